Source: an optimization exercise on an open RTL-to-GDS flow (aim: small area, a short achievable clock period and few clock cycles). Production flows keep margins and buffers that such runs may drop.
RTL that was checked went through simulation tests only; none was proved equivalent to the original.
The runs stand in the order in which they began. Some may have run side by side, so a run need not build on the results above it, and the first need not be the original design.
Some runs may be left out. An edit can pass the tests and still lose a function that they never use.
Function not checked in runs 3, 4, 11, 13, 15, 17 and 18: the RTL went through the layout flow alone.
Power is estimated from default activity; no workload was simulated.

==> design/flow/design.v <==
package BasicTypes;
localparam TRUE  = 1'b1;
localparam FALSE = 1'b0;
localparam DATA_WIDTH = 32;
typedef logic [DATA_WIDTH-1:0] DataPath;
endpackage
package OpFormatTypes;
typedef enum logic [1:0]     
{
    AC_MUL    = 2'b00,     
    AC_MULH   = 2'b01,     
    AC_MULHSU = 2'b10,     
    AC_MULHU  = 2'b11      
} IntMUL_Code;
typedef enum logic [1:0]     
{
    AC_DIV    = 2'b00,     
    AC_DIVU   = 2'b01,     
    AC_REM    = 2'b10,     
    AC_REMU   = 2'b11      
} IntDIV_Code;
endpackage
module SignExtender #( 
    parameter BIT_WIDTH = 32
)(
    input  logic [   BIT_WIDTH-1:0 ] in, 
    input  logic sign,
    output logic [   BIT_WIDTH:0 ] out
);
    always_comb begin
        if (sign) begin
            out = {in[BIT_WIDTH-1], in};
        end
        else begin
            out = {1'b0, in};
        end
    end    
endmodule : SignExtender
module PipelinedMultiplier #(
    parameter BIT_WIDTH = 32,
    parameter PIPELINE_DEPTH = 3
)(
    input  logic clk, stall,
    input  logic [   BIT_WIDTH-1:0 ] srcA,
    input  logic [   BIT_WIDTH-1:0 ] srcB,
    input  logic signA,
    input  logic signB,
    output logic [ 2*BIT_WIDTH-1:0 ] dst
);
    localparam RESULT_PIPELINE_DEPTH = PIPELINE_DEPTH - 2;
    logic signed [ 2*BIT_WIDTH+1:0 ] pipeReg [RESULT_PIPELINE_DEPTH];  
    logic signed [ 2*BIT_WIDTH+1:0 ] mulResult;
    logic signed [ BIT_WIDTH:0 ] exSrcA;
    logic signed [ BIT_WIDTH:0 ] exSrcB;
    logic signed [ BIT_WIDTH:0 ] exSrcA_Reg;
    logic signed [ BIT_WIDTH:0 ] exSrcB_Reg;
    SignExtender #( 
        .BIT_WIDTH(BIT_WIDTH) 
    ) signExtenderA (
        .in(srcA),
        .sign(signA),
        .out(exSrcA)
    );
    SignExtender #( 
        .BIT_WIDTH(BIT_WIDTH) 
    ) signExtenderB (
        .in(srcB),
        .sign(signB),
        .out(exSrcB)
    );
    always_comb begin
        mulResult = exSrcA_Reg * exSrcB_Reg;    
        dst = pipeReg[RESULT_PIPELINE_DEPTH-1][2*BIT_WIDTH-1:0];
    end
    always_ff @(posedge clk) begin
        if (stall) begin
            exSrcA_Reg <= exSrcA_Reg;
            exSrcB_Reg <= exSrcB_Reg;
            for ( int i = 0; i < RESULT_PIPELINE_DEPTH; i++) begin
                pipeReg[i] <= pipeReg[i];
            end
        end
        else begin
            exSrcA_Reg <= exSrcA;
            exSrcB_Reg <= exSrcB;
            pipeReg[0] <= mulResult;
            for ( int i = 1; i < RESULT_PIPELINE_DEPTH; i++) begin
                pipeReg[i] <= pipeReg[i-1];
            end
        end
    end
endmodule : PipelinedMultiplier
import BasicTypes::*;
import OpFormatTypes::*;
module PipelinedMultiplierUnit #( 
    parameter BIT_WIDTH = 32,
    parameter PIPELINE_DEPTH = 3
)( 
    input logic clk, stall,
    input BasicTypes::DataPath fuOpA_In,
    input BasicTypes::DataPath fuOpB_In,
    input logic getUpper,  
    input OpFormatTypes::IntMUL_Code mulCode,
    output BasicTypes::DataPath dataOut
);
    logic [ PIPELINE_DEPTH-2:0 ] pipeRegGetUpper;
    logic [ 1:0 ] pipeRegMulCode [ PIPELINE_DEPTH-1 ];
    logic [ 2*DATA_WIDTH-1:0 ] mulResult;
    logic signed [ DATA_WIDTH-1:0 ] fuOpA_signed;
    logic signed [ DATA_WIDTH-1:0 ] fuOpB_signed;
    logic fuOpA_sign;
    logic fuOpB_sign;
    logic signA;
    logic signB;
    logic [ DATA_WIDTH-1:0 ] srcA;
    logic [ DATA_WIDTH-1:0 ] srcB;
    PipelinedMultiplier #( 
        .BIT_WIDTH( DATA_WIDTH ),
        .PIPELINE_DEPTH( PIPELINE_DEPTH )
    ) mul (
        .clk( clk ),
        .stall( stall ),
        .srcA(srcA),
        .srcB(srcB),
        .signA(signA),
        .signB(signB),
        .dst(mulResult)
    );
    always_comb begin
        if ( mulCode == AC_MULHU ) begin
            signA = '0;
        end
        else begin
            signA = '1;
        end
        if ( (mulCode == AC_MULHU) || (mulCode == AC_MULHSU) ) begin
            signB = '0;
        end
        else begin
            signB = '1;
        end
        srcA = fuOpA_In;
        srcB = fuOpB_In;
    end
    always_comb begin
        if ( pipeRegGetUpper[ PIPELINE_DEPTH-2 ] ) begin
            dataOut = mulResult[ 2*DATA_WIDTH-1:DATA_WIDTH ];
        end
        else begin
            dataOut = mulResult[ DATA_WIDTH-1:0 ];
        end
    end
    always_ff @(posedge clk) begin
        if ( stall ) begin
            for ( int i = 0; i < PIPELINE_DEPTH-1; i++) begin
                pipeRegGetUpper[i] <= pipeRegGetUpper[i];
                pipeRegMulCode[i] <= pipeRegMulCode[i];
            end
        end
        else begin
            pipeRegGetUpper[0] <= getUpper;
            pipeRegMulCode[0]  <= mulCode;
            for ( int i = 1; i < PIPELINE_DEPTH-1; i++) begin
                pipeRegGetUpper[i] <= pipeRegGetUpper[i-1];
                pipeRegMulCode[i] <= pipeRegMulCode[i-1];
            end
        end
    end
endmodule : PipelinedMultiplierUnit
import BasicTypes::*;
module QuickDivider(
    input logic clk, rst,          
    input logic req,               
    input BasicTypes::DataPath dividend,
    input BasicTypes::DataPath divisor,
    input logic isSigned,           
    output logic finished,
    output BasicTypes::DataPath quotient,
    output BasicTypes::DataPath remainder
);
    parameter DIVIDER_WIDTH = DATA_WIDTH + 1;
    typedef logic [DIVIDER_WIDTH-1:0] DividerPath;
    function automatic logic [$clog2(DIVIDER_WIDTH+1)-1:0] CountSignificantBits(
    input
        DividerPath dividend
    );
        CountSignificantBits = 1;
        for (int i = 0; i <= DIVIDER_WIDTH-2; ++i) begin
            if (dividend[DIVIDER_WIDTH-1] != dividend[i]) begin
                CountSignificantBits = i + 2;
            end
        end
    endfunction
    parameter MAX_LOOP_COUNT = DATA_WIDTH + 1;
    parameter DATA_MINUS_ONE = (1 << DATA_WIDTH) - 1;
    parameter DATA_MINIMUM = (1 << (DATA_WIDTH - 1));
    DividerPath regZ, nextZ;   
    DividerPath regD, nextD;   
    DividerPath regQ, nextQ;   
    DividerPath regR, nextR;   
    logic regSigned, nextSigned;  
    logic [$clog2(MAX_LOOP_COUNT+1)-1:0] regCounter, nextCounter;
    typedef enum logic[1:0]
    {
        PHASE_FINISHED = 0,      
        PHASE_FIRSTBIT = 1,      
        PHASE_PROCESSING = 2,    
        PHASE_COMPENSATING = 3   
    } Phase;
    Phase regPhase, nextPhase;
    always_ff @(posedge clk) begin
        if (rst) begin
            regZ <= 0;
            regD <= 0;
            regQ <= 0;
            regR <= 0;
            regPhase <= PHASE_FINISHED;
            regCounter <= 0;
            regSigned <= FALSE;
        end
        else begin
            regZ <= nextZ;
            regD <= nextD;
            regQ <= nextQ;
            regR <= nextR;
            regPhase <= nextPhase;
            regCounter <= nextCounter;
            regSigned <= nextSigned;
        end
    end
    always_comb begin
        finished = (regPhase == PHASE_FINISHED) ? TRUE : FALSE;
        if (req) begin
            if (isSigned) begin
                nextZ = dividend[DATA_WIDTH - 1] ? {1'b1, dividend} : {1'b0, dividend};
                nextD = divisor[DATA_WIDTH - 1] ? {1'b1, divisor} : {1'b0, divisor};
            end
            else begin
                nextZ = {1'b0, dividend};
                nextD = {1'b0, divisor};
            end
            nextQ = 0;
            nextR = nextZ[DIVIDER_WIDTH-1] ? -1 : 0;
            nextSigned = isSigned;
            nextPhase = PHASE_FIRSTBIT;
            nextCounter = CountSignificantBits(nextZ);
        end
        else begin 
            nextZ = regZ;
            nextD = regD;
            nextQ = regQ;
            nextR = regR;
            nextSigned = regSigned;
            nextCounter = regCounter;
            if (regPhase == PHASE_FIRSTBIT) begin
                nextR = (regR << 1) | regZ[regCounter - 1];
                if (regR[DIVIDER_WIDTH-1] != regD[DIVIDER_WIDTH-1]) begin
                    nextR += regD;
                    nextQ = -1;
                end
                else begin
                    nextR -= regD;
                    nextQ = 0;
                end
                nextCounter = regCounter - 1;
                nextPhase = (nextCounter == 0) ? PHASE_COMPENSATING : PHASE_PROCESSING;
            end
            else if (regPhase == PHASE_PROCESSING) begin
                nextR = (regR << 1) | regZ[regCounter - 1];
                if (regR[DIVIDER_WIDTH-1] != regD[DIVIDER_WIDTH-1]) begin
                    nextR += regD;
                    nextQ = regQ << 1;
                end
                else begin
                    nextR -= regD;
                    nextQ = (regQ << 1) | 1;
                end
                nextCounter = regCounter - 1;
                nextPhase = (nextCounter == 0) ? PHASE_COMPENSATING : PHASE_PROCESSING;
            end
            else if (regPhase == PHASE_COMPENSATING) begin
                nextQ = (regQ << 1) + 1;
                nextR = regR;
                if (regR == 0) begin
                end 
                else begin
                    if (regR == regD) begin
                        nextR -= regD;
                        nextQ += 1;
                    end
                    else if (regR == -regD) begin
                        nextR += regD;
                        nextQ -= 1;
                    end
                    else if (regR[DIVIDER_WIDTH-1] != regZ[DIVIDER_WIDTH-1]) begin
                        if (regR[DIVIDER_WIDTH-1] != regD[DIVIDER_WIDTH-1]) begin
                            nextR += regD;
                            nextQ -= 1;
                        end
                        else begin
                            nextR -= regD;
                            nextQ += 1;
                        end
                    end
                end
                if (regD == 0) begin
                    nextQ = -1;
                    nextR = regZ;
                end
                else if (regSigned && regZ == DATA_MINIMUM && regD == DATA_MINUS_ONE) begin 
                    nextQ = regZ;
                    nextR = 0;
                end
                nextPhase = PHASE_FINISHED;
            end
            else begin   
                nextPhase = regPhase;
            end
        end
        quotient = regQ;
        remainder = regR;
    end
endmodule : QuickDivider
import BasicTypes::*;
import OpFormatTypes::*;
module DividerUnit (
    input logic clk, rst,
    input logic req,
    input BasicTypes::DataPath fuOpA_In,
    input BasicTypes::DataPath fuOpB_In,
    input OpFormatTypes::IntDIV_Code divCode,
    output logic finished,
    output BasicTypes::DataPath dataOut
);
    logic regIsSigned, nextIsSigned;
    BasicTypes::DataPath regDividend, nextDividend;
    BasicTypes::DataPath regDivisor, nextDivisor;
    OpFormatTypes::IntDIV_Code regDivCode, nextDivCode;
    BasicTypes::DataPath quotient, remainder;
    QuickDivider div ( 
        .clk( clk ),
        .rst( rst ),
        .req ( req ),
        .dividend ( nextDividend ),
        .divisor ( nextDivisor ),
        .isSigned ( nextIsSigned ),
        .finished ( finished ),
        .quotient ( quotient ),
        .remainder ( remainder )
    );
    always_ff @(posedge clk) begin
        if (rst) begin
            regIsSigned <= FALSE;
            regDividend <= '0;
            regDivisor <= '0;
            regDivCode <= AC_DIV;
        end
        else begin
            regIsSigned <= nextIsSigned;
            regDividend <= nextDividend;
            regDivisor <= nextDivisor;
            regDivCode <= nextDivCode;
        end
    end
    always_comb begin
        if (req) begin
            if (divCode == AC_DIVU || divCode == AC_REMU) begin
                nextIsSigned = FALSE;
            end
            else begin
                nextIsSigned = TRUE;
            end
            nextDividend = fuOpA_In;
            nextDivisor = fuOpB_In;
            nextDivCode = divCode;
        end
        else begin
            nextIsSigned = regIsSigned;
            nextDividend = regDividend;
            nextDivisor = regDivisor;
            nextDivCode = regDivCode;
        end
        if (regDivCode == AC_DIV || regDivCode == AC_DIVU) begin
            dataOut = quotient;
        end
        else begin
            dataOut = remainder;
        end
    end
endmodule : DividerUnit
import BasicTypes::*;
import OpFormatTypes::*;
module MulDivUnit (
    input logic clk,
    input logic rst,
    input logic stall,
    input logic [DATA_WIDTH-1:0] dataInA,
    input logic [DATA_WIDTH-1:0] dataInB,
    input logic mulGetUpper,
    input logic [1:0] mulCode,
    input logic [1:0] divCode,
    input logic divReset,
    input logic divResetFromCI_Stage,
    input logic divReq,
    input logic divAcquire,
    input logic divRelease,
    output logic [DATA_WIDTH-1:0] mulDataOut,
    output logic [DATA_WIDTH-1:0] divDataOut,
    output logic divFinished,
    output logic divBusy,
    output logic divReserved,
    output logic divFree
);
    localparam MULDIV_STAGE_DEPTH = 3;
    PipelinedMultiplierUnit #(
        .BIT_WIDTH(DATA_WIDTH),
        .PIPELINE_DEPTH(MULDIV_STAGE_DEPTH)
    ) mulUnit (
        .clk(clk),
        .stall(stall),
        .fuOpA_In(dataInA),
        .fuOpB_In(dataInB),
        .getUpper(mulGetUpper),
        .mulCode(mulCode),
        .dataOut(mulDataOut)
    );
    typedef enum logic[1:0]
    {
        DIVIDER_PHASE_FREE       = 0,   
        DIVIDER_PHASE_RESERVED   = 1,   
        DIVIDER_PHASE_PROCESSING = 2,   
        DIVIDER_PHASE_WAITING    = 3    
    } DividerPhase;
    DividerPhase regPhase;
    DividerPhase nextPhase;
    logic finished;
    DividerUnit divUnit(
        .clk(clk),
        .rst(rst),
        .req(divReq),
        .fuOpA_In(dataInA),
        .fuOpB_In(dataInB),
        .divCode(divCode),
        .finished(finished),
        .dataOut(divDataOut)
    );
    always_ff @(posedge clk) begin
        if (rst) begin
            regPhase <= DIVIDER_PHASE_FREE;
        end
        else begin
            regPhase <= nextPhase;
        end
    end
    always_comb begin
        nextPhase = regPhase;
        case (regPhase)
        default: begin
            nextPhase = DIVIDER_PHASE_FREE;
        end
        DIVIDER_PHASE_FREE: begin
            if (divAcquire) begin
                nextPhase = DIVIDER_PHASE_RESERVED;
            end
        end
        DIVIDER_PHASE_RESERVED: begin
            if (divReq) begin
                nextPhase = DIVIDER_PHASE_PROCESSING;
            end
        end
        DIVIDER_PHASE_PROCESSING: begin
            if (finished) begin
                nextPhase = DIVIDER_PHASE_WAITING;
            end
        end
        DIVIDER_PHASE_WAITING: begin
            if (divRelease) begin
                nextPhase = DIVIDER_PHASE_FREE;
            end
        end
        endcase  
        if (divReset) begin
            nextPhase = DIVIDER_PHASE_FREE;
        end
        if (divResetFromCI_Stage) begin
            nextPhase = DIVIDER_PHASE_FREE;
        end
        divFree     = nextPhase == DIVIDER_PHASE_FREE ? TRUE : FALSE;
        divFinished = regPhase == DIVIDER_PHASE_WAITING ? TRUE : FALSE;
        divBusy     = regPhase == DIVIDER_PHASE_PROCESSING ? TRUE : FALSE;
        divReserved = regPhase == DIVIDER_PHASE_RESERVED ? TRUE : FALSE;
    end  
endmodule
==> design/flow/run.sh <==
#!/bin/bash
# synth_recipe.tcl (not shown) runs the flow's synth.tcl, then flattens the netlist and writes it again
# the make line also repeats each setting of config.mk as NAME=value (left out here)
make -C /OpenROAD-flow-scripts/flow DESIGN_CONFIG=/design/flow/config.mk WORK_HOME=/design/flow/orfs CLKGATE_MAP_FILE= SYNTH_SCRIPT=/design/flow/synth_recipe.tcl finish
==> design/flow/config.mk <==
export PLATFORM = sky130hd
export DESIGN_NAME = MulDivUnit
export DESIGN_NICKNAME = MulDivUnit
export VERILOG_FILES = /design/flow/design.v
export SDC_FILE = /design/flow/constraint.sdc
export NUM_CORES = 4
export LEC_CHECK = 0
export CAP_MARGIN = 20
export CORE_MARGIN = 2
export CORE_UTILIZATION = 40
export SLEW_MARGIN = 20
==> design/flow/constraint.sdc <==
create_clock -name core_clock -period 10.0 [get_ports {clk}]
set_input_delay 2.0000 -clock core_clock [delete_from_list [all_inputs] [get_ports {clk}]]
set_output_delay 2.0000 -clock core_clock [all_outputs]
set_load 0.01 [all_outputs]
==> impl_metrics.yaml, run 1 <==
status:
  outcome: "complete, no violations"
synthesis:
  async_flop_share: 0
  synthesis.area_sq_um: 59300
  synth_nets: 8055
  syn_inst: 6531
  ys_seq_area_frac: 0.126
  synthFlopType: "dfxtp_1"
  synth-seq-cells: 307
  synth_area_leader_cell: "fa_1"
  synth_cell_types: 90
  synthTopCellsByArea: "fa_1 38%, inv_1 7.7%, ha_1 6.7%"
  synth-edff-count: 132
  yosys_warnings: 8
  yosys.area.top_type_share: 0.381
  avgSynthCellArea_sq_um: 9.07
sta:
  slew_violations: 0
  worst_slew_margin_rel: 0.144
  finalCritPeriodShare: 0.924
  worstMarginPinSlew_ns: 1.27
  finalSetupViolations: 0
  final-hold-violation-count: 0
  max_freq_ghz: 0.108
  fin_ws_ns: 0.762
  skew_ns: 0.0559
  rsz0062_at_grt: "no"
  hold_ws_ns: 0.418
  setup-tns-final_ns: 0
  fin_crit_ns: 9.24
cts:
  cts_sinks: 307
  cts_root_buffer: "clkbuf_16"
  cts-buffers-inserted: 42
  cts.clk_slew.worst_paths_ns: 0.06
  cts_tree: "built"
  clk_latency_ns: 0.66
  hold_buffers: 0
  cts_buffer_depth: 3
  ctsResizeCount: 0
  cts_setup_buffers: 0
  htree_levels: 2
global_routing:
  grt_max_degree: 111
  overflow: 0
  antenna_found_initial: 9
  grt_pass1_wl_microns: 297000
  grt_pass1_vias: 48000
  track_usage: 0.259
critical_path:
  crit_arrival_ns: 9.61
  endpoint: "mulUnit.mul.pipeReg[0][62]"
  cp.depth: 25
  path_buf_inv: 5
  rr_worst_depth: 25
  critPathCaptureType: "flip-flop"
  worstSetupStartpoint: "mulUnit.mul.exSrcB_Reg[7]"
  path_class: "reg -> reg"
  cpMostUsedCell: "fa_1"
  r2r-start: "mulUnit.mul.exSrcB_Reg[7]"
  crit-reg2reg-capture: "mulUnit.mul.pipeReg[0][62]"
  worstPathRequired_ns: 10.37
  cp-start-kind: "flip-flop"
  r2r_slack_ns: 0.76
  critPathSlowestCell: "edfxtp_1"
  cp_top_family: "adder cells"
  cpPeakStageDelay_ns: 0.93
  cp_max_fo: 20
placed_design:
  port_buffers: 144
  gp_congestion: 0.972
  post-place-ws_ns: 0.765
  hpwl_microns: 158000
routing:
  first_pass_iters: 5
  viasPerCell: 5.48
  vias: 46400
  drc: 0
  wl_microns: 196000
  drt-initial-drc-count: 4068
  routedWlPerCell_microns: 23.1
  ant_nets: 0
layout:
  final_nets: 8019
  area_growth_pct: 8.52
  drive_gt1_frac: 0.0501
floorplanning:
  die_area_sq_um: 151000
  die_w_microns: 389
  coreArea_sq_um: 147000
  ioPinCount: 145
  die_y_microns: 389
  start_util: 0.402
  rows: 141
worst_hold_path:
  hp-class: "reg -> reg"
flow_run:
  cap_violations: 0
==> registers in the layout, indices dropped and copies added, names as in the netlist <==
signal                   cells
divUnit.div.regSigned        1
regPhase                     2
divUnit.div.regD            33
divUnit.div.regPhase         2
divUnit.regDividend         31
divUnit.div.regQ            32
mulUnit.mul.exSrcB_Reg      33
divUnit.regDivCode           1
divUnit.div.regR            33
mulUnit.mul.exSrcA_Reg      33
divUnit.regIsSigned          1
mulUnit.pipeRegGetUpper      2
divUnit.div.regZ            33
mulUnit.mul.pipeReg         64
divUnit.div.regCounter       6
==> stage by stage <==
stage               instance area (sq um)  instances   util
CTS                                 64200       8451  0.435
global placement                    62700       8372  0.425
detailed placement                  62700       8374  0.425
floorplan                           59300       6531      -
global route                        64300       8458  0.436
finish                              64300       8459  0.436
==> Yosys cell counts, types with 33 or more instances <==
| library cell | n |
|---|---|
| fa_1 | 1128 |
| nand2b_1 | 89 |
| nor2b_1 | 58 |
| mux2i_1 | 77 |
| mux2_2 | 66 |
| a31oi_1 | 42 |
| clkbuf_1 | 326 |
| inv_1 | 1212 |
| nor3_1 | 69 |
| a211oi_1 | 33 |
| nand3_1 | 73 |
| and2_1 | 559 |
| a21oi_1 | 293 |
| ha_1 | 319 |
| nor4_1 | 45 |
| a21o_1 | 59 |
| nand2_1 | 692 |
| edfxtp_1 | 132 |
| dfxtp_1 | 175 |
| xnor2_1 | 151 |
| or3_1 | 35 |
| nor2_1 | 225 |
| o21ai_0 | 163 |
| xor2_1 | 61 |
==> kinds of logic (layout without fill, tap and decap cells) <==
logic type / Yosys count / after routing / synth area share
buffers and inverters: 1569 / 1566 / 0.100
flip-flops: 307 / 307 / 0.126
AND/OR/NAND/NOR: 1980 / 1980 / 0.171
multiplexers: 154 / 154 / 0.0292
other: 0 / 1 / 0
adder cells (fa/ha/maj): 1447 / 1447 / 0.448
XOR/XNOR: 212 / 212 / 0.0313
AO/OA/AOI/OAI: 862 / 862 / 0.0941
==> cell usage in the layout (no fill, tap or decap), types with 11 or more instances in the layout <==
| master | count |
|---|---|
| nor2b_1 | 58 |
| edfxtp_1 | 132 |
| o21a_1 | 28 |
| clkbuf_16 | 42 |
| nor3b_1 | 12 |
| a31oi_1 | 42 |
| dfxtp_1 | 175 |
| o211ai_1 | 15 |
| buf_4 | 125 |
| a21boi_0 | 11 |
| mux2_2 | 66 |
| inv_1 | 1211 |
| nand2_1 | 692 |
| xor2_1 | 60 |
| clkdlybuf4s50_1 | 142 |
| nand2b_1 | 89 |
| xnor2_1 | 150 |
| or3_1 | 35 |
| o21ai_0 | 162 |
| a211oi_1 | 33 |
| nor4_1 | 45 |
| o21bai_1 | 27 |
| nor3_1 | 69 |
| a21oi_1 | 292 |
| nor2_1 | 224 |
| nand4_1 | 28 |
| and2_1 | 559 |
| and4_1 | 13 |
| or4_1 | 13 |
| a21o_1 | 59 |
| nand3_1 | 73 |
| mux2i_1 | 77 |
| a211o_1 | 14 |
| o221ai_1 | 23 |
| fa_1 | 1128 |
| and3_1 | 21 |
| o31ai_1 | 16 |
| ha_1 | 319 |
==> how the worst min path moves through the flow <==
stage,end,from,cells past startpoint
final,mulUnit.pipeRegGetUpper[1],mulUnit.pipeRegGetUpper[0],0
after detailed placement,mulUnit.pipeRegGetUpper[1],mulUnit.pipeRegGetUpper[0],0
after global placement,mulUnit.pipeRegGetUpper[1],mulUnit.pipeRegGetUpper[0],0
after global routing,mulUnit.pipeRegGetUpper[1],mulUnit.pipeRegGetUpper[0],0
after floorplan,mulUnit.pipeRegGetUpper[1],mulUnit.pipeRegGetUpper[0],0
after CTS,mulUnit.pipeRegGetUpper[1],mulUnit.pipeRegGetUpper[0],0
==> per-layer routing <==
metal	up-vias	wire length (microns)	track usage
li1	20400	-	-
met1	23600	80900	0.348
met2	1892	90200	0.415
met3	437	15300	0.0416
met4	10	9090	0.107
met5	-	64	0
==> layout make-up <==
type	count	area, sq um
antenna	1	2.50
fill	14400	83200
inverter	1212	4550
clock inverter	30	390
clock buffer	47	1080
sequential	307	7470
timing repair buffer	277	2510
tap	1930	2410
multi-input combinational	4655	45900
Testbench counts, summed over its fixed seeds: cycles 59,690.
Power of run 1 is not shown: default switching activity piles up to over one toggle a cycle in this logic, so the estimate is an artifact.
==> run 2, diff against run 1 <==
==> design/flow/design.v (replaced) <==
package BasicTypes;
localparam TRUE  = 1'b1;
localparam FALSE = 1'b0;
localparam DATA_WIDTH = 32;
typedef logic [DATA_WIDTH-1:0] DataPath;
endpackage
package OpFormatTypes;
typedef enum logic [1:0]     
{
    AC_MUL    = 2'b00,     
    AC_MULH   = 2'b01,     
    AC_MULHSU = 2'b10,     
    AC_MULHU  = 2'b11      
} IntMUL_Code;
typedef enum logic [1:0]     
{
    AC_DIV    = 2'b00,     
    AC_DIVU   = 2'b01,     
    AC_REM    = 2'b10,     
    AC_REMU   = 2'b11      
} IntDIV_Code;
endpackage
module BoothDaddaMul33 (
    input  logic [32:0] x,    
    input  logic [32:0] y,    
    output logic [63:0] s,
    output logic [63:0] c
);
    logic [16:0] neg, one, two;
    logic [33:0] pp0;
    logic [33:0] pp1;
    logic [33:0] pp2;
    logic [33:0] pp3;
    logic [33:0] pp4;
    logic [33:0] pp5;
    logic [33:0] pp6;
    logic [33:0] pp7;
    logic [33:0] pp8;
    logic [33:0] pp9;
    logic [33:0] pp10;
    logic [33:0] pp11;
    logic [33:0] pp12;
    logic [33:0] pp13;
    logic [33:0] pp14;
    logic [33:0] pp15;
    logic [33:0] pp16;
    logic [34:0] yy;
    logic [34:0] xx;
    assign yy = {y[32], y, 1'b0};    
    assign xx = {x[32], x, 1'b0};    
    always_comb begin
        for (int j = 0; j < 17; j++) begin
            neg[j] = yy[2*j+2];
            one[j] = yy[2*j+1] ^ yy[2*j];
            two[j] = (yy[2*j+2] & ~yy[2*j+1] & ~yy[2*j]) | (~yy[2*j+2] & yy[2*j+1] & yy[2*j]);
        end
    end
    always_comb for (int k = 0; k <= 33; k++) pp0[k] = ((one[0] & xx[k+1]) | (two[0] & xx[k])) ^ neg[0];
    always_comb for (int k = 0; k <= 33; k++) pp1[k] = ((one[1] & xx[k+1]) | (two[1] & xx[k])) ^ neg[1];
    always_comb for (int k = 0; k <= 33; k++) pp2[k] = ((one[2] & xx[k+1]) | (two[2] & xx[k])) ^ neg[2];
    always_comb for (int k = 0; k <= 33; k++) pp3[k] = ((one[3] & xx[k+1]) | (two[3] & xx[k])) ^ neg[3];
    always_comb for (int k = 0; k <= 33; k++) pp4[k] = ((one[4] & xx[k+1]) | (two[4] & xx[k])) ^ neg[4];
    always_comb for (int k = 0; k <= 33; k++) pp5[k] = ((one[5] & xx[k+1]) | (two[5] & xx[k])) ^ neg[5];
    always_comb for (int k = 0; k <= 33; k++) pp6[k] = ((one[6] & xx[k+1]) | (two[6] & xx[k])) ^ neg[6];
    always_comb for (int k = 0; k <= 33; k++) pp7[k] = ((one[7] & xx[k+1]) | (two[7] & xx[k])) ^ neg[7];
    always_comb for (int k = 0; k <= 33; k++) pp8[k] = ((one[8] & xx[k+1]) | (two[8] & xx[k])) ^ neg[8];
    always_comb for (int k = 0; k <= 33; k++) pp9[k] = ((one[9] & xx[k+1]) | (two[9] & xx[k])) ^ neg[9];
    always_comb for (int k = 0; k <= 33; k++) pp10[k] = ((one[10] & xx[k+1]) | (two[10] & xx[k])) ^ neg[10];
    always_comb for (int k = 0; k <= 33; k++) pp11[k] = ((one[11] & xx[k+1]) | (two[11] & xx[k])) ^ neg[11];
    always_comb for (int k = 0; k <= 33; k++) pp12[k] = ((one[12] & xx[k+1]) | (two[12] & xx[k])) ^ neg[12];
    always_comb for (int k = 0; k <= 33; k++) pp13[k] = ((one[13] & xx[k+1]) | (two[13] & xx[k])) ^ neg[13];
    always_comb for (int k = 0; k <= 33; k++) pp14[k] = ((one[14] & xx[k+1]) | (two[14] & xx[k])) ^ neg[14];
    always_comb for (int k = 0; k <= 33; k++) pp15[k] = ((one[15] & xx[k+1]) | (two[15] & xx[k])) ^ neg[15];
    always_comb for (int k = 0; k <= 33; k++) pp16[k] = ((one[16] & xx[k+1]) | (two[16] & xx[k])) ^ neg[16];
    logic t1, t2, t3, t4, t5, t6, t7, t8, t9, t10, t11, t12, t13, t14, t15, t16, t17, t18, t19, t20, t21, t22, t23, t24, t25, t26, t27, t28, t29, t30, t31, t32, t33, t34, t35, t36, t37, t38, t39, t40, t41, t42, t43, t44, t45, t46, t47, t48, t49, t50, t51, t52, t53, t54, t55, t56, t57, t58, t59, t60, t61, t62, t63, t64, t65, t66, t67, t68, t69, t70, t71, t72, t73, t74, t75, t76, t77, t78, t79, t80, t81, t82, t83, t84, t85, t86, t87, t88, t89, t90, t91, t92, t93, t94, t95, t96, t97, t98, t99, t100, t101, t102, t103, t104, t105, t106, t107, t108, t109, t110, t111, t112, t113, t114, t115, t116, t117, t118, t119, t120, t121, t122, t123, t124, t125, t126, t127, t128, t129, t130, t131, t132, t133, t134, t135, t136, t137, t138, t139, t140, t141, t142, t143, t144, t145, t146, t147, t148, t149, t150, t151, t152, t153, t154, t155, t156, t157, t158, t159, t160, t161, t162, t163, t164, t165, t166, t167, t168, t169, t170, t171, t172, t173, t174, t175, t176, t177, t178, t179, t180, t181, t182, t183, t184, t185, t186, t187, t188, t189, t190, t191, t192, t193, t194, t195, t196, t197, t198, t199, t200, t201, t202, t203, t204, t205, t206, t207, t208, t209, t210, t211, t212, t213, t214, t215, t216, t217, t218, t219, t220, t221, t222, t223, t224, t225, t226, t227, t228, t229, t230, t231, t232, t233, t234, t235, t236, t237, t238, t239, t240, t241, t242, t243, t244, t245, t246, t247, t248, t249, t250, t251, t252, t253, t254, t255, t256, t257, t258, t259, t260, t261, t262, t263, t264, t265, t266, t267, t268, t269, t270, t271, t272, t273, t274, t275, t276, t277, t278, t279, t280, t281, t282, t283, t284, t285, t286, t287, t288, t289, t290, t291, t292, t293, t294, t295, t296, t297, t298, t299, t300, t301, t302, t303, t304, t305, t306, t307, t308, t309, t310, t311, t312, t313, t314, t315, t316, t317, t318, t319, t320, t321, t322, t323, t324, t325, t326, t327, t328, t329, t330, t331, t332, t333, t334, t335, t336, t337, t338, t339, t340, t341, t342, t343, t344, t345, t346, t347, t348, t349, t350, t351, t352, t353, t354, t355, t356, t357, t358, t359, t360, t361, t362, t363, t364, t365, t366, t367, t368, t369, t370, t371, t372, t373, t374, t375, t376, t377, t378, t379, t380, t381, t382, t383, t384, t385, t386, t387, t388, t389, t390, t391, t392, t393, t394, t395, t396, t397, t398, t399, t400, t401, t402, t403, t404, t405, t406, t407, t408, t409, t410, t411, t412, t413, t414, t415, t416, t417, t418, t419, t420, t421, t422, t423, t424, t425, t426, t427, t428, t429, t430, t431, t432, t433, t434, t435, t436, t437, t438, t439, t440, t441, t442, t443, t444, t445, t446, t447, t448, t449, t450, t451, t452, t453, t454, t455, t456, t457, t458, t459, t460, t461, t462, t463, t464, t465, t466, t467, t468, t469, t470, t471, t472, t473, t474, t475, t476, t477, t478, t479, t480, t481, t482, t483, t484, t485, t486, t487, t488, t489, t490, t491, t492, t493, t494, t495, t496, t497, t498, t499, t500, t501, t502, t503, t504, t505, t506, t507, t508, t509, t510, t511, t512, t513, t514, t515, t516, t517, t518, t519, t520, t521, t522, t523, t524, t525, t526, t527, t528, t529, t530, t531, t532, t533, t534, t535, t536, t537, t538, t539, t540, t541, t542, t543, t544, t545, t546, t547, t548, t549, t550, t551, t552, t553, t554, t555, t556, t557, t558, t559, t560, t561, t562, t563, t564, t565, t566, t567, t568, t569, t570, t571, t572, t573, t574, t575, t576, t577, t578, t579, t580, t581, t582, t583, t584, t585, t586, t587, t588, t589, t590, t591, t592, t593, t594, t595, t596, t597, t598, t599, t600, t601, t602, t603, t604, t605, t606, t607, t608, t609, t610, t611, t612, t613, t614, t615, t616, t617, t618, t619, t620, t621, t622, t623, t624, t625, t626, t627, t628, t629, t630, t631, t632, t633, t634, t635, t636, t637, t638, t639, t640, t641, t642, t643, t644, t645, t646, t647, t648, t649, t650, t651, t652, t653, t654, t655, t656, t657, t658, t659, t660, t661, t662, t663, t664, t665, t666, t667, t668, t669, t670, t671, t672, t673, t674, t675, t676, t677, t678, t679, t680, t681, t682, t683, t684, t685, t686, t687, t688, t689, t690, t691, t692, t693, t694, t695, t696, t697, t698, t699, t700, t701, t702, t703, t704, t705, t706, t707, t708, t709, t710, t711, t712, t713, t714, t715, t716, t717, t718, t719, t720, t721, t722, t723, t724, t725, t726, t727, t728, t729, t730, t731, t732, t733, t734, t735, t736, t737, t738, t739, t740, t741, t742, t743, t744, t745, t746, t747, t748, t749, t750, t751, t752, t753, t754, t755, t756, t757, t758, t759, t760, t761, t762, t763, t764, t765, t766, t767, t768, t769, t770, t771, t772, t773, t774, t775, t776, t777, t778, t779, t780, t781, t782, t783, t784, t785, t786, t787, t788, t789, t790, t791, t792, t793, t794, t795, t796, t797, t798, t799, t800, t801, t802, t803, t804, t805, t806, t807, t808, t809, t810, t811, t812, t813, t814, t815, t816, t817, t818, t819, t820, t821, t822, t823, t824, t825, t826, t827, t828, t829, t830, t831, t832, t833, t834, t835, t836, t837, t838, t839, t840, t841, t842, t843, t844, t845, t846, t847, t848, t849, t850, t851, t852, t853, t854, t855, t856, t857, t858, t859, t860, t861, t862, t863, t864, t865, t866, t867, t868, t869, t870, t871, t872, t873, t874, t875, t876, t877, t878, t879, t880, t881, t882, t883, t884, t885, t886, t887, t888, t889, t890, t891, t892, t893, t894, t895, t896, t897, t898, t899, t900, t901, t902, t903, t904, t905, t906, t907, t908, t909, t910, t911, t912, t913, t914, t915, t916, t917, t918, t919, t920, t921, t922, t923, t924, t925, t926, t927, t928, t929, t930, t931, t932, t933, t934, t935, t936, t937, t938, t939, t940, t941, t942, t943, t944, t945, t946, t947, t948, t949, t950, t951, t952, t953, t954, t955, t956, t957, t958, t959, t960, t961, t962, t963, t964, t965, t966, t967, t968, t969, t970, t971, t972, t973, t974, t975, t976, t977, t978, t979, t980, t981, t982, t983, t984, t985, t986, t987, t988, t989, t990, t991, t992, t993, t994, t995, t996, t997, t998, t999, t1000, t1001, t1002, t1003, t1004, t1005, t1006, t1007, t1008, t1009, t1010, t1011, t1012, t1013, t1014, t1015, t1016, t1017, t1018, t1019, t1020, t1021, t1022, t1023, t1024, t1025, t1026, t1027, t1028, t1029, t1030, t1031, t1032, t1033, t1034, t1035, t1036, t1037, t1038, t1039, t1040, t1041, t1042, t1043, t1044, t1045, t1046, t1047, t1048, t1049, t1050, t1051, t1052, t1053, t1054;
    assign t1 = pp0[24] ^ pp1[22];
    assign t2 = pp0[24] & pp1[22];
    assign t3 = pp0[25] ^ pp1[23];
    assign t4 = pp0[25] & pp1[23];
    assign t5 = pp0[26] ^ pp1[24] ^ pp2[22];
    assign t6 = (pp0[26] & pp1[24]) | (pp0[26] & pp2[22]) | (pp1[24] & pp2[22]);
    assign t7 = pp3[20] ^ pp4[18];
    assign t8 = pp3[20] & pp4[18];
    assign t9 = pp0[27] ^ pp1[25] ^ pp2[23];
    assign t10 = (pp0[27] & pp1[25]) | (pp0[27] & pp2[23]) | (pp1[25] & pp2[23]);
    assign t11 = pp3[21] ^ pp4[19];
    assign t12 = pp3[21] & pp4[19];
    assign t13 = pp0[28] ^ pp1[26] ^ pp2[24];
    assign t14 = (pp0[28] & pp1[26]) | (pp0[28] & pp2[24]) | (pp1[26] & pp2[24]);
    assign t15 = pp3[22] ^ pp4[20] ^ pp5[18];
    assign t16 = (pp3[22] & pp4[20]) | (pp3[22] & pp5[18]) | (pp4[20] & pp5[18]);
    assign t17 = pp6[16] ^ pp7[14];
    assign t18 = pp6[16] & pp7[14];
    assign t19 = pp0[29] ^ pp1[27] ^ pp2[25];
    assign t20 = (pp0[29] & pp1[27]) | (pp0[29] & pp2[25]) | (pp1[27] & pp2[25]);
    assign t21 = pp3[23] ^ pp4[21] ^ pp5[19];
    assign t22 = (pp3[23] & pp4[21]) | (pp3[23] & pp5[19]) | (pp4[21] & pp5[19]);
    assign t23 = pp6[17] ^ pp7[15];
    assign t24 = pp6[17] & pp7[15];
    assign t25 = pp0[30] ^ pp1[28] ^ pp2[26];
    assign t26 = (pp0[30] & pp1[28]) | (pp0[30] & pp2[26]) | (pp1[28] & pp2[26]);
    assign t27 = pp3[24] ^ pp4[22] ^ pp5[20];
    assign t28 = (pp3[24] & pp4[22]) | (pp3[24] & pp5[20]) | (pp4[22] & pp5[20]);
    assign t29 = pp6[18] ^ pp7[16] ^ pp8[14];
    assign t30 = (pp6[18] & pp7[16]) | (pp6[18] & pp8[14]) | (pp7[16] & pp8[14]);
    assign t31 = pp9[12] ^ pp10[10];
    assign t32 = pp9[12] & pp10[10];
    assign t33 = pp0[31] ^ pp1[29] ^ pp2[27];
    assign t34 = (pp0[31] & pp1[29]) | (pp0[31] & pp2[27]) | (pp1[29] & pp2[27]);
    assign t35 = pp3[25] ^ pp4[23] ^ pp5[21];
    assign t36 = (pp3[25] & pp4[23]) | (pp3[25] & pp5[21]) | (pp4[23] & pp5[21]);
    assign t37 = pp6[19] ^ pp7[17] ^ pp8[15];
    assign t38 = (pp6[19] & pp7[17]) | (pp6[19] & pp8[15]) | (pp7[17] & pp8[15]);
    assign t39 = pp9[13] ^ pp10[11];
    assign t40 = pp9[13] & pp10[11];
    assign t41 = pp0[32] ^ pp1[30] ^ pp2[28];
    assign t42 = (pp0[32] & pp1[30]) | (pp0[32] & pp2[28]) | (pp1[30] & pp2[28]);
    assign t43 = pp3[26] ^ pp4[24] ^ pp5[22];
    assign t44 = (pp3[26] & pp4[24]) | (pp3[26] & pp5[22]) | (pp4[24] & pp5[22]);
    assign t45 = pp6[20] ^ pp7[18] ^ pp8[16];
    assign t46 = (pp6[20] & pp7[18]) | (pp6[20] & pp8[16]) | (pp7[18] & pp8[16]);
    assign t47 = pp9[14] ^ pp10[12] ^ pp11[10];
    assign t48 = (pp9[14] & pp10[12]) | (pp9[14] & pp11[10]) | (pp10[12] & pp11[10]);
    assign t49 = pp12[8] ^ pp13[6];
    assign t50 = pp12[8] & pp13[6];
    assign t51 = ~pp0[33] ^ pp1[31] ^ pp2[29];
    assign t52 = (~pp0[33] & pp1[31]) | (~pp0[33] & pp2[29]) | (pp1[31] & pp2[29]);
    assign t53 = pp3[27] ^ pp4[25] ^ pp5[23];
    assign t54 = (pp3[27] & pp4[25]) | (pp3[27] & pp5[23]) | (pp4[25] & pp5[23]);
    assign t55 = pp6[21] ^ pp7[19] ^ pp8[17];
    assign t56 = (pp6[21] & pp7[19]) | (pp6[21] & pp8[17]) | (pp7[19] & pp8[17]);
    assign t57 = pp9[15] ^ pp10[13] ^ pp11[11];
    assign t58 = (pp9[15] & pp10[13]) | (pp9[15] & pp11[11]) | (pp10[13] & pp11[11]);
    assign t59 = pp12[9] ^ pp13[7] ^ pp14[5];
    assign t60 = (pp12[9] & pp13[7]) | (pp12[9] & pp14[5]) | (pp13[7] & pp14[5]);
    assign t61 = pp1[32] ^ pp2[30] ^ pp3[28];
    assign t62 = (pp1[32] & pp2[30]) | (pp1[32] & pp3[28]) | (pp2[30] & pp3[28]);
    assign t63 = pp4[26] ^ pp5[24] ^ pp6[22];
    assign t64 = (pp4[26] & pp5[24]) | (pp4[26] & pp6[22]) | (pp5[24] & pp6[22]);
    assign t65 = pp7[20] ^ pp8[18] ^ pp9[16];
    assign t66 = (pp7[20] & pp8[18]) | (pp7[20] & pp9[16]) | (pp8[18] & pp9[16]);
    assign t67 = pp10[14] ^ pp11[12] ^ pp12[10];
    assign t68 = (pp10[14] & pp11[12]) | (pp10[14] & pp12[10]) | (pp11[12] & pp12[10]);
    assign t69 = pp13[8] ^ pp14[6];
    assign t70 = pp13[8] & pp14[6];
    assign t71 = ~pp1[33] ^ pp2[31] ^ pp3[29];
    assign t72 = (~pp1[33] & pp2[31]) | (~pp1[33] & pp3[29]) | (pp2[31] & pp3[29]);
    assign t73 = pp4[27] ^ pp5[25] ^ pp6[23];
    assign t74 = (pp4[27] & pp5[25]) | (pp4[27] & pp6[23]) | (pp5[25] & pp6[23]);
    assign t75 = pp7[21] ^ pp8[19] ^ pp9[17];
    assign t76 = (pp7[21] & pp8[19]) | (pp7[21] & pp9[17]) | (pp8[19] & pp9[17]);
    assign t77 = pp10[15] ^ pp11[13] ^ pp12[11];
    assign t78 = (pp10[15] & pp11[13]) | (pp10[15] & pp12[11]) | (pp11[13] & pp12[11]);
    assign t79 = pp2[32] ^ pp3[30] ^ pp4[28];
    assign t80 = (pp2[32] & pp3[30]) | (pp2[32] & pp4[28]) | (pp3[30] & pp4[28]);
    assign t81 = pp5[26] ^ pp6[24] ^ pp7[22];
    assign t82 = (pp5[26] & pp6[24]) | (pp5[26] & pp7[22]) | (pp6[24] & pp7[22]);
    assign t83 = pp8[20] ^ pp9[18] ^ pp10[16];
    assign t84 = (pp8[20] & pp9[18]) | (pp8[20] & pp10[16]) | (pp9[18] & pp10[16]);
    assign t85 = pp11[14] ^ pp12[12];
    assign t86 = pp11[14] & pp12[12];
    assign t87 = ~pp2[33] ^ pp3[31] ^ pp4[29];
    assign t88 = (~pp2[33] & pp3[31]) | (~pp2[33] & pp4[29]) | (pp3[31] & pp4[29]);
    assign t89 = pp5[27] ^ pp6[25] ^ pp7[23];
    assign t90 = (pp5[27] & pp6[25]) | (pp5[27] & pp7[23]) | (pp6[25] & pp7[23]);
    assign t91 = pp8[21] ^ pp9[19] ^ pp10[17];
    assign t92 = (pp8[21] & pp9[19]) | (pp8[21] & pp10[17]) | (pp9[19] & pp10[17]);
    assign t93 = pp3[32] ^ pp4[30] ^ pp5[28];
    assign t94 = (pp3[32] & pp4[30]) | (pp3[32] & pp5[28]) | (pp4[30] & pp5[28]);
    assign t95 = pp6[26] ^ pp7[24] ^ pp8[22];
    assign t96 = (pp6[26] & pp7[24]) | (pp6[26] & pp8[22]) | (pp7[24] & pp8[22]);
    assign t97 = pp9[20] ^ pp10[18];
    assign t98 = pp9[20] & pp10[18];
    assign t99 = ~pp3[33] ^ pp4[31] ^ pp5[29];
    assign t100 = (~pp3[33] & pp4[31]) | (~pp3[33] & pp5[29]) | (pp4[31] & pp5[29]);
    assign t101 = pp6[27] ^ pp7[25] ^ pp8[23];
    assign t102 = (pp6[27] & pp7[25]) | (pp6[27] & pp8[23]) | (pp7[25] & pp8[23]);
    assign t103 = pp4[32] ^ pp5[30] ^ pp6[28];
    assign t104 = (pp4[32] & pp5[30]) | (pp4[32] & pp6[28]) | (pp5[30] & pp6[28]);
    assign t105 = pp7[26] ^ pp8[24];
    assign t106 = pp7[26] & pp8[24];
    assign t107 = ~pp4[33] ^ pp5[31] ^ pp6[29];
    assign t108 = (~pp4[33] & pp5[31]) | (~pp4[33] & pp6[29]) | (pp5[31] & pp6[29]);
    assign t109 = pp5[32] ^ pp6[30];
    assign t110 = pp5[32] & pp6[30];
    assign t111 = pp0[16] ^ pp1[14];
    assign t112 = pp0[16] & pp1[14];
    assign t113 = pp0[17] ^ pp1[15];
    assign t114 = pp0[17] & pp1[15];
    assign t115 = pp0[18] ^ pp1[16] ^ pp2[14];
    assign t116 = (pp0[18] & pp1[16]) | (pp0[18] & pp2[14]) | (pp1[16] & pp2[14]);
    assign t117 = pp3[12] ^ pp4[10];
    assign t118 = pp3[12] & pp4[10];
    assign t119 = pp0[19] ^ pp1[17] ^ pp2[15];
    assign t120 = (pp0[19] & pp1[17]) | (pp0[19] & pp2[15]) | (pp1[17] & pp2[15]);
    assign t121 = pp3[13] ^ pp4[11];
    assign t122 = pp3[13] & pp4[11];
    assign t123 = pp0[20] ^ pp1[18] ^ pp2[16];
    assign t124 = (pp0[20] & pp1[18]) | (pp0[20] & pp2[16]) | (pp1[18] & pp2[16]);
    assign t125 = pp3[14] ^ pp4[12] ^ pp5[10];
    assign t126 = (pp3[14] & pp4[12]) | (pp3[14] & pp5[10]) | (pp4[12] & pp5[10]);
    assign t127 = pp6[8] ^ pp7[6];
    assign t128 = pp6[8] & pp7[6];
    assign t129 = pp0[21] ^ pp1[19] ^ pp2[17];
    assign t130 = (pp0[21] & pp1[19]) | (pp0[21] & pp2[17]) | (pp1[19] & pp2[17]);
    assign t131 = pp3[15] ^ pp4[13] ^ pp5[11];
    assign t132 = (pp3[15] & pp4[13]) | (pp3[15] & pp5[11]) | (pp4[13] & pp5[11]);
    assign t133 = pp6[9] ^ pp7[7];
    assign t134 = pp6[9] & pp7[7];
    assign t135 = pp0[22] ^ pp1[20] ^ pp2[18];
    assign t136 = (pp0[22] & pp1[20]) | (pp0[22] & pp2[18]) | (pp1[20] & pp2[18]);
    assign t137 = pp3[16] ^ pp4[14] ^ pp5[12];
    assign t138 = (pp3[16] & pp4[14]) | (pp3[16] & pp5[12]) | (pp4[14] & pp5[12]);
    assign t139 = pp6[10] ^ pp7[8] ^ pp8[6];
    assign t140 = (pp6[10] & pp7[8]) | (pp6[10] & pp8[6]) | (pp7[8] & pp8[6]);
    assign t141 = pp9[4] ^ pp10[2];
    assign t142 = pp9[4] & pp10[2];
    assign t143 = pp0[23] ^ pp1[21] ^ pp2[19];
    assign t144 = (pp0[23] & pp1[21]) | (pp0[23] & pp2[19]) | (pp1[21] & pp2[19]);
    assign t145 = pp3[17] ^ pp4[15] ^ pp5[13];
    assign t146 = (pp3[17] & pp4[15]) | (pp3[17] & pp5[13]) | (pp4[15] & pp5[13]);
    assign t147 = pp6[11] ^ pp7[9] ^ pp8[7];
    assign t148 = (pp6[11] & pp7[9]) | (pp6[11] & pp8[7]) | (pp7[9] & pp8[7]);
    assign t149 = pp9[5] ^ pp10[3];
    assign t150 = pp9[5] & pp10[3];
    assign t151 = t1 ^ pp2[20] ^ pp3[18];
    assign t152 = (t1 & pp2[20]) | (t1 & pp3[18]) | (pp2[20] & pp3[18]);
    assign t153 = pp4[16] ^ pp5[14] ^ pp6[12];
    assign t154 = (pp4[16] & pp5[14]) | (pp4[16] & pp6[12]) | (pp5[14] & pp6[12]);
    assign t155 = pp7[10] ^ pp8[8] ^ pp9[6];
    assign t156 = (pp7[10] & pp8[8]) | (pp7[10] & pp9[6]) | (pp8[8] & pp9[6]);
    assign t157 = pp10[4] ^ pp11[2] ^ pp12[0];
    assign t158 = (pp10[4] & pp11[2]) | (pp10[4] & pp12[0]) | (pp11[2] & pp12[0]);
    assign t159 = t2 ^ t3 ^ pp2[21];
    assign t160 = (t2 & t3) | (t2 & pp2[21]) | (t3 & pp2[21]);
    assign t161 = pp3[19] ^ pp4[17] ^ pp5[15];
    assign t162 = (pp3[19] & pp4[17]) | (pp3[19] & pp5[15]) | (pp4[17] & pp5[15]);
    assign t163 = pp6[13] ^ pp7[11] ^ pp8[9];
    assign t164 = (pp6[13] & pp7[11]) | (pp6[13] & pp8[9]) | (pp7[11] & pp8[9]);
    assign t165 = pp9[7] ^ pp10[5] ^ pp11[3];
    assign t166 = (pp9[7] & pp10[5]) | (pp9[7] & pp11[3]) | (pp10[5] & pp11[3]);
    assign t167 = t4 ^ t5 ^ t7;
    assign t168 = (t4 & t5) | (t4 & t7) | (t5 & t7);
    assign t169 = pp5[16] ^ pp6[14] ^ pp7[12];
    assign t170 = (pp5[16] & pp6[14]) | (pp5[16] & pp7[12]) | (pp6[14] & pp7[12]);
    assign t171 = pp8[10] ^ pp9[8] ^ pp10[6];
    assign t172 = (pp8[10] & pp9[8]) | (pp8[10] & pp10[6]) | (pp9[8] & pp10[6]);
    assign t173 = pp11[4] ^ pp12[2] ^ pp13[0];
    assign t174 = (pp11[4] & pp12[2]) | (pp11[4] & pp13[0]) | (pp12[2] & pp13[0]);
    assign t175 = t6 ^ t8 ^ t9;
    assign t176 = (t6 & t8) | (t6 & t9) | (t8 & t9);
    assign t177 = t11 ^ pp5[17] ^ pp6[15];
    assign t178 = (t11 & pp5[17]) | (t11 & pp6[15]) | (pp5[17] & pp6[15]);
    assign t179 = pp7[13] ^ pp8[11] ^ pp9[9];
    assign t180 = (pp7[13] & pp8[11]) | (pp7[13] & pp9[9]) | (pp8[11] & pp9[9]);
    assign t181 = pp10[7] ^ pp11[5] ^ pp12[3];
    assign t182 = (pp10[7] & pp11[5]) | (pp10[7] & pp12[3]) | (pp11[5] & pp12[3]);
    assign t183 = t10 ^ t12 ^ t13;
    assign t184 = (t10 & t12) | (t10 & t13) | (t12 & t13);
    assign t185 = t15 ^ t17 ^ pp8[12];
    assign t186 = (t15 & t17) | (t15 & pp8[12]) | (t17 & pp8[12]);
    assign t187 = pp9[10] ^ pp10[8] ^ pp11[6];
    assign t188 = (pp9[10] & pp10[8]) | (pp9[10] & pp11[6]) | (pp10[8] & pp11[6]);
    assign t189 = pp12[4] ^ pp13[2] ^ pp14[0];
    assign t190 = (pp12[4] & pp13[2]) | (pp12[4] & pp14[0]) | (pp13[2] & pp14[0]);
    assign t191 = t14 ^ t16 ^ t18;
    assign t192 = (t14 & t16) | (t14 & t18) | (t16 & t18);
    assign t193 = t19 ^ t21 ^ t23;
    assign t194 = (t19 & t21) | (t19 & t23) | (t21 & t23);
    assign t195 = pp8[13] ^ pp9[11] ^ pp10[9];
    assign t196 = (pp8[13] & pp9[11]) | (pp8[13] & pp10[9]) | (pp9[11] & pp10[9]);
    assign t197 = pp11[7] ^ pp12[5] ^ pp13[3];
    assign t198 = (pp11[7] & pp12[5]) | (pp11[7] & pp13[3]) | (pp12[5] & pp13[3]);
    assign t199 = t20 ^ t22 ^ t24;
    assign t200 = (t20 & t22) | (t20 & t24) | (t22 & t24);
    assign t201 = t25 ^ t27 ^ t29;
    assign t202 = (t25 & t27) | (t25 & t29) | (t27 & t29);
    assign t203 = t31 ^ pp11[8] ^ pp12[6];
    assign t204 = (t31 & pp11[8]) | (t31 & pp12[6]) | (pp11[8] & pp12[6]);
    assign t205 = pp13[4] ^ pp14[2] ^ pp15[0];
    assign t206 = (pp13[4] & pp14[2]) | (pp13[4] & pp15[0]) | (pp14[2] & pp15[0]);
    assign t207 = t26 ^ t28 ^ t30;
    assign t208 = (t26 & t28) | (t26 & t30) | (t28 & t30);
    assign t209 = t32 ^ t33 ^ t35;
    assign t210 = (t32 & t33) | (t32 & t35) | (t33 & t35);
    assign t211 = t37 ^ t39 ^ pp11[9];
    assign t212 = (t37 & t39) | (t37 & pp11[9]) | (t39 & pp11[9]);
    assign t213 = pp12[7] ^ pp13[5] ^ pp14[3];
    assign t214 = (pp12[7] & pp13[5]) | (pp12[7] & pp14[3]) | (pp13[5] & pp14[3]);
    assign t215 = t34 ^ t36 ^ t38;
    assign t216 = (t34 & t36) | (t34 & t38) | (t36 & t38);
    assign t217 = t40 ^ t41 ^ t43;
    assign t218 = (t40 & t41) | (t40 & t43) | (t41 & t43);
    assign t219 = t45 ^ t47 ^ t49;
    assign t220 = (t45 & t47) | (t45 & t49) | (t47 & t49);
    assign t221 = pp14[4] ^ pp15[2] ^ pp16[0];
    assign t222 = (pp14[4] & pp15[2]) | (pp14[4] & pp16[0]) | (pp15[2] & pp16[0]);
    assign t223 = t42 ^ t44 ^ t46;
    assign t224 = (t42 & t44) | (t42 & t46) | (t44 & t46);
    assign t225 = t48 ^ t50 ^ t51;
    assign t226 = (t48 & t50) | (t48 & t51) | (t50 & t51);
    assign t227 = t53 ^ t55 ^ t57;
    assign t228 = (t53 & t55) | (t53 & t57) | (t55 & t57);
    assign t229 = t59 ^ pp15[3] ^ pp16[1];
    assign t230 = (t59 & pp15[3]) | (t59 & pp16[1]) | (pp15[3] & pp16[1]);
    assign t231 = t52 ^ t54 ^ t56;
    assign t232 = (t52 & t54) | (t52 & t56) | (t54 & t56);
    assign t233 = t58 ^ t60 ^ t61;
    assign t234 = (t58 & t60) | (t58 & t61) | (t60 & t61);
    assign t235 = t63 ^ t65 ^ t67;
    assign t236 = (t63 & t65) | (t63 & t67) | (t65 & t67);
    assign t237 = t69 ^ pp15[4] ^ pp16[2];
    assign t238 = (t69 & pp15[4]) | (t69 & pp16[2]) | (pp15[4] & pp16[2]);
    assign t239 = t62 ^ t64 ^ t66;
    assign t240 = (t62 & t64) | (t62 & t66) | (t64 & t66);
    assign t241 = t68 ^ t70 ^ t71;
    assign t242 = (t68 & t70) | (t68 & t71) | (t70 & t71);
    assign t243 = t73 ^ t75 ^ t77;
    assign t244 = (t73 & t75) | (t73 & t77) | (t75 & t77);
    assign t245 = pp13[9] ^ pp14[7] ^ pp15[5];
    assign t246 = (pp13[9] & pp14[7]) | (pp13[9] & pp15[5]) | (pp14[7] & pp15[5]);
    assign t247 = t72 ^ t74 ^ t76;
    assign t248 = (t72 & t74) | (t72 & t76) | (t74 & t76);
    assign t249 = t78 ^ t79 ^ t81;
    assign t250 = (t78 & t79) | (t78 & t81) | (t79 & t81);
    assign t251 = t83 ^ t85 ^ pp13[10];
    assign t252 = (t83 & t85) | (t83 & pp13[10]) | (t85 & pp13[10]);
    assign t253 = pp14[8] ^ pp15[6] ^ pp16[4];
    assign t254 = (pp14[8] & pp15[6]) | (pp14[8] & pp16[4]) | (pp15[6] & pp16[4]);
    assign t255 = t80 ^ t82 ^ t84;
    assign t256 = (t80 & t82) | (t80 & t84) | (t82 & t84);
    assign t257 = t86 ^ t87 ^ t89;
    assign t258 = (t86 & t87) | (t86 & t89) | (t87 & t89);
    assign t259 = t91 ^ pp11[15] ^ pp12[13];
    assign t260 = (t91 & pp11[15]) | (t91 & pp12[13]) | (pp11[15] & pp12[13]);
    assign t261 = pp13[11] ^ pp14[9] ^ pp15[7];
    assign t262 = (pp13[11] & pp14[9]) | (pp13[11] & pp15[7]) | (pp14[9] & pp15[7]);
    assign t263 = t88 ^ t90 ^ t92;
    assign t264 = (t88 & t90) | (t88 & t92) | (t90 & t92);
    assign t265 = t93 ^ t95 ^ t97;
    assign t266 = (t93 & t95) | (t93 & t97) | (t95 & t97);
    assign t267 = pp11[16] ^ pp12[14] ^ pp13[12];
    assign t268 = (pp11[16] & pp12[14]) | (pp11[16] & pp13[12]) | (pp12[14] & pp13[12]);
    assign t269 = pp14[10] ^ pp15[8] ^ pp16[6];
    assign t270 = (pp14[10] & pp15[8]) | (pp14[10] & pp16[6]) | (pp15[8] & pp16[6]);
    assign t271 = t94 ^ t96 ^ t98;
    assign t272 = (t94 & t96) | (t94 & t98) | (t96 & t98);
    assign t273 = t99 ^ t101 ^ pp9[21];
    assign t274 = (t99 & t101) | (t99 & pp9[21]) | (t101 & pp9[21]);
    assign t275 = pp10[19] ^ pp11[17] ^ pp12[15];
    assign t276 = (pp10[19] & pp11[17]) | (pp10[19] & pp12[15]) | (pp11[17] & pp12[15]);
    assign t277 = pp13[13] ^ pp14[11] ^ pp15[9];
    assign t278 = (pp13[13] & pp14[11]) | (pp13[13] & pp15[9]) | (pp14[11] & pp15[9]);
    assign t279 = t100 ^ t102 ^ t103;
    assign t280 = (t100 & t102) | (t100 & t103) | (t102 & t103);
    assign t281 = t105 ^ pp9[22] ^ pp10[20];
    assign t282 = (t105 & pp9[22]) | (t105 & pp10[20]) | (pp9[22] & pp10[20]);
    assign t283 = pp11[18] ^ pp12[16] ^ pp13[14];
    assign t284 = (pp11[18] & pp12[16]) | (pp11[18] & pp13[14]) | (pp12[16] & pp13[14]);
    assign t285 = pp14[12] ^ pp15[10] ^ pp16[8];
    assign t286 = (pp14[12] & pp15[10]) | (pp14[12] & pp16[8]) | (pp15[10] & pp16[8]);
    assign t287 = t104 ^ t106 ^ t107;
    assign t288 = (t104 & t106) | (t104 & t107) | (t106 & t107);
    assign t289 = pp7[27] ^ pp8[25] ^ pp9[23];
    assign t290 = (pp7[27] & pp8[25]) | (pp7[27] & pp9[23]) | (pp8[25] & pp9[23]);
    assign t291 = pp10[21] ^ pp11[19] ^ pp12[17];
    assign t292 = (pp10[21] & pp11[19]) | (pp10[21] & pp12[17]) | (pp11[19] & pp12[17]);
    assign t293 = pp13[15] ^ pp14[13] ^ pp15[11];
    assign t294 = (pp13[15] & pp14[13]) | (pp13[15] & pp15[11]) | (pp14[13] & pp15[11]);
    assign t295 = t108 ^ t109 ^ pp7[28];
    assign t296 = (t108 & t109) | (t108 & pp7[28]) | (t109 & pp7[28]);
    assign t297 = pp8[26] ^ pp9[24] ^ pp10[22];
    assign t298 = (pp8[26] & pp9[24]) | (pp8[26] & pp10[22]) | (pp9[24] & pp10[22]);
    assign t299 = pp11[20] ^ pp12[18] ^ pp13[16];
    assign t300 = (pp11[20] & pp12[18]) | (pp11[20] & pp13[16]) | (pp12[18] & pp13[16]);
    assign t301 = pp14[14] ^ pp15[12] ^ pp16[10];
    assign t302 = (pp14[14] & pp15[12]) | (pp14[14] & pp16[10]) | (pp15[12] & pp16[10]);
    assign t303 = t110 ^ ~pp5[33] ^ pp6[31];
    assign t304 = (t110 & ~pp5[33]) | (t110 & pp6[31]) | (~pp5[33] & pp6[31]);
    assign t305 = pp7[29] ^ pp8[27] ^ pp9[25];
    assign t306 = (pp7[29] & pp8[27]) | (pp7[29] & pp9[25]) | (pp8[27] & pp9[25]);
    assign t307 = pp10[23] ^ pp11[21] ^ pp12[19];
    assign t308 = (pp10[23] & pp11[21]) | (pp10[23] & pp12[19]) | (pp11[21] & pp12[19]);
    assign t309 = pp13[17] ^ pp14[15] ^ pp15[13];
    assign t310 = (pp13[17] & pp14[15]) | (pp13[17] & pp15[13]) | (pp14[15] & pp15[13]);
    assign t311 = pp6[32] ^ pp7[30] ^ pp8[28];
    assign t312 = (pp6[32] & pp7[30]) | (pp6[32] & pp8[28]) | (pp7[30] & pp8[28]);
    assign t313 = pp9[26] ^ pp10[24] ^ pp11[22];
    assign t314 = (pp9[26] & pp10[24]) | (pp9[26] & pp11[22]) | (pp10[24] & pp11[22]);
    assign t315 = pp12[20] ^ pp13[18] ^ pp14[16];
    assign t316 = (pp12[20] & pp13[18]) | (pp12[20] & pp14[16]) | (pp13[18] & pp14[16]);
    assign t317 = pp15[14] ^ pp16[12];
    assign t318 = pp15[14] & pp16[12];
    assign t319 = ~pp6[33] ^ pp7[31] ^ pp8[29];
    assign t320 = (~pp6[33] & pp7[31]) | (~pp6[33] & pp8[29]) | (pp7[31] & pp8[29]);
    assign t321 = pp9[27] ^ pp10[25] ^ pp11[23];
    assign t322 = (pp9[27] & pp10[25]) | (pp9[27] & pp11[23]) | (pp10[25] & pp11[23]);
    assign t323 = pp12[21] ^ pp13[19] ^ pp14[17];
    assign t324 = (pp12[21] & pp13[19]) | (pp12[21] & pp14[17]) | (pp13[19] & pp14[17]);
    assign t325 = pp7[32] ^ pp8[30] ^ pp9[28];
    assign t326 = (pp7[32] & pp8[30]) | (pp7[32] & pp9[28]) | (pp8[30] & pp9[28]);
    assign t327 = pp10[26] ^ pp11[24] ^ pp12[22];
    assign t328 = (pp10[26] & pp11[24]) | (pp10[26] & pp12[22]) | (pp11[24] & pp12[22]);
    assign t329 = pp13[20] ^ pp14[18];
    assign t330 = pp13[20] & pp14[18];
    assign t331 = ~pp7[33] ^ pp8[31] ^ pp9[29];
    assign t332 = (~pp7[33] & pp8[31]) | (~pp7[33] & pp9[29]) | (pp8[31] & pp9[29]);
    assign t333 = pp10[27] ^ pp11[25] ^ pp12[23];
    assign t334 = (pp10[27] & pp11[25]) | (pp10[27] & pp12[23]) | (pp11[25] & pp12[23]);
    assign t335 = pp8[32] ^ pp9[30] ^ pp10[28];
    assign t336 = (pp8[32] & pp9[30]) | (pp8[32] & pp10[28]) | (pp9[30] & pp10[28]);
    assign t337 = pp11[26] ^ pp12[24];
    assign t338 = pp11[26] & pp12[24];
    assign t339 = ~pp8[33] ^ pp9[31] ^ pp10[29];
    assign t340 = (~pp8[33] & pp9[31]) | (~pp8[33] & pp10[29]) | (pp9[31] & pp10[29]);
    assign t341 = pp9[32] ^ pp10[30];
    assign t342 = pp9[32] & pp10[30];
    assign t343 = pp0[10] ^ pp1[8];
    assign t344 = pp0[10] & pp1[8];
    assign t345 = pp0[11] ^ pp1[9];
    assign t346 = pp0[11] & pp1[9];
    assign t347 = pp0[12] ^ pp1[10] ^ pp2[8];
    assign t348 = (pp0[12] & pp1[10]) | (pp0[12] & pp2[8]) | (pp1[10] & pp2[8]);
    assign t349 = pp3[6] ^ pp4[4];
    assign t350 = pp3[6] & pp4[4];
    assign t351 = pp0[13] ^ pp1[11] ^ pp2[9];
    assign t352 = (pp0[13] & pp1[11]) | (pp0[13] & pp2[9]) | (pp1[11] & pp2[9]);
    assign t353 = pp3[7] ^ pp4[5];
    assign t354 = pp3[7] & pp4[5];
    assign t355 = pp0[14] ^ pp1[12] ^ pp2[10];
    assign t356 = (pp0[14] & pp1[12]) | (pp0[14] & pp2[10]) | (pp1[12] & pp2[10]);
    assign t357 = pp3[8] ^ pp4[6] ^ pp5[4];
    assign t358 = (pp3[8] & pp4[6]) | (pp3[8] & pp5[4]) | (pp4[6] & pp5[4]);
    assign t359 = pp6[2] ^ pp7[0];
    assign t360 = pp6[2] & pp7[0];
    assign t361 = pp0[15] ^ pp1[13] ^ pp2[11];
    assign t362 = (pp0[15] & pp1[13]) | (pp0[15] & pp2[11]) | (pp1[13] & pp2[11]);
    assign t363 = pp3[9] ^ pp4[7] ^ pp5[5];
    assign t364 = (pp3[9] & pp4[7]) | (pp3[9] & pp5[5]) | (pp4[7] & pp5[5]);
    assign t365 = pp6[3] ^ pp7[1];
    assign t366 = pp6[3] & pp7[1];
    assign t367 = t111 ^ pp2[12] ^ pp3[10];
    assign t368 = (t111 & pp2[12]) | (t111 & pp3[10]) | (pp2[12] & pp3[10]);
    assign t369 = pp4[8] ^ pp5[6] ^ pp6[4];
    assign t370 = (pp4[8] & pp5[6]) | (pp4[8] & pp6[4]) | (pp5[6] & pp6[4]);
    assign t371 = pp7[2] ^ pp8[0] ^ neg[8];
    assign t372 = (pp7[2] & pp8[0]) | (pp7[2] & neg[8]) | (pp8[0] & neg[8]);
    assign t373 = t112 ^ t113 ^ pp2[13];
    assign t374 = (t112 & t113) | (t112 & pp2[13]) | (t113 & pp2[13]);
    assign t375 = pp3[11] ^ pp4[9] ^ pp5[7];
    assign t376 = (pp3[11] & pp4[9]) | (pp3[11] & pp5[7]) | (pp4[9] & pp5[7]);
    assign t377 = pp6[5] ^ pp7[3] ^ pp8[1];
    assign t378 = (pp6[5] & pp7[3]) | (pp6[5] & pp8[1]) | (pp7[3] & pp8[1]);
    assign t379 = t114 ^ t115 ^ t117;
    assign t380 = (t114 & t115) | (t114 & t117) | (t115 & t117);
    assign t381 = pp5[8] ^ pp6[6] ^ pp7[4];
    assign t382 = (pp5[8] & pp6[6]) | (pp5[8] & pp7[4]) | (pp6[6] & pp7[4]);
    assign t383 = pp8[2] ^ pp9[0] ^ neg[9];
    assign t384 = (pp8[2] & pp9[0]) | (pp8[2] & neg[9]) | (pp9[0] & neg[9]);
    assign t385 = t116 ^ t118 ^ t119;
    assign t386 = (t116 & t118) | (t116 & t119) | (t118 & t119);
    assign t387 = t121 ^ pp5[9] ^ pp6[7];
    assign t388 = (t121 & pp5[9]) | (t121 & pp6[7]) | (pp5[9] & pp6[7]);
    assign t389 = pp7[5] ^ pp8[3] ^ pp9[1];
    assign t390 = (pp7[5] & pp8[3]) | (pp7[5] & pp9[1]) | (pp8[3] & pp9[1]);
    assign t391 = t120 ^ t122 ^ t123;
    assign t392 = (t120 & t122) | (t120 & t123) | (t122 & t123);
    assign t393 = t125 ^ t127 ^ pp8[4];
    assign t394 = (t125 & t127) | (t125 & pp8[4]) | (t127 & pp8[4]);
    assign t395 = pp9[2] ^ pp10[0] ^ neg[10];
    assign t396 = (pp9[2] & pp10[0]) | (pp9[2] & neg[10]) | (pp10[0] & neg[10]);
    assign t397 = t124 ^ t126 ^ t128;
    assign t398 = (t124 & t126) | (t124 & t128) | (t126 & t128);
    assign t399 = t129 ^ t131 ^ t133;
    assign t400 = (t129 & t131) | (t129 & t133) | (t131 & t133);
    assign t401 = pp8[5] ^ pp9[3] ^ pp10[1];
    assign t402 = (pp8[5] & pp9[3]) | (pp8[5] & pp10[1]) | (pp9[3] & pp10[1]);
    assign t403 = t130 ^ t132 ^ t134;
    assign t404 = (t130 & t132) | (t130 & t134) | (t132 & t134);
    assign t405 = t135 ^ t137 ^ t139;
    assign t406 = (t135 & t137) | (t135 & t139) | (t137 & t139);
    assign t407 = t141 ^ pp11[0] ^ neg[11];
    assign t408 = (t141 & pp11[0]) | (t141 & neg[11]) | (pp11[0] & neg[11]);
    assign t409 = t136 ^ t138 ^ t140;
    assign t410 = (t136 & t138) | (t136 & t140) | (t138 & t140);
    assign t411 = t142 ^ t143 ^ t145;
    assign t412 = (t142 & t143) | (t142 & t145) | (t143 & t145);
    assign t413 = t147 ^ t149 ^ pp11[1];
    assign t414 = (t147 & t149) | (t147 & pp11[1]) | (t149 & pp11[1]);
    assign t415 = t144 ^ t146 ^ t148;
    assign t416 = (t144 & t146) | (t144 & t148) | (t146 & t148);
    assign t417 = t150 ^ t151 ^ t153;
    assign t418 = (t150 & t151) | (t150 & t153) | (t151 & t153);
    assign t419 = t155 ^ t157 ^ neg[12];
    assign t420 = (t155 & t157) | (t155 & neg[12]) | (t157 & neg[12]);
    assign t421 = t152 ^ t154 ^ t156;
    assign t422 = (t152 & t154) | (t152 & t156) | (t154 & t156);
    assign t423 = t158 ^ t159 ^ t161;
    assign t424 = (t158 & t159) | (t158 & t161) | (t159 & t161);
    assign t425 = t163 ^ t165 ^ pp12[1];
    assign t426 = (t163 & t165) | (t163 & pp12[1]) | (t165 & pp12[1]);
    assign t427 = t160 ^ t162 ^ t164;
    assign t428 = (t160 & t162) | (t160 & t164) | (t162 & t164);
    assign t429 = t166 ^ t167 ^ t169;
    assign t430 = (t166 & t167) | (t166 & t169) | (t167 & t169);
    assign t431 = t171 ^ t173 ^ neg[13];
    assign t432 = (t171 & t173) | (t171 & neg[13]) | (t173 & neg[13]);
    assign t433 = t168 ^ t170 ^ t172;
    assign t434 = (t168 & t170) | (t168 & t172) | (t170 & t172);
    assign t435 = t174 ^ t175 ^ t177;
    assign t436 = (t174 & t175) | (t174 & t177) | (t175 & t177);
    assign t437 = t179 ^ t181 ^ pp13[1];
    assign t438 = (t179 & t181) | (t179 & pp13[1]) | (t181 & pp13[1]);
    assign t439 = t176 ^ t178 ^ t180;
    assign t440 = (t176 & t178) | (t176 & t180) | (t178 & t180);
    assign t441 = t182 ^ t183 ^ t185;
    assign t442 = (t182 & t183) | (t182 & t185) | (t183 & t185);
    assign t443 = t187 ^ t189 ^ neg[14];
    assign t444 = (t187 & t189) | (t187 & neg[14]) | (t189 & neg[14]);
    assign t445 = t184 ^ t186 ^ t188;
    assign t446 = (t184 & t186) | (t184 & t188) | (t186 & t188);
    assign t447 = t190 ^ t191 ^ t193;
    assign t448 = (t190 & t191) | (t190 & t193) | (t191 & t193);
    assign t449 = t195 ^ t197 ^ pp14[1];
    assign t450 = (t195 & t197) | (t195 & pp14[1]) | (t197 & pp14[1]);
    assign t451 = t192 ^ t194 ^ t196;
    assign t452 = (t192 & t194) | (t192 & t196) | (t194 & t196);
    assign t453 = t198 ^ t199 ^ t201;
    assign t454 = (t198 & t199) | (t198 & t201) | (t199 & t201);
    assign t455 = t203 ^ t205 ^ neg[15];
    assign t456 = (t203 & t205) | (t203 & neg[15]) | (t205 & neg[15]);
    assign t457 = t200 ^ t202 ^ t204;
    assign t458 = (t200 & t202) | (t200 & t204) | (t202 & t204);
    assign t459 = t206 ^ t207 ^ t209;
    assign t460 = (t206 & t207) | (t206 & t209) | (t207 & t209);
    assign t461 = t211 ^ t213 ^ pp15[1];
    assign t462 = (t211 & t213) | (t211 & pp15[1]) | (t213 & pp15[1]);
    assign t463 = t208 ^ t210 ^ t212;
    assign t464 = (t208 & t210) | (t208 & t212) | (t210 & t212);
    assign t465 = t214 ^ t215 ^ t217;
    assign t466 = (t214 & t215) | (t214 & t217) | (t215 & t217);
    assign t467 = t219 ^ t221 ^ neg[16];
    assign t468 = (t219 & t221) | (t219 & neg[16]) | (t221 & neg[16]);
    assign t469 = t216 ^ t218 ^ t220;
    assign t470 = (t216 & t218) | (t216 & t220) | (t218 & t220);
    assign t471 = t222 ^ t223 ^ t225;
    assign t472 = (t222 & t223) | (t222 & t225) | (t223 & t225);
    assign t473 = t227 ^ t229 ^ 1'b1;
    assign t474 = (t227 & t229) | (t227 & 1'b1) | (t229 & 1'b1);
    assign t475 = t224 ^ t226 ^ t228;
    assign t476 = (t224 & t226) | (t224 & t228) | (t226 & t228);
    assign t477 = t230 ^ t231 ^ t233;
    assign t478 = (t230 & t231) | (t230 & t233) | (t231 & t233);
    assign t479 = t235 ^ t237 ^ 1'b1;
    assign t480 = (t235 & t237) | (t235 & 1'b1) | (t237 & 1'b1);
    assign t481 = t232 ^ t234 ^ t236;
    assign t482 = (t232 & t234) | (t232 & t236) | (t234 & t236);
    assign t483 = t238 ^ t239 ^ t241;
    assign t484 = (t238 & t239) | (t238 & t241) | (t239 & t241);
    assign t485 = t243 ^ t245 ^ pp16[3];
    assign t486 = (t243 & t245) | (t243 & pp16[3]) | (t245 & pp16[3]);
    assign t487 = t240 ^ t242 ^ t244;
    assign t488 = (t240 & t242) | (t240 & t244) | (t242 & t244);
    assign t489 = t246 ^ t247 ^ t249;
    assign t490 = (t246 & t247) | (t246 & t249) | (t247 & t249);
    assign t491 = t251 ^ t253 ^ 1'b1;
    assign t492 = (t251 & t253) | (t251 & 1'b1) | (t253 & 1'b1);
    assign t493 = t248 ^ t250 ^ t252;
    assign t494 = (t248 & t250) | (t248 & t252) | (t250 & t252);
    assign t495 = t254 ^ t255 ^ t257;
    assign t496 = (t254 & t255) | (t254 & t257) | (t255 & t257);
    assign t497 = t259 ^ t261 ^ pp16[5];
    assign t498 = (t259 & t261) | (t259 & pp16[5]) | (t261 & pp16[5]);
    assign t499 = t256 ^ t258 ^ t260;
    assign t500 = (t256 & t258) | (t256 & t260) | (t258 & t260);
    assign t501 = t262 ^ t263 ^ t265;
    assign t502 = (t262 & t263) | (t262 & t265) | (t263 & t265);
    assign t503 = t267 ^ t269 ^ 1'b1;
    assign t504 = (t267 & t269) | (t267 & 1'b1) | (t269 & 1'b1);
    assign t505 = t264 ^ t266 ^ t268;
    assign t506 = (t264 & t266) | (t264 & t268) | (t266 & t268);
    assign t507 = t270 ^ t271 ^ t273;
    assign t508 = (t270 & t271) | (t270 & t273) | (t271 & t273);
    assign t509 = t275 ^ t277 ^ pp16[7];
    assign t510 = (t275 & t277) | (t275 & pp16[7]) | (t277 & pp16[7]);
    assign t511 = t272 ^ t274 ^ t276;
    assign t512 = (t272 & t274) | (t272 & t276) | (t274 & t276);
    assign t513 = t278 ^ t279 ^ t281;
    assign t514 = (t278 & t279) | (t278 & t281) | (t279 & t281);
    assign t515 = t283 ^ t285 ^ 1'b1;
    assign t516 = (t283 & t285) | (t283 & 1'b1) | (t285 & 1'b1);
    assign t517 = t280 ^ t282 ^ t284;
    assign t518 = (t280 & t282) | (t280 & t284) | (t282 & t284);
    assign t519 = t286 ^ t287 ^ t289;
    assign t520 = (t286 & t287) | (t286 & t289) | (t287 & t289);
    assign t521 = t291 ^ t293 ^ pp16[9];
    assign t522 = (t291 & t293) | (t291 & pp16[9]) | (t293 & pp16[9]);
    assign t523 = t288 ^ t290 ^ t292;
    assign t524 = (t288 & t290) | (t288 & t292) | (t290 & t292);
    assign t525 = t294 ^ t295 ^ t297;
    assign t526 = (t294 & t295) | (t294 & t297) | (t295 & t297);
    assign t527 = t299 ^ t301 ^ 1'b1;
    assign t528 = (t299 & t301) | (t299 & 1'b1) | (t301 & 1'b1);
    assign t529 = t296 ^ t298 ^ t300;
    assign t530 = (t296 & t298) | (t296 & t300) | (t298 & t300);
    assign t531 = t302 ^ t303 ^ t305;
    assign t532 = (t302 & t303) | (t302 & t305) | (t303 & t305);
    assign t533 = t307 ^ t309 ^ pp16[11];
    assign t534 = (t307 & t309) | (t307 & pp16[11]) | (t309 & pp16[11]);
    assign t535 = t304 ^ t306 ^ t308;
    assign t536 = (t304 & t306) | (t304 & t308) | (t306 & t308);
    assign t537 = t310 ^ t311 ^ t313;
    assign t538 = (t310 & t311) | (t310 & t313) | (t311 & t313);
    assign t539 = t315 ^ t317 ^ 1'b1;
    assign t540 = (t315 & t317) | (t315 & 1'b1) | (t317 & 1'b1);
    assign t541 = t312 ^ t314 ^ t316;
    assign t542 = (t312 & t314) | (t312 & t316) | (t314 & t316);
    assign t543 = t318 ^ t319 ^ t321;
    assign t544 = (t318 & t319) | (t318 & t321) | (t319 & t321);
    assign t545 = t323 ^ pp15[15] ^ pp16[13];
    assign t546 = (t323 & pp15[15]) | (t323 & pp16[13]) | (pp15[15] & pp16[13]);
    assign t547 = t320 ^ t322 ^ t324;
    assign t548 = (t320 & t322) | (t320 & t324) | (t322 & t324);
    assign t549 = t325 ^ t327 ^ t329;
    assign t550 = (t325 & t327) | (t325 & t329) | (t327 & t329);
    assign t551 = pp15[16] ^ pp16[14] ^ 1'b1;
    assign t552 = (pp15[16] & pp16[14]) | (pp15[16] & 1'b1) | (pp16[14] & 1'b1);
    assign t553 = t326 ^ t328 ^ t330;
    assign t554 = (t326 & t328) | (t326 & t330) | (t328 & t330);
    assign t555 = t331 ^ t333 ^ pp13[21];
    assign t556 = (t331 & t333) | (t331 & pp13[21]) | (t333 & pp13[21]);
    assign t557 = pp14[19] ^ pp15[17] ^ pp16[15];
    assign t558 = (pp14[19] & pp15[17]) | (pp14[19] & pp16[15]) | (pp15[17] & pp16[15]);
    assign t559 = t332 ^ t334 ^ t335;
    assign t560 = (t332 & t334) | (t332 & t335) | (t334 & t335);
    assign t561 = t337 ^ pp13[22] ^ pp14[20];
    assign t562 = (t337 & pp13[22]) | (t337 & pp14[20]) | (pp13[22] & pp14[20]);
    assign t563 = pp15[18] ^ pp16[16] ^ 1'b1;
    assign t564 = (pp15[18] & pp16[16]) | (pp15[18] & 1'b1) | (pp16[16] & 1'b1);
    assign t565 = t336 ^ t338 ^ t339;
    assign t566 = (t336 & t338) | (t336 & t339) | (t338 & t339);
    assign t567 = pp11[27] ^ pp12[25] ^ pp13[23];
    assign t568 = (pp11[27] & pp12[25]) | (pp11[27] & pp13[23]) | (pp12[25] & pp13[23]);
    assign t569 = pp14[21] ^ pp15[19] ^ pp16[17];
    assign t570 = (pp14[21] & pp15[19]) | (pp14[21] & pp16[17]) | (pp15[19] & pp16[17]);
    assign t571 = t340 ^ t341 ^ pp11[28];
    assign t572 = (t340 & t341) | (t340 & pp11[28]) | (t341 & pp11[28]);
    assign t573 = pp12[26] ^ pp13[24] ^ pp14[22];
    assign t574 = (pp12[26] & pp13[24]) | (pp12[26] & pp14[22]) | (pp13[24] & pp14[22]);
    assign t575 = pp15[20] ^ pp16[18] ^ 1'b1;
    assign t576 = (pp15[20] & pp16[18]) | (pp15[20] & 1'b1) | (pp16[18] & 1'b1);
    assign t577 = t342 ^ ~pp9[33] ^ pp10[31];
    assign t578 = (t342 & ~pp9[33]) | (t342 & pp10[31]) | (~pp9[33] & pp10[31]);
    assign t579 = pp11[29] ^ pp12[27] ^ pp13[25];
    assign t580 = (pp11[29] & pp12[27]) | (pp11[29] & pp13[25]) | (pp12[27] & pp13[25]);
    assign t581 = pp14[23] ^ pp15[21] ^ pp16[19];
    assign t582 = (pp14[23] & pp15[21]) | (pp14[23] & pp16[19]) | (pp15[21] & pp16[19]);
    assign t583 = pp10[32] ^ pp11[30] ^ pp12[28];
    assign t584 = (pp10[32] & pp11[30]) | (pp10[32] & pp12[28]) | (pp11[30] & pp12[28]);
    assign t585 = pp13[26] ^ pp14[24] ^ pp15[22];
    assign t586 = (pp13[26] & pp14[24]) | (pp13[26] & pp15[22]) | (pp14[24] & pp15[22]);
    assign t587 = pp16[20] ^ 1'b1;
    assign t588 = pp16[20] & 1'b1;
    assign t589 = ~pp10[33] ^ pp11[31] ^ pp12[29];
    assign t590 = (~pp10[33] & pp11[31]) | (~pp10[33] & pp12[29]) | (pp11[31] & pp12[29]);
    assign t591 = pp13[27] ^ pp14[25] ^ pp15[23];
    assign t592 = (pp13[27] & pp14[25]) | (pp13[27] & pp15[23]) | (pp14[25] & pp15[23]);
    assign t593 = pp11[32] ^ pp12[30] ^ pp13[28];
    assign t594 = (pp11[32] & pp12[30]) | (pp11[32] & pp13[28]) | (pp12[30] & pp13[28]);
    assign t595 = pp14[26] ^ pp15[24];
    assign t596 = pp14[26] & pp15[24];
    assign t597 = ~pp11[33] ^ pp12[31] ^ pp13[29];
    assign t598 = (~pp11[33] & pp12[31]) | (~pp11[33] & pp13[29]) | (pp12[31] & pp13[29]);
    assign t599 = pp12[32] ^ pp13[30];
    assign t600 = pp12[32] & pp13[30];
    assign t601 = pp0[6] ^ pp1[4];
    assign t602 = pp0[6] & pp1[4];
    assign t603 = pp0[7] ^ pp1[5];
    assign t604 = pp0[7] & pp1[5];
    assign t605 = pp0[8] ^ pp1[6] ^ pp2[4];
    assign t606 = (pp0[8] & pp1[6]) | (pp0[8] & pp2[4]) | (pp1[6] & pp2[4]);
    assign t607 = pp3[2] ^ pp4[0];
    assign t608 = pp3[2] & pp4[0];
    assign t609 = pp0[9] ^ pp1[7] ^ pp2[5];
    assign t610 = (pp0[9] & pp1[7]) | (pp0[9] & pp2[5]) | (pp1[7] & pp2[5]);
    assign t611 = pp3[3] ^ pp4[1];
    assign t612 = pp3[3] & pp4[1];
    assign t613 = t343 ^ pp2[6] ^ pp3[4];
    assign t614 = (t343 & pp2[6]) | (t343 & pp3[4]) | (pp2[6] & pp3[4]);
    assign t615 = pp4[2] ^ pp5[0] ^ neg[5];
    assign t616 = (pp4[2] & pp5[0]) | (pp4[2] & neg[5]) | (pp5[0] & neg[5]);
    assign t617 = t344 ^ t345 ^ pp2[7];
    assign t618 = (t344 & t345) | (t344 & pp2[7]) | (t345 & pp2[7]);
    assign t619 = pp3[5] ^ pp4[3] ^ pp5[1];
    assign t620 = (pp3[5] & pp4[3]) | (pp3[5] & pp5[1]) | (pp4[3] & pp5[1]);
    assign t621 = t346 ^ t347 ^ t349;
    assign t622 = (t346 & t347) | (t346 & t349) | (t347 & t349);
    assign t623 = pp5[2] ^ pp6[0] ^ neg[6];
    assign t624 = (pp5[2] & pp6[0]) | (pp5[2] & neg[6]) | (pp6[0] & neg[6]);
    assign t625 = t348 ^ t350 ^ t351;
    assign t626 = (t348 & t350) | (t348 & t351) | (t350 & t351);
    assign t627 = t353 ^ pp5[3] ^ pp6[1];
    assign t628 = (t353 & pp5[3]) | (t353 & pp6[1]) | (pp5[3] & pp6[1]);
    assign t629 = t352 ^ t354 ^ t355;
    assign t630 = (t352 & t354) | (t352 & t355) | (t354 & t355);
    assign t631 = t357 ^ t359 ^ neg[7];
    assign t632 = (t357 & t359) | (t357 & neg[7]) | (t359 & neg[7]);
    assign t633 = t356 ^ t358 ^ t360;
    assign t634 = (t356 & t358) | (t356 & t360) | (t358 & t360);
    assign t635 = t361 ^ t363 ^ t365;
    assign t636 = (t361 & t363) | (t361 & t365) | (t363 & t365);
    assign t637 = t362 ^ t364 ^ t366;
    assign t638 = (t362 & t364) | (t362 & t366) | (t364 & t366);
    assign t639 = t367 ^ t369 ^ t371;
    assign t640 = (t367 & t369) | (t367 & t371) | (t369 & t371);
    assign t641 = t368 ^ t370 ^ t372;
    assign t642 = (t368 & t370) | (t368 & t372) | (t370 & t372);
    assign t643 = t373 ^ t375 ^ t377;
    assign t644 = (t373 & t375) | (t373 & t377) | (t375 & t377);
    assign t645 = t374 ^ t376 ^ t378;
    assign t646 = (t374 & t376) | (t374 & t378) | (t376 & t378);
    assign t647 = t379 ^ t381 ^ t383;
    assign t648 = (t379 & t381) | (t379 & t383) | (t381 & t383);
    assign t649 = t380 ^ t382 ^ t384;
    assign t650 = (t380 & t382) | (t380 & t384) | (t382 & t384);
    assign t651 = t385 ^ t387 ^ t389;
    assign t652 = (t385 & t387) | (t385 & t389) | (t387 & t389);
    assign t653 = t386 ^ t388 ^ t390;
    assign t654 = (t386 & t388) | (t386 & t390) | (t388 & t390);
    assign t655 = t391 ^ t393 ^ t395;
    assign t656 = (t391 & t393) | (t391 & t395) | (t393 & t395);
    assign t657 = t392 ^ t394 ^ t396;
    assign t658 = (t392 & t394) | (t392 & t396) | (t394 & t396);
    assign t659 = t397 ^ t399 ^ t401;
    assign t660 = (t397 & t399) | (t397 & t401) | (t399 & t401);
    assign t661 = t398 ^ t400 ^ t402;
    assign t662 = (t398 & t400) | (t398 & t402) | (t400 & t402);
    assign t663 = t403 ^ t405 ^ t407;
    assign t664 = (t403 & t405) | (t403 & t407) | (t405 & t407);
    assign t665 = t404 ^ t406 ^ t408;
    assign t666 = (t404 & t406) | (t404 & t408) | (t406 & t408);
    assign t667 = t409 ^ t411 ^ t413;
    assign t668 = (t409 & t411) | (t409 & t413) | (t411 & t413);
    assign t669 = t410 ^ t412 ^ t414;
    assign t670 = (t410 & t412) | (t410 & t414) | (t412 & t414);
    assign t671 = t415 ^ t417 ^ t419;
    assign t672 = (t415 & t417) | (t415 & t419) | (t417 & t419);
    assign t673 = t416 ^ t418 ^ t420;
    assign t674 = (t416 & t418) | (t416 & t420) | (t418 & t420);
    assign t675 = t421 ^ t423 ^ t425;
    assign t676 = (t421 & t423) | (t421 & t425) | (t423 & t425);
    assign t677 = t422 ^ t424 ^ t426;
    assign t678 = (t422 & t424) | (t422 & t426) | (t424 & t426);
    assign t679 = t427 ^ t429 ^ t431;
    assign t680 = (t427 & t429) | (t427 & t431) | (t429 & t431);
    assign t681 = t428 ^ t430 ^ t432;
    assign t682 = (t428 & t430) | (t428 & t432) | (t430 & t432);
    assign t683 = t433 ^ t435 ^ t437;
    assign t684 = (t433 & t435) | (t433 & t437) | (t435 & t437);
    assign t685 = t434 ^ t436 ^ t438;
    assign t686 = (t434 & t436) | (t434 & t438) | (t436 & t438);
    assign t687 = t439 ^ t441 ^ t443;
    assign t688 = (t439 & t441) | (t439 & t443) | (t441 & t443);
    assign t689 = t440 ^ t442 ^ t444;
    assign t690 = (t440 & t442) | (t440 & t444) | (t442 & t444);
    assign t691 = t445 ^ t447 ^ t449;
    assign t692 = (t445 & t447) | (t445 & t449) | (t447 & t449);
    assign t693 = t446 ^ t448 ^ t450;
    assign t694 = (t446 & t448) | (t446 & t450) | (t448 & t450);
    assign t695 = t451 ^ t453 ^ t455;
    assign t696 = (t451 & t453) | (t451 & t455) | (t453 & t455);
    assign t697 = t452 ^ t454 ^ t456;
    assign t698 = (t452 & t454) | (t452 & t456) | (t454 & t456);
    assign t699 = t457 ^ t459 ^ t461;
    assign t700 = (t457 & t459) | (t457 & t461) | (t459 & t461);
    assign t701 = t458 ^ t460 ^ t462;
    assign t702 = (t458 & t460) | (t458 & t462) | (t460 & t462);
    assign t703 = t463 ^ t465 ^ t467;
    assign t704 = (t463 & t465) | (t463 & t467) | (t465 & t467);
    assign t705 = t464 ^ t466 ^ t468;
    assign t706 = (t464 & t466) | (t464 & t468) | (t466 & t468);
    assign t707 = t469 ^ t471 ^ t473;
    assign t708 = (t469 & t471) | (t469 & t473) | (t471 & t473);
    assign t709 = t470 ^ t472 ^ t474;
    assign t710 = (t470 & t472) | (t470 & t474) | (t472 & t474);
    assign t711 = t475 ^ t477 ^ t479;
    assign t712 = (t475 & t477) | (t475 & t479) | (t477 & t479);
    assign t713 = t476 ^ t478 ^ t480;
    assign t714 = (t476 & t478) | (t476 & t480) | (t478 & t480);
    assign t715 = t481 ^ t483 ^ t485;
    assign t716 = (t481 & t483) | (t481 & t485) | (t483 & t485);
    assign t717 = t482 ^ t484 ^ t486;
    assign t718 = (t482 & t484) | (t482 & t486) | (t484 & t486);
    assign t719 = t487 ^ t489 ^ t491;
    assign t720 = (t487 & t489) | (t487 & t491) | (t489 & t491);
    assign t721 = t488 ^ t490 ^ t492;
    assign t722 = (t488 & t490) | (t488 & t492) | (t490 & t492);
    assign t723 = t493 ^ t495 ^ t497;
    assign t724 = (t493 & t495) | (t493 & t497) | (t495 & t497);
    assign t725 = t494 ^ t496 ^ t498;
    assign t726 = (t494 & t496) | (t494 & t498) | (t496 & t498);
    assign t727 = t499 ^ t501 ^ t503;
    assign t728 = (t499 & t501) | (t499 & t503) | (t501 & t503);
    assign t729 = t500 ^ t502 ^ t504;
    assign t730 = (t500 & t502) | (t500 & t504) | (t502 & t504);
    assign t731 = t505 ^ t507 ^ t509;
    assign t732 = (t505 & t507) | (t505 & t509) | (t507 & t509);
    assign t733 = t506 ^ t508 ^ t510;
    assign t734 = (t506 & t508) | (t506 & t510) | (t508 & t510);
    assign t735 = t511 ^ t513 ^ t515;
    assign t736 = (t511 & t513) | (t511 & t515) | (t513 & t515);
    assign t737 = t512 ^ t514 ^ t516;
    assign t738 = (t512 & t514) | (t512 & t516) | (t514 & t516);
    assign t739 = t517 ^ t519 ^ t521;
    assign t740 = (t517 & t519) | (t517 & t521) | (t519 & t521);
    assign t741 = t518 ^ t520 ^ t522;
    assign t742 = (t518 & t520) | (t518 & t522) | (t520 & t522);
    assign t743 = t523 ^ t525 ^ t527;
    assign t744 = (t523 & t525) | (t523 & t527) | (t525 & t527);
    assign t745 = t524 ^ t526 ^ t528;
    assign t746 = (t524 & t526) | (t524 & t528) | (t526 & t528);
    assign t747 = t529 ^ t531 ^ t533;
    assign t748 = (t529 & t531) | (t529 & t533) | (t531 & t533);
    assign t749 = t530 ^ t532 ^ t534;
    assign t750 = (t530 & t532) | (t530 & t534) | (t532 & t534);
    assign t751 = t535 ^ t537 ^ t539;
    assign t752 = (t535 & t537) | (t535 & t539) | (t537 & t539);
    assign t753 = t536 ^ t538 ^ t540;
    assign t754 = (t536 & t538) | (t536 & t540) | (t538 & t540);
    assign t755 = t541 ^ t543 ^ t545;
    assign t756 = (t541 & t543) | (t541 & t545) | (t543 & t545);
    assign t757 = t542 ^ t544 ^ t546;
    assign t758 = (t542 & t544) | (t542 & t546) | (t544 & t546);
    assign t759 = t547 ^ t549 ^ t551;
    assign t760 = (t547 & t549) | (t547 & t551) | (t549 & t551);
    assign t761 = t548 ^ t550 ^ t552;
    assign t762 = (t548 & t550) | (t548 & t552) | (t550 & t552);
    assign t763 = t553 ^ t555 ^ t557;
    assign t764 = (t553 & t555) | (t553 & t557) | (t555 & t557);
    assign t765 = t554 ^ t556 ^ t558;
    assign t766 = (t554 & t556) | (t554 & t558) | (t556 & t558);
    assign t767 = t559 ^ t561 ^ t563;
    assign t768 = (t559 & t561) | (t559 & t563) | (t561 & t563);
    assign t769 = t560 ^ t562 ^ t564;
    assign t770 = (t560 & t562) | (t560 & t564) | (t562 & t564);
    assign t771 = t565 ^ t567 ^ t569;
    assign t772 = (t565 & t567) | (t565 & t569) | (t567 & t569);
    assign t773 = t566 ^ t568 ^ t570;
    assign t774 = (t566 & t568) | (t566 & t570) | (t568 & t570);
    assign t775 = t571 ^ t573 ^ t575;
    assign t776 = (t571 & t573) | (t571 & t575) | (t573 & t575);
    assign t777 = t572 ^ t574 ^ t576;
    assign t778 = (t572 & t574) | (t572 & t576) | (t574 & t576);
    assign t779 = t577 ^ t579 ^ t581;
    assign t780 = (t577 & t579) | (t577 & t581) | (t579 & t581);
    assign t781 = t578 ^ t580 ^ t582;
    assign t782 = (t578 & t580) | (t578 & t582) | (t580 & t582);
    assign t783 = t583 ^ t585 ^ t587;
    assign t784 = (t583 & t585) | (t583 & t587) | (t585 & t587);
    assign t785 = t584 ^ t586 ^ t588;
    assign t786 = (t584 & t586) | (t584 & t588) | (t586 & t588);
    assign t787 = t589 ^ t591 ^ pp16[21];
    assign t788 = (t589 & t591) | (t589 & pp16[21]) | (t591 & pp16[21]);
    assign t789 = t590 ^ t592 ^ t593;
    assign t790 = (t590 & t592) | (t590 & t593) | (t592 & t593);
    assign t791 = t595 ^ pp16[22] ^ 1'b1;
    assign t792 = (t595 & pp16[22]) | (t595 & 1'b1) | (pp16[22] & 1'b1);
    assign t793 = t594 ^ t596 ^ t597;
    assign t794 = (t594 & t596) | (t594 & t597) | (t596 & t597);
    assign t795 = pp14[27] ^ pp15[25] ^ pp16[23];
    assign t796 = (pp14[27] & pp15[25]) | (pp14[27] & pp16[23]) | (pp15[25] & pp16[23]);
    assign t797 = t598 ^ t599 ^ pp14[28];
    assign t798 = (t598 & t599) | (t598 & pp14[28]) | (t599 & pp14[28]);
    assign t799 = pp15[26] ^ pp16[24] ^ 1'b1;
    assign t800 = (pp15[26] & pp16[24]) | (pp15[26] & 1'b1) | (pp16[24] & 1'b1);
    assign t801 = t600 ^ ~pp12[33] ^ pp13[31];
    assign t802 = (t600 & ~pp12[33]) | (t600 & pp13[31]) | (~pp12[33] & pp13[31]);
    assign t803 = pp14[29] ^ pp15[27] ^ pp16[25];
    assign t804 = (pp14[29] & pp15[27]) | (pp14[29] & pp16[25]) | (pp15[27] & pp16[25]);
    assign t805 = pp13[32] ^ pp14[30] ^ pp15[28];
    assign t806 = (pp13[32] & pp14[30]) | (pp13[32] & pp15[28]) | (pp14[30] & pp15[28]);
    assign t807 = pp16[26] ^ 1'b1;
    assign t808 = pp16[26] & 1'b1;
    assign t809 = ~pp13[33] ^ pp14[31] ^ pp15[29];
    assign t810 = (~pp13[33] & pp14[31]) | (~pp13[33] & pp15[29]) | (pp14[31] & pp15[29]);
    assign t811 = pp14[32] ^ pp15[30];
    assign t812 = pp14[32] & pp15[30];
    assign t813 = pp0[4] ^ pp1[2];
    assign t814 = pp0[4] & pp1[2];
    assign t815 = pp0[5] ^ pp1[3];
    assign t816 = pp0[5] & pp1[3];
    assign t817 = t601 ^ pp2[2] ^ pp3[0];
    assign t818 = (t601 & pp2[2]) | (t601 & pp3[0]) | (pp2[2] & pp3[0]);
    assign t819 = t602 ^ t603 ^ pp2[3];
    assign t820 = (t602 & t603) | (t602 & pp2[3]) | (t603 & pp2[3]);
    assign t821 = t604 ^ t605 ^ t607;
    assign t822 = (t604 & t605) | (t604 & t607) | (t605 & t607);
    assign t823 = t606 ^ t608 ^ t609;
    assign t824 = (t606 & t608) | (t606 & t609) | (t608 & t609);
    assign t825 = t610 ^ t612 ^ t613;
    assign t826 = (t610 & t612) | (t610 & t613) | (t612 & t613);
    assign t827 = t614 ^ t616 ^ t617;
    assign t828 = (t614 & t616) | (t614 & t617) | (t616 & t617);
    assign t829 = t618 ^ t620 ^ t621;
    assign t830 = (t618 & t620) | (t618 & t621) | (t620 & t621);
    assign t831 = t622 ^ t624 ^ t625;
    assign t832 = (t622 & t624) | (t622 & t625) | (t624 & t625);
    assign t833 = t626 ^ t628 ^ t629;
    assign t834 = (t626 & t628) | (t626 & t629) | (t628 & t629);
    assign t835 = t630 ^ t632 ^ t633;
    assign t836 = (t630 & t632) | (t630 & t633) | (t632 & t633);
    assign t837 = t634 ^ t636 ^ t637;
    assign t838 = (t634 & t636) | (t634 & t637) | (t636 & t637);
    assign t839 = t638 ^ t640 ^ t641;
    assign t840 = (t638 & t640) | (t638 & t641) | (t640 & t641);
    assign t841 = t642 ^ t644 ^ t645;
    assign t842 = (t642 & t644) | (t642 & t645) | (t644 & t645);
    assign t843 = t646 ^ t648 ^ t649;
    assign t844 = (t646 & t648) | (t646 & t649) | (t648 & t649);
    assign t845 = t650 ^ t652 ^ t653;
    assign t846 = (t650 & t652) | (t650 & t653) | (t652 & t653);
    assign t847 = t654 ^ t656 ^ t657;
    assign t848 = (t654 & t656) | (t654 & t657) | (t656 & t657);
    assign t849 = t658 ^ t660 ^ t661;
    assign t850 = (t658 & t660) | (t658 & t661) | (t660 & t661);
    assign t851 = t662 ^ t664 ^ t665;
    assign t852 = (t662 & t664) | (t662 & t665) | (t664 & t665);
    assign t853 = t666 ^ t668 ^ t669;
    assign t854 = (t666 & t668) | (t666 & t669) | (t668 & t669);
    assign t855 = t670 ^ t672 ^ t673;
    assign t856 = (t670 & t672) | (t670 & t673) | (t672 & t673);
    assign t857 = t674 ^ t676 ^ t677;
    assign t858 = (t674 & t676) | (t674 & t677) | (t676 & t677);
    assign t859 = t678 ^ t680 ^ t681;
    assign t860 = (t678 & t680) | (t678 & t681) | (t680 & t681);
    assign t861 = t682 ^ t684 ^ t685;
    assign t862 = (t682 & t684) | (t682 & t685) | (t684 & t685);
    assign t863 = t686 ^ t688 ^ t689;
    assign t864 = (t686 & t688) | (t686 & t689) | (t688 & t689);
    assign t865 = t690 ^ t692 ^ t693;
    assign t866 = (t690 & t692) | (t690 & t693) | (t692 & t693);
    assign t867 = t694 ^ t696 ^ t697;
    assign t868 = (t694 & t696) | (t694 & t697) | (t696 & t697);
    assign t869 = t698 ^ t700 ^ t701;
    assign t870 = (t698 & t700) | (t698 & t701) | (t700 & t701);
    assign t871 = t702 ^ t704 ^ t705;
    assign t872 = (t702 & t704) | (t702 & t705) | (t704 & t705);
    assign t873 = t706 ^ t708 ^ t709;
    assign t874 = (t706 & t708) | (t706 & t709) | (t708 & t709);
    assign t875 = t710 ^ t712 ^ t713;
    assign t876 = (t710 & t712) | (t710 & t713) | (t712 & t713);
    assign t877 = t714 ^ t716 ^ t717;
    assign t878 = (t714 & t716) | (t714 & t717) | (t716 & t717);
    assign t879 = t718 ^ t720 ^ t721;
    assign t880 = (t718 & t720) | (t718 & t721) | (t720 & t721);
    assign t881 = t722 ^ t724 ^ t725;
    assign t882 = (t722 & t724) | (t722 & t725) | (t724 & t725);
    assign t883 = t726 ^ t728 ^ t729;
    assign t884 = (t726 & t728) | (t726 & t729) | (t728 & t729);
    assign t885 = t730 ^ t732 ^ t733;
    assign t886 = (t730 & t732) | (t730 & t733) | (t732 & t733);
    assign t887 = t734 ^ t736 ^ t737;
    assign t888 = (t734 & t736) | (t734 & t737) | (t736 & t737);
    assign t889 = t738 ^ t740 ^ t741;
    assign t890 = (t738 & t740) | (t738 & t741) | (t740 & t741);
    assign t891 = t742 ^ t744 ^ t745;
    assign t892 = (t742 & t744) | (t742 & t745) | (t744 & t745);
    assign t893 = t746 ^ t748 ^ t749;
    assign t894 = (t746 & t748) | (t746 & t749) | (t748 & t749);
    assign t895 = t750 ^ t752 ^ t753;
    assign t896 = (t750 & t752) | (t750 & t753) | (t752 & t753);
    assign t897 = t754 ^ t756 ^ t757;
    assign t898 = (t754 & t756) | (t754 & t757) | (t756 & t757);
    assign t899 = t758 ^ t760 ^ t761;
    assign t900 = (t758 & t760) | (t758 & t761) | (t760 & t761);
    assign t901 = t762 ^ t764 ^ t765;
    assign t902 = (t762 & t764) | (t762 & t765) | (t764 & t765);
    assign t903 = t766 ^ t768 ^ t769;
    assign t904 = (t766 & t768) | (t766 & t769) | (t768 & t769);
    assign t905 = t770 ^ t772 ^ t773;
    assign t906 = (t770 & t772) | (t770 & t773) | (t772 & t773);
    assign t907 = t774 ^ t776 ^ t777;
    assign t908 = (t774 & t776) | (t774 & t777) | (t776 & t777);
    assign t909 = t778 ^ t780 ^ t781;
    assign t910 = (t778 & t780) | (t778 & t781) | (t780 & t781);
    assign t911 = t782 ^ t784 ^ t785;
    assign t912 = (t782 & t784) | (t782 & t785) | (t784 & t785);
    assign t913 = t786 ^ t788 ^ t789;
    assign t914 = (t786 & t788) | (t786 & t789) | (t788 & t789);
    assign t915 = t790 ^ t792 ^ t793;
    assign t916 = (t790 & t792) | (t790 & t793) | (t792 & t793);
    assign t917 = t794 ^ t796 ^ t797;
    assign t918 = (t794 & t796) | (t794 & t797) | (t796 & t797);
    assign t919 = t798 ^ t800 ^ t801;
    assign t920 = (t798 & t800) | (t798 & t801) | (t800 & t801);
    assign t921 = t802 ^ t804 ^ t805;
    assign t922 = (t802 & t804) | (t802 & t805) | (t804 & t805);
    assign t923 = t806 ^ t808 ^ t809;
    assign t924 = (t806 & t808) | (t806 & t809) | (t808 & t809);
    assign t925 = t810 ^ t811 ^ pp16[28];
    assign t926 = (t810 & t811) | (t810 & pp16[28]) | (t811 & pp16[28]);
    assign t927 = t812 ^ ~pp14[33] ^ pp15[31];
    assign t928 = (t812 & ~pp14[33]) | (t812 & pp15[31]) | (~pp14[33] & pp15[31]);
    assign t929 = pp15[32] ^ pp16[30];
    assign t930 = pp15[32] & pp16[30];
    assign t931 = pp0[2] ^ pp1[0];
    assign t932 = pp0[2] & pp1[0];
    assign t933 = pp0[3] ^ pp1[1];
    assign t934 = pp0[3] & pp1[1];
    assign t935 = t813 ^ pp2[0] ^ neg[2];
    assign t936 = (t813 & pp2[0]) | (t813 & neg[2]) | (pp2[0] & neg[2]);
    assign t937 = t814 ^ t815 ^ pp2[1];
    assign t938 = (t814 & t815) | (t814 & pp2[1]) | (t815 & pp2[1]);
    assign t939 = t816 ^ t817 ^ neg[3];
    assign t940 = (t816 & t817) | (t816 & neg[3]) | (t817 & neg[3]);
    assign t941 = t818 ^ t819 ^ pp3[1];
    assign t942 = (t818 & t819) | (t818 & pp3[1]) | (t819 & pp3[1]);
    assign t943 = t820 ^ t821 ^ neg[4];
    assign t944 = (t820 & t821) | (t820 & neg[4]) | (t821 & neg[4]);
    assign t945 = t822 ^ t823 ^ t611;
    assign t946 = (t822 & t823) | (t822 & t611) | (t823 & t611);
    assign t947 = t824 ^ t825 ^ t615;
    assign t948 = (t824 & t825) | (t824 & t615) | (t825 & t615);
    assign t949 = t826 ^ t827 ^ t619;
    assign t950 = (t826 & t827) | (t826 & t619) | (t827 & t619);
    assign t951 = t828 ^ t829 ^ t623;
    assign t952 = (t828 & t829) | (t828 & t623) | (t829 & t623);
    assign t953 = t830 ^ t831 ^ t627;
    assign t954 = (t830 & t831) | (t830 & t627) | (t831 & t627);
    assign t955 = t832 ^ t833 ^ t631;
    assign t956 = (t832 & t833) | (t832 & t631) | (t833 & t631);
    assign t957 = t834 ^ t835 ^ t635;
    assign t958 = (t834 & t835) | (t834 & t635) | (t835 & t635);
    assign t959 = t836 ^ t837 ^ t639;
    assign t960 = (t836 & t837) | (t836 & t639) | (t837 & t639);
    assign t961 = t838 ^ t839 ^ t643;
    assign t962 = (t838 & t839) | (t838 & t643) | (t839 & t643);
    assign t963 = t840 ^ t841 ^ t647;
    assign t964 = (t840 & t841) | (t840 & t647) | (t841 & t647);
    assign t965 = t842 ^ t843 ^ t651;
    assign t966 = (t842 & t843) | (t842 & t651) | (t843 & t651);
    assign t967 = t844 ^ t845 ^ t655;
    assign t968 = (t844 & t845) | (t844 & t655) | (t845 & t655);
    assign t969 = t846 ^ t847 ^ t659;
    assign t970 = (t846 & t847) | (t846 & t659) | (t847 & t659);
    assign t971 = t848 ^ t849 ^ t663;
    assign t972 = (t848 & t849) | (t848 & t663) | (t849 & t663);
    assign t973 = t850 ^ t851 ^ t667;
    assign t974 = (t850 & t851) | (t850 & t667) | (t851 & t667);
    assign t975 = t852 ^ t853 ^ t671;
    assign t976 = (t852 & t853) | (t852 & t671) | (t853 & t671);
    assign t977 = t854 ^ t855 ^ t675;
    assign t978 = (t854 & t855) | (t854 & t675) | (t855 & t675);
    assign t979 = t856 ^ t857 ^ t679;
    assign t980 = (t856 & t857) | (t856 & t679) | (t857 & t679);
    assign t981 = t858 ^ t859 ^ t683;
    assign t982 = (t858 & t859) | (t858 & t683) | (t859 & t683);
    assign t983 = t860 ^ t861 ^ t687;
    assign t984 = (t860 & t861) | (t860 & t687) | (t861 & t687);
    assign t985 = t862 ^ t863 ^ t691;
    assign t986 = (t862 & t863) | (t862 & t691) | (t863 & t691);
    assign t987 = t864 ^ t865 ^ t695;
    assign t988 = (t864 & t865) | (t864 & t695) | (t865 & t695);
    assign t989 = t866 ^ t867 ^ t699;
    assign t990 = (t866 & t867) | (t866 & t699) | (t867 & t699);
    assign t991 = t868 ^ t869 ^ t703;
    assign t992 = (t868 & t869) | (t868 & t703) | (t869 & t703);
    assign t993 = t870 ^ t871 ^ t707;
    assign t994 = (t870 & t871) | (t870 & t707) | (t871 & t707);
    assign t995 = t872 ^ t873 ^ t711;
    assign t996 = (t872 & t873) | (t872 & t711) | (t873 & t711);
    assign t997 = t874 ^ t875 ^ t715;
    assign t998 = (t874 & t875) | (t874 & t715) | (t875 & t715);
    assign t999 = t876 ^ t877 ^ t719;
    assign t1000 = (t876 & t877) | (t876 & t719) | (t877 & t719);
    assign t1001 = t878 ^ t879 ^ t723;
    assign t1002 = (t878 & t879) | (t878 & t723) | (t879 & t723);
    assign t1003 = t880 ^ t881 ^ t727;
    assign t1004 = (t880 & t881) | (t880 & t727) | (t881 & t727);
    assign t1005 = t882 ^ t883 ^ t731;
    assign t1006 = (t882 & t883) | (t882 & t731) | (t883 & t731);
    assign t1007 = t884 ^ t885 ^ t735;
    assign t1008 = (t884 & t885) | (t884 & t735) | (t885 & t735);
    assign t1009 = t886 ^ t887 ^ t739;
    assign t1010 = (t886 & t887) | (t886 & t739) | (t887 & t739);
    assign t1011 = t888 ^ t889 ^ t743;
    assign t1012 = (t888 & t889) | (t888 & t743) | (t889 & t743);
    assign t1013 = t890 ^ t891 ^ t747;
    assign t1014 = (t890 & t891) | (t890 & t747) | (t891 & t747);
    assign t1015 = t892 ^ t893 ^ t751;
    assign t1016 = (t892 & t893) | (t892 & t751) | (t893 & t751);
    assign t1017 = t894 ^ t895 ^ t755;
    assign t1018 = (t894 & t895) | (t894 & t755) | (t895 & t755);
    assign t1019 = t896 ^ t897 ^ t759;
    assign t1020 = (t896 & t897) | (t896 & t759) | (t897 & t759);
    assign t1021 = t898 ^ t899 ^ t763;
    assign t1022 = (t898 & t899) | (t898 & t763) | (t899 & t763);
    assign t1023 = t900 ^ t901 ^ t767;
    assign t1024 = (t900 & t901) | (t900 & t767) | (t901 & t767);
    assign t1025 = t902 ^ t903 ^ t771;
    assign t1026 = (t902 & t903) | (t902 & t771) | (t903 & t771);
    assign t1027 = t904 ^ t905 ^ t775;
    assign t1028 = (t904 & t905) | (t904 & t775) | (t905 & t775);
    assign t1029 = t906 ^ t907 ^ t779;
    assign t1030 = (t906 & t907) | (t906 & t779) | (t907 & t779);
    assign t1031 = t908 ^ t909 ^ t783;
    assign t1032 = (t908 & t909) | (t908 & t783) | (t909 & t783);
    assign t1033 = t910 ^ t911 ^ t787;
    assign t1034 = (t910 & t911) | (t910 & t787) | (t911 & t787);
    assign t1035 = t912 ^ t913 ^ t791;
    assign t1036 = (t912 & t913) | (t912 & t791) | (t913 & t791);
    assign t1037 = t914 ^ t915 ^ t795;
    assign t1038 = (t914 & t915) | (t914 & t795) | (t915 & t795);
    assign t1039 = t916 ^ t917 ^ t799;
    assign t1040 = (t916 & t917) | (t916 & t799) | (t917 & t799);
    assign t1041 = t918 ^ t919 ^ t803;
    assign t1042 = (t918 & t919) | (t918 & t803) | (t919 & t803);
    assign t1043 = t920 ^ t921 ^ t807;
    assign t1044 = (t920 & t921) | (t920 & t807) | (t921 & t807);
    assign t1045 = t922 ^ t923 ^ pp16[27];
    assign t1046 = (t922 & t923) | (t922 & pp16[27]) | (t923 & pp16[27]);
    assign t1047 = t924 ^ t925 ^ 1'b1;
    assign t1048 = (t924 & t925) | (t924 & 1'b1) | (t925 & 1'b1);
    assign t1049 = t926 ^ t927 ^ pp16[29];
    assign t1050 = (t926 & t927) | (t926 & pp16[29]) | (t927 & pp16[29]);
    assign t1051 = t928 ^ t929 ^ 1'b1;
    assign t1052 = (t928 & t929) | (t928 & 1'b1) | (t929 & 1'b1);
    assign t1053 = t930 ^ ~pp15[33] ^ pp16[31];
    assign t1054 = (t930 & ~pp15[33]) | (t930 & pp16[31]) | (~pp15[33] & pp16[31]);
    assign s[0] = pp0[0];
    assign c[0] = neg[0];
    assign s[1] = pp0[1];
    assign c[1] = 1'b0;
    assign s[2] = t931;
    assign c[2] = neg[1];
    assign s[3] = t932;
    assign c[3] = t933;
    assign s[4] = t934;
    assign c[4] = t935;
    assign s[5] = t936;
    assign c[5] = t937;
    assign s[6] = t938;
    assign c[6] = t939;
    assign s[7] = t940;
    assign c[7] = t941;
    assign s[8] = t942;
    assign c[8] = t943;
    assign s[9] = t944;
    assign c[9] = t945;
    assign s[10] = t946;
    assign c[10] = t947;
    assign s[11] = t948;
    assign c[11] = t949;
    assign s[12] = t950;
    assign c[12] = t951;
    assign s[13] = t952;
    assign c[13] = t953;
    assign s[14] = t954;
    assign c[14] = t955;
    assign s[15] = t956;
    assign c[15] = t957;
    assign s[16] = t958;
    assign c[16] = t959;
    assign s[17] = t960;
    assign c[17] = t961;
    assign s[18] = t962;
    assign c[18] = t963;
    assign s[19] = t964;
    assign c[19] = t965;
    assign s[20] = t966;
    assign c[20] = t967;
    assign s[21] = t968;
    assign c[21] = t969;
    assign s[22] = t970;
    assign c[22] = t971;
    assign s[23] = t972;
    assign c[23] = t973;
    assign s[24] = t974;
    assign c[24] = t975;
    assign s[25] = t976;
    assign c[25] = t977;
    assign s[26] = t978;
    assign c[26] = t979;
    assign s[27] = t980;
    assign c[27] = t981;
    assign s[28] = t982;
    assign c[28] = t983;
    assign s[29] = t984;
    assign c[29] = t985;
    assign s[30] = t986;
    assign c[30] = t987;
    assign s[31] = t988;
    assign c[31] = t989;
    assign s[32] = t990;
    assign c[32] = t991;
    assign s[33] = t992;
    assign c[33] = t993;
    assign s[34] = t994;
    assign c[34] = t995;
    assign s[35] = t996;
    assign c[35] = t997;
    assign s[36] = t998;
    assign c[36] = t999;
    assign s[37] = t1000;
    assign c[37] = t1001;
    assign s[38] = t1002;
    assign c[38] = t1003;
    assign s[39] = t1004;
    assign c[39] = t1005;
    assign s[40] = t1006;
    assign c[40] = t1007;
    assign s[41] = t1008;
    assign c[41] = t1009;
    assign s[42] = t1010;
    assign c[42] = t1011;
    assign s[43] = t1012;
    assign c[43] = t1013;
    assign s[44] = t1014;
    assign c[44] = t1015;
    assign s[45] = t1016;
    assign c[45] = t1017;
    assign s[46] = t1018;
    assign c[46] = t1019;
    assign s[47] = t1020;
    assign c[47] = t1021;
    assign s[48] = t1022;
    assign c[48] = t1023;
    assign s[49] = t1024;
    assign c[49] = t1025;
    assign s[50] = t1026;
    assign c[50] = t1027;
    assign s[51] = t1028;
    assign c[51] = t1029;
    assign s[52] = t1030;
    assign c[52] = t1031;
    assign s[53] = t1032;
    assign c[53] = t1033;
    assign s[54] = t1034;
    assign c[54] = t1035;
    assign s[55] = t1036;
    assign c[55] = t1037;
    assign s[56] = t1038;
    assign c[56] = t1039;
    assign s[57] = t1040;
    assign c[57] = t1041;
    assign s[58] = t1042;
    assign c[58] = t1043;
    assign s[59] = t1044;
    assign c[59] = t1045;
    assign s[60] = t1046;
    assign c[60] = t1047;
    assign s[61] = t1048;
    assign c[61] = t1049;
    assign s[62] = t1050;
    assign c[62] = t1051;
    assign s[63] = t1052;
    assign c[63] = t1053;
endmodule : BoothDaddaMul33
import BasicTypes::*;
import OpFormatTypes::*;
module PipelinedMultiplierUnit #(
    parameter BIT_WIDTH = 32,
    parameter PIPELINE_DEPTH = 3
)(
    input logic clk, stall,
    input BasicTypes::DataPath fuOpA_In,
    input BasicTypes::DataPath fuOpB_In,
    input logic getUpper,  
    input OpFormatTypes::IntMUL_Code mulCode,
    output BasicTypes::DataPath dataOut
);
    logic [DATA_WIDTH:0] exSrcA_Reg, exSrcB_Reg;
    logic getUpperReg;
    BasicTypes::DataPath sumReg, carryReg;
    logic carryInReg;
    logic signA, signB;
    logic [2*DATA_WIDTH-1:0] prodS, prodC;
    logic [DATA_WIDTH:0] lowerSum;
    always_comb begin
        signA = (mulCode != AC_MULHU);
        signB = (mulCode == AC_MUL) || (mulCode == AC_MULH);
    end
    BoothDaddaMul33 mul (
        .x(exSrcA_Reg),
        .y(exSrcB_Reg),
        .s(prodS),
        .c(prodC)
    );
    assign lowerSum = {1'b0, prodS[DATA_WIDTH-1:0]} + {1'b0, prodC[DATA_WIDTH-1:0]};
    always_ff @(posedge clk) begin
        if (!stall) begin
            exSrcA_Reg <= {signA & fuOpA_In[DATA_WIDTH-1], fuOpA_In};
            exSrcB_Reg <= {signB & fuOpB_In[DATA_WIDTH-1], fuOpB_In};
            getUpperReg <= getUpper;
            if (getUpperReg) begin
                sumReg <= prodS[2*DATA_WIDTH-1:DATA_WIDTH];
                carryReg <= prodC[2*DATA_WIDTH-1:DATA_WIDTH];
                carryInReg <= lowerSum[DATA_WIDTH];
            end
            else begin
                sumReg <= prodS[DATA_WIDTH-1:0];
                carryReg <= prodC[DATA_WIDTH-1:0];
                carryInReg <= 1'b0;
            end
        end
    end
    assign dataOut = sumReg + carryReg + {{(DATA_WIDTH-1){1'b0}}, carryInReg};
endmodule : PipelinedMultiplierUnit
import BasicTypes::*;
module QuickDivider(
    input logic clk,
    input logic req,               
    input logic busy,              
    input BasicTypes::DataPath dividend,   
    input BasicTypes::DataPath divisor,    
    output logic doneAtReq,        
    output logic doneNext,         
    output BasicTypes::DataPath quotient,
    output BasicTypes::DataPath remainder
);
    localparam SHIFT_WIDTH = $clog2(DATA_WIDTH) + 1;
    function automatic logic [$clog2(DATA_WIDTH)-1:0] LeadingZeros(
        input BasicTypes::DataPath value
    );
        LeadingZeros = DATA_WIDTH - 1;
        for (int i = 0; i < DATA_WIDTH; ++i) begin
            if (value[i]) begin
                LeadingZeros = DATA_WIDTH - 1 - i;
            end
        end
    endfunction
    BasicTypes::DataPath regR, regQ, regD;
    logic [$clog2(DATA_WIDTH)-1:0] regLzA, regLzB;
    logic [SHIFT_WIDTH-2:0] regCount;      
    logic regFirst;                        
    logic divisorIsZero, dividendIsSmaller;
    logic [$clog2(DATA_WIDTH)-1:0] shift;
    logic [SHIFT_WIDTH-1:0] shiftEven;
    logic [DATA_WIDTH:0] shiftedD;         
    logic [DATA_WIDTH:0] stepD;
    logic [DATA_WIDTH+1:0] diff1;
    logic [DATA_WIDTH:0] diff2;
    logic ge1, ge2;
    BasicTypes::DataPath r1, r2;
    always_comb begin
        divisorIsZero = (divisor == '0);
        dividendIsSmaller = (dividend < divisor);
        doneAtReq = divisorIsZero || dividendIsSmaller;
        shift = regLzB - regLzA;
        shiftEven = {1'b0, shift} + {{(SHIFT_WIDTH-1){1'b0}}, shift[0]};
        shiftedD = {1'b0, regD} << shiftEven;
        stepD = regFirst ? shiftedD : {1'b0, regD};
        diff1 = {2'b0, regR} - {1'b0, stepD};
        ge1 = !diff1[DATA_WIDTH+1];
        r1 = ge1 ? diff1[DATA_WIDTH-1:0] : regR;
        diff2 = {1'b0, r1} - {2'b0, regD[DATA_WIDTH-1:1]};
        ge2 = !diff2[DATA_WIDTH];
        r2 = ge2 ? diff2[DATA_WIDTH-1:0] : r1;
        doneNext = regFirst ? (shiftEven == '0) : (regCount == 1);
        quotient = regQ;
        remainder = regR;
    end
    always_ff @(posedge clk) begin
        if (req) begin
            regR <= dividend;
            regQ <= divisorIsZero ? '1 : '0;
            regD <= divisor;
            regLzA <= LeadingZeros(dividend);
            regLzB <= LeadingZeros(divisor);
            regFirst <= 1'b1;
        end
        else if (busy) begin
            regFirst <= 1'b0;
            if (regFirst) begin
                regR <= r1;
                regQ <= {regQ[DATA_WIDTH-2:0], ge1};
                regD <= shiftedD[DATA_WIDTH:1];
                regCount <= shiftEven[SHIFT_WIDTH-1:1];
            end
            else begin
                regR <= r2;
                regQ <= {regQ[DATA_WIDTH-3:0], ge1, ge2};
                regD <= {2'b0, regD[DATA_WIDTH-1:2]};
                regCount <= regCount - 1;
            end
        end
    end
endmodule : QuickDivider
import BasicTypes::*;
import OpFormatTypes::*;
module DividerUnit (
    input logic clk,
    input logic req,
    input logic busy,
    input BasicTypes::DataPath fuOpA_In,
    input BasicTypes::DataPath fuOpB_In,
    input OpFormatTypes::IntDIV_Code divCode,
    output logic doneAtReq,
    output logic doneNext,
    output BasicTypes::DataPath dataOut
);
    logic isSigned, signA, signB;
    BasicTypes::DataPath absA, absB;
    BasicTypes::DataPath quotient, remainder, result;
    logic regNegate, regIsRem;
    QuickDivider div (
        .clk(clk),
        .req(req),
        .busy(busy),
        .dividend(absA),
        .divisor(absB),
        .doneAtReq(doneAtReq),
        .doneNext(doneNext),
        .quotient(quotient),
        .remainder(remainder)
    );
    always_comb begin
        isSigned = (divCode == AC_DIV) || (divCode == AC_REM);
        signA = isSigned && fuOpA_In[DATA_WIDTH-1];
        signB = isSigned && fuOpB_In[DATA_WIDTH-1];
        absA = signA ? -fuOpA_In : fuOpA_In;
        absB = signB ? -fuOpB_In : fuOpB_In;
        result = regIsRem ? remainder : quotient;
        dataOut = regNegate ? -result : result;
    end
    always_ff @(posedge clk) begin
        if (req) begin
            regIsRem <= (divCode == AC_REM) || (divCode == AC_REMU);
            if ((divCode == AC_REM) || (divCode == AC_REMU)) begin
                regNegate <= signA;
            end
            else begin
                regNegate <= (signA ^ signB) && (fuOpB_In != '0);
            end
        end
    end
endmodule : DividerUnit
import BasicTypes::*;
import OpFormatTypes::*;
module MulDivUnit (
    input logic clk,
    input logic rst,
    input logic stall,
    input logic [DATA_WIDTH-1:0] dataInA,
    input logic [DATA_WIDTH-1:0] dataInB,
    input logic mulGetUpper,
    input logic [1:0] mulCode,
    input logic [1:0] divCode,
    input logic divReset,
    input logic divResetFromCI_Stage,
    input logic divReq,
    input logic divAcquire,
    input logic divRelease,
    output logic [DATA_WIDTH-1:0] mulDataOut,
    output logic [DATA_WIDTH-1:0] divDataOut,
    output logic divFinished,
    output logic divBusy,
    output logic divReserved,
    output logic divFree
);
    localparam MULDIV_STAGE_DEPTH = 3;
    PipelinedMultiplierUnit #(
        .BIT_WIDTH(DATA_WIDTH),
        .PIPELINE_DEPTH(MULDIV_STAGE_DEPTH)
    ) mulUnit (
        .clk(clk),
        .stall(stall),
        .fuOpA_In(dataInA),
        .fuOpB_In(dataInB),
        .getUpper(mulGetUpper),
        .mulCode(mulCode),
        .dataOut(mulDataOut)
    );
    typedef enum logic[1:0]
    {
        DIVIDER_PHASE_FREE       = 0,   
        DIVIDER_PHASE_RESERVED   = 1,   
        DIVIDER_PHASE_PROCESSING = 2,   
        DIVIDER_PHASE_WAITING    = 3    
    } DividerPhase;
    DividerPhase regPhase;
    DividerPhase nextPhase;
    logic divStart, doneAtReq, doneNext, flush;
    assign divStart = (regPhase == DIVIDER_PHASE_RESERVED) && divReq;
    DividerUnit divUnit(
        .clk(clk),
        .req(divStart),
        .busy(regPhase == DIVIDER_PHASE_PROCESSING),
        .fuOpA_In(dataInA),
        .fuOpB_In(dataInB),
        .divCode(divCode),
        .doneAtReq(doneAtReq),
        .doneNext(doneNext),
        .dataOut(divDataOut)
    );
    always_ff @(posedge clk) begin
        if (rst) begin
            regPhase <= DIVIDER_PHASE_FREE;
        end
        else begin
            regPhase <= nextPhase;
        end
    end
    always_comb begin
        nextPhase = regPhase;
        case (regPhase)
        default: begin
            nextPhase = DIVIDER_PHASE_FREE;
        end
        DIVIDER_PHASE_FREE: begin
            if (divAcquire) begin
                nextPhase = DIVIDER_PHASE_RESERVED;
            end
        end
        DIVIDER_PHASE_RESERVED: begin
            if (divReq) begin
                nextPhase = doneAtReq ? DIVIDER_PHASE_WAITING : DIVIDER_PHASE_PROCESSING;
            end
        end
        DIVIDER_PHASE_PROCESSING: begin
            if (doneNext) begin
                nextPhase = DIVIDER_PHASE_WAITING;
            end
        end
        DIVIDER_PHASE_WAITING: begin
            if (divRelease) begin
                nextPhase = DIVIDER_PHASE_FREE;
            end
        end
        endcase  
        flush = divReset || divResetFromCI_Stage;
        if (flush) begin
            nextPhase = DIVIDER_PHASE_FREE;
        end
        divFree     = flush ||
                      (regPhase == DIVIDER_PHASE_FREE && !divAcquire) ||
                      (regPhase == DIVIDER_PHASE_WAITING && divRelease);
        divFinished = regPhase == DIVIDER_PHASE_WAITING ? TRUE : FALSE;
        divBusy     = regPhase == DIVIDER_PHASE_PROCESSING ? TRUE : FALSE;
        divReserved = regPhase == DIVIDER_PHASE_RESERVED ? TRUE : FALSE;
    end  
endmodule
--- a/design/flow/config.mk
+++ b/design/flow/config.mk
@@ -7,2 +7,3 @@
 export LEC_CHECK = 0
+export ABC_AREA = 1
 export CAP_MARGIN = 20
@@ -10,2 +11,4 @@
 export CORE_UTILIZATION = 40
+export SETUP_SLACK_MARGIN = 5.0
 export SLEW_MARGIN = 20
+export TNS_END_PERCENT = 100
==> impl_metrics.yaml, run 2 <==
status:
  outcome: "complete, no violations"
layout:
  area_growth_pct: 29.8
  final_cell_mix: "757 x nand2_1, 741 x inv_1, 604 x xor2_1"
  final_nets: 6624
  drive_gt1_frac: 0.255
  fillCellCount: 9787
  reg_top3: "mulUnit.exSrcA_Reg x33, mulUnit.exSrcB_Reg x33"
  layout_commonest_cell: "nand2_1"
synthesis:
  syn_inst: 5431
  avgSynthCellArea_sq_um: 7.95
  synthTopCellsByArea: "fa_1 22%, edfxtp_1 17%, xor2_1 13%"
  synth_compound_area_frac: 0.170
  synth_common_cells: "892 x nand2_1, 855 x inv_1, 643 x xor2_1"
  synth-adder-area-share: 0.281
  synth_most_common_cell: "nand2_1"
  synthSimpleGateAreaFrac: 0.124
  synthesis.area_sq_um: 43200
  synth-seq-cells: 248
  synth.mux.area_fraction: 0.000754
  synthFlopType: "edfxtp_1"
  async_flop_share: 0
  yosys_warnings: 5
  synth-edff-count: 245
  yosys.area.top_type_share: 0.215
  synthXorXnorAreaFrac: 0.143
  synth_area_leader_cell: "fa_1"
  synth_nets: 6200
  synth_cell_types: 69
  synth_top_family_by_area: "adder cells"
  ys_seq_area_frac: 0.172
sta:
  worstMarginPinSlew_ns: 1.20
  slew_violations: 0
  setup-tns-final_ns: 0
  finalCritPeriodShare: 0.781
  max_freq_ghz: 0.128
  finalSetupViolations: 0
  fin_crit_ns: 7.81
  skew_ns: 0.0308
  worst_slew_margin_rel: 0.201
  rsz0062_at_grt: "yes"
  final-hold-violation-count: 0
worst_hold_path:
  hp-class: "reg -> reg"
  min-delay-start: "regPhase[0]"
  hold_depth: 2
  hold_end: "regPhase[0]"
global_routing:
  grt_max_degree: 72
  antenna_found_initial: 4
  overflow: 0
  track_usage: 0.325
  grt_pass1_vias: 42700
  grt_pass1_wl_microns: 270000
cts:
  htree_levels: 2
  clk_latency_ns: 0.66
  cts_buffer_depth: 3
  hold_buffers: 0
  cts.clk_slew.worst_paths_ns: 0.06
  cts_sinks: 248
  cts_root_buffer: "clkbuf_16"
  cts-buffers-inserted: 36
  cts_tree: "built"
routing:
  highest_layer: "met5"
  wl_met2_microns: 83500
  routedWlPerCell_microns: 25.8
  drc: 0
  viasPerCell: 5.92
  drt-initial-drc-count: 4880
  wl_met1_microns: 65900
  vias: 43100
  first_pass_iters: 6
  ant_nets: 0
  wl_microns: 188000
  met3_length_microns: 22800
floorplanning:
  ioPinCount: 145
  die_area_sq_um: 111000
  rows: 120
  die_y_microns: 333
  coreArea_sq_um: 107000
  die_w_microns: 333
  start_util: 0.403
critical_path:
  critPathSlowestCell: "fa_2"
  critPathCaptureType: "flip-flop"
  cp-start-kind: "flip-flop"
  crit_arrival_ns: 8.16
  rr_worst_depth: 43
  r2r_slack_ns: 2.19
  cp_top_family: "compound AO/OA/AOI/OAI gates"
  r2r-start: "divUnit.div.regLzB[0]"
  path_buf_inv: 9
  worstPathRequired_ns: 10.35
  crit-reg2reg-capture: "divUnit.div.regR[10]"
  cp_max_fo: 16
  cpPeakStageDelay_ns: 0.62
  path_class: "reg -> reg"
placed_design:
  hpwl_microns: 120000
  gp_congestion: 0.985
  port_buffers: 144
flow_run:
  cap_violations: 0
## run 2: cell families after synthesis
group           after synthesis
simple gates               1292
mux                           3
compound gates             1258
xor+xnor                    701
buf+inv                    1237
fa+ha+maj                   692
flops                       248
## run 2: cell type report
class | count | area, sq um | share of cell area
Clock inverter | 23 | 308 | 0.00549
Timing Repair inverter | 3 | 23.8 | 0.000424
Tap cell | 1403 | 1760 | 0.0313
Clock buffer | 42 | 923 | 0.0165
Antenna cell | 1 | 2.50 | 0.0000447
Inverter | 880 | 3490 | 0.0623
Multi-Input combinational cell | 3959 | 34600 | 0.618
Timing Repair Buffer | 727 | 7500 | 0.134
Sequential cell | 248 | 7420 | 0.132
## run 2: metal layers
layer / global-route usage / vias to the layer above
li1: - / 18700
met1: 0.378 / 20700
met2: 0.519 / 2788
met3: 0.102 / 917
met4: 0.210 / 4
met5: 0.000434 / -
## run 2: how the worst max path moves through the flow
stage          slack, ns                   from  cells after the start              endpoint
4_1_cts             2.45  divUnit.div.regLzB[0]                     50  divUnit.div.regR[30]
2_1_floorplan       2.62  divUnit.div.regLzB[0]                     56  divUnit.div.regR[25]
5_1_grt             1.86  divUnit.div.regLzB[0]                     52  divUnit.div.regR[17]
3_3_place_gp        0.66  divUnit.div.regLzB[0]                     44   divUnit.div.regQ[0]
3_5_place_dp        0.49  divUnit.div.regLzB[0]                     44  divUnit.div.regR[30]
6_report            2.19  divUnit.div.regLzB[0]                     43  divUnit.div.regR[10]
## run 2: worst reg2reg max path: cells and delay by family (launching register included)
| kind | cells | cell delay [ns] |
|---|---|---|
| adders and majority gates | 5 | 1.64 |
| and+or+nand+nor | 10 | 1.20 |
| buffers and inverters | 9 | 0.87 |
| AOI/OAI and AO/OA | 19 | 3.48 |
| DFF | 1 | 0.35 |
## run 2: what timing repair did
| action | CTS | global route |
|---|---|---|
| buffers inserted | 284 | 162 |
| pin swaps | 186 | 301 |
| resized for setup | 873 | 639 |
| endpoints found under the setup margin | 192 | 169 |
| gates cloned | 36 | 6 |
## run 2: metrics by stage
stage	setup WS, ns	cell area, sq um	util	cells	hold WS (ns)
final	2.19	56000	0.523	7286	0.565
after global routing	1.86	56000	0.523	7286	0.587
after CTS	2.45	52600	0.491	7117	0.564
after global placement	0.662	46000	0.430	6732	0.550
after floorplan	2.62	43400	-	5431	0.515
after detailed placement	0.495	46000	0.430	6732	0.554
Testbench counts for the RTL of run 2, summed over its fixed seeds: cycles 9,861.
Power of run 2 is left out for the same reason.
==> run 3, diff against run 2 <==
--- a/design/flow/design.v
+++ b/design/flow/design.v
@@ -6,2 +6,33 @@
 endpackage
+module PrefixAdder #(
+    parameter WIDTH = 32
+)(
+    input  logic [WIDTH-1:0] a,
+    input  logic [WIDTH-1:0] b,
+    input  logic cin,
+    output logic [WIDTH-1:0] sum,
+    output logic cout
+);
+    localparam LEVELS = $clog2(WIDTH);
+    logic [WIDTH-1:0] g [LEVELS+1];
+    logic [WIDTH-1:0] p [LEVELS+1];
+    logic [WIDTH:0] c;
+    assign g[0] = a & b;
+    assign p[0] = a ^ b;
+    for (genvar l = 0; l < LEVELS; l++) begin : level
+        for (genvar i = 0; i < WIDTH; i++) begin : bit_
+            if ((i >> l) & 1) begin : merge
+                assign g[l+1][i] = g[l][i] | (p[l][i] & g[l][((i >> l) << l) - 1]);
+                assign p[l+1][i] = p[l][i] & p[l][((i >> l) << l) - 1];
+            end
+            else begin : pass
+                assign g[l+1][i] = g[l][i];
+                assign p[l+1][i] = p[l][i];
+            end
+        end
+    end
+    assign c = {g[LEVELS] | (p[LEVELS] & {WIDTH{cin}}), cin};
+    assign sum = p[0] ^ c[WIDTH-1:0];
+    assign cout = c[WIDTH];
+endmodule : PrefixAdder
 package OpFormatTypes;
@@ -1271,2 +1302,3 @@
 );
+    localparam GROUPS = DATA_WIDTH / 4;
     logic [DATA_WIDTH:0] exSrcA_Reg, exSrcB_Reg;
@@ -1274,6 +1306,9 @@
     BasicTypes::DataPath sumReg, carryReg;
-    logic carryInReg;
+    logic [GROUPS-1:0] lowerGenReg, lowerPropReg;
+    logic upperReg;
     logic signA, signB;
     logic [2*DATA_WIDTH-1:0] prodS, prodC;
-    logic [DATA_WIDTH:0] lowerSum;
+    logic [DATA_WIDTH-1:0] lowG, lowP;
+    logic [GROUPS-1:0] groupG, groupP;
+    logic lowerCarry;
     always_comb begin
@@ -1288,3 +1323,13 @@
     );
-    assign lowerSum = {1'b0, prodS[DATA_WIDTH-1:0]} + {1'b0, prodC[DATA_WIDTH-1:0]};
+    always_comb begin
+        lowG = prodS[DATA_WIDTH-1:0] & prodC[DATA_WIDTH-1:0];
+        lowP = prodS[DATA_WIDTH-1:0] ^ prodC[DATA_WIDTH-1:0];
+        for (int k = 0; k < GROUPS; k++) begin
+            groupG[k] = lowG[4*k+3] |
+                        (lowP[4*k+3] & lowG[4*k+2]) |
+                        (lowP[4*k+3] & lowP[4*k+2] & lowG[4*k+1]) |
+                        (lowP[4*k+3] & lowP[4*k+2] & lowP[4*k+1] & lowG[4*k]);
+            groupP[k] = lowP[4*k+3] & lowP[4*k+2] & lowP[4*k+1] & lowP[4*k];
+        end
+    end
     always_ff @(posedge clk) begin
@@ -1294,2 +1339,5 @@
             getUpperReg <= getUpper;
+            upperReg <= getUpperReg;
+            lowerGenReg <= groupG;
+            lowerPropReg <= groupP;
             if (getUpperReg) begin
@@ -1297,3 +1345,2 @@
                 carryReg <= prodC[2*DATA_WIDTH-1:DATA_WIDTH];
-                carryInReg <= lowerSum[DATA_WIDTH];
             end
@@ -1302,3 +1349,2 @@
                 carryReg <= prodC[DATA_WIDTH-1:0];
-                carryInReg <= 1'b0;
             end
@@ -1306,3 +1352,24 @@
     end
-    assign dataOut = sumReg + carryReg + {{(DATA_WIDTH-1){1'b0}}, carryInReg};
+    logic [GROUPS-1:0] treeG [$clog2(GROUPS)+1];
+    logic [GROUPS-1:0] treeP [$clog2(GROUPS)+1];
+    always_comb begin
+        treeG[0] = lowerGenReg;
+        treeP[0] = lowerPropReg;
+        for (int l = 0; l < $clog2(GROUPS); l++) begin
+            treeG[l+1] = '0;
+            treeP[l+1] = '0;
+            for (int k = 0; k < (GROUPS >> (l+1)); k++) begin
+                treeG[l+1][k] = treeG[l][2*k+1] | (treeP[l][2*k+1] & treeG[l][2*k]);
+                treeP[l+1][k] = treeP[l][2*k+1] & treeP[l][2*k];
+            end
+        end
+        lowerCarry = treeG[$clog2(GROUPS)][0];
+    end
+    PrefixAdder #(.WIDTH(DATA_WIDTH)) finalAdder (
+        .a(sumReg),
+        .b(carryReg),
+        .cin(upperReg & lowerCarry),
+        .sum(dataOut),
+        .cout()
+    );
 endmodule : PipelinedMultiplierUnit
@@ -1313,4 +1380,5 @@
     input logic busy,              
-    input BasicTypes::DataPath dividend,   
-    input BasicTypes::DataPath divisor,    
+    input BasicTypes::DataPath dividend,
+    input BasicTypes::DataPath divisor,
+    input logic isSigned,
     output logic doneAtReq,        
@@ -1320,41 +1388,104 @@
 );
-    localparam SHIFT_WIDTH = $clog2(DATA_WIDTH) + 1;
-    function automatic logic [$clog2(DATA_WIDTH)-1:0] LeadingZeros(
+    localparam SHIFT_WIDTH = $clog2(DATA_WIDTH) + 1;    
+    function automatic BasicTypes::DataPath LeadingOne(
         input BasicTypes::DataPath value
     );
-        LeadingZeros = DATA_WIDTH - 1;
-        for (int i = 0; i < DATA_WIDTH; ++i) begin
-            if (value[i]) begin
-                LeadingZeros = DATA_WIDTH - 1 - i;
+        BasicTypes::DataPath smear;
+        smear = value;
+        for (int l = 1; l < DATA_WIDTH; l = l * 2) begin
+            smear = smear | (smear >> l);
+        end
+        LeadingOne = smear & ~(smear >> 1);
+    endfunction
+    function automatic logic [$clog2(DATA_WIDTH)-1:0] Encode(
+        input BasicTypes::DataPath oneHot
+    );
+        for (int j = 0; j < $clog2(DATA_WIDTH); j++) begin
+            BasicTypes::DataPath mask;
+            for (int i = 0; i < DATA_WIDTH; i++) begin
+                mask[i] = (i >> j) & 1;
             end
+            Encode[j] = |(oneHot & mask);
         end
     endfunction
+    function automatic logic LowOnes(
+        input BasicTypes::DataPath value
+    );
+        LowOnes = !(|(value[DATA_WIDTH-1:1] & ~value[DATA_WIDTH-2:0]));
+    endfunction
     BasicTypes::DataPath regR, regQ, regD;
-    logic [$clog2(DATA_WIDTH)-1:0] regLzA, regLzB;
+    logic [SHIFT_WIDTH-2:0] regHalfShift;   
     logic [SHIFT_WIDTH-2:0] regCount;      
     logic regFirst;                        
-    logic divisorIsZero, dividendIsSmaller;
-    logic [$clog2(DATA_WIDTH)-1:0] shift;
-    logic [SHIFT_WIDTH-1:0] shiftEven;
+    logic signA, signB;
+    BasicTypes::DataPath onesA, onesB;     
+    BasicTypes::DataPath absA, absB;
+    logic divisorIsZero, lessThan, lessEqual, nextTo, dividendIsSmaller;
+    BasicTypes::DataPath diffBits;
+    BasicTypes::DataPath leadA, leadB;
+    logic [$clog2(DATA_WIDTH)-1:0] posA, posB;
+    logic [SHIFT_WIDTH-2:0] halfShift;
     logic [DATA_WIDTH:0] shiftedD;         
     logic [DATA_WIDTH:0] stepD;
-    logic [DATA_WIDTH+1:0] diff1;
-    logic [DATA_WIDTH:0] diff2;
+    logic [DATA_WIDTH:0] diff1;
+    BasicTypes::DataPath diff2;
+    logic carry1, carry2;
     logic ge1, ge2;
     BasicTypes::DataPath r1, r2;
+    PrefixAdder #(.WIDTH(DATA_WIDTH+1)) sub1 (
+        .a({1'b0, regR}),
+        .b(~stepD),
+        .cin(1'b1),
+        .sum(diff1),
+        .cout(carry1)
+    );
+    PrefixAdder #(.WIDTH(DATA_WIDTH)) sub2 (
+        .a(r1),
+        .b(~{1'b0, regD[DATA_WIDTH-1:1]}),
+        .cin(1'b1),
+        .sum(diff2),
+        .cout(carry2)
+    );
     always_comb begin
+        signA = isSigned && dividend[DATA_WIDTH-1];
+        signB = isSigned && divisor[DATA_WIDTH-1];
+        onesA = signA ? ~dividend : dividend;
+        onesB = signB ? ~divisor : divisor;
+        absA = onesA + {{(DATA_WIDTH-1){1'b0}}, signA};
+        absB = onesB + {{(DATA_WIDTH-1){1'b0}}, signB};
         divisorIsZero = (divisor == '0);
-        dividendIsSmaller = (dividend < divisor);
+        lessThan = (onesA < onesB);
+        lessEqual = (onesA <= onesB);
+        diffBits = onesA ^ onesB;
+        nextTo = LowOnes(diffBits) && (diffBits != '0) &&
+                 ((onesB & diffBits) == (diffBits & ~(diffBits >> 1)));
+        if (signA == signB) begin
+            dividendIsSmaller = lessThan;
+        end
+        else if (signB) begin
+            dividendIsSmaller = lessEqual;
+        end
+        else begin
+            dividendIsSmaller = lessThan && !nextTo;
+        end
         doneAtReq = divisorIsZero || dividendIsSmaller;
-        shift = regLzB - regLzA;
-        shiftEven = {1'b0, shift} + {{(SHIFT_WIDTH-1){1'b0}}, shift[0]};
-        shiftedD = {1'b0, regD} << shiftEven;
+        leadA = LeadingOne(onesA);
+        leadB = LeadingOne(onesB);
+        if (signA && LowOnes(onesA)) begin
+            leadA = {leadA[DATA_WIDTH-2:0], onesA == '0};
+        end
+        if (signB && LowOnes(onesB)) begin
+            leadB = {leadB[DATA_WIDTH-2:0], onesB == '0};
+        end
+        posA = Encode(leadA);
+        posB = Encode(leadB);
+        halfShift = {1'b0, posA[$clog2(DATA_WIDTH)-1:1]} - {1'b0, posB[$clog2(DATA_WIDTH)-1:1]} +
+                    {{($clog2(DATA_WIDTH)-1){1'b0}}, posA[0] && !posB[0]};
+        shiftedD = {1'b0, regD} << {regHalfShift, 1'b0};
         stepD = regFirst ? shiftedD : {1'b0, regD};
-        diff1 = {2'b0, regR} - {1'b0, stepD};
-        ge1 = !diff1[DATA_WIDTH+1];
+        ge1 = carry1;
         r1 = ge1 ? diff1[DATA_WIDTH-1:0] : regR;
-        diff2 = {1'b0, r1} - {2'b0, regD[DATA_WIDTH-1:1]};
-        ge2 = !diff2[DATA_WIDTH];
-        r2 = ge2 ? diff2[DATA_WIDTH-1:0] : r1;
-        doneNext = regFirst ? (shiftEven == '0) : (regCount == 1);
+        ge2 = carry2;
+        r2 = ge2 ? diff2 : r1;
+        doneNext = regFirst ? (regHalfShift == '0) : (regCount == 1);
         quotient = regQ;
@@ -1364,7 +1495,6 @@
         if (req) begin
-            regR <= dividend;
+            regR <= absA;
             regQ <= divisorIsZero ? '1 : '0;
-            regD <= divisor;
-            regLzA <= LeadingZeros(dividend);
-            regLzB <= LeadingZeros(divisor);
+            regD <= absB;
+            regHalfShift <= halfShift;
             regFirst <= 1'b1;
@@ -1377,3 +1507,3 @@
                 regD <= shiftedD[DATA_WIDTH:1];
-                regCount <= shiftEven[SHIFT_WIDTH-1:1];
+                regCount <= regHalfShift;
             end
@@ -1401,6 +1531,7 @@
 );
-    logic isSigned, signA, signB;
-    BasicTypes::DataPath absA, absB;
+    localparam LEVELS = $clog2(DATA_WIDTH);
+    logic isSigned, isRem, signA, signB;
     BasicTypes::DataPath quotient, remainder, result;
     logic regNegate, regIsRem;
+    BasicTypes::DataPath lowOr [LEVELS+1];
     QuickDivider div (
@@ -1409,4 +1540,5 @@
         .busy(busy),
-        .dividend(absA),
-        .divisor(absB),
+        .dividend(fuOpA_In),
+        .divisor(fuOpB_In),
+        .isSigned(isSigned),
         .doneAtReq(doneAtReq),
@@ -1418,8 +1550,11 @@
         isSigned = (divCode == AC_DIV) || (divCode == AC_REM);
+        isRem = (divCode == AC_REM) || (divCode == AC_REMU);
         signA = isSigned && fuOpA_In[DATA_WIDTH-1];
         signB = isSigned && fuOpB_In[DATA_WIDTH-1];
-        absA = signA ? -fuOpA_In : fuOpA_In;
-        absB = signB ? -fuOpB_In : fuOpB_In;
         result = regIsRem ? remainder : quotient;
-        dataOut = regNegate ? -result : result;
+        lowOr[0] = {result[DATA_WIDTH-2:0], 1'b0};
+        for (int l = 0; l < LEVELS; l++) begin
+            lowOr[l+1] = lowOr[l] | (lowOr[l] << (1 << l));
+        end
+        dataOut = result ^ ({DATA_WIDTH{regNegate}} & lowOr[LEVELS]);
     end
@@ -1427,4 +1562,4 @@
         if (req) begin
-            regIsRem <= (divCode == AC_REM) || (divCode == AC_REMU);
-            if ((divCode == AC_REM) || (divCode == AC_REMU)) begin
+            regIsRem <= isRem;
+            if (isRem) begin
                 regNegate <= signA;
--- a/design/flow/config.mk
+++ b/design/flow/config.mk
@@ -11,3 +11,3 @@
 export CORE_UTILIZATION = 40
-export SETUP_SLACK_MARGIN = 5.0
+export SETUP_SLACK_MARGIN = 4.8
 export SLEW_MARGIN = 20
==> impl_metrics.yaml, run 3 <==
critical_path:
  r2r_slack_ns: 4.34
  worstPathRequired_ns: 10.38
  r2r-start: "divUnit.div.regHalfShift[0]"
  critPathCaptureType: "flip-flop"
  cpMostUsedCell: "buf_12"
  rr_worst_depth: 33
  cp_max_fo: 8
  cp-start-kind: "flip-flop"
  crit_arrival_ns: 6.04
  critPathSlowestCell: "edfxtp_1"
  path_class: "reg -> reg"
  cpPeakStageDelay_ns: 0.41
  crit-reg2reg-capture: "divUnit.div.regR[0]"
floorplanning:
  rows: 128
  coreArea_sq_um: 122000
  die_y_microns: 354
  die_area_sq_um: 125000
  start_util: 0.403
  ioPinCount: 145
  die_w_microns: 354
synthesis:
  synth_most_common_cell: "nand2_1"
  synth-edff-count: 255
  synth_nets: 7643
  async_flop_share: 0
  synthesis.area_sq_um: 49100
  avgSynthCellArea_sq_um: 7.18
  synth-seq-cells: 258
  yosys_warnings: 14
  yosys.area.top_type_share: 0.188
  syn_inst: 6838
  synth_common_cells: "1585 x nand2_1, 979 x inv_1, 621 x xor2_1"
  ys_seq_area_frac: 0.157
  synth_area_leader_cell: "fa_1"
  synthTopCellsByArea: "fa_1 19%, edfxtp_1 16%, nand2_1 12%"
  synth_cell_types: 50
  synthFlopType: "edfxtp_1"
routing:
  drt-initial-drc-count: 7131
  drc: 0
  viasPerCell: 6.03
  vias: 53700
  routedWlPerCell_microns: 26.8
  ant_nets: 0
  first_pass_iters: 10
  wl_microns: 239000
global_routing:
  grt_pass1_wl_microns: 336000
  antenna_found_initial: 15
  grt_max_degree: 71
  grt_pass1_vias: 51300
  track_usage: 0.359
  overflow: 0
worst_hold_path:
  hp-class: "reg -> reg"
  hold_depth: 2
  hold_end: "regPhase[0]"
  min-delay-start: "regPhase[0]"
layout:
  final_nets: 8049
  final_cell_mix: "1311 x nand2_1, 897 x inv_1, 611 x xor2_1"
  drive_gt1_frac: 0.221
  layout_commonest_cell: "nand2_1"
  area_growth_pct: 30.2
  reg_top3: "mulUnit.exSrcA_Reg x33, mulUnit.exSrcB_Reg x33"
sta:
  finalSetupViolations: 0
  setup-tns-final_ns: 0
  skew_ns: 0.0361
  worst_slew_margin_rel: 0.233
  fin_crit_ns: 5.66
  finalCritPeriodShare: 0.566
  worstMarginPinSlew_ns: 1.14
  rsz0062_at_grt: "yes"
  final-hold-violation-count: 0
  slew_violations: 0
  fin_ws_ns: 4.34
  max_freq_ghz: 0.177
flow_run:
  cap_violations: 0
cts:
  clk_latency_ns: 0.65
  cts-buffers-inserted: 35
  cts_tree: "built"
  hold_buffers: 0
  htree_levels: 2
  cts_sinks: 258
  cts_root_buffer: "clkbuf_16"
  cts.clk_slew.worst_paths_ns: 0.07
  cts_buffer_depth: 3
placed_design:
  hpwl_microns: 156000
  port_buffers: 144
  post-place-ws_ns: 1.74
  gp_congestion: 1.02
status:
  outcome: "complete, no violations"
## run 3: routing by layer
layer / vias up / track usage / part of all wire
met1: 25700 / 0.434 / 0.36
met5: - / 0.00604 / 0.0010
met2: 3624 / 0.553 / 0.43
met4: 12 / 0.255 / 0.093
li1: 23200 / - / -
met3: 1187 / 0.0948 / 0.11
## run 3: cells by family (layout without fill, tap and decap cells)
logic type | after synthesis | in the layout | synth area share
compound gates | 1161 | 1164 | 0.140
xor+xnor | 655 | 655 | 0.117
fa+ha+maj | 728 | 728 | 0.256
buf+inv | 1390 | 1801 | 0.108
flops | 258 | 258 | 0.157
mux | 13 | 13 | 0.00268
other cells | 0 | 7 | 0
simple gates | 2633 | 2651 | 0.220
## run 3: worst max-delay path by stage
stage	from	endpoint	slack (ns)	depth (start not counted)
2_1_floorplan	divCode[0]	divUnit.div.regHalfShift[4]	4.59	29
3_3_place_gp	dataInA[31]	divUnit.div.regHalfShift[4]	1.76	27
3_5_place_dp	divCode[0]	divUnit.div.regHalfShift[4]	1.74	27
4_1_cts	divUnit.div.regHalfShift[0]	divUnit.div.regR[5]	4.47	38
5_1_grt	divUnit.div.regHalfShift[0]	divUnit.div.regR[1]	4.11	35
6_report	divUnit.div.regHalfShift[0]	divUnit.div.regR[0]	4.34	33
## run 3: cell type report
type / count / area, sq um
multi-input combinational: 5211 / 40700
sequential: 258 / 7720
fill: 11500 / 57800
inverter: 998 / 3970
timing repair inverter: 6 / 56.3
clock inverter: 24 / 299
tap: 1625 / 2030
clock buffer: 39 / 911
antenna: 7 / 17.5
timing repair buffer: 734 / 8190
## run 3: stage by stage
| stage | area [sq um] | utilization | instances | hold WS [ns] |
|---|---|---|---|---|
| floorplan | 49200 | - | 6838 | 0.478 |
| global placement | 52100 | 0.428 | 8344 | 0.519 |
| detailed placement | 52100 | 0.428 | 8344 | 0.519 |
| CTS | 60100 | 0.494 | 8717 | 0.528 |
| global route | 63900 | 0.525 | 8895 | 0.560 |
| finish | 63900 | 0.525 | 8902 | 0.529 |
## run 3: what timing repair did
action | CTS | global route
cloned | 59 | 15
buffers inserted | 251 | 163
endpoints found under the setup margin | 198 | 121
gates resized for setup | 1104 | 647
pin swaps | 204 | 291
endpoints found under the hold margin | 0 | 0
## run 3: worst max-delay path, delay by kind of cell, from the launching register on
family / cells / cell delay, ns
compound gates: 11 / 1.91
mux: 1 / 0.12
simple gates: 13 / 1.38
fa+ha+maj: 2 / 0.66
flops: 1 / 0.41
buf+inv: 6 / 0.88
Power of run 3 is not shown: the default activity estimate is doubtful for this run.
==> run 4, diff against run 3 <==
--- a/design/flow/design.v
+++ b/design/flow/design.v
@@ -13,3 +13,5 @@
     output logic [WIDTH-1:0] sum,
-    output logic cout
+    output logic cout,
+    output logic gAll,       
+    output logic pAll        
 );
@@ -36,2 +38,4 @@
     assign cout = c[WIDTH];
+    assign gAll = g[LEVELS][WIDTH-1];
+    assign pAll = p[LEVELS][WIDTH-1];
 endmodule : PrefixAdder
@@ -1372,3 +1376,5 @@
         .sum(dataOut),
-        .cout()
+        .cout(),
+        .gAll(),
+        .pAll()
     );
@@ -1428,2 +1434,3 @@
     logic [DATA_WIDTH:0] shiftedD;         
+    logic [DATA_WIDTH:0] shiftedFine;
     logic [DATA_WIDTH:0] stepD;
@@ -1439,3 +1446,5 @@
         .sum(diff1),
-        .cout(carry1)
+        .cout(carry1),
+        .gAll(),
+        .pAll()
     );
@@ -1443,6 +1452,18 @@
         .a(r1),
-        .b(~{1'b0, regD[DATA_WIDTH-1:1]}),
+        .b(~shiftedD[DATA_WIDTH-1:0]),
         .cin(1'b1),
         .sum(diff2),
-        .cout(carry2)
+        .cout(carry2),
+        .gAll(),
+        .pAll()
+    );
+    logic cmpG, cmpP;
+    PrefixAdder #(.WIDTH(DATA_WIDTH)) cmp (
+        .a(onesA),
+        .b(~onesB),
+        .cin(1'b0),
+        .sum(),
+        .cout(),
+        .gAll(cmpG),
+        .pAll(cmpP)
     );
@@ -1456,4 +1477,4 @@
         divisorIsZero = (divisor == '0);
-        lessThan = (onesA < onesB);
-        lessEqual = (onesA <= onesB);
+        lessThan = !(cmpG || cmpP);
+        lessEqual = !cmpG;
         diffBits = onesA ^ onesB;
@@ -1481,6 +1502,17 @@
         posB = Encode(leadB);
-        halfShift = {1'b0, posA[$clog2(DATA_WIDTH)-1:1]} - {1'b0, posB[$clog2(DATA_WIDTH)-1:1]} +
-                    {{($clog2(DATA_WIDTH)-1){1'b0}}, posA[0] && !posB[0]};
-        shiftedD = {1'b0, regD} << {regHalfShift, 1'b0};
-        stepD = regFirst ? shiftedD : {1'b0, regD};
+        halfShift = {1'b0, posA[$clog2(DATA_WIDTH)-1:1]} - {1'b0, posB[$clog2(DATA_WIDTH)-1:1]} -
+                    {{($clog2(DATA_WIDTH)-1){1'b0}}, !posA[0] && posB[0]};
+        shiftedFine = '0;
+        for (int v = 0; v < 4; v++) begin
+            if (regHalfShift[1:0] == v) begin
+                shiftedFine = shiftedFine | ({1'b0, regD} << (2*v));
+            end
+        end
+        shiftedD = '0;
+        for (int u = 0; u <= (DATA_WIDTH / 8); u++) begin
+            if (regHalfShift[SHIFT_WIDTH-2:2] == u) begin
+                shiftedD = shiftedD | (shiftedFine << (8*u));
+            end
+        end
+        stepD = {shiftedD[DATA_WIDTH-1:0], 1'b0};
         ge1 = carry1;
@@ -1503,14 +1535,7 @@
             regFirst <= 1'b0;
-            if (regFirst) begin
-                regR <= r1;
-                regQ <= {regQ[DATA_WIDTH-2:0], ge1};
-                regD <= shiftedD[DATA_WIDTH:1];
-                regCount <= regHalfShift;
-            end
-            else begin
-                regR <= r2;
-                regQ <= {regQ[DATA_WIDTH-3:0], ge1, ge2};
-                regD <= {2'b0, regD[DATA_WIDTH-1:2]};
-                regCount <= regCount - 1;
-            end
+            regHalfShift <= '0;
+            regR <= r2;
+            regQ <= {regQ[DATA_WIDTH-3:0], ge1, ge2};
+            regD <= {2'b0, shiftedD[DATA_WIDTH-1:2]};
+            regCount <= regFirst ? regHalfShift : regCount - 1;
         end
--- a/design/flow/config.mk
+++ b/design/flow/config.mk
@@ -11,3 +11,3 @@
 export CORE_UTILIZATION = 40
-export SETUP_SLACK_MARGIN = 4.8
+export SETUP_SLACK_MARGIN = 4.3
 export SLEW_MARGIN = 20
==> impl_metrics.yaml, run 4 <==
floorplanning:
  start_util: 0.405
  rows: 125
  die_w_microns: 347
  die_y_microns: 347
  die_area_sq_um: 121000
  ioPinCount: 145
  coreArea_sq_um: 117000
cts:
  cts_sinks: 258
  clk_latency_ns: 0.63
  cts-buffers-inserted: 35
  cts_root_buffer: "clkbuf_16"
  cts_tree: "built"
  hold_buffers: 0
  htree_levels: 2
  cts.clk_slew.worst_paths_ns: 0.07
  cts_buffer_depth: 3
synthesis:
  synth_nets: 7009
  yosys_warnings: 14
  synth_most_common_cell: "nand2_1"
  synth_common_cells: "1217 x nand2_1, 904 x inv_1, 645 x xor2_1"
  async_flop_share: 0
  synthesis.area_sq_um: 47200
  syn_inst: 6208
  synth_cell_types: 65
  yosys.area.top_type_share: 0.196
  ys_seq_area_frac: 0.164
  synthFlopType: "edfxtp_1"
  synth-seq-cells: 258
  synth-edff-count: 255
  synth_area_leader_cell: "fa_1"
  synthTopCellsByArea: "fa_1 20%, edfxtp_1 16%, xor2_1 12%"
  avgSynthCellArea_sq_um: 7.60
critical_path:
  r2r-start: "divUnit.div.regHalfShift[1]"
  endpoint: "divUnit.div.regR[14]"
  cp-start-kind: "flip-flop"
  cp_max_fo: 7
  r2r_slack_ns: 4.08
  crit-reg2reg-capture: "divUnit.div.regR[14]"
  rr_worst_depth: 36
  cpPeakStageDelay_ns: 0.45
  critPathSlowestCell: "edfxtp_1"
  worstSetupStartpoint: "divUnit.div.regHalfShift[1]"
  crit_arrival_ns: 6.30
  path_class: "reg -> reg"
  cpMostUsedCell: "buf_12"
  critPathCaptureType: "flip-flop"
  worstPathRequired_ns: 10.39
sta:
  hold_ws_ns: 0.542
  fin_crit_ns: 5.92
  worst_slew_margin_rel: 0.198
  worstMarginPinSlew_ns: 1.20
  finalSetupViolations: 0
  slew_violations: 0
  setup-tns-final_ns: 0
  skew_ns: 0.0339
  final-hold-violation-count: 0
  rsz0062_at_grt: "yes"
  finalCritPeriodShare: 0.592
  max_freq_ghz: 0.169
placed_design:
  gp_congestion: 1.02
  hpwl_microns: 143000
  port_buffers: 144
routing:
  drc: 0
  viasPerCell: 5.97
  routedWlPerCell_microns: 26.1
  vias: 47600
  first_pass_iters: 8
  wl_microns: 208000
  drt-initial-drc-count: 5903
  ant_nets: 0
global_routing:
  grt_pass1_vias: 45400
  grt_pass1_wl_microns: 294000
  grt_max_degree: 90
  track_usage: 0.326
  antenna_found_initial: 6
  overflow: 0
worst_hold_path:
  hp-class: "reg -> reg"
layout:
  fin_util: 0.495
  fillCellCount: 11200
  final_cell_mix: "1119 x nand2_1, 857 x inv_1, 641 x xor2_1"
  drive_gt1_frac: 0.153
  layout_commonest_cell: "nand2_1"
  final_nets: 7226
  area_growth_pct: 22.2
  reg_top3: "mulUnit.exSrcA_Reg x33, mulUnit.exSrcB_Reg x33"
flow_run:
  cap_violations: 0
status:
  outcome: "complete, no violations"
==> run 4: layout make-up <==
class,instances,area [sq um],area share
multi-input cells,4678,37600,0.653
flip-flops and latches,258,7720,0.134
repair buffers,517,5480,0.0951
inverters,931,3650,0.0633
well taps,1524,1910,0.0331
clock buffers,36,880,0.0153
clock inverters,28,342,0.00593
repair inverters,4,37.5,0.000651
diodes,2,5.00,0.0000868
==> run 4: repair_timing <==
| item | in CTS | in global routing |
|---|---|---|
| setup buffers | 70 | 149 |
| gates cloned | 20 | 25 |
| resized for setup | 373 | 543 |
| setup endpoints to repair | 136 | 83 |
| pin swaps | 44 | 108 |
==> run 4: kinds of logic after synthesis <==
logic type / share of synthesized area
compound gates: 0.145
xor+xnor: 0.138
fa+ha+maj: 0.266
buf+inv: 0.104
flops: 0.164
mux: 0.00130
simple gates: 0.182
==> run 4: worst min path at each step <==
| stage | cells after the start | from | end | slack [ns] |
|---|---|---|---|---|
| CTS | 2 | divUnit.div.regQ[26] | divUnit.div.regQ[28] | 0.54 |
| finish | 2 | divUnit.div.regQ[26] | divUnit.div.regQ[28] | 0.54 |
| global placement | 2 | divUnit.div.regQ[3] | divUnit.div.regQ[5] | 0.52 |
| global route | 2 | divUnit.div.regQ[9] | divUnit.div.regQ[11] | 0.56 |
| detailed placement | 2 | divUnit.div.regQ[26] | divUnit.div.regQ[28] | 0.53 |
| floorplan | 0 | mulUnit.getUpperReg | mulUnit.upperReg | 0.48 |
==> run 4: per-stage QoR <==
step / cell area [sq um] / setup slack (ns) / instances
3_3_place_gp: 50200 / 2.03 / 7648
4_1_cts: 53800 / 4.12 / 7802
6_report: 57600 / 4.08 / 7978
2_1_floorplan: 47200 / 4.35 / 6208
5_1_grt: 57600 / 3.86 / 7976
3_5_place_dp: 50200 / 1.99 / 7648
==> run 4: metal layers <==
metal  routed length [microns]  up-vias  track usage
met5                        17        -            0
li1                          -    20800            -
met3                     21900      886       0.0706
met2                     90800     2992        0.509
met4                     18900        2        0.240
met1                     76600    22900        0.398
==> run 4: worst max-delay path, delay by kind of cell (launching register included) <==
family,cells,cell delay (ns)
buf+inv,12,1.72
simple gates,13,1.50
flops,1,0.45
fa+ha+maj,2,0.44
compound gates,9,1.60
Power of run 4 is not shown: the default activity estimate is doubtful for this run.
==> run 5, diff against run 4 <==
--- a/design/flow/design.v
+++ b/design/flow/design.v
@@ -59,3 +59,5 @@
     input  logic [32:0] x,    
-    input  logic [32:0] y,    
+    input  logic [16:0] neg,   
+    input  logic [16:0] one,   
+    input  logic [16:0] two,   
     output logic [63:0] s,
@@ -63,3 +65,2 @@
 );
-    logic [16:0] neg, one, two;
     logic [33:0] pp0;
@@ -81,13 +82,4 @@
     logic [33:0] pp16;
-    logic [34:0] yy;
     logic [34:0] xx;
-    assign yy = {y[32], y, 1'b0};    
     assign xx = {x[32], x, 1'b0};    
-    always_comb begin
-        for (int j = 0; j < 17; j++) begin
-            neg[j] = yy[2*j+2];
-            one[j] = yy[2*j+1] ^ yy[2*j];
-            two[j] = (yy[2*j+2] & ~yy[2*j+1] & ~yy[2*j]) | (~yy[2*j+2] & yy[2*j+1] & yy[2*j]);
-        end
-    end
     always_comb for (int k = 0; k <= 33; k++) pp0[k] = ((one[0] & xx[k+1]) | (two[0] & xx[k])) ^ neg[0];
@@ -1307,3 +1299,5 @@
     localparam GROUPS = DATA_WIDTH / 4;
-    logic [DATA_WIDTH:0] exSrcA_Reg, exSrcB_Reg;
+    localparam DIGITS = (DATA_WIDTH + 2) / 2;
+    logic [DATA_WIDTH:0] exSrcA_Reg;
+    logic [DIGITS-1:0] boothNegReg, boothOneReg, boothTwoReg;
     logic getUpperReg;
@@ -1313,2 +1307,4 @@
     logic signA, signB;
+    logic [DATA_WIDTH+2:0] exSrcB;     
+    logic [DIGITS-1:0] boothNeg, boothOne, boothTwo;
     logic [2*DATA_WIDTH-1:0] prodS, prodC;
@@ -1320,2 +1316,9 @@
         signB = (mulCode == AC_MUL) || (mulCode == AC_MULH);
+        exSrcB = {{2{signB & fuOpB_In[DATA_WIDTH-1]}}, fuOpB_In, 1'b0};
+        for (int j = 0; j < DIGITS; j++) begin
+            boothNeg[j] = exSrcB[2*j+2];
+            boothOne[j] = exSrcB[2*j+1] ^ exSrcB[2*j];
+            boothTwo[j] = (exSrcB[2*j+2] & ~exSrcB[2*j+1] & ~exSrcB[2*j]) |
+                          (~exSrcB[2*j+2] & exSrcB[2*j+1] & exSrcB[2*j]);
+        end
     end
@@ -1323,3 +1326,5 @@
         .x(exSrcA_Reg),
-        .y(exSrcB_Reg),
+        .neg(boothNegReg),
+        .one(boothOneReg),
+        .two(boothTwoReg),
         .s(prodS),
@@ -1341,3 +1346,5 @@
             exSrcA_Reg <= {signA & fuOpA_In[DATA_WIDTH-1], fuOpA_In};
-            exSrcB_Reg <= {signB & fuOpB_In[DATA_WIDTH-1], fuOpB_In};
+            boothNegReg <= boothNeg;
+            boothOneReg <= boothOne;
+            boothTwoReg <= boothTwo;
             getUpperReg <= getUpper;
@@ -1435,11 +1442,13 @@
     logic [DATA_WIDTH:0] shiftedFine;
-    logic [DATA_WIDTH:0] stepD;
+    BasicTypes::DataPath alignedD;
     logic [DATA_WIDTH:0] diff1;
-    BasicTypes::DataPath diff2;
-    logic carry1, carry2;
-    logic ge1, ge2;
-    BasicTypes::DataPath r1, r2;
+    BasicTypes::DataPath diffA;
+    logic [DATA_WIDTH+2:0] diffB;
+    logic [DATA_WIDTH+2:0] csaX, csaY, csaZ, csaS, csaC;
+    logic carry1, carryA;
+    logic ge1, ge2, geB;
+    BasicTypes::DataPath r2;
     PrefixAdder #(.WIDTH(DATA_WIDTH+1)) sub1 (
         .a({1'b0, regR}),
-        .b(~stepD),
+        .b(~{alignedD, 1'b0}),
         .cin(1'b1),
@@ -1450,8 +1459,26 @@
     );
-    PrefixAdder #(.WIDTH(DATA_WIDTH)) sub2 (
-        .a(r1),
-        .b(~shiftedD[DATA_WIDTH-1:0]),
+    PrefixAdder #(.WIDTH(DATA_WIDTH)) subA (
+        .a(regR),
+        .b(~alignedD),
         .cin(1'b1),
-        .sum(diff2),
-        .cout(carry2),
+        .sum(diffA),
+        .cout(carryA),
+        .gAll(),
+        .pAll()
+    );
+    always_comb begin
+        csaX = {3'b0, regR};
+        csaY = ~{3'b0, alignedD};
+        csaZ = ~{2'b0, alignedD, 1'b0};
+        csaS = csaX ^ csaY ^ csaZ;
+        csaC = {(csaX[DATA_WIDTH+1:0] & csaY[DATA_WIDTH+1:0]) |
+                (csaX[DATA_WIDTH+1:0] & csaZ[DATA_WIDTH+1:0]) |
+                (csaY[DATA_WIDTH+1:0] & csaZ[DATA_WIDTH+1:0]), 1'b1};
+    end
+    PrefixAdder #(.WIDTH(DATA_WIDTH+3)) subB (
+        .a(csaS),
+        .b(csaC),
+        .cin(1'b1),
+        .sum(diffB),
+        .cout(),
         .gAll(),
@@ -1516,7 +1543,12 @@
         end
-        stepD = {shiftedD[DATA_WIDTH-1:0], 1'b0};
-        ge1 = carry1;
-        r1 = ge1 ? diff1[DATA_WIDTH-1:0] : regR;
-        ge2 = carry2;
-        r2 = ge2 ? diff2 : r1;
+        alignedD = shiftedD[DATA_WIDTH-1:0];
+        ge1 = carry1;                        
+        geB = !diffB[DATA_WIDTH+2];          
+        ge2 = ge1 ? geB : carryA;
+        if (ge1) begin
+            r2 = geB ? diffB[DATA_WIDTH-1:0] : diff1[DATA_WIDTH-1:0];
+        end
+        else begin
+            r2 = carryA ? diffA : regR;
+        end
         doneNext = regFirst ? (regHalfShift == '0) : (regCount == 1);
@@ -1529,14 +1561,19 @@
             regQ <= divisorIsZero ? '1 : '0;
-            regD <= absB;
-            regHalfShift <= halfShift;
-            regFirst <= 1'b1;
         end
         else if (busy) begin
-            regFirst <= 1'b0;
-            regHalfShift <= '0;
             regR <= r2;
             regQ <= {regQ[DATA_WIDTH-3:0], ge1, ge2};
+        end
+    end
+    always_ff @(posedge clk) begin
+        regFirst <= req;
+        if (req) begin
+            regD <= absB;
+            regHalfShift <= halfShift;
+        end
+        else begin
             regD <= {2'b0, shiftedD[DATA_WIDTH-1:2]};
-            regCount <= regFirst ? regHalfShift : regCount - 1;
+            regHalfShift <= '0;
         end
+        regCount <= regFirst ? regHalfShift : regCount - 1;
     end
--- a/design/flow/config.mk
+++ b/design/flow/config.mk
@@ -11,3 +11,3 @@
 export CORE_UTILIZATION = 40
-export SETUP_SLACK_MARGIN = 4.3
+export SETUP_SLACK_MARGIN = 4.8
 export SLEW_MARGIN = 20
==> impl_metrics.yaml, run 5 <==
status:
  outcome: "complete, no violations"
routing:
  viasPerCell: 5.82
  routedWlPerCell_microns: 25.9
  drc: 0
  vias: 48200
  drt-initial-drc-count: 5389
  first_pass_iters: 11
  wl_microns: 214000
  ant_nets: 0
layout:
  layout_commonest_cell: "nand2_1"
  fillCellCount: 12100
  final_nets: 7491
  largest_reg_flops: 33
  final_cell_mix: "1089 x nand2_1, 920 x inv_1, 703 x xor2_1"
  seq_area_sq_um: 7820
  area_growth_pct: 18.4
  drive_gt1_frac: 0.147
  fin_cells: 8289
  fin_util: 0.479
  multi_input_area_sq_um: 38200
  regMostFlops: "mulUnit.exSrcA_Reg"
synthesis:
  synth_area_leader_cell: "fa_1"
  synthFlopType: "edfxtp_1"
  avgSynthCellArea_sq_um: 7.69
  synth_common_cells: "1208 x nand2_1, 980 x inv_1, 709 x xor2_1"
  yosys.area.top_type_share: 0.199
  synth-edff-count: 230
  syn_inst: 6414
  synthesis.area_sq_um: 49400
  synth-seq-cells: 275
  synth_cell_types: 69
  synth_nets: 7273
  synth_most_common_cell: "nand2_1"
  yosys_warnings: 17
  synthTopCellsByArea: "fa_1 20%, edfxtp_1 14%, xor2_1 13%"
  async_flop_share: 0
  ys_seq_area_frac: 0.158
sta:
  fin_crit_ns: 5.47
  finalSetupViolations: 0
  finalCritPeriodShare: 0.547
  rsz0062_at_grt: "yes"
  worst_slew_margin_rel: 0.209
  max_freq_ghz: 0.183
  fin_ws_ns: 4.53
  worstMarginPinSlew_ns: 1.18
  setup-tns-final_ns: 0
  final-hold-violation-count: 0
  slew_violations: 0
  skew_ns: 0.0485
flow_run:
  cap_violations: 0
floorplanning:
  die_w_microns: 355
  ioPinCount: 145
  die_area_sq_um: 126000
  die_y_microns: 355
  coreArea_sq_um: 122000
  start_util: 0.404
  rows: 128
placed_design:
  gp_congestion: 1.01
  port_buffers: 144
  dp_cells: 7930
  hpwl_microns: 154000
  post-place-ws_ns: 2.16
global_routing:
  antenna_found_initial: 5
  track_usage: 0.327
  overflow: 0
  grt_pass1_wl_microns: 307000
  grt_max_degree: 68
  grt_pass1_vias: 46900
cts:
  clk_latency_ns: 0.65
  hold_buffers: 0
  cts-buffers-inserted: 37
  cts_sinks: 275
  cts.clk_slew.worst_paths_ns: 0.06
  htree_levels: 2
  cts_root_buffer: "clkbuf_16"
  cts_buffer_depth: 3
  cts_tree: "built"
critical_path:
  critPathCaptureType: "output pin"
  worstPathRequired_ns: 8.00
  path_buf_inv: 3
  cp_max_fo: 5
  crit_arrival_ns: 3.47
  r2r_slack_ns: 4.91
  cp-start-kind: "flip-flop"
  cpPeakStageDelay_ns: 0.51
  crit_chain: "clkbuf_16 > o21ai_4 > nand2_2 > nor2_4 > nand4_1 > nor2_2 > nand2_2 > nor2_4 > nand4_1 > nor2_2 > nand2_2 > nor2_4 > buf_4 > a21oi_2 > xnor2_1 > buf_2"
  cp_top_family: "simple AND/OR/NAND/NOR gates"
  path_class: "reg -> out"
  critPathSlowestCell: "edfxtp_1"
worst_hold_path:
  hp-class: "reg -> reg"
run 5: cell types whose count changed after synthesis, moves of 11 or more:
cell	before	now
inv_1	904	980
xor2_1	645	709
ha_1	262	291
xor2_4	1	15
nand3_1	247	263
a21boi_0	13	2
o21ai_1	24	11
fa_1	462	491
a21oi_1	162	195
o21ai_0	258	207
mux2i_1	5	17
dfxtp_1	3	45
and2_1	18	2
edfxtp_1	255	230
run 5: cell families (layout without fill, tap and decap cells):
logic type      Yosys count  after routing  synth area share
compound gates         1093           1093             0.132
xor+xnor                787            787             0.148
fa+ha+maj               782            782             0.273
buf+inv                1366           1604             0.106
flops                   275            275             0.158
mux                      22             22           0.00459
other cells               0              3                 0
simple gates           2089           2098             0.177
run 5: what timing repair did:
action / 4_1_cts / 5_1_grt
setup buffers: 95 / 161
pin swaps: 60 / 132
setup endpoints to repair: 185 / 141
resized for setup: 583 / 359
endpoints found under the hold margin: 0 / 0
cloned: 17 / 15
run 5: worst register-to-register path: stages, from the launching register on:
cell	delay, ns
edfxtp_1	0.53
inv_1	0.17
buf_6	0.37
o22ai_2	0.15
xor2_2	0.18
fa_1	0.53
fa_1	0.59
inv_1	0.07
fa_1	0.42
inv_1	0.08
fa_2	0.43
fa_1	0.52
inv_1	0.06
fa_1	0.46
nand2_1	0.11
o21ai_0	0.12
run 5: cell type report:
cell class,count,share of cell area
Antenna cell,3,0.000128
Inverter,1010,0.0685
Timing Repair inverter,5,0.000599
Multi-Input combinational cell,4782,0.654
Timing Repair Buffer,521,0.0877
Tap cell,1625,0.0348
Clock inverter,22,0.00381
Sequential cell,275,0.134
Clock buffer,46,0.0169
run 5: worst paths after layout:
check                                                to  cells after the start                     from
worst min register to register  divUnit.div.regCount[0]                      1  divUnit.div.regCount[0]
worst max-delay path                     divDataOut[25]                     16         divUnit.regIsRem
worst max register to register      mulUnit.carryReg[6]                     15  mulUnit.boothOneReg[10]
worst min-delay path            divUnit.div.regCount[0]                      1  divUnit.div.regCount[0]
run 5: metrics by stage:
stage	instance area [sq um]	hold slack [ns]
6_report	58400	0.515
5_1_grt	58400	0.563
4_1_cts	55800	0.517
3_5_place_dp	52200	0.511
3_3_place_gp	52200	0.490
2_1_floorplan	49400	0.424
run 5: metal layers:
layer / vias to the layer above / GRT usage / routed length, microns
met3: 848 / 0.0770 / 21400
met5: - / 0.00226 / 59
met2: 2919 / 0.512 / 93400
met1: 23100 / 0.398 / 79700
li1: 21300 / - / -
met4: 4 / 0.230 / 19800
Testbench counts for the RTL of run 5, summed over its fixed seeds: cycles 9,452.
Power of run 5 is not shown: the default activity estimate is doubtful for this run.
==> run 6, diff against run 5 <==
--- a/design/flow/config.mk
+++ b/design/flow/config.mk
@@ -13,2 +13,2 @@
 export SLEW_MARGIN = 20
-export TNS_END_PERCENT = 100
+export TNS_END_PERCENT = 20
==> impl_metrics.yaml, run 6 <==
placed_design:
  port_buffers: 144
  dp_cells: 7946
  gp_congestion: 1.02
  hpwl_microns: 146000
  placed_area_sq_um: 52300
cts:
  cts_root_buffer: "clkbuf_16"
  cts-buffers-inserted: 36
  cts_tree: "built"
  hold_buffers: 0
  cts_buffer_depth: 3
  htree_levels: 2
  cts_sinks: 275
  clk_latency_ns: 0.62
  cts.clk_slew.worst_paths_ns: 0.08
floorplanning:
  die_area_sq_um: 126000
  coreArea_sq_um: 122000
  die_y_microns: 355
  start_util: 0.404
  rows: 128
  ioPinCount: 145
  die_w_microns: 355
sta:
  slew_violations: 0
  finalCritPeriodShare: 0.544
  final-hold-violation-count: 0
  setup-tns-final_ns: 0
  max_freq_ghz: 0.184
  finalSetupViolations: 0
  skew_ns: 0.0306
  worstMarginPinSlew_ns: 1.24
  worst_slew_margin_rel: 0.166
  fin_crit_ns: 5.44
  rsz0062_at_grt: "yes"
synthesis:
  synth_nets: 7273
  synthTopCellsByArea: "fa_1 20%, edfxtp_1 14%, xor2_1 13%"
  synth_area_leader_cell: "fa_1"
  yosys_warnings: 17
  synth_cell_types: 69
  ys_seq_area_frac: 0.158
  synth_common_cells: "1208 x nand2_1, 980 x inv_1, 709 x xor2_1"
  synth-seq-cells: 275
  synth-edff-count: 230
  synth_most_common_cell: "nand2_1"
  async_flop_share: 0
  synthesis.area_sq_um: 49400
  avgSynthCellArea_sq_um: 7.69
  syn_inst: 6414
  synthFlopType: "edfxtp_1"
  yosys.area.top_type_share: 0.199
routing:
  highest_layer: "met5"
  met3_length_microns: 20500
  first_pass_iters: 7
  drc: 0
  wl_met2_microns: 87000
  wl_microns: 200000
  routedWlPerCell_microns: 24.5
  viasPerCell: 5.75
  vias: 46900
  wl_met1_microns: 76300
  drt-initial-drc-count: 5157
  ant_nets: 0
layout:
  layout_commonest_cell: "nand2_1"
  stdcell_area_sq_um: 56000
  fillCellCount: 12200
  seq_area_sq_um: 7820
  fin_cells: 8150
  regMostFlops: "mulUnit.exSrcA_Reg"
  multi_input_area_sq_um: 37500
  largest_reg_flops: 33
  area_growth_pct: 13.5
  final_nets: 7355
  final_cell_mix: "1139 x nand2_1, 950 x inv_1, 704 x xor2_1"
  drive_gt1_frac: 0.105
critical_path:
  cpMostUsedCell: "fa_1"
  cp_max_fo: 32
  path_class: "reg -> reg"
  critPathSlowestCell: "fa_2"
  critPathCaptureType: "flip-flop"
  cp_top_family: "adder cells"
  cp-start-kind: "flip-flop"
  crit_arrival_ns: 5.80
  worstPathRequired_ns: 10.36
  cpPeakStageDelay_ns: 0.64
  crit_chain: "inv_1 > buf_4 > o22ai_1 > xor2_1 > fa_1 > fa_1 > inv_1 > fa_1 > inv_1 > fa_1 > fa_1 > fa_2 > inv_1 > ha_1 > a21oi_1 > nand3_1"
  path_buf_inv: 5
global_routing:
  grt_pass1_vias: 46300
  grt_pass1_wl_microns: 295000
  antenna_found_initial: 5
  grt_max_degree: 81
  overflow: 0
  track_usage: 0.311
status:
  outcome: "complete, no violations"
worst_hold_path:
  hp-class: "reg -> reg"
flow_run:
  cap_violations: 0
==> run 6: cell counts after synthesis <==
Identical to the previous run, type by type.
==> run 6: repair_timing <==
| action | CTS | global route |
|---|---|---|
| buffers inserted | 79 | 44 |
| cloned | 12 | 1 |
| gates resized for setup | 406 | 137 |
| pin swaps | 50 | 35 |
| endpoints found under the setup margin | 159 | 158 |
==> run 6: cell type report <==
cell class | count | area share
tap | 1625 | 0.0363
inverter | 1010 | 0.0687
timing repair buffer | 392 | 0.0643
multi-input combinational | 4779 | 0.669
timing repair inverter | 2 | 0.000268
clock inverter | 21 | 0.00474
antenna | 1 | 0.0000447
clock buffer | 45 | 0.0172
sequential | 275 | 0.140
==> run 6: final timing paths <==
path / startpoint / end / slack, ns / cells past startpoint
hold reg to reg: divUnit.div.regHalfShift[4] / divUnit.div.regCount[4] / 0.51 / 2
setup / recovery: mulUnit.exSrcA_Reg[13] / mulUnit.lowerGenReg[7] / 4.56 / 16
hold / removal: divUnit.div.regHalfShift[4] / divUnit.div.regCount[4] / 0.51 / 2
setup reg to reg: mulUnit.exSrcA_Reg[13] / mulUnit.lowerGenReg[7] / 4.56 / 16
==> run 6: tightest hold or removal path, delay by kind of cell (launching register included) <==
kind            cells  cell delay, ns
flops               1            0.31
buf+inv             1            0.08
compound gates      1            0.07
==> run 6: cells by family after synthesis <==
group / synth area share
simple gates: 0.177
buf+inv: 0.106
compound gates: 0.132
xor+xnor: 0.148
fa+ha+maj: 0.273
flops: 0.158
mux: 0.00459
==> run 6: layer usage <==
metal,GRT usage,vias to the layer above
li1,-,21000
met1,0.387,22600
met2,0.481,2600
met3,0.0742,682
met4,0.204,6
met5,0,-
==> run 6: per-stage QoR <==
step / setup WS (ns) / utilization / hold WS (ns)
finish: 4.56 / 0.459 / 0.511
global route: 4.41 / 0.459 / 0.554
CTS: 4.52 / 0.452 / 0.506
detailed placement: 2.52 / 0.428 / 0.498
global placement: 2.48 / 0.428 / 0.494
floorplan: 4.33 / - / 0.424
Power of run 6 is not shown: the default activity estimate is doubtful for this run.
==> run 7, diff against run 6 <==
--- a/design/flow/design.v
+++ b/design/flow/design.v
@@ -1402,22 +1402,18 @@
     localparam SHIFT_WIDTH = $clog2(DATA_WIDTH) + 1;    
-    function automatic BasicTypes::DataPath LeadingOne(
+    localparam POS_WIDTH = $clog2(DATA_WIDTH);
+    function automatic logic [POS_WIDTH-1:0] MsbPosition(
         input BasicTypes::DataPath value
     );
-        BasicTypes::DataPath smear;
-        smear = value;
-        for (int l = 1; l < DATA_WIDTH; l = l * 2) begin
-            smear = smear | (smear >> l);
-        end
-        LeadingOne = smear & ~(smear >> 1);
-    endfunction
-    function automatic logic [$clog2(DATA_WIDTH)-1:0] Encode(
-        input BasicTypes::DataPath oneHot
-    );
-        for (int j = 0; j < $clog2(DATA_WIDTH); j++) begin
-            BasicTypes::DataPath mask;
-            for (int i = 0; i < DATA_WIDTH; i++) begin
-                mask[i] = (i >> j) & 1;
+        logic [DATA_WIDTH-1:0] any;
+        logic [DATA_WIDTH-1:0][POS_WIDTH-1:0] pos;
+        any = value;
+        pos = '0;
+        for (int l = 0; l < POS_WIDTH; l++) begin
+            for (int k = 0; k < (DATA_WIDTH >> (l+1)); k++) begin
+                pos[k] = any[2*k+1] ? pos[2*k+1] : pos[2*k];
+                pos[k][l] = any[2*k+1];
+                any[k] = any[2*k+1] | any[2*k];
             end
-            Encode[j] = |(oneHot & mask);
         end
+        MsbPosition = pos[0];
     endfunction
@@ -1437,4 +1433,5 @@
     BasicTypes::DataPath diffBits;
-    BasicTypes::DataPath leadA, leadB;
-    logic [$clog2(DATA_WIDTH)-1:0] posA, posB;
+    logic [POS_WIDTH-1:0] posA, posB;
+    logic upA, upB;
+    logic [POS_WIDTH:0] distance;
     logic [SHIFT_WIDTH-2:0] halfShift;
@@ -1519,14 +1516,8 @@
         doneAtReq = divisorIsZero || dividendIsSmaller;
-        leadA = LeadingOne(onesA);
-        leadB = LeadingOne(onesB);
-        if (signA && LowOnes(onesA)) begin
-            leadA = {leadA[DATA_WIDTH-2:0], onesA == '0};
-        end
-        if (signB && LowOnes(onesB)) begin
-            leadB = {leadB[DATA_WIDTH-2:0], onesB == '0};
-        end
-        posA = Encode(leadA);
-        posB = Encode(leadB);
-        halfShift = {1'b0, posA[$clog2(DATA_WIDTH)-1:1]} - {1'b0, posB[$clog2(DATA_WIDTH)-1:1]} -
-                    {{($clog2(DATA_WIDTH)-1){1'b0}}, !posA[0] && posB[0]};
+        posA = MsbPosition(onesA);
+        posB = MsbPosition(onesB);
+        upA = signA && LowOnes(onesA) && (onesA != '0);
+        upB = signB && LowOnes(onesB) && (onesB != '0);
+        distance = {1'b0, posA} + {1'b0, ~posB} + {{POS_WIDTH{1'b0}}, upA} + {{POS_WIDTH{1'b0}}, !upB};
+        halfShift = {1'b0, distance[POS_WIDTH-1:1]};
         shiftedFine = '0;
==> impl_metrics.yaml, run 7 <==
status:
  outcome: "complete, no violations"
cts:
  cts.clk_slew.worst_paths_ns: 0.06
  htree_levels: 2
  cts_sinks: 274
  cts_buffer_depth: 3
  cts_tree: "built"
  hold_buffers: 0
  clk_latency_ns: 0.62
  cts_root_buffer: "clkbuf_16"
  cts-buffers-inserted: 36
routing:
  vias: 43900
  ant_nets: 0
  drt-initial-drc-count: 5206
  drc: 0
  viasPerCell: 5.83
  routedWlPerCell_microns: 25.7
  first_pass_iters: 9
  wl_microns: 194000
flow_run:
  cap_violations: 0
synthesis:
  async_flop_share: 0
  synth_nets: 6770
  ys_seq_area_frac: 0.164
  synth_area_leader_cell: "fa_1"
  synth_common_cells: "954 x inv_1, 917 x nand2_1, 725 x xor2_1"
  synthFlopType: "edfxtp_1"
  synthTopCellsByArea: "fa_1 21%, edfxtp_1 15%, xor2_1 13%"
  synthesis.area_sq_um: 47600
  synth-seq-cells: 274
  yosys.area.top_type_share: 0.207
  yosys_warnings: 17
  syn_inst: 5909
  synth_cell_types: 66
  synth-edff-count: 230
  synth_most_common_cell: "inv_1"
  avgSynthCellArea_sq_um: 8.05
critical_path:
  cp-start-kind: "flip-flop"
  worstPathRequired_ns: 10.33
  path_class: "reg -> reg"
  cp_max_fo: 25
  crit_arrival_ns: 5.76
  critPathCaptureType: "flip-flop"
layout:
  layout_commonest_cell: "inv_1"
  fin_util: 0.454
  drive_gt1_frac: 0.0937
  regMostFlops: "mulUnit.exSrcA_Reg"
  largest_reg_flops: 33
  final_cell_mix: "920 x inv_1, 906 x nand2_1, 708 x xor2_1"
  area_growth_pct: 12.8
  final_nets: 6824
  fillCellCount: 11700
floorplanning:
  die_w_microns: 349
  coreArea_sq_um: 118000
  die_area_sq_um: 122000
  start_util: 0.403
  rows: 126
  ioPinCount: 145
  die_y_microns: 349
sta:
  worst_slew_margin_rel: 0.288
  finalCritPeriodShare: 0.543
  fin_crit_ns: 5.43
  slew_violations: 0
  worstMarginPinSlew_ns: 1.07
  final-hold-violation-count: 0
  rsz0062_at_grt: "yes"
  setup-tns-final_ns: 0
  skew_ns: 0.0384
  finalSetupViolations: 0
  max_freq_ghz: 0.184
placed_design:
  hpwl_microns: 144000
  port_buffers: 144
  gp_congestion: 0.974
global_routing:
  track_usage: 0.315
  grt_max_degree: 150
  grt_pass1_wl_microns: 285000
  overflow: 0
  antenna_found_initial: 6
  grt_pass1_vias: 43100
worst_hold_path:
  hp-class: "reg -> reg"
==> run 7: cell types whose count changed after synthesis, moves of 15 or more <==
| cell | before | now |
|---|---|---|
| nand2_1 | 1208 | 917 |
| nand3_1 | 263 | 168 |
| a21oi_1 | 195 | 211 |
| nor3_1 | 62 | 47 |
| xor2_1 | 709 | 725 |
| nor2_1 | 393 | 275 |
| nand4_1 | 70 | 55 |
| inv_1 | 980 | 954 |
==> run 7: layout make-up <==
type,instances,area (sq um),share of cell area
well taps,1536,1920,0.0358
repair buffers,344,3200,0.0597
multi-input cells,4320,35800,0.667
inverters,987,3790,0.0706
clock buffers,42,923,0.0172
clock inverters,21,206,0.00385
diodes,2,5.00,0.0000933
flip-flops and latches,274,7790,0.145
==> run 7: path summary, 6_finish.rpt <==
path,from,to,slack (ns),cells past startpoint
max reg2reg,mulUnit.boothOneReg[3],mulUnit.lowerGenReg[7],4.57,16
min reg2reg,divUnit.div.regCount[4],divUnit.div.regCount[4],0.54,2
min,divUnit.div.regCount[4],divUnit.div.regCount[4],0.54,2
max,mulUnit.boothOneReg[3],mulUnit.lowerGenReg[7],4.57,16
==> run 7: timing repair <==
| item | CTS | global route |
|---|---|---|
| setup endpoints to repair | 183 | 151 |
| setup buffers | 44 | 33 |
| gates cloned | 7 | 2 |
| pin swaps | 32 | 19 |
| resized for setup | 284 | 89 |
==> run 7: metal layers <==
layer,global-route usage,vias up,wire [microns]
li1,-,19400,-
met1,0.409,21400,76500
met2,0.501,2563,86800
met3,0.0742,566,19700
met4,0.136,4,10700
met5,0,-,27
==> run 7: metrics by stage <==
stage	area [sq um]	cells	setup WS (ns)	hold slack, ns
global route	53600	7524	4.47	0.560
CTS	53000	7489	4.52	0.538
finish	53600	7526	4.57	0.536
floorplan	47600	5909	4.66	0.424
detailed placement	50400	7375	2.83	0.503
global placement	50400	7375	2.80	0.506
==> run 7: cell families (layout without fill, tap and decap cells) <==
| logic type | Yosys count | after routing | synth area share |
|---|---|---|---|
| XOR/XNOR | 820 | 820 | 0.159 |
| adder cells (fa/ha/maj) | 784 | 784 | 0.284 |
| AND/OR/NAND/NOR | 1579 | 1584 | 0.143 |
| multiplexers | 20 | 20 | 0.00434 |
| other | 0 | 2 | 0 |
| flip-flops | 274 | 274 | 0.164 |
| AO/OA/AOI/OAI | 1112 | 1112 | 0.138 |
| buffers and inverters | 1320 | 1394 | 0.107 |
==> run 7: worst max-delay path: stages, from the launching register on <==
cell and delay (ns):
edfxtp_1 0.55, inv_2 0.23, buf_6 0.31, o22ai_1 0.14, xor2_1 0.19, fa_1 0.53, fa_1 0.53, inv_1 0.05
fa_1 0.47, inv_1 0.05, fa_1 0.41, fa_1 0.50, fa_1 0.55, inv_1 0.06, ha_1 0.32, a21oi_1 0.18
nand3_1 0.09
Testbench counts for the RTL of run 7, summed over its fixed seeds: cycles 9,452.
Power of run 7 is not shown: the default activity estimate is doubtful for this run.
==> run 8, diff against run 7 <==
--- a/design/flow/config.mk
+++ b/design/flow/config.mk
@@ -11,4 +11,4 @@
 export CORE_UTILIZATION = 40
-export SETUP_SLACK_MARGIN = 4.8
+export SETUP_SLACK_MARGIN = 5.0
 export SLEW_MARGIN = 20
-export TNS_END_PERCENT = 20
+export TNS_END_PERCENT = 5
==> impl_metrics.yaml, run 8 <==
layout:
  drive_gt1_frac: 0.0991
  largest_reg_flops: 33
  final_cell_mix: "918 x inv_1, 904 x nand2_1, 706 x xor2_1"
  area_growth_pct: 13.3
  seq_area_sq_um: 7800
  fillCellCount: 11600
  layout_commonest_cell: "inv_1"
  stdcell_area_sq_um: 53900
  final_nets: 6841
  multi_input_area_sq_um: 35900
  regMostFlops: "mulUnit.exSrcA_Reg"
sta:
  max_freq_ghz: 0.186
  worst_slew_margin_rel: 0.291
  finalSetupViolations: 0
  fin_crit_ns: 5.37
  finalCritPeriodShare: 0.537
  worstMarginPinSlew_ns: 1.06
  final-hold-violation-count: 0
  skew_ns: 0.0357
  rsz0062_at_grt: "yes"
  setup-tns-final_ns: 0
  slew_violations: 0
synthesis:
  synth_nets: 6770
  avgSynthCellArea_sq_um: 8.05
  synth-edff-count: 230
  yosys.area.top_type_share: 0.207
  yosys_warnings: 17
  syn_inst: 5909
  synthesis.area_sq_um: 47600
  synth_area_leader_cell: "fa_1"
  ys_seq_area_frac: 0.164
  synthTopCellsByArea: "fa_1 21%, edfxtp_1 15%, xor2_1 13%"
  synth_cell_types: 66
  async_flop_share: 0
  synth-seq-cells: 274
  synth_common_cells: "954 x inv_1, 917 x nand2_1, 725 x xor2_1"
  synthFlopType: "edfxtp_1"
  synth_most_common_cell: "inv_1"
routing:
  ant_nets: 0
  vias: 44000
  wl_microns: 194000
  drt-initial-drc-count: 5229
  first_pass_iters: 7
  drc: 0
  routedWlPerCell_microns: 25.7
  viasPerCell: 5.83
global_routing:
  track_usage: 0.315
  grt_pass1_wl_microns: 286000
  antenna_found_initial: 5
  grt_max_degree: 150
  overflow: 0
  grt_pass1_vias: 43200
cts:
  cts_tree: "built"
  cts-buffers-inserted: 36
  cts.clk_slew.worst_paths_ns: 0.06
  htree_levels: 2
  cts_sinks: 274
  clk_latency_ns: 0.61
  cts_buffer_depth: 3
  cts_root_buffer: "clkbuf_16"
critical_path:
  cp-start-kind: "input pin"
  cp_max_fo: 5
  crit_arrival_ns: 5.80
  path_class: "in -> reg"
  critPathCaptureType: "flip-flop"
  worstPathRequired_ns: 10.43
floorplanning:
  start_util: 0.403
  die_w_microns: 349
  die_y_microns: 349
  rows: 126
  ioPinCount: 145
  coreArea_sq_um: 118000
  die_area_sq_um: 122000
placed_design:
  gp_congestion: 0.974
  hpwl_microns: 144000
  port_buffers: 144
  placed_area_sq_um: 50400
worst_hold_path:
  hp-class: "reg -> reg"
flow_run:
  cap_violations: 0
status:
  outcome: "complete, no violations"
## run 8: repair_timing
action | CTS | global route
gates cloned | 7 | 3
endpoints found under the setup margin | 209 | 187
hold buffers | 0 | 0
gates resized for setup | 350 | 77
endpoints found under the hold margin | 0 | 0
pin swaps | 36 | 15
buffers inserted | 61 | 32
## run 8: final timing paths
kind                      startpoint                      end  slack, ns  cells after the start
max                       dataInB[1]     divUnit.div.regD[30]       4.63                     14
min          divUnit.div.regCount[4]  divUnit.div.regCount[4]       0.54                      2
max reg2reg   mulUnit.boothOneReg[3]   mulUnit.lowerGenReg[7]       4.66                     16
min reg2reg  divUnit.div.regCount[4]  divUnit.div.regCount[4]       0.54                      2
## run 8: worst max-delay path: stages
cell	delay, ns
clkdlybuf4s50_1	0.76
inv_1	0.28
xor2_4	0.34
ha_1	0.25
inv_1	0.06
nor2_2	0.22
nand2_1	0.17
nor2_2	0.26
nand4_2	0.18
nor2_2	0.23
nand2_2	0.14
nor2_1	0.23
a21oi_1	0.10
nor3_1	0.56
## run 8: metrics by stage
step | worst slack (ns) | std cells | util | hold slack, ns
after global placement | 2.80 | 7375 | 0.427 | 0.506
after floorplan | 4.66 | 5909 | - | 0.424
after global routing | 4.54 | 7541 | 0.456 | 0.560
after CTS | 4.70 | 7506 | 0.451 | 0.538
final | 4.63 | 7546 | 0.457 | 0.536
after detailed placement | 2.83 | 7375 | 0.427 | 0.503
## run 8: final cells by class
type,instances,share of cell area
Inverter,987,0.0704
Antenna cell,5,0.000232
Tap cell,1536,0.0356
Sequential cell,274,0.145
Clock inverter,21,0.00383
Timing Repair Buffer,360,0.0624
Clock buffer,42,0.0171
Multi-Input combinational cell,4320,0.666
Timing Repair inverter,1,0.0000928
## run 8: logic make-up (layout without fill, tap and decap cells)
| kind of cell | Yosys count | count (layout) | share of synthesized area |
|---|---|---|---|
| compound gates | 1112 | 1112 | 0.138 |
| xor+xnor | 820 | 820 | 0.159 |
| fa+ha+maj | 784 | 784 | 0.284 |
| buf+inv | 1320 | 1411 | 0.107 |
| flops | 274 | 274 | 0.164 |
| mux | 20 | 20 | 0.00434 |
| other cells | 0 | 5 | 0 |
| simple gates | 1579 | 1584 | 0.143 |
## run 8: layer usage
| metal | vias up | GRT usage | wire length [microns] |
|---|---|---|---|
| met3 | 567 | 0.0759 | 19800 |
| met4 | 2 | 0.136 | 10600 |
| met1 | 21500 | 0.408 | 76500 |
| met5 | - | 0 | 13 |
| met2 | 2547 | 0.502 | 87000 |
| li1 | 19400 | - | - |
Power of run 8 is not shown: the default activity estimate is doubtful for this run.
==> run 9, diff against run 8 <==
--- a/design/flow/config.mk
+++ b/design/flow/config.mk
@@ -11,2 +11,3 @@
 export CORE_UTILIZATION = 40
+export PLACE_DENSITY = 0.72
 export SETUP_SLACK_MARGIN = 5.0
==> impl_metrics.yaml, run 9 <==
routing:
  viasPerCell: 5.92
  wl_microns: 187000
  vias: 44600
  drt-initial-drc-count: 6041
  first_pass_iters: 7
  routedWlPerCell_microns: 24.8
  ant_nets: 0
  drc: 0
synthesis:
  synth-adder-area-share: 0.284
  synth_compound_area_frac: 0.138
  synth_common_cells: "954 x inv_1, 917 x nand2_1, 725 x xor2_1"
  synth_most_common_cell: "inv_1"
  synth_nets: 6770
  yosys_warnings: 17
  synthXorXnorAreaFrac: 0.159
  synth-seq-cells: 274
  avgSynthCellArea_sq_um: 8.05
  synthTopCellsByArea: "fa_1 21%, edfxtp_1 15%, xor2_1 13%"
  synthesis.area_sq_um: 47600
  synth_area_leader_cell: "fa_1"
  synth.mux.area_fraction: 0.00434
  async_flop_share: 0
  synth_cell_types: 66
  yosys.area.top_type_share: 0.207
  synthFlopType: "edfxtp_1"
  synth-edff-count: 230
  ys_seq_area_frac: 0.164
  synth_top_family_by_area: "adder cells"
  synthSimpleGateAreaFrac: 0.143
  syn_inst: 5909
placed_design:
  placed_area_sq_um: 50400
  gp_congestion: 0.999
  port_buffers: 144
  dp_cells: 7370
  hpwl_microns: 136000
cts:
  clk_latency_ns: 0.65
  htree_levels: 2
  hold_buffers: 0
  cts_sinks: 274
  cts_root_buffer: "clkbuf_16"
  cts.clk_slew.worst_paths_ns: 0.06
  cts_tree: "built"
  cts-buffers-inserted: 37
  cts_buffer_depth: 3
floorplanning:
  die_w_microns: 349
  die_y_microns: 349
  ioPinCount: 145
  die_area_sq_um: 122000
  rows: 126
  coreArea_sq_um: 118000
  start_util: 0.403
layout:
  final_nets: 6827
  fin_util: 0.457
  drive_gt1_frac: 0.0952
  stdcell_area_sq_um: 53900
  final_cell_mix: "929 x inv_1, 905 x nand2_1, 710 x xor2_1"
  area_growth_pct: 13.3
  layout_commonest_cell: "inv_1"
  regMostFlops: "mulUnit.exSrcA_Reg"
  fin_cells: 7533
  largest_reg_flops: 33
global_routing:
  overflow: 0
  track_usage: 0.300
  grt_pass1_wl_microns: 275000
  grt_max_degree: 82
  antenna_found_initial: 8
  grt_pass1_vias: 44000
sta:
  max_freq_ghz: 0.182
  setup-tns-final_ns: 0
  skew_ns: 0.0461
  worst_slew_margin_rel: 0.298
  worstMarginPinSlew_ns: 1.05
  rsz0062_at_grt: "yes"
  slew_violations: 0
  final-hold-violation-count: 0
  finalCritPeriodShare: 0.548
  finalSetupViolations: 0
  fin_crit_ns: 5.48
flow_run:
  cap_violations: 0
worst_hold_path:
  hold_depth: 2
  hp-class: "reg -> reg"
  min-delay-start: "divUnit.div.regCount[4]"
critical_path:
  crit_arrival_ns: 5.83
  cp_max_fo: 17
  rr_worst_depth: 15
  worstPathRequired_ns: 10.35
  r2r-start: "mulUnit.exSrcA_Reg[32]"
  critPathCaptureType: "flip-flop"
  cp-start-kind: "flip-flop"
  worstSetupStartpoint: "mulUnit.exSrcA_Reg[32]"
  path_class: "reg -> reg"
status:
  outcome: "complete, no violations"
==> run 9: cells by family after synthesis <==
group,after synthesis
AO/OA/AOI/OAI,1112
XOR/XNOR,820
adder cells (fa/ha/maj),784
buffers and inverters,1320
flip-flops,274
multiplexers,20
AND/OR/NAND/NOR,1579
==> run 9: worst paths after layout <==
path | to | slack, ns
worst max-delay path | mulUnit.carryReg[10] | 4.52
worst min-delay path | divUnit.div.regCount[4] | 0.52
worst max register to register | mulUnit.carryReg[10] | 4.52
worst min register to register | divUnit.div.regCount[4] | 0.52
==> run 9: what timing repair did <==
item | 4_1_cts | 5_1_grt
cloned | 8 | 1
endpoints found under the setup margin | 192 | 182
gates resized for setup | 269 | 113
pin swaps | 29 | 24
buffers inserted | 50 | 33
==> run 9: layout make-up <==
class | count | area (sq um)
Antenna cell | 2 | 5.00
Clock buffer | 49 | 1070
Clock inverter | 19 | 213
Fill cell | 11300 | 64200
Inverter | 987 | 3760
Multi-Input combinational cell | 4319 | 35900
Sequential cell | 274 | 7790
Tap cell | 1536 | 1920
Timing Repair Buffer | 347 | 3280
==> run 9: metrics by stage <==
step / setup slack, ns / hold WS, ns
after global placement: 2.61 / 0.496
after CTS: 4.59 / 0.515
after detailed placement: 2.69 / 0.501
final: 4.52 / 0.517
after floorplan: 4.66 / 0.424
after global routing: 4.48 / 0.545
==> run 9: critical path: stages, from the launching register on <==
cell and delay [ns]:
edfxtp_1 0.35, buf_4 0.24, inv_1 0.77, o22ai_1 0.21, xor2_1 0.20, fa_1 0.47, fa_1 0.56, inv_1 0.08
fa_1 0.40, inv_1 0.09, fa_1 0.43, fa_1 0.53, inv_1 0.07, fa_1 0.61, nand2_1 0.13, nand2_1 0.06
==> run 9: layer usage <==
| metal | part of all wire | GRT usage | vias up |
|---|---|---|---|
| met5 | 0.00091 | 0 | - |
| met4 | 0.071 | 0.158 | 8 |
| met3 | 0.12 | 0.0940 | 918 |
| met2 | 0.44 | 0.476 | 3167 |
| met1 | 0.36 | 0.363 | 21200 |
| li1 | - | - | 19300 |
Power of run 9 is not shown: the default activity estimate is doubtful for this run.
==> run 10, diff against run 9 <==
--- a/design/flow/config.mk
+++ b/design/flow/config.mk
@@ -10,4 +10,3 @@
 export CORE_MARGIN = 2
-export CORE_UTILIZATION = 40
-export PLACE_DENSITY = 0.72
+export CORE_UTILIZATION = 50
 export SETUP_SLACK_MARGIN = 5.0
==> impl_metrics.yaml, run 10 <==
global_routing:
  grt_max_degree: 77
  grt_pass1_vias: 43900
  grt_pass1_wl_microns: 285000
  track_usage: 0.393
  antenna_found_initial: 2
  overflow: 0
sta:
  fin_ws_ns: 4.61
  final-hold-violation-count: 0
  worstMarginPinSlew_ns: 1.06
  slew_violations: 0
  fin_crit_ns: 5.39
  rsz0062_at_grt: "yes"
  setup-tns-final_ns: 0
  skew_ns: 0.0393
  finalCritPeriodShare: 0.539
  worst_slew_margin_rel: 0.289
  max_freq_ghz: 0.186
  finalSetupViolations: 0
placed_design:
  gp_congestion: 1.01
  post-place-ws_ns: 2.86
  port_buffers: 144
  hpwl_microns: 140000
floorplanning:
  die_w_microns: 312
  ioPinCount: 145
  start_util: 0.503
  die_area_sq_um: 97600
  coreArea_sq_um: 94600
  rows: 113
  die_y_microns: 312
layout:
  layout_commonest_cell: "inv_1"
  regMostFlops: "mulUnit.exSrcA_Reg"
  area_growth_pct: 14.0
  drive_gt1_frac: 0.110
  final_nets: 6883
  multi_input_area_sq_um: 36100
  largest_reg_flops: 33
  final_cell_mix: "915 x inv_1, 899 x nand2_1, 704 x xor2_1"
  seq_area_sq_um: 7790
  fillCellCount: 8767
critical_path:
  path_class: "reg -> reg"
  crit_chain: "inv_1 > buf_6 > o22ai_1 > xor2_1 > fa_1 > fa_1 > inv_1 > fa_1 > inv_1 > fa_1 > fa_1 > fa_1 > inv_1 > ha_1 > a21oi_1 > nand3_1"
  cp_max_fo: 32
  cpPeakStageDelay_ns: 0.59
  critPathCaptureType: "flip-flop"
  cp-start-kind: "flip-flop"
  crit_arrival_ns: 5.75
  critPathSlowestCell: "fa_1"
  cpMostUsedCell: "fa_1"
  worstPathRequired_ns: 10.36
synthesis:
  synthTopCellsByArea: "fa_1 21%, edfxtp_1 15%, xor2_1 13%"
  syn_inst: 5909
  synth-seq-cells: 274
  synthesis.area_sq_um: 47600
  synth_common_cells: "954 x inv_1, 917 x nand2_1, 725 x xor2_1"
  synth-edff-count: 230
  synth_cell_types: 66
  async_flop_share: 0
  synthFlopType: "edfxtp_1"
  avgSynthCellArea_sq_um: 8.05
  synth_nets: 6770
  synth_most_common_cell: "inv_1"
  yosys.area.top_type_share: 0.207
  ys_seq_area_frac: 0.164
  yosys_warnings: 17
  synth_area_leader_cell: "fa_1"
routing:
  drt-initial-drc-count: 5085
  routedWlPerCell_microns: 26.5
  first_pass_iters: 8
  ant_nets: 0
  drc: 0
  wl_microns: 194000
  vias: 44200
  viasPerCell: 6.05
cts:
  cts_buffer_depth: 3
  cts_tree: "built"
  hold_buffers: 0
  htree_levels: 2
  clk_latency_ns: 0.63
  cts_sinks: 274
  cts_root_buffer: "clkbuf_16"
  cts.clk_slew.worst_paths_ns: 0.06
  cts-buffers-inserted: 34
flow_run:
  cap_violations: 0
status:
  outcome: "complete, no violations"
worst_hold_path:
  hp-class: "reg -> reg"
[run 10: cell types whose count changed in the layout (fill, tap and decap cells not counted), sizes merged]
cell	previous run	this run
dlygate4sd2	19	53
buf	206	259
inv	975	967
clkinvlp	13	9
dlymetal6s2s	10	5
clkdlybuf4s50	96	61
nand2	938	941
clkbuf	55	56
bufinv	1	2
clkinv	17	26
clkdlybuf4s15	7	9
[run 10: final timing paths]
path                            slack (ns)  depth (start not counted)                   startpoint                 endpoint
worst max-delay path                  4.61                         16       mulUnit.boothOneReg[8]   mulUnit.lowerGenReg[7]
worst min register to register        0.52                          2  divUnit.div.regHalfShift[3]  divUnit.div.regCount[3]
worst min-delay path                  0.52                          2  divUnit.div.regHalfShift[3]  divUnit.div.regCount[3]
worst max register to register        4.61                         16       mulUnit.boothOneReg[8]   mulUnit.lowerGenReg[7]
[run 10: layout make-up]
type                            instances  area share
Multi-Input combinational cell       4322       0.666
Sequential cell                       274       0.144
Timing Repair Buffer                  402      0.0709
Inverter                              987      0.0695
Tap cell                             1265      0.0292
Clock buffer                           44      0.0173
Clock inverter                         16     0.00344
Timing Repair inverter                  1    0.000115
Antenna cell                            2   0.0000923
[run 10: cells by family (layout without fill, tap and decap cells)]
family,count (synthesis),in the layout,synth area share
muxes,20,20,0.00434
other,0,2,0
adders and majority gates,784,784,0.284
buffers and inverters,1320,1450,0.107
and+or+nand+nor,1579,1586,0.143
AOI/OAI and AO/OA,1112,1112,0.138
xor gates and xnor gates,820,820,0.159
DFF,274,274,0.164
[run 10: critical path, delay by kind of cell, from the launching register on]
family	cells	cell delay [ns]
adders and majority gates	7	3.36
buffers and inverters	5	0.58
DFF	1	0.42
xor gates and xnor gates	1	0.34
AOI/OAI and AO/OA	2	0.30
and+or+nand+nor	1	0.11
[run 10: through the flow]
step           hold WS, ns  area [sq um]  instances  utilization
6_report             0.521         54200       7313        0.573
5_1_grt              0.564         54200       7311        0.573
4_1_cts              0.519         53300       7270        0.563
3_5_place_dp         0.499         50100       7107        0.530
3_3_place_gp         0.500         50100       7106        0.530
2_1_floorplan        0.424         47600       5909            -
[run 10: what timing repair did]
action	in CTS	in global routing
gates resized for setup	360	164
pin swaps	54	24
endpoints found under the setup margin	197	183
cloned	11	5
setup buffers	92	36
[run 10: routing by layer]
layer	wire (microns)	global-route usage
met2	86100	0.625
met1	70100	0.469
met3	20200	0.0958
met4	17700	0.275
met5	57	0
Power of run 10 is not shown: the default activity estimate is doubtful for this run.
==> run 11, diff against run 10 <==
==> design/flow/design.v (replaced) <==
package BasicTypes;
localparam TRUE  = 1'b1;
localparam FALSE = 1'b0;
localparam DATA_WIDTH = 32;
typedef logic [DATA_WIDTH-1:0] DataPath;
endpackage
module PrefixAdder #(
    parameter WIDTH = 32
)(
    input  logic [WIDTH-1:0] a,
    input  logic [WIDTH-1:0] b,
    input  logic cin,
    output logic [WIDTH-1:0] sum,
    output logic cout,
    output logic gAll,       
    output logic pAll        
);
    localparam LEVELS = $clog2(WIDTH);
    logic [WIDTH-1:0] g [LEVELS+1];
    logic [WIDTH-1:0] p [LEVELS+1];
    logic [WIDTH:0] c;
    assign g[0] = a & b;
    assign p[0] = a ^ b;
    for (genvar l = 0; l < LEVELS; l++) begin : level
        for (genvar i = 0; i < WIDTH; i++) begin : bit_
            if ((i >> l) & 1) begin : merge
                assign g[l+1][i] = g[l][i] | (p[l][i] & g[l][((i >> l) << l) - 1]);
                assign p[l+1][i] = p[l][i] & p[l][((i >> l) << l) - 1];
            end
            else begin : pass
                assign g[l+1][i] = g[l][i];
                assign p[l+1][i] = p[l][i];
            end
        end
    end
    assign c = {g[LEVELS] | (p[LEVELS] & {WIDTH{cin}}), cin};
    assign sum = p[0] ^ c[WIDTH-1:0];
    assign cout = c[WIDTH];
    assign gAll = g[LEVELS][WIDTH-1];
    assign pAll = p[LEVELS][WIDTH-1];
endmodule : PrefixAdder
package OpFormatTypes;
typedef enum logic [1:0]     
{
    AC_MUL    = 2'b00,     
    AC_MULH   = 2'b01,     
    AC_MULHSU = 2'b10,     
    AC_MULHU  = 2'b11      
} IntMUL_Code;
typedef enum logic [1:0]     
{
    AC_DIV    = 2'b00,     
    AC_DIVU   = 2'b01,     
    AC_REM    = 2'b10,     
    AC_REMU   = 2'b11      
} IntDIV_Code;
endpackage
module BoothDaddaMul33 (
    input  logic [32:0] x,    
    input  logic [16:0] neg,   
    input  logic [16:0] one,   
    input  logic [16:0] two,   
    output logic [63:0] s,
    output logic [63:0] c
);
    logic [33:0] pp0;
    logic [33:0] pp1;
    logic [33:0] pp2;
    logic [33:0] pp3;
    logic [33:0] pp4;
    logic [33:0] pp5;
    logic [33:0] pp6;
    logic [33:0] pp7;
    logic [33:0] pp8;
    logic [33:0] pp9;
    logic [33:0] pp10;
    logic [33:0] pp11;
    logic [33:0] pp12;
    logic [33:0] pp13;
    logic [33:0] pp14;
    logic [33:0] pp15;
    logic [33:0] pp16;
    logic [34:0] xx;
    assign xx = {x[32], x, 1'b0};    
    always_comb for (int k = 0; k <= 33; k++) pp0[k] = ((one[0] & xx[k+1]) | (two[0] & xx[k])) ^ neg[0];
    always_comb for (int k = 0; k <= 33; k++) pp1[k] = ((one[1] & xx[k+1]) | (two[1] & xx[k])) ^ neg[1];
    always_comb for (int k = 0; k <= 33; k++) pp2[k] = ((one[2] & xx[k+1]) | (two[2] & xx[k])) ^ neg[2];
    always_comb for (int k = 0; k <= 33; k++) pp3[k] = ((one[3] & xx[k+1]) | (two[3] & xx[k])) ^ neg[3];
    always_comb for (int k = 0; k <= 33; k++) pp4[k] = ((one[4] & xx[k+1]) | (two[4] & xx[k])) ^ neg[4];
    always_comb for (int k = 0; k <= 33; k++) pp5[k] = ((one[5] & xx[k+1]) | (two[5] & xx[k])) ^ neg[5];
    always_comb for (int k = 0; k <= 33; k++) pp6[k] = ((one[6] & xx[k+1]) | (two[6] & xx[k])) ^ neg[6];
    always_comb for (int k = 0; k <= 33; k++) pp7[k] = ((one[7] & xx[k+1]) | (two[7] & xx[k])) ^ neg[7];
    always_comb for (int k = 0; k <= 33; k++) pp8[k] = ((one[8] & xx[k+1]) | (two[8] & xx[k])) ^ neg[8];
    always_comb for (int k = 0; k <= 33; k++) pp9[k] = ((one[9] & xx[k+1]) | (two[9] & xx[k])) ^ neg[9];
    always_comb for (int k = 0; k <= 33; k++) pp10[k] = ((one[10] & xx[k+1]) | (two[10] & xx[k])) ^ neg[10];
    always_comb for (int k = 0; k <= 33; k++) pp11[k] = ((one[11] & xx[k+1]) | (two[11] & xx[k])) ^ neg[11];
    always_comb for (int k = 0; k <= 33; k++) pp12[k] = ((one[12] & xx[k+1]) | (two[12] & xx[k])) ^ neg[12];
    always_comb for (int k = 0; k <= 33; k++) pp13[k] = ((one[13] & xx[k+1]) | (two[13] & xx[k])) ^ neg[13];
    always_comb for (int k = 0; k <= 33; k++) pp14[k] = ((one[14] & xx[k+1]) | (two[14] & xx[k])) ^ neg[14];
    always_comb for (int k = 0; k <= 33; k++) pp15[k] = ((one[15] & xx[k+1]) | (two[15] & xx[k])) ^ neg[15];
    always_comb for (int k = 0; k <= 33; k++) pp16[k] = ((one[16] & xx[k+1]) | (two[16] & xx[k])) ^ neg[16];
    logic t1, t2, t3, t4, t5, t6, t7, t8, t9, t10, t11, t12, t13, t14, t15, t16, t17, t18, t19, t20, t21, t22, t23, t24, t25, t26, t27, t28, t29, t30, t31, t32, t33, t34, t35, t36, t37, t38, t39, t40, t41, t42, t43, t44, t45, t46, t47, t48, t49, t50, t51, t52, t53, t54, t55, t56, t57, t58, t59, t60, t61, t62, t63, t64, t65, t66, t67, t68, t69, t70, t71, t72, t73, t74, t75, t76, t77, t78, t79, t80, t81, t82, t83, t84, t85, t86, t87, t88, t89, t90, t91, t92, t93, t94, t95, t96, t97, t98, t99, t100, t101, t102, t103, t104, t105, t106, t107, t108, t109, t110, t111, t112, t113, t114, t115, t116, t117, t118, t119, t120, t121, t122, t123, t124, t125, t126, t127, t128, t129, t130, t131, t132, t133, t134, t135, t136, t137, t138, t139, t140, t141, t142, t143, t144, t145, t146, t147, t148, t149, t150, t151, t152, t153, t154, t155, t156, t157, t158, t159, t160, t161, t162, t163, t164, t165, t166, t167, t168, t169, t170, t171, t172, t173, t174, t175, t176, t177, t178, t179, t180, t181, t182, t183, t184, t185, t186, t187, t188, t189, t190, t191, t192, t193, t194, t195, t196, t197, t198, t199, t200, t201, t202, t203, t204, t205, t206, t207, t208, t209, t210, t211, t212, t213, t214, t215, t216, t217, t218, t219, t220, t221, t222, t223, t224, t225, t226, t227, t228, t229, t230, t231, t232, t233, t234, t235, t236, t237, t238, t239, t240, t241, t242, t243, t244, t245, t246, t247, t248, t249, t250, t251, t252, t253, t254, t255, t256, t257, t258, t259, t260, t261, t262, t263, t264, t265, t266, t267, t268, t269, t270, t271, t272, t273, t274, t275, t276, t277, t278, t279, t280, t281, t282, t283, t284, t285, t286, t287, t288, t289, t290, t291, t292, t293, t294, t295, t296, t297, t298, t299, t300, t301, t302, t303, t304, t305, t306, t307, t308, t309, t310, t311, t312, t313, t314, t315, t316, t317, t318, t319, t320, t321, t322, t323, t324, t325, t326, t327, t328, t329, t330, t331, t332, t333, t334, t335, t336, t337, t338, t339, t340, t341, t342, t343, t344, t345, t346, t347, t348, t349, t350, t351, t352, t353, t354, t355, t356, t357, t358, t359, t360, t361, t362, t363, t364, t365, t366, t367, t368, t369, t370, t371, t372, t373, t374, t375, t376, t377, t378, t379, t380, t381, t382, t383, t384, t385, t386, t387, t388, t389, t390, t391, t392, t393, t394, t395, t396, t397, t398, t399, t400, t401, t402, t403, t404, t405, t406, t407, t408, t409, t410, t411, t412, t413, t414, t415, t416, t417, t418, t419, t420, t421, t422, t423, t424, t425, t426, t427, t428, t429, t430, t431, t432, t433, t434, t435, t436, t437, t438, t439, t440, t441, t442, t443, t444, t445, t446, t447, t448, t449, t450, t451, t452, t453, t454, t455, t456, t457, t458, t459, t460, t461, t462, t463, t464, t465, t466, t467, t468, t469, t470, t471, t472, t473, t474, t475, t476, t477, t478, t479, t480, t481, t482, t483, t484, t485, t486, t487, t488, t489, t490, t491, t492, t493, t494, t495, t496, t497, t498, t499, t500, t501, t502, t503, t504, t505, t506, t507, t508, t509, t510, t511, t512, t513, t514, t515, t516, t517, t518, t519, t520, t521, t522, t523, t524, t525, t526, t527, t528, t529, t530, t531, t532, t533, t534, t535, t536, t537, t538, t539, t540, t541, t542, t543, t544, t545, t546, t547, t548, t549, t550, t551, t552, t553, t554, t555, t556, t557, t558, t559, t560, t561, t562, t563, t564, t565, t566, t567, t568, t569, t570, t571, t572, t573, t574, t575, t576, t577, t578, t579, t580, t581, t582, t583, t584, t585, t586, t587, t588, t589, t590, t591, t592, t593, t594, t595, t596, t597, t598, t599, t600, t601, t602, t603, t604, t605, t606, t607, t608, t609, t610, t611, t612, t613, t614, t615, t616, t617, t618, t619, t620, t621, t622, t623, t624, t625, t626, t627, t628, t629, t630, t631, t632, t633, t634, t635, t636, t637, t638, t639, t640, t641, t642, t643, t644, t645, t646, t647, t648, t649, t650, t651, t652, t653, t654, t655, t656, t657, t658, t659, t660, t661, t662, t663, t664, t665, t666, t667, t668, t669, t670, t671, t672, t673, t674, t675, t676, t677, t678, t679, t680, t681, t682, t683, t684, t685, t686, t687, t688, t689, t690, t691, t692, t693, t694, t695, t696, t697, t698, t699, t700, t701, t702, t703, t704, t705, t706, t707, t708, t709, t710, t711, t712, t713, t714, t715, t716, t717, t718, t719, t720, t721, t722, t723, t724, t725, t726, t727, t728, t729, t730, t731, t732, t733, t734, t735, t736, t737, t738, t739, t740, t741, t742, t743, t744, t745, t746, t747, t748, t749, t750, t751, t752, t753, t754, t755, t756, t757, t758, t759, t760, t761, t762, t763, t764, t765, t766, t767, t768, t769, t770, t771, t772, t773, t774, t775, t776, t777, t778, t779, t780, t781, t782, t783, t784, t785, t786, t787, t788, t789, t790, t791, t792, t793, t794, t795, t796, t797, t798, t799, t800, t801, t802, t803, t804, t805, t806, t807, t808, t809, t810, t811, t812, t813, t814, t815, t816, t817, t818, t819, t820, t821, t822, t823, t824, t825, t826, t827, t828, t829, t830, t831, t832, t833, t834, t835, t836, t837, t838, t839, t840, t841, t842, t843, t844, t845, t846, t847, t848, t849, t850, t851, t852, t853, t854, t855, t856, t857, t858, t859, t860, t861, t862, t863, t864, t865, t866, t867, t868, t869, t870, t871, t872, t873, t874, t875, t876, t877, t878, t879, t880, t881, t882, t883, t884, t885, t886, t887, t888, t889, t890, t891, t892, t893, t894, t895, t896, t897, t898, t899, t900, t901, t902, t903, t904, t905, t906, t907, t908, t909, t910, t911, t912, t913, t914, t915, t916, t917, t918, t919, t920, t921, t922, t923, t924, t925, t926, t927, t928, t929, t930, t931, t932, t933, t934, t935, t936, t937, t938, t939, t940, t941, t942, t943, t944, t945, t946, t947, t948, t949, t950, t951, t952, t953, t954, t955, t956, t957, t958, t959, t960, t961, t962, t963, t964, t965, t966, t967, t968, t969, t970, t971, t972, t973, t974, t975, t976, t977, t978, t979, t980, t981, t982, t983, t984, t985, t986, t987, t988, t989, t990, t991, t992, t993, t994, t995, t996, t997, t998, t999, t1000, t1001, t1002, t1003, t1004, t1005, t1006, t1007, t1008, t1009, t1010, t1011, t1012, t1013, t1014, t1015, t1016, t1017, t1018, t1019, t1020, t1021, t1022, t1023, t1024, t1025, t1026, t1027, t1028, t1029, t1030, t1031, t1032, t1033, t1034, t1035, t1036, t1037, t1038, t1039, t1040, t1041, t1042, t1043, t1044, t1045, t1046, t1047, t1048, t1049, t1050, t1051, t1052, t1053, t1054;
    assign t1 = pp0[24] ^ pp1[22];
    assign t2 = pp0[24] & pp1[22];
    assign t3 = pp0[25] ^ pp1[23];
    assign t4 = pp0[25] & pp1[23];
    assign {t6, t5} = {1'b0, pp0[26]} + {1'b0, pp1[24]} + {1'b0, pp2[22]};
    assign t7 = pp3[20] ^ pp4[18];
    assign t8 = pp3[20] & pp4[18];
    assign {t10, t9} = {1'b0, pp0[27]} + {1'b0, pp1[25]} + {1'b0, pp2[23]};
    assign t11 = pp3[21] ^ pp4[19];
    assign t12 = pp3[21] & pp4[19];
    assign {t14, t13} = {1'b0, pp0[28]} + {1'b0, pp1[26]} + {1'b0, pp2[24]};
    assign {t16, t15} = {1'b0, pp3[22]} + {1'b0, pp4[20]} + {1'b0, pp5[18]};
    assign t17 = pp6[16] ^ pp7[14];
    assign t18 = pp6[16] & pp7[14];
    assign {t20, t19} = {1'b0, pp0[29]} + {1'b0, pp1[27]} + {1'b0, pp2[25]};
    assign {t22, t21} = {1'b0, pp3[23]} + {1'b0, pp4[21]} + {1'b0, pp5[19]};
    assign t23 = pp6[17] ^ pp7[15];
    assign t24 = pp6[17] & pp7[15];
    assign {t26, t25} = {1'b0, pp0[30]} + {1'b0, pp1[28]} + {1'b0, pp2[26]};
    assign {t28, t27} = {1'b0, pp3[24]} + {1'b0, pp4[22]} + {1'b0, pp5[20]};
    assign {t30, t29} = {1'b0, pp6[18]} + {1'b0, pp7[16]} + {1'b0, pp8[14]};
    assign t31 = pp9[12] ^ pp10[10];
    assign t32 = pp9[12] & pp10[10];
    assign {t34, t33} = {1'b0, pp0[31]} + {1'b0, pp1[29]} + {1'b0, pp2[27]};
    assign {t36, t35} = {1'b0, pp3[25]} + {1'b0, pp4[23]} + {1'b0, pp5[21]};
    assign {t38, t37} = {1'b0, pp6[19]} + {1'b0, pp7[17]} + {1'b0, pp8[15]};
    assign t39 = pp9[13] ^ pp10[11];
    assign t40 = pp9[13] & pp10[11];
    assign {t42, t41} = {1'b0, pp0[32]} + {1'b0, pp1[30]} + {1'b0, pp2[28]};
    assign {t44, t43} = {1'b0, pp3[26]} + {1'b0, pp4[24]} + {1'b0, pp5[22]};
    assign {t46, t45} = {1'b0, pp6[20]} + {1'b0, pp7[18]} + {1'b0, pp8[16]};
    assign {t48, t47} = {1'b0, pp9[14]} + {1'b0, pp10[12]} + {1'b0, pp11[10]};
    assign t49 = pp12[8] ^ pp13[6];
    assign t50 = pp12[8] & pp13[6];
    assign {t52, t51} = {1'b0, ~pp0[33]} + {1'b0, pp1[31]} + {1'b0, pp2[29]};
    assign {t54, t53} = {1'b0, pp3[27]} + {1'b0, pp4[25]} + {1'b0, pp5[23]};
    assign {t56, t55} = {1'b0, pp6[21]} + {1'b0, pp7[19]} + {1'b0, pp8[17]};
    assign {t58, t57} = {1'b0, pp9[15]} + {1'b0, pp10[13]} + {1'b0, pp11[11]};
    assign {t60, t59} = {1'b0, pp12[9]} + {1'b0, pp13[7]} + {1'b0, pp14[5]};
    assign {t62, t61} = {1'b0, pp1[32]} + {1'b0, pp2[30]} + {1'b0, pp3[28]};
    assign {t64, t63} = {1'b0, pp4[26]} + {1'b0, pp5[24]} + {1'b0, pp6[22]};
    assign {t66, t65} = {1'b0, pp7[20]} + {1'b0, pp8[18]} + {1'b0, pp9[16]};
    assign {t68, t67} = {1'b0, pp10[14]} + {1'b0, pp11[12]} + {1'b0, pp12[10]};
    assign t69 = pp13[8] ^ pp14[6];
    assign t70 = pp13[8] & pp14[6];
    assign {t72, t71} = {1'b0, ~pp1[33]} + {1'b0, pp2[31]} + {1'b0, pp3[29]};
    assign {t74, t73} = {1'b0, pp4[27]} + {1'b0, pp5[25]} + {1'b0, pp6[23]};
    assign {t76, t75} = {1'b0, pp7[21]} + {1'b0, pp8[19]} + {1'b0, pp9[17]};
    assign {t78, t77} = {1'b0, pp10[15]} + {1'b0, pp11[13]} + {1'b0, pp12[11]};
    assign {t80, t79} = {1'b0, pp2[32]} + {1'b0, pp3[30]} + {1'b0, pp4[28]};
    assign {t82, t81} = {1'b0, pp5[26]} + {1'b0, pp6[24]} + {1'b0, pp7[22]};
    assign {t84, t83} = {1'b0, pp8[20]} + {1'b0, pp9[18]} + {1'b0, pp10[16]};
    assign t85 = pp11[14] ^ pp12[12];
    assign t86 = pp11[14] & pp12[12];
    assign {t88, t87} = {1'b0, ~pp2[33]} + {1'b0, pp3[31]} + {1'b0, pp4[29]};
    assign {t90, t89} = {1'b0, pp5[27]} + {1'b0, pp6[25]} + {1'b0, pp7[23]};
    assign {t92, t91} = {1'b0, pp8[21]} + {1'b0, pp9[19]} + {1'b0, pp10[17]};
    assign {t94, t93} = {1'b0, pp3[32]} + {1'b0, pp4[30]} + {1'b0, pp5[28]};
    assign {t96, t95} = {1'b0, pp6[26]} + {1'b0, pp7[24]} + {1'b0, pp8[22]};
    assign t97 = pp9[20] ^ pp10[18];
    assign t98 = pp9[20] & pp10[18];
    assign {t100, t99} = {1'b0, ~pp3[33]} + {1'b0, pp4[31]} + {1'b0, pp5[29]};
    assign {t102, t101} = {1'b0, pp6[27]} + {1'b0, pp7[25]} + {1'b0, pp8[23]};
    assign {t104, t103} = {1'b0, pp4[32]} + {1'b0, pp5[30]} + {1'b0, pp6[28]};
    assign t105 = pp7[26] ^ pp8[24];
    assign t106 = pp7[26] & pp8[24];
    assign {t108, t107} = {1'b0, ~pp4[33]} + {1'b0, pp5[31]} + {1'b0, pp6[29]};
    assign t109 = pp5[32] ^ pp6[30];
    assign t110 = pp5[32] & pp6[30];
    assign t111 = pp0[16] ^ pp1[14];
    assign t112 = pp0[16] & pp1[14];
    assign t113 = pp0[17] ^ pp1[15];
    assign t114 = pp0[17] & pp1[15];
    assign {t116, t115} = {1'b0, pp0[18]} + {1'b0, pp1[16]} + {1'b0, pp2[14]};
    assign t117 = pp3[12] ^ pp4[10];
    assign t118 = pp3[12] & pp4[10];
    assign {t120, t119} = {1'b0, pp0[19]} + {1'b0, pp1[17]} + {1'b0, pp2[15]};
    assign t121 = pp3[13] ^ pp4[11];
    assign t122 = pp3[13] & pp4[11];
    assign {t124, t123} = {1'b0, pp0[20]} + {1'b0, pp1[18]} + {1'b0, pp2[16]};
    assign {t126, t125} = {1'b0, pp3[14]} + {1'b0, pp4[12]} + {1'b0, pp5[10]};
    assign t127 = pp6[8] ^ pp7[6];
    assign t128 = pp6[8] & pp7[6];
    assign {t130, t129} = {1'b0, pp0[21]} + {1'b0, pp1[19]} + {1'b0, pp2[17]};
    assign {t132, t131} = {1'b0, pp3[15]} + {1'b0, pp4[13]} + {1'b0, pp5[11]};
    assign t133 = pp6[9] ^ pp7[7];
    assign t134 = pp6[9] & pp7[7];
    assign {t136, t135} = {1'b0, pp0[22]} + {1'b0, pp1[20]} + {1'b0, pp2[18]};
    assign {t138, t137} = {1'b0, pp3[16]} + {1'b0, pp4[14]} + {1'b0, pp5[12]};
    assign {t140, t139} = {1'b0, pp6[10]} + {1'b0, pp7[8]} + {1'b0, pp8[6]};
    assign t141 = pp9[4] ^ pp10[2];
    assign t142 = pp9[4] & pp10[2];
    assign {t144, t143} = {1'b0, pp0[23]} + {1'b0, pp1[21]} + {1'b0, pp2[19]};
    assign {t146, t145} = {1'b0, pp3[17]} + {1'b0, pp4[15]} + {1'b0, pp5[13]};
    assign {t148, t147} = {1'b0, pp6[11]} + {1'b0, pp7[9]} + {1'b0, pp8[7]};
    assign t149 = pp9[5] ^ pp10[3];
    assign t150 = pp9[5] & pp10[3];
    assign {t152, t151} = {1'b0, t1} + {1'b0, pp2[20]} + {1'b0, pp3[18]};
    assign {t154, t153} = {1'b0, pp4[16]} + {1'b0, pp5[14]} + {1'b0, pp6[12]};
    assign {t156, t155} = {1'b0, pp7[10]} + {1'b0, pp8[8]} + {1'b0, pp9[6]};
    assign {t158, t157} = {1'b0, pp10[4]} + {1'b0, pp11[2]} + {1'b0, pp12[0]};
    assign {t160, t159} = {1'b0, t2} + {1'b0, t3} + {1'b0, pp2[21]};
    assign {t162, t161} = {1'b0, pp3[19]} + {1'b0, pp4[17]} + {1'b0, pp5[15]};
    assign {t164, t163} = {1'b0, pp6[13]} + {1'b0, pp7[11]} + {1'b0, pp8[9]};
    assign {t166, t165} = {1'b0, pp9[7]} + {1'b0, pp10[5]} + {1'b0, pp11[3]};
    assign {t168, t167} = {1'b0, t4} + {1'b0, t5} + {1'b0, t7};
    assign {t170, t169} = {1'b0, pp5[16]} + {1'b0, pp6[14]} + {1'b0, pp7[12]};
    assign {t172, t171} = {1'b0, pp8[10]} + {1'b0, pp9[8]} + {1'b0, pp10[6]};
    assign {t174, t173} = {1'b0, pp11[4]} + {1'b0, pp12[2]} + {1'b0, pp13[0]};
    assign {t176, t175} = {1'b0, t6} + {1'b0, t8} + {1'b0, t9};
    assign {t178, t177} = {1'b0, t11} + {1'b0, pp5[17]} + {1'b0, pp6[15]};
    assign {t180, t179} = {1'b0, pp7[13]} + {1'b0, pp8[11]} + {1'b0, pp9[9]};
    assign {t182, t181} = {1'b0, pp10[7]} + {1'b0, pp11[5]} + {1'b0, pp12[3]};
    assign {t184, t183} = {1'b0, t10} + {1'b0, t12} + {1'b0, t13};
    assign {t186, t185} = {1'b0, t15} + {1'b0, t17} + {1'b0, pp8[12]};
    assign {t188, t187} = {1'b0, pp9[10]} + {1'b0, pp10[8]} + {1'b0, pp11[6]};
    assign {t190, t189} = {1'b0, pp12[4]} + {1'b0, pp13[2]} + {1'b0, pp14[0]};
    assign {t192, t191} = {1'b0, t14} + {1'b0, t16} + {1'b0, t18};
    assign {t194, t193} = {1'b0, t19} + {1'b0, t21} + {1'b0, t23};
    assign {t196, t195} = {1'b0, pp8[13]} + {1'b0, pp9[11]} + {1'b0, pp10[9]};
    assign {t198, t197} = {1'b0, pp11[7]} + {1'b0, pp12[5]} + {1'b0, pp13[3]};
    assign {t200, t199} = {1'b0, t20} + {1'b0, t22} + {1'b0, t24};
    assign {t202, t201} = {1'b0, t25} + {1'b0, t27} + {1'b0, t29};
    assign {t204, t203} = {1'b0, t31} + {1'b0, pp11[8]} + {1'b0, pp12[6]};
    assign {t206, t205} = {1'b0, pp13[4]} + {1'b0, pp14[2]} + {1'b0, pp15[0]};
    assign {t208, t207} = {1'b0, t26} + {1'b0, t28} + {1'b0, t30};
    assign {t210, t209} = {1'b0, t32} + {1'b0, t33} + {1'b0, t35};
    assign {t212, t211} = {1'b0, t37} + {1'b0, t39} + {1'b0, pp11[9]};
    assign {t214, t213} = {1'b0, pp12[7]} + {1'b0, pp13[5]} + {1'b0, pp14[3]};
    assign {t216, t215} = {1'b0, t34} + {1'b0, t36} + {1'b0, t38};
    assign {t218, t217} = {1'b0, t40} + {1'b0, t41} + {1'b0, t43};
    assign {t220, t219} = {1'b0, t45} + {1'b0, t47} + {1'b0, t49};
    assign {t222, t221} = {1'b0, pp14[4]} + {1'b0, pp15[2]} + {1'b0, pp16[0]};
    assign {t224, t223} = {1'b0, t42} + {1'b0, t44} + {1'b0, t46};
    assign {t226, t225} = {1'b0, t48} + {1'b0, t50} + {1'b0, t51};
    assign {t228, t227} = {1'b0, t53} + {1'b0, t55} + {1'b0, t57};
    assign {t230, t229} = {1'b0, t59} + {1'b0, pp15[3]} + {1'b0, pp16[1]};
    assign {t232, t231} = {1'b0, t52} + {1'b0, t54} + {1'b0, t56};
    assign {t234, t233} = {1'b0, t58} + {1'b0, t60} + {1'b0, t61};
    assign {t236, t235} = {1'b0, t63} + {1'b0, t65} + {1'b0, t67};
    assign {t238, t237} = {1'b0, t69} + {1'b0, pp15[4]} + {1'b0, pp16[2]};
    assign {t240, t239} = {1'b0, t62} + {1'b0, t64} + {1'b0, t66};
    assign {t242, t241} = {1'b0, t68} + {1'b0, t70} + {1'b0, t71};
    assign {t244, t243} = {1'b0, t73} + {1'b0, t75} + {1'b0, t77};
    assign {t246, t245} = {1'b0, pp13[9]} + {1'b0, pp14[7]} + {1'b0, pp15[5]};
    assign {t248, t247} = {1'b0, t72} + {1'b0, t74} + {1'b0, t76};
    assign {t250, t249} = {1'b0, t78} + {1'b0, t79} + {1'b0, t81};
    assign {t252, t251} = {1'b0, t83} + {1'b0, t85} + {1'b0, pp13[10]};
    assign {t254, t253} = {1'b0, pp14[8]} + {1'b0, pp15[6]} + {1'b0, pp16[4]};
    assign {t256, t255} = {1'b0, t80} + {1'b0, t82} + {1'b0, t84};
    assign {t258, t257} = {1'b0, t86} + {1'b0, t87} + {1'b0, t89};
    assign {t260, t259} = {1'b0, t91} + {1'b0, pp11[15]} + {1'b0, pp12[13]};
    assign {t262, t261} = {1'b0, pp13[11]} + {1'b0, pp14[9]} + {1'b0, pp15[7]};
    assign {t264, t263} = {1'b0, t88} + {1'b0, t90} + {1'b0, t92};
    assign {t266, t265} = {1'b0, t93} + {1'b0, t95} + {1'b0, t97};
    assign {t268, t267} = {1'b0, pp11[16]} + {1'b0, pp12[14]} + {1'b0, pp13[12]};
    assign {t270, t269} = {1'b0, pp14[10]} + {1'b0, pp15[8]} + {1'b0, pp16[6]};
    assign {t272, t271} = {1'b0, t94} + {1'b0, t96} + {1'b0, t98};
    assign {t274, t273} = {1'b0, t99} + {1'b0, t101} + {1'b0, pp9[21]};
    assign {t276, t275} = {1'b0, pp10[19]} + {1'b0, pp11[17]} + {1'b0, pp12[15]};
    assign {t278, t277} = {1'b0, pp13[13]} + {1'b0, pp14[11]} + {1'b0, pp15[9]};
    assign {t280, t279} = {1'b0, t100} + {1'b0, t102} + {1'b0, t103};
    assign {t282, t281} = {1'b0, t105} + {1'b0, pp9[22]} + {1'b0, pp10[20]};
    assign {t284, t283} = {1'b0, pp11[18]} + {1'b0, pp12[16]} + {1'b0, pp13[14]};
    assign {t286, t285} = {1'b0, pp14[12]} + {1'b0, pp15[10]} + {1'b0, pp16[8]};
    assign {t288, t287} = {1'b0, t104} + {1'b0, t106} + {1'b0, t107};
    assign {t290, t289} = {1'b0, pp7[27]} + {1'b0, pp8[25]} + {1'b0, pp9[23]};
    assign {t292, t291} = {1'b0, pp10[21]} + {1'b0, pp11[19]} + {1'b0, pp12[17]};
    assign {t294, t293} = {1'b0, pp13[15]} + {1'b0, pp14[13]} + {1'b0, pp15[11]};
    assign {t296, t295} = {1'b0, t108} + {1'b0, t109} + {1'b0, pp7[28]};
    assign {t298, t297} = {1'b0, pp8[26]} + {1'b0, pp9[24]} + {1'b0, pp10[22]};
    assign {t300, t299} = {1'b0, pp11[20]} + {1'b0, pp12[18]} + {1'b0, pp13[16]};
    assign {t302, t301} = {1'b0, pp14[14]} + {1'b0, pp15[12]} + {1'b0, pp16[10]};
    assign {t304, t303} = {1'b0, t110} + {1'b0, ~pp5[33]} + {1'b0, pp6[31]};
    assign {t306, t305} = {1'b0, pp7[29]} + {1'b0, pp8[27]} + {1'b0, pp9[25]};
    assign {t308, t307} = {1'b0, pp10[23]} + {1'b0, pp11[21]} + {1'b0, pp12[19]};
    assign {t310, t309} = {1'b0, pp13[17]} + {1'b0, pp14[15]} + {1'b0, pp15[13]};
    assign {t312, t311} = {1'b0, pp6[32]} + {1'b0, pp7[30]} + {1'b0, pp8[28]};
    assign {t314, t313} = {1'b0, pp9[26]} + {1'b0, pp10[24]} + {1'b0, pp11[22]};
    assign {t316, t315} = {1'b0, pp12[20]} + {1'b0, pp13[18]} + {1'b0, pp14[16]};
    assign t317 = pp15[14] ^ pp16[12];
    assign t318 = pp15[14] & pp16[12];
    assign {t320, t319} = {1'b0, ~pp6[33]} + {1'b0, pp7[31]} + {1'b0, pp8[29]};
    assign {t322, t321} = {1'b0, pp9[27]} + {1'b0, pp10[25]} + {1'b0, pp11[23]};
    assign {t324, t323} = {1'b0, pp12[21]} + {1'b0, pp13[19]} + {1'b0, pp14[17]};
    assign {t326, t325} = {1'b0, pp7[32]} + {1'b0, pp8[30]} + {1'b0, pp9[28]};
    assign {t328, t327} = {1'b0, pp10[26]} + {1'b0, pp11[24]} + {1'b0, pp12[22]};
    assign t329 = pp13[20] ^ pp14[18];
    assign t330 = pp13[20] & pp14[18];
    assign {t332, t331} = {1'b0, ~pp7[33]} + {1'b0, pp8[31]} + {1'b0, pp9[29]};
    assign {t334, t333} = {1'b0, pp10[27]} + {1'b0, pp11[25]} + {1'b0, pp12[23]};
    assign {t336, t335} = {1'b0, pp8[32]} + {1'b0, pp9[30]} + {1'b0, pp10[28]};
    assign t337 = pp11[26] ^ pp12[24];
    assign t338 = pp11[26] & pp12[24];
    assign {t340, t339} = {1'b0, ~pp8[33]} + {1'b0, pp9[31]} + {1'b0, pp10[29]};
    assign t341 = pp9[32] ^ pp10[30];
    assign t342 = pp9[32] & pp10[30];
    assign t343 = pp0[10] ^ pp1[8];
    assign t344 = pp0[10] & pp1[8];
    assign t345 = pp0[11] ^ pp1[9];
    assign t346 = pp0[11] & pp1[9];
    assign {t348, t347} = {1'b0, pp0[12]} + {1'b0, pp1[10]} + {1'b0, pp2[8]};
    assign t349 = pp3[6] ^ pp4[4];
    assign t350 = pp3[6] & pp4[4];
    assign {t352, t351} = {1'b0, pp0[13]} + {1'b0, pp1[11]} + {1'b0, pp2[9]};
    assign t353 = pp3[7] ^ pp4[5];
    assign t354 = pp3[7] & pp4[5];
    assign {t356, t355} = {1'b0, pp0[14]} + {1'b0, pp1[12]} + {1'b0, pp2[10]};
    assign {t358, t357} = {1'b0, pp3[8]} + {1'b0, pp4[6]} + {1'b0, pp5[4]};
    assign t359 = pp6[2] ^ pp7[0];
    assign t360 = pp6[2] & pp7[0];
    assign {t362, t361} = {1'b0, pp0[15]} + {1'b0, pp1[13]} + {1'b0, pp2[11]};
    assign {t364, t363} = {1'b0, pp3[9]} + {1'b0, pp4[7]} + {1'b0, pp5[5]};
    assign t365 = pp6[3] ^ pp7[1];
    assign t366 = pp6[3] & pp7[1];
    assign {t368, t367} = {1'b0, t111} + {1'b0, pp2[12]} + {1'b0, pp3[10]};
    assign {t370, t369} = {1'b0, pp4[8]} + {1'b0, pp5[6]} + {1'b0, pp6[4]};
    assign {t372, t371} = {1'b0, pp7[2]} + {1'b0, pp8[0]} + {1'b0, neg[8]};
    assign {t374, t373} = {1'b0, t112} + {1'b0, t113} + {1'b0, pp2[13]};
    assign {t376, t375} = {1'b0, pp3[11]} + {1'b0, pp4[9]} + {1'b0, pp5[7]};
    assign {t378, t377} = {1'b0, pp6[5]} + {1'b0, pp7[3]} + {1'b0, pp8[1]};
    assign {t380, t379} = {1'b0, t114} + {1'b0, t115} + {1'b0, t117};
    assign {t382, t381} = {1'b0, pp5[8]} + {1'b0, pp6[6]} + {1'b0, pp7[4]};
    assign {t384, t383} = {1'b0, pp8[2]} + {1'b0, pp9[0]} + {1'b0, neg[9]};
    assign {t386, t385} = {1'b0, t116} + {1'b0, t118} + {1'b0, t119};
    assign {t388, t387} = {1'b0, t121} + {1'b0, pp5[9]} + {1'b0, pp6[7]};
    assign {t390, t389} = {1'b0, pp7[5]} + {1'b0, pp8[3]} + {1'b0, pp9[1]};
    assign {t392, t391} = {1'b0, t120} + {1'b0, t122} + {1'b0, t123};
    assign {t394, t393} = {1'b0, t125} + {1'b0, t127} + {1'b0, pp8[4]};
    assign {t396, t395} = {1'b0, pp9[2]} + {1'b0, pp10[0]} + {1'b0, neg[10]};
    assign {t398, t397} = {1'b0, t124} + {1'b0, t126} + {1'b0, t128};
    assign {t400, t399} = {1'b0, t129} + {1'b0, t131} + {1'b0, t133};
    assign {t402, t401} = {1'b0, pp8[5]} + {1'b0, pp9[3]} + {1'b0, pp10[1]};
    assign {t404, t403} = {1'b0, t130} + {1'b0, t132} + {1'b0, t134};
    assign {t406, t405} = {1'b0, t135} + {1'b0, t137} + {1'b0, t139};
    assign {t408, t407} = {1'b0, t141} + {1'b0, pp11[0]} + {1'b0, neg[11]};
    assign {t410, t409} = {1'b0, t136} + {1'b0, t138} + {1'b0, t140};
    assign {t412, t411} = {1'b0, t142} + {1'b0, t143} + {1'b0, t145};
    assign {t414, t413} = {1'b0, t147} + {1'b0, t149} + {1'b0, pp11[1]};
    assign {t416, t415} = {1'b0, t144} + {1'b0, t146} + {1'b0, t148};
    assign {t418, t417} = {1'b0, t150} + {1'b0, t151} + {1'b0, t153};
    assign {t420, t419} = {1'b0, t155} + {1'b0, t157} + {1'b0, neg[12]};
    assign {t422, t421} = {1'b0, t152} + {1'b0, t154} + {1'b0, t156};
    assign {t424, t423} = {1'b0, t158} + {1'b0, t159} + {1'b0, t161};
    assign {t426, t425} = {1'b0, t163} + {1'b0, t165} + {1'b0, pp12[1]};
    assign {t428, t427} = {1'b0, t160} + {1'b0, t162} + {1'b0, t164};
    assign {t430, t429} = {1'b0, t166} + {1'b0, t167} + {1'b0, t169};
    assign {t432, t431} = {1'b0, t171} + {1'b0, t173} + {1'b0, neg[13]};
    assign {t434, t433} = {1'b0, t168} + {1'b0, t170} + {1'b0, t172};
    assign {t436, t435} = {1'b0, t174} + {1'b0, t175} + {1'b0, t177};
    assign {t438, t437} = {1'b0, t179} + {1'b0, t181} + {1'b0, pp13[1]};
    assign {t440, t439} = {1'b0, t176} + {1'b0, t178} + {1'b0, t180};
    assign {t442, t441} = {1'b0, t182} + {1'b0, t183} + {1'b0, t185};
    assign {t444, t443} = {1'b0, t187} + {1'b0, t189} + {1'b0, neg[14]};
    assign {t446, t445} = {1'b0, t184} + {1'b0, t186} + {1'b0, t188};
    assign {t448, t447} = {1'b0, t190} + {1'b0, t191} + {1'b0, t193};
    assign {t450, t449} = {1'b0, t195} + {1'b0, t197} + {1'b0, pp14[1]};
    assign {t452, t451} = {1'b0, t192} + {1'b0, t194} + {1'b0, t196};
    assign {t454, t453} = {1'b0, t198} + {1'b0, t199} + {1'b0, t201};
    assign {t456, t455} = {1'b0, t203} + {1'b0, t205} + {1'b0, neg[15]};
    assign {t458, t457} = {1'b0, t200} + {1'b0, t202} + {1'b0, t204};
    assign {t460, t459} = {1'b0, t206} + {1'b0, t207} + {1'b0, t209};
    assign {t462, t461} = {1'b0, t211} + {1'b0, t213} + {1'b0, pp15[1]};
    assign {t464, t463} = {1'b0, t208} + {1'b0, t210} + {1'b0, t212};
    assign {t466, t465} = {1'b0, t214} + {1'b0, t215} + {1'b0, t217};
    assign {t468, t467} = {1'b0, t219} + {1'b0, t221} + {1'b0, neg[16]};
    assign {t470, t469} = {1'b0, t216} + {1'b0, t218} + {1'b0, t220};
    assign {t472, t471} = {1'b0, t222} + {1'b0, t223} + {1'b0, t225};
    assign {t474, t473} = {1'b0, t227} + {1'b0, t229} + {1'b0, 1'b1};
    assign {t476, t475} = {1'b0, t224} + {1'b0, t226} + {1'b0, t228};
    assign {t478, t477} = {1'b0, t230} + {1'b0, t231} + {1'b0, t233};
    assign {t480, t479} = {1'b0, t235} + {1'b0, t237} + {1'b0, 1'b1};
    assign {t482, t481} = {1'b0, t232} + {1'b0, t234} + {1'b0, t236};
    assign {t484, t483} = {1'b0, t238} + {1'b0, t239} + {1'b0, t241};
    assign {t486, t485} = {1'b0, t243} + {1'b0, t245} + {1'b0, pp16[3]};
    assign {t488, t487} = {1'b0, t240} + {1'b0, t242} + {1'b0, t244};
    assign {t490, t489} = {1'b0, t246} + {1'b0, t247} + {1'b0, t249};
    assign {t492, t491} = {1'b0, t251} + {1'b0, t253} + {1'b0, 1'b1};
    assign {t494, t493} = {1'b0, t248} + {1'b0, t250} + {1'b0, t252};
    assign {t496, t495} = {1'b0, t254} + {1'b0, t255} + {1'b0, t257};
    assign {t498, t497} = {1'b0, t259} + {1'b0, t261} + {1'b0, pp16[5]};
    assign {t500, t499} = {1'b0, t256} + {1'b0, t258} + {1'b0, t260};
    assign {t502, t501} = {1'b0, t262} + {1'b0, t263} + {1'b0, t265};
    assign {t504, t503} = {1'b0, t267} + {1'b0, t269} + {1'b0, 1'b1};
    assign {t506, t505} = {1'b0, t264} + {1'b0, t266} + {1'b0, t268};
    assign {t508, t507} = {1'b0, t270} + {1'b0, t271} + {1'b0, t273};
    assign {t510, t509} = {1'b0, t275} + {1'b0, t277} + {1'b0, pp16[7]};
    assign {t512, t511} = {1'b0, t272} + {1'b0, t274} + {1'b0, t276};
    assign {t514, t513} = {1'b0, t278} + {1'b0, t279} + {1'b0, t281};
    assign {t516, t515} = {1'b0, t283} + {1'b0, t285} + {1'b0, 1'b1};
    assign {t518, t517} = {1'b0, t280} + {1'b0, t282} + {1'b0, t284};
    assign {t520, t519} = {1'b0, t286} + {1'b0, t287} + {1'b0, t289};
    assign {t522, t521} = {1'b0, t291} + {1'b0, t293} + {1'b0, pp16[9]};
    assign {t524, t523} = {1'b0, t288} + {1'b0, t290} + {1'b0, t292};
    assign {t526, t525} = {1'b0, t294} + {1'b0, t295} + {1'b0, t297};
    assign {t528, t527} = {1'b0, t299} + {1'b0, t301} + {1'b0, 1'b1};
    assign {t530, t529} = {1'b0, t296} + {1'b0, t298} + {1'b0, t300};
    assign {t532, t531} = {1'b0, t302} + {1'b0, t303} + {1'b0, t305};
    assign {t534, t533} = {1'b0, t307} + {1'b0, t309} + {1'b0, pp16[11]};
    assign {t536, t535} = {1'b0, t304} + {1'b0, t306} + {1'b0, t308};
    assign {t538, t537} = {1'b0, t310} + {1'b0, t311} + {1'b0, t313};
    assign {t540, t539} = {1'b0, t315} + {1'b0, t317} + {1'b0, 1'b1};
    assign {t542, t541} = {1'b0, t312} + {1'b0, t314} + {1'b0, t316};
    assign {t544, t543} = {1'b0, t318} + {1'b0, t319} + {1'b0, t321};
    assign {t546, t545} = {1'b0, t323} + {1'b0, pp15[15]} + {1'b0, pp16[13]};
    assign {t548, t547} = {1'b0, t320} + {1'b0, t322} + {1'b0, t324};
    assign {t550, t549} = {1'b0, t325} + {1'b0, t327} + {1'b0, t329};
    assign {t552, t551} = {1'b0, pp15[16]} + {1'b0, pp16[14]} + {1'b0, 1'b1};
    assign {t554, t553} = {1'b0, t326} + {1'b0, t328} + {1'b0, t330};
    assign {t556, t555} = {1'b0, t331} + {1'b0, t333} + {1'b0, pp13[21]};
    assign {t558, t557} = {1'b0, pp14[19]} + {1'b0, pp15[17]} + {1'b0, pp16[15]};
    assign {t560, t559} = {1'b0, t332} + {1'b0, t334} + {1'b0, t335};
    assign {t562, t561} = {1'b0, t337} + {1'b0, pp13[22]} + {1'b0, pp14[20]};
    assign {t564, t563} = {1'b0, pp15[18]} + {1'b0, pp16[16]} + {1'b0, 1'b1};
    assign {t566, t565} = {1'b0, t336} + {1'b0, t338} + {1'b0, t339};
    assign {t568, t567} = {1'b0, pp11[27]} + {1'b0, pp12[25]} + {1'b0, pp13[23]};
    assign {t570, t569} = {1'b0, pp14[21]} + {1'b0, pp15[19]} + {1'b0, pp16[17]};
    assign {t572, t571} = {1'b0, t340} + {1'b0, t341} + {1'b0, pp11[28]};
    assign {t574, t573} = {1'b0, pp12[26]} + {1'b0, pp13[24]} + {1'b0, pp14[22]};
    assign {t576, t575} = {1'b0, pp15[20]} + {1'b0, pp16[18]} + {1'b0, 1'b1};
    assign {t578, t577} = {1'b0, t342} + {1'b0, ~pp9[33]} + {1'b0, pp10[31]};
    assign {t580, t579} = {1'b0, pp11[29]} + {1'b0, pp12[27]} + {1'b0, pp13[25]};
    assign {t582, t581} = {1'b0, pp14[23]} + {1'b0, pp15[21]} + {1'b0, pp16[19]};
    assign {t584, t583} = {1'b0, pp10[32]} + {1'b0, pp11[30]} + {1'b0, pp12[28]};
    assign {t586, t585} = {1'b0, pp13[26]} + {1'b0, pp14[24]} + {1'b0, pp15[22]};
    assign t587 = pp16[20] ^ 1'b1;
    assign t588 = pp16[20] & 1'b1;
    assign {t590, t589} = {1'b0, ~pp10[33]} + {1'b0, pp11[31]} + {1'b0, pp12[29]};
    assign {t592, t591} = {1'b0, pp13[27]} + {1'b0, pp14[25]} + {1'b0, pp15[23]};
    assign {t594, t593} = {1'b0, pp11[32]} + {1'b0, pp12[30]} + {1'b0, pp13[28]};
    assign t595 = pp14[26] ^ pp15[24];
    assign t596 = pp14[26] & pp15[24];
    assign {t598, t597} = {1'b0, ~pp11[33]} + {1'b0, pp12[31]} + {1'b0, pp13[29]};
    assign t599 = pp12[32] ^ pp13[30];
    assign t600 = pp12[32] & pp13[30];
    assign t601 = pp0[6] ^ pp1[4];
    assign t602 = pp0[6] & pp1[4];
    assign t603 = pp0[7] ^ pp1[5];
    assign t604 = pp0[7] & pp1[5];
    assign {t606, t605} = {1'b0, pp0[8]} + {1'b0, pp1[6]} + {1'b0, pp2[4]};
    assign t607 = pp3[2] ^ pp4[0];
    assign t608 = pp3[2] & pp4[0];
    assign {t610, t609} = {1'b0, pp0[9]} + {1'b0, pp1[7]} + {1'b0, pp2[5]};
    assign t611 = pp3[3] ^ pp4[1];
    assign t612 = pp3[3] & pp4[1];
    assign {t614, t613} = {1'b0, t343} + {1'b0, pp2[6]} + {1'b0, pp3[4]};
    assign {t616, t615} = {1'b0, pp4[2]} + {1'b0, pp5[0]} + {1'b0, neg[5]};
    assign {t618, t617} = {1'b0, t344} + {1'b0, t345} + {1'b0, pp2[7]};
    assign {t620, t619} = {1'b0, pp3[5]} + {1'b0, pp4[3]} + {1'b0, pp5[1]};
    assign {t622, t621} = {1'b0, t346} + {1'b0, t347} + {1'b0, t349};
    assign {t624, t623} = {1'b0, pp5[2]} + {1'b0, pp6[0]} + {1'b0, neg[6]};
    assign {t626, t625} = {1'b0, t348} + {1'b0, t350} + {1'b0, t351};
    assign {t628, t627} = {1'b0, t353} + {1'b0, pp5[3]} + {1'b0, pp6[1]};
    assign {t630, t629} = {1'b0, t352} + {1'b0, t354} + {1'b0, t355};
    assign {t632, t631} = {1'b0, t357} + {1'b0, t359} + {1'b0, neg[7]};
    assign {t634, t633} = {1'b0, t356} + {1'b0, t358} + {1'b0, t360};
    assign {t636, t635} = {1'b0, t361} + {1'b0, t363} + {1'b0, t365};
    assign {t638, t637} = {1'b0, t362} + {1'b0, t364} + {1'b0, t366};
    assign {t640, t639} = {1'b0, t367} + {1'b0, t369} + {1'b0, t371};
    assign {t642, t641} = {1'b0, t368} + {1'b0, t370} + {1'b0, t372};
    assign {t644, t643} = {1'b0, t373} + {1'b0, t375} + {1'b0, t377};
    assign {t646, t645} = {1'b0, t374} + {1'b0, t376} + {1'b0, t378};
    assign {t648, t647} = {1'b0, t379} + {1'b0, t381} + {1'b0, t383};
    assign {t650, t649} = {1'b0, t380} + {1'b0, t382} + {1'b0, t384};
    assign {t652, t651} = {1'b0, t385} + {1'b0, t387} + {1'b0, t389};
    assign {t654, t653} = {1'b0, t386} + {1'b0, t388} + {1'b0, t390};
    assign {t656, t655} = {1'b0, t391} + {1'b0, t393} + {1'b0, t395};
    assign {t658, t657} = {1'b0, t392} + {1'b0, t394} + {1'b0, t396};
    assign {t660, t659} = {1'b0, t397} + {1'b0, t399} + {1'b0, t401};
    assign {t662, t661} = {1'b0, t398} + {1'b0, t400} + {1'b0, t402};
    assign {t664, t663} = {1'b0, t403} + {1'b0, t405} + {1'b0, t407};
    assign {t666, t665} = {1'b0, t404} + {1'b0, t406} + {1'b0, t408};
    assign {t668, t667} = {1'b0, t409} + {1'b0, t411} + {1'b0, t413};
    assign {t670, t669} = {1'b0, t410} + {1'b0, t412} + {1'b0, t414};
    assign {t672, t671} = {1'b0, t415} + {1'b0, t417} + {1'b0, t419};
    assign {t674, t673} = {1'b0, t416} + {1'b0, t418} + {1'b0, t420};
    assign {t676, t675} = {1'b0, t421} + {1'b0, t423} + {1'b0, t425};
    assign {t678, t677} = {1'b0, t422} + {1'b0, t424} + {1'b0, t426};
    assign {t680, t679} = {1'b0, t427} + {1'b0, t429} + {1'b0, t431};
    assign {t682, t681} = {1'b0, t428} + {1'b0, t430} + {1'b0, t432};
    assign {t684, t683} = {1'b0, t433} + {1'b0, t435} + {1'b0, t437};
    assign {t686, t685} = {1'b0, t434} + {1'b0, t436} + {1'b0, t438};
    assign {t688, t687} = {1'b0, t439} + {1'b0, t441} + {1'b0, t443};
    assign {t690, t689} = {1'b0, t440} + {1'b0, t442} + {1'b0, t444};
    assign {t692, t691} = {1'b0, t445} + {1'b0, t447} + {1'b0, t449};
    assign {t694, t693} = {1'b0, t446} + {1'b0, t448} + {1'b0, t450};
    assign {t696, t695} = {1'b0, t451} + {1'b0, t453} + {1'b0, t455};
    assign {t698, t697} = {1'b0, t452} + {1'b0, t454} + {1'b0, t456};
    assign {t700, t699} = {1'b0, t457} + {1'b0, t459} + {1'b0, t461};
    assign {t702, t701} = {1'b0, t458} + {1'b0, t460} + {1'b0, t462};
    assign {t704, t703} = {1'b0, t463} + {1'b0, t465} + {1'b0, t467};
    assign {t706, t705} = {1'b0, t464} + {1'b0, t466} + {1'b0, t468};
    assign {t708, t707} = {1'b0, t469} + {1'b0, t471} + {1'b0, t473};
    assign {t710, t709} = {1'b0, t470} + {1'b0, t472} + {1'b0, t474};
    assign {t712, t711} = {1'b0, t475} + {1'b0, t477} + {1'b0, t479};
    assign {t714, t713} = {1'b0, t476} + {1'b0, t478} + {1'b0, t480};
    assign {t716, t715} = {1'b0, t481} + {1'b0, t483} + {1'b0, t485};
    assign {t718, t717} = {1'b0, t482} + {1'b0, t484} + {1'b0, t486};
    assign {t720, t719} = {1'b0, t487} + {1'b0, t489} + {1'b0, t491};
    assign {t722, t721} = {1'b0, t488} + {1'b0, t490} + {1'b0, t492};
    assign {t724, t723} = {1'b0, t493} + {1'b0, t495} + {1'b0, t497};
    assign {t726, t725} = {1'b0, t494} + {1'b0, t496} + {1'b0, t498};
    assign {t728, t727} = {1'b0, t499} + {1'b0, t501} + {1'b0, t503};
    assign {t730, t729} = {1'b0, t500} + {1'b0, t502} + {1'b0, t504};
    assign {t732, t731} = {1'b0, t505} + {1'b0, t507} + {1'b0, t509};
    assign {t734, t733} = {1'b0, t506} + {1'b0, t508} + {1'b0, t510};
    assign {t736, t735} = {1'b0, t511} + {1'b0, t513} + {1'b0, t515};
    assign {t738, t737} = {1'b0, t512} + {1'b0, t514} + {1'b0, t516};
    assign {t740, t739} = {1'b0, t517} + {1'b0, t519} + {1'b0, t521};
    assign {t742, t741} = {1'b0, t518} + {1'b0, t520} + {1'b0, t522};
    assign {t744, t743} = {1'b0, t523} + {1'b0, t525} + {1'b0, t527};
    assign {t746, t745} = {1'b0, t524} + {1'b0, t526} + {1'b0, t528};
    assign {t748, t747} = {1'b0, t529} + {1'b0, t531} + {1'b0, t533};
    assign {t750, t749} = {1'b0, t530} + {1'b0, t532} + {1'b0, t534};
    assign {t752, t751} = {1'b0, t535} + {1'b0, t537} + {1'b0, t539};
    assign {t754, t753} = {1'b0, t536} + {1'b0, t538} + {1'b0, t540};
    assign {t756, t755} = {1'b0, t541} + {1'b0, t543} + {1'b0, t545};
    assign {t758, t757} = {1'b0, t542} + {1'b0, t544} + {1'b0, t546};
    assign {t760, t759} = {1'b0, t547} + {1'b0, t549} + {1'b0, t551};
    assign {t762, t761} = {1'b0, t548} + {1'b0, t550} + {1'b0, t552};
    assign {t764, t763} = {1'b0, t553} + {1'b0, t555} + {1'b0, t557};
    assign {t766, t765} = {1'b0, t554} + {1'b0, t556} + {1'b0, t558};
    assign {t768, t767} = {1'b0, t559} + {1'b0, t561} + {1'b0, t563};
    assign {t770, t769} = {1'b0, t560} + {1'b0, t562} + {1'b0, t564};
    assign {t772, t771} = {1'b0, t565} + {1'b0, t567} + {1'b0, t569};
    assign {t774, t773} = {1'b0, t566} + {1'b0, t568} + {1'b0, t570};
    assign {t776, t775} = {1'b0, t571} + {1'b0, t573} + {1'b0, t575};
    assign {t778, t777} = {1'b0, t572} + {1'b0, t574} + {1'b0, t576};
    assign {t780, t779} = {1'b0, t577} + {1'b0, t579} + {1'b0, t581};
    assign {t782, t781} = {1'b0, t578} + {1'b0, t580} + {1'b0, t582};
    assign {t784, t783} = {1'b0, t583} + {1'b0, t585} + {1'b0, t587};
    assign {t786, t785} = {1'b0, t584} + {1'b0, t586} + {1'b0, t588};
    assign {t788, t787} = {1'b0, t589} + {1'b0, t591} + {1'b0, pp16[21]};
    assign {t790, t789} = {1'b0, t590} + {1'b0, t592} + {1'b0, t593};
    assign {t792, t791} = {1'b0, t595} + {1'b0, pp16[22]} + {1'b0, 1'b1};
    assign {t794, t793} = {1'b0, t594} + {1'b0, t596} + {1'b0, t597};
    assign {t796, t795} = {1'b0, pp14[27]} + {1'b0, pp15[25]} + {1'b0, pp16[23]};
    assign {t798, t797} = {1'b0, t598} + {1'b0, t599} + {1'b0, pp14[28]};
    assign {t800, t799} = {1'b0, pp15[26]} + {1'b0, pp16[24]} + {1'b0, 1'b1};
    assign {t802, t801} = {1'b0, t600} + {1'b0, ~pp12[33]} + {1'b0, pp13[31]};
    assign {t804, t803} = {1'b0, pp14[29]} + {1'b0, pp15[27]} + {1'b0, pp16[25]};
    assign {t806, t805} = {1'b0, pp13[32]} + {1'b0, pp14[30]} + {1'b0, pp15[28]};
    assign t807 = pp16[26] ^ 1'b1;
    assign t808 = pp16[26] & 1'b1;
    assign {t810, t809} = {1'b0, ~pp13[33]} + {1'b0, pp14[31]} + {1'b0, pp15[29]};
    assign t811 = pp14[32] ^ pp15[30];
    assign t812 = pp14[32] & pp15[30];
    assign t813 = pp0[4] ^ pp1[2];
    assign t814 = pp0[4] & pp1[2];
    assign t815 = pp0[5] ^ pp1[3];
    assign t816 = pp0[5] & pp1[3];
    assign {t818, t817} = {1'b0, t601} + {1'b0, pp2[2]} + {1'b0, pp3[0]};
    assign {t820, t819} = {1'b0, t602} + {1'b0, t603} + {1'b0, pp2[3]};
    assign {t822, t821} = {1'b0, t604} + {1'b0, t605} + {1'b0, t607};
    assign {t824, t823} = {1'b0, t606} + {1'b0, t608} + {1'b0, t609};
    assign {t826, t825} = {1'b0, t610} + {1'b0, t612} + {1'b0, t613};
    assign {t828, t827} = {1'b0, t614} + {1'b0, t616} + {1'b0, t617};
    assign {t830, t829} = {1'b0, t618} + {1'b0, t620} + {1'b0, t621};
    assign {t832, t831} = {1'b0, t622} + {1'b0, t624} + {1'b0, t625};
    assign {t834, t833} = {1'b0, t626} + {1'b0, t628} + {1'b0, t629};
    assign {t836, t835} = {1'b0, t630} + {1'b0, t632} + {1'b0, t633};
    assign {t838, t837} = {1'b0, t634} + {1'b0, t636} + {1'b0, t637};
    assign {t840, t839} = {1'b0, t638} + {1'b0, t640} + {1'b0, t641};
    assign {t842, t841} = {1'b0, t642} + {1'b0, t644} + {1'b0, t645};
    assign {t844, t843} = {1'b0, t646} + {1'b0, t648} + {1'b0, t649};
    assign {t846, t845} = {1'b0, t650} + {1'b0, t652} + {1'b0, t653};
    assign {t848, t847} = {1'b0, t654} + {1'b0, t656} + {1'b0, t657};
    assign {t850, t849} = {1'b0, t658} + {1'b0, t660} + {1'b0, t661};
    assign {t852, t851} = {1'b0, t662} + {1'b0, t664} + {1'b0, t665};
    assign {t854, t853} = {1'b0, t666} + {1'b0, t668} + {1'b0, t669};
    assign {t856, t855} = {1'b0, t670} + {1'b0, t672} + {1'b0, t673};
    assign {t858, t857} = {1'b0, t674} + {1'b0, t676} + {1'b0, t677};
    assign {t860, t859} = {1'b0, t678} + {1'b0, t680} + {1'b0, t681};
    assign {t862, t861} = {1'b0, t682} + {1'b0, t684} + {1'b0, t685};
    assign {t864, t863} = {1'b0, t686} + {1'b0, t688} + {1'b0, t689};
    assign {t866, t865} = {1'b0, t690} + {1'b0, t692} + {1'b0, t693};
    assign {t868, t867} = {1'b0, t694} + {1'b0, t696} + {1'b0, t697};
    assign {t870, t869} = {1'b0, t698} + {1'b0, t700} + {1'b0, t701};
    assign {t872, t871} = {1'b0, t702} + {1'b0, t704} + {1'b0, t705};
    assign {t874, t873} = {1'b0, t706} + {1'b0, t708} + {1'b0, t709};
    assign {t876, t875} = {1'b0, t710} + {1'b0, t712} + {1'b0, t713};
    assign {t878, t877} = {1'b0, t714} + {1'b0, t716} + {1'b0, t717};
    assign {t880, t879} = {1'b0, t718} + {1'b0, t720} + {1'b0, t721};
    assign {t882, t881} = {1'b0, t722} + {1'b0, t724} + {1'b0, t725};
    assign {t884, t883} = {1'b0, t726} + {1'b0, t728} + {1'b0, t729};
    assign {t886, t885} = {1'b0, t730} + {1'b0, t732} + {1'b0, t733};
    assign {t888, t887} = {1'b0, t734} + {1'b0, t736} + {1'b0, t737};
    assign {t890, t889} = {1'b0, t738} + {1'b0, t740} + {1'b0, t741};
    assign {t892, t891} = {1'b0, t742} + {1'b0, t744} + {1'b0, t745};
    assign {t894, t893} = {1'b0, t746} + {1'b0, t748} + {1'b0, t749};
    assign {t896, t895} = {1'b0, t750} + {1'b0, t752} + {1'b0, t753};
    assign {t898, t897} = {1'b0, t754} + {1'b0, t756} + {1'b0, t757};
    assign {t900, t899} = {1'b0, t758} + {1'b0, t760} + {1'b0, t761};
    assign {t902, t901} = {1'b0, t762} + {1'b0, t764} + {1'b0, t765};
    assign {t904, t903} = {1'b0, t766} + {1'b0, t768} + {1'b0, t769};
    assign {t906, t905} = {1'b0, t770} + {1'b0, t772} + {1'b0, t773};
    assign {t908, t907} = {1'b0, t774} + {1'b0, t776} + {1'b0, t777};
    assign {t910, t909} = {1'b0, t778} + {1'b0, t780} + {1'b0, t781};
    assign {t912, t911} = {1'b0, t782} + {1'b0, t784} + {1'b0, t785};
    assign {t914, t913} = {1'b0, t786} + {1'b0, t788} + {1'b0, t789};
    assign {t916, t915} = {1'b0, t790} + {1'b0, t792} + {1'b0, t793};
    assign {t918, t917} = {1'b0, t794} + {1'b0, t796} + {1'b0, t797};
    assign {t920, t919} = {1'b0, t798} + {1'b0, t800} + {1'b0, t801};
    assign {t922, t921} = {1'b0, t802} + {1'b0, t804} + {1'b0, t805};
    assign {t924, t923} = {1'b0, t806} + {1'b0, t808} + {1'b0, t809};
    assign {t926, t925} = {1'b0, t810} + {1'b0, t811} + {1'b0, pp16[28]};
    assign {t928, t927} = {1'b0, t812} + {1'b0, ~pp14[33]} + {1'b0, pp15[31]};
    assign t929 = pp15[32] ^ pp16[30];
    assign t930 = pp15[32] & pp16[30];
    assign t931 = pp0[2] ^ pp1[0];
    assign t932 = pp0[2] & pp1[0];
    assign t933 = pp0[3] ^ pp1[1];
    assign t934 = pp0[3] & pp1[1];
    assign {t936, t935} = {1'b0, t813} + {1'b0, pp2[0]} + {1'b0, neg[2]};
    assign {t938, t937} = {1'b0, t814} + {1'b0, t815} + {1'b0, pp2[1]};
    assign {t940, t939} = {1'b0, t816} + {1'b0, t817} + {1'b0, neg[3]};
    assign {t942, t941} = {1'b0, t818} + {1'b0, t819} + {1'b0, pp3[1]};
    assign {t944, t943} = {1'b0, t820} + {1'b0, t821} + {1'b0, neg[4]};
    assign {t946, t945} = {1'b0, t822} + {1'b0, t823} + {1'b0, t611};
    assign {t948, t947} = {1'b0, t824} + {1'b0, t825} + {1'b0, t615};
    assign {t950, t949} = {1'b0, t826} + {1'b0, t827} + {1'b0, t619};
    assign {t952, t951} = {1'b0, t828} + {1'b0, t829} + {1'b0, t623};
    assign {t954, t953} = {1'b0, t830} + {1'b0, t831} + {1'b0, t627};
    assign {t956, t955} = {1'b0, t832} + {1'b0, t833} + {1'b0, t631};
    assign {t958, t957} = {1'b0, t834} + {1'b0, t835} + {1'b0, t635};
    assign {t960, t959} = {1'b0, t836} + {1'b0, t837} + {1'b0, t639};
    assign {t962, t961} = {1'b0, t838} + {1'b0, t839} + {1'b0, t643};
    assign {t964, t963} = {1'b0, t840} + {1'b0, t841} + {1'b0, t647};
    assign {t966, t965} = {1'b0, t842} + {1'b0, t843} + {1'b0, t651};
    assign {t968, t967} = {1'b0, t844} + {1'b0, t845} + {1'b0, t655};
    assign {t970, t969} = {1'b0, t846} + {1'b0, t847} + {1'b0, t659};
    assign {t972, t971} = {1'b0, t848} + {1'b0, t849} + {1'b0, t663};
    assign {t974, t973} = {1'b0, t850} + {1'b0, t851} + {1'b0, t667};
    assign {t976, t975} = {1'b0, t852} + {1'b0, t853} + {1'b0, t671};
    assign {t978, t977} = {1'b0, t854} + {1'b0, t855} + {1'b0, t675};
    assign {t980, t979} = {1'b0, t856} + {1'b0, t857} + {1'b0, t679};
    assign {t982, t981} = {1'b0, t858} + {1'b0, t859} + {1'b0, t683};
    assign {t984, t983} = {1'b0, t860} + {1'b0, t861} + {1'b0, t687};
    assign {t986, t985} = {1'b0, t862} + {1'b0, t863} + {1'b0, t691};
    assign {t988, t987} = {1'b0, t864} + {1'b0, t865} + {1'b0, t695};
    assign {t990, t989} = {1'b0, t866} + {1'b0, t867} + {1'b0, t699};
    assign {t992, t991} = {1'b0, t868} + {1'b0, t869} + {1'b0, t703};
    assign {t994, t993} = {1'b0, t870} + {1'b0, t871} + {1'b0, t707};
    assign {t996, t995} = {1'b0, t872} + {1'b0, t873} + {1'b0, t711};
    assign {t998, t997} = {1'b0, t874} + {1'b0, t875} + {1'b0, t715};
    assign {t1000, t999} = {1'b0, t876} + {1'b0, t877} + {1'b0, t719};
    assign {t1002, t1001} = {1'b0, t878} + {1'b0, t879} + {1'b0, t723};
    assign {t1004, t1003} = {1'b0, t880} + {1'b0, t881} + {1'b0, t727};
    assign {t1006, t1005} = {1'b0, t882} + {1'b0, t883} + {1'b0, t731};
    assign {t1008, t1007} = {1'b0, t884} + {1'b0, t885} + {1'b0, t735};
    assign {t1010, t1009} = {1'b0, t886} + {1'b0, t887} + {1'b0, t739};
    assign {t1012, t1011} = {1'b0, t888} + {1'b0, t889} + {1'b0, t743};
    assign {t1014, t1013} = {1'b0, t890} + {1'b0, t891} + {1'b0, t747};
    assign {t1016, t1015} = {1'b0, t892} + {1'b0, t893} + {1'b0, t751};
    assign {t1018, t1017} = {1'b0, t894} + {1'b0, t895} + {1'b0, t755};
    assign {t1020, t1019} = {1'b0, t896} + {1'b0, t897} + {1'b0, t759};
    assign {t1022, t1021} = {1'b0, t898} + {1'b0, t899} + {1'b0, t763};
    assign {t1024, t1023} = {1'b0, t900} + {1'b0, t901} + {1'b0, t767};
    assign {t1026, t1025} = {1'b0, t902} + {1'b0, t903} + {1'b0, t771};
    assign {t1028, t1027} = {1'b0, t904} + {1'b0, t905} + {1'b0, t775};
    assign {t1030, t1029} = {1'b0, t906} + {1'b0, t907} + {1'b0, t779};
    assign {t1032, t1031} = {1'b0, t908} + {1'b0, t909} + {1'b0, t783};
    assign {t1034, t1033} = {1'b0, t910} + {1'b0, t911} + {1'b0, t787};
    assign {t1036, t1035} = {1'b0, t912} + {1'b0, t913} + {1'b0, t791};
    assign {t1038, t1037} = {1'b0, t914} + {1'b0, t915} + {1'b0, t795};
    assign {t1040, t1039} = {1'b0, t916} + {1'b0, t917} + {1'b0, t799};
    assign {t1042, t1041} = {1'b0, t918} + {1'b0, t919} + {1'b0, t803};
    assign {t1044, t1043} = {1'b0, t920} + {1'b0, t921} + {1'b0, t807};
    assign {t1046, t1045} = {1'b0, t922} + {1'b0, t923} + {1'b0, pp16[27]};
    assign {t1048, t1047} = {1'b0, t924} + {1'b0, t925} + {1'b0, 1'b1};
    assign {t1050, t1049} = {1'b0, t926} + {1'b0, t927} + {1'b0, pp16[29]};
    assign {t1052, t1051} = {1'b0, t928} + {1'b0, t929} + {1'b0, 1'b1};
    assign {t1054, t1053} = {1'b0, t930} + {1'b0, ~pp15[33]} + {1'b0, pp16[31]};
    assign s[0] = pp0[0];
    assign c[0] = neg[0];
    assign s[1] = pp0[1];
    assign c[1] = 1'b0;
    assign s[2] = t931;
    assign c[2] = neg[1];
    assign s[3] = t932;
    assign c[3] = t933;
    assign s[4] = t934;
    assign c[4] = t935;
    assign s[5] = t936;
    assign c[5] = t937;
    assign s[6] = t938;
    assign c[6] = t939;
    assign s[7] = t940;
    assign c[7] = t941;
    assign s[8] = t942;
    assign c[8] = t943;
    assign s[9] = t944;
    assign c[9] = t945;
    assign s[10] = t946;
    assign c[10] = t947;
    assign s[11] = t948;
    assign c[11] = t949;
    assign s[12] = t950;
    assign c[12] = t951;
    assign s[13] = t952;
    assign c[13] = t953;
    assign s[14] = t954;
    assign c[14] = t955;
    assign s[15] = t956;
    assign c[15] = t957;
    assign s[16] = t958;
    assign c[16] = t959;
    assign s[17] = t960;
    assign c[17] = t961;
    assign s[18] = t962;
    assign c[18] = t963;
    assign s[19] = t964;
    assign c[19] = t965;
    assign s[20] = t966;
    assign c[20] = t967;
    assign s[21] = t968;
    assign c[21] = t969;
    assign s[22] = t970;
    assign c[22] = t971;
    assign s[23] = t972;
    assign c[23] = t973;
    assign s[24] = t974;
    assign c[24] = t975;
    assign s[25] = t976;
    assign c[25] = t977;
    assign s[26] = t978;
    assign c[26] = t979;
    assign s[27] = t980;
    assign c[27] = t981;
    assign s[28] = t982;
    assign c[28] = t983;
    assign s[29] = t984;
    assign c[29] = t985;
    assign s[30] = t986;
    assign c[30] = t987;
    assign s[31] = t988;
    assign c[31] = t989;
    assign s[32] = t990;
    assign c[32] = t991;
    assign s[33] = t992;
    assign c[33] = t993;
    assign s[34] = t994;
    assign c[34] = t995;
    assign s[35] = t996;
    assign c[35] = t997;
    assign s[36] = t998;
    assign c[36] = t999;
    assign s[37] = t1000;
    assign c[37] = t1001;
    assign s[38] = t1002;
    assign c[38] = t1003;
    assign s[39] = t1004;
    assign c[39] = t1005;
    assign s[40] = t1006;
    assign c[40] = t1007;
    assign s[41] = t1008;
    assign c[41] = t1009;
    assign s[42] = t1010;
    assign c[42] = t1011;
    assign s[43] = t1012;
    assign c[43] = t1013;
    assign s[44] = t1014;
    assign c[44] = t1015;
    assign s[45] = t1016;
    assign c[45] = t1017;
    assign s[46] = t1018;
    assign c[46] = t1019;
    assign s[47] = t1020;
    assign c[47] = t1021;
    assign s[48] = t1022;
    assign c[48] = t1023;
    assign s[49] = t1024;
    assign c[49] = t1025;
    assign s[50] = t1026;
    assign c[50] = t1027;
    assign s[51] = t1028;
    assign c[51] = t1029;
    assign s[52] = t1030;
    assign c[52] = t1031;
    assign s[53] = t1032;
    assign c[53] = t1033;
    assign s[54] = t1034;
    assign c[54] = t1035;
    assign s[55] = t1036;
    assign c[55] = t1037;
    assign s[56] = t1038;
    assign c[56] = t1039;
    assign s[57] = t1040;
    assign c[57] = t1041;
    assign s[58] = t1042;
    assign c[58] = t1043;
    assign s[59] = t1044;
    assign c[59] = t1045;
    assign s[60] = t1046;
    assign c[60] = t1047;
    assign s[61] = t1048;
    assign c[61] = t1049;
    assign s[62] = t1050;
    assign c[62] = t1051;
    assign s[63] = t1052;
    assign c[63] = t1053;
endmodule : BoothDaddaMul33
import BasicTypes::*;
import OpFormatTypes::*;
module PipelinedMultiplierUnit #(
    parameter BIT_WIDTH = 32,
    parameter PIPELINE_DEPTH = 3
)(
    input logic clk, stall,
    input BasicTypes::DataPath fuOpA_In,
    input BasicTypes::DataPath fuOpB_In,
    input logic getUpper,  
    input OpFormatTypes::IntMUL_Code mulCode,
    output BasicTypes::DataPath dataOut
);
    localparam GROUPS = DATA_WIDTH / 4;
    localparam DIGITS = (DATA_WIDTH + 2) / 2;
    logic [DATA_WIDTH:0] exSrcA_Reg;
    logic [DIGITS-1:0] boothNegReg, boothOneReg, boothTwoReg;
    logic getUpperReg;
    BasicTypes::DataPath sumReg, carryReg;
    logic [GROUPS-1:0] lowerGenReg, lowerPropReg;
    logic upperReg;
    logic signA, signB;
    logic [DATA_WIDTH+2:0] exSrcB;     
    logic [DIGITS-1:0] boothNeg, boothOne, boothTwo;
    logic [2*DATA_WIDTH-1:0] prodS, prodC;
    logic [DATA_WIDTH-1:0] lowG, lowP;
    logic [GROUPS-1:0] groupG, groupP;
    logic lowerCarry;
    always_comb begin
        signA = (mulCode != AC_MULHU);
        signB = (mulCode == AC_MUL) || (mulCode == AC_MULH);
        exSrcB = {{2{signB & fuOpB_In[DATA_WIDTH-1]}}, fuOpB_In, 1'b0};
        for (int j = 0; j < DIGITS; j++) begin
            boothNeg[j] = exSrcB[2*j+2];
            boothOne[j] = exSrcB[2*j+1] ^ exSrcB[2*j];
            boothTwo[j] = (exSrcB[2*j+2] & ~exSrcB[2*j+1] & ~exSrcB[2*j]) |
                          (~exSrcB[2*j+2] & exSrcB[2*j+1] & exSrcB[2*j]);
        end
    end
    BoothDaddaMul33 mul (
        .x(exSrcA_Reg),
        .neg(boothNegReg),
        .one(boothOneReg),
        .two(boothTwoReg),
        .s(prodS),
        .c(prodC)
    );
    always_comb begin
        lowG = prodS[DATA_WIDTH-1:0] & prodC[DATA_WIDTH-1:0];
        lowP = prodS[DATA_WIDTH-1:0] ^ prodC[DATA_WIDTH-1:0];
        for (int k = 0; k < GROUPS; k++) begin
            groupG[k] = lowG[4*k+3] |
                        (lowP[4*k+3] & lowG[4*k+2]) |
                        (lowP[4*k+3] & lowP[4*k+2] & lowG[4*k+1]) |
                        (lowP[4*k+3] & lowP[4*k+2] & lowP[4*k+1] & lowG[4*k]);
            groupP[k] = lowP[4*k+3] & lowP[4*k+2] & lowP[4*k+1] & lowP[4*k];
        end
    end
    always_ff @(posedge clk) begin
        if (!stall) begin
            exSrcA_Reg <= {signA & fuOpA_In[DATA_WIDTH-1], fuOpA_In};
            boothNegReg <= boothNeg;
            boothOneReg <= boothOne;
            boothTwoReg <= boothTwo;
            getUpperReg <= getUpper;
            upperReg <= getUpperReg;
            lowerGenReg <= groupG;
            lowerPropReg <= groupP;
            if (getUpperReg) begin
                sumReg <= prodS[2*DATA_WIDTH-1:DATA_WIDTH];
                carryReg <= prodC[2*DATA_WIDTH-1:DATA_WIDTH];
            end
            else begin
                sumReg <= prodS[DATA_WIDTH-1:0];
                carryReg <= prodC[DATA_WIDTH-1:0];
            end
        end
    end
    logic [GROUPS-1:0] treeG [$clog2(GROUPS)+1];
    logic [GROUPS-1:0] treeP [$clog2(GROUPS)+1];
    always_comb begin
        treeG[0] = lowerGenReg;
        treeP[0] = lowerPropReg;
        for (int l = 0; l < $clog2(GROUPS); l++) begin
            treeG[l+1] = '0;
            treeP[l+1] = '0;
            for (int k = 0; k < (GROUPS >> (l+1)); k++) begin
                treeG[l+1][k] = treeG[l][2*k+1] | (treeP[l][2*k+1] & treeG[l][2*k]);
                treeP[l+1][k] = treeP[l][2*k+1] & treeP[l][2*k];
            end
        end
        lowerCarry = treeG[$clog2(GROUPS)][0];
    end
    PrefixAdder #(.WIDTH(DATA_WIDTH)) finalAdder (
        .a(sumReg),
        .b(carryReg),
        .cin(upperReg & lowerCarry),
        .sum(dataOut),
        .cout(),
        .gAll(),
        .pAll()
    );
endmodule : PipelinedMultiplierUnit
import BasicTypes::*;
module QuickDivider(
    input logic clk,
    input logic req,               
    input logic busy,              
    input BasicTypes::DataPath dividend,
    input BasicTypes::DataPath divisor,
    input logic isSigned,
    output logic doneAtReq,        
    output logic doneNext,         
    output BasicTypes::DataPath quotient,
    output BasicTypes::DataPath remainder
);
    localparam SHIFT_WIDTH = $clog2(DATA_WIDTH) + 1;    
    localparam POS_WIDTH = $clog2(DATA_WIDTH);
    function automatic logic [POS_WIDTH-1:0] MsbPosition(
        input BasicTypes::DataPath value
    );
        logic [DATA_WIDTH-1:0] any;
        logic [DATA_WIDTH-1:0][POS_WIDTH-1:0] pos;
        any = value;
        pos = '0;
        for (int l = 0; l < POS_WIDTH; l++) begin
            for (int k = 0; k < (DATA_WIDTH >> (l+1)); k++) begin
                pos[k] = any[2*k+1] ? pos[2*k+1] : pos[2*k];
                pos[k][l] = any[2*k+1];
                any[k] = any[2*k+1] | any[2*k];
            end
        end
        MsbPosition = pos[0];
    endfunction
    function automatic logic LowOnes(
        input BasicTypes::DataPath value
    );
        LowOnes = !(|(value[DATA_WIDTH-1:1] & ~value[DATA_WIDTH-2:0]));
    endfunction
    BasicTypes::DataPath regR, regQ, regD;
    logic [SHIFT_WIDTH-2:0] regHalfShift;   
    logic [SHIFT_WIDTH-2:0] regCount;      
    logic regFirst;                        
    logic signA, signB;
    BasicTypes::DataPath onesA, onesB;     
    BasicTypes::DataPath absA, absB;
    logic divisorIsZero, lessThan, lessEqual, nextTo, dividendIsSmaller;
    BasicTypes::DataPath diffBits;
    logic [POS_WIDTH-1:0] posA, posB;
    logic upA, upB;
    logic [POS_WIDTH:0] distance;
    logic [SHIFT_WIDTH-2:0] halfShift;
    logic [DATA_WIDTH:0] shiftedD;         
    logic [DATA_WIDTH:0] shiftedFine;
    BasicTypes::DataPath alignedD;
    logic [DATA_WIDTH:0] diff1;
    BasicTypes::DataPath diffA;
    logic [DATA_WIDTH+2:0] diffB;
    logic [DATA_WIDTH+2:0] csaX, csaY, csaZ, csaS, csaC;
    logic carry1, carryA;
    logic ge1, ge2, geB;
    BasicTypes::DataPath r2;
    PrefixAdder #(.WIDTH(DATA_WIDTH+1)) sub1 (
        .a({1'b0, regR}),
        .b(~{alignedD, 1'b0}),
        .cin(1'b1),
        .sum(diff1),
        .cout(carry1),
        .gAll(),
        .pAll()
    );
    PrefixAdder #(.WIDTH(DATA_WIDTH)) subA (
        .a(regR),
        .b(~alignedD),
        .cin(1'b1),
        .sum(diffA),
        .cout(carryA),
        .gAll(),
        .pAll()
    );
    always_comb begin
        csaX = {3'b0, regR};
        csaY = ~{3'b0, alignedD};
        csaZ = ~{2'b0, alignedD, 1'b0};
        csaS = csaX ^ csaY ^ csaZ;
        csaC = {(csaX[DATA_WIDTH+1:0] & csaY[DATA_WIDTH+1:0]) |
                (csaX[DATA_WIDTH+1:0] & csaZ[DATA_WIDTH+1:0]) |
                (csaY[DATA_WIDTH+1:0] & csaZ[DATA_WIDTH+1:0]), 1'b1};
    end
    PrefixAdder #(.WIDTH(DATA_WIDTH+3)) subB (
        .a(csaS),
        .b(csaC),
        .cin(1'b1),
        .sum(diffB),
        .cout(),
        .gAll(),
        .pAll()
    );
    logic cmpG, cmpP;
    PrefixAdder #(.WIDTH(DATA_WIDTH)) cmp (
        .a(onesA),
        .b(~onesB),
        .cin(1'b0),
        .sum(),
        .cout(),
        .gAll(cmpG),
        .pAll(cmpP)
    );
    always_comb begin
        signA = isSigned && dividend[DATA_WIDTH-1];
        signB = isSigned && divisor[DATA_WIDTH-1];
        onesA = signA ? ~dividend : dividend;
        onesB = signB ? ~divisor : divisor;
        absA = onesA + {{(DATA_WIDTH-1){1'b0}}, signA};
        absB = onesB + {{(DATA_WIDTH-1){1'b0}}, signB};
        divisorIsZero = (divisor == '0);
        lessThan = !(cmpG || cmpP);
        lessEqual = !cmpG;
        diffBits = onesA ^ onesB;
        nextTo = LowOnes(diffBits) && (diffBits != '0) &&
                 ((onesB & diffBits) == (diffBits & ~(diffBits >> 1)));
        if (signA == signB) begin
            dividendIsSmaller = lessThan;
        end
        else if (signB) begin
            dividendIsSmaller = lessEqual;
        end
        else begin
            dividendIsSmaller = lessThan && !nextTo;
        end
        doneAtReq = divisorIsZero || dividendIsSmaller;
        posA = MsbPosition(onesA);
        posB = MsbPosition(onesB);
        upA = signA && LowOnes(onesA) && (onesA != '0);
        upB = signB && LowOnes(onesB) && (onesB != '0);
        distance = {1'b0, posA} + {1'b0, ~posB} + {{POS_WIDTH{1'b0}}, upA} + {{POS_WIDTH{1'b0}}, !upB};
        halfShift = {1'b0, distance[POS_WIDTH-1:1]};
        shiftedFine = '0;
        for (int v = 0; v < 4; v++) begin
            if (regHalfShift[1:0] == v) begin
                shiftedFine = shiftedFine | ({1'b0, regD} << (2*v));
            end
        end
        shiftedD = '0;
        for (int u = 0; u <= (DATA_WIDTH / 8); u++) begin
            if (regHalfShift[SHIFT_WIDTH-2:2] == u) begin
                shiftedD = shiftedD | (shiftedFine << (8*u));
            end
        end
        alignedD = shiftedD[DATA_WIDTH-1:0];
        ge1 = carry1;                        
        geB = !diffB[DATA_WIDTH+2];          
        ge2 = ge1 ? geB : carryA;
        if (ge1) begin
            r2 = geB ? diffB[DATA_WIDTH-1:0] : diff1[DATA_WIDTH-1:0];
        end
        else begin
            r2 = carryA ? diffA : regR;
        end
        doneNext = regFirst ? (regHalfShift == '0) : (regCount == 1);
        quotient = regQ;
        remainder = regR;
    end
    always_ff @(posedge clk) begin
        if (req) begin
            regR <= absA;
            regQ <= divisorIsZero ? '1 : '0;
        end
        else if (busy) begin
            regR <= r2;
            regQ <= {regQ[DATA_WIDTH-3:0], ge1, ge2};
        end
    end
    always_ff @(posedge clk) begin
        regFirst <= req;
        if (req) begin
            regD <= absB;
            regHalfShift <= halfShift;
        end
        else begin
            regD <= {2'b0, shiftedD[DATA_WIDTH-1:2]};
            regHalfShift <= '0;
        end
        regCount <= regFirst ? regHalfShift : regCount - 1;
    end
endmodule : QuickDivider
import BasicTypes::*;
import OpFormatTypes::*;
module DividerUnit (
    input logic clk,
    input logic req,
    input logic busy,
    input BasicTypes::DataPath fuOpA_In,
    input BasicTypes::DataPath fuOpB_In,
    input OpFormatTypes::IntDIV_Code divCode,
    output logic doneAtReq,
    output logic doneNext,
    output BasicTypes::DataPath dataOut
);
    localparam LEVELS = $clog2(DATA_WIDTH);
    logic isSigned, isRem, signA, signB;
    BasicTypes::DataPath quotient, remainder, result;
    logic regNegate, regIsRem;
    BasicTypes::DataPath lowOr [LEVELS+1];
    QuickDivider div (
        .clk(clk),
        .req(req),
        .busy(busy),
        .dividend(fuOpA_In),
        .divisor(fuOpB_In),
        .isSigned(isSigned),
        .doneAtReq(doneAtReq),
        .doneNext(doneNext),
        .quotient(quotient),
        .remainder(remainder)
    );
    always_comb begin
        isSigned = (divCode == AC_DIV) || (divCode == AC_REM);
        isRem = (divCode == AC_REM) || (divCode == AC_REMU);
        signA = isSigned && fuOpA_In[DATA_WIDTH-1];
        signB = isSigned && fuOpB_In[DATA_WIDTH-1];
        result = regIsRem ? remainder : quotient;
        lowOr[0] = {result[DATA_WIDTH-2:0], 1'b0};
        for (int l = 0; l < LEVELS; l++) begin
            lowOr[l+1] = lowOr[l] | (lowOr[l] << (1 << l));
        end
        dataOut = result ^ ({DATA_WIDTH{regNegate}} & lowOr[LEVELS]);
    end
    always_ff @(posedge clk) begin
        if (req) begin
            regIsRem <= isRem;
            if (isRem) begin
                regNegate <= signA;
            end
            else begin
                regNegate <= (signA ^ signB) && (fuOpB_In != '0);
            end
        end
    end
endmodule : DividerUnit
import BasicTypes::*;
import OpFormatTypes::*;
module MulDivUnit (
    input logic clk,
    input logic rst,
    input logic stall,
    input logic [DATA_WIDTH-1:0] dataInA,
    input logic [DATA_WIDTH-1:0] dataInB,
    input logic mulGetUpper,
    input logic [1:0] mulCode,
    input logic [1:0] divCode,
    input logic divReset,
    input logic divResetFromCI_Stage,
    input logic divReq,
    input logic divAcquire,
    input logic divRelease,
    output logic [DATA_WIDTH-1:0] mulDataOut,
    output logic [DATA_WIDTH-1:0] divDataOut,
    output logic divFinished,
    output logic divBusy,
    output logic divReserved,
    output logic divFree
);
    localparam MULDIV_STAGE_DEPTH = 3;
    PipelinedMultiplierUnit #(
        .BIT_WIDTH(DATA_WIDTH),
        .PIPELINE_DEPTH(MULDIV_STAGE_DEPTH)
    ) mulUnit (
        .clk(clk),
        .stall(stall),
        .fuOpA_In(dataInA),
        .fuOpB_In(dataInB),
        .getUpper(mulGetUpper),
        .mulCode(mulCode),
        .dataOut(mulDataOut)
    );
    typedef enum logic[1:0]
    {
        DIVIDER_PHASE_FREE       = 0,   
        DIVIDER_PHASE_RESERVED   = 1,   
        DIVIDER_PHASE_PROCESSING = 2,   
        DIVIDER_PHASE_WAITING    = 3    
    } DividerPhase;
    DividerPhase regPhase;
    DividerPhase nextPhase;
    logic divStart, doneAtReq, doneNext, flush;
    assign divStart = (regPhase == DIVIDER_PHASE_RESERVED) && divReq;
    DividerUnit divUnit(
        .clk(clk),
        .req(divStart),
        .busy(regPhase == DIVIDER_PHASE_PROCESSING),
        .fuOpA_In(dataInA),
        .fuOpB_In(dataInB),
        .divCode(divCode),
        .doneAtReq(doneAtReq),
        .doneNext(doneNext),
        .dataOut(divDataOut)
    );
    always_ff @(posedge clk) begin
        if (rst) begin
            regPhase <= DIVIDER_PHASE_FREE;
        end
        else begin
            regPhase <= nextPhase;
        end
    end
    always_comb begin
        nextPhase = regPhase;
        case (regPhase)
        default: begin
            nextPhase = DIVIDER_PHASE_FREE;
        end
        DIVIDER_PHASE_FREE: begin
            if (divAcquire) begin
                nextPhase = DIVIDER_PHASE_RESERVED;
            end
        end
        DIVIDER_PHASE_RESERVED: begin
            if (divReq) begin
                nextPhase = doneAtReq ? DIVIDER_PHASE_WAITING : DIVIDER_PHASE_PROCESSING;
            end
        end
        DIVIDER_PHASE_PROCESSING: begin
            if (doneNext) begin
                nextPhase = DIVIDER_PHASE_WAITING;
            end
        end
        DIVIDER_PHASE_WAITING: begin
            if (divRelease) begin
                nextPhase = DIVIDER_PHASE_FREE;
            end
        end
        endcase  
        flush = divReset || divResetFromCI_Stage;
        if (flush) begin
            nextPhase = DIVIDER_PHASE_FREE;
        end
        divFree     = flush ||
                      (regPhase == DIVIDER_PHASE_FREE && !divAcquire) ||
                      (regPhase == DIVIDER_PHASE_WAITING && divRelease);
        divFinished = regPhase == DIVIDER_PHASE_WAITING ? TRUE : FALSE;
        divBusy     = regPhase == DIVIDER_PHASE_PROCESSING ? TRUE : FALSE;
        divReserved = regPhase == DIVIDER_PHASE_RESERVED ? TRUE : FALSE;
    end  
endmodule
--- a/design/flow/config.mk
+++ b/design/flow/config.mk
@@ -10,5 +10,5 @@
 export CORE_MARGIN = 2
-export CORE_UTILIZATION = 50
+export CORE_UTILIZATION = 40
 export SETUP_SLACK_MARGIN = 5.0
 export SLEW_MARGIN = 20
-export TNS_END_PERCENT = 5
+export TNS_END_PERCENT = 1
==> impl_metrics.yaml, run 11 <==
status:
  outcome: "complete, no violations"
critical_path:
  r2r_slack_ns: 4.67
  crit_arrival_ns: 5.87
  crit-reg2reg-capture: "mulUnit.carryReg[0]"
  critPathCaptureType: "flip-flop"
  path_class: "in -> reg"
  endpoint: "regPhase[0]"
  cp.depth: 18
  path_buf_inv: 4
  cpPeakStageDelay_ns: 0.72
  critPathSlowestCell: "clkdlybuf4s50_1"
  rr_worst_depth: 13
  cp-start-kind: "input pin"
  cp_top_family: "simple AND/OR/NAND/NOR gates"
  worstSetupStartpoint: "dataInB[3]"
  r2r-start: "mulUnit.boothOneReg[4]"
  cp_max_fo: 7
  crit_chain: "clkdlybuf4s50_1 > inv_1 > xor2_2 > inv_1 > ha_1 > inv_1 > nand2_1 > o211ai_1 > nor2_1 > nand2_1 > nor2_1 > nand3_1 > nand2_1 > nand2_1 > nand2_1 > nand2_1 > nand2_1 > a21oi_1"
  cpMostUsedCell: "nand2_1"
  worstPathRequired_ns: 10.50
placed_design:
  gp_congestion: 1.05
  hpwl_microns: 147000
  port_buffers: 144
  post-place-ws_ns: 3.06
layout:
  fin_util: 0.461
  area_growth_pct: 14.9
  regMostFlops: "mulUnit.exSrcA_Reg"
  layout_commonest_cell: "nand2_1"
  final_cell_mix: "993 x nand2_1, 747 x inv_1, 692 x xor2_1"
  final_nets: 7002
  drive_gt1_frac: 0.0994
  largest_reg_flops: 33
sta:
  finalCritPeriodShare: 0.538
  worst_slew_margin_rel: 0.323
  finalSetupViolations: 0
  max_freq_ghz: 0.186
  final-hold-violation-count: 0
  hold_ws_ns: 0.517
  setup-tns-final_ns: 0
  skew_ns: 0.0347
  fin_crit_ns: 5.38
  worstMarginPinSlew_ns: 1.00
  fin_ws_ns: 4.62
  slew_violations: 0
  rsz0062_at_grt: "yes"
routing:
  routedWlPerCell_microns: 25.8
  viasPerCell: 5.89
  wl_microns: 200000
  ant_nets: 0
  drc: 0
  first_pass_iters: 10
  vias: 45800
  drt-initial-drc-count: 5348
synthesis:
  ys_seq_area_frac: 0.162
  synth_most_common_cell: "nand2_1"
  synth-seq-cells: 274
  synth_cell_types: 61
  avgSynthCellArea_sq_um: 7.95
  synthTopCellsByArea: "fa_1 21%, edfxtp_1 14%, xor2_1 13%"
  synth-edff-count: 230
  synth_common_cells: "1014 x nand2_1, 784 x inv_1, 711 x xor2_1"
  synthesis.area_sq_um: 48000
  synth_nets: 6910
  synthFlopType: "edfxtp_1"
  syn_inst: 6038
  yosys_warnings: 17
  yosys.area.top_type_share: 0.206
  synth_area_leader_cell: "fa_1"
  async_flop_share: 0
floorplanning:
  die_y_microns: 350
  coreArea_sq_um: 119000
  ioPinCount: 145
  die_w_microns: 350
  start_util: 0.402
  rows: 127
  die_area_sq_um: 123000
cts:
  cts.clk_slew.worst_paths_ns: 0.06
  cts_sinks: 274
  cts_buffer_depth: 3
  clk_latency_ns: 0.61
  cts_tree: "built"
  cts_root_buffer: "clkbuf_16"
  cts-buffers-inserted: 35
  htree_levels: 2
global_routing:
  antenna_found_initial: 9
  grt_pass1_wl_microns: 291000
  overflow: 0
  grt_max_degree: 94
  grt_pass1_vias: 44100
  track_usage: 0.320
flow_run:
  cap_violations: 0
worst_hold_path:
  hp-class: "reg -> reg"
-- run 11: cells by family (layout without fill, tap and decap cells) --
kind of cell             after synthesis  after routing  synth area share
AO/OA/AOI/OAI                       1165           1165             0.143
XOR/XNOR                             803            803             0.154
adder cells (fa/ha/maj)              795            795             0.284
buffers and inverters               1149           1262            0.0922
flip-flops                           274            274             0.162
multiplexers                           3              3          0.000678
other                                  0              6                 0
AND/OR/NAND/NOR                     1849           1854             0.163
-- run 11: worst min path at each step --
| stage | from | endpoint | slack, ns | depth (start not counted) |
|---|---|---|---|---|
| floorplan | divUnit.div.regHalfShift[2] | divUnit.div.regCount[2] | 0.46 | 2 |
| global placement | divUnit.div.regCount[0] | divUnit.div.regCount[0] | 0.49 | 1 |
| detailed placement | divUnit.div.regCount[0] | divUnit.div.regCount[0] | 0.50 | 1 |
| CTS | divUnit.div.regCount[0] | divUnit.div.regCount[0] | 0.51 | 1 |
| global route | divUnit.div.regCount[4] | divUnit.div.regCount[4] | 0.56 | 2 |
| finish | divUnit.div.regCount[0] | divUnit.div.regCount[0] | 0.52 | 1 |
-- run 11: worst reg2reg max path, stage by stage (launching register included) --
cell and delay, ns:
edfxtp_1 0.62, clkinvlp_4 0.32, buf_12 0.21, buf_12 0.13, buf_4 0.16, o22ai_1 0.18
xor2_1 0.20, fa_1 0.47, fa_1 0.50, fa_1 0.42, fa_1 0.47, fa_1 0.57
fa_1 0.48, o21ai_0 0.36
-- run 11: timing repair --
item	CTS	global route
gates resized for setup	298	133
setup endpoints to repair	192	173
pin swaps	34	44
hold buffers	0	0
cloned	10	3
buffers inserted	77	45
-- run 11: layout make-up --
cell class              count  area (sq um)
clock inverters            18           235
fillers                 11800         64400
inverters                 807          3150
well taps                1612          2020
flip-flops and latches    274          7790
diodes                      6          15.0
clock buffers              45           965
repair inverters            2          12.5
multi-input cells        4620         37300
repair buffers            390          3670
-- run 11: per-layer routing --
layer	vias up	wire (microns)	global-route usage
met3	747	19700	0.0746
met1	22200	74400	0.391
met5	-	57	0
li1	20200	-	-
met2	2664	89100	0.505
met4	10	17000	0.216
-- run 11: metrics by stage --
| stage | instance area (sq um) | instances |
|---|---|---|
| 3_5_place_dp | 50900 | 7570 |
| 6_report | 55100 | 7774 |
| 3_3_place_gp | 50900 | 7570 |
| 2_1_floorplan | 48000 | 6038 |
| 5_1_grt | 55100 | 7768 |
| 4_1_cts | 54300 | 7720 |
Power of run 11 is not shown: the default activity estimate is doubtful for this run.
==> run 12, diff against run 11 <==
==> design/flow/design.v: back to that of run 7 <==
==> design/flow/flow/run.sh (new file) <==
#!/bin/bash
# The standard layout, except that the ports are buffered with buf_2 cells
# (the default picks clkdlybuf4s50_1, a delay cell, for every port buffer).
set -euo pipefail
echo 'export BUFFER_PORTS_ARGS = -buffer_cell sky130_fd_sc_hd__buf_2' >> config.mk
bash standard.sh finish > standard.log 2>&1
==> design/flow/standard.sh (new file) <==
#!/bin/bash
# synth_recipe.tcl (not shown) runs the flow's synth.tcl, then flattens the netlist and writes it again
# the make line also repeats each setting of config.mk as NAME=value (left out here)
make -C /OpenROAD-flow-scripts/flow DESIGN_CONFIG=/design/flow/config.mk WORK_HOME=/design/flow/orfs CLKGATE_MAP_FILE= SYNTH_SCRIPT=/design/flow/synth_recipe.tcl "${@:-finish}"
--- a/design/flow/config.mk
+++ b/design/flow/config.mk
@@ -14 +14,2 @@
 export TNS_END_PERCENT = 1
+export BUFFER_PORTS_ARGS = -buffer_cell sky130_fd_sc_hd__buf_2
removed: design/flow/run.sh
==> impl_metrics.yaml, run 12 <==
synthesis:
  synth_area_leader_cell: "fa_1"
  synth_common_cells: "954 x inv_1, 917 x nand2_1, 725 x xor2_1"
  synth_nets: 6770
  synthesis.area_sq_um: 47600
  synth-edff-count: 230
  synth_most_common_cell: "inv_1"
  yosys.area.top_type_share: 0.207
  synthTopCellsByArea: "fa_1 21%, edfxtp_1 15%, xor2_1 13%"
  avgSynthCellArea_sq_um: 8.05
  ys_seq_area_frac: 0.164
  synth_cell_types: 66
  synth-seq-cells: 274
  syn_inst: 5909
  yosys_warnings: 17
  async_flop_share: 0
  synthFlopType: "edfxtp_1"
critical_path:
  r2r-start: "mulUnit.boothNegReg[11]"
  cp_top_family: "adder cells"
  cp-start-kind: "flip-flop"
  r2r_slack_ns: 4.59
  critPathSlowestCell: "edfxtp_1"
  rr_worst_depth: 14
  path_buf_inv: 5
  cpMostUsedCell: "fa_1"
  worstPathRequired_ns: 10.33
  cp.depth: 14
  path_class: "reg -> reg"
  cp_max_fo: 21
  crit_arrival_ns: 5.74
  crit-reg2reg-capture: "mulUnit.lowerGenReg[7]"
  crit_chain: "inv_2 > buf_4 > xor2_1 > fa_1 > inv_1 > fa_1 > inv_1 > fa_1 > fa_1 > fa_1 > inv_1 > ha_1 > a21oi_1 > nand3_1"
  critPathCaptureType: "flip-flop"
  cpPeakStageDelay_ns: 0.87
status:
  outcome: "complete, no violations"
cts:
  cts_sinks: 274
  cts_tree: "built"
  cts_buffer_depth: 3
  cts_root_buffer: "clkbuf_16"
  cts-buffers-inserted: 34
  cts.clk_slew.worst_paths_ns: 0.06
  htree_levels: 2
  clk_latency_ns: 0.64
floorplanning:
  die_y_microns: 349
  die_area_sq_um: 122000
  ioPinCount: 145
  start_util: 0.403
  coreArea_sq_um: 118000
  rows: 126
  die_w_microns: 349
routing:
  ant_nets: 0
  routedWlPerCell_microns: 25.8
  vias: 43800
  viasPerCell: 5.83
  drt-initial-drc-count: 5179
  drc: 0
  wl_microns: 194000
  first_pass_iters: 8
sta:
  slew_violations: 0
  worst_slew_margin_rel: 0.291
  fin_crit_ns: 5.41
  worstMarginPinSlew_ns: 1.06
  setup-tns-final_ns: 0
  rsz0062_at_grt: "yes"
  skew_ns: 0.0576
  max_freq_ghz: 0.185
  final-hold-violation-count: 0
  finalSetupViolations: 0
  finalCritPeriodShare: 0.541
layout:
  stdcell_area_sq_um: 52900
  fillCellCount: 11700
  fin_util: 0.448
  regMostFlops: "mulUnit.exSrcA_Reg"
  drive_gt1_frac: 0.111
  final_nets: 6807
  fin_cells: 7511
  layout_commonest_cell: "inv_1"
  final_cell_mix: "923 x inv_1, 907 x nand2_1, 714 x xor2_1"
  largest_reg_flops: 33
  area_growth_pct: 11.1
placed_design:
  gp_congestion: 0.989
  hpwl_microns: 143000
  dp_cells: 7370
  port_buffers: 144
  placed_area_sq_um: 49700
worst_hold_path:
  hold_end: "divUnit.div.regCount[4]"
  min-delay-start: "divUnit.div.regCount[4]"
  hp-class: "reg -> reg"
  hold_depth: 2
global_routing:
  grt_util_met1: 0.408
  antenna_found_initial: 7
  grt_max_degree: 89
  grtUsageMet2: 0.492
  grt_pass1_vias: 43200
  use_met3: 0.0828
  grt_pass1_wl_microns: 287000
  track_usage: 0.316
  overflow: 0
  gr-max-usage-layer: "met2"
flow_run:
  cap_violations: 0
==> run 12: cell types whose count changed in the layout (fill, tap and decap cells not counted), moves of 66 or more <==
cell	previous run	this run
o21ai_0	255	189
nand3_1	252	166
inv_1	747	923
nand2_1	993	907
nor2_1	341	257
buf_2	3	144
clkdlybuf4s50_1	90	0
==> run 12: routing by layer <==
| layer | part of all wire | vias to the layer above |
|---|---|---|
| met5 | 0.00022 | - |
| met4 | 0.060 | 6 |
| met3 | 0.11 | 622 |
| met2 | 0.44 | 2597 |
| met1 | 0.39 | 21200 |
| li1 | - | 19300 |
==> run 12: stage by stage <==
step / setup WS (ns) / hold WS [ns]
CTS: 4.76 / 0.516
global placement: 3.32 / 0.504
detailed placement: 3.31 / 0.502
floorplan: 4.66 / 0.424
finish: 4.59 / 0.517
global route: 4.59 / 0.546
==> run 12: worst max path at each step <==
stage                                       start                     endpoint  slack [ns]
final                     mulUnit.boothNegReg[11]       mulUnit.lowerGenReg[7]        4.59
after global routing             divUnit.regIsRem               divDataOut[28]        4.59
after CTS                        divUnit.regIsRem               divDataOut[31]        4.76
after detailed placement               divCode[0]  divUnit.div.regHalfShift[3]        3.31
after global placement                dataInB[31]  divUnit.div.regHalfShift[3]        3.32
after floorplan                        divCode[0]  divUnit.div.regHalfShift[3]        4.66
==> run 12: timing repair <==
action | in CTS | in global routing
setup buffers | 48 | 18
endpoints found under the setup margin | 178 | 158
hold buffers | 0 | 0
cloned | 8 | 2
pin swaps | 17 | 13
resized for setup | 199 | 82
==> run 12: final cells by class <==
cell class	instances	area, sq um	area share
clock buffers	43	932	0.0176
flip-flops and latches	274	7790	0.147
repair buffers	333	2610	0.0493
diodes	3	7.51	0.000142
well taps	1536	1920	0.0364
clock inverters	19	228	0.00431
inverters	987	3790	0.0717
multi-input cells	4316	35600	0.673
==> run 12: tightest hold or removal path, delay by kind of cell, from the launching register on <==
family / cells / cell delay, ns
buffers and inverters: 1 / 0.08
AO/OA/AOI/OAI: 1 / 0.12
flip-flops: 1 / 0.29
==> run 12: kinds of logic (layout without fill, tap and decap cells) <==
logic type	Yosys count	in the layout	share of synthesized area
mux	20	20	0.00434
buf+inv	1320	1382	0.107
other cells	0	3	0
fa+ha+maj	784	784	0.284
xor+xnor	820	820	0.159
simple gates	1579	1580	0.143
compound gates	1112	1112	0.138
flops	274	274	0.164
Testbench counts for the RTL of run 12, summed over its fixed seeds: cycles 9,452.
Power of run 12 is not shown: the default activity estimate is doubtful for this run.
==> run 13, diff against run 12 <==
==> design/flow/design.v (replaced) <==
package BasicTypes;
localparam TRUE  = 1'b1;
localparam FALSE = 1'b0;
localparam DATA_WIDTH = 32;
typedef logic [DATA_WIDTH-1:0] DataPath;
endpackage
module PrefixAdder #(
    parameter WIDTH = 32
)(
    input  logic [WIDTH-1:0] a,
    input  logic [WIDTH-1:0] b,
    input  logic cin,
    output logic [WIDTH-1:0] sum,
    output logic cout,
    output logic gAll,       
    output logic pAll        
);
    localparam LEVELS = $clog2(WIDTH);
    logic [WIDTH-1:0] g [LEVELS+1];
    logic [WIDTH-1:0] p [LEVELS+1];
    logic [WIDTH:0] c;
    assign g[0] = a & b;
    assign p[0] = a ^ b;
    for (genvar l = 0; l < LEVELS; l++) begin : level
        for (genvar i = 0; i < WIDTH; i++) begin : bit_
            if ((i >> l) & 1) begin : merge
                assign g[l+1][i] = g[l][i] | (p[l][i] & g[l][((i >> l) << l) - 1]);
                assign p[l+1][i] = p[l][i] & p[l][((i >> l) << l) - 1];
            end
            else begin : pass
                assign g[l+1][i] = g[l][i];
                assign p[l+1][i] = p[l][i];
            end
        end
    end
    assign c = {g[LEVELS] | (p[LEVELS] & {WIDTH{cin}}), cin};
    assign sum = p[0] ^ c[WIDTH-1:0];
    assign cout = c[WIDTH];
    assign gAll = g[LEVELS][WIDTH-1];
    assign pAll = p[LEVELS][WIDTH-1];
endmodule : PrefixAdder
package OpFormatTypes;
typedef enum logic [1:0]     
{
    AC_MUL    = 2'b00,     
    AC_MULH   = 2'b01,     
    AC_MULHSU = 2'b10,     
    AC_MULHU  = 2'b11      
} IntMUL_Code;
typedef enum logic [1:0]     
{
    AC_DIV    = 2'b00,     
    AC_DIVU   = 2'b01,     
    AC_REM    = 2'b10,     
    AC_REMU   = 2'b11      
} IntDIV_Code;
endpackage
module BoothDaddaMul33 (
    input  logic [32:0] x,     
    input  logic [34:0] x3,    
    input  logic [10:0] neg,   
    input  logic [10:0] sel1,  
    input  logic [10:0] sel2,  
    input  logic [10:0] sel3,  
    input  logic [10:0] sel4,  
    output logic [63:0] s,
    output logic [63:0] c
);
    logic [35:0] pp0;
    logic [35:0] pp1;
    logic [35:0] pp2;
    logic [35:0] pp3;
    logic [35:0] pp4;
    logic [35:0] pp5;
    logic [35:0] pp6;
    logic [35:0] pp7;
    logic [35:0] pp8;
    logic [35:0] pp9;
    logic [35:0] pp10;
    logic [37:0] xx;     
    logic [35:0] xx3;    
    assign xx = {{3{x[32]}}, x, 2'b00};
    assign xx3 = {x3[34], x3};
    always_comb for (int k = 0; k < 36; k++) pp0[k] = ((sel1[0] & xx[k+2]) | (sel2[0] & xx[k+1]) | (sel3[0] & xx3[k]) | (sel4[0] & xx[k])) ^ neg[0];
    always_comb for (int k = 0; k < 36; k++) pp1[k] = ((sel1[1] & xx[k+2]) | (sel2[1] & xx[k+1]) | (sel3[1] & xx3[k]) | (sel4[1] & xx[k])) ^ neg[1];
    always_comb for (int k = 0; k < 36; k++) pp2[k] = ((sel1[2] & xx[k+2]) | (sel2[2] & xx[k+1]) | (sel3[2] & xx3[k]) | (sel4[2] & xx[k])) ^ neg[2];
    always_comb for (int k = 0; k < 36; k++) pp3[k] = ((sel1[3] & xx[k+2]) | (sel2[3] & xx[k+1]) | (sel3[3] & xx3[k]) | (sel4[3] & xx[k])) ^ neg[3];
    always_comb for (int k = 0; k < 36; k++) pp4[k] = ((sel1[4] & xx[k+2]) | (sel2[4] & xx[k+1]) | (sel3[4] & xx3[k]) | (sel4[4] & xx[k])) ^ neg[4];
    always_comb for (int k = 0; k < 36; k++) pp5[k] = ((sel1[5] & xx[k+2]) | (sel2[5] & xx[k+1]) | (sel3[5] & xx3[k]) | (sel4[5] & xx[k])) ^ neg[5];
    always_comb for (int k = 0; k < 36; k++) pp6[k] = ((sel1[6] & xx[k+2]) | (sel2[6] & xx[k+1]) | (sel3[6] & xx3[k]) | (sel4[6] & xx[k])) ^ neg[6];
    always_comb for (int k = 0; k < 36; k++) pp7[k] = ((sel1[7] & xx[k+2]) | (sel2[7] & xx[k+1]) | (sel3[7] & xx3[k]) | (sel4[7] & xx[k])) ^ neg[7];
    always_comb for (int k = 0; k < 36; k++) pp8[k] = ((sel1[8] & xx[k+2]) | (sel2[8] & xx[k+1]) | (sel3[8] & xx3[k]) | (sel4[8] & xx[k])) ^ neg[8];
    always_comb for (int k = 0; k < 36; k++) pp9[k] = ((sel1[9] & xx[k+2]) | (sel2[9] & xx[k+1]) | (sel3[9] & xx3[k]) | (sel4[9] & xx[k])) ^ neg[9];
    always_comb for (int k = 0; k < 36; k++) pp10[k] = ((sel1[10] & xx[k+2]) | (sel2[10] & xx[k+1]) | (sel3[10] & xx3[k]) | (sel4[10] & xx[k])) ^ neg[10];
    logic t1, t2, t3, t4, t5, t6, t7, t8, t9, t10, t11, t12, t13, t14, t15, t16, t17, t18, t19, t20, t21, t22, t23, t24, t25, t26, t27, t28, t29, t30, t31, t32, t33, t34, t35, t36, t37, t38, t39, t40, t41, t42, t43, t44, t45, t46, t47, t48, t49, t50, t51, t52, t53, t54, t55, t56, t57, t58, t59, t60, t61, t62, t63, t64, t65, t66, t67, t68, t69, t70, t71, t72, t73, t74, t75, t76, t77, t78, t79, t80, t81, t82, t83, t84, t85, t86, t87, t88, t89, t90, t91, t92, t93, t94, t95, t96, t97, t98, t99, t100, t101, t102, t103, t104, t105, t106, t107, t108, t109, t110, t111, t112, t113, t114, t115, t116, t117, t118, t119, t120, t121, t122, t123, t124, t125, t126, t127, t128, t129, t130, t131, t132, t133, t134, t135, t136, t137, t138, t139, t140, t141, t142, t143, t144, t145, t146, t147, t148, t149, t150, t151, t152, t153, t154, t155, t156, t157, t158, t159, t160, t161, t162, t163, t164, t165, t166, t167, t168, t169, t170, t171, t172, t173, t174, t175, t176, t177, t178, t179, t180, t181, t182, t183, t184, t185, t186, t187, t188, t189, t190, t191, t192, t193, t194, t195, t196, t197, t198, t199, t200, t201, t202, t203, t204, t205, t206, t207, t208, t209, t210, t211, t212, t213, t214, t215, t216, t217, t218, t219, t220, t221, t222, t223, t224, t225, t226, t227, t228, t229, t230, t231, t232, t233, t234, t235, t236, t237, t238, t239, t240, t241, t242, t243, t244, t245, t246, t247, t248, t249, t250, t251, t252, t253, t254, t255, t256, t257, t258, t259, t260, t261, t262, t263, t264, t265, t266, t267, t268, t269, t270, t271, t272, t273, t274, t275, t276, t277, t278, t279, t280, t281, t282, t283, t284, t285, t286, t287, t288, t289, t290, t291, t292, t293, t294, t295, t296, t297, t298, t299, t300, t301, t302, t303, t304, t305, t306, t307, t308, t309, t310, t311, t312, t313, t314, t315, t316, t317, t318, t319, t320, t321, t322, t323, t324, t325, t326, t327, t328, t329, t330, t331, t332, t333, t334, t335, t336, t337, t338, t339, t340, t341, t342, t343, t344, t345, t346, t347, t348, t349, t350, t351, t352, t353, t354, t355, t356, t357, t358, t359, t360, t361, t362, t363, t364, t365, t366, t367, t368, t369, t370, t371, t372, t373, t374, t375, t376, t377, t378, t379, t380, t381, t382, t383, t384, t385, t386, t387, t388, t389, t390, t391, t392, t393, t394, t395, t396, t397, t398, t399, t400, t401, t402, t403, t404, t405, t406, t407, t408, t409, t410, t411, t412, t413, t414, t415, t416, t417, t418, t419, t420, t421, t422, t423, t424, t425, t426, t427, t428, t429, t430, t431, t432, t433, t434, t435, t436, t437, t438, t439, t440, t441, t442, t443, t444, t445, t446, t447, t448, t449, t450, t451, t452, t453, t454, t455, t456, t457, t458, t459, t460, t461, t462, t463, t464, t465, t466, t467, t468, t469, t470, t471, t472, t473, t474, t475, t476, t477, t478, t479, t480, t481, t482, t483, t484, t485, t486, t487, t488, t489, t490, t491, t492, t493, t494, t495, t496, t497, t498, t499, t500, t501, t502, t503, t504, t505, t506, t507, t508, t509, t510, t511, t512, t513, t514, t515, t516, t517, t518, t519, t520, t521, t522, t523, t524, t525, t526, t527, t528, t529, t530, t531, t532, t533, t534, t535, t536, t537, t538, t539, t540, t541, t542, t543, t544, t545, t546, t547, t548, t549, t550, t551, t552, t553, t554, t555, t556, t557, t558, t559, t560, t561, t562, t563, t564, t565, t566, t567, t568, t569, t570, t571, t572, t573, t574, t575, t576, t577, t578, t579, t580, t581, t582, t583, t584, t585, t586, t587, t588, t589, t590, t591, t592, t593, t594, t595, t596, t597, t598, t599, t600, t601, t602, t603, t604, t605, t606, t607, t608, t609, t610, t611, t612, t613, t614, t615, t616, t617, t618, t619, t620, t621, t622, t623, t624, t625, t626, t627, t628, t629, t630, t631, t632, t633, t634, t635, t636, t637, t638, t639, t640, t641, t642, t643, t644, t645, t646, t647, t648, t649, t650, t651, t652, t653, t654, t655, t656, t657, t658, t659, t660, t661, t662, t663, t664, t665, t666, t667, t668, t669, t670, t671, t672, t673, t674, t675, t676, t677, t678, t679, t680, t681, t682, t683, t684, t685, t686, t687, t688, t689, t690, t691, t692, t693, t694, t695, t696, t697, t698;
    assign t1 = pp0[24] ^ pp1[21];
    assign t2 = pp0[24] & pp1[21];
    assign t3 = pp0[25] ^ pp1[22];
    assign t4 = pp0[25] & pp1[22];
    assign t5 = pp0[26] ^ pp1[23];
    assign t6 = pp0[26] & pp1[23];
    assign {t8, t7} = {1'b0, pp0[27]} + {1'b0, pp1[24]} + {1'b0, pp2[21]};
    assign t9 = pp3[18] ^ pp4[15];
    assign t10 = pp3[18] & pp4[15];
    assign {t12, t11} = {1'b0, pp0[28]} + {1'b0, pp1[25]} + {1'b0, pp2[22]};
    assign t13 = pp3[19] ^ pp4[16];
    assign t14 = pp3[19] & pp4[16];
    assign {t16, t15} = {1'b0, pp0[29]} + {1'b0, pp1[26]} + {1'b0, pp2[23]};
    assign t17 = pp3[20] ^ pp4[17];
    assign t18 = pp3[20] & pp4[17];
    assign {t20, t19} = {1'b0, pp0[30]} + {1'b0, pp1[27]} + {1'b0, pp2[24]};
    assign {t22, t21} = {1'b0, pp3[21]} + {1'b0, pp4[18]} + {1'b0, pp5[15]};
    assign t23 = pp6[12] ^ pp7[9];
    assign t24 = pp6[12] & pp7[9];
    assign {t26, t25} = {1'b0, pp0[31]} + {1'b0, pp1[28]} + {1'b0, pp2[25]};
    assign {t28, t27} = {1'b0, pp3[22]} + {1'b0, pp4[19]} + {1'b0, pp5[16]};
    assign t29 = pp6[13] ^ pp7[10];
    assign t30 = pp6[13] & pp7[10];
    assign {t32, t31} = {1'b0, pp0[32]} + {1'b0, pp1[29]} + {1'b0, pp2[26]};
    assign {t34, t33} = {1'b0, pp3[23]} + {1'b0, pp4[20]} + {1'b0, pp5[17]};
    assign t35 = pp6[14] ^ pp7[11];
    assign t36 = pp6[14] & pp7[11];
    assign {t38, t37} = {1'b0, pp0[33]} + {1'b0, pp1[30]} + {1'b0, pp2[27]};
    assign {t40, t39} = {1'b0, pp3[24]} + {1'b0, pp4[21]} + {1'b0, pp5[18]};
    assign t41 = pp6[15] ^ pp7[12];
    assign t42 = pp6[15] & pp7[12];
    assign {t44, t43} = {1'b0, pp0[34]} + {1'b0, pp1[31]} + {1'b0, pp2[28]};
    assign {t46, t45} = {1'b0, pp3[25]} + {1'b0, pp4[22]} + {1'b0, pp5[19]};
    assign t47 = pp6[16] ^ pp7[13];
    assign t48 = pp6[16] & pp7[13];
    assign {t50, t49} = {1'b0, ~pp0[35]} + {1'b0, pp1[32]} + {1'b0, pp2[29]};
    assign {t52, t51} = {1'b0, pp3[26]} + {1'b0, pp4[23]} + {1'b0, pp5[20]};
    assign {t54, t53} = {1'b0, pp6[17]} + {1'b0, pp7[14]} + {1'b0, pp8[11]};
    assign {t56, t55} = {1'b0, pp1[33]} + {1'b0, pp2[30]} + {1'b0, pp3[27]};
    assign {t58, t57} = {1'b0, pp4[24]} + {1'b0, pp5[21]} + {1'b0, pp6[18]};
    assign t59 = pp7[15] ^ pp8[12];
    assign t60 = pp7[15] & pp8[12];
    assign {t62, t61} = {1'b0, pp1[34]} + {1'b0, pp2[31]} + {1'b0, pp3[28]};
    assign {t64, t63} = {1'b0, pp4[25]} + {1'b0, pp5[22]} + {1'b0, pp6[19]};
    assign t65 = pp7[16] ^ pp8[13];
    assign t66 = pp7[16] & pp8[13];
    assign {t68, t67} = {1'b0, ~pp1[35]} + {1'b0, pp2[32]} + {1'b0, pp3[29]};
    assign {t70, t69} = {1'b0, pp4[26]} + {1'b0, pp5[23]} + {1'b0, pp6[20]};
    assign {t72, t71} = {1'b0, pp2[33]} + {1'b0, pp3[30]} + {1'b0, pp4[27]};
    assign t73 = pp5[24] ^ pp6[21];
    assign t74 = pp5[24] & pp6[21];
    assign {t76, t75} = {1'b0, pp2[34]} + {1'b0, pp3[31]} + {1'b0, pp4[28]};
    assign t77 = pp5[25] ^ pp6[22];
    assign t78 = pp5[25] & pp6[22];
    assign {t80, t79} = {1'b0, ~pp2[35]} + {1'b0, pp3[32]} + {1'b0, pp4[29]};
    assign t81 = pp3[33] ^ pp4[30];
    assign t82 = pp3[33] & pp4[30];
    assign t83 = pp3[34] ^ pp4[31];
    assign t84 = pp3[34] & pp4[31];
    assign t85 = pp0[15] ^ pp1[12];
    assign t86 = pp0[15] & pp1[12];
    assign t87 = pp0[16] ^ pp1[13];
    assign t88 = pp0[16] & pp1[13];
    assign t89 = pp0[17] ^ pp1[14];
    assign t90 = pp0[17] & pp1[14];
    assign {t92, t91} = {1'b0, pp0[18]} + {1'b0, pp1[15]} + {1'b0, pp2[12]};
    assign t93 = pp3[9] ^ pp4[6];
    assign t94 = pp3[9] & pp4[6];
    assign {t96, t95} = {1'b0, pp0[19]} + {1'b0, pp1[16]} + {1'b0, pp2[13]};
    assign t97 = pp3[10] ^ pp4[7];
    assign t98 = pp3[10] & pp4[7];
    assign {t100, t99} = {1'b0, pp0[20]} + {1'b0, pp1[17]} + {1'b0, pp2[14]};
    assign t101 = pp3[11] ^ pp4[8];
    assign t102 = pp3[11] & pp4[8];
    assign {t104, t103} = {1'b0, pp0[21]} + {1'b0, pp1[18]} + {1'b0, pp2[15]};
    assign {t106, t105} = {1'b0, pp3[12]} + {1'b0, pp4[9]} + {1'b0, pp5[6]};
    assign t107 = pp6[3] ^ pp7[0];
    assign t108 = pp6[3] & pp7[0];
    assign {t110, t109} = {1'b0, pp0[22]} + {1'b0, pp1[19]} + {1'b0, pp2[16]};
    assign {t112, t111} = {1'b0, pp3[13]} + {1'b0, pp4[10]} + {1'b0, pp5[7]};
    assign t113 = pp6[4] ^ pp7[1];
    assign t114 = pp6[4] & pp7[1];
    assign {t116, t115} = {1'b0, pp0[23]} + {1'b0, pp1[20]} + {1'b0, pp2[17]};
    assign {t118, t117} = {1'b0, pp3[14]} + {1'b0, pp4[11]} + {1'b0, pp5[8]};
    assign t119 = pp6[5] ^ pp7[2];
    assign t120 = pp6[5] & pp7[2];
    assign {t122, t121} = {1'b0, t1} + {1'b0, pp2[18]} + {1'b0, pp3[15]};
    assign {t124, t123} = {1'b0, pp4[12]} + {1'b0, pp5[9]} + {1'b0, pp6[6]};
    assign {t126, t125} = {1'b0, pp7[3]} + {1'b0, pp8[0]} + {1'b0, neg[8]};
    assign {t128, t127} = {1'b0, t2} + {1'b0, t3} + {1'b0, pp2[19]};
    assign {t130, t129} = {1'b0, pp3[16]} + {1'b0, pp4[13]} + {1'b0, pp5[10]};
    assign {t132, t131} = {1'b0, pp6[7]} + {1'b0, pp7[4]} + {1'b0, pp8[1]};
    assign {t134, t133} = {1'b0, t4} + {1'b0, t5} + {1'b0, pp2[20]};
    assign {t136, t135} = {1'b0, pp3[17]} + {1'b0, pp4[14]} + {1'b0, pp5[11]};
    assign {t138, t137} = {1'b0, pp6[8]} + {1'b0, pp7[5]} + {1'b0, pp8[2]};
    assign {t140, t139} = {1'b0, t6} + {1'b0, t7} + {1'b0, t9};
    assign {t142, t141} = {1'b0, pp5[12]} + {1'b0, pp6[9]} + {1'b0, pp7[6]};
    assign {t144, t143} = {1'b0, pp8[3]} + {1'b0, pp9[0]} + {1'b0, neg[9]};
    assign {t146, t145} = {1'b0, t8} + {1'b0, t10} + {1'b0, t11};
    assign {t148, t147} = {1'b0, t13} + {1'b0, pp5[13]} + {1'b0, pp6[10]};
    assign {t150, t149} = {1'b0, pp7[7]} + {1'b0, pp8[4]} + {1'b0, pp9[1]};
    assign {t152, t151} = {1'b0, t12} + {1'b0, t14} + {1'b0, t15};
    assign {t154, t153} = {1'b0, t17} + {1'b0, pp5[14]} + {1'b0, pp6[11]};
    assign {t156, t155} = {1'b0, pp7[8]} + {1'b0, pp8[5]} + {1'b0, pp9[2]};
    assign {t158, t157} = {1'b0, t16} + {1'b0, t18} + {1'b0, t19};
    assign {t160, t159} = {1'b0, t21} + {1'b0, t23} + {1'b0, pp8[6]};
    assign {t162, t161} = {1'b0, pp9[3]} + {1'b0, pp10[0]} + {1'b0, neg[10]};
    assign {t164, t163} = {1'b0, t20} + {1'b0, t22} + {1'b0, t24};
    assign {t166, t165} = {1'b0, t25} + {1'b0, t27} + {1'b0, t29};
    assign {t168, t167} = {1'b0, pp8[7]} + {1'b0, pp9[4]} + {1'b0, pp10[1]};
    assign {t170, t169} = {1'b0, t26} + {1'b0, t28} + {1'b0, t30};
    assign {t172, t171} = {1'b0, t31} + {1'b0, t33} + {1'b0, t35};
    assign {t174, t173} = {1'b0, pp8[8]} + {1'b0, pp9[5]} + {1'b0, pp10[2]};
    assign {t176, t175} = {1'b0, t32} + {1'b0, t34} + {1'b0, t36};
    assign {t178, t177} = {1'b0, t37} + {1'b0, t39} + {1'b0, t41};
    assign {t180, t179} = {1'b0, pp8[9]} + {1'b0, pp9[6]} + {1'b0, pp10[3]};
    assign {t182, t181} = {1'b0, t38} + {1'b0, t40} + {1'b0, t42};
    assign {t184, t183} = {1'b0, t43} + {1'b0, t45} + {1'b0, t47};
    assign {t186, t185} = {1'b0, pp8[10]} + {1'b0, pp9[7]} + {1'b0, pp10[4]};
    assign {t188, t187} = {1'b0, t44} + {1'b0, t46} + {1'b0, t48};
    assign {t190, t189} = {1'b0, t49} + {1'b0, t51} + {1'b0, t53};
    assign {t192, t191} = {1'b0, pp9[8]} + {1'b0, pp10[5]} + {1'b0, 1'b1};
    assign {t194, t193} = {1'b0, t50} + {1'b0, t52} + {1'b0, t54};
    assign {t196, t195} = {1'b0, t55} + {1'b0, t57} + {1'b0, t59};
    assign {t198, t197} = {1'b0, pp9[9]} + {1'b0, pp10[6]} + {1'b0, 1'b1};
    assign {t200, t199} = {1'b0, t56} + {1'b0, t58} + {1'b0, t60};
    assign {t202, t201} = {1'b0, t61} + {1'b0, t63} + {1'b0, t65};
    assign {t204, t203} = {1'b0, pp9[10]} + {1'b0, pp10[7]} + {1'b0, 1'b1};
    assign {t206, t205} = {1'b0, t62} + {1'b0, t64} + {1'b0, t66};
    assign {t208, t207} = {1'b0, t67} + {1'b0, t69} + {1'b0, pp7[17]};
    assign {t210, t209} = {1'b0, pp8[14]} + {1'b0, pp9[11]} + {1'b0, pp10[8]};
    assign {t212, t211} = {1'b0, t68} + {1'b0, t70} + {1'b0, t71};
    assign {t214, t213} = {1'b0, t73} + {1'b0, pp7[18]} + {1'b0, pp8[15]};
    assign {t216, t215} = {1'b0, pp9[12]} + {1'b0, pp10[9]} + {1'b0, 1'b1};
    assign {t218, t217} = {1'b0, t72} + {1'b0, t74} + {1'b0, t75};
    assign {t220, t219} = {1'b0, t77} + {1'b0, pp7[19]} + {1'b0, pp8[16]};
    assign {t222, t221} = {1'b0, pp9[13]} + {1'b0, pp10[10]} + {1'b0, 1'b1};
    assign {t224, t223} = {1'b0, t76} + {1'b0, t78} + {1'b0, t79};
    assign {t226, t225} = {1'b0, pp5[26]} + {1'b0, pp6[23]} + {1'b0, pp7[20]};
    assign {t228, t227} = {1'b0, pp8[17]} + {1'b0, pp9[14]} + {1'b0, pp10[11]};
    assign {t230, t229} = {1'b0, t80} + {1'b0, t81} + {1'b0, pp5[27]};
    assign {t232, t231} = {1'b0, pp6[24]} + {1'b0, pp7[21]} + {1'b0, pp8[18]};
    assign {t234, t233} = {1'b0, pp9[15]} + {1'b0, pp10[12]} + {1'b0, 1'b1};
    assign {t236, t235} = {1'b0, t82} + {1'b0, t83} + {1'b0, pp5[28]};
    assign {t238, t237} = {1'b0, pp6[25]} + {1'b0, pp7[22]} + {1'b0, pp8[19]};
    assign {t240, t239} = {1'b0, pp9[16]} + {1'b0, pp10[13]} + {1'b0, 1'b1};
    assign {t242, t241} = {1'b0, t84} + {1'b0, ~pp3[35]} + {1'b0, pp4[32]};
    assign {t244, t243} = {1'b0, pp5[29]} + {1'b0, pp6[26]} + {1'b0, pp7[23]};
    assign {t246, t245} = {1'b0, pp8[20]} + {1'b0, pp9[17]} + {1'b0, pp10[14]};
    assign {t248, t247} = {1'b0, pp4[33]} + {1'b0, pp5[30]} + {1'b0, pp6[27]};
    assign {t250, t249} = {1'b0, pp7[24]} + {1'b0, pp8[21]} + {1'b0, pp9[18]};
    assign t251 = pp10[15] ^ 1'b1;
    assign t252 = pp10[15] & 1'b1;
    assign {t254, t253} = {1'b0, pp4[34]} + {1'b0, pp5[31]} + {1'b0, pp6[28]};
    assign {t256, t255} = {1'b0, pp7[25]} + {1'b0, pp8[22]} + {1'b0, pp9[19]};
    assign t257 = pp10[16] ^ 1'b1;
    assign t258 = pp10[16] & 1'b1;
    assign {t260, t259} = {1'b0, ~pp4[35]} + {1'b0, pp5[32]} + {1'b0, pp6[29]};
    assign {t262, t261} = {1'b0, pp7[26]} + {1'b0, pp8[23]} + {1'b0, pp9[20]};
    assign {t264, t263} = {1'b0, pp5[33]} + {1'b0, pp6[30]} + {1'b0, pp7[27]};
    assign t265 = pp8[24] ^ pp9[21];
    assign t266 = pp8[24] & pp9[21];
    assign {t268, t267} = {1'b0, pp5[34]} + {1'b0, pp6[31]} + {1'b0, pp7[28]};
    assign t269 = pp8[25] ^ pp9[22];
    assign t270 = pp8[25] & pp9[22];
    assign {t272, t271} = {1'b0, ~pp5[35]} + {1'b0, pp6[32]} + {1'b0, pp7[29]};
    assign t273 = pp6[33] ^ pp7[30];
    assign t274 = pp6[33] & pp7[30];
    assign t275 = pp6[34] ^ pp7[31];
    assign t276 = pp6[34] & pp7[31];
    assign t277 = pp0[9] ^ pp1[6];
    assign t278 = pp0[9] & pp1[6];
    assign t279 = pp0[10] ^ pp1[7];
    assign t280 = pp0[10] & pp1[7];
    assign t281 = pp0[11] ^ pp1[8];
    assign t282 = pp0[11] & pp1[8];
    assign {t284, t283} = {1'b0, pp0[12]} + {1'b0, pp1[9]} + {1'b0, pp2[6]};
    assign t285 = pp3[3] ^ pp4[0];
    assign t286 = pp3[3] & pp4[0];
    assign {t288, t287} = {1'b0, pp0[13]} + {1'b0, pp1[10]} + {1'b0, pp2[7]};
    assign t289 = pp3[4] ^ pp4[1];
    assign t290 = pp3[4] & pp4[1];
    assign {t292, t291} = {1'b0, pp0[14]} + {1'b0, pp1[11]} + {1'b0, pp2[8]};
    assign t293 = pp3[5] ^ pp4[2];
    assign t294 = pp3[5] & pp4[2];
    assign {t296, t295} = {1'b0, t85} + {1'b0, pp2[9]} + {1'b0, pp3[6]};
    assign {t298, t297} = {1'b0, pp4[3]} + {1'b0, pp5[0]} + {1'b0, neg[5]};
    assign {t300, t299} = {1'b0, t86} + {1'b0, t87} + {1'b0, pp2[10]};
    assign {t302, t301} = {1'b0, pp3[7]} + {1'b0, pp4[4]} + {1'b0, pp5[1]};
    assign {t304, t303} = {1'b0, t88} + {1'b0, t89} + {1'b0, pp2[11]};
    assign {t306, t305} = {1'b0, pp3[8]} + {1'b0, pp4[5]} + {1'b0, pp5[2]};
    assign {t308, t307} = {1'b0, t90} + {1'b0, t91} + {1'b0, t93};
    assign {t310, t309} = {1'b0, pp5[3]} + {1'b0, pp6[0]} + {1'b0, neg[6]};
    assign {t312, t311} = {1'b0, t92} + {1'b0, t94} + {1'b0, t95};
    assign {t314, t313} = {1'b0, t97} + {1'b0, pp5[4]} + {1'b0, pp6[1]};
    assign {t316, t315} = {1'b0, t96} + {1'b0, t98} + {1'b0, t99};
    assign {t318, t317} = {1'b0, t101} + {1'b0, pp5[5]} + {1'b0, pp6[2]};
    assign {t320, t319} = {1'b0, t100} + {1'b0, t102} + {1'b0, t103};
    assign {t322, t321} = {1'b0, t105} + {1'b0, t107} + {1'b0, neg[7]};
    assign {t324, t323} = {1'b0, t104} + {1'b0, t106} + {1'b0, t108};
    assign {t326, t325} = {1'b0, t109} + {1'b0, t111} + {1'b0, t113};
    assign {t328, t327} = {1'b0, t110} + {1'b0, t112} + {1'b0, t114};
    assign {t330, t329} = {1'b0, t115} + {1'b0, t117} + {1'b0, t119};
    assign {t332, t331} = {1'b0, t116} + {1'b0, t118} + {1'b0, t120};
    assign {t334, t333} = {1'b0, t121} + {1'b0, t123} + {1'b0, t125};
    assign {t336, t335} = {1'b0, t122} + {1'b0, t124} + {1'b0, t126};
    assign {t338, t337} = {1'b0, t127} + {1'b0, t129} + {1'b0, t131};
    assign {t340, t339} = {1'b0, t128} + {1'b0, t130} + {1'b0, t132};
    assign {t342, t341} = {1'b0, t133} + {1'b0, t135} + {1'b0, t137};
    assign {t344, t343} = {1'b0, t134} + {1'b0, t136} + {1'b0, t138};
    assign {t346, t345} = {1'b0, t139} + {1'b0, t141} + {1'b0, t143};
    assign {t348, t347} = {1'b0, t140} + {1'b0, t142} + {1'b0, t144};
    assign {t350, t349} = {1'b0, t145} + {1'b0, t147} + {1'b0, t149};
    assign {t352, t351} = {1'b0, t146} + {1'b0, t148} + {1'b0, t150};
    assign {t354, t353} = {1'b0, t151} + {1'b0, t153} + {1'b0, t155};
    assign {t356, t355} = {1'b0, t152} + {1'b0, t154} + {1'b0, t156};
    assign {t358, t357} = {1'b0, t157} + {1'b0, t159} + {1'b0, t161};
    assign {t360, t359} = {1'b0, t158} + {1'b0, t160} + {1'b0, t162};
    assign {t362, t361} = {1'b0, t163} + {1'b0, t165} + {1'b0, t167};
    assign {t364, t363} = {1'b0, t164} + {1'b0, t166} + {1'b0, t168};
    assign {t366, t365} = {1'b0, t169} + {1'b0, t171} + {1'b0, t173};
    assign {t368, t367} = {1'b0, t170} + {1'b0, t172} + {1'b0, t174};
    assign {t370, t369} = {1'b0, t175} + {1'b0, t177} + {1'b0, t179};
    assign {t372, t371} = {1'b0, t176} + {1'b0, t178} + {1'b0, t180};
    assign {t374, t373} = {1'b0, t181} + {1'b0, t183} + {1'b0, t185};
    assign {t376, t375} = {1'b0, t182} + {1'b0, t184} + {1'b0, t186};
    assign {t378, t377} = {1'b0, t187} + {1'b0, t189} + {1'b0, t191};
    assign {t380, t379} = {1'b0, t188} + {1'b0, t190} + {1'b0, t192};
    assign {t382, t381} = {1'b0, t193} + {1'b0, t195} + {1'b0, t197};
    assign {t384, t383} = {1'b0, t194} + {1'b0, t196} + {1'b0, t198};
    assign {t386, t385} = {1'b0, t199} + {1'b0, t201} + {1'b0, t203};
    assign {t388, t387} = {1'b0, t200} + {1'b0, t202} + {1'b0, t204};
    assign {t390, t389} = {1'b0, t205} + {1'b0, t207} + {1'b0, t209};
    assign {t392, t391} = {1'b0, t206} + {1'b0, t208} + {1'b0, t210};
    assign {t394, t393} = {1'b0, t211} + {1'b0, t213} + {1'b0, t215};
    assign {t396, t395} = {1'b0, t212} + {1'b0, t214} + {1'b0, t216};
    assign {t398, t397} = {1'b0, t217} + {1'b0, t219} + {1'b0, t221};
    assign {t400, t399} = {1'b0, t218} + {1'b0, t220} + {1'b0, t222};
    assign {t402, t401} = {1'b0, t223} + {1'b0, t225} + {1'b0, t227};
    assign {t404, t403} = {1'b0, t224} + {1'b0, t226} + {1'b0, t228};
    assign {t406, t405} = {1'b0, t229} + {1'b0, t231} + {1'b0, t233};
    assign {t408, t407} = {1'b0, t230} + {1'b0, t232} + {1'b0, t234};
    assign {t410, t409} = {1'b0, t235} + {1'b0, t237} + {1'b0, t239};
    assign {t412, t411} = {1'b0, t236} + {1'b0, t238} + {1'b0, t240};
    assign {t414, t413} = {1'b0, t241} + {1'b0, t243} + {1'b0, t245};
    assign {t416, t415} = {1'b0, t242} + {1'b0, t244} + {1'b0, t246};
    assign {t418, t417} = {1'b0, t247} + {1'b0, t249} + {1'b0, t251};
    assign {t420, t419} = {1'b0, t248} + {1'b0, t250} + {1'b0, t252};
    assign {t422, t421} = {1'b0, t253} + {1'b0, t255} + {1'b0, t257};
    assign {t424, t423} = {1'b0, t254} + {1'b0, t256} + {1'b0, t258};
    assign {t426, t425} = {1'b0, t259} + {1'b0, t261} + {1'b0, pp10[17]};
    assign {t428, t427} = {1'b0, t260} + {1'b0, t262} + {1'b0, t263};
    assign {t430, t429} = {1'b0, t265} + {1'b0, pp10[18]} + {1'b0, 1'b1};
    assign {t432, t431} = {1'b0, t264} + {1'b0, t266} + {1'b0, t267};
    assign {t434, t433} = {1'b0, t269} + {1'b0, pp10[19]} + {1'b0, 1'b1};
    assign {t436, t435} = {1'b0, t268} + {1'b0, t270} + {1'b0, t271};
    assign {t438, t437} = {1'b0, pp8[26]} + {1'b0, pp9[23]} + {1'b0, pp10[20]};
    assign {t440, t439} = {1'b0, t272} + {1'b0, t273} + {1'b0, pp8[27]};
    assign {t442, t441} = {1'b0, pp9[24]} + {1'b0, pp10[21]} + {1'b0, 1'b1};
    assign {t444, t443} = {1'b0, t274} + {1'b0, t275} + {1'b0, pp8[28]};
    assign {t446, t445} = {1'b0, pp9[25]} + {1'b0, pp10[22]} + {1'b0, 1'b1};
    assign {t448, t447} = {1'b0, t276} + {1'b0, ~pp6[35]} + {1'b0, pp7[32]};
    assign {t450, t449} = {1'b0, pp8[29]} + {1'b0, pp9[26]} + {1'b0, pp10[23]};
    assign {t452, t451} = {1'b0, pp7[33]} + {1'b0, pp8[30]} + {1'b0, pp9[27]};
    assign t453 = pp10[24] ^ 1'b1;
    assign t454 = pp10[24] & 1'b1;
    assign {t456, t455} = {1'b0, pp7[34]} + {1'b0, pp8[31]} + {1'b0, pp9[28]};
    assign t457 = pp10[25] ^ 1'b1;
    assign t458 = pp10[25] & 1'b1;
    assign {t460, t459} = {1'b0, ~pp7[35]} + {1'b0, pp8[32]} + {1'b0, pp9[29]};
    assign t461 = pp8[33] ^ pp9[30];
    assign t462 = pp8[33] & pp9[30];
    assign t463 = pp8[34] ^ pp9[31];
    assign t464 = pp8[34] & pp9[31];
    assign t465 = pp0[6] ^ pp1[3];
    assign t466 = pp0[6] & pp1[3];
    assign t467 = pp0[7] ^ pp1[4];
    assign t468 = pp0[7] & pp1[4];
    assign t469 = pp0[8] ^ pp1[5];
    assign t470 = pp0[8] & pp1[5];
    assign {t472, t471} = {1'b0, t277} + {1'b0, pp2[3]} + {1'b0, pp3[0]};
    assign {t474, t473} = {1'b0, t278} + {1'b0, t279} + {1'b0, pp2[4]};
    assign {t476, t475} = {1'b0, t280} + {1'b0, t281} + {1'b0, pp2[5]};
    assign {t478, t477} = {1'b0, t282} + {1'b0, t283} + {1'b0, t285};
    assign {t480, t479} = {1'b0, t284} + {1'b0, t286} + {1'b0, t287};
    assign {t482, t481} = {1'b0, t288} + {1'b0, t290} + {1'b0, t291};
    assign {t484, t483} = {1'b0, t292} + {1'b0, t294} + {1'b0, t295};
    assign {t486, t485} = {1'b0, t296} + {1'b0, t298} + {1'b0, t299};
    assign {t488, t487} = {1'b0, t300} + {1'b0, t302} + {1'b0, t303};
    assign {t490, t489} = {1'b0, t304} + {1'b0, t306} + {1'b0, t307};
    assign {t492, t491} = {1'b0, t308} + {1'b0, t310} + {1'b0, t311};
    assign {t494, t493} = {1'b0, t312} + {1'b0, t314} + {1'b0, t315};
    assign {t496, t495} = {1'b0, t316} + {1'b0, t318} + {1'b0, t319};
    assign {t498, t497} = {1'b0, t320} + {1'b0, t322} + {1'b0, t323};
    assign {t500, t499} = {1'b0, t324} + {1'b0, t326} + {1'b0, t327};
    assign {t502, t501} = {1'b0, t328} + {1'b0, t330} + {1'b0, t331};
    assign {t504, t503} = {1'b0, t332} + {1'b0, t334} + {1'b0, t335};
    assign {t506, t505} = {1'b0, t336} + {1'b0, t338} + {1'b0, t339};
    assign {t508, t507} = {1'b0, t340} + {1'b0, t342} + {1'b0, t343};
    assign {t510, t509} = {1'b0, t344} + {1'b0, t346} + {1'b0, t347};
    assign {t512, t511} = {1'b0, t348} + {1'b0, t350} + {1'b0, t351};
    assign {t514, t513} = {1'b0, t352} + {1'b0, t354} + {1'b0, t355};
    assign {t516, t515} = {1'b0, t356} + {1'b0, t358} + {1'b0, t359};
    assign {t518, t517} = {1'b0, t360} + {1'b0, t362} + {1'b0, t363};
    assign {t520, t519} = {1'b0, t364} + {1'b0, t366} + {1'b0, t367};
    assign {t522, t521} = {1'b0, t368} + {1'b0, t370} + {1'b0, t371};
    assign {t524, t523} = {1'b0, t372} + {1'b0, t374} + {1'b0, t375};
    assign {t526, t525} = {1'b0, t376} + {1'b0, t378} + {1'b0, t379};
    assign {t528, t527} = {1'b0, t380} + {1'b0, t382} + {1'b0, t383};
    assign {t530, t529} = {1'b0, t384} + {1'b0, t386} + {1'b0, t387};
    assign {t532, t531} = {1'b0, t388} + {1'b0, t390} + {1'b0, t391};
    assign {t534, t533} = {1'b0, t392} + {1'b0, t394} + {1'b0, t395};
    assign {t536, t535} = {1'b0, t396} + {1'b0, t398} + {1'b0, t399};
    assign {t538, t537} = {1'b0, t400} + {1'b0, t402} + {1'b0, t403};
    assign {t540, t539} = {1'b0, t404} + {1'b0, t406} + {1'b0, t407};
    assign {t542, t541} = {1'b0, t408} + {1'b0, t410} + {1'b0, t411};
    assign {t544, t543} = {1'b0, t412} + {1'b0, t414} + {1'b0, t415};
    assign {t546, t545} = {1'b0, t416} + {1'b0, t418} + {1'b0, t419};
    assign {t548, t547} = {1'b0, t420} + {1'b0, t422} + {1'b0, t423};
    assign {t550, t549} = {1'b0, t424} + {1'b0, t426} + {1'b0, t427};
    assign {t552, t551} = {1'b0, t428} + {1'b0, t430} + {1'b0, t431};
    assign {t554, t553} = {1'b0, t432} + {1'b0, t434} + {1'b0, t435};
    assign {t556, t555} = {1'b0, t436} + {1'b0, t438} + {1'b0, t439};
    assign {t558, t557} = {1'b0, t440} + {1'b0, t442} + {1'b0, t443};
    assign {t560, t559} = {1'b0, t444} + {1'b0, t446} + {1'b0, t447};
    assign {t562, t561} = {1'b0, t448} + {1'b0, t450} + {1'b0, t451};
    assign {t564, t563} = {1'b0, t452} + {1'b0, t454} + {1'b0, t455};
    assign {t566, t565} = {1'b0, t456} + {1'b0, t458} + {1'b0, t459};
    assign {t568, t567} = {1'b0, t460} + {1'b0, t461} + {1'b0, pp10[27]};
    assign {t570, t569} = {1'b0, t462} + {1'b0, t463} + {1'b0, pp10[28]};
    assign {t572, t571} = {1'b0, t464} + {1'b0, ~pp8[35]} + {1'b0, pp9[32]};
    assign t573 = pp9[33] ^ pp10[30];
    assign t574 = pp9[33] & pp10[30];
    assign t575 = pp9[34] ^ pp10[31];
    assign t576 = pp9[34] & pp10[31];
    assign t577 = pp0[3] ^ pp1[0];
    assign t578 = pp0[3] & pp1[0];
    assign t579 = pp0[4] ^ pp1[1];
    assign t580 = pp0[4] & pp1[1];
    assign t581 = pp0[5] ^ pp1[2];
    assign t582 = pp0[5] & pp1[2];
    assign {t584, t583} = {1'b0, t465} + {1'b0, pp2[0]} + {1'b0, neg[2]};
    assign {t586, t585} = {1'b0, t466} + {1'b0, t467} + {1'b0, pp2[1]};
    assign {t588, t587} = {1'b0, t468} + {1'b0, t469} + {1'b0, pp2[2]};
    assign {t590, t589} = {1'b0, t470} + {1'b0, t471} + {1'b0, neg[3]};
    assign {t592, t591} = {1'b0, t472} + {1'b0, t473} + {1'b0, pp3[1]};
    assign {t594, t593} = {1'b0, t474} + {1'b0, t475} + {1'b0, pp3[2]};
    assign {t596, t595} = {1'b0, t476} + {1'b0, t477} + {1'b0, neg[4]};
    assign {t598, t597} = {1'b0, t478} + {1'b0, t479} + {1'b0, t289};
    assign {t600, t599} = {1'b0, t480} + {1'b0, t481} + {1'b0, t293};
    assign {t602, t601} = {1'b0, t482} + {1'b0, t483} + {1'b0, t297};
    assign {t604, t603} = {1'b0, t484} + {1'b0, t485} + {1'b0, t301};
    assign {t606, t605} = {1'b0, t486} + {1'b0, t487} + {1'b0, t305};
    assign {t608, t607} = {1'b0, t488} + {1'b0, t489} + {1'b0, t309};
    assign {t610, t609} = {1'b0, t490} + {1'b0, t491} + {1'b0, t313};
    assign {t612, t611} = {1'b0, t492} + {1'b0, t493} + {1'b0, t317};
    assign {t614, t613} = {1'b0, t494} + {1'b0, t495} + {1'b0, t321};
    assign {t616, t615} = {1'b0, t496} + {1'b0, t497} + {1'b0, t325};
    assign {t618, t617} = {1'b0, t498} + {1'b0, t499} + {1'b0, t329};
    assign {t620, t619} = {1'b0, t500} + {1'b0, t501} + {1'b0, t333};
    assign {t622, t621} = {1'b0, t502} + {1'b0, t503} + {1'b0, t337};
    assign {t624, t623} = {1'b0, t504} + {1'b0, t505} + {1'b0, t341};
    assign {t626, t625} = {1'b0, t506} + {1'b0, t507} + {1'b0, t345};
    assign {t628, t627} = {1'b0, t508} + {1'b0, t509} + {1'b0, t349};
    assign {t630, t629} = {1'b0, t510} + {1'b0, t511} + {1'b0, t353};
    assign {t632, t631} = {1'b0, t512} + {1'b0, t513} + {1'b0, t357};
    assign {t634, t633} = {1'b0, t514} + {1'b0, t515} + {1'b0, t361};
    assign {t636, t635} = {1'b0, t516} + {1'b0, t517} + {1'b0, t365};
    assign {t638, t637} = {1'b0, t518} + {1'b0, t519} + {1'b0, t369};
    assign {t640, t639} = {1'b0, t520} + {1'b0, t521} + {1'b0, t373};
    assign {t642, t641} = {1'b0, t522} + {1'b0, t523} + {1'b0, t377};
    assign {t644, t643} = {1'b0, t524} + {1'b0, t525} + {1'b0, t381};
    assign {t646, t645} = {1'b0, t526} + {1'b0, t527} + {1'b0, t385};
    assign {t648, t647} = {1'b0, t528} + {1'b0, t529} + {1'b0, t389};
    assign {t650, t649} = {1'b0, t530} + {1'b0, t531} + {1'b0, t393};
    assign {t652, t651} = {1'b0, t532} + {1'b0, t533} + {1'b0, t397};
    assign {t654, t653} = {1'b0, t534} + {1'b0, t535} + {1'b0, t401};
    assign {t656, t655} = {1'b0, t536} + {1'b0, t537} + {1'b0, t405};
    assign {t658, t657} = {1'b0, t538} + {1'b0, t539} + {1'b0, t409};
    assign {t660, t659} = {1'b0, t540} + {1'b0, t541} + {1'b0, t413};
    assign {t662, t661} = {1'b0, t542} + {1'b0, t543} + {1'b0, t417};
    assign {t664, t663} = {1'b0, t544} + {1'b0, t545} + {1'b0, t421};
    assign {t666, t665} = {1'b0, t546} + {1'b0, t547} + {1'b0, t425};
    assign {t668, t667} = {1'b0, t548} + {1'b0, t549} + {1'b0, t429};
    assign {t670, t669} = {1'b0, t550} + {1'b0, t551} + {1'b0, t433};
    assign {t672, t671} = {1'b0, t552} + {1'b0, t553} + {1'b0, t437};
    assign {t674, t673} = {1'b0, t554} + {1'b0, t555} + {1'b0, t441};
    assign {t676, t675} = {1'b0, t556} + {1'b0, t557} + {1'b0, t445};
    assign {t678, t677} = {1'b0, t558} + {1'b0, t559} + {1'b0, t449};
    assign {t680, t679} = {1'b0, t560} + {1'b0, t561} + {1'b0, t453};
    assign {t682, t681} = {1'b0, t562} + {1'b0, t563} + {1'b0, t457};
    assign {t684, t683} = {1'b0, t564} + {1'b0, t565} + {1'b0, pp10[26]};
    assign {t686, t685} = {1'b0, t566} + {1'b0, t567} + {1'b0, 1'b1};
    assign {t688, t687} = {1'b0, t568} + {1'b0, t569} + {1'b0, 1'b1};
    assign {t690, t689} = {1'b0, t570} + {1'b0, t571} + {1'b0, pp10[29]};
    assign {t692, t691} = {1'b0, t572} + {1'b0, t573} + {1'b0, 1'b1};
    assign {t694, t693} = {1'b0, t574} + {1'b0, t575} + {1'b0, 1'b1};
    assign {t696, t695} = {1'b0, t576} + {1'b0, ~pp9[35]} + {1'b0, pp10[32]};
    assign t697 = pp10[33] ^ 1'b1;
    assign t698 = pp10[33] & 1'b1;
    assign s[0] = pp0[0];
    assign c[0] = neg[0];
    assign s[1] = pp0[1];
    assign c[1] = 1'b0;
    assign s[2] = pp0[2];
    assign c[2] = 1'b0;
    assign s[3] = t577;
    assign c[3] = neg[1];
    assign s[4] = t578;
    assign c[4] = t579;
    assign s[5] = t580;
    assign c[5] = t581;
    assign s[6] = t582;
    assign c[6] = t583;
    assign s[7] = t584;
    assign c[7] = t585;
    assign s[8] = t586;
    assign c[8] = t587;
    assign s[9] = t588;
    assign c[9] = t589;
    assign s[10] = t590;
    assign c[10] = t591;
    assign s[11] = t592;
    assign c[11] = t593;
    assign s[12] = t594;
    assign c[12] = t595;
    assign s[13] = t596;
    assign c[13] = t597;
    assign s[14] = t598;
    assign c[14] = t599;
    assign s[15] = t600;
    assign c[15] = t601;
    assign s[16] = t602;
    assign c[16] = t603;
    assign s[17] = t604;
    assign c[17] = t605;
    assign s[18] = t606;
    assign c[18] = t607;
    assign s[19] = t608;
    assign c[19] = t609;
    assign s[20] = t610;
    assign c[20] = t611;
    assign s[21] = t612;
    assign c[21] = t613;
    assign s[22] = t614;
    assign c[22] = t615;
    assign s[23] = t616;
    assign c[23] = t617;
    assign s[24] = t618;
    assign c[24] = t619;
    assign s[25] = t620;
    assign c[25] = t621;
    assign s[26] = t622;
    assign c[26] = t623;
    assign s[27] = t624;
    assign c[27] = t625;
    assign s[28] = t626;
    assign c[28] = t627;
    assign s[29] = t628;
    assign c[29] = t629;
    assign s[30] = t630;
    assign c[30] = t631;
    assign s[31] = t632;
    assign c[31] = t633;
    assign s[32] = t634;
    assign c[32] = t635;
    assign s[33] = t636;
    assign c[33] = t637;
    assign s[34] = t638;
    assign c[34] = t639;
    assign s[35] = t640;
    assign c[35] = t641;
    assign s[36] = t642;
    assign c[36] = t643;
    assign s[37] = t644;
    assign c[37] = t645;
    assign s[38] = t646;
    assign c[38] = t647;
    assign s[39] = t648;
    assign c[39] = t649;
    assign s[40] = t650;
    assign c[40] = t651;
    assign s[41] = t652;
    assign c[41] = t653;
    assign s[42] = t654;
    assign c[42] = t655;
    assign s[43] = t656;
    assign c[43] = t657;
    assign s[44] = t658;
    assign c[44] = t659;
    assign s[45] = t660;
    assign c[45] = t661;
    assign s[46] = t662;
    assign c[46] = t663;
    assign s[47] = t664;
    assign c[47] = t665;
    assign s[48] = t666;
    assign c[48] = t667;
    assign s[49] = t668;
    assign c[49] = t669;
    assign s[50] = t670;
    assign c[50] = t671;
    assign s[51] = t672;
    assign c[51] = t673;
    assign s[52] = t674;
    assign c[52] = t675;
    assign s[53] = t676;
    assign c[53] = t677;
    assign s[54] = t678;
    assign c[54] = t679;
    assign s[55] = t680;
    assign c[55] = t681;
    assign s[56] = t682;
    assign c[56] = t683;
    assign s[57] = t684;
    assign c[57] = t685;
    assign s[58] = t686;
    assign c[58] = t687;
    assign s[59] = t688;
    assign c[59] = t689;
    assign s[60] = t690;
    assign c[60] = t691;
    assign s[61] = t692;
    assign c[61] = t693;
    assign s[62] = t694;
    assign c[62] = t695;
    assign s[63] = t696;
    assign c[63] = t697;
endmodule : BoothDaddaMul33
import BasicTypes::*;
import OpFormatTypes::*;
module PipelinedMultiplierUnit #(
    parameter BIT_WIDTH = 32,
    parameter PIPELINE_DEPTH = 3
)(
    input logic clk, stall,
    input BasicTypes::DataPath fuOpA_In,
    input BasicTypes::DataPath fuOpB_In,
    input logic getUpper,  
    input OpFormatTypes::IntMUL_Code mulCode,
    output BasicTypes::DataPath dataOut
);
    localparam GROUPS = DATA_WIDTH / 4;
    localparam DIGITS = (DATA_WIDTH + 3) / 3;
    logic [DATA_WIDTH:0] exSrcA_Reg;
    logic [DATA_WIDTH+2:0] tripleA_Reg;
    logic [DIGITS-1:0] boothNegReg, boothSel1Reg, boothSel2Reg, boothSel3Reg, boothSel4Reg;
    logic getUpperReg;
    BasicTypes::DataPath sumReg, carryReg;
    logic [GROUPS-1:0] lowerGenReg, lowerPropReg;
    logic upperReg;
    logic signA, signB;
    logic [DATA_WIDTH:0] exSrcA;
    logic [DATA_WIDTH+2:0] tripleA;
    logic [DATA_WIDTH+1:0] exSrcB;     
    logic [DIGITS-1:0] boothNeg, boothSel1, boothSel2, boothSel3, boothSel4;
    logic [3:0] bits;
    logic [2*DATA_WIDTH-1:0] prodS, prodC;
    logic [DATA_WIDTH-1:0] lowG, lowP;
    logic [GROUPS-1:0] groupG, groupP;
    logic lowerCarry;
    always_comb begin
        signA = (mulCode != AC_MULHU);
        signB = (mulCode == AC_MUL) || (mulCode == AC_MULH);
        exSrcA = {signA & fuOpA_In[DATA_WIDTH-1], fuOpA_In};
        tripleA = {{2{exSrcA[DATA_WIDTH]}}, exSrcA} + {exSrcA[DATA_WIDTH], exSrcA, 1'b0};
        exSrcB = {signB & fuOpB_In[DATA_WIDTH-1], fuOpB_In, 1'b0};
        for (int j = 0; j < DIGITS; j++) begin
            bits = exSrcB[3*j +: 4];
            boothNeg[j] = bits[3] & ~(bits[2] & bits[1] & bits[0]);
            boothSel1[j] = (bits[1] ^ bits[0]) & ~(bits[3] ^ bits[2]);
            boothSel2[j] = ~(bits[1] ^ bits[0]) & (bits[2] ^ bits[1]);
            boothSel3[j] = (bits[1] ^ bits[0]) & (bits[3] ^ bits[2]);
            boothSel4[j] = (bits[3] ^ bits[2]) & ~(bits[2] ^ bits[1]) & ~(bits[1] ^ bits[0]);
        end
    end
    BoothDaddaMul33 mul (
        .x(exSrcA_Reg),
        .x3(tripleA_Reg),
        .neg(boothNegReg),
        .sel1(boothSel1Reg),
        .sel2(boothSel2Reg),
        .sel3(boothSel3Reg),
        .sel4(boothSel4Reg),
        .s(prodS),
        .c(prodC)
    );
    always_comb begin
        lowG = prodS[DATA_WIDTH-1:0] & prodC[DATA_WIDTH-1:0];
        lowP = prodS[DATA_WIDTH-1:0] ^ prodC[DATA_WIDTH-1:0];
        for (int k = 0; k < GROUPS; k++) begin
            groupG[k] = lowG[4*k+3] |
                        (lowP[4*k+3] & lowG[4*k+2]) |
                        (lowP[4*k+3] & lowP[4*k+2] & lowG[4*k+1]) |
                        (lowP[4*k+3] & lowP[4*k+2] & lowP[4*k+1] & lowG[4*k]);
            groupP[k] = lowP[4*k+3] & lowP[4*k+2] & lowP[4*k+1] & lowP[4*k];
        end
    end
    always_ff @(posedge clk) begin
        if (!stall) begin
            exSrcA_Reg <= exSrcA;
            tripleA_Reg <= tripleA;
            boothNegReg <= boothNeg;
            boothSel1Reg <= boothSel1;
            boothSel2Reg <= boothSel2;
            boothSel3Reg <= boothSel3;
            boothSel4Reg <= boothSel4;
            getUpperReg <= getUpper;
            upperReg <= getUpperReg;
            lowerGenReg <= groupG;
            lowerPropReg <= groupP;
            if (getUpperReg) begin
                sumReg <= prodS[2*DATA_WIDTH-1:DATA_WIDTH];
                carryReg <= prodC[2*DATA_WIDTH-1:DATA_WIDTH];
            end
            else begin
                sumReg <= prodS[DATA_WIDTH-1:0];
                carryReg <= prodC[DATA_WIDTH-1:0];
            end
        end
    end
    logic [GROUPS-1:0] treeG [$clog2(GROUPS)+1];
    logic [GROUPS-1:0] treeP [$clog2(GROUPS)+1];
    always_comb begin
        treeG[0] = lowerGenReg;
        treeP[0] = lowerPropReg;
        for (int l = 0; l < $clog2(GROUPS); l++) begin
            treeG[l+1] = '0;
            treeP[l+1] = '0;
            for (int k = 0; k < (GROUPS >> (l+1)); k++) begin
                treeG[l+1][k] = treeG[l][2*k+1] | (treeP[l][2*k+1] & treeG[l][2*k]);
                treeP[l+1][k] = treeP[l][2*k+1] & treeP[l][2*k];
            end
        end
        lowerCarry = treeG[$clog2(GROUPS)][0];
    end
    PrefixAdder #(.WIDTH(DATA_WIDTH)) finalAdder (
        .a(sumReg),
        .b(carryReg),
        .cin(upperReg & lowerCarry),
        .sum(dataOut),
        .cout(),
        .gAll(),
        .pAll()
    );
endmodule : PipelinedMultiplierUnit
import BasicTypes::*;
module QuickDivider(
    input logic clk,
    input logic req,               
    input logic busy,              
    input BasicTypes::DataPath dividend,
    input BasicTypes::DataPath divisor,
    input logic isSigned,
    input logic wantRemainder,     
    output logic doneAtReq,        
    output logic doneNext,         
    output BasicTypes::DataPath result     
);
    localparam SHIFT_WIDTH = $clog2(DATA_WIDTH) + 1;    
    localparam POS_WIDTH = $clog2(DATA_WIDTH);
    function automatic logic [POS_WIDTH-1:0] MsbPosition(
        input BasicTypes::DataPath value
    );
        logic [DATA_WIDTH-1:0] any;
        logic [DATA_WIDTH-1:0][POS_WIDTH-1:0] pos;
        any = value;
        pos = '0;
        for (int l = 0; l < POS_WIDTH; l++) begin
            for (int k = 0; k < (DATA_WIDTH >> (l+1)); k++) begin
                pos[k] = any[2*k+1] ? pos[2*k+1] : pos[2*k];
                pos[k][l] = any[2*k+1];
                any[k] = any[2*k+1] | any[2*k];
            end
        end
        MsbPosition = pos[0];
    endfunction
    function automatic logic LowOnes(
        input BasicTypes::DataPath value
    );
        LowOnes = !(|(value[DATA_WIDTH-1:1] & ~value[DATA_WIDTH-2:0]));
    endfunction
    BasicTypes::DataPath regR, regQ, regD;
    logic [SHIFT_WIDTH-2:0] regHalfShift;   
    logic [SHIFT_WIDTH-2:0] regCount;      
    logic regFirst;                        
    logic signA, signB;
    BasicTypes::DataPath onesA, onesB;     
    BasicTypes::DataPath absA, absB;
    logic divisorIsZero, lessThan, lessEqual, nextTo, dividendIsSmaller;
    BasicTypes::DataPath diffBits;
    logic [POS_WIDTH-1:0] posA, posB;
    logic upA, upB;
    logic [POS_WIDTH:0] distance;
    logic [SHIFT_WIDTH-2:0] halfShift;
    logic [DATA_WIDTH:0] shiftedD;         
    logic [DATA_WIDTH:0] shiftedFine;
    BasicTypes::DataPath alignedD;
    logic [DATA_WIDTH:0] diff1;
    BasicTypes::DataPath diffA;
    logic [DATA_WIDTH+2:0] diffB;
    logic [DATA_WIDTH+2:0] csaX, csaY, csaZ, csaS, csaC;
    logic carry1, carryA;
    logic ge1, ge2, geB;
    BasicTypes::DataPath r2;
    PrefixAdder #(.WIDTH(DATA_WIDTH+1)) sub1 (
        .a({1'b0, regR}),
        .b(~{alignedD, 1'b0}),
        .cin(1'b1),
        .sum(diff1),
        .cout(carry1),
        .gAll(),
        .pAll()
    );
    PrefixAdder #(.WIDTH(DATA_WIDTH)) subA (
        .a(regR),
        .b(~alignedD),
        .cin(1'b1),
        .sum(diffA),
        .cout(carryA),
        .gAll(),
        .pAll()
    );
    always_comb begin
        csaX = {3'b0, regR};
        csaY = ~{3'b0, alignedD};
        csaZ = ~{2'b0, alignedD, 1'b0};
        csaS = csaX ^ csaY ^ csaZ;
        csaC = {(csaX[DATA_WIDTH+1:0] & csaY[DATA_WIDTH+1:0]) |
                (csaX[DATA_WIDTH+1:0] & csaZ[DATA_WIDTH+1:0]) |
                (csaY[DATA_WIDTH+1:0] & csaZ[DATA_WIDTH+1:0]), 1'b1};
    end
    PrefixAdder #(.WIDTH(DATA_WIDTH+3)) subB (
        .a(csaS),
        .b(csaC),
        .cin(1'b1),
        .sum(diffB),
        .cout(),
        .gAll(),
        .pAll()
    );
    logic cmpG, cmpP;
    PrefixAdder #(.WIDTH(DATA_WIDTH)) cmp (
        .a(onesA),
        .b(~onesB),
        .cin(1'b0),
        .sum(),
        .cout(),
        .gAll(cmpG),
        .pAll(cmpP)
    );
    always_comb begin
        signA = isSigned && dividend[DATA_WIDTH-1];
        signB = isSigned && divisor[DATA_WIDTH-1];
        onesA = signA ? ~dividend : dividend;
        onesB = signB ? ~divisor : divisor;
        absA = onesA + {{(DATA_WIDTH-1){1'b0}}, signA};
        absB = onesB + {{(DATA_WIDTH-1){1'b0}}, signB};
        divisorIsZero = (divisor == '0);
        lessThan = !(cmpG || cmpP);
        lessEqual = !cmpG;
        diffBits = onesA ^ onesB;
        nextTo = LowOnes(diffBits) && (diffBits != '0) &&
                 ((onesB & diffBits) == (diffBits & ~(diffBits >> 1)));
        if (signA == signB) begin
            dividendIsSmaller = lessThan;
        end
        else if (signB) begin
            dividendIsSmaller = lessEqual;
        end
        else begin
            dividendIsSmaller = lessThan && !nextTo;
        end
        doneAtReq = divisorIsZero || dividendIsSmaller;
        posA = MsbPosition(onesA);
        posB = MsbPosition(onesB);
        upA = signA && LowOnes(onesA) && (onesA != '0);
        upB = signB && LowOnes(onesB) && (onesB != '0);
        distance = {1'b0, posA} + {1'b0, ~posB} + {{POS_WIDTH{1'b0}}, upA} + {{POS_WIDTH{1'b0}}, !upB};
        halfShift = {1'b0, distance[POS_WIDTH-1:1]};
        shiftedFine = '0;
        for (int v = 0; v < 4; v++) begin
            if (regHalfShift[1:0] == v) begin
                shiftedFine = shiftedFine | ({1'b0, regD} << (2*v));
            end
        end
        shiftedD = '0;
        for (int u = 0; u <= (DATA_WIDTH / 8); u++) begin
            if (regHalfShift[SHIFT_WIDTH-2:2] == u) begin
                shiftedD = shiftedD | (shiftedFine << (8*u));
            end
        end
        alignedD = shiftedD[DATA_WIDTH-1:0];
        ge1 = carry1;                        
        geB = !diffB[DATA_WIDTH+2];          
        ge2 = ge1 ? geB : carryA;
        if (ge1) begin
            r2 = geB ? diffB[DATA_WIDTH-1:0] : diff1[DATA_WIDTH-1:0];
        end
        else begin
            r2 = carryA ? diffA : regR;
        end
        doneNext = regFirst ? (regHalfShift == '0) : (regCount == 1);
        result = regR;
    end
    logic regWantRemainder;
    always_ff @(posedge clk) begin
        if (req) begin
            regWantRemainder <= wantRemainder;
            regR <= (doneAtReq && !wantRemainder) ? (divisorIsZero ? '1 : '0) : absA;
            regQ <= '0;
        end
        else if (busy) begin
            regR <= (doneNext && !regWantRemainder) ? {regQ[DATA_WIDTH-3:0], ge1, ge2} : r2;
            regQ <= {regQ[DATA_WIDTH-3:0], ge1, ge2};
        end
    end
    always_ff @(posedge clk) begin
        regFirst <= req;
        if (req) begin
            regD <= absB;
            regHalfShift <= halfShift;
        end
        else begin
            regD <= {2'b0, shiftedD[DATA_WIDTH-1:2]};
            regHalfShift <= '0;
        end
        regCount <= regFirst ? regHalfShift : regCount - 1;
    end
endmodule : QuickDivider
import BasicTypes::*;
import OpFormatTypes::*;
module DividerUnit (
    input logic clk,
    input logic req,
    input logic busy,
    input BasicTypes::DataPath fuOpA_In,
    input BasicTypes::DataPath fuOpB_In,
    input OpFormatTypes::IntDIV_Code divCode,
    output logic doneAtReq,
    output logic doneNext,
    output BasicTypes::DataPath dataOut
);
    localparam LEVELS = $clog2(DATA_WIDTH);
    logic isSigned, isRem, signA, signB;
    BasicTypes::DataPath result;
    logic regNegate;
    BasicTypes::DataPath lowOr [LEVELS+1];
    QuickDivider div (
        .clk(clk),
        .req(req),
        .busy(busy),
        .dividend(fuOpA_In),
        .divisor(fuOpB_In),
        .isSigned(isSigned),
        .wantRemainder(isRem),
        .doneAtReq(doneAtReq),
        .doneNext(doneNext),
        .result(result)
    );
    always_comb begin
        isSigned = (divCode == AC_DIV) || (divCode == AC_REM);
        isRem = (divCode == AC_REM) || (divCode == AC_REMU);
        signA = isSigned && fuOpA_In[DATA_WIDTH-1];
        signB = isSigned && fuOpB_In[DATA_WIDTH-1];
        lowOr[0] = {result[DATA_WIDTH-2:0], 1'b0};
        for (int l = 0; l < LEVELS; l++) begin
            lowOr[l+1] = lowOr[l] | (lowOr[l] << (1 << l));
        end
        dataOut = result ^ ({DATA_WIDTH{regNegate}} & lowOr[LEVELS]);
    end
    always_ff @(posedge clk) begin
        if (req) begin
            if (isRem) begin
                regNegate <= signA;
            end
            else begin
                regNegate <= (signA ^ signB) && (fuOpB_In != '0);
            end
        end
    end
endmodule : DividerUnit
import BasicTypes::*;
import OpFormatTypes::*;
module MulDivUnit (
    input logic clk,
    input logic rst,
    input logic stall,
    input logic [DATA_WIDTH-1:0] dataInA,
    input logic [DATA_WIDTH-1:0] dataInB,
    input logic mulGetUpper,
    input logic [1:0] mulCode,
    input logic [1:0] divCode,
    input logic divReset,
    input logic divResetFromCI_Stage,
    input logic divReq,
    input logic divAcquire,
    input logic divRelease,
    output logic [DATA_WIDTH-1:0] mulDataOut,
    output logic [DATA_WIDTH-1:0] divDataOut,
    output logic divFinished,
    output logic divBusy,
    output logic divReserved,
    output logic divFree
);
    localparam MULDIV_STAGE_DEPTH = 3;
    PipelinedMultiplierUnit #(
        .BIT_WIDTH(DATA_WIDTH),
        .PIPELINE_DEPTH(MULDIV_STAGE_DEPTH)
    ) mulUnit (
        .clk(clk),
        .stall(stall),
        .fuOpA_In(dataInA),
        .fuOpB_In(dataInB),
        .getUpper(mulGetUpper),
        .mulCode(mulCode),
        .dataOut(mulDataOut)
    );
    typedef enum logic[1:0]
    {
        DIVIDER_PHASE_FREE       = 0,   
        DIVIDER_PHASE_RESERVED   = 1,   
        DIVIDER_PHASE_PROCESSING = 2,   
        DIVIDER_PHASE_WAITING    = 3    
    } DividerPhase;
    DividerPhase regPhase;
    DividerPhase nextPhase;
    logic divStart, doneAtReq, doneNext, flush;
    assign divStart = (regPhase == DIVIDER_PHASE_RESERVED) && divReq;
    DividerUnit divUnit(
        .clk(clk),
        .req(divStart),
        .busy(regPhase == DIVIDER_PHASE_PROCESSING),
        .fuOpA_In(dataInA),
        .fuOpB_In(dataInB),
        .divCode(divCode),
        .doneAtReq(doneAtReq),
        .doneNext(doneNext),
        .dataOut(divDataOut)
    );
    always_ff @(posedge clk) begin
        if (rst) begin
            regPhase <= DIVIDER_PHASE_FREE;
        end
        else begin
            regPhase <= nextPhase;
        end
    end
    always_comb begin
        nextPhase = regPhase;
        case (regPhase)
        default: begin
            nextPhase = DIVIDER_PHASE_FREE;
        end
        DIVIDER_PHASE_FREE: begin
            if (divAcquire) begin
                nextPhase = DIVIDER_PHASE_RESERVED;
            end
        end
        DIVIDER_PHASE_RESERVED: begin
            if (divReq) begin
                nextPhase = doneAtReq ? DIVIDER_PHASE_WAITING : DIVIDER_PHASE_PROCESSING;
            end
        end
        DIVIDER_PHASE_PROCESSING: begin
            if (doneNext) begin
                nextPhase = DIVIDER_PHASE_WAITING;
            end
        end
        DIVIDER_PHASE_WAITING: begin
            if (divRelease) begin
                nextPhase = DIVIDER_PHASE_FREE;
            end
        end
        endcase  
        flush = divReset || divResetFromCI_Stage;
        if (flush) begin
            nextPhase = DIVIDER_PHASE_FREE;
        end
        divFree     = flush ||
                      (regPhase == DIVIDER_PHASE_FREE && !divAcquire) ||
                      (regPhase == DIVIDER_PHASE_WAITING && divRelease);
        divFinished = regPhase == DIVIDER_PHASE_WAITING ? TRUE : FALSE;
        divBusy     = regPhase == DIVIDER_PHASE_PROCESSING ? TRUE : FALSE;
        divReserved = regPhase == DIVIDER_PHASE_RESERVED ? TRUE : FALSE;
    end  
endmodule
==> design/flow/run.sh (new file) <==
#!/bin/bash
# synth_recipe.tcl (not shown) runs the flow's synth.tcl, then flattens the netlist and writes it again
# the make line also repeats each setting of config.mk as NAME=value (left out here)
make -C /OpenROAD-flow-scripts/flow DESIGN_CONFIG=/design/flow/config.mk WORK_HOME=/design/flow/orfs CLKGATE_MAP_FILE= SYNTH_SCRIPT=/design/flow/synth_recipe.tcl finish
--- a/design/flow/config.mk
+++ b/design/flow/config.mk
@@ -14,2 +14 @@
 export TNS_END_PERCENT = 1
-export BUFFER_PORTS_ARGS = -buffer_cell sky130_fd_sc_hd__buf_2
removed: design/flow/flow/run.sh
removed: design/flow/standard.sh
==> impl_metrics.yaml, run 13 <==
sta:
  hold_ws_ns: 0.479
  finalSetupViolations: 0
  fin_crit_ns: 5.55
  setup-tns-final_ns: 0
  worstMarginPinSlew_ns: 1.12
  worst_slew_margin_rel: 0.251
  finalCritPeriodShare: 0.555
  max_freq_ghz: 0.180
  rsz0062_at_grt: "yes"
  slew_violations: 0
  skew_ns: 0.0531
  final-hold-violation-count: 0
synthesis:
  synth-edff-count: 236
  synth_common_cells: "747 x inv_1, 721 x nand2_1, 568 x xor2_1"
  syn_inst: 5839
  synth_cell_types: 69
  synthesis.area_sq_um: 46500
  synth_most_common_cell: "inv_1"
  yosys_warnings: 17
  yosys.area.top_type_share: 0.153
  synth-seq-cells: 310
  avgSynthCellArea_sq_um: 7.96
  synthTopCellsByArea: "edfxtp_1 15%, fa_1 13%, xor2_1 11%"
  ys_seq_area_frac: 0.184
  synthFlopType: "edfxtp_1"
  synth_nets: 6579
  async_flop_share: 0
  synth_area_leader_cell: "edfxtp_1"
global_routing:
  antenna_found_initial: 6
  grt_max_degree: 115
  grt_pass1_vias: 44300
  overflow: 0
  grt_pass1_wl_microns: 300000
  track_usage: 0.342
layout:
  largest_reg_flops: 35
  final_cell_mix: "710 x inv_1, 698 x nand2_1, 545 x xor2_1"
  drive_gt1_frac: 0.128
  fin_util: 0.464
  stdcell_area_sq_um: 53700
  layout_commonest_cell: "inv_1"
  area_growth_pct: 15.5
  regMostFlops: "mulUnit.tripleA_Reg"
  final_nets: 6661
cts:
  cts_sinks: 310
  cts_buffer_depth: 3
  cts_root_buffer: "clkbuf_16"
  htree_levels: 2
  cts_tree: "built"
  cts.clk_slew.worst_paths_ns: 0.06
  hold_buffers: 0
  clk_latency_ns: 0.62
  cts-buffers-inserted: 38
critical_path:
  cp-start-kind: "flip-flop"
  crit_arrival_ns: 5.90
  path_class: "reg -> reg"
  cpPeakStageDelay_ns: 0.72
  critPathCaptureType: "flip-flop"
  worstSetupStartpoint: "mulUnit.exSrcA_Reg[18]"
  cpMostUsedCell: "fa_1"
  r2r-start: "mulUnit.exSrcA_Reg[18]"
  crit_chain: "inv_1 > buf_4 > o22ai_1 > a221oi_1 > xor2_1 > fa_1 > fa_1 > fa_1 > fa_1 > inv_1 > fa_1 > ha_1 > a21oi_1 > nand3_1"
  rr_worst_depth: 14
  worstPathRequired_ns: 10.35
  cp_max_fo: 17
  critPathSlowestCell: "edfxtp_1"
power_and_ir_drop:
  vdd_drop_max_uv: 330
  cellPowerDensity_nw_per_um2: 333
  p_total_mw: 17.9
  power.leakage_nw: 23.3
routing:
  drt-initial-drc-count: 6559
  viasPerCell: 6.24
  ant_nets: 0
  routedWlPerCell_microns: 28.2
  wl_microns: 211000
  first_pass_iters: 10
  drc: 0
  vias: 46600
floorplanning:
  rows: 125
  die_w_microns: 345
  die_y_microns: 345
  die_area_sq_um: 119000
  coreArea_sq_um: 116000
  ioPinCount: 145
  start_util: 0.402
worst_hold_path:
  min-delay-start: "divUnit.div.regQ[0]"
  hold_depth: 2
  hp-class: "reg -> reg"
flow_run:
  cap_violations: 0
placed_design:
  gp_congestion: 1.07
  hpwl_microns: 152000
  port_buffers: 144
  placed_area_sq_um: 49300
status:
  outcome: "complete, no violations"
## run 13: changes by cell type in the layout (fill, tap and decap cells not counted), moves of 52 or more
cell and change:
fa_1 -186, nand2_1 -209, a221oi_1 +347, buf_2 -133
xor2_1 -169, o21ai_0 +71, ha_1 +52, buf_4 +135
a21oi_1 +58, o22ai_1 -169, inv_1 -213
## run 13: power breakdown
part | internal [mW] | switching [mW]
Combinational | 5.58 | 8.46
Sequential | 2.09 | 0.288
Clock | 0.861 | 0.615
Total | 8.53 | 9.36
## run 13: path summary, 6_finish.rpt
check / to / slack, ns
min: divUnit.div.regQ[0] / 0.48
max reg2reg: mulUnit.lowerGenReg[7] / 4.45
min reg2reg: divUnit.div.regQ[0] / 0.48
max: mulUnit.lowerGenReg[7] / 4.45
## run 13: routing by layer
metal / wire, microns / vias to the layer above / part of all wire / track usage
li1: - / 20300 / - / -
met1: 78500 / 22000 / 0.37 / 0.426
met2: 88600 / 3322 / 0.42 / 0.516
met3: 24800 / 958 / 0.12 / 0.0972
met4: 18800 / 8 / 0.089 / 0.225
met5: 115 / - / 0.00055 / 0.00441
## run 13: final cells by class
| type | instances | area [sq um] |
|---|---|---|
| clock buffers | 49 | 1060 |
| inverters | 788 | 3030 |
| well taps | 1524 | 1910 |
| fillers | 11400 | 62100 |
| diodes | 2 | 5.00 |
| flip-flops and latches | 310 | 8580 |
| repair buffers | 444 | 3880 |
| clock inverters | 21 | 256 |
| repair inverters | 3 | 20.0 |
| multi-input cells | 4336 | 34900 |
## run 13: worst max-delay path: cells and delay by family, from the launching register on
family | cells | cell delay (ns)
xor+xnor | 1 | 0.23
simple gates | 1 | 0.10
compound gates | 3 | 0.58
buf+inv | 3 | 0.78
fa+ha+maj | 6 | 2.86
flops | 1 | 0.72
## run 13: kinds of logic (layout without fill, tap and decap cells)
kind of cell | after synthesis | count (layout) | share of synthesized area
AOI/OAI and AO/OA | 1445 | 1445 | 0.203
DFF | 310 | 310 | 0.184
other | 0 | 2 | 0
buffers and inverters | 1199 | 1305 | 0.0998
adders and majority gates | 663 | 663 | 0.228
xor gates and xnor gates | 684 | 684 | 0.137
and+or+nand+nor | 1536 | 1542 | 0.147
muxes | 2 | 2 | 0.000431
## run 13: timing repair
action | CTS | global route
setup buffers | 55 | 92
setup endpoints to repair | 152 | 242
cloned | 4 | 7
pin swaps | 32 | 50
gates resized for setup | 211 | 269
## run 13: per-stage QoR
stage	setup slack (ns)	instances
after global routing	4.41	7475
after global placement	2.44	7246
final	4.45	7477
after CTS	4.51	7376
after floorplan	4.66	5839
after detailed placement	2.66	7247
==> run 14, diff against run 13 <==
==> design/flow/design.v: back to that of run 7 <==
==> impl_metrics.yaml, run 14 <==
status:
  outcome: "complete, no violations"
layout:
  drive_gt1_frac: 0.0932
  regMostFlops: "mulUnit.exSrcA_Reg"
  final_cell_mix: "921 x inv_1, 907 x nand2_1, 706 x xor2_1"
  fillCellCount: 11600
  layout_commonest_cell: "inv_1"
  multi_input_area_sq_um: 35800
  fin_cells: 7526
  seq_area_sq_um: 7790
  area_growth_pct: 12.8
  final_nets: 6824
  largest_reg_flops: 33
synthesis:
  yosys.area.top_type_share: 0.207
  synth_cell_types: 66
  synthFlopType: "edfxtp_1"
  synth-seq-cells: 274
  yosys_warnings: 17
  avgSynthCellArea_sq_um: 8.05
  ys_seq_area_frac: 0.164
  async_flop_share: 0
  synth_most_common_cell: "inv_1"
  synth-edff-count: 230
  synth_common_cells: "954 x inv_1, 917 x nand2_1, 725 x xor2_1"
  synth_nets: 6770
  synth_area_leader_cell: "fa_1"
  synthesis.area_sq_um: 47600
  synthTopCellsByArea: "fa_1 21%, edfxtp_1 15%, xor2_1 13%"
  syn_inst: 5909
global_routing:
  gr-max-usage-layer: "met2"
  grt_max_degree: 150
  track_usage: 0.315
  grt_pass1_vias: 43200
  overflow: 0
  grt_util_met1: 0.409
  antenna_found_initial: 5
  grt_pass1_wl_microns: 286000
  grtUsageMet2: 0.502
  use_met3: 0.0758
cts:
  cts_sinks: 274
  clk_latency_ns: 0.61
  cts_root_buffer: "clkbuf_16"
  cts_tree: "built"
  cts-buffers-inserted: 36
  cts.clk_slew.worst_paths_ns: 0.06
  htree_levels: 2
  cts_buffer_depth: 3
  hold_buffers: 0
critical_path:
  crit_arrival_ns: 3.38
  cp-start-kind: "flip-flop"
  worstPathRequired_ns: 8.00
  path_class: "reg -> out"
  critPathCaptureType: "output pin"
  cp_max_fo: 7
routing:
  ant_nets: 0
  drt-initial-drc-count: 5190
  vias: 43800
  wl_microns: 193000
  routedWlPerCell_microns: 25.7
  first_pass_iters: 7
  drc: 0
  viasPerCell: 5.82
sta:
  finalCritPeriodShare: 0.538
  fin_crit_ns: 5.38
  skew_ns: 0.0348
  setup-tns-final_ns: 0
  max_freq_ghz: 0.186
  rsz0062_at_grt: "yes"
  worstMarginPinSlew_ns: 1.06
  worst_slew_margin_rel: 0.293
  finalSetupViolations: 0
  slew_violations: 0
  final-hold-violation-count: 0
placed_design:
  hpwl_microns: 144000
  dp_cells: 7375
  gp_congestion: 0.974
  port_buffers: 144
floorplanning:
  die_y_microns: 349
  coreArea_sq_um: 118000
  start_util: 0.403
  die_w_microns: 349
  ioPinCount: 145
  die_area_sq_um: 122000
  rows: 126
flow_run:
  cap_violations: 0
worst_hold_path:
  hp-class: "reg -> reg"
-- run 14: cell types whose count changed after synthesis, sizes merged, moves of 48 or more --
| cell | change |
|---|---|
| a221oi | -350 |
| inv | +203 |
| nand2 | +196 |
| fa | +185 |
| o22ai | +164 |
| xor2 | +154 |
| clkbuf | -75 |
| o21ai | -70 |
| ha | -64 |
| a21oi | -62 |
| nand3 | -52 |
| nor2 | -48 |
-- run 14: routing by layer --
layer	routed length (microns)	part of all wire	up-vias
met4	10400	0.054	2
met5	13	0.000067	-
met2	86700	0.45	2532
li1	-	-	19400
met3	20500	0.11	569
met1	75600	0.39	21400
-- run 14: layout make-up --
| class | count | share of cell area |
|---|---|---|
| multi-input combinational | 4319 | 0.667 |
| tap | 1536 | 0.0358 |
| timing repair buffer | 345 | 0.0604 |
| inverter | 987 | 0.0704 |
| sequential | 274 | 0.145 |
| clock inverter | 21 | 0.00385 |
| antenna | 2 | 0.0000933 |
| clock buffer | 42 | 0.0172 |
-- run 14: through the flow --
step	setup slack, ns	cell area (sq um)	hold WS, ns	utilization
after global routing	4.53	53600	0.560	0.454
final	4.62	53600	0.534	0.454
after CTS	4.70	53100	0.538	0.450
after detailed placement	2.83	50400	0.503	0.427
after global placement	2.80	50400	0.506	0.427
after floorplan	4.66	47600	0.424	-
-- run 14: kinds of logic (layout without fill, tap and decap cells) --
family / after synthesis / in the layout / share of synthesized area
adder cells (fa/ha/maj): 784 / 784 / 0.284
XOR/XNOR: 820 / 820 / 0.159
other: 0 / 2 / 0
buffers and inverters: 1320 / 1395 / 0.107
multiplexers: 20 / 20 / 0.00434
flip-flops: 274 / 274 / 0.164
AO/OA/AOI/OAI: 1112 / 1112 / 0.138
AND/OR/NAND/NOR: 1579 / 1583 / 0.143
-- run 14: what timing repair did --
action | in CTS | in global routing
gates cloned | 7 | 1
setup buffers | 55 | 23
endpoints found under the setup margin | 209 | 187
resized for setup | 311 | 70
endpoints found under the hold margin | 0 | 0
pin swaps | 34 | 12
-- run 14: path summary, 6_finish.rpt --
check | slack (ns) | startpoint | to | cells after the start
setup / recovery | 4.62 | divUnit.regIsRem | divDataOut[15] | 9
hold / removal | 0.53 | divUnit.div.regCount[4] | divUnit.div.regCount[4] | 2
setup reg to reg | 4.66 | mulUnit.boothTwoReg[7] | mulUnit.lowerGenReg[7] | 16
hold reg to reg | 0.53 | divUnit.div.regCount[4] | divUnit.div.regCount[4] | 2
-- run 14: critical path: stages (launching register included) --
cell and delay, ns:
edfxtp_1 0.38, buf_6 0.16, buf_16 0.15, o21ai_0 0.63
inv_1 0.24, nor2_4 0.20, nand3_4 0.12, o21ai_0 0.22
xor2_1 0.32, dlygate4sd2_1 0.31
Testbench counts for the RTL of run 14, summed over its fixed seeds: cycles 9,452.
Power of run 14 is not shown: the default activity estimate is doubtful for this run.
==> run 15, diff against run 14 <==
--- a/design/flow/design.v
+++ b/design/flow/design.v
@@ -1396,6 +1396,6 @@
     input logic isSigned,
+    input logic wantRemainder,     
     output logic doneAtReq,        
     output logic doneNext,         
-    output BasicTypes::DataPath quotient,
-    output BasicTypes::DataPath remainder
+    output BasicTypes::DataPath result     
 );
@@ -1545,12 +1545,13 @@
         doneNext = regFirst ? (regHalfShift == '0) : (regCount == 1);
-        quotient = regQ;
-        remainder = regR;
+        result = regR;
     end
+    logic regWantRemainder;
     always_ff @(posedge clk) begin
         if (req) begin
-            regR <= absA;
-            regQ <= divisorIsZero ? '1 : '0;
+            regWantRemainder <= wantRemainder;
+            regR <= (doneAtReq && !wantRemainder) ? (divisorIsZero ? '1 : '0) : absA;
+            regQ <= '0;
         end
         else if (busy) begin
-            regR <= r2;
+            regR <= (doneNext && !regWantRemainder) ? {regQ[DATA_WIDTH-3:0], ge1, ge2} : r2;
             regQ <= {regQ[DATA_WIDTH-3:0], ge1, ge2};
@@ -1586,4 +1587,4 @@
     logic isSigned, isRem, signA, signB;
-    BasicTypes::DataPath quotient, remainder, result;
-    logic regNegate, regIsRem;
+    BasicTypes::DataPath result;
+    logic regNegate;
     BasicTypes::DataPath lowOr [LEVELS+1];
@@ -1596,6 +1597,6 @@
         .isSigned(isSigned),
+        .wantRemainder(isRem),
         .doneAtReq(doneAtReq),
         .doneNext(doneNext),
-        .quotient(quotient),
-        .remainder(remainder)
+        .result(result)
     );
@@ -1606,3 +1607,2 @@
         signB = isSigned && fuOpB_In[DATA_WIDTH-1];
-        result = regIsRem ? remainder : quotient;
         lowOr[0] = {result[DATA_WIDTH-2:0], 1'b0};
@@ -1615,3 +1615,2 @@
         if (req) begin
-            regIsRem <= isRem;
             if (isRem) begin
==> impl_metrics.yaml, run 15 <==
cts:
  htree_levels: 2
  cts.clk_slew.worst_paths_ns: 0.06
  clk_latency_ns: 0.62
  cts_buffer_depth: 3
  cts_root_buffer: "clkbuf_16"
  cts_sinks: 272
  cts-buffers-inserted: 34
  cts_tree: "built"
floorplanning:
  start_util: 0.401
  die_area_sq_um: 121000
  coreArea_sq_um: 118000
  die_w_microns: 348
  die_y_microns: 348
  rows: 126
  ioPinCount: 145
worst_hold_path:
  hold_depth: 2
  min-delay-start: "divUnit.div.regQ[0]"
  hold_end: "divUnit.div.regQ[0]"
  hp-class: "reg -> reg"
placed_design:
  port_buffers: 144
  gp_congestion: 0.994
  hpwl_microns: 142000
global_routing:
  grt_pass1_vias: 43800
  track_usage: 0.317
  overflow: 0
  grt_max_degree: 148
  antenna_found_initial: 4
  grt_pass1_wl_microns: 286000
synthesis:
  synth-seq-cells: 272
  ys_seq_area_frac: 0.157
  synthesis.area_sq_um: 47200
  synth_nets: 6779
  syn_inst: 5918
  synth_common_cells: "907 x inv_1, 859 x nand2_1, 754 x xor2_1"
  synth_area_leader_cell: "fa_1"
  synthTopCellsByArea: "fa_1 21%, xor2_1 14%, edfxtp_1 13%"
  synth_most_common_cell: "inv_1"
  async_flop_share: 0
  yosys.area.top_type_share: 0.208
  avgSynthCellArea_sq_um: 7.98
  synth_cell_types: 68
  synth-edff-count: 198
  yosys_warnings: 17
  synthFlopType: "edfxtp_1"
routing:
  vias: 44000
  routedWlPerCell_microns: 26.0
  drc: 0
  ant_nets: 0
  drt-initial-drc-count: 4926
  wl_microns: 197000
  viasPerCell: 5.82
  first_pass_iters: 6
layout:
  regMostFlops: "mulUnit.exSrcA_Reg"
  final_cell_mix: "864 x inv_1, 839 x nand2_1, 725 x xor2_1"
  drive_gt1_frac: 0.108
  final_nets: 6869
  area_growth_pct: 14.0
  layout_commonest_cell: "inv_1"
  largest_reg_flops: 33
  fillCellCount: 11700
  antenna_cells: 0
sta:
  rsz0062_at_grt: "yes"
  worstMarginPinSlew_ns: 1.09
  finalCritPeriodShare: 0.531
  finalSetupViolations: 0
  max_freq_ghz: 0.188
  fin_crit_ns: 5.31
  final-hold-violation-count: 0
  worst_slew_margin_rel: 0.272
  slew_violations: 0
  setup-tns-final_ns: 0
  skew_ns: 0.0439
critical_path:
  cpMostUsedCell: "nand2_1"
  path_class: "in -> reg"
  worstPathRequired_ns: 10.33
  critPathCaptureType: "flip-flop"
  r2r_slack_ns: 4.71
  cp-start-kind: "input pin"
  cp_max_fo: 6
  crit-reg2reg-capture: "mulUnit.lowerGenReg[7]"
  cp_top_family: "simple AND/OR/NAND/NOR gates"
  rr_worst_depth: 16
  cpPeakStageDelay_ns: 0.63
  critPathSlowestCell: "clkdlybuf4s50_1"
  path_buf_inv: 3
  r2r-start: "mulUnit.boothOneReg[4]"
  crit_arrival_ns: 5.64
  crit_chain: "clkdlybuf4s50_1 > xor2_1 > inv_2 > ha_1 > inv_1 > nor3_2 > nand2_1 > nor2_4 > nand2_1 > nor2_4 > nand2_1 > nor2_1 > nand3_1 > xor2_2 > nand2_1 > nand2_1 > nand2_1 > nand2_1"
status:
  outcome: "complete, no violations"
flow_run:
  cap_violations: 0
==> run 15: cell types whose count changed after synthesis, moves of 21 or more <==
| cell | previous run | this run |
|---|---|---|
| nand2_1 | 917 | 859 |
| nor2_1 | 275 | 327 |
| inv_1 | 954 | 907 |
| nand3_1 | 168 | 205 |
| edfxtp_1 | 230 | 198 |
| dfxtp_1 | 44 | 74 |
| xor2_1 | 725 | 754 |
| or2_2 | 17 | 38 |
==> run 15: worst min-delay path: cells and delay by family (launching register included) <==
family           cells  cell delay, ns
flip-flops           1            0.32
AND/OR/NAND/NOR      1            0.06
AO/OA/AOI/OAI        1            0.06
==> run 15: kinds of logic after synthesis <==
| family | count (synthesis) | share of synthesized area |
|---|---|---|
| simple gates | 1618 | 0.147 |
| buf+inv | 1294 | 0.106 |
| compound gates | 1090 | 0.137 |
| xor+xnor | 852 | 0.165 |
| fa+ha+maj | 784 | 0.286 |
| flops | 272 | 0.157 |
| mux | 8 | 0.00188 |
==> run 15: per-layer routing <==
metal / global-route usage / wire (microns) / vias to the layer above
met1: 0.394 / 75100 / 21200
met4: 0.169 / 12900 / 6
met3: 0.0862 / 21300 / 750
li1: - / - / 19400
met5: 0.00360 / 70 / -
met2: 0.500 / 87300 / 2617
==> run 15: worst max-delay path by stage <==
stage | startpoint | end | slack (ns) | depth (start not counted)
final | dataInA[1] | divUnit.div.regR[26] | 4.69 | 18
after global routing | mulUnit.boothOneReg[4] | mulUnit.lowerGenReg[7] | 4.60 | 16
after CTS | divUnit.div.regR[2] | divDataOut[31] | 4.63 | 17
after detailed placement | divCode[0] | divUnit.div.regR[2] | 2.77 | 23
after global placement | divCode[0] | divUnit.div.regR[0] | 2.74 | 23
after floorplan | divCode[0] | divUnit.div.regHalfShift[3] | 4.64 | 22
==> run 15: stage by stage <==
stage	cell area, sq um	setup WS [ns]	hold slack [ns]	instances	utilization
2_1_floorplan	47200	4.64	0.424	5918	-
3_3_place_gp	50000	2.74	0.465	7374	0.426
3_5_place_dp	50100	2.77	0.475	7375	0.426
4_1_cts	52600	4.63	0.484	7500	0.447
5_1_grt	53800	4.60	0.507	7568	0.458
6_report	53800	4.69	0.491	7568	0.458
==> run 15: cell type report <==
type / count / area [sq um] / area share
Multi-Input combinational cell: 4355 / 36100 / 0.670
Sequential cell: 272 / 7430 / 0.138
Inverter: 952 / 3680 / 0.0683
Timing Repair Buffer: 391 / 3620 / 0.0673
Tap cell: 1536 / 1920 / 0.0357
Clock buffer: 43 / 885 / 0.0164
Clock inverter: 17 / 198 / 0.00367
Timing Repair inverter: 2 / 13.8 / 0.000256
==> run 15: repair_timing <==
item	CTS	global route
hold buffers	0	0
cloned	3	5
pin swaps	33	36
endpoints found under the setup margin	191	180
gates resized for setup	263	175
buffers inserted	62	63
Power of run 15 is not shown: the default activity estimate is doubtful for this run.
==> run 16, diff against run 15 <==
--- a/design/flow/design.v
+++ b/design/flow/design.v
@@ -1396,6 +1396,6 @@
     input logic isSigned,
-    input logic wantRemainder,     
     output logic doneAtReq,        
     output logic doneNext,         
-    output BasicTypes::DataPath result     
+    output BasicTypes::DataPath quotient,
+    output BasicTypes::DataPath remainder
 );
@@ -1545,13 +1545,12 @@
         doneNext = regFirst ? (regHalfShift == '0) : (regCount == 1);
-        result = regR;
+        quotient = regQ;
+        remainder = regR;
     end
-    logic regWantRemainder;
     always_ff @(posedge clk) begin
         if (req) begin
-            regWantRemainder <= wantRemainder;
-            regR <= (doneAtReq && !wantRemainder) ? (divisorIsZero ? '1 : '0) : absA;
-            regQ <= '0;
+            regR <= absA;
+            regQ <= divisorIsZero ? '1 : '0;
         end
         else if (busy) begin
-            regR <= (doneNext && !regWantRemainder) ? {regQ[DATA_WIDTH-3:0], ge1, ge2} : r2;
+            regR <= r2;
             regQ <= {regQ[DATA_WIDTH-3:0], ge1, ge2};
@@ -1587,4 +1586,4 @@
     logic isSigned, isRem, signA, signB;
-    BasicTypes::DataPath result;
-    logic regNegate;
+    BasicTypes::DataPath quotient, remainder, result;
+    logic regNegate, regIsRem;
     BasicTypes::DataPath lowOr [LEVELS+1];
@@ -1597,6 +1596,6 @@
         .isSigned(isSigned),
-        .wantRemainder(isRem),
         .doneAtReq(doneAtReq),
         .doneNext(doneNext),
-        .result(result)
+        .quotient(quotient),
+        .remainder(remainder)
     );
@@ -1607,2 +1606,3 @@
         signB = isSigned && fuOpB_In[DATA_WIDTH-1];
+        result = regIsRem ? remainder : quotient;
         lowOr[0] = {result[DATA_WIDTH-2:0], 1'b0};
@@ -1615,2 +1615,3 @@
         if (req) begin
+            regIsRem <= isRem;
             if (isRem) begin
--- a/design/flow/config.mk
+++ b/design/flow/config.mk
@@ -8,3 +8,3 @@
 export ABC_AREA = 1
-export CAP_MARGIN = 20
+export CAP_MARGIN = 10
 export CORE_MARGIN = 2
@@ -12,3 +12,3 @@
 export SETUP_SLACK_MARGIN = 5.0
-export SLEW_MARGIN = 20
+export SLEW_MARGIN = 10
 export TNS_END_PERCENT = 1
==> impl_metrics.yaml, run 16 <==
global_routing:
  grt_max_degree: 150
  antenna_found_initial: 5
  grt_pass1_vias: 43200
  grt_pass1_wl_microns: 286000
  overflow: 0
  track_usage: 0.315
sta:
  fin_crit_ns: 5.40
  finalCritPeriodShare: 0.540
  rsz0062_at_grt: "yes"
  setup-tns-final_ns: 0
  worstMarginPinSlew_ns: 1.13
  max_freq_ghz: 0.185
  final-hold-violation-count: 0
  hold_ws_ns: 0.534
  skew_ns: 0.0346
  slew_violations: 0
  finalSetupViolations: 0
  worst_slew_margin_rel: 0.243
routing:
  wl_met1_microns: 75800
  met3_length_microns: 20000
  vias: 43800
  highest_layer: "met5"
  drt-initial-drc-count: 5214
  ant_nets: 0
  routedWlPerCell_microns: 25.6
  drc: 0
  viasPerCell: 5.81
  wl_met2_microns: 87100
  first_pass_iters: 7
  wl_microns: 193000
synthesis:
  synth.mux.area_fraction: 0.00434
  synthXorXnorAreaFrac: 0.159
  synth_most_common_cell: "inv_1"
  ys_seq_area_frac: 0.164
  syn_inst: 5909
  async_flop_share: 0
  synth_cell_types: 66
  synth_common_cells: "954 x inv_1, 917 x nand2_1, 725 x xor2_1"
  yosys.area.top_type_share: 0.207
  synthSimpleGateAreaFrac: 0.143
  synth-adder-area-share: 0.284
  synth_compound_area_frac: 0.138
  synth_area_leader_cell: "fa_1"
  synth-seq-cells: 274
  avgSynthCellArea_sq_um: 8.05
  synthesis.area_sq_um: 47600
  synthTopCellsByArea: "fa_1 21%, edfxtp_1 15%, xor2_1 13%"
  synth_top_family_by_area: "adder cells"
  synthFlopType: "edfxtp_1"
  synth_nets: 6770
  yosys_warnings: 17
  synth-edff-count: 230
floorplanning:
  ioPinCount: 145
  die_y_microns: 349
  coreArea_sq_um: 118000
  die_area_sq_um: 122000
  start_util: 0.403
  rows: 126
  die_w_microns: 349
cts:
  cts_buffer_depth: 3
  cts_root_buffer: "clkbuf_16"
  cts_tree: "built"
  clk_latency_ns: 0.61
  htree_levels: 2
  cts-buffers-inserted: 36
  cts_sinks: 274
  hold_buffers: 0
  cts.clk_slew.worst_paths_ns: 0.06
layout:
  final_nets: 6824
  layout_commonest_cell: "inv_1"
  final_cell_mix: "921 x inv_1, 908 x nand2_1, 706 x xor2_1"
  largest_reg_flops: 33
  fin_util: 0.454
  fillCellCount: 11600
  stdcell_area_sq_um: 53600
  regMostFlops: "mulUnit.exSrcA_Reg"
  drive_gt1_frac: 0.0930
  area_growth_pct: 12.8
critical_path:
  critPathSlowestCell: "o21ai_0"
  path_buf_inv: 4
  r2r-start: "mulUnit.boothTwoReg[7]"
  cp_max_fo: 7
  cp_top_family: "buffers and inverters"
  path_class: "reg -> out"
  cpPeakStageDelay_ns: 0.63
  crit_chain: "buf_6 > buf_16 > o21ai_0 > inv_1 > nor2_4 > nand3_4 > o21ai_0 > xor2_1 > dlygate4sd2_1"
  cpMostUsedCell: "o21ai_0"
  critPathCaptureType: "output pin"
  cp-start-kind: "flip-flop"
  worstSetupStartpoint: "divUnit.regIsRem"
  crit_arrival_ns: 3.40
  worstPathRequired_ns: 8.00
placed_design:
  port_buffers: 144
  placed_area_sq_um: 50400
  gp_congestion: 0.974
  hpwl_microns: 144000
status:
  outcome: "complete, no violations"
worst_hold_path:
  hp-class: "reg -> reg"
  min-delay-start: "divUnit.div.regCount[4]"
flow_run:
  cap_violations: 0
==> run 16: metrics by stage <==
| stage | setup WS [ns] | std cells |
|---|---|---|
| after global routing | 4.53 | 7524 |
| after floorplan | 4.66 | 5909 |
| after detailed placement | 2.83 | 7375 |
| after global placement | 2.80 | 7375 |
| final | 4.60 | 7527 |
| after CTS | 4.70 | 7500 |
==> run 16: worst register-to-register path, delay by kind of cell (launching register included) <==
kind	cells	cell delay, ns
AO/OA/AOI/OAI	2	0.40
flip-flops	1	0.42
AND/OR/NAND/NOR	1	0.09
XOR/XNOR	1	0.25
adder cells (fa/ha/maj)	7	3.23
buffers and inverters	5	0.69
==> run 16: path summary, 6_finish.rpt <==
check	end	slack, ns	cells past startpoint
worst max-delay path	divDataOut[15]	4.60	9
worst min register to register	divUnit.div.regCount[4]	0.53	2
worst max register to register	mulUnit.lowerGenReg[7]	4.65	16
worst min-delay path	divUnit.div.regCount[4]	0.53	2
==> run 16: routing by layer <==
| metal | GRT usage | vias up |
|---|---|---|
| met5 | 0 | - |
| met4 | 0.134 | 2 |
| met3 | 0.0758 | 556 |
| met2 | 0.502 | 2519 |
| met1 | 0.409 | 21300 |
| li1 | - | 19400 |
==> run 16: layout make-up <==
| cell class | instances | area, sq um | share of cell area |
|---|---|---|---|
| Multi-Input combinational cell | 4319 | 35800 | 0.667 |
| Antenna cell | 3 | 7.51 | 0.000140 |
| Timing Repair Buffer | 345 | 3240 | 0.0604 |
| Tap cell | 1536 | 1920 | 0.0358 |
| Clock inverter | 21 | 206 | 0.00385 |
| Inverter | 987 | 3780 | 0.0704 |
| Clock buffer | 42 | 923 | 0.0172 |
| Sequential cell | 274 | 7790 | 0.145 |
==> run 16: cells by family (layout without fill, tap and decap cells) <==
kind of cell | Yosys count | after routing
DFF | 274 | 274
and+or+nand+nor | 1579 | 1583
AOI/OAI and AO/OA | 1112 | 1112
muxes | 20 | 20
other | 0 | 3
buffers and inverters | 1320 | 1395
xor gates and xnor gates | 820 | 820
adders and majority gates | 784 | 784
==> run 16: timing repair <==
action	in CTS	in global routing
gates resized for setup	311	70
setup endpoints to repair	209	189
endpoints found under the hold margin	0	0
buffers inserted	55	23
gates cloned	7	1
pin swaps	34	12
Testbench counts for the RTL of run 16, summed over its fixed seeds: cycles 9,452.
Power of run 16 is not shown: the default activity estimate is doubtful for this run.
--- run 17: outline of the changes from run 16 ---
design/flow/design.v: 1730 -> 2210 lines; modules unchanged: 3
  BoothDaddaMul33: edited, 1228 -> 1709 lines, shown in part
  QuickDivider: edited, 182 -> 183 lines
  DividerUnit: edited, 52 -> 50 lines
==> module BoothDaddaMul33, changes in run 17, first 37 of 2481 lines <==
@@ -49,106 +49,147 @@
     assign t4 = pp0[25] & pp1[23];
-    assign t5 = pp0[26] ^ pp1[24] ^ pp2[22];
-    assign t6 = (pp0[26] & pp1[24]) | (pp0[26] & pp2[22]) | (pp1[24] & pp2[22]);
+    wire t5_t = pp0[26] ^ pp1[24];
+    assign t5 = t5_t ^ pp2[22];
+    assign t6 = (pp0[26] & pp1[24]) | (t5_t & pp2[22]);
     assign t7 = pp3[20] ^ pp4[18];
     assign t8 = pp3[20] & pp4[18];
-    assign t9 = pp0[27] ^ pp1[25] ^ pp2[23];
-    assign t10 = (pp0[27] & pp1[25]) | (pp0[27] & pp2[23]) | (pp1[25] & pp2[23]);
+    wire t9_t = pp0[27] ^ pp1[25];
+    assign t9 = t9_t ^ pp2[23];
+    assign t10 = (pp0[27] & pp1[25]) | (t9_t & pp2[23]);
     assign t11 = pp3[21] ^ pp4[19];
     assign t12 = pp3[21] & pp4[19];
-    assign t13 = pp0[28] ^ pp1[26] ^ pp2[24];
-    assign t14 = (pp0[28] & pp1[26]) | (pp0[28] & pp2[24]) | (pp1[26] & pp2[24]);
-    assign t15 = pp3[22] ^ pp4[20] ^ pp5[18];
-    assign t16 = (pp3[22] & pp4[20]) | (pp3[22] & pp5[18]) | (pp4[20] & pp5[18]);
+    wire t13_t = pp0[28] ^ pp1[26];
+    assign t13 = t13_t ^ pp2[24];
+    assign t14 = (pp0[28] & pp1[26]) | (t13_t & pp2[24]);
+    wire t15_t = pp3[22] ^ pp4[20];
+    assign t15 = t15_t ^ pp5[18];
+    assign t16 = (pp3[22] & pp4[20]) | (t15_t & pp5[18]);
     assign t17 = pp6[16] ^ pp7[14];
     assign t18 = pp6[16] & pp7[14];
-    assign t19 = pp0[29] ^ pp1[27] ^ pp2[25];
-    assign t20 = (pp0[29] & pp1[27]) | (pp0[29] & pp2[25]) | (pp1[27] & pp2[25]);
-    assign t21 = pp3[23] ^ pp4[21] ^ pp5[19];
-    assign t22 = (pp3[23] & pp4[21]) | (pp3[23] & pp5[19]) | (pp4[21] & pp5[19]);
+    wire t19_t = pp0[29] ^ pp1[27];
+    assign t19 = t19_t ^ pp2[25];
+    assign t20 = (pp0[29] & pp1[27]) | (t19_t & pp2[25]);
+    wire t21_t = pp3[23] ^ pp4[21];
+    assign t21 = t21_t ^ pp5[19];
==> module QuickDivider, changes in run 17 <==
@@ -7,6 +7,6 @@
     input logic isSigned,
+    input logic wantRemainder,     
     output logic doneAtReq,        
     output logic doneNext,         
-    output BasicTypes::DataPath quotient,
-    output BasicTypes::DataPath remainder
+    output BasicTypes::DataPath result     
 );
@@ -156,12 +156,13 @@
         doneNext = regFirst ? (regHalfShift == '0) : (regCount == 1);
-        quotient = regQ;
-        remainder = regR;
+        result = regR;
     end
+    logic regWantRemainder;
     always_ff @(posedge clk) begin
         if (req) begin
-            regR <= absA;
-            regQ <= divisorIsZero ? '1 : '0;
+            regWantRemainder <= wantRemainder;
+            regR <= (doneAtReq && !wantRemainder) ? (divisorIsZero ? '1 : '0) : absA;
+            regQ <= '0;
         end
         else if (busy) begin
-            regR <= r2;
+            regR <= (doneNext && !regWantRemainder) ? {regQ[DATA_WIDTH-3:0], ge1, ge2} : r2;
             regQ <= {regQ[DATA_WIDTH-3:0], ge1, ge2};
==> module DividerUnit, changes in run 17 <==
@@ -13,4 +13,4 @@
     logic isSigned, isRem, signA, signB;
-    BasicTypes::DataPath quotient, remainder, result;
-    logic regNegate, regIsRem;
+    BasicTypes::DataPath result;
+    logic regNegate;
     BasicTypes::DataPath lowOr [LEVELS+1];
@@ -23,6 +23,6 @@
         .isSigned(isSigned),
+        .wantRemainder(isRem),
         .doneAtReq(doneAtReq),
         .doneNext(doneNext),
-        .quotient(quotient),
-        .remainder(remainder)
+        .result(result)
     );
@@ -33,3 +33,2 @@
         signB = isSigned && fuOpB_In[DATA_WIDTH-1];
-        result = regIsRem ? remainder : quotient;
         lowOr[0] = {result[DATA_WIDTH-2:0], 1'b0};
@@ -42,3 +41,2 @@
         if (req) begin
-            regIsRem <= isRem;
             if (isRem) begin
--- a/design/flow/config.mk
+++ b/design/flow/config.mk
@@ -8,3 +8,3 @@
 export ABC_AREA = 1
-export CAP_MARGIN = 10
+export CAP_MARGIN = 20
 export CORE_MARGIN = 2
@@ -12,3 +12,3 @@
 export SETUP_SLACK_MARGIN = 5.0
-export SLEW_MARGIN = 10
+export SLEW_MARGIN = 20
 export TNS_END_PERCENT = 1
==> impl_metrics.yaml, run 17 <==
cts:
  cts_tree: "built"
  cts_buffer_depth: 3
  cts_sinks: 272
  cts_root_buffer: "clkbuf_16"
  clk_latency_ns: 0.60
  htree_levels: 2
  cts.clk_slew.worst_paths_ns: 0.06
  cts-buffers-inserted: 35
layout:
  final_nets: 6640
  area_growth_pct: 13.5
  final_cell_mix: "737 x inv_1, 715 x xor2_1, 703 x nand2_1"
  layout_commonest_cell: "inv_1"
  largest_reg_flops: 33
  regMostFlops: "mulUnit.exSrcA_Reg"
  drive_gt1_frac: 0.0999
placed_design:
  hpwl_microns: 141000
  port_buffers: 144
  gp_congestion: 1.01
synthesis:
  synth_cell_types: 65
  synth_nets: 6569
  synthTopCellsByArea: "fa_1 21%, xor2_1 14%, edfxtp_1 13%"
  synth_most_common_cell: "inv_1"
  yosys_warnings: 17
  synthesis.area_sq_um: 46600
  avgSynthCellArea_sq_um: 8.16
  synth_area_leader_cell: "fa_1"
  synth_common_cells: "766 x inv_1, 730 x xor2_1, 726 x nand2_1"
  synthFlopType: "edfxtp_1"
  synth-edff-count: 198
  ys_seq_area_frac: 0.159
  syn_inst: 5708
  synth-seq-cells: 272
  yosys.area.top_type_share: 0.211
  async_flop_share: 0
floorplanning:
  start_util: 0.402
  coreArea_sq_um: 116000
  rows: 125
  die_w_microns: 345
  ioPinCount: 145
  die_area_sq_um: 119000
  die_y_microns: 345
worst_hold_path:
  hp-class: "reg -> reg"
routing:
  drt-initial-drc-count: 5340
  drc: 0
  wl_microns: 191000
  vias: 43000
  met3_length_microns: 19100
  wl_met2_microns: 84700
  first_pass_iters: 9
  ant_nets: 0
  highest_layer: "met5"
  viasPerCell: 5.86
  wl_met1_microns: 74200
  routedWlPerCell_microns: 26.1
global_routing:
  track_usage: 0.314
  overflow: 0
  grt_pass1_wl_microns: 281000
  antenna_found_initial: 5
  grt_pass1_vias: 42600
  grt_max_degree: 110
sta:
  skew_ns: 0.0340
  fin_crit_ns: 5.37
  rsz0062_at_grt: "yes"
  slew_violations: 0
  max_freq_ghz: 0.186
  finalCritPeriodShare: 0.537
  setup-tns-final_ns: 0
  finalSetupViolations: 0
  worst_slew_margin_rel: 0.297
  worstMarginPinSlew_ns: 1.05
  final-hold-violation-count: 0
critical_path:
  crit_arrival_ns: 3.37
  critPathCaptureType: "output pin"
  worstPathRequired_ns: 8.00
  path_class: "reg -> out"
  cp-start-kind: "flip-flop"
  cp_max_fo: 3
  r2r_slack_ns: 4.63
flow_run:
  cap_violations: 0
status:
  outcome: "complete, no violations"
==> run 17: final timing paths <==
| check | from | cells after the start | endpoint |
|---|---|---|---|
| max | mulUnit.lowerPropReg[3] | 15 | mulDataOut[4] |
| min | divUnit.div.regCount[0] | 1 | divUnit.div.regCount[0] |
| max reg2reg | mulUnit.exSrcA_Reg[31] | 13 | mulUnit.lowerGenReg[7] |
| min reg2reg | divUnit.div.regCount[0] | 1 | divUnit.div.regCount[0] |
==> run 17: per-layer routing <==
layer | vias up | GRT usage
li1 | 19000 | -
met1 | 20800 | 0.404
met2 | 2539 | 0.490
met3 | 614 | 0.0688
met4 | 4 | 0.176
met5 | - | 0
==> run 17: per-stage QoR <==
stage / utilization / instance area [sq um] / cells / worst slack, ns / hold WS, ns
finish: 0.456 / 52900 / 7329 / 4.63 / 0.495
global route: 0.456 / 52900 / 7328 / 4.49 / 0.521
CTS: 0.451 / 52200 / 7294 / 4.61 / 0.501
detailed placement: 0.427 / 49500 / 7166 / 3.01 / 0.491
global placement: 0.427 / 49500 / 7166 / 3.06 / 0.477
floorplan: - / 46600 / 5708 / 4.50 / 0.455
==> run 17: timing repair <==
item,CTS,global route
gates resized for setup,274,115
hold buffers,0,0
setup buffers,60,33
pin swaps,32,29
gates cloned,6,1
endpoints found under the setup margin,190,181
==> run 17: logic make-up (layout without fill, tap and decap cells) <==
group | after synthesis | after routing | share of synthesized area
and+or+nand+nor | 1473 | 1475 | 0.138
buffers and inverters | 1147 | 1240 | 0.0950
other | 0 | 1 | 0
xor gates and xnor gates | 830 | 830 | 0.167
adders and majority gates | 784 | 784 | 0.290
AOI/OAI and AO/OA | 1195 | 1196 | 0.150
DFF | 272 | 272 | 0.159
muxes | 7 | 7 | 0.00169
==> run 17: layout make-up <==
cell class | count | area [sq um]
antenna | 1 | 2.50
clock buffer | 41 | 898
clock inverter | 21 | 175
fill | 11400 | 63000
inverter | 807 | 3080
multi-input combinational | 4292 | 35900
sequential | 272 | 7430
tap | 1524 | 1910
timing repair buffer | 369 | 3440
timing repair inverter | 2 | 15.0
==> run 17: critical path: stages (launching register included) <==
cell and delay [ns]:
edfxtp_1 0.44, a21oi_2 0.26, o21ai_1 0.11, buf_4 0.18, nand3_1 0.07, and2_4 0.17, o21ai_2 0.06, nand2_2 0.09
buf_12 0.14, clkinvlp_4 0.08, buf_6 0.15, buf_8 0.15, nand2_1 0.07, nand2_1 0.09, xor2_1 0.15, clkdlybuf4s50_1 0.57
Power of run 17 is not shown: the default activity estimate is doubtful for this run.
==> run 18, diff against run 17 <==
--- a/design/flow/design.v
+++ b/design/flow/design.v
@@ -1877,6 +1877,6 @@
     input logic isSigned,
-    input logic wantRemainder,     
     output logic doneAtReq,        
     output logic doneNext,         
-    output BasicTypes::DataPath result     
+    output BasicTypes::DataPath quotient,
+    output BasicTypes::DataPath remainder
 );
@@ -2026,13 +2026,12 @@
         doneNext = regFirst ? (regHalfShift == '0) : (regCount == 1);
-        result = regR;
+        quotient = regQ;
+        remainder = regR;
     end
-    logic regWantRemainder;
     always_ff @(posedge clk) begin
         if (req) begin
-            regWantRemainder <= wantRemainder;
-            regR <= (doneAtReq && !wantRemainder) ? (divisorIsZero ? '1 : '0) : absA;
-            regQ <= '0;
+            regR <= absA;
+            regQ <= divisorIsZero ? '1 : '0;
         end
         else if (busy) begin
-            regR <= (doneNext && !regWantRemainder) ? {regQ[DATA_WIDTH-3:0], ge1, ge2} : r2;
+            regR <= r2;
             regQ <= {regQ[DATA_WIDTH-3:0], ge1, ge2};
@@ -2068,4 +2067,4 @@
     logic isSigned, isRem, signA, signB;
-    BasicTypes::DataPath result;
-    logic regNegate;
+    BasicTypes::DataPath quotient, remainder, result;
+    logic regNegate, regIsRem;
     BasicTypes::DataPath lowOr [LEVELS+1];
@@ -2078,6 +2077,6 @@
         .isSigned(isSigned),
-        .wantRemainder(isRem),
         .doneAtReq(doneAtReq),
         .doneNext(doneNext),
-        .result(result)
+        .quotient(quotient),
+        .remainder(remainder)
     );
@@ -2088,2 +2087,3 @@
         signB = isSigned && fuOpB_In[DATA_WIDTH-1];
+        result = regIsRem ? remainder : quotient;
         lowOr[0] = {result[DATA_WIDTH-2:0], 1'b0};
@@ -2096,2 +2096,3 @@
         if (req) begin
+            regIsRem <= isRem;
             if (isRem) begin
==> impl_metrics.yaml, run 18 <==
synthesis:
  yosys_warnings: 17
  synthTopCellsByArea: "fa_1 21%, edfxtp_1 15%, xor2_1 14%"
  synthFlopType: "edfxtp_1"
  avgSynthCellArea_sq_um: 8.26
  ys_seq_area_frac: 0.166
  synth-edff-count: 230
  synth_cell_types: 69
  synth_area_leader_cell: "fa_1"
  yosys.area.top_type_share: 0.209
  synth_most_common_cell: "inv_1"
  synth_nets: 6546
  synth_common_cells: "795 x inv_1, 740 x nand2_1, 736 x xor2_1"
  syn_inst: 5685
  synthesis.area_sq_um: 46900
  async_flop_share: 0
  synth-seq-cells: 274
placed_design:
  hpwl_microns: 140000
  port_buffers: 144
  gp_congestion: 0.990
global_routing:
  grt_pass1_vias: 42200
  grt_pass1_wl_microns: 281000
  track_usage: 0.313
  gr-max-usage-layer: "met2"
  grt_max_degree: 165
  use_met3: 0.0688
  grtUsageMet2: 0.492
  antenna_found_initial: 6
  grt_util_met1: 0.410
  overflow: 0
floorplanning:
  die_y_microns: 347
  coreArea_sq_um: 116000
  die_area_sq_um: 120000
  start_util: 0.403
  die_w_microns: 347
  ioPinCount: 145
  rows: 125
critical_path:
  crit_chain: "clkdlybuf4s50_1 > xor2_4 > nand2_1 > nor2_1 > nand2_2 > nor2_4 > inv_1 > o41ai_4 > fa_1 > inv_1 > nand3_1 > fa_1 > nor3_1 > a211oi_1 > o21ai_0 > a21oi_1"
  critPathCaptureType: "flip-flop"
  worstPathRequired_ns: 10.52
  cpPeakStageDelay_ns: 0.82
  critPathSlowestCell: "clkdlybuf4s50_1"
  cp-start-kind: "input pin"
  cp_max_fo: 7
  path_class: "in -> reg"
  crit_arrival_ns: 5.98
sta:
  finalCritPeriodShare: 0.546
  setup-tns-final_ns: 0
  worstMarginPinSlew_ns: 1.16
  max_freq_ghz: 0.183
  final-hold-violation-count: 0
  fin_crit_ns: 5.46
  slew_violations: 0
  skew_ns: 0.0456
  worst_slew_margin_rel: 0.224
  rsz0062_at_grt: "yes"
  finalSetupViolations: 0
cts:
  cts_sinks: 274
  cts_tree: "built"
  htree_levels: 2
  cts-buffers-inserted: 39
  cts_root_buffer: "clkbuf_16"
  cts.clk_slew.worst_paths_ns: 0.08
  clk_latency_ns: 0.66
  cts_buffer_depth: 3
routing:
  ant_nets: 0
  vias: 42700
  routedWlPerCell_microns: 26.2
  drt-initial-drc-count: 4717
  wl_microns: 191000
  drc: 0
  viasPerCell: 5.84
  first_pass_iters: 5
layout:
  drive_gt1_frac: 0.0949
  fillCellCount: 11600
  final_nets: 6618
  final_cell_mix: "780 x inv_1, 724 x xor2_1, 723 x nand2_1"
  layout_commonest_cell: "inv_1"
  largest_reg_flops: 33
  area_growth_pct: 13.1
  regMostFlops: "mulUnit.exSrcA_Reg"
status:
  outcome: "complete, no violations"
flow_run:
  cap_violations: 0
worst_hold_path:
  hp-class: "reg -> reg"
[run 18: changes by cell type in the layout (fill, tap and decap cells not counted), sizes merged, moves of 13 or more]
cell / delta
o21ai: +21
or2: -16
mux2i: +13
nor2: -24
dfxtp: -30
edfxtp: +32
clkdlybuf4s50: +19
clkinv: -15
dlygate4sd2: -18
a21oi: -65
nor3: +13
inv: +32
[run 18: area by class of cell]
class | instances | area (sq um) | share of cell area
Antenna cell | 3 | 7.51 | 0.000141
Clock buffer | 49 | 1130 | 0.0213
Clock inverter | 23 | 239 | 0.00450
Inverter | 827 | 3160 | 0.0596
Multi-Input combinational cell | 4255 | 35500 | 0.669
Sequential cell | 274 | 7790 | 0.147
Tap cell | 1524 | 1910 | 0.0359
Timing Repair Buffer | 358 | 3340 | 0.0628
Timing Repair inverter | 2 | 15.0 | 0.000283
[run 18: worst max-delay path: cells and delay by family]
family | cells | cell delay (ns)
AO/OA/AOI/OAI | 4 | 0.78
XOR/XNOR | 1 | 0.36
adder cells (fa/ha/maj) | 2 | 0.91
buffers and inverters | 3 | 1.02
AND/OR/NAND/NOR | 6 | 0.91
[run 18: final timing paths]
check	start	slack, ns	depth (start not counted)	to
setup / recovery	dataInA[27]	4.54	16	divUnit.div.regHalfShift[3]
hold reg to reg	divUnit.div.regCount[4]	0.47	2	divUnit.div.regCount[4]
setup reg to reg	mulUnit.boothOneReg[8]	4.62	14	mulUnit.lowerGenReg[7]
hold / removal	divUnit.div.regCount[4]	0.47	2	divUnit.div.regCount[4]
[run 18: through the flow]
step	area [sq um]	std cells	setup slack [ns]	util	hold slack (ns)
after global placement	49800	7134	2.85	0.428	0.463
after floorplan	46900	5685	4.65	-	0.450
final	53100	7315	4.54	0.456	0.475
after detailed placement	49800	7134	2.82	0.428	0.471
after global routing	53100	7312	4.42	0.456	0.498
after CTS	52500	7275	4.56	0.451	0.479
[run 18: repair_timing]
| item | CTS | global route |
|---|---|---|
| setup buffers | 62 | 36 |
| cloned | 7 | 1 |
| resized for setup | 227 | 85 |
| pin swaps | 23 | 18 |
| hold buffers | 0 | 0 |
| setup endpoints to repair | 223 | 213 |
[run 18: cell families (layout without fill, tap and decap cells)]
| group | Yosys count | after routing | share of synthesized area |
|---|---|---|---|
| muxes | 19 | 19 | 0.00421 |
| and+or+nand+nor | 1452 | 1454 | 0.134 |
| buffers and inverters | 1158 | 1259 | 0.0956 |
| other | 0 | 3 | 0 |
| AOI/OAI and AO/OA | 1165 | 1165 | 0.147 |
| adders and majority gates | 784 | 784 | 0.287 |
| xor gates and xnor gates | 833 | 833 | 0.166 |
| DFF | 274 | 274 | 0.166 |
[run 18: layer usage]
| layer | wire [microns] | vias up | part of all wire |
|---|---|---|---|
| li1 | - | 19000 | - |
| met1 | 76500 | 20900 | 0.40 |
| met2 | 84900 | 2246 | 0.44 |
| met3 | 18300 | 545 | 0.096 |
| met4 | 11500 | 8 | 0.060 |
| met5 | 53 | - | 0.00028 |
Power of run 18 is not shown: the default activity estimate is doubtful for this run.

==> separate check: timing with driven ports <==
The results above use ideal ports. As a check the final layouts listed here were re-extracted and re-timed, cells and wires unchanged.
Step 1 (the two cells are an assumption about what drives the block):
set clk [get_ports {clk}]
set_driving_cell -lib_cell sky130_fd_sc_hd__clkbuf_16 $clk
set_driving_cell -lib_cell sky130_fd_sc_hd__buf_2 [delete_from_list [all_inputs] $clk]
Step 2, shift: input delay + t, output delay - t, t = (earliest + latest rising clock arrival at the registers) / 2. This alone moves slack from input paths to output paths.
Slacks: ideal ports / drivers / drivers and shift; pairs: ideal ports / drivers.
run	t, ns	setup slack, ns	pins driven straight from the clock port
run 1	0.714	0.762 / 0.762 / 0.762	1
run 2	0.706	2.191 / 2.191 / 2.191	1
run 3	0.708	4.335 / 4.335 / 4.106	1
run 4	0.684	4.085 / 4.085 / 3.627	1
run 5	0.713	4.533 / 4.449 / 4.110	1
run 6	0.675	4.564 / 4.514 / 3.926	1
run 7	0.669	4.571 / 4.561 / 3.986	1
run 8	0.665	4.630 / 4.604 / 3.996	1
run 9	0.695	4.518 / 4.518 / 3.990	1
run 10	0.677	4.611 / 4.611 / 4.184	1
run 11	0.663	4.624 / 4.665 / 4.002	1
run 12	0.675	4.594 / 4.594 / 4.074	1
run 13	0.667	4.450 / 4.450 / 3.941	1
run 14	0.665	4.618 / 4.547 / 4.032	1
run 15	0.668	4.689 / 4.690 / 4.071	1
run 16	0.665	4.601 / 4.530 / 4.017	1
run 17	0.663	4.625 / 4.549 / 4.017	1
run 18	0.706	4.538 / 4.536 / 3.881	1
After both steps setup and hold are still met in every run listed. The setup slack of run 18, which loses most, moves by -0.002 ns with the drivers and by -0.657 ns with both steps.
